This is an optimization exercise on Yosys and OpenROAD, whose aim is small area, not a production implementation. Where RTL was checked, it was by simulation tests only, not by an equivalence proof against the original. Order is by start time. A run may have started before the one above it ended, and the first run may already hold edits. The series may have gaps, and a smaller design here may also do less where the tests do not look. Only the layout flow was run in runs 4, 5, 14, 18, 19, 21, 22, 31, 32, 35, 42, 45 and 47 to 49; the RTL was not checked for function there. Power and IR drop assume default switching activity. The clock port is modelled as an ideal driver; clocking choices that lean on that would not hold on a real chip.

**design/flow/run.sh**
```bash
#!/bin/bash
# synth_recipe.tcl (not shown) runs the flow's synth.tcl, then flattens the netlist and writes it again
# the make line also repeats each setting of config.mk as NAME=value (left out here)
make -C /OpenROAD-flow-scripts/flow DESIGN_CONFIG=/design/flow/config.mk WORK_HOME=/design/flow/orfs CLKGATE_MAP_FILE= SYNTH_SCRIPT=/design/flow/synth_recipe.tcl finish
```
**design/flow/config.mk**
```make
export PLATFORM = sky130hd
export DESIGN_NAME = cnn_top
export DESIGN_NICKNAME = cnn_top
export VERILOG_FILES = /design/flow/design.v
export SDC_FILE = /design/flow/constraint.sdc
export NUM_CORES = 4
export LEC_CHECK = 0
export CAP_MARGIN = 20
export CORE_MARGIN = 2
export CORE_UTILIZATION = 40
export SLEW_MARGIN = 20
```
**design/flow/constraint.sdc**
```tcl
create_clock -name core_clock -period 5.5 [get_ports {clk}]
set_input_delay 1.1000 -clock core_clock [delete_from_list [all_inputs] [get_ports {clk}]]
set_output_delay 1.1000 -clock core_clock [all_outputs]
set_load 0.01 [all_outputs]
```
**design/flow/design.v**
```verilog
`timescale 1ns / 1ps
module sliding_window #(
    parameter int DATA_WIDTH = 8,   
    parameter int IMG_WIDTH  = 28    
)(
    input  logic                   clk,
    input  logic                   rst_n,    
    input  logic                   i_valid,  
    input  logic [DATA_WIDTH-1:0]  i_data,   
    output logic                   o_valid,  
    output logic [8:0][DATA_WIDTH-1:0] o_window
);
    logic [IMG_WIDTH-1:0][DATA_WIDTH-1:0] line_buf_0;  
    logic [IMG_WIDTH-1:0][DATA_WIDTH-1:0] line_buf_1;  
    logic [2:0][2:0][DATA_WIDTH-1:0] window;
    logic [$clog2(IMG_WIDTH)-1:0] x_cnt;
    logic [$clog2(IMG_WIDTH)-1:0] y_cnt; 
    logic                         warmup_done; 
    always_ff @(posedge clk or negedge rst_n) begin
        if (!rst_n) begin
            x_cnt <= 0;
            y_cnt <= 0;
            o_valid <= 0;
            warmup_done <= 0;
            line_buf_0 <= '0;
            line_buf_1 <= '0;
            for (int r=0; r<3; r++) begin
                for (int c=0; c<3; c++) window[r][c] <= 0;
            end
        end
        else if (i_valid) begin
            line_buf_0 <= {line_buf_0[IMG_WIDTH-2:0], i_data};
            line_buf_1 <= {line_buf_1[IMG_WIDTH-2:0], line_buf_0[IMG_WIDTH-1]};
            window[0][0] <= line_buf_1[IMG_WIDTH-1]; 
            window[0][1] <= window[0][0];            
            window[0][2] <= window[0][1];
            window[1][0] <= line_buf_0[IMG_WIDTH-1]; 
            window[1][1] <= window[1][0];
            window[1][2] <= window[1][1];
            window[2][0] <= i_data;
            window[2][1] <= window[2][0];
            window[2][2] <= window[2][1];
            if (x_cnt == IMG_WIDTH - 1) begin
                x_cnt <= 0;
                y_cnt <= y_cnt + 1; 
                if (y_cnt >= 2) warmup_done <= 1; 
            end
            else begin
                x_cnt <= x_cnt + 1;
            end
            if ((warmup_done || y_cnt >= 2) && x_cnt >= 2) 
                o_valid <= 1;
            else
                o_valid <= 0;
        end 
        else begin
            o_valid <= 0;
        end
    end
    always_comb begin
        o_window[0] = window[0][2]; o_window[1] = window[0][1]; o_window[2] = window[0][0];
        o_window[3] = window[1][2]; o_window[4] = window[1][1]; o_window[5] = window[1][0];
        o_window[6] = window[2][2]; o_window[7] = window[2][1]; o_window[8] = window[2][0];
    end
endmodule
`timescale 1ns / 1ps
module conv_mac #(
    parameter int DATA_WIDTH = 8,
    parameter int OUT_WIDTH  = 32  
)(
    input  logic                   clk,
    input  logic                   rst_n,
    input  logic                   i_valid,  
    input  logic [8:0][DATA_WIDTH-1:0] i_window,
    input  logic [8:0][7:0]        i_weights,
    output logic                   o_valid,
    output logic signed [OUT_WIDTH-1:0] o_result
);
    logic [8:0][OUT_WIDTH-1:0]   mult_results;
    logic                        valid_stage1;
    always_ff @(posedge clk or negedge rst_n) begin
        if (!rst_n) begin
            valid_stage1 <= 0;
            for(int i=0; i<9; i++) mult_results[i] <= 0;
        end
        else begin
            valid_stage1 <= i_valid;
            if (i_valid) begin
                for(int i=0; i<9; i++) begin
                    mult_results[i] <= $signed({1'b0, i_window[i]}) * $signed(i_weights[i]);
                end
            end
        end
    end
    always_ff @(posedge clk or negedge rst_n) begin
        if (!rst_n) begin
            o_valid <= 0;
            o_result <= 0;
        end
        else begin
            o_valid <= valid_stage1;
            if (valid_stage1) begin
                o_result <= mult_results[0] + mult_results[1] + mult_results[2] +
                            mult_results[3] + mult_results[4] + mult_results[5] +
                            mult_results[6] + mult_results[7] + mult_results[8];
            end
        end
    end
endmodule
`timescale 1ns / 1ps
module cnn_top #(
    parameter int DATA_WIDTH = 8,
    parameter int OUT_WIDTH  = 32,
    parameter int IMG_WIDTH  = 28   
)(
    input  logic                   clk,
    input  logic                   rst_n,
    input  logic [DATA_WIDTH-1:0]  s_axis_tdata,    
    input  logic                   s_axis_tvalid,   
    output logic                   s_axis_tready,   
    output logic [OUT_WIDTH-1:0]   m_axis_tdata,    
    output logic                   m_axis_tvalid,   
    input  logic                   m_axis_tready,   
    output logic                   m_axis_tlast     
);
    logic                  win_valid;
    logic [8:0][DATA_WIDTH-1:0] win_data;
    logic [8:0][7:0]       weights;
    assign s_axis_tready = 1'b1; 
    assign m_axis_tlast  = 1'b0;  
    assign weights[0] = -8'sd1; assign weights[1] = -8'sd1; assign weights[2] = -8'sd1;
    assign weights[3] = -8'sd1; assign weights[4] =  8'sd8; assign weights[5] = -8'sd1;
    assign weights[6] = -8'sd1; assign weights[7] = -8'sd1; assign weights[8] = -8'sd1;
    sliding_window #(
        .DATA_WIDTH(DATA_WIDTH),
        .IMG_WIDTH(IMG_WIDTH)
    ) u_sliding_window (
        .clk(clk),
        .rst_n(rst_n),
        .i_valid(s_axis_tvalid),   
        .i_data(s_axis_tdata),     
        .o_valid(win_valid),
        .o_window(win_data)
    );
    conv_mac #(
        .DATA_WIDTH(DATA_WIDTH),
        .OUT_WIDTH(OUT_WIDTH)
    ) u_conv_mac (
        .clk(clk),
        .rst_n(rst_n),
        .i_valid(win_valid),
        .i_window(win_data),
        .i_weights(weights),       
        .o_valid(m_axis_tvalid),   
        .o_result(m_axis_tdata)    
    );
endmodule
```
==> results of run 1 <==
through the flow:
stage	cell area [sq um]	hold slack [ns]
3_5_place_dp	30800	0.466
5_1_grt	33100	0.490
6_report	33100	0.473
4_1_cts	33100	0.479
2_1_floorplan	29300	0.372
3_3_place_gp	30800	0.464
cells in the mapped netlist, types with 2 or more instances:
cell type,n
sky130_fd_sc_hd__a221o_1,2
sky130_fd_sc_hd__o31ai_1,4
sky130_fd_sc_hd__a31oi_1,5
sky130_fd_sc_hd__nand2_1,97
sky130_fd_sc_hd__a21o_1,6
sky130_fd_sc_hd__or3_1,8
sky130_fd_sc_hd__o21ai_0,128
sky130_fd_sc_hd__nand3_1,11
sky130_fd_sc_hd__a21oi_2,4
sky130_fd_sc_hd__a21oi_1,27
sky130_fd_sc_hd__ha_1,55
sky130_fd_sc_hd__and2_1,9
sky130_fd_sc_hd__nand2b_1,15
sky130_fd_sc_hd__nand4_1,10
sky130_fd_sc_hd__o21ai_1,5
sky130_fd_sc_hd__nor3_1,13
sky130_fd_sc_hd__inv_1,268
sky130_fd_sc_hd__mux2i_1,8
sky130_fd_sc_hd__o211a_1,3
sky130_fd_sc_hd__fa_1,114
sky130_fd_sc_hd__xnor2_1,44
sky130_fd_sc_hd__nor3b_1,2
sky130_fd_sc_hd__mux2_2,505
sky130_fd_sc_hd__a211oi_1,2
sky130_fd_sc_hd__buf_1,4
sky130_fd_sc_hd__o21bai_1,2
sky130_fd_sc_hd__o311a_1,2
sky130_fd_sc_hd__o21a_1,12
sky130_fd_sc_hd__buf_2,36
sky130_fd_sc_hd__clkbuf_1,51
sky130_fd_sc_hd__o211ai_1,4
sky130_fd_sc_hd__and3_1,5
sky130_fd_sc_hd__a221oi_1,2
sky130_fd_sc_hd__o311ai_1,2
sky130_fd_sc_hd__nor2_1,43
sky130_fd_sc_hd__nor2b_1,5
sky130_fd_sc_hd__buf_4,2
sky130_fd_sc_hd__conb_1,2
sky130_fd_sc_hd__dfrtp_1,646
sky130_fd_sc_hd__nor4_1,17
sky130_fd_sc_hd__xor2_1,10
sky130_fd_sc_hd__a22oi_1,2
routing by layer:
layer,vias up,share of wire (%)
met5,-,0
li1,7477,-
met4,0,3.2
met1,8214,46
met3,106,3.1
met2,178,48
worst max path at each step:
stage | from | to | slack, ns
final | u_conv_mac.mult_results[2] | u_conv_mac.o_result[16] | 0.64
after global routing | u_conv_mac.mult_results[2] | u_conv_mac.o_result[16] | 0.32
after CTS | u_conv_mac.mult_results[2] | u_conv_mac.o_result[16] | 0.62
after detailed placement | u_conv_mac.mult_results[2] | u_conv_mac.o_result[16] | 0.65
after global placement | u_conv_mac.mult_results[2] | u_conv_mac.o_result[16] | 0.63
after floorplan | u_conv_mac.mult_results[124] | u_conv_mac.o_result[17] | 1.12
state kept, by name, indices dropped and copies added, names as in the netlist:
register,cells
u_sliding_window.warmup_done,1
u_sliding_window.x_cnt,5
u_sliding_window.y_cnt,5
u_conv_mac.o_result,32
u_conv_mac.o_valid,1
u_sliding_window.o_valid,1
u_sliding_window.line_buf_0,201
u_sliding_window.line_buf_1,200
u_sliding_window.window,71
u_conv_mac.valid_stage1,1
u_conv_mac.mult_results,128
layout make-up:
cell class / instances / share of cell area, %
Inverter: 268 / 3.04
Sequential cell: 646 / 48.8
Tap cell: 959 / 3.62
Timing Repair Buffer: 60 / 2.04
Clock buffer: 106 / 6.19
Clock inverter: 22 / 0.831
Multi-Input combinational cell: 1205 / 35.4
cells by family (layout without fill, tap and decap cells):
kind of cell,after synthesis,after routing,share of synthesized area [%]
mux,513,513,19.7
simple gates,243,243,3.95
fa+ha+maj,169,169,10.1
flops,646,646,55.2
compound gates,224,224,4.63
buf+inv,361,456,4.80
xor+xnor,54,54,1.61
other cells,2,2,0.0256
worst register-to-register path, delay by kind of cell, from the launching register on:
kind	cells	cell delay (ns)
adders and majority gates	6	2.74
AOI/OAI and AO/OA	3	0.75
DFF	1	0.32
and+or+nand+nor	1	0.17
xor gates and xnor gates	1	0.18
muxes	1	0.26
buffers and inverters	5	0.31
==> qor.log, run 1 <==
qor: yosys.synth.cell_area 29300 sq um
qor: cts.cts_repair_resize_count 0
qor: cts.postCtsHoldBufs 0
qor: cells_and_area.post-route-util 45.5%
qor: place.dp_worst_setup_slack 0.649 ns
qor: sta.worst_slew_margin 46.3%
qor: cells_and_area.commonest_cells_after_routing_fill_and_taps_aside sky130_fd_sc_hd__dfrtp_1, sky130_fd_sc_hd__mux2_2, sky130_fd_sc_hd__inv_1, sky130_fd_sc_hd__o21ai_0, sky130_fd_sc_hd__fa_1
qor: cells_and_area.multiInputGateArea 11700 sq um
qor: sta.setup_violations 0
qor: worst_setup_path.worstSetupEndpointType register
qor: job.max_cap_viol_count 0
qor: cells_and_area.final_cells 3266
qor: worst_setup_path.instance_count_on_the_critical_path 17
qor: cts.clkTransAtPathRegs 0.06 ns
qor: die.core 72700 sq um
qor: place.post-place-cells 3137
qor: cts.clock-sinks 646
qor: die.ios 47
qor: worst_setup_path.worst_setup_path_start_kind register
qor: worst_hold_path.hold_path_startpoint u_sliding_window.line_buf_1[216]
qor: die.rows 99
qor: worst_setup_path.rr_startpoint u_conv_mac.mult_results[2]
qor: cells_and_area.fillCellCount 6467
qor: routing.vias_per_cell 4.89
qor: routing.route.vias.total 16.0k
qor: status.status complete, no violations
qor: worst_setup_path.worstPathBufferInverterCount 5
qor: yosys.postSynthRegisterBits 646
qor: die.dieHeight 275 um
qor: grt.antenna_found_initial 0
qor: worst_setup_path.worst_path_dominant_cell_family adder cells
qor: sta.rsz_0062_raised_after_global_routing false
qor: sta.fin_worst_skew 0.0237 ns
qor: sta.final_hold_viol_count 0
qor: routing.wl_per_cell 15.6 um
qor: worst_setup_path.reg2reg_depth 17
qor: grt.grtUsageTotal 14.0%
qor: cts.worst_skew_pair.late_latency 0.62 ns
qor: grt.first_global_vias 16.9k
qor: sta.fin_setup_tns 0 ns
qor: sta.layout_setup_ws 0.643 ns
qor: routing.drt-initial-drc-count 872
qor: yosys.syn-mean-instance-area 13.2 sq um
qor: routing.totalWireLength 50900 um
qor: worst_setup_path.crit_chain inv_1 -> fa_1 -> inv_1 -> fa_1 -> fa_1 -> inv_1 -> fa_1 -> inv_1 -> ha_1 -> inv_1 -> fa_1 -> nor2b_1 -> o31ai_1 -> a21oi_2 -> a41oi_2 -> xnor2_1 -> mux2_2
qor: yosys.ys_types 62
qor: worst_hold_path.min_path_cells 2
qor: yosys.cells_taking_the_most_area_after_synthesis sky130_fd_sc_hd__dfrtp_1, sky130_fd_sc_hd__mux2_2, sky130_fd_sc_hd__fa_1
qor: yosys.synth_edf_count 0
qor: cts.clockBufferDepth 3
qor: grt.grt_pass1_wl 86400 um
qor: worst_setup_path.critPathMaxFanout 6
qor: sta.tightest_slew 0.805 ns
qor: routing.remaining_drc_errors 0
qor: place.port-buffer-count 43
qor: sta.period_needed 4.86 ns
qor: cts.post_cts_buffers 0
qor: cells_and_area.final_net_count 2433
qor: cells_and_area.mostFrequentLayoutCell sky130_fd_sc_hd__dfrtp_1
qor: cts.cts_max_level 3
qor: die.floorplan.die.width 275 um
qor: cts.cts_root_buffer_type sky130_fd_sc_hd__clkbuf_16
qor: worst_setup_path.crit_arrival 5.34 ns
qor: worst_setup_path.cp.required 5.99 ns
qor: grt.busiest_layer met2
qor: die.initial_utilization 40.3%
qor: worst_setup_path.r2r_setup_slack 0.64 ns
qor: sta.max_freq 206 MHz
qor: cells_and_area.combined_flip_flop_and_latch_cell_area 16200 sq um
qor: die.design.die.area 75400 sq um
qor: yosys.synth_cells 2212
qor: worst_setup_path.worst_path_max_delay_cell sky130_fd_sc_hd__fa_1
qor: sta.ratio_of_final_minimum_period_to_clock_period 88.3%
qor: cells_and_area.antennaDiodeCount 0
qor: yosys.synth_top_cell_by_area sky130_fd_sc_hd__dfrtp_1
qor: cts.cts-buffers-inserted 71
qor: place.post-dp-hpwl 34100 um
qor: grt.globalRouteMet2Util 22.8%
qor: yosys.async_set_or_reset_register_ratio_after_synthesis 100%
qor: worst_hold_path.min_to u_sliding_window.window[0]
qor: routing.drt-pass1-iter-count 5
qor: grt.globalRouteMet1Util 18.8%
qor: worst_setup_path.critPathMaxStageDelay 0.57 ns
qor: grt.grt-ovfl-total 0
qor: worst_hold_path.min-delay-path-class reg2reg
qor: grt.maximum_number_of_pins_on_one_net_before_global_route_repair 158
qor: cells_and_area.post_route_cells_drive_above_1_share 28.0%
qor: sta.timing_max_transition_violations_final 0
qor: yosys.ys.warnings.count 2
qor: routing.route.antenna.remaining_nets 0
qor: yosys.sequential_area_share_after_synthesis 55.2%
qor: worst_setup_path.critPathKind reg2reg
qor: yosys.ys.flop_type sky130_fd_sc_hd__dfrtp_1
qor: cts.tritoncts built
qor: cells_and_area.area_delta_synth_final 13.0%
qor: worst_setup_path.reg2reg_capture_point u_conv_mac.o_result[16]
qor: place.globalplace.congestion 0.860
qor: yosys.synth.top_cell.area_share 55.2%
qor: grt.grt.met3_usage 2.72%
Power of run 1 is left out: the tool's default activity adds up to more than one toggle a clock period on the data nets, which glitch-free logic cannot reach.
==> inputs of run 2 (changes only) <==
==> design/flow/design.v (replaced) <==
`timescale 1ns / 1ps
module sliding_window #(
    parameter int DATA_WIDTH = 8,
    parameter int IMG_WIDTH  = 28,
    parameter int DEPTH      = 2*IMG_WIDTH + 2
)(
    input  logic                              clk,
    input  logic                              rst_n,
    input  logic                              i_valid,
    input  logic [DATA_WIDTH-1:0]             i_data,
    output logic                              o_ready,    
    output logic [DEPTH-1:0][DATA_WIDTH-1:0]  o_hist
);
    logic [DEPTH-1:0][DATA_WIDTH-1:0] hist;
    logic [4:0] x_cnt;       
    logic [1:0] y_cnt;       
    always_ff @(posedge clk) begin
        if (i_valid)
            hist <= {hist[DEPTH-2:0], i_data};
    end
    wire x_last = x_cnt[4] & x_cnt[3] & x_cnt[1] & x_cnt[0];    
    always_ff @(posedge clk or negedge rst_n) begin
        if (!rst_n) begin
            x_cnt <= '0;
            y_cnt <= '0;
        end else if (i_valid) begin
            if (x_last) begin
                x_cnt <= '0;
                if (!y_cnt[1]) y_cnt <= y_cnt + 2'd1;
            end else begin
                x_cnt <= x_cnt + 5'd1;
            end
        end
    end
    assign o_ready = y_cnt[1] & (x_cnt[4] | x_cnt[3] | x_cnt[2] | x_cnt[1]);
    assign o_hist  = hist;
endmodule
`timescale 1ns / 1ps
module conv_mac #(
    parameter int DATA_WIDTH = 8,
    parameter int IMG_WIDTH  = 28,
    parameter int DEPTH      = 2*IMG_WIDTH + 2
)(
    input  logic [DATA_WIDTH-1:0]             i_px,
    input  logic [DEPTH-1:0][DATA_WIDTH-1:0]  i_hist,    
    output logic [11:0]                       o_result
);
    localparam int W = IMG_WIDTH;
    logic [10:0] nsum;    
    assign nsum = 11'(i_hist[2*W+1]) + 11'(i_hist[2*W]) + 11'(i_hist[2*W-1])
                + 11'(i_hist[W+1])   + 11'(i_hist[W-1])
                + 11'(i_hist[1])     + 11'(i_hist[0]);
    assign o_result = {1'b0, i_hist[W], 3'b000} - {1'b0, nsum} - 12'(i_px);
endmodule
`timescale 1ns / 1ps
module cnn_top #(
    parameter int DATA_WIDTH = 8,
    parameter int OUT_WIDTH  = 32,
    parameter int IMG_WIDTH  = 28
)(
    input  logic                   clk,
    input  logic                   rst_n,
    input  logic [DATA_WIDTH-1:0]  s_axis_tdata,
    input  logic                   s_axis_tvalid,
    output logic                   s_axis_tready,
    output logic [OUT_WIDTH-1:0]   m_axis_tdata,
    output logic                   m_axis_tvalid,
    input  logic                   m_axis_tready,
    output logic                   m_axis_tlast
);
    localparam int DEPTH = 2*IMG_WIDTH + 2;
    logic                              win_ready;
    logic [DEPTH-1:0][DATA_WIDTH-1:0]  hist;
    logic [11:0]                       result;
    assign s_axis_tready = 1'b1;
    assign m_axis_tlast  = 1'b0;
    sliding_window #(
        .DATA_WIDTH(DATA_WIDTH),
        .IMG_WIDTH(IMG_WIDTH),
        .DEPTH(DEPTH)
    ) u_sliding_window (
        .clk(clk),
        .rst_n(rst_n),
        .i_valid(s_axis_tvalid),
        .i_data(s_axis_tdata),
        .o_ready(win_ready),
        .o_hist(hist)
    );
    conv_mac #(
        .DATA_WIDTH(DATA_WIDTH),
        .IMG_WIDTH(IMG_WIDTH),
        .DEPTH(DEPTH)
    ) u_conv_mac (
        .i_px(s_axis_tdata),
        .i_hist(hist),
        .o_result(result)
    );
    assign m_axis_tvalid = s_axis_tvalid & win_ready;
    assign m_axis_tdata  = {{(OUT_WIDTH-12){result[11]}}, result};
endmodule
==> qor.log, run 2 <==
qor: worst_hold_path.min-delay-path-class reg2reg
qor: sta.max_freq 136 MHz [-34%]
qor: sta.period_needed 7.34 ns [+2.48 ns]
qor: routing.wl_per_cell 15.1 um [-3.3%]
qor: sta.fin_worst_skew 0.0157 ns [-0.00807 ns]
qor: routing.totalWireLength 22400 um [-56%]
qor: place.dp_worst_setup_slack -1.66 ns [-2.31 ns]
qor: routing.drt-initial-drc-count 479 [-45%]
qor: worst_setup_path.crit_arrival 6.24 ns [+0.90 ns]
qor: job.max_cap_viol_count 0 [unchanged]
qor: cells_and_area.biggestRegsByFlops u_sliding_window.hist (464), u_sliding_window.x_cnt (5), u_sliding_window.y_cnt (2)
qor: cts.cts_repair_resize_count 153 [+153]
qor: grt.grtUsageTotal 10.6% [-3.5 points]
qor: die.ios 47 [unchanged]
qor: die.rows 74 [-25%]
qor: yosys.async_set_or_reset_register_ratio_after_synthesis 1.49% [-99 points]
qor: cells_and_area.registers.top_by_ff_count u_sliding_window.hist
qor: yosys.ys.warnings.count 1 [-1]
qor: grt.grt_pass1_wl 36200 um [-58%]
qor: die.design.die.area 43200 sq um [-43%]
qor: grt.first_global_vias 6703 [-60%]
qor: cells_and_area.post-route-cell-area 19900 sq um [-40%]
qor: yosys.cells_taking_the_most_area_after_synthesis sky130_fd_sc_hd__edfxtp_1, sky130_fd_sc_hd__fa_1, sky130_fd_sc_hd__ha_1
qor: cts.clock-sinks 471 [-27%]
qor: cts.clockBufferDepth 3 [unchanged]
qor: sta.setup_violations 30 [+30]
qor: yosys.synth_cells 788 [-64%]
qor: routing.remaining_drc_errors 0 [unchanged]
qor: yosys.synth_common_cells sky130_fd_sc_hd__edfxtp_1, sky130_fd_sc_hd__inv_1, sky130_fd_sc_hd__fa_1, sky130_fd_sc_hd__ha_1, sky130_fd_sc_hd__buf_4
qor: yosys.synth_edf_count 464 [+464]
qor: status.status failed layout checks
qor: worst_setup_path.worstSetupEndpointType primary output
qor: cts.postCtsHoldBufs 0 [unchanged]
qor: worst_setup_path.worst_setup_path_start_kind register
qor: yosys.post-synth-top-count-cell sky130_fd_sc_hd__edfxtp_1
qor: die.floorplan.die.width 208 um [-24%]
qor: place.post-dp-hpwl 12700 um [-63%]
qor: cts.cts-buffers-inserted 44 [-38%]
qor: worst_setup_path.cp.required 4.40 ns [-1.59 ns]
qor: place.port-buffer-count 43 [unchanged]
qor: yosys.ys.flop_type sky130_fd_sc_hd__edfxtp_1
qor: routing.route.vias.total 6615 [-59%]
qor: yosys.synth_top_cell_by_area sky130_fd_sc_hd__edfxtp_1
qor: grt.grt-ovfl-total 0 [unchanged]
qor: cts.tritoncts built
qor: sta.layout_setup_ws -1.84 ns [-2.48 ns]
qor: cells_and_area.post_route_cells_drive_above_1_share 24.2% [-3.8 points]
qor: sta.timing_max_transition_violations_final 0 [unchanged]
qor: cts.clkTransAtPathRegs 0.06 ns [about the same]
qor: cells_and_area.final_net_count 1007 [-59%]
qor: die.initial_utilization 40.6% [+0.34 points]
qor: cts.worst_skew_pair.late_latency 0.55 ns [-0.07 ns]
qor: yosys.syn-mean-instance-area 21.1 sq um [+59%]
qor: yosys.synth.cell_area 16600 sq um [-43%]
qor: sta.ratio_of_final_minimum_period_to_clock_period 133% [+45 points]
qor: status.checkFailReasons negative setup slack
qor: yosys.sequential_area_share_after_synthesis 84.8% [+30 points]
qor: grt.maximum_number_of_pins_on_one_net_before_global_route_repair 196 [+24%]
qor: cts.post_cts_buffers 10 [+10]
qor: sta.fin_setup_tns -49.69 ns [-49.69 ns]
qor: sta.final.hold.worst_slack 0.412 ns [-0.0609 ns]
qor: worst_setup_path.worst_path_max_delay_cell sky130_fd_sc_hd__fa_1
qor: sta.tightest_slew 0.985 ns [+0.180 ns]
qor: routing.vias_per_cell 4.45 [-9.1%]
qor: cells_and_area.commonest_cells_after_routing_fill_and_taps_aside sky130_fd_sc_hd__edfxtp_1, sky130_fd_sc_hd__inv_1, sky130_fd_sc_hd__buf_4, sky130_fd_sc_hd__clkbuf_16, sky130_fd_sc_hd__fa_1
qor: grt.antenna_found_initial 1 [+1]
qor: worst_setup_path.critPathKind reg2out
qor: worst_setup_path.critPathMaxFanout 10 [+4]
qor: place.globalplace.congestion 0.768 [-11%]
qor: sta.worst_slew_margin 34.3% [-12 points]
qor: place.postPlaceCellArea 18300 sq um [-40%]
qor: die.dieHeight 208 um [-24%]
qor: cells_and_area.flip_flop_count_of_the_largest_register_after_layout 464 [+130%]
qor: worst_setup_path.path_common_cell sky130_fd_sc_hd__fa_1
qor: worst_setup_path.critPathMaxStageDelay 0.55 ns [-0.02 ns]
qor: routing.route.antenna.remaining_nets 0 [unchanged]
qor: sta.rsz_0062_raised_after_global_routing true
qor: cts.cts_root_buffer_type sky130_fd_sc_hd__clkbuf_16
qor: die.core 40900 sq um [-44%]
qor: cells_and_area.mostFrequentLayoutCell sky130_fd_sc_hd__edfxtp_1
qor: yosys.synth.top_cell.area_share 83.8% [+29 points]
qor: cells_and_area.antennaDiodeCount 0 [unchanged]
qor: yosys.ys_types 38 [-39%]
qor: routing.drt-pass1-iter-count 6 [+1]
qor: cts.cts_max_level 2 [-1]
qor: yosys.postSynthRegisterBits 471 [-27%]
qor: sta.final_hold_viol_count 0 [unchanged]
qor: cells_and_area.area_delta_synth_final 19.8%
## run 2: cell count changes in the layout (fill, tap and decap cells not counted), moves of 34 or more
cell	before	now
sky130_fd_sc_hd__dfrtp_1	645	7
sky130_fd_sc_hd__fa_1	114	37
sky130_fd_sc_hd__o21ai_0	128	5
sky130_fd_sc_hd__nand2_1	97	17
sky130_fd_sc_hd__inv_1	268	90
sky130_fd_sc_hd__ha_1	55	19
sky130_fd_sc_hd__edfxtp_1	0	464
sky130_fd_sc_hd__mux2_2	505	1
sky130_fd_sc_hd__nor2_1	43	9
sky130_fd_sc_hd__buf_4	9	53
sky130_fd_sc_hd__xnor2_1	44	10
## run 2: metal layers
layer,part of all wire (%),routed length [um],track usage (%),vias to the layer above
met5,0,0,0,-
met2,43,9560,14.9,90
met3,4.2,944,2.49,35
li1,-,-,-,3138
met4,1.9,422,3.33,0
met1,51,11500,16.2,3352
## run 2: final cells by class
class,count,area (sq um)
Timing Repair Buffer,109,963
Inverter,98,368
Multi-Input combinational cell,197,2400
Clock buffer,55,1170
Tap cell,532,666
Clock inverter,26,259
Fill cell,3371,21000
Sequential cell,471,14100
## run 2: per-stage QoR
stage	util [%]	cells
after floorplan	-	788
after detailed placement	44.7	1396
after global placement	44.7	1396
after global routing	48.7	1488
after CTS	48.6	1488
final	48.7	1488
## run 2: kinds of logic (layout without fill, tap and decap cells)
logic type,Yosys count,in the layout,synth area share (%)
AND/OR/NAND/NOR,60,60,1.82
flip-flops,471,471,84.8
XOR/XNOR,24,24,1.26
multiplexers,1,1,0.0677
AO/OA/AOI/OAI,36,36,1.45
buffers and inverters,120,288,3.20
adder cells (fa/ha/maj),74,74,7.33
other,2,2,0.0451
## run 2: worst max-delay path, delay by kind of cell, from the launching register on
family	cells	cell delay, ns
fa+ha+maj	8	2.96
buf+inv	7	0.58
flops	1	0.35
xor+xnor	3	0.58
compound gates	6	0.75
simple gates	4	0.47
## run 2: path summary, 6_finish.rpt
| kind | start | to | slack [ns] | cells past startpoint |
|---|---|---|---|---|
| max in group asynchronous | rst_n | u_sliding_window.x_cnt[2] | 4.46 | 1 |
| min reg2reg | u_sliding_window.hist[316] | u_sliding_window.hist[324] | 0.41 | 0 |
| min in group asynchronous | rst_n | u_sliding_window.x_cnt[3] | 0.81 | 1 |
| min | u_sliding_window.hist[316] | u_sliding_window.hist[324] | 0.41 | 0 |
| max | u_sliding_window.hist[448] | m_axis_tdata[16] | -1.84 | 28 |
| max reg2reg | u_sliding_window.x_cnt[0] | u_sliding_window.x_cnt[4] | 4.33 | 5 |
Power of run 2 is left out for the same reason.
==> inputs of run 3 (changes only) <==
--- a/design/flow/design.v
+++ b/design/flow/design.v
@@ -42,14 +42,22 @@
     parameter int DEPTH      = 2*IMG_WIDTH + 2
 )(
+    input  logic                              clk,
+    input  logic                              rst_n,
+    input  logic                              i_valid,
     input  logic [DATA_WIDTH-1:0]             i_px,
     input  logic [DEPTH-1:0][DATA_WIDTH-1:0]  i_hist,    
+    output logic                              o_valid,
     output logic [11:0]                       o_result
 );
     localparam int W = IMG_WIDTH;
-    logic [10:0] nsum;    
+    logic [10:0] nsum;
     assign nsum = 11'(i_hist[2*W+1]) + 11'(i_hist[2*W]) + 11'(i_hist[2*W-1])
                 + 11'(i_hist[W+1])   + 11'(i_hist[W-1])
-                + 11'(i_hist[1])     + 11'(i_hist[0]);
-    assign o_result = {1'b0, i_hist[W], 3'b000} - {1'b0, nsum} - 12'(i_px);
+                + 11'(i_hist[1])     + 11'(i_hist[0]) + 11'(i_px);
+    always_ff @(posedge clk)
+        o_result <= {1'b0, i_hist[W], 3'b000} - {1'b0, nsum};
+    always_ff @(posedge clk or negedge rst_n)
+        if (!rst_n) o_valid <= 1'b0;
+        else        o_valid <= i_valid;
 endmodule
 `timescale 1ns / 1ps
@@ -92,9 +100,12 @@
         .DEPTH(DEPTH)
     ) u_conv_mac (
+        .clk(clk),
+        .rst_n(rst_n),
+        .i_valid(s_axis_tvalid & win_ready),
         .i_px(s_axis_tdata),
         .i_hist(hist),
+        .o_valid(m_axis_tvalid),
         .o_result(result)
     );
-    assign m_axis_tvalid = s_axis_tvalid & win_ready;
-    assign m_axis_tdata  = {{(OUT_WIDTH-12){result[11]}}, result};
+    assign m_axis_tdata = {{(OUT_WIDTH-12){result[11]}}, result};
 endmodule
==> qor.log, run 3 <==
qor: sta.timing_max_transition_violations_final 0 [unchanged]
qor: cells_and_area.antennaDiodeCount 1 [+1]
qor: cells_and_area.commonest_cells_after_routing_fill_and_taps_aside sky130_fd_sc_hd__edfxtp_1, sky130_fd_sc_hd__inv_1, sky130_fd_sc_hd__clkbuf_16, sky130_fd_sc_hd__clkdlybuf4s50_1, sky130_fd_sc_hd__fa_1
qor: cells_and_area.clkCellAreaFrac 7.14% [-0.037 points]
qor: cells_and_area.multiInputGateArea 2140 sq um [-11%]
qor: cells_and_area.nFlopsAndLatches 484 [+2.8%]
qor: sta.tightest_slew 0.688 ns [-0.297 ns]
qor: routing.drt-pass1-iter-count 4 [-2]
qor: die.rows 74 [unchanged]
qor: worst_setup_path.critPathMaxFanout 4 [-6]
qor: yosys.sequential_area_share_after_synthesis 85.9% [+1.1 points]
qor: cells_and_area.fraction_of_area_in_registers 73.4% [+2.6 points]
qor: die.ios 47 [unchanged]
qor: cells_and_area.biggestRegsByFlops u_sliding_window.hist (464), u_conv_mac.o_result (12), u_sliding_window.x_cnt (5)
qor: sta.worst_slew_margin 54.1% [+20 points]
qor: cts.cts-buffers-inserted 45 [+2.3%]
qor: die.floorplan.die.width 209 um [+0.31%]
qor: yosys.synth_edf_count 464 [unchanged]
qor: cts.tritoncts built
qor: yosys.synth_common_cells sky130_fd_sc_hd__edfxtp_1, sky130_fd_sc_hd__inv_1, sky130_fd_sc_hd__fa_1, sky130_fd_sc_hd__ha_1, sky130_fd_sc_hd__buf_4
qor: cells_and_area.post-route-cell-area 19600 sq um [-1.8%]
qor: cells_and_area.combined_flip_flop_and_latch_cell_area 14400 sq um [+1.9%]
qor: routing.top_layer met4
qor: grt.first_global_vias 6406 [-4.4%]
qor: cells_and_area.final_net_count 945 [-6.2%]
qor: yosys.postSynthRegisterBits 484 [+2.8%]
qor: routing.wl_per_cell 15.5 um [+3.0%]
qor: routing.route.antenna.remaining_nets 0 [unchanged]
qor: cells_and_area.multi_input_area_share 10.9% [-1.1 points]
qor: place.dp_worst_setup_slack -0.684 ns [+0.981 ns]
qor: routing.vias_per_cell 4.48 [+0.75%]
qor: cells_and_area.registers.top_by_ff_count u_sliding_window.hist
qor: cts.postCtsHoldBufs 0 [unchanged]
qor: cts.cts_root_buffer_type sky130_fd_sc_hd__clkbuf_16
qor: worst_setup_path.crit_arrival 6.19 ns [-0.05 ns]
qor: status.status failed layout checks
qor: cells_and_area.multi_input_comb_cells 184 [-6.6%]
qor: die.design.die.area 43500 sq um [+0.61%]
qor: die.nWellTaps 532 [unchanged]
qor: routing.detail_route.wirelength.met1 11300 um [-1.6%]
qor: cells_and_area.post_route_cells_drive_above_1_share 15.7% [-8.4 points]
qor: worst_setup_path.r2r_setup_slack -0.22 ns [-4.55 ns]
qor: yosys.ys_types 40 [+5.3%]
qor: yosys.ys.flop_type sky130_fd_sc_hd__edfxtp_1
qor: grt.maximum_number_of_pins_on_one_net_before_global_route_repair 123 [-37%]
qor: sta.rsz_0062_raised_after_global_routing true
qor: cells_and_area.fillCellCount 3407 [+1.1%]
qor: cells_and_area.flip_flop_count_of_the_largest_register_after_layout 464 [unchanged]
qor: cells_and_area.post-route-util 47.6% [-1.1 points]
qor: worst_setup_path.cp.required 5.97 ns [+1.57 ns]
qor: die.initial_utilization 40.7% [+0.070 points]
qor: cells_and_area.area_delta_synth_final 17.0%
qor: routing.totalWireLength 22200 um [-1.1%]
qor: cells_and_area.final_cells 1430 [-3.9%]
qor: sta.setup_violations 3 [-90%]
qor: status.checkFailReasons negative setup slack
qor: yosys.synth_cells 758 [-3.8%]
qor: routing.detailroute.wirelength.met2 9540 um [-0.16%]
qor: worst_setup_path.worstSetupEndpointType register
qor: worst_setup_path.worst_setup_path_start_kind register
qor: yosys.cells_taking_the_most_area_after_synthesis sky130_fd_sc_hd__edfxtp_1, sky130_fd_sc_hd__fa_1, sky130_fd_sc_hd__ha_1
qor: sta.final.hold.worst_slack 0.412 ns [+0.000202 ns]
qor: cells_and_area.mostFrequentLayoutCell sky130_fd_sc_hd__edfxtp_1
qor: place.post-place-cells 1342 [-3.9%]
qor: job.max_cap_viol_count 0 [unchanged]
qor: place.port-buffer-count 43 [unchanged]
qor: worst_setup_path.critPathKind reg2reg
qor: sta.ratio_of_final_minimum_period_to_clock_period 104% [-29 points]
qor: worst_hold_path.min-delay-path-class reg2reg
qor: cts.clock-sinks 484 [+2.8%]
qor: sta.layout_setup_ws -0.221 ns [+1.62 ns]
-- run 3: changes by cell type after synthesis, moves of 3 or more --
cell                      delta
sky130_fd_sc_hd__a21o_1      +4
sky130_fd_sc_hd__dfxtp_1    +12
sky130_fd_sc_hd__inv_1      -30
sky130_fd_sc_hd__nand2_1     -7
sky130_fd_sc_hd__nand3_1     -3
sky130_fd_sc_hd__nor2_1      -4
sky130_fd_sc_hd__nor3_1      -3
-- run 3: kinds of logic (layout without fill, tap and decap cells) --
group           count (synthesis)  count (layout)  synth area share [%]
xor+xnor                       26              26                  1.36
mux                             1               1                0.0673
flops                         484             484                  85.9
other cells                     2               3                0.0449
fa+ha+maj                      72              72                  7.13
buf+inv                        90             229                  2.51
simple gates                   42              42                  1.32
compound gates                 41              41                  1.68
-- run 3: final timing paths --
| kind | start | end | depth (start not counted) |
|---|---|---|---|
| setup reg to reg | u_sliding_window.hist[448] | u_conv_mac.o_result[10] | 24 |
| min in group asynchronous | rst_n | u_sliding_window.x_cnt[1] | 1 |
| hold reg to reg | u_sliding_window.hist[256] | u_sliding_window.hist[264] | 0 |
| setup / recovery | u_sliding_window.hist[448] | u_conv_mac.o_result[10] | 24 |
| max in group asynchronous | rst_n | u_sliding_window.x_cnt[4] | 1 |
| hold / removal | u_sliding_window.hist[256] | u_sliding_window.hist[264] | 0 |
-- run 3: critical path, stage by stage, from the launching register on --
cell and delay, ns:
sky130_fd_sc_hd__edfxtp_1 0.37, sky130_fd_sc_hd__ha_2 0.21, sky130_fd_sc_hd__inv_2 0.04, sky130_fd_sc_hd__fa_2 0.36, sky130_fd_sc_hd__nor2b_2 0.14, sky130_fd_sc_hd__o21ai_2 0.07, sky130_fd_sc_hd__a21oi_2 0.19, sky130_fd_sc_hd__a211oi_2 0.07
sky130_fd_sc_hd__xnor2_2 0.16, sky130_fd_sc_hd__fa_1 0.48, sky130_fd_sc_hd__inv_1 0.05, sky130_fd_sc_hd__fa_1 0.49, sky130_fd_sc_hd__fa_1 0.44, sky130_fd_sc_hd__fa_1 0.51, sky130_fd_sc_hd__inv_1 0.06, sky130_fd_sc_hd__ha_4 0.28
sky130_fd_sc_hd__nand3_1 0.07, sky130_fd_sc_hd__o211ai_1 0.25, sky130_fd_sc_hd__nor2_1 0.10, sky130_fd_sc_hd__xor2_1 0.15, sky130_fd_sc_hd__ha_1 0.32, sky130_fd_sc_hd__a21o_1 0.18, sky130_fd_sc_hd__a21o_1 0.21, sky130_fd_sc_hd__a221oi_2 0.30
sky130_fd_sc_hd__xnor2_1 0.15
-- run 3: routing by layer --
layer,GRT usage [%],up-vias
li1,-,3030
met1,16.1,3250
met2,14.2,88
met3,2.57,37
met4,3.28,0
met5,0,-
Power of run 3 is not shown: the default activity estimate is doubtful for this run.
==> inputs of run 4 (changes only) <==
--- a/design/flow/design.v
+++ b/design/flow/design.v
@@ -3,5 +3,5 @@
     parameter int DATA_WIDTH = 8,
     parameter int IMG_WIDTH  = 28,
-    parameter int DEPTH      = 2*IMG_WIDTH + 2
+    parameter int DEPTH      = 2*IMG_WIDTH
 )(
     input  logic                              clk,
@@ -40,9 +40,10 @@
     parameter int DATA_WIDTH = 8,
     parameter int IMG_WIDTH  = 28,
-    parameter int DEPTH      = 2*IMG_WIDTH + 2
+    parameter int DEPTH      = 2*IMG_WIDTH
 )(
     input  logic                              clk,
     input  logic                              rst_n,
-    input  logic                              i_valid,
+    input  logic                              i_beat,    
+    input  logic                              i_valid,   
     input  logic [DATA_WIDTH-1:0]             i_px,
     input  logic [DEPTH-1:0][DATA_WIDTH-1:0]  i_hist,    
@@ -51,8 +52,13 @@
 );
     localparam int W = IMG_WIDTH;
+    logic [8:0] t0, t1, t2;
+    assign t0 = 9'(i_px) + 9'(i_hist[2*W-1]);
+    always_ff @(posedge clk)
+        if (i_beat) begin
+            t1 <= t0;
+            t2 <= t1;
+        end
     logic [10:0] nsum;
-    assign nsum = 11'(i_hist[2*W+1]) + 11'(i_hist[2*W]) + 11'(i_hist[2*W-1])
-                + 11'(i_hist[W+1])   + 11'(i_hist[W-1])
-                + 11'(i_hist[1])     + 11'(i_hist[0]) + 11'(i_px);
+    assign nsum = 11'(t0) + 11'(t1) + 11'(t2) + 11'(i_hist[W-1]) + 11'(i_hist[W+1]);
     always_ff @(posedge clk)
         o_result <= {1'b0, i_hist[W], 3'b000} - {1'b0, nsum};
@@ -77,5 +83,5 @@
     output logic                   m_axis_tlast
 );
-    localparam int DEPTH = 2*IMG_WIDTH + 2;
+    localparam int DEPTH = 2*IMG_WIDTH;
     logic                              win_ready;
     logic [DEPTH-1:0][DATA_WIDTH-1:0]  hist;
@@ -102,4 +108,5 @@
         .clk(clk),
         .rst_n(rst_n),
+        .i_beat(s_axis_tvalid),
         .i_valid(s_axis_tvalid & win_ready),
         .i_px(s_axis_tdata),
--- a/design/flow/config.mk
+++ b/design/flow/config.mk
@@ -8,4 +8,5 @@
 export CAP_MARGIN = 20
 export CORE_MARGIN = 2
-export CORE_UTILIZATION = 40
+export CORE_UTILIZATION = 70
+export CTS_BUF_LIST = sky130_fd_sc_hd__clkbuf_4 sky130_fd_sc_hd__clkbuf_8
 export SLEW_MARGIN = 20
==> qor.log, run 4 <==
qor: status.status failed layout checks
qor: status.checkFailReasons negative setup slack
qor: sta.ratio_of_final_minimum_period_to_clock_period 104% [-0.32 points]
qor: routing.route.vias.total 6906
qor: pwr.p_seq_share 38.6%
qor: yosys.cells_taking_the_most_area_after_synthesis sky130_fd_sc_hd__edfxtp_1, sky130_fd_sc_hd__ha_1, sky130_fd_sc_hd__fa_1
qor: die.floorplan.die.width 158 um [-24%]
qor: cells_and_area.final_net_count 1007 [+6.6%]
qor: routing.totalWireLength 22900 um [+3.5%]
qor: cells_and_area.post_route_cells_drive_above_1_share 24.7% [+9.0 points]
qor: cts.cts_root_buffer_type sky130_fd_sc_hd__clkbuf_8
qor: die.ios 47 [unchanged]
qor: worst_setup_path.reg2reg_depth 26 [+8.3%]
qor: place.dp_worst_setup_slack -1.40 ns [-0.719 ns]
qor: die.design.die.area 25000 sq um [-43%]
qor: grt.maximum_number_of_pins_on_one_net_before_global_route_repair 120 [-2.4%]
qor: worst_setup_path.r2r_setup_slack 0.02 ns [+0.24 ns]
qor: cells_and_area.area_delta_synth_final 18.2%
qor: worst_hold_path.min_to u_sliding_window.hist[286]
qor: routing.route.antenna.remaining_nets 0 [unchanged]
qor: routing.vias_per_cell 5.28 [+18%]
qor: sta.worst_slew_margin 41.7% [-12 points]
qor: yosys.postSynthRegisterBits 486 [+0.41%]
qor: worst_setup_path.worstPathBufferInverterCount 6 [+3]
qor: worst_setup_path.crit_arrival 6.20 ns [about the same]
qor: cells_and_area.mostFrequentLayoutCell sky130_fd_sc_hd__edfxtp_1
qor: cts.tritoncts built
qor: worst_setup_path.path_common_cell sky130_fd_sc_hd__buf_4
qor: routing.remaining_drc_errors 0
qor: cts.clock-sinks 486 [+0.41%]
qor: cells_and_area.post-route-cell-area 19600 sq um [+0.26%]
qor: worst_hold_path.min_path_cells 0 [unchanged]
qor: yosys.sequential_area_share_after_synthesis 86.9% [+1.1 points]
qor: pwr.static-leakage-power 0.00716 uW
qor: worst_hold_path.hold_path_startpoint u_sliding_window.hist[278]
qor: worst_setup_path.reg2reg_capture_point u_conv_mac.o_result[11]
qor: place.post-place-cells 1166 [-13%]
qor: place.port-buffer-count 43 [unchanged]
qor: sta.tightest_slew 0.874 ns [+0.186 ns]
qor: yosys.synth_cells 764 [+0.79%]
qor: yosys.post-synth-top-count-cell sky130_fd_sc_hd__edfxtp_1
qor: cts.cts-buffers-inserted 73 [+62%]
qor: routing.wl_per_cell 17.5 um [+13%]
qor: sta.timing_max_transition_violations_final 0 [unchanged]
qor: cells_and_area.post-route-util 83.9% [+36 points]
qor: cells_and_area.commonest_cells_after_routing_fill_and_taps_aside sky130_fd_sc_hd__edfxtp_1, sky130_fd_sc_hd__clkbuf_8, sky130_fd_sc_hd__buf_4, sky130_fd_sc_hd__inv_1, sky130_fd_sc_hd__clkdlybuf4s50_1
qor: worst_setup_path.cp.required 6.00 ns [+0.03 ns]
qor: worst_setup_path.critPathMaxStageDelay 0.49 ns [-0.02 ns]
qor: cells_and_area.antennaDiodeCount 0 [-1]
qor: cells_and_area.final_cells 1309 [-8.5%]
qor: sta.final.hold.worst_slack 0.410 ns [-0.00200 ns]
qor: sta.layout_setup_ws -0.204 ns [+0.0178 ns]
qor: worst_setup_path.critPathKind in2reg
qor: yosys.synth_edf_count 466 [+0.43%]
qor: worst_setup_path.worst_setup_path_start_kind input pin
qor: sta.rsz_0062_raised_after_global_routing true
qor: job.max_cap_viol_count 0 [unchanged]
qor: pwr.net_switching_fraction_of_the_power 29.1%
qor: worst_setup_path.critPathMaxFanout 4 [unchanged]
qor: worst_setup_path.worst_path_max_delay_cell sky130_fd_sc_hd__fa_1
qor: worst_setup_path.worst_path_dominant_cell_family adder cells
qor: grt.first_global_vias 6970 [+8.8%]
qor: worst_hold_path.min-delay-path-class reg2reg
qor: yosys.synth_common_cells sky130_fd_sc_hd__edfxtp_1, sky130_fd_sc_hd__inv_1, sky130_fd_sc_hd__ha_1, sky130_fd_sc_hd__buf_4, sky130_fd_sc_hd__xnor2_1
qor: sta.final_hold_viol_count 0
qor: worst_setup_path.rr_startpoint u_sliding_window.hist[440]
qor: cts.postCtsHoldBufs 0 [unchanged]
qor: cells_and_area.flip_flop_count_of_the_largest_register_after_layout 448 [-3.4%]
qor: worst_setup_path.worstSetupEndpointType register
qor: yosys.ys.flop_type sky130_fd_sc_hd__edfxtp_1
qor: sta.setup_violations 4 [+1]
[run 4: changes by cell type in the layout (fill, tap and decap cells not counted), moves of 4 or more]
cell / delta
sky130_fd_sc_hd__xnor2_1: +6
sky130_fd_sc_hd__clkdlybuf4s50_1: -5
sky130_fd_sc_hd__clkinv_1: +16
sky130_fd_sc_hd__buf_4: +43
sky130_fd_sc_hd__nand3_1: +4
sky130_fd_sc_hd__clkbuf_16: -47
sky130_fd_sc_hd__clkbuf_1: -9
sky130_fd_sc_hd__clkbuf_4: +15
sky130_fd_sc_hd__clkbuf_8: +76
sky130_fd_sc_hd__nor3_1: +4
sky130_fd_sc_hd__inv_1: -18
sky130_fd_sc_hd__ha_4: +8
sky130_fd_sc_hd__clkinv_2: -7
sky130_fd_sc_hd__fa_1: -23
[run 4: cells by family (layout without fill, tap and decap cells)]
family	Yosys count	count (layout)	share of synthesized area, %
muxes	1	1	0.0678
buffers and inverters	75	301	2.19
other	2	2	0.0452
AOI/OAI and AO/OA	55	55	2.19
and+or+nand+nor	54	54	1.65
DFF	486	486	86.9
adders and majority gates	58	58	5.18
xor gates and xnor gates	33	33	1.74
[run 4: area by class of cell]
class,instances,area (sq um)
inverters,53,199
fillers,1083,3770
clock inverters,37,201
well taps,319,399
repair buffers,120,1040
multi-input cells,203,2200
clock buffers,91,1160
flip-flops and latches,486,14400
[run 4: repair_timing]
action | 4_1_cts | 5_1_grt
pin swaps | 23 | 45
setup endpoints to repair | 6 | 5
resized for setup | 34 | 42
setup buffers | 7 | 9
[run 4: how the worst max path moves through the flow]
stage          slack [ns]            start                      end  cells after the start
6_report            -0.20  s_axis_tdata[1]  u_conv_mac.o_result[11]                     25
5_1_grt             -0.39  s_axis_tdata[2]  u_conv_mac.o_result[10]                     26
4_1_cts             -0.21  s_axis_tdata[0]  u_conv_mac.o_result[10]                     28
3_3_place_gp        -1.23  s_axis_tdata[0]  u_conv_mac.o_result[10]                     28
2_1_floorplan       -0.48  s_axis_tdata[0]  u_conv_mac.o_result[10]                     27
3_5_place_dp        -1.40  s_axis_tdata[0]  u_conv_mac.o_result[10]                     27
[run 4: power groups by stage]
stage | Sequential (uW) | Combinational [uW] | Clock (uW)
5_1_grt | 4570 | 4930 | 2940
3_3_place_gp | 4590 | 3590 | 0
6_report | 4540 | 4520 | 2700
4_1_cts | 4540 | 3980 | 2790
3_5_place_dp | 4610 | 3750 | 0
2_1_floorplan | 4590 | 2370 | 0
[run 4: per-layer routing]
metal	track usage [%]	wire, um
met3	4.05	1100
met4	7.51	391
met2	27.1	10800
met5	0	0
met1	28.0	10700
==> inputs of run 5 (changes only) <==
--- a/design/flow/config.mk
+++ b/design/flow/config.mk
@@ -9,4 +9,3 @@
 export CORE_MARGIN = 2
 export CORE_UTILIZATION = 70
-export CTS_BUF_LIST = sky130_fd_sc_hd__clkbuf_4 sky130_fd_sc_hd__clkbuf_8
 export SLEW_MARGIN = 20
==> qor.log, run 5 <==
qor: sta.layout_setup_ws -0.390 ns [-0.186 ns]
qor: cells_and_area.fillCellCount 995 [-8.1%]
qor: yosys.synth_common_cells sky130_fd_sc_hd__edfxtp_1, sky130_fd_sc_hd__inv_1, sky130_fd_sc_hd__ha_1, sky130_fd_sc_hd__buf_4, sky130_fd_sc_hd__xnor2_1
qor: worst_setup_path.reg2reg_capture_point u_conv_mac.o_result[11]
qor: sta.timing_max_transition_violations_final 0 [unchanged]
qor: sta.rsz_0062_raised_after_global_routing true
qor: worst_setup_path.crit_arrival 6.35 ns [+0.15 ns]
qor: worst_setup_path.critPathMaxFanout 5 [+1]
qor: pwr.p_total 12400 uW
qor: worst_setup_path.r2r_setup_slack -0.17 ns [-0.19 ns]
qor: worst_hold_path.hold_path_startpoint u_sliding_window.hist[88]
qor: grt.maximum_number_of_pins_on_one_net_before_global_route_repair 120 [unchanged]
qor: cells_and_area.flip_flop_count_of_the_largest_register_after_layout 448 [unchanged]
qor: place.dp_worst_setup_slack -1.40 ns [unchanged]
qor: yosys.syn-mean-instance-area 21.7 sq um
qor: routing.vias_per_cell 5.64 [+6.9%]
qor: cells_and_area.multiInputGateArea 2220 sq um [+1.0%]
qor: cts.clock-sinks 486 [unchanged]
qor: worst_hold_path.min_path_cells 0 [unchanged]
qor: cts.cts_root_buffer_type sky130_fd_sc_hd__clkbuf_16
qor: place.port-buffer-count 43 [unchanged]
qor: yosys.synth_cells 764 [unchanged]
qor: worst_hold_path.min-delay-path-class reg2reg
qor: cells_and_area.post_route_cells_drive_above_1_share 22.9% [-1.8 points]
qor: cells_and_area.mostFrequentLayoutCell sky130_fd_sc_hd__edfxtp_1
qor: status.status failed layout checks
qor: cells_and_area.commonest_cells_after_routing_fill_and_taps_aside sky130_fd_sc_hd__edfxtp_1, sky130_fd_sc_hd__buf_4, sky130_fd_sc_hd__clkbuf_16, sky130_fd_sc_hd__inv_1, sky130_fd_sc_hd__clkdlybuf4s50_1
qor: routing.wl_per_cell 22.3 um [+27%]
qor: cts.cts-buffers-inserted 45 [-38%]
qor: worst_setup_path.path_common_cell sky130_fd_sc_hd__ha_1
qor: die.ios 47 [unchanged]
qor: sta.ratio_of_final_minimum_period_to_clock_period 107% [+3.4 points]
qor: die.design.die.area 25000 sq um [unchanged]
qor: sta.setup_violations 5 [+1]
qor: yosys.ys.flop_type sky130_fd_sc_hd__edfxtp_1
qor: worst_setup_path.rr_startpoint u_sliding_window.hist[440]
qor: yosys.synth_top_cell_by_area sky130_fd_sc_hd__edfxtp_1
qor: worst_hold_path.min_to u_sliding_window.hist[96]
qor: sta.final.hold.worst_slack 0.412 ns [+0.00137 ns]
qor: pwr.static-leakage-power 0.00722 uW [+0.84%]
qor: cells_and_area.area_delta_synth_final 19.2%
qor: worst_setup_path.critPathMaxStageDelay 0.39 ns [-0.10 ns]
qor: routing.totalWireLength 28200 um [+23%]
qor: cells_and_area.antennaDiodeCount 0 [unchanged]
qor: worst_setup_path.reg2reg_depth 26 [unchanged]
qor: cts.tritoncts built
qor: sta.worst_slew_margin 42.6% [+0.89 points]
qor: yosys.postSynthRegisterBits 486 [unchanged]
qor: sta.final_hold_viol_count 0 [unchanged]
qor: worst_setup_path.worstSetupEndpointType register
qor: yosys.synth.top_cell.area_share 84.3%
qor: yosys.synth_edf_count 466 [unchanged]
qor: die.core 23400 sq um
qor: routing.route.antenna.remaining_nets 0 [unchanged]
qor: yosys.cells_taking_the_most_area_after_synthesis sky130_fd_sc_hd__edfxtp_1, sky130_fd_sc_hd__ha_1, sky130_fd_sc_hd__fa_1
qor: worst_setup_path.critPathKind in2reg
qor: worst_setup_path.worst_setup_path_start_kind input pin
qor: routing.remaining_drc_errors 0 [unchanged]
qor: die.floorplan.die.width 158 um [unchanged]
qor: yosys.sequential_area_share_after_synthesis 86.9% [unchanged]
qor: worst_setup_path.worst_path_max_delay_cell sky130_fd_sc_hd__ha_1
qor: sta.tightest_slew 0.860 ns [-0.0134 ns]
qor: worst_setup_path.cp.required 5.96 ns [-0.04 ns]
qor: cells_and_area.final_net_count 982 [-2.5%]
qor: pwr.pwr_density_cell 626 nW/um^2
qor: routing.route.vias.total 7143 [+3.4%]
qor: status.checkFailReasons negative setup slack
qor: yosys.post-synth-top-count-cell sky130_fd_sc_hd__edfxtp_1
qor: job.max_cap_viol_count 0 [unchanged]
qor: cells_and_area.combined_flip_flop_and_latch_cell_area 14400 sq um [unchanged]
qor: grt.first_global_vias 7343 [+5.4%]
[run 5: cell counts after synthesis]
No cell type changed its count.
[run 5: metal layers]
| layer | up-vias | global-route usage, % | routed length (um) |
|---|---|---|---|
| met5 | - | 0 | 0 |
| li1 | 3174 | - | - |
| met2 | 296 | 37.9 | 14100 |
| met4 | 0 | 8.02 | 915 |
| met3 | 88 | 3.81 | 1560 |
| met1 | 3585 | 31.2 | 11600 |
[run 5: cell families (layout without fill, tap and decap cells)]
logic type      count (synthesis)  count (layout)  synth area share, %
buf+inv                        75             258                 2.19
other cells                     2               2               0.0452
flops                         486             486                 86.9
mux                             1               1               0.0678
simple gates                   54              54                 1.65
compound gates                 55              55                 2.19
xor+xnor                       33              33                 1.74
fa+ha+maj                      58              58                 5.18
[run 5: final cells by class]
class	count	area share (%)
tap	319	2.02
clock inverter	25	1.19
multi-input combinational	203	11.2
clock buffer	57	6.03
timing repair buffer	123	5.61
sequential	486	72.9
inverter	53	1.01
[run 5: report_power, final]
part | total (uW) | leakage [uW] | switching (uW) | internal [uW]
clock network | 3040 | 0.000703 | 1340 | 1700
logic | 4800 | 0.00175 | 2230 | 2570
registers | 4550 | 0.00476 | 142 | 4410
[run 5: repair_timing]
action | 4_1_cts | 5_1_grt
endpoints found under the setup margin | 8 | 6
pin swaps | 52 | 44
gates cloned | 0 | 0
buffers inserted | 13 | 6
resized for setup | 55 | 37
hold endpoints to repair | 0 | 0
hold buffers | 0 | 0
[run 5: worst max-delay path by stage]
stage | slack, ns | endpoint | startpoint
6_report | -0.39 | u_conv_mac.o_result[11] | s_axis_tdata[4]
2_1_floorplan | -0.48 | u_conv_mac.o_result[10] | s_axis_tdata[0]
5_1_grt | -0.51 | u_conv_mac.o_result[9] | s_axis_tdata[0]
3_5_place_dp | -1.40 | u_conv_mac.o_result[10] | s_axis_tdata[0]
3_3_place_gp | -1.23 | u_conv_mac.o_result[10] | s_axis_tdata[0]
4_1_cts | -0.34 | u_conv_mac.o_result[10] | s_axis_tdata[0]
[run 5: worst max-delay path: cells and delay by family]
kind | cells | cell delay [ns]
buffers and inverters | 6 | 1.03
and+or+nand+nor | 3 | 0.36
xor gates and xnor gates | 3 | 0.61
AOI/OAI and AO/OA | 6 | 1.30
adders and majority gates | 6 | 1.94
[run 5: per-stage QoR]
stage / area (sq um) / utilization (%) / std cells / TNS [ns]
after floorplan: 16700 / - / 764 / -1.51
after global placement: 17800 / 76.2 / 1166 / -7.64
after detailed placement: 17800 / 76.2 / 1166 / -8.40
after CTS: 19500 / 83.5 / 1260 / -0.921
after global routing: 19800 / 84.6 / 1266 / -2.06
final: 19800 / 84.6 / 1266 / -1.30
==> inputs of run 6 (changes only) <==
--- a/design/flow/design.v
+++ b/design/flow/design.v
@@ -52,6 +52,11 @@
 );
     localparam int W = IMG_WIDTH;
+    logic [7:0] p56, m0, m2, cn;
+    assign p56 = i_hist[2*W-1];      
+    assign m0  = i_hist[W-1];        
+    assign m2  = i_hist[W+1];        
+    assign cn  = ~i_hist[W];         
     logic [8:0] t0, t1, t2;
-    assign t0 = 9'(i_px) + 9'(i_hist[2*W-1]);
+    assign t0 = 9'(i_px) + 9'(p56);
     always_ff @(posedge clk)
         if (i_beat) begin
@@ -59,8 +64,94 @@
             t2 <= t1;
         end
-    logic [10:0] nsum;
-    assign nsum = 11'(t0) + 11'(t1) + 11'(t2) + 11'(i_hist[W-1]) + 11'(i_hist[W+1]);
+    wire c_1 = i_px[0] ^ p56[0];
+    wire c_2 = i_px[0] & p56[0];
+    wire c_3 = i_px[1] ^ p56[1] ^ t1[1];
+    wire c_4 = (i_px[1] & p56[1]) | (i_px[1] & t1[1]) | (p56[1] & t1[1]);
+    wire c_5 = i_px[2] ^ p56[2] ^ t1[2];
+    wire c_6 = (i_px[2] & p56[2]) | (i_px[2] & t1[2]) | (p56[2] & t1[2]);
+    wire c_7 = i_px[3] ^ p56[3] ^ t1[3];
+    wire c_8 = (i_px[3] & p56[3]) | (i_px[3] & t1[3]) | (p56[3] & t1[3]);
+    wire c_9 = i_px[4] ^ p56[4] ^ t1[4];
+    wire c_10 = (i_px[4] & p56[4]) | (i_px[4] & t1[4]) | (p56[4] & t1[4]);
+    wire c_11 = i_px[5] ^ p56[5] ^ t1[5];
+    wire c_12 = (i_px[5] & p56[5]) | (i_px[5] & t1[5]) | (p56[5] & t1[5]);
+    wire c_13 = i_px[6] ^ p56[6] ^ t1[6];
+    wire c_14 = (i_px[6] & p56[6]) | (i_px[6] & t1[6]) | (p56[6] & t1[6]);
+    wire c_15 = i_px[7] ^ p56[7] ^ t1[7];
+    wire c_16 = (i_px[7] & p56[7]) | (i_px[7] & t1[7]) | (p56[7] & t1[7]);
+    wire c_17 = c_1 ^ t1[0] ^ t2[0];
+    wire c_18 = (c_1 & t1[0]) | (c_1 & t2[0]) | (t1[0] & t2[0]);
+    wire c_19 = c_3 ^ t2[1] ^ m0[1];
+    wire c_20 = (c_3 & t2[1]) | (c_3 & m0[1]) | (t2[1] & m0[1]);
+    wire c_21 = m2[1] ^ 1'b1;
+    wire c_22 = m2[1] & 1'b1;
+    wire c_23 = c_5 ^ t2[2] ^ m0[2];
+    wire c_24 = (c_5 & t2[2]) | (c_5 & m0[2]) | (t2[2] & m0[2]);
+    wire c_25 = m2[2] ^ 1'b1 ^ c_4;
+    wire c_26 = (m2[2] & 1'b1) | (m2[2] & c_4) | (1'b1 & c_4);
+    wire c_27 = c_7 ^ t2[3] ^ m0[3];
+    wire c_28 = (c_7 & t2[3]) | (c_7 & m0[3]) | (t2[3] & m0[3]);
+    wire c_29 = m2[3] ^ cn[0] ^ c_6;
+    wire c_30 = (m2[3] & cn[0]) | (m2[3] & c_6) | (cn[0] & c_6);
+    wire c_31 = c_9 ^ t2[4] ^ m0[4];
+    wire c_32 = (c_9 & t2[4]) | (c_9 & m0[4]) | (t2[4] & m0[4]);
+    wire c_33 = m2[4] ^ cn[1] ^ c_8;
+    wire c_34 = (m2[4] & cn[1]) | (m2[4] & c_8) | (cn[1] & c_8);
+    wire c_35 = c_11 ^ t2[5] ^ m0[5];
+    wire c_36 = (c_11 & t2[5]) | (c_11 & m0[5]) | (t2[5] & m0[5]);
+    wire c_37 = m2[5] ^ cn[2] ^ c_10;
+    wire c_38 = (m2[5] & cn[2]) | (m2[5] & c_10) | (cn[2] & c_10);
+    wire c_39 = c_13 ^ t2[6] ^ m0[6];
+    wire c_40 = (c_13 & t2[6]) | (c_13 & m0[6]) | (t2[6] & m0[6]);
+    wire c_41 = m2[6] ^ cn[3] ^ c_12;
+    wire c_42 = (m2[6] & cn[3]) | (m2[6] & c_12) | (cn[3] & c_12);
+    wire c_43 = c_15 ^ t2[7] ^ m0[7];
+    wire c_44 = (c_15 & t2[7]) | (c_15 & m0[7]) | (t2[7] & m0[7]);
+    wire c_45 = m2[7] ^ cn[4] ^ c_14;
+    wire c_46 = (m2[7] & cn[4]) | (m2[7] & c_14) | (cn[4] & c_14);
+    wire c_47 = t1[8] ^ t2[8] ^ cn[5];
+    wire c_48 = (t1[8] & t2[8]) | (t1[8] & cn[5]) | (t2[8] & cn[5]);
+    wire c_49 = c_17 ^ m0[0];
+    wire c_50 = c_17 & m0[0];
+    wire c_51 = c_19 ^ c_21 ^ c_2;
+    wire c_52 = (c_19 & c_21) | (c_19 & c_2) | (c_21 & c_2);
+    wire c_53 = c_23 ^ c_25 ^ c_20;
+    wire c_54 = (c_23 & c_25) | (c_23 & c_20) | (c_25 & c_20);
+    wire c_55 = c_27 ^ c_29 ^ c_24;
+    wire c_56 = (c_27 & c_29) | (c_27 & c_24) | (c_29 & c_24);
+    wire c_57 = c_31 ^ c_33 ^ c_28;
+    wire c_58 = (c_31 & c_33) | (c_31 & c_28) | (c_33 & c_28);
+    wire c_59 = c_35 ^ c_37 ^ c_32;
+    wire c_60 = (c_35 & c_37) | (c_35 & c_32) | (c_37 & c_32);
+    wire c_61 = c_39 ^ c_41 ^ c_36;
+    wire c_62 = (c_39 & c_41) | (c_39 & c_36) | (c_41 & c_36);
+    wire c_63 = c_43 ^ c_45 ^ c_40;
+    wire c_64 = (c_43 & c_45) | (c_43 & c_40) | (c_45 & c_40);
+    wire c_65 = c_47 ^ c_16 ^ c_44;
+    wire c_66 = (c_47 & c_16) | (c_47 & c_44) | (c_16 & c_44);
+    wire c_67 = c_49 ^ m2[0];
+    wire c_68 = c_49 & m2[0];
+    wire c_69 = c_51 ^ c_18 ^ c_50;
+    wire c_70 = (c_51 & c_18) | (c_51 & c_50) | (c_18 & c_50);
+    wire c_71 = c_53 ^ c_22 ^ c_52;
+    wire c_72 = (c_53 & c_22) | (c_53 & c_52) | (c_22 & c_52);
+    wire c_73 = c_55 ^ c_26 ^ c_54;
+    wire c_74 = (c_55 & c_26) | (c_55 & c_54) | (c_26 & c_54);
+    wire c_75 = c_57 ^ c_30 ^ c_56;
+    wire c_76 = (c_57 & c_30) | (c_57 & c_56) | (c_30 & c_56);
+    wire c_77 = c_59 ^ c_34 ^ c_58;
+    wire c_78 = (c_59 & c_34) | (c_59 & c_58) | (c_34 & c_58);
+    wire c_79 = c_61 ^ c_38 ^ c_60;
+    wire c_80 = (c_61 & c_38) | (c_61 & c_60) | (c_38 & c_60);
+    wire c_81 = c_63 ^ c_42 ^ c_62;
+    wire c_82 = (c_63 & c_42) | (c_63 & c_62) | (c_42 & c_62);
+    wire c_83 = c_65 ^ c_46 ^ c_64;
+    wire c_84 = (c_65 & c_46) | (c_65 & c_64) | (c_46 & c_64);
+    wire c_85 = cn[6] ^ c_48 ^ c_66;
+    wire c_86 = (cn[6] & c_48) | (cn[6] & c_66) | (c_48 & c_66);
+    logic [11:0] sum;
+    assign sum = {1'b1, cn[7], c_85, c_83, c_81, c_79, c_77, c_75, c_73, c_71, c_69, c_67} + {1'b0, c_86, c_84, c_82, c_80, c_78, c_76, c_74, c_72, c_70, c_68, 1'b1};
     always_ff @(posedge clk)
-        o_result <= {1'b0, i_hist[W], 3'b000} - {1'b0, nsum};
+        o_result <= ~sum;
     always_ff @(posedge clk or negedge rst_n)
         if (!rst_n) o_valid <= 1'b0;
--- a/design/flow/config.mk
+++ b/design/flow/config.mk
@@ -9,3 +9,6 @@
 export CORE_MARGIN = 2
 export CORE_UTILIZATION = 70
+export CTS_BUF_LIST = sky130_fd_sc_hd__clkbuf_8
+export CTS_CLUSTER_DIAMETER = 35
+export CTS_CLUSTER_SIZE = 22
 export SLEW_MARGIN = 20
==> qor.log, run 6 <==
qor: status.status complete, no violations
qor: worst_setup_path.worst_path_dominant_cell_family adder cells
qor: cells_and_area.final_cells 1163 [-8.1%]
qor: place.port-buffer-count 43 [unchanged]
qor: worst_setup_path.worstPathBufferInverterCount 3 [-3]
qor: sta.layout_setup_ws 0.735 ns [+1.12 ns]
qor: yosys.post-synth-top-count-cell sky130_fd_sc_hd__edfxtp_1
qor: routing.wl_per_cell 17.6 um [-21%]
qor: yosys.syn-mean-instance-area 23.0 sq um [+5.8%]
qor: cells_and_area.mostFrequentLayoutCell sky130_fd_sc_hd__edfxtp_1
qor: routing.vias_per_cell 5.26 [-6.7%]
qor: routing.drt-initial-drc-count 583
qor: cts.cts_repair_resize_count 0 [-100%]
qor: sta.timing_max_transition_violations_final 0 [unchanged]
qor: worst_setup_path.critPathMaxFanout 2 [-3]
qor: worst_setup_path.worstSetupEndpointType register
qor: cts.postCtsHoldBufs 0 [unchanged]
qor: cells_and_area.fillCellCount 1227 [+23%]
qor: yosys.sequential_area_share_after_synthesis 87.6% [+0.66 points]
qor: cells_and_area.final_net_count 875 [-11%]
qor: cells_and_area.post-route-cell-area 18300 sq um [-7.3%]
qor: worst_setup_path.worst_setup_path_start_kind input pin
qor: die.ios 47 [unchanged]
qor: cells_and_area.post_route_cells_drive_above_1_share 12.2% [-11 points]
qor: sta.final_hold_viol_count 0 [unchanged]
qor: pwr.static-leakage-power 0.00650 uW [-9.9%]
qor: sta.ratio_of_final_minimum_period_to_clock_period 86.6% [-20 points]
qor: cells_and_area.area_delta_synth_final 11.3%
qor: cells_and_area.commonest_cells_after_routing_fill_and_taps_aside sky130_fd_sc_hd__edfxtp_1, sky130_fd_sc_hd__inv_1, sky130_fd_sc_hd__clkbuf_8, sky130_fd_sc_hd__clkdlybuf4s50_1, sky130_fd_sc_hd__fa_1
qor: yosys.synth_common_cells sky130_fd_sc_hd__edfxtp_1, sky130_fd_sc_hd__inv_1, sky130_fd_sc_hd__fa_1, sky130_fd_sc_hd__buf_4, sky130_fd_sc_hd__ha_1
qor: yosys.dominant_combinational_cell_family_by_area_after_synthesis adder cells
qor: place.dp_worst_setup_slack 0.150 ns [+1.55 ns]
qor: sta.worst_slew_margin 34.5% [-8.1 points]
qor: sta.rsz_0062_raised_after_global_routing false
qor: die.initial_utilization 70.8%
qor: routing.totalWireLength 20400 um [-28%]
qor: yosys.synth.top_cell.area_share 84.9% [+0.64 points]
qor: worst_setup_path.critPathMaxStageDelay 0.59 ns [+0.20 ns]
qor: worst_setup_path.worst_path_max_delay_cell sky130_fd_sc_hd__fa_1
qor: yosys.synth_fa_ha_area_share 6.53% [+1.3 points]
qor: yosys.synth_edf_count 466 [unchanged]
qor: place.post-place-cells 1067 [-8.5%]
qor: grt.first_global_vias 6153 [-16%]
qor: worst_setup_path.path_common_cell sky130_fd_sc_hd__fa_1
qor: worst_hold_path.min-delay-path-class reg2reg
qor: cts.clock-sinks 486 [unchanged]
qor: die.floorplan.die.width 157 um [-0.37%]
qor: cells_and_area.antennaDiodeCount 0 [unchanged]
qor: sta.tightest_slew 0.982 ns [+0.122 ns]
qor: yosys.synth_top_cell_by_area sky130_fd_sc_hd__edfxtp_1
qor: routing.route.vias.total 6119 [-14%]
qor: yosys.synth_mux_area_share 0.129% [+0.061 points]
qor: cells_and_area.multiInputGateArea 1680 sq um [-24%]
qor: cts.post_cts_buffers 0 [-13]
qor: worst_setup_path.critPathKind in2reg
qor: pwr.pwr_density_cell 461 nW/um^2 [-26%]
qor: routing.route.antenna.remaining_nets 0 [unchanged]
qor: cts.cts-buffers-inserted 51 [+13%]
qor: worst_setup_path.cp.required 5.97 ns [about the same]
qor: yosys.cells_taking_the_most_area_after_synthesis sky130_fd_sc_hd__edfxtp_1, sky130_fd_sc_hd__fa_1, sky130_fd_sc_hd__ha_1
qor: cells_and_area.post-route-util 78.9% [-5.7 points]
qor: cells_and_area.combined_flip_flop_and_latch_cell_area 14400 sq um [unchanged]
qor: worst_setup_path.crit_arrival 5.23 ns [-1.12 ns]
qor: yosys.simple_gate_area_share_of_the_yosys_netlist 1.07% [-0.58 points]
qor: yosys.synth_cells 717 [-6.2%]
qor: job.max_cap_viol_count 0 [unchanged]
qor: cells_and_area.flip_flop_count_of_the_largest_register_after_layout 448 [unchanged]
qor: grt.maximum_number_of_pins_on_one_net_before_global_route_repair 137 [+14%]
qor: pwr.p_total 8450 uW [-32%]
qor: cts.tritoncts built
qor: die.design.die.area 24800 sq um [-0.73%]
-- run 6: cell types whose count changed after synthesis, moves of 2 or more --
cell	change
sky130_fd_sc_hd__nor3_1	-5
sky130_fd_sc_hd__a211oi_1	-2
sky130_fd_sc_hd__and3_1	-2
sky130_fd_sc_hd__or3_1	-2
sky130_fd_sc_hd__a21oi_1	-12
sky130_fd_sc_hd__o21bai_1	-3
sky130_fd_sc_hd__xor2_1	-2
sky130_fd_sc_hd__xnor2_1	-14
sky130_fd_sc_hd__fa_1	+22
sky130_fd_sc_hd__o21ai_0	-5
sky130_fd_sc_hd__ha_1	-18
-- run 6: worst register-to-register path, cell delays in order, from the launching register on --
cell	delay [ns]
sky130_fd_sc_hd__edfxtp_1	0.53
sky130_fd_sc_hd__fa_1	0.56
sky130_fd_sc_hd__inv_1	0.05
sky130_fd_sc_hd__fa_1	0.46
sky130_fd_sc_hd__fa_1	0.50
sky130_fd_sc_hd__fa_1	0.59
sky130_fd_sc_hd__inv_1	0.05
sky130_fd_sc_hd__ha_1	0.29
sky130_fd_sc_hd__a211oi_2	0.27
sky130_fd_sc_hd__o21ai_1	0.15
sky130_fd_sc_hd__a31oi_1	0.30
sky130_fd_sc_hd__o221ai_1	0.18
sky130_fd_sc_hd__a21o_1	0.20
-- run 6: final cells by class --
type	instances	area share (%)
multi-input cells	156	9.16
flip-flops and latches	486	78.7
clock buffers	51	3.83
inverters	52	1.06
clock inverters	45	2.13
repair buffers	54	2.96
well taps	319	2.18
-- run 6: kinds of logic after synthesis --
group	count (synthesis)
flops	486
buf+inv	75
fa+ha+maj	62
simple gates	38
compound gates	35
xor+xnor	17
other cells	2
mux	2
-- run 6: per-layer routing --
layer / track usage (%) / up-vias / part of all wire [%]
li1: - / 2861 / -
met1: 27.5 / 3103 / 50
met2: 23.7 / 119 / 44
met3: 3.83 / 36 / 4.4
met4: 5.06 / 0 / 1.8
met5: 0 / - / 0
-- run 6: worst paths after layout --
path | from | end | depth (start not counted)
max | s_axis_tdata[1] | u_conv_mac.o_result[11] | 13
min | u_sliding_window.hist[198] | u_sliding_window.hist[206] | 0
max reg2reg | u_sliding_window.hist[441] | u_conv_mac.o_result[11] | 12
min reg2reg | u_sliding_window.hist[198] | u_sliding_window.hist[206] | 0
max in group asynchronous | rst_n | u_sliding_window.y_cnt[1] | 1
min in group asynchronous | rst_n | u_sliding_window.x_cnt[4] | 1
-- run 6: report_power, final --
part	switching [uW]	internal [uW]	leakage, uW
clock	1280	1080	0.000525
combinational	857	731	0.00121
sequential	133	4380	0.00476
==> inputs of run 7 (changes only) <==
--- a/design/flow/config.mk
+++ b/design/flow/config.mk
@@ -10,5 +10,5 @@
 export CORE_UTILIZATION = 70
 export CTS_BUF_LIST = sky130_fd_sc_hd__clkbuf_8
-export CTS_CLUSTER_DIAMETER = 35
-export CTS_CLUSTER_SIZE = 22
+export CTS_CLUSTER_DIAMETER = 50
+export CTS_CLUSTER_SIZE = 20
 export SLEW_MARGIN = 20
==> qor.log, run 7 <==
qor: sta.worst_slew_margin 32.4% [-2.1 points]
qor: cells_and_area.final_net_count 861 [-1.6%]
qor: routing.totalWireLength 20100 um [-1.5%]
qor: yosys.synth.cell_area 16500 sq um
qor: cells_and_area.antennaDiodeCount 0 [unchanged]
qor: die.initial_utilization 70.8% [unchanged]
qor: sta.timing_max_transition_violations_final 0 [unchanged]
qor: yosys.cells_taking_the_most_area_after_synthesis sky130_fd_sc_hd__edfxtp_1, sky130_fd_sc_hd__fa_1, sky130_fd_sc_hd__ha_1
qor: sta.tightest_slew 1.01 ns [+0.0320 ns]
qor: sta.ratio_of_final_minimum_period_to_clock_period 86.6% [about the same]
qor: cts.tritoncts built
qor: sta.final_hold_viol_count 0 [unchanged]
qor: yosys.synth.top_cell.area_share 84.9% [unchanged]
qor: sta.max_freq 210 MHz
qor: cts.postCtsHoldBufs 0 [unchanged]
qor: cts.clockBufferDepth 3
qor: routing.route.antenna.remaining_nets 0 [unchanged]
qor: yosys.synth_cells 717 [unchanged]
qor: routing.drt-initial-drc-count 594 [+1.9%]
qor: cts.cts_repair_resize_count 0 [unchanged]
qor: grt.first_global_vias 6026 [-2.1%]
qor: yosys.dominant_combinational_cell_family_by_area_after_synthesis adder cells
qor: cells_and_area.post-route-util 77.5% [-1.3 points]
qor: worst_setup_path.r2r_setup_slack 1.30 ns
qor: status.status complete, no violations
qor: worst_setup_path.crit_arrival 5.20 ns [-0.03 ns]
qor: yosys.sequential_area_share_after_synthesis 87.6% [unchanged]
qor: cells_and_area.commonest_cells_after_routing_fill_and_taps_aside sky130_fd_sc_hd__edfxtp_1, sky130_fd_sc_hd__inv_1, sky130_fd_sc_hd__clkdlybuf4s50_1, sky130_fd_sc_hd__fa_1, sky130_fd_sc_hd__clkbuf_8
qor: die.floorplan.die.width 157 um [unchanged]
qor: worst_setup_path.worstSetupEndpointType register
qor: yosys.post-synth-top-count-cell sky130_fd_sc_hd__edfxtp_1
qor: yosys.syn-mean-instance-area 23.0 sq um [unchanged]
qor: cts.cts-buffers-inserted 37 [-27%]
qor: worst_hold_path.min-delay-path-class reg2reg
qor: worst_setup_path.worst_setup_path_start_kind input pin
qor: yosys.synth_common_cells sky130_fd_sc_hd__edfxtp_1, sky130_fd_sc_hd__inv_1, sky130_fd_sc_hd__fa_1, sky130_fd_sc_hd__buf_4, sky130_fd_sc_hd__ha_1
qor: worst_setup_path.reg2reg_depth 12 [unchanged]
qor: place.port-buffer-count 43 [unchanged]
qor: cts.post_cts_buffers 0 [unchanged]
qor: worst_setup_path.critPathMaxFanout 2 [unchanged]
qor: die.dieHeight 157 um
qor: worst_setup_path.critPathKind in2reg
qor: worst_setup_path.reg2reg_capture_point u_conv_mac.o_result[11]
qor: worst_hold_path.min_to u_sliding_window.hist[248]
qor: pwr.static-leakage-power 0.00637 uW [-1.9%]
qor: yosys.postSynthRegisterBits 486
qor: job.max_cap_viol_count 0 [unchanged]
qor: sta.rsz_0062_raised_after_global_routing false
qor: die.ios 47 [unchanged]
qor: grt.maximum_number_of_pins_on_one_net_before_global_route_repair 137 [unchanged]
qor: worst_hold_path.min_path_cells 0 [unchanged]
qor: routing.wl_per_cell 17.8 um [+1.2%]
qor: routing.vias_per_cell 5.32 [+1.2%]
qor: cells_and_area.flip_flop_count_of_the_largest_register_after_layout 448 [unchanged]
qor: cells_and_area.fillCellCount 1255 [+2.3%]
qor: cts.cts_root_buffer_type sky130_fd_sc_hd__clkbuf_8
qor: yosys.synth_edf_count 466 [unchanged]
qor: pwr.p_total 8020 uW [-5.1%]
qor: yosys.ys.warnings.count 2
qor: yosys.synth_fa_ha_area_share 6.53% [unchanged]
qor: yosys.synth_top_cell_by_area sky130_fd_sc_hd__edfxtp_1
qor: place.post-dp-hpwl 11200 um
qor: die.design.die.area 24800 sq um [unchanged]
qor: yosys.synth_mux_area_share 0.129% [unchanged]
qor: cells_and_area.post_route_cells_drive_above_1_share 9.21% [-3.0 points]
qor: cells_and_area.area_delta_synth_final 9.46%
qor: pwr.pwr_density_cell 445 nW/um^2 [-3.5%]
qor: die.rows 56
qor: worst_hold_path.hold_path_startpoint u_sliding_window.hist[240]
qor: routing.route.vias.total 6033 [-1.4%]
qor: yosys.simple_gate_area_share_of_the_yosys_netlist 1.07% [unchanged]
run 7: per-layer routing:
layer / global-route usage (%) / part of all wire [%] / up-vias
met3: 3.30 / 3.3 / 34
met5: 0 / 0 / -
li1: - / - / 2814
met1: 27.4 / 51 / 3088
met4: 5.41 / 1.9 / 0
met2: 23.9 / 44 / 97
run 7: layout make-up:
| class | count | area, sq um | share of cell area [%] |
|---|---|---|---|
| inverters | 52 | 195 | 1.08 |
| flip-flops and latches | 486 | 14400 | 80.0 |
| repair buffers | 54 | 543 | 3.01 |
| well taps | 319 | 399 | 2.21 |
| clock buffers | 39 | 537 | 2.98 |
| clock inverters | 27 | 249 | 1.38 |
| multi-input cells | 156 | 1680 | 9.32 |
run 7: worst max path at each step:
stage / cells past startpoint / startpoint / to / slack [ns]
3_3_place_gp: 13 / s_axis_tdata[1] / u_conv_mac.o_result[11] / 0.19
4_1_cts: 13 / s_axis_tdata[1] / u_conv_mac.o_result[11] / 0.75
3_5_place_dp: 13 / s_axis_tdata[1] / u_conv_mac.o_result[11] / 0.15
6_report: 13 / s_axis_tdata[1] / u_conv_mac.o_result[11] / 0.74
2_1_floorplan: 12 / s_axis_tdata[1] / u_conv_mac.o_result[11] / 0.96
5_1_grt: 13 / s_axis_tdata[1] / u_conv_mac.o_result[11] / 0.55
run 7: per-stage QoR:
step                      worst slack (ns)  instances
after global routing                 0.553       1133
after floorplan                      0.965        717
after global placement               0.186       1067
after detailed placement             0.150       1067
final                                0.739       1133
after CTS                            0.749       1133
run 7: cells by family after synthesis:
logic type      count (synthesis)
other cells                     2
xor+xnor                       17
simple gates                   38
fa+ha+maj                      62
flops                         486
mux                             2
buf+inv                        75
compound gates                 35
run 7: worst max-delay path: stages:
cell and delay (ns):
sky130_fd_sc_hd__clkdlybuf4s50_1 0.51, sky130_fd_sc_hd__fa_1 0.57, sky130_fd_sc_hd__inv_1 0.05, sky130_fd_sc_hd__fa_1 0.46
sky130_fd_sc_hd__fa_1 0.50, sky130_fd_sc_hd__fa_1 0.59, sky130_fd_sc_hd__inv_1 0.05, sky130_fd_sc_hd__ha_1 0.29
sky130_fd_sc_hd__a211oi_2 0.27, sky130_fd_sc_hd__o21ai_1 0.14, sky130_fd_sc_hd__a31oi_1 0.28, sky130_fd_sc_hd__o221ai_1 0.17
sky130_fd_sc_hd__a21o_1 0.20
run 7: where the power goes:
part	internal (uW)	total, uW	switching [uW]
Combinational	731	1580	846
Sequential	4380	4510	133
Clock	805	1930	1130
Total	5910	8020	2110
==> inputs of run 8 (changes only) <==
==> design/flow/flow/run.sh (new file) <==
#!/bin/bash
# Standard layout (standard.sh: the ORFS flow, synthesis unchanged), with
# clock tree synthesis told not to add dummy loads.
set -euo pipefail
export CTS_ARGS="-sink_clustering_enable -repair_clock_nets -buf_list sky130_fd_sc_hd__clkbuf_8 -sink_clustering_size 20 -sink_clustering_max_diameter 50 -dont_use_dummy_load"
bash standard.sh > standard.log 2>&1
==> design/flow/standard.sh (new file) <==
#!/bin/bash
# synth_recipe.tcl (not shown) runs the flow's synth.tcl, then flattens the netlist and writes it again
# the make line also repeats each setting of config.mk as NAME=value (left out here)
make -C /OpenROAD-flow-scripts/flow DESIGN_CONFIG=/design/flow/config.mk WORK_HOME=/design/flow/orfs CLKGATE_MAP_FILE= SYNTH_SCRIPT=/design/flow/synth_recipe.tcl "${@:-finish}"
removed: design/flow/run.sh
==> qor.log, run 8 <==
qor: sta.layout_setup_ws 0.725 ns [-0.0142 ns]
qor: worst_hold_path.min_path_cells 0 [unchanged]
qor: sta.timing_max_transition_violations_final 0 [unchanged]
qor: yosys.ys.flop_type sky130_fd_sc_hd__edfxtp_1
qor: routing.route.antenna.remaining_nets 0 [unchanged]
qor: yosys.ys.warnings.count 2 [unchanged]
qor: place.post-dp-hpwl 11200 um [unchanged]
qor: yosys.synth_top_cell_by_area sky130_fd_sc_hd__edfxtp_1
qor: status.status complete, no violations
qor: worst_setup_path.reg2reg_depth 12 [unchanged]
qor: cells_and_area.fillCellCount 1279 [+1.9%]
qor: die.ios 47 [unchanged]
qor: pwr.worst_ir_drop_vdd 0.287 mV
qor: yosys.postSynthRegisterBits 486 [unchanged]
qor: yosys.post-synth-top-count-cell sky130_fd_sc_hd__edfxtp_1
qor: cells_and_area.commonest_cells_after_routing_fill_and_taps_aside sky130_fd_sc_hd__edfxtp_1, sky130_fd_sc_hd__inv_1, sky130_fd_sc_hd__clkdlybuf4s50_1, sky130_fd_sc_hd__fa_1, sky130_fd_sc_hd__clkbuf_8
qor: cells_and_area.antennaDiodeCount 0 [unchanged]
qor: yosys.synth.top_cell.area_share 84.9% [unchanged]
qor: cts.clockBufferDepth 3 [unchanged]
qor: place.dp_worst_setup_slack 0.150 ns [unchanged]
qor: routing.wl_per_cell 18.2 um [+2.3%]
qor: cts.postCtsHoldBufs 0 [unchanged]
qor: cells_and_area.area_delta_synth_final 7.78%
qor: cells_and_area.post-route-util 76.4% [-1.2 points]
qor: place.port-buffer-count 43 [unchanged]
qor: pwr.pwr_density_cell 432 nW/um^2 [-2.9%]
qor: yosys.async_set_or_reset_register_ratio_after_synthesis 1.65%
qor: yosys.sequential_area_share_after_synthesis 87.6% [unchanged]
qor: yosys.syn-mean-instance-area 23.0 sq um [unchanged]
qor: die.dieHeight 157 um [unchanged]
qor: sta.fin_setup_tns 0 ns
qor: yosys.synth_cells 717 [unchanged]
qor: cts.cts-buffers-inserted 37 [unchanged]
qor: die.rows 56 [unchanged]
qor: die.design.die.area 24800 sq um [unchanged]
qor: worst_setup_path.critPathKind in2reg
qor: yosys.synth_common_cells sky130_fd_sc_hd__edfxtp_1, sky130_fd_sc_hd__inv_1, sky130_fd_sc_hd__fa_1, sky130_fd_sc_hd__buf_4, sky130_fd_sc_hd__ha_1
qor: cts.cts_root_buffer_type sky130_fd_sc_hd__clkbuf_8
qor: yosys.synth.cell_area 16500 sq um [unchanged]
qor: pwr.static-leakage-power 0.00624 uW [-2.1%]
qor: sta.rsz_0062_raised_after_global_routing false
qor: grt.first_global_vias 5998 [-0.46%]
qor: die.floorplan.die.width 157 um [unchanged]
qor: die.initial_utilization 70.8% [unchanged]
qor: cells_and_area.final_net_count 861 [unchanged]
qor: yosys.cells_taking_the_most_area_after_synthesis sky130_fd_sc_hd__edfxtp_1, sky130_fd_sc_hd__fa_1, sky130_fd_sc_hd__ha_1
qor: worst_setup_path.worst_setup_path_start_kind input pin
qor: sta.worst_slew_margin 31.7% [-0.68 points]
qor: cts.cts_repair_resize_count 0 [unchanged]
qor: grt.maximum_number_of_pins_on_one_net_before_global_route_repair 137 [unchanged]
qor: worst_hold_path.min-delay-path-class reg2reg
qor: cells_and_area.post_route_cells_drive_above_1_share 6.75% [-2.5 points]
qor: sta.tightest_slew 1.02 ns [+0.0102 ns]
qor: cts.tritoncts built
qor: sta.ratio_of_final_minimum_period_to_clock_period 86.8% [+0.26 points]
qor: routing.vias_per_cell 5.44 [+2.1%]
qor: cts.post_cts_buffers 0 [unchanged]
qor: routing.drt-initial-drc-count 537 [-9.6%]
qor: routing.route.vias.total 6003 [-0.50%]
qor: worst_setup_path.reg2reg_capture_point u_conv_mac.o_result[11]
qor: cells_and_area.flip_flop_count_of_the_largest_register_after_layout 448 [unchanged]
qor: job.max_cap_viol_count 0 [unchanged]
qor: routing.totalWireLength 20100 um [-0.30%]
qor: worst_setup_path.crit_arrival 5.20 ns [about the same]
qor: worst_setup_path.worstSetupEndpointType register
qor: worst_setup_path.r2r_setup_slack 1.28 ns [-0.02 ns]
qor: yosys.synth_edf_count 466 [unchanged]
qor: place.post-place-cells 1067 [unchanged]
qor: worst_setup_path.critPathMaxFanout 2 [unchanged]
qor: sta.max_freq 209 MHz [-0.30%]
qor: sta.final_hold_viol_count 0 [unchanged]
run 8: cell counts after synthesis:
No cell type changed its count.
run 8: cells by family (layout without fill, tap and decap cells):
group	Yosys count	count (layout)	synth area share (%)
flip-flops	486	486	87.6
buffers and inverters	75	143	2.21
adder cells (fa/ha/maj)	62	62	6.53
AND/OR/NAND/NOR	38	38	1.07
AO/OA/AOI/OAI	35	35	1.52
XOR/XNOR	17	17	0.904
other	2	2	0.0456
multiplexers	2	2	0.129
run 8: worst max-delay path by stage:
stage / to / slack (ns) / depth (start not counted) / startpoint
2_1_floorplan: u_conv_mac.o_result[11] / 0.96 / 12 / s_axis_tdata[1]
3_3_place_gp: u_conv_mac.o_result[11] / 0.19 / 13 / s_axis_tdata[1]
3_5_place_dp: u_conv_mac.o_result[11] / 0.15 / 13 / s_axis_tdata[1]
4_1_cts: u_conv_mac.o_result[11] / 0.73 / 13 / s_axis_tdata[1]
5_1_grt: u_conv_mac.o_result[11] / 0.53 / 13 / s_axis_tdata[1]
6_report: u_conv_mac.o_result[11] / 0.72 / 13 / s_axis_tdata[1]
run 8: metal layers:
metal	up-vias	wire (um)	track usage (%)	share of wire (%)
met5	-	0	0	0
li1	2779	-	-	-
met2	95	8880	23.7	44
met1	3093	10100	27.4	50
met4	0	394	5.11	2.0
met3	36	736	3.36	3.7
run 8: report_power, final:
part | internal, uW | switching, uW
clock network | 606 | 968
logic | 731 | 850
registers | 4380 | 133
total | 5720 | 1950
run 8: final cells by class:
type | count | area (sq um) | area share, %
Sequential cell | 486 | 14400 | 81.3
Tap cell | 319 | 399 | 2.25
Inverter | 52 | 195 | 1.10
Multi-Input combinational cell | 156 | 1680 | 9.46
Timing Repair Buffer | 54 | 543 | 3.06
Clock buffer | 37 | 509 | 2.87
run 8: critical path, cell delays in order:
cell and delay [ns]:
sky130_fd_sc_hd__clkdlybuf4s50_1 0.51, sky130_fd_sc_hd__fa_1 0.57, sky130_fd_sc_hd__inv_1 0.05, sky130_fd_sc_hd__fa_1 0.46
sky130_fd_sc_hd__fa_1 0.50, sky130_fd_sc_hd__fa_1 0.59, sky130_fd_sc_hd__inv_1 0.05, sky130_fd_sc_hd__ha_1 0.29
sky130_fd_sc_hd__a211oi_2 0.27, sky130_fd_sc_hd__o21ai_1 0.14, sky130_fd_sc_hd__a31oi_1 0.28, sky130_fd_sc_hd__o221ai_1 0.18
sky130_fd_sc_hd__a21o_1 0.20
==> inputs of run 9 (changes only) <==
==> design/flow/flow/run.sh (replaced) <==
#!/bin/bash
# Standard layout (standard.sh: the ORFS flow, synthesis unchanged), with
# clock tree synthesis told not to add dummy loads, the smallest buffer on the
# ports, and power recovery (downsizing off the critical paths) after routing.
set -euo pipefail
export CTS_ARGS="-sink_clustering_enable -repair_clock_nets -buf_list sky130_fd_sc_hd__clkbuf_8 -sink_clustering_size 20 -sink_clustering_max_diameter 50 -dont_use_dummy_load"
export BUFFER_PORTS_ARGS="-buffer_cell sky130_fd_sc_hd__buf_1"
export RECOVER_POWER=100
bash standard.sh > standard.log 2>&1
==> qor.log, run 9 <==
qor: worst_setup_path.critPathKind in2reg
qor: worst_setup_path.worst_setup_path_start_kind input pin
qor: pwr.worst_ir_drop_vdd 0.278 mV [-3.3%]
qor: routing.route.antenna.remaining_nets 0 [unchanged]
qor: sta.setup_violations 0
qor: worst_setup_path.crit_arrival 5.03 ns [-0.17 ns]
qor: die.design.die.area 24800 sq um [unchanged]
qor: cts.clkTransAtPathRegs 0.11 ns
qor: routing.totalWireLength 19400 um [-3.2%]
qor: sta.final.hold.worst_slack 0.361 ns
qor: routing.drt-initial-drc-count 365 [-32%]
qor: cts.postCtsHoldBufs 0 [unchanged]
qor: sta.timing_max_transition_violations_final 55 [+55]
qor: worst_hold_path.min_path_cells 0 [unchanged]
qor: pwr.pwr_density_cell 428 nW/um^2 [-0.91%]
qor: cells_and_area.post-route-util 75.1% [-1.2 points]
qor: worst_setup_path.reg2reg_capture_point u_conv_mac.o_result[11]
qor: worst_setup_path.worst_setup_path_endpoint u_conv_mac.o_result[11]
qor: cells_and_area.biggestRegsByFlops u_sliding_window.hist (448), u_conv_mac.o_result (12)
qor: pwr.p_total 7470 uW
qor: yosys.post-synth-top-count-cell sky130_fd_sc_hd__edfxtp_1
qor: yosys.ys_types 36
qor: place.post-dp-hpwl 10700 um [-4.2%]
qor: routing.route.vias.total 5967 [-0.60%]
qor: routing.drt-pass1-iter-count 4
qor: cts.cts_max_level 2
qor: place.dp_worst_setup_slack 0.486 ns [+0.335 ns]
qor: routing.wl_per_cell 17.6 um [-3.2%]
qor: die.rows 56 [unchanged]
qor: cells_and_area.registers.top_by_ff_count u_sliding_window.hist
qor: cells_and_area.mostFrequentLayoutCell sky130_fd_sc_hd__edfxtp_1
qor: worst_hold_path.min-delay-path-class reg2reg
qor: yosys.postSynthRegisterBits 486 [unchanged]
qor: die.dieHeight 157 um [unchanged]
qor: grt.grt-ovfl-total 0
qor: sta.rsz_0062_raised_after_global_routing false
qor: grt.grtUsageTotal 16.4%
qor: yosys.synth_top_cell_by_area sky130_fd_sc_hd__edfxtp_1
qor: cells_and_area.antennaDiodeCount 0 [unchanged]
qor: cts.clock-sinks 486
qor: grt.grt_pass1_wl 30700 um
qor: cells_and_area.flip_flop_count_of_the_largest_register_after_layout 448 [unchanged]
qor: worst_setup_path.cp.required 5.89 ns
qor: yosys.synth.cell_area 16500 sq um [unchanged]
qor: sta.tightest_slew 3.35 ns [+2.32 ns]
qor: cts.worst_skew_pair.late_latency 0.55 ns
qor: die.ios 47 [unchanged]
qor: yosys.async_set_or_reset_register_ratio_after_synthesis 1.65% [unchanged]
qor: cells_and_area.final_net_count 860 [-0.12%]
qor: worst_setup_path.reg2reg_depth 12 [unchanged]
qor: place.globalplace.congestion 0.718
qor: cts.cts_repair_resize_count 0 [unchanged]
qor: cts.clockBufferDepth 3 [unchanged]
qor: worst_hold_path.hold_path_startpoint u_sliding_window.hist[164]
qor: sta.ratio_of_final_minimum_period_to_clock_period 84.2% [-2.6 points]
qor: worst_setup_path.rr_startpoint u_sliding_window.hist[441]
qor: yosys.synth.top_cell.area_share 84.9% [unchanged]
qor: yosys.ys.warnings.count 2 [unchanged]
qor: sta.fin_setup_tns 0 ns [unchanged]
qor: worst_setup_path.critPathMaxFanout 2 [unchanged]
qor: die.core 23300 sq um
qor: cts.cts_root_buffer_type sky130_fd_sc_hd__clkbuf_8
qor: cells_and_area.post_route_cells_drive_above_1_share 5.99% [-0.76 points]
qor: worst_setup_path.setup.worst_path.start s_axis_tdata[1]
qor: place.port-buffer-count 43 [unchanged]
qor: yosys.synth_common_cells sky130_fd_sc_hd__edfxtp_1, sky130_fd_sc_hd__inv_1, sky130_fd_sc_hd__fa_1, sky130_fd_sc_hd__buf_4, sky130_fd_sc_hd__ha_1
qor: die.initial_utilization 70.8% [unchanged]
qor: status.status failed layout checks
qor: sta.period_needed 4.63 ns
qor: cells_and_area.area_delta_synth_final 6.02%
qor: yosys.sequential_area_share_after_synthesis 87.6% [unchanged]
qor: sta.fin_worst_skew 0.0844 ns
qor: yosys.cells_taking_the_most_area_after_synthesis sky130_fd_sc_hd__edfxtp_1, sky130_fd_sc_hd__fa_1, sky130_fd_sc_hd__ha_1
qor: routing.vias_per_cell 5.41 [-0.51%]
qor: routing.remaining_drc_errors 0
qor: pwr.static-leakage-power 0.00611 uW [-2.1%]
qor: status.checkFailReasons max-capacitance violations, max-slew violations
qor: sta.max_freq 216 MHz [+3.1%]
qor: yosys.syn-mean-instance-area 23.0 sq um [unchanged]
qor: grt.first_global_vias 5877 [-2.0%]
qor: sta.layout_setup_ws 0.867 ns [+0.143 ns]
qor: sta.worst_slew_margin -123% [-150 points]
qor: yosys.synth_edf_count 466 [unchanged]
qor: cells_and_area.combined_flip_flop_and_latch_cell_area 14400 sq um [unchanged]
qor: cells_and_area.commonest_cells_after_routing_fill_and_taps_aside sky130_fd_sc_hd__edfxtp_1, sky130_fd_sc_hd__inv_1, sky130_fd_sc_hd__fa_1, sky130_fd_sc_hd__clkbuf_8, sky130_fd_sc_hd__buf_1
qor: sta.final_hold_viol_count 0 [unchanged]
qor: yosys.ys.flop_type sky130_fd_sc_hd__edfxtp_1
qor: cts.tritoncts built
qor: worst_setup_path.worstSetupEndpointType register
qor: cts.cts-buffers-inserted 37 [unchanged]
qor: job.max_cap_viol_count 1 [+1]
qor: cells_and_area.multiInputGateArea 1670 sq um [-0.52%]
qor: cells_and_area.fillCellCount 1314 [+2.7%]
qor: grt.antenna_found_initial 0
qor: cts.post_cts_buffers 0 [unchanged]
qor: die.floorplan.die.width 157 um [unchanged]
qor: grt.maximum_number_of_pins_on_one_net_before_global_route_repair 149 [+8.8%]
qor: worst_setup_path.r2r_setup_slack 1.07 ns [-0.21 ns]
qor: yosys.synth_cells 717 [unchanged]
## run 9: cell counts after synthesis
Identical to the previous run, type by type.
## run 9: area by class of cell
class / instances / share of cell area [%]
Inverter: 52 / 1.12
Clock buffer: 37 / 2.91
Sequential cell: 486 / 82.6
Multi-Input combinational cell: 156 / 9.57
Timing Repair Buffer: 53 / 1.50
Tap cell: 319 / 2.28
## run 9: report_power, final
part	leakage, uW	switching [uW]	internal, uW
Sequential	0.00476	128	4380
Clock	0.000266	954	605
Combinational	0.00108	832	572
## run 9: cells by family (layout without fill, tap and decap cells)
group / Yosys count / in the layout / synth area share (%)
mux: 2 / 2 / 0.129
other cells: 2 / 2 / 0.0456
xor+xnor: 17 / 17 / 0.904
fa+ha+maj: 62 / 62 / 6.53
compound gates: 35 / 35 / 1.52
buf+inv: 75 / 142 / 2.21
simple gates: 38 / 38 / 1.07
flops: 486 / 486 / 87.6
## run 9: how the worst min path moves through the flow
| stage | slack (ns) | to |
|---|---|---|
| after floorplan | 0.40 | u_sliding_window.hist[100] |
| after global placement | 0.40 | u_sliding_window.hist[445] |
| after detailed placement | 0.40 | u_sliding_window.hist[149] |
| after CTS | 0.37 | u_sliding_window.hist[172] |
| after global routing | 0.36 | u_sliding_window.hist[172] |
| final | 0.36 | u_sliding_window.hist[172] |
## run 9: through the flow
step,std cells,instance area (sq um)
finish,1103,17500
global route,1103,17500
CTS,1103,17500
detailed placement,1066,17000
global placement,1066,17000
floorplan,717,16500
## run 9: critical path: stages
cell	delay (ns)
sky130_fd_sc_hd__clkbuf_1	0.15
sky130_fd_sc_hd__fa_1	0.56
sky130_fd_sc_hd__inv_1	0.05
sky130_fd_sc_hd__fa_1	0.47
sky130_fd_sc_hd__fa_1	0.51
sky130_fd_sc_hd__fa_1	0.60
sky130_fd_sc_hd__inv_1	0.05
sky130_fd_sc_hd__ha_1	0.29
sky130_fd_sc_hd__a211oi_1	0.31
sky130_fd_sc_hd__o21ai_0	0.21
sky130_fd_sc_hd__a31oi_1	0.33
sky130_fd_sc_hd__o221ai_1	0.19
sky130_fd_sc_hd__a21o_1	0.20
## run 9: routing by layer
layer	track usage, %	share of wire, %
met3	2.97	3.1
met5	0	0
met1	27.0	51
met2	23.1	44
met4	5.32	2.0
==> inputs of run 10 (changes only) <==
==> design/flow/flow/run.sh (replaced) <==
#!/bin/bash
# Standard layout (standard.sh: the ORFS flow, synthesis unchanged), with
# clock tree synthesis told not to add dummy loads and the smallest buffer on
# the ports.
set -euo pipefail
export CTS_ARGS="-sink_clustering_enable -repair_clock_nets -buf_list sky130_fd_sc_hd__clkbuf_8 -sink_clustering_size 20 -sink_clustering_max_diameter 50 -dont_use_dummy_load"
export BUFFER_PORTS_ARGS="-buffer_cell sky130_fd_sc_hd__buf_1"
bash standard.sh > standard.log 2>&1
--- a/design/flow/config.mk
+++ b/design/flow/config.mk
@@ -8,5 +8,5 @@
 export CAP_MARGIN = 20
 export CORE_MARGIN = 2
-export CORE_UTILIZATION = 70
+export CORE_UTILIZATION = 80
 export CTS_BUF_LIST = sky130_fd_sc_hd__clkbuf_8
 export CTS_CLUSTER_DIAMETER = 50
==> qor.log, run 10 <==
qor: status.status stopped before the end
qor: status.last-stage-reached 4_1_cts
qor: status.run.stop_error [ERROR DPL-0033] detailed placement checks failed during check placement.
qor: cts.cts_root_buffer_type sky130_fd_sc_hd__clkbuf_8
qor: yosys.simple_gate_area_share_of_the_yosys_netlist 1.07% [unchanged]
qor: yosys.cells_taking_the_most_area_after_synthesis sky130_fd_sc_hd__edfxtp_1, sky130_fd_sc_hd__fa_1, sky130_fd_sc_hd__ha_1
qor: yosys.synth-compound-area-share 1.52% [unchanged]
qor: cts.clockBufferDepth 3 [unchanged]
qor: yosys.sequential_area_share_after_synthesis 87.6% [unchanged]
qor: yosys.ys.warnings.count 2 [unchanged]
qor: yosys.synth.cell_area 16500 sq um [unchanged]
qor: yosys.xor_xnor_fraction_of_synth_area 0.904% [unchanged]
qor: yosys.synth_top_cell_by_area sky130_fd_sc_hd__edfxtp_1
qor: place.port-buffer-count 43 [unchanged]
qor: cts.cts-buffers-inserted 37 [unchanged]
qor: cts.cts_repair_resize_count 0 [unchanged]
qor: yosys.dominant_combinational_cell_family_by_area_after_synthesis adder cells
qor: die.rows 52 [-7.1%]
qor: yosys.ys_types 36 [unchanged]
qor: yosys.synth_mux_area_share 0.129% [unchanged]
qor: yosys.synth_fa_ha_area_share 6.53% [unchanged]
qor: place.dp_worst_setup_slack 0.378 ns [-0.107 ns]
qor: cts.post_cts_buffers 0 [unchanged]
qor: place.postPlaceCellArea 16900 sq um [-0.36%]
qor: die.ios 47 [unchanged]
qor: yosys.synth_cells 717 [unchanged]
qor: die.floorplan.die.width 148 um [-6.3%]
qor: place.globalplace.congestion 0.729 [+1.5%]
qor: yosys.syn-mean-instance-area 23.0 sq um [unchanged]
qor: cts.cts_max_level 2 [unchanged]
qor: yosys.async_set_or_reset_register_ratio_after_synthesis 1.65% [unchanged]
qor: yosys.synth_common_cells sky130_fd_sc_hd__edfxtp_1, sky130_fd_sc_hd__inv_1, sky130_fd_sc_hd__fa_1, sky130_fd_sc_hd__buf_4, sky130_fd_sc_hd__ha_1
qor: yosys.post-synth-top-count-cell sky130_fd_sc_hd__edfxtp_1
qor: yosys.ys.flop_type sky130_fd_sc_hd__edfxtp_1
qor: die.initial_utilization 81.4% [+11 points]
qor: place.post-dp-hpwl 13800 um [+29%]
qor: die.dieHeight 148 um [-6.3%]
qor: yosys.synth.top_cell.area_share 84.9% [unchanged]
qor: yosys.synth_edf_count 466 [unchanged]
qor: cts.postCtsHoldBufs 0 [unchanged]
qor: yosys.postSynthRegisterBits 486 [unchanged]
qor: cts.clock-sinks 486 [unchanged]
==> run 10: cell counts after synthesis <==
No cell type changed its count.
==> run 10: per-stage QoR <==
| step | instances | hold slack (ns) |
|---|---|---|
| after floorplan | 717 | 0.400 |
| after global placement | 1017 | 0.404 |
| after detailed placement | 1017 | 0.405 |
==> run 10: cells by family after synthesis <==
kind of cell / count (synthesis)
DFF: 486
buffers and inverters: 75
adders and majority gates: 62
and+or+nand+nor: 38
AOI/OAI and AO/OA: 35
xor gates and xnor gates: 17
other: 2
muxes: 2
==> run 10: worst min-delay path by stage <==
stage,endpoint,slack [ns],cells after the start
detailed placement,u_sliding_window.hist[203],0.40,0
global placement,u_sliding_window.hist[219],0.40,0
floorplan,u_sliding_window.hist[100],0.40,0
==> inputs of run 11 (changes only) <==
--- a/design/flow/config.mk
+++ b/design/flow/config.mk
@@ -8,5 +8,5 @@
 export CAP_MARGIN = 20
 export CORE_MARGIN = 2
-export CORE_UTILIZATION = 80
+export CORE_UTILIZATION = 70
 export CTS_BUF_LIST = sky130_fd_sc_hd__clkbuf_8
 export CTS_CLUSTER_DIAMETER = 50
==> qor.log, run 11 <==
qor: yosys.ys.flop_type sky130_fd_sc_hd__edfxtp_1
qor: yosys.async_set_or_reset_register_ratio_after_synthesis 1.65% [unchanged]
qor: yosys.sequential_area_share_after_synthesis 87.6% [unchanged]
qor: yosys.xor_xnor_fraction_of_synth_area 0.904% [unchanged]
qor: worst_setup_path.worst_path_dominant_cell_family adder cells
qor: routing.totalWireLength 19500 um
qor: die.initial_utilization 70.8% [-11 points]
qor: grt.first_global_vias 5877
qor: cells_and_area.fillCellCount 1308
qor: yosys.ys.warnings.count 2 [unchanged]
qor: yosys.post-synth-top-count-cell sky130_fd_sc_hd__edfxtp_1
qor: die.dieHeight 157 um [+6.7%]
qor: cts.worst_skew_pair.late_latency 0.55 ns
qor: yosys.dominant_combinational_cell_family_by_area_after_synthesis adder cells
qor: place.port-buffer-count 43 [unchanged]
qor: cts.postCtsHoldBufs 0 [unchanged]
qor: die.floorplan.die.width 157 um [+6.7%]
qor: pwr.static-leakage-power 0.00613 uW
qor: yosys.synth.top_cell.area_share 84.9% [unchanged]
qor: yosys.synth_edf_count 466 [unchanged]
qor: sta.period_needed 4.50 ns
qor: sta.setup_violations 0
qor: routing.vias_per_cell 5.42
qor: cts.clockBufferDepth 3 [unchanged]
qor: cts.tritoncts built
qor: cts.cts_root_buffer_type sky130_fd_sc_hd__clkbuf_8
qor: die.ios 47 [unchanged]
qor: routing.route.antenna.remaining_nets 0
qor: routing.remaining_drc_errors 0
qor: yosys.syn-mean-instance-area 23.0 sq um [unchanged]
qor: worst_setup_path.r2r_setup_slack 1.21 ns
qor: sta.timing_max_transition_violations_final 0
qor: cells_and_area.flip_flop_count_of_the_largest_register_after_layout 448
qor: worst_setup_path.worstSetupEndpointType register
qor: worst_setup_path.rr_startpoint u_sliding_window.hist[441]
qor: cts.clock-sinks 486 [unchanged]
qor: cells_and_area.antennaDiodeCount 0
qor: yosys.synth_common_cells sky130_fd_sc_hd__edfxtp_1, sky130_fd_sc_hd__inv_1, sky130_fd_sc_hd__fa_1, sky130_fd_sc_hd__buf_4, sky130_fd_sc_hd__ha_1
qor: yosys.ys_types 36 [unchanged]
qor: place.post-dp-hpwl 10700 um [-22%]
qor: yosys.postSynthRegisterBits 486 [unchanged]
qor: yosys.synth.cell_area 16500 sq um [unchanged]
qor: sta.ratio_of_final_minimum_period_to_clock_period 81.8%
qor: yosys.cells_taking_the_most_area_after_synthesis sky130_fd_sc_hd__edfxtp_1, sky130_fd_sc_hd__fa_1, sky130_fd_sc_hd__ha_1
qor: pwr.switching_power 1920 uW
qor: routing.drt-initial-drc-count 401
qor: cts.cts_max_level 2 [unchanged]
qor: yosys.synth_cells 717 [unchanged]
qor: worst_setup_path.reg2reg_depth 12
qor: yosys.synth_top_cell_by_area sky130_fd_sc_hd__edfxtp_1
qor: yosys.simple_gate_area_share_of_the_yosys_netlist 1.07% [unchanged]
qor: die.rows 56 [+7.7%]
qor: yosys.synth_mux_area_share 0.129% [unchanged]
qor: worst_setup_path.worstPathBufferInverterCount 3
qor: worst_setup_path.worst_setup_path_start_kind input pin
qor: pwr.cellInternalPower 5570 uW
qor: worst_hold_path.min-delay-path-class reg2reg
qor: yosys.synth-compound-area-share 1.52% [unchanged]
qor: worst_setup_path.critPathKind in2reg
qor: yosys.synth_fa_ha_area_share 6.53% [unchanged]
qor: grt.grt_pass1_wl 30700 um
qor: routing.wl_per_cell 17.6 um
qor: sta.max_freq 222 MHz
qor: cts.cts-buffers-inserted 37 [unchanged]
qor: cts.cts_repair_resize_count 0 [unchanged]
qor: status.status complete, no violations
qor: worst_setup_path.crit_chain buf_1 -> fa_1 -> inv_1 -> fa_1 -> fa_1 -> fa_1 -> inv_1 -> ha_1 -> a211oi_2 -> o21ai_1 -> a31oi_1 -> o221ai_1 -> a21o_1
qor: grt.busiest_layer met1
qor: cts.post_cts_buffers 0 [unchanged]
qor: cells_and_area.final_net_count 860
qor: place.globalplace.congestion 0.718 [-1.5%]
run 11: cell counts after synthesis:
No cell type changed its count.
run 11: layout make-up:
class	instances	area [sq um]	share of cell area (%)
Tap cell	319	399	2.28
Multi-Input combinational cell	156	1680	9.60
Sequential cell	486	14400	82.5
Clock buffer	37	509	2.91
Timing Repair Buffer	53	278	1.59
Inverter	52	195	1.12
run 11: through the flow:
step / util [%] / instance area, sq um / cells / total power [uW] / setup slack [ns]
finish: 75.2 / 17500 / 1103 / 7490 / 1.00
global route: 75.2 / 17500 / 1103 / 7930 / 0.841
CTS: 75.2 / 17500 / 1103 / 7590 / 1.03
detailed placement: 73.0 / 17000 / 1066 / 6020 / 0.486
global placement: 73.0 / 17000 / 1066 / 5960 / 0.547
floorplan: - / 16500 / 717 / 5660 / 0.965
run 11: worst register-to-register path, stage by stage, from the launching register on:
cell                       delay (ns)
sky130_fd_sc_hd__edfxtp_1        0.52
sky130_fd_sc_hd__fa_1            0.55
sky130_fd_sc_hd__inv_1           0.05
sky130_fd_sc_hd__fa_1            0.47
sky130_fd_sc_hd__fa_1            0.51
sky130_fd_sc_hd__fa_1            0.60
sky130_fd_sc_hd__inv_1           0.05
sky130_fd_sc_hd__ha_1            0.30
sky130_fd_sc_hd__a211oi_2        0.26
sky130_fd_sc_hd__o21ai_1         0.14
sky130_fd_sc_hd__a31oi_1         0.31
sky130_fd_sc_hd__o221ai_1        0.19
sky130_fd_sc_hd__a21o_1          0.20
run 11: layer usage:
| metal | vias up | share of wire, % |
|---|---|---|
| li1 | 2776 | - |
| met1 | 3077 | 51 |
| met2 | 90 | 44 |
| met3 | 32 | 3.2 |
| met4 | 0 | 2.0 |
| met5 | - | 0 |
run 11: how the worst max path moves through the flow:
stage                         start                      end  slack [ns]  cells past startpoint
floorplan           s_axis_tdata[1]  u_conv_mac.o_result[11]        0.96                     12
global placement    s_axis_tdata[1]  u_conv_mac.o_result[11]        0.55                     13
detailed placement  s_axis_tdata[1]  u_conv_mac.o_result[11]        0.49                     13
CTS                 s_axis_tdata[1]  u_conv_mac.o_result[11]        1.03                     13
global route        s_axis_tdata[1]  u_conv_mac.o_result[11]        0.84                     13
finish              s_axis_tdata[1]  u_conv_mac.o_result[11]        1.00                     13
run 11: cell families (layout without fill, tap and decap cells):
kind of cell,count (synthesis),in the layout
flops,486,486
compound gates,35,35
other cells,2,2
xor+xnor,17,17
mux,2,2
buf+inv,75,142
simple gates,38,38
fa+ha+maj,62,62
run 11: power groups by stage:
stage,Sequential [uW],Combinational (uW),Clock [uW]
floorplan,4570,1100,0
global placement,4580,1380,0
detailed placement,4590,1430,0
CTS,4510,1430,1640
global route,4540,1620,1760
finish,4510,1420,1560
==> inputs of run 12 (changes only) <==
==> design/flow/flow/run.sh (replaced) <==
#!/bin/bash
# Standard layout (standard.sh: the ORFS flow, synthesis unchanged), with
# clock tree synthesis told not to add dummy loads and the smallest buffer on
# the ports.
set -euo pipefail
export CTS_ARGS="-sink_clustering_enable -repair_clock_nets -buf_list sky130_fd_sc_hd__clkbuf_16 -sink_clustering_size 30 -sink_clustering_max_diameter 60 -dont_use_dummy_load"
export BUFFER_PORTS_ARGS="-buffer_cell sky130_fd_sc_hd__buf_1"
bash standard.sh > standard.log 2>&1
--- a/design/flow/config.mk
+++ b/design/flow/config.mk
@@ -9,6 +9,6 @@
 export CORE_MARGIN = 2
 export CORE_UTILIZATION = 70
-export CTS_BUF_LIST = sky130_fd_sc_hd__clkbuf_8
-export CTS_CLUSTER_DIAMETER = 50
-export CTS_CLUSTER_SIZE = 20
+export CTS_BUF_LIST = sky130_fd_sc_hd__clkbuf_16
+export CTS_CLUSTER_DIAMETER = 60
+export CTS_CLUSTER_SIZE = 30
 export SLEW_MARGIN = 20
==> qor.log, run 12 <==
qor: die.floorplan.die.width 157 um [unchanged]
qor: cells_and_area.antennaDiodeCount 0 [unchanged]
qor: cts.tritoncts built
qor: routing.route.antenna.remaining_nets 0 [unchanged]
qor: yosys.synth_top_cell_by_area sky130_fd_sc_hd__edfxtp_1
qor: routing.vias_per_cell 5.45 [+0.55%]
qor: yosys.async_set_or_reset_register_ratio_after_synthesis 1.65% [unchanged]
qor: sta.period_needed 4.47 ns [-0.0283 ns]
qor: grt.first_global_vias 5785 [-1.6%]
qor: cts.postCtsHoldBufs 0 [unchanged]
qor: cts.cts_max_level 1 [-1]
qor: yosys.ys.warnings.count 2 [unchanged]
qor: yosys.sequential_area_share_after_synthesis 87.6% [unchanged]
qor: cts.clkTransAtPathRegs 0.10 ns
qor: yosys.post-synth-top-count-cell sky130_fd_sc_hd__edfxtp_1
qor: yosys.synth.top_cell.area_share 84.9% [unchanged]
qor: yosys.synth_common_cells sky130_fd_sc_hd__edfxtp_1, sky130_fd_sc_hd__inv_1, sky130_fd_sc_hd__fa_1, sky130_fd_sc_hd__buf_4, sky130_fd_sc_hd__ha_1
qor: routing.totalWireLength 19400 um [about the same]
qor: sta.final_hold_viol_count 0
qor: cts.clock-sinks 486 [unchanged]
qor: worst_setup_path.worstPathBufferInverterCount 3 [unchanged]
qor: place.post-dp-hpwl 10700 um [unchanged]
qor: worst_hold_path.min-delay-path-class reg2reg
qor: pwr.cellInternalPower 5890 uW [+5.9%]
qor: die.rows 56 [unchanged]
qor: cts.cts_root_buffer_type sky130_fd_sc_hd__clkbuf_16
qor: worst_setup_path.critPathKind in2reg
qor: worst_setup_path.worst_path_dominant_cell_family adder cells
qor: sta.layout_setup_ws 1.03 ns [+0.0283 ns]
qor: sta.ratio_of_final_minimum_period_to_clock_period 81.3% [-0.52 points]
qor: place.port-buffer-count 43 [unchanged]
qor: yosys.synth_edf_count 466 [unchanged]
qor: yosys.cells_taking_the_most_area_after_synthesis sky130_fd_sc_hd__edfxtp_1, sky130_fd_sc_hd__fa_1, sky130_fd_sc_hd__ha_1
qor: place.dp_worst_setup_slack 0.486 ns [unchanged]
qor: pwr.static-leakage-power 0.00622 uW [+1.5%]
qor: yosys.synth.cell_area 16500 sq um [unchanged]
qor: sta.max_freq 224 MHz [+0.63%]
qor: cts.clockBufferDepth 3 [unchanged]
qor: place.post-place-cells 1066 [unchanged]
qor: worst_setup_path.worst_setup_path_start_kind input pin
qor: pwr.switching_power 1970 uW [+2.3%]
qor: worst_setup_path.crit_chain buf_1 -> fa_1 -> inv_1 -> fa_1 -> fa_1 -> fa_1 -> inv_1 -> ha_1 -> a211oi_2 -> o21ai_1 -> a31oi_1 -> o221ai_1 -> a21o_1
qor: cts.post_cts_buffers 0 [unchanged]
qor: status.status complete, no violations
qor: worst_setup_path.worstSetupEndpointType register
qor: cts.cts_repair_resize_count 0 [unchanged]
qor: job.max_cap_viol_count 0
qor: place.globalplace.congestion 0.718 [unchanged]
qor: routing.remaining_drc_errors 0 [unchanged]
qor: yosys.postSynthRegisterBits 486 [unchanged]
qor: yosys.synth_cells 717 [unchanged]
qor: pwr.net_switching_fraction_of_the_power 25.0%
qor: die.initial_utilization 70.8% [unchanged]
qor: yosys.ys.flop_type sky130_fd_sc_hd__edfxtp_1
qor: yosys.syn-mean-instance-area 23.0 sq um [unchanged]
qor: cells_and_area.area_delta_synth_final 7.49%
qor: sta.timing_max_transition_violations_final 0 [unchanged]
qor: routing.wl_per_cell 17.8 um [+0.64%]
qor: cts.cts-buffers-inserted 29 [-22%]
qor: cells_and_area.fillCellCount 1292 [-1.2%]
qor: routing.drt-initial-drc-count 422 [+5.2%]
qor: cts.worst_skew_pair.late_latency 0.54 ns [about the same]
qor: cells_and_area.final_net_count 852 [-0.93%]
qor: grt.grt_pass1_wl 30700 um [+0.20%]
qor: worst_setup_path.worst_path_max_delay_cell sky130_fd_sc_hd__fa_1
qor: cells_and_area.final_cells 1095 [-0.73%]
qor: die.dieHeight 157 um [unchanged]
qor: die.ios 47 [unchanged]
qor: yosys.ys_types 36 [unchanged]
qor: cells_and_area.flip_flop_count_of_the_largest_register_after_layout 448 [unchanged]
qor: sta.setup_violations 0 [unchanged]
[run 12: per-stage QoR]
stage / utilization, % / total power, uW / hold WS (ns) / cell area (sq um)
floorplan: - / 5660 / 0.400 / 16500
global placement: 73.0 / 5960 / 0.401 / 17000
detailed placement: 73.0 / 6020 / 0.405 / 17000
CTS: 76.1 / 7950 / 0.387 / 17700
global route: 76.1 / 8280 / 0.391 / 17700
finish: 76.1 / 7860 / 0.389 / 17700
[run 12: cells by family after synthesis]
logic type / synth area share (%)
xor gates and xnor gates: 0.904
other: 0.0456
DFF: 87.6
muxes: 0.129
AOI/OAI and AO/OA: 1.52
adders and majority gates: 6.53
and+or+nand+nor: 1.07
buffers and inverters: 2.21
[run 12: metal layers]
| metal | up-vias | GRT usage (%) | part of all wire [%] |
|---|---|---|---|
| met5 | - | 0 | 0 |
| met4 | 0 | 4.11 | 2.2 |
| met3 | 37 | 2.37 | 2.8 |
| met2 | 93 | 23.0 | 44 |
| met1 | 3063 | 27.4 | 51 |
| li1 | 2771 | - | - |
[run 12: final timing paths]
path	startpoint	endpoint	slack (ns)	depth (start not counted)
min reg2reg	u_sliding_window.hist[341]	u_sliding_window.hist[349]	0.39	0
max in group asynchronous	rst_n	u_sliding_window.x_cnt[3]	4.75	1
max reg2reg	u_sliding_window.hist[441]	u_conv_mac.o_result[11]	1.25	12
min in group asynchronous	rst_n	u_sliding_window.x_cnt[4]	0.46	1
max	s_axis_tdata[1]	u_conv_mac.o_result[11]	1.03	13
min	u_sliding_window.hist[341]	u_sliding_window.hist[349]	0.39	0
[run 12: final cells by class]
type	instances	area, sq um	area share (%)
flip-flops and latches	486	14400	81.5
multi-input cells	156	1680	9.49
clock buffers	29	726	4.10
well taps	319	399	2.25
repair buffers	53	278	1.57
inverters	52	195	1.10
[run 12: power groups by stage]
stage	Combinational, uW	Sequential (uW)	Clock, uW
floorplan	1100	4570	0
global placement	1380	4580	0
detailed placement	1430	4590	0
CTS	1430	4520	2000
global route	1620	4540	2110
finish	1420	4510	1940
[run 12: worst register-to-register path, stage by stage (launching register included)]
cell and delay [ns]:
sky130_fd_sc_hd__edfxtp_1 0.51, sky130_fd_sc_hd__fa_1 0.55, sky130_fd_sc_hd__inv_1 0.05, sky130_fd_sc_hd__fa_1 0.47, sky130_fd_sc_hd__fa_1 0.51, sky130_fd_sc_hd__fa_1 0.60, sky130_fd_sc_hd__inv_1 0.06, sky130_fd_sc_hd__ha_1 0.30
sky130_fd_sc_hd__a211oi_2 0.26, sky130_fd_sc_hd__o21ai_1 0.14, sky130_fd_sc_hd__a31oi_1 0.31, sky130_fd_sc_hd__o221ai_1 0.19, sky130_fd_sc_hd__a21o_1 0.20
==> inputs of run 13 (changes only) <==
==> design/flow/flow/run.sh (replaced) <==
#!/bin/bash
# Standard layout (standard.sh: the ORFS flow, synthesis unchanged), with
# clock tree synthesis told not to add dummy loads and the smallest buffer on
# the ports.
set -euo pipefail
export CTS_ARGS="-sink_clustering_enable -repair_clock_nets -buf_list sky130_fd_sc_hd__clkbuf_16 -sink_clustering_size 40 -sink_clustering_max_diameter 60 -dont_use_dummy_load"
export BUFFER_PORTS_ARGS="-buffer_cell sky130_fd_sc_hd__buf_1"
bash standard.sh > standard.log 2>&1
--- a/design/flow/config.mk
+++ b/design/flow/config.mk
@@ -11,4 +11,4 @@
 export CTS_BUF_LIST = sky130_fd_sc_hd__clkbuf_16
 export CTS_CLUSTER_DIAMETER = 60
-export CTS_CLUSTER_SIZE = 30
+export CTS_CLUSTER_SIZE = 40
 export SLEW_MARGIN = 20
==> qor.log, run 13 <==
qor: sta.period_needed 4.46 ns [-0.0132 ns]
qor: cts.cts_max_level 1 [unchanged]
qor: sta.timing_max_transition_violations_final 0 [unchanged]
qor: place.post-place-cells 1066 [unchanged]
qor: cts.tritoncts built
qor: grt.grtUsageTotal 16.1%
qor: yosys.dominant_combinational_cell_family_by_area_after_synthesis adder cells
qor: job.max_cap_viol_count 0 [unchanged]
qor: cts.cts_root_buffer_type sky130_fd_sc_hd__clkbuf_16
qor: routing.route.antenna.remaining_nets 0 [unchanged]
qor: yosys.synth.top_cell.area_share 84.9% [unchanged]
qor: grt.first_global_vias 5733 [-0.90%]
qor: yosys.ys.flop_type sky130_fd_sc_hd__edfxtp_1
qor: yosys.ys_types 36 [unchanged]
qor: routing.remaining_drc_errors 0 [unchanged]
qor: yosys.postSynthRegisterBits 486 [unchanged]
qor: worst_setup_path.worst_setup_path_start_kind input pin
qor: routing.vias_per_cell 5.43 [-0.34%]
qor: yosys.synth_fa_ha_area_share 6.53% [unchanged]
qor: sta.final_hold_viol_count 0 [unchanged]
qor: place.globalplace.congestion 0.718 [unchanged]
qor: yosys.synth.cell_area 16500 sq um [unchanged]
qor: yosys.synth-compound-area-share 1.52% [unchanged]
qor: yosys.synth_cells 717 [unchanged]
qor: yosys.syn-mean-instance-area 23.0 sq um [unchanged]
qor: yosys.synth_edf_count 466 [unchanged]
qor: status.status complete, no violations
qor: cts.worst_skew_pair.late_latency 0.57 ns [+0.03 ns]
qor: worst_setup_path.critPathKind in2reg
qor: yosys.async_set_or_reset_register_ratio_after_synthesis 1.65% [unchanged]
qor: routing.totalWireLength 19300 um [-0.91%]
qor: cells_and_area.flip_flop_count_of_the_largest_register_after_layout 448 [unchanged]
qor: cts.cts_repair_resize_count 0 [unchanged]
qor: sta.max_freq 224 MHz [+0.30%]
qor: die.dieHeight 157 um [unchanged]
qor: die.floorplan.die.width 157 um [unchanged]
qor: yosys.synth_top_cell_by_area sky130_fd_sc_hd__edfxtp_1
qor: yosys.post-synth-top-count-cell sky130_fd_sc_hd__edfxtp_1
qor: worst_setup_path.reg2reg_depth 12 [unchanged]
qor: cells_and_area.final_cells 1094 [-0.091%]
qor: die.ios 47 [unchanged]
qor: grt.grt_pass1_wl 30400 um [-0.99%]
qor: cells_and_area.fillCellCount 1297 [+0.39%]
qor: worst_setup_path.worst_path_max_delay_cell sky130_fd_sc_hd__fa_1
qor: cells_and_area.antennaDiodeCount 0 [unchanged]
qor: worst_hold_path.min_path_cells 0 [unchanged]
qor: cells_and_area.final_net_count 851 [-0.12%]
qor: cts.clkTransAtPathRegs 0.10 ns [about the same]
qor: sta.setup_violations 0 [unchanged]
qor: pwr.worst_ir_drop_vdd 0.309 mV
qor: worst_hold_path.min-delay-path-class reg2reg
qor: pwr.static-leakage-power 0.00621 uW [-0.20%]
qor: die.rows 56 [unchanged]
qor: cts.post_cts_buffers 0 [unchanged]
qor: worst_setup_path.crit_chain buf_1 -> fa_1 -> inv_1 -> fa_1 -> fa_1 -> fa_1 -> inv_1 -> ha_1 -> a211oi_2 -> o21ai_1 -> a31oi_1 -> o221ai_1 -> a21o_1
qor: cells_and_area.area_delta_synth_final 7.34%
qor: yosys.simple_gate_area_share_of_the_yosys_netlist 1.07% [unchanged]
qor: yosys.xor_xnor_fraction_of_synth_area 0.904% [unchanged]
qor: yosys.synth_common_cells sky130_fd_sc_hd__edfxtp_1, sky130_fd_sc_hd__inv_1, sky130_fd_sc_hd__fa_1, sky130_fd_sc_hd__buf_4, sky130_fd_sc_hd__ha_1
qor: worst_setup_path.worstSetupEndpointType register
qor: yosys.ys.warnings.count 2 [unchanged]
qor: yosys.synth_mux_area_share 0.129% [unchanged]
qor: cts.postCtsHoldBufs 0 [unchanged]
qor: routing.drt-initial-drc-count 398 [-5.7%]
qor: place.post-dp-hpwl 10700 um [unchanged]
qor: die.initial_utilization 70.8% [unchanged]
qor: place.port-buffer-count 43 [unchanged]
qor: pwr.p_total 7820 uW [-0.53%]
qor: cts.cts-buffers-inserted 28 [-3.4%]
qor: yosys.sequential_area_share_after_synthesis 87.6% [unchanged]
qor: cts.clock-sinks 486 [unchanged]
[run 13: cell types whose count changed in the layout (fill, tap and decap cells not counted), sizes merged]
| cell | previous run | this run |
|---|---|---|
| clkbuf | 30 | 29 |
[run 13: critical path: cells and delay by family]
| kind | cells | cell delay [ns] |
|---|---|---|
| buf+inv | 3 | 0.25 |
| fa+ha+maj | 5 | 2.44 |
| compound gates | 5 | 1.11 |
[run 13: cell families (layout without fill, tap and decap cells)]
logic type	count (synthesis)	count (layout)
AOI/OAI and AO/OA	35	35
buffers and inverters	75	133
muxes	2	2
other	2	2
and+or+nand+nor	38	38
xor gates and xnor gates	17	17
adders and majority gates	62	62
DFF	486	486
[run 13: final timing paths]
kind | startpoint | to | slack, ns
worst max-delay path | s_axis_tdata[1] | u_conv_mac.o_result[11] | 1.04
worst min-delay path | u_sliding_window.hist[341] | u_sliding_window.hist[349] | 0.38
worst max register to register | u_sliding_window.hist[441] | u_conv_mac.o_result[11] | 1.25
worst min register to register | u_sliding_window.hist[341] | u_sliding_window.hist[349] | 0.38
max in group asynchronous | rst_n | u_sliding_window.x_cnt[3] | 4.74
min in group asynchronous | rst_n | u_sliding_window.x_cnt[4] | 0.47
[run 13: through the flow]
stage | setup WS, ns | area (sq um) | util [%] | hold slack [ns]
2_1_floorplan | 0.965 | 16500 | - | 0.400
3_3_place_gp | 0.547 | 17000 | 73.0 | 0.401
3_5_place_dp | 0.486 | 17000 | 73.0 | 0.405
4_1_cts | 1.04 | 17700 | 76.0 | 0.383
5_1_grt | 0.857 | 17700 | 76.0 | 0.389
6_report | 1.04 | 17700 | 76.0 | 0.381
[run 13: layer usage]
layer | GRT usage, % | up-vias | part of all wire (%)
li1 | - | 2763 | -
met4 | 4.11 | 0 | 2.2
met1 | 27.2 | 3055 | 52
met3 | 2.37 | 35 | 2.7
met2 | 22.7 | 85 | 43
met5 | 0 | - | 0
[run 13: power by group]
part | internal, uW | switching [uW]
Clock | 900 | 996
Combinational | 583 | 833
Sequential | 4380 | 128
Total | 5860 | 1960
[run 13: final cells by class]
type | count | area, sq um | area share (%)
sequential | 486 | 14400 | 81.6
inverter | 52 | 195 | 1.10
tap | 319 | 399 | 2.26
multi-input combinational | 156 | 1680 | 9.50
timing repair buffer | 53 | 278 | 1.57
clock buffer | 28 | 701 | 3.96
==> inputs of run 14 (changes only) <==
--- a/design/flow/design.v
+++ b/design/flow/design.v
@@ -151,5 +151,27 @@
     wire c_86 = (cn[6] & c_48) | (cn[6] & c_66) | (c_48 & c_66);
     logic [11:0] sum;
-    assign sum = {1'b1, cn[7], c_85, c_83, c_81, c_79, c_77, c_75, c_73, c_71, c_69, c_67} + {1'b0, c_86, c_84, c_82, c_80, c_78, c_76, c_74, c_72, c_70, c_68, 1'b1};
+        assign sum[0] = c_67 ^ 1'b1 ^ 1'b0;
+    wire r_0 = (c_67 & 1'b1) | (c_67 & 1'b0) | (1'b1 & 1'b0);
+    assign sum[1] = c_69 ^ c_68 ^ r_0;
+    wire r_1 = (c_69 & c_68) | (c_69 & r_0) | (c_68 & r_0);
+    assign sum[2] = c_71 ^ c_70 ^ r_1;
+    wire r_2 = (c_71 & c_70) | (c_71 & r_1) | (c_70 & r_1);
+    assign sum[3] = c_73 ^ c_72 ^ r_2;
+    wire r_3 = (c_73 & c_72) | (c_73 & r_2) | (c_72 & r_2);
+    assign sum[4] = c_75 ^ c_74 ^ r_3;
+    wire r_4 = (c_75 & c_74) | (c_75 & r_3) | (c_74 & r_3);
+    assign sum[5] = c_77 ^ c_76 ^ r_4;
+    wire r_5 = (c_77 & c_76) | (c_77 & r_4) | (c_76 & r_4);
+    assign sum[6] = c_79 ^ c_78 ^ r_5;
+    wire r_6 = (c_79 & c_78) | (c_79 & r_5) | (c_78 & r_5);
+    assign sum[7] = c_81 ^ c_80 ^ r_6;
+    wire r_7 = (c_81 & c_80) | (c_81 & r_6) | (c_80 & r_6);
+    assign sum[8] = c_83 ^ c_82 ^ r_7;
+    wire r_8 = (c_83 & c_82) | (c_83 & r_7) | (c_82 & r_7);
+    assign sum[9] = c_85 ^ c_84 ^ r_8;
+    wire r_9 = (c_85 & c_84) | (c_85 & r_8) | (c_84 & r_8);
+    assign sum[10] = cn[7] ^ c_86 ^ r_9;
+    wire r_10 = (cn[7] & c_86) | (cn[7] & r_9) | (c_86 & r_9);
+    assign sum[11] = 1'b1 ^ 1'b0 ^ r_10;
     always_ff @(posedge clk)
         o_result <= ~sum;
==> design/flow/flow/run.sh (replaced) <==
#!/bin/bash
# Standard layout (standard.sh: the ORFS flow, synthesis unchanged), with
# clock tree synthesis told not to add dummy loads and the smallest buffer on
# the ports.
set -euo pipefail
export CTS_ARGS="-sink_clustering_enable -repair_clock_nets -buf_list sky130_fd_sc_hd__clkbuf_16 -sink_clustering_size 36 -sink_clustering_max_diameter 70 -dont_use_dummy_load"
export BUFFER_PORTS_ARGS="-buffer_cell sky130_fd_sc_hd__buf_1"
bash standard.sh > standard.log 2>&1
--- a/design/flow/config.mk
+++ b/design/flow/config.mk
@@ -10,5 +10,5 @@
 export CORE_UTILIZATION = 70
 export CTS_BUF_LIST = sky130_fd_sc_hd__clkbuf_16
-export CTS_CLUSTER_DIAMETER = 60
-export CTS_CLUSTER_SIZE = 40
+export CTS_CLUSTER_DIAMETER = 70
+export CTS_CLUSTER_SIZE = 36
 export SLEW_MARGIN = 20
==> qor.log, run 14 <==
qor: status.status failed layout checks
qor: status.checkFailReasons negative setup slack
qor: die.ios 47 [unchanged]
qor: yosys.postSynthRegisterBits 486 [unchanged]
qor: grt.grt_pass1_wl 31000 um [+2.0%]
qor: yosys.ys.flop_type sky130_fd_sc_hd__edfxtp_1
qor: yosys.ys.warnings.count 2 [unchanged]
qor: worst_setup_path.worst_path_dominant_cell_family adder cells
qor: yosys.synth_cells 708 [-1.3%]
qor: yosys.synth_fa_ha_area_share 6.90% [+0.37 points]
qor: die.initial_utilization 71.9% [+1.1 points]
qor: worst_setup_path.worstSetupEndpointType register
qor: cts.clkTransAtPathRegs 0.12 ns [+0.02 ns]
qor: worst_setup_path.worst_path_max_delay_cell sky130_fd_sc_hd__fa_1
qor: cells_and_area.flip_flop_count_of_the_largest_register_after_layout 448 [unchanged]
qor: worst_setup_path.rr_startpoint u_sliding_window.hist[441]
qor: cells_and_area.area_delta_synth_final 6.20%
qor: grt.grtUsageTotal 16.5% [+0.48 points]
qor: worst_setup_path.worst_setup_path_start_kind input pin
qor: yosys.synth_top_cell_by_area sky130_fd_sc_hd__edfxtp_1
qor: sta.period_needed 6.43 ns [+1.97 ns]
qor: cts.cts_root_buffer_type sky130_fd_sc_hd__clkbuf_16
qor: place.post-place-cells 1055 [-1.0%]
qor: sta.max_freq 156 MHz [-31%]
qor: cts.cts-buffers-inserted 18 [-36%]
qor: cts.cts_max_level 1 [unchanged]
qor: worst_setup_path.reg2reg_depth 19 [+7]
qor: place.dp_worst_setup_slack -1.49 ns [-1.98 ns]
qor: grt.first_global_vias 5707 [-0.45%]
qor: worst_setup_path.critPathKind in2reg
qor: die.dieHeight 157 um [-0.28%]
qor: worst_hold_path.min_path_cells 0 [unchanged]
qor: yosys.synth.top_cell.area_share 85.4% [+0.49 points]
qor: cts.worst_skew_pair.late_latency 0.52 ns [-0.05 ns]
qor: place.globalplace.congestion 0.772 [+7.6%]
qor: cells_and_area.fillCellCount 1266 [-2.4%]
qor: yosys.syn-mean-instance-area 23.1 sq um [+0.69%]
qor: die.floorplan.die.width 157 um [-0.28%]
qor: pwr.worst_ir_drop_vdd 0.331 mV [+7.1%]
qor: sta.layout_setup_ws -0.927 ns [-1.97 ns]
qor: cells_and_area.post-route-util 76.4% [+0.36 points]
qor: sta.setup_violations 5 [+5]
qor: yosys.synth-compound-area-share 0.611% [-0.91 points]
qor: yosys.post-synth-top-count-cell sky130_fd_sc_hd__edfxtp_1
qor: routing.totalWireLength 19400 um [+0.83%]
qor: sta.final_hold_viol_count 0 [unchanged]
qor: yosys.synth_common_cells sky130_fd_sc_hd__edfxtp_1, sky130_fd_sc_hd__inv_1, sky130_fd_sc_hd__fa_1, sky130_fd_sc_hd__buf_4
qor: cts.clock-sinks 486 [unchanged]
qor: job.max_cap_viol_count 0 [unchanged]
qor: worst_hold_path.min-delay-path-class reg2reg
qor: routing.drt-initial-drc-count 478 [+20%]
qor: worst_setup_path.worstPathBufferInverterCount 6 [+3]
qor: cells_and_area.antennaDiodeCount 0 [unchanged]
qor: worst_setup_path.crit_chain buf_8 -> fa_1 -> inv_1 -> fa_1 -> inv_1 -> fa_1 -> fa_1 -> fa_2 -> fa_2 -> fa_2 -> fa_2 -> fa_2 -> fa_2 -> fa_2 -> fa_2 -> inv_2 -> fa_1 -> inv_1 -> fa_1 -> inv_1
qor: routing.remaining_drc_errors 0 [unchanged]
qor: yosys.xor_xnor_fraction_of_synth_area 0.527% [-0.38 points]
qor: sta.timing_max_transition_violations_final 0 [unchanged]
qor: routing.vias_per_cell 5.27 [-2.9%]
qor: place.post-dp-hpwl 11100 um [+3.4%]
qor: yosys.ys_types 26 [-28%]
qor: pwr.static-leakage-power 0.00618 uW [-0.42%]
qor: yosys.sequential_area_share_after_synthesis 88.1% [+0.50 points]
qor: cts.postCtsHoldBufs 0 [unchanged]
qor: die.rows 55 [-1.8%]
qor: yosys.async_set_or_reset_register_ratio_after_synthesis 1.65% [unchanged]
qor: cells_and_area.final_cells 1074 [-1.8%]
qor: worst_hold_path.hold_path_startpoint u_sliding_window.hist[187]
qor: yosys.dominant_combinational_cell_family_by_area_after_synthesis adder cells
qor: yosys.synth_mux_area_share 0.0687% [-0.060 points]
qor: place.port-buffer-count 43 [unchanged]
qor: yosys.synth.cell_area 16400 sq um [-0.57%]
[run 14: cell types whose count changed after synthesis, moves of 3 or more]
cell,previous run,this run
sky130_fd_sc_hd__xor2_1,10,3
sky130_fd_sc_hd__ha_1,22,12
sky130_fd_sc_hd__o211ai_1,4,0
sky130_fd_sc_hd__nand3_1,6,0
sky130_fd_sc_hd__nor2_1,8,4
sky130_fd_sc_hd__nand2_1,13,8
sky130_fd_sc_hd__a21oi_1,7,4
sky130_fd_sc_hd__nand2b_1,3,0
sky130_fd_sc_hd__a21o_1,7,2
sky130_fd_sc_hd__inv_1,52,91
sky130_fd_sc_hd__and3_1,3,0
sky130_fd_sc_hd__fa_1,40,49
[run 14: cells by family after synthesis]
logic type / count (synthesis)
other cells: 2
fa+ha+maj: 61
buf+inv: 113
compound gates: 17
simple gates: 19
mux: 1
flops: 486
xor+xnor: 9
[run 14: final timing paths]
check	to	slack, ns
max in group asynchronous	u_sliding_window.y_cnt[1]	4.68
worst max-delay path	u_conv_mac.o_result[10]	-0.93
min in group asynchronous	u_sliding_window.x_cnt[4]	0.49
worst min-delay path	u_sliding_window.hist[195]	0.39
worst min register to register	u_sliding_window.hist[195]	0.39
worst max register to register	u_conv_mac.o_result[10]	-0.68
[run 14: layout make-up]
class,count,area [sq um],share of cell area [%]
Timing Repair Buffer,57,319,1.83
Inverter,91,342,1.96
Sequential cell,486,14400,83.0
Tap cell,313,392,2.25
Multi-Input combinational cell,109,1460,8.41
Clock buffer,18,450,2.59
[run 14: what timing repair did]
action	4_1_cts	5_1_grt
endpoints found under the setup margin	5	5
buffers inserted	1	0
resized for setup	4	0
[run 14: through the flow]
| stage | setup TNS (ns) | cell area [sq um] | total power [uW] |
|---|---|---|---|
| after floorplan | -4.16 | 16400 | 5280 |
| after global placement | -5.73 | 16900 | 5570 |
| after detailed placement | -5.87 | 16900 | 5610 |
| after CTS | -2.74 | 17400 | 7110 |
| after global routing | -3.24 | 17400 | 7390 |
| final | -2.70 | 17400 | 7010 |
[run 14: power breakdown]
part / switching (uW) / internal (uW) / leakage, uW
logic: 592 / 392 / 0.00119
registers: 136 / 4380 / 0.00476
clock network: 918 / 595 / 0.000222
total: 1650 / 5370 / 0.00618
[run 14: routing by layer]
layer  track usage (%)  vias to the layer above  routed length (um)
met1              27.5                     2909                9650
met5                 0                        -                   0
li1                  -                     2632                   -
met3              2.18                       24                 699
met4              4.02                        0                 399
met2              24.3                       96                8680
==> inputs of run 15 (changes only) <==
--- a/design/flow/design.v
+++ b/design/flow/design.v
@@ -151,27 +151,5 @@
     wire c_86 = (cn[6] & c_48) | (cn[6] & c_66) | (c_48 & c_66);
     logic [11:0] sum;
-        assign sum[0] = c_67 ^ 1'b1 ^ 1'b0;
-    wire r_0 = (c_67 & 1'b1) | (c_67 & 1'b0) | (1'b1 & 1'b0);
-    assign sum[1] = c_69 ^ c_68 ^ r_0;
-    wire r_1 = (c_69 & c_68) | (c_69 & r_0) | (c_68 & r_0);
-    assign sum[2] = c_71 ^ c_70 ^ r_1;
-    wire r_2 = (c_71 & c_70) | (c_71 & r_1) | (c_70 & r_1);
-    assign sum[3] = c_73 ^ c_72 ^ r_2;
-    wire r_3 = (c_73 & c_72) | (c_73 & r_2) | (c_72 & r_2);
-    assign sum[4] = c_75 ^ c_74 ^ r_3;
-    wire r_4 = (c_75 & c_74) | (c_75 & r_3) | (c_74 & r_3);
-    assign sum[5] = c_77 ^ c_76 ^ r_4;
-    wire r_5 = (c_77 & c_76) | (c_77 & r_4) | (c_76 & r_4);
-    assign sum[6] = c_79 ^ c_78 ^ r_5;
-    wire r_6 = (c_79 & c_78) | (c_79 & r_5) | (c_78 & r_5);
-    assign sum[7] = c_81 ^ c_80 ^ r_6;
-    wire r_7 = (c_81 & c_80) | (c_81 & r_6) | (c_80 & r_6);
-    assign sum[8] = c_83 ^ c_82 ^ r_7;
-    wire r_8 = (c_83 & c_82) | (c_83 & r_7) | (c_82 & r_7);
-    assign sum[9] = c_85 ^ c_84 ^ r_8;
-    wire r_9 = (c_85 & c_84) | (c_85 & r_8) | (c_84 & r_8);
-    assign sum[10] = cn[7] ^ c_86 ^ r_9;
-    wire r_10 = (cn[7] & c_86) | (cn[7] & r_9) | (c_86 & r_9);
-    assign sum[11] = 1'b1 ^ 1'b0 ^ r_10;
+    assign sum = {1'b1, cn[7], c_85, c_83, c_81, c_79, c_77, c_75, c_73, c_71, c_69, c_67} + {1'b0, c_86, c_84, c_82, c_80, c_78, c_76, c_74, c_72, c_70, c_68, 1'b1};
     always_ff @(posedge clk)
         o_result <= ~sum;
==> qor.log, run 15 <==
qor: place.postPlaceCellArea 17000 sq um [+0.33%]
qor: yosys.synth.cell_area 16500 sq um [+0.57%]
qor: cts.cts_max_level 1 [unchanged]
qor: cells_and_area.fillCellCount 1319 [+4.2%]
qor: cells_and_area.post-route-cell-area 17500 sq um [+0.35%]
qor: cells_and_area.antennaDiodeCount 0 [unchanged]
qor: cts.cts_root_buffer_type sky130_fd_sc_hd__clkbuf_16
qor: cts.cts-buffers-inserted 19 [+1]
qor: sta.worst_slew_margin 42.4%
qor: die.floorplan.die.width 157 um [+0.28%]
qor: routing.route.antenna.remaining_nets 0
qor: grt.grtUsageTotal 15.9% [-0.67 points]
qor: cts.cts_repair_resize_count 0 [-4]
qor: worst_setup_path.worst_path_max_delay_cell sky130_fd_sc_hd__fa_1
qor: cells_and_area.area_delta_synth_final 5.97%
qor: sta.period_needed 4.44 ns [-1.98 ns]
qor: yosys.synth_top_cell_by_area sky130_fd_sc_hd__edfxtp_1
qor: sta.layout_setup_ws 1.06 ns [+1.98 ns]
qor: die.initial_utilization 70.8% [-1.1 points]
qor: sta.timing_max_transition_violations_final 0 [unchanged]
qor: cells_and_area.final_cells 1085 [+1.0%]
qor: sta.setup_violations 0 [-5]
qor: yosys.post-synth-top-count-cell sky130_fd_sc_hd__edfxtp_1
qor: sta.fin_setup_tns 0 ns [+2.70 ns]
qor: sta.final_hold_viol_count 0 [unchanged]
qor: cells_and_area.flip_flop_count_of_the_largest_register_after_layout 448 [unchanged]
qor: cts.clkTransAtPathRegs 0.11 ns [about the same]
qor: pwr.worst_ir_drop_vdd 0.257 mV [-22%]
qor: sta.max_freq 225 MHz [+45%]
qor: cts.clock-sinks 486 [unchanged]
qor: place.post-dp-hpwl 10700 um [-3.3%]
qor: routing.vias_per_cell 5.43 [+3.0%]
qor: place.dp_worst_setup_slack 0.486 ns [+1.98 ns]
qor: worst_setup_path.critPathKind in2reg
qor: yosys.ys.warnings.count 2 [unchanged]
qor: cts.worst_skew_pair.late_latency 0.53 ns [about the same]
qor: worst_setup_path.critPathMaxStageDelay 0.60 ns
qor: yosys.synth.top_cell.area_share 84.9% [-0.49 points]
qor: routing.remaining_drc_errors 0 [unchanged]
qor: worst_setup_path.crit_arrival 4.88 ns
qor: die.rows 56 [+1.8%]
qor: cts.post_cts_buffers 0 [-1]
qor: place.globalplace.congestion 0.718 [-7.0%]
qor: yosys.synth_edf_count 466
qor: cells_and_area.post-route-util 75.1% [-1.3 points]
qor: yosys.syn-mean-instance-area 23.0 sq um [-0.69%]
qor: worst_setup_path.crit_chain buf_1 -> fa_1 -> inv_1 -> fa_1 -> fa_1 -> fa_1 -> inv_1 -> ha_1 -> a211oi_2 -> o21ai_1 -> a31oi_1 -> o221ai_1 -> a21o_1
qor: worst_setup_path.worst_setup_path_start_kind input pin
qor: grt.first_global_vias 5642 [-1.1%]
qor: die.ios 47 [unchanged]
qor: yosys.async_set_or_reset_register_ratio_after_synthesis 1.65% [unchanged]
qor: routing.totalWireLength 19000 um [-2.3%]
qor: yosys.synth_common_cells sky130_fd_sc_hd__edfxtp_1, sky130_fd_sc_hd__inv_1, sky130_fd_sc_hd__fa_1, sky130_fd_sc_hd__buf_4, sky130_fd_sc_hd__ha_1
qor: worst_setup_path.worstSetupEndpointType register
qor: yosys.postSynthRegisterBits 486 [unchanged]
qor: worst_hold_path.min-delay-path-class reg2reg
qor: place.post-place-cells 1066 [+1.0%]
qor: cts.postCtsHoldBufs 0 [unchanged]
qor: cells_and_area.final_net_count 842
qor: yosys.ys.flop_type sky130_fd_sc_hd__edfxtp_1
qor: pwr.pwr_density_cell 428 nW/um^2
qor: die.dieHeight 157 um [+0.28%]
qor: grt.grt_pass1_wl 30000 um [-3.3%]
qor: routing.drt-initial-drc-count 408 [-15%]
qor: status.status complete, no violations
qor: yosys.synth_cells 717 [+1.3%]
qor: yosys.sequential_area_share_after_synthesis 87.6% [-0.50 points]
qor: job.max_cap_viol_count 0 [unchanged]
qor: place.port-buffer-count 43 [unchanged]
qor: yosys.ys_types 36 [+38%]
qor: pwr.static-leakage-power 0.00609 uW [-1.4%]
[run 15: changes by cell type after synthesis, moves of 5 or more]
cell	before	now
sky130_fd_sc_hd__fa_1	49	40
sky130_fd_sc_hd__ha_1	12	22
sky130_fd_sc_hd__nand3_1	0	6
sky130_fd_sc_hd__nand2_1	8	13
sky130_fd_sc_hd__xor2_1	3	10
sky130_fd_sc_hd__a21o_1	2	7
sky130_fd_sc_hd__inv_1	91	52
[run 15: through the flow]
stage          hold WS, ns  total power, uW
2_1_floorplan        0.400             5660
3_3_place_gp         0.401             5960
3_5_place_dp         0.405             6020
4_1_cts              0.381             7560
5_1_grt              0.380             7890
6_report             0.376             7470
[run 15: logic make-up (layout without fill, tap and decap cells)]
| group | after synthesis | in the layout | synth area share (%) |
|---|---|---|---|
| compound gates | 35 | 35 | 1.52 |
| flops | 486 | 486 | 87.6 |
| mux | 2 | 2 | 0.129 |
| other cells | 2 | 2 | 0.0456 |
| buf+inv | 75 | 124 | 2.21 |
| simple gates | 38 | 38 | 1.07 |
| fa+ha+maj | 62 | 62 | 6.53 |
| xor+xnor | 17 | 17 | 0.904 |
[run 15: area by class of cell]
cell class	instances	area, sq um	area share [%]
Multi-Input combinational cell	156	1680	9.62
Timing Repair Buffer	53	278	1.59
Tap cell	319	399	2.29
Sequential cell	486	14400	82.7
Inverter	52	195	1.12
Clock buffer	19	475	2.72
[run 15: worst max-delay path: cells and delay by family]
| kind | cells | cell delay (ns) |
|---|---|---|
| AO/OA/AOI/OAI | 5 | 1.11 |
| adder cells (fa/ha/maj) | 5 | 2.43 |
| buffers and inverters | 3 | 0.24 |
[run 15: where the power goes]
group / internal, uW / leakage (uW) / switching [uW] / total, uW
sequential: 4380 / 0.00476 / 127 / 4510
combinational: 583 / 0.00110 / 834 / 1420
clock: 626 / 0.000234 / 924 / 1550
total: 5590 / 0.00609 / 1890 / 7470
[run 15: worst paths after layout]
kind / start / end / slack, ns / cells past startpoint
setup / recovery: s_axis_tdata[1] / u_conv_mac.o_result[11] / 1.06 / 13
hold / removal: u_sliding_window.hist[386] / u_sliding_window.hist[394] / 0.38 / 0
setup reg to reg: u_sliding_window.hist[441] / u_conv_mac.o_result[11] / 1.26 / 12
hold reg to reg: u_sliding_window.hist[386] / u_sliding_window.hist[394] / 0.38 / 0
max in group asynchronous: rst_n / u_conv_mac.o_valid / 4.74 / 1
min in group asynchronous: rst_n / u_sliding_window.y_cnt[1] / 0.47 / 1
[run 15: metal layers]
metal / global-route usage, % / vias up / wire [um]
met5: 0 / - / 0
met2: 22.5 / 85 / 8320
met3: 2.42 / 24 / 596
met4: 3.55 / 0 / 355
met1: 26.9 / 3039 / 9700
li1: - / 2745 / -
==> inputs of run 16 (changes only) <==
==> design/flow/flow/run.sh (replaced) <==
#!/bin/bash
# Standard layout (standard.sh: the ORFS flow, synthesis unchanged), with
# clock tree synthesis told not to add dummy loads and the smallest buffer on
# the ports.
set -euo pipefail
export CTS_ARGS="-sink_clustering_enable -repair_clock_nets -buf_list sky130_fd_sc_hd__clkbuf_16 -sink_clustering_size 40 -sink_clustering_max_diameter 70 -dont_use_dummy_load"
export BUFFER_PORTS_ARGS="-buffer_cell sky130_fd_sc_hd__buf_1"
bash standard.sh > standard.log 2>&1
--- a/design/flow/config.mk
+++ b/design/flow/config.mk
@@ -11,4 +11,4 @@
 export CTS_BUF_LIST = sky130_fd_sc_hd__clkbuf_16
 export CTS_CLUSTER_DIAMETER = 70
-export CTS_CLUSTER_SIZE = 36
+export CTS_CLUSTER_SIZE = 40
 export SLEW_MARGIN = 20
==> qor.log, run 16 <==
qor: yosys.synth-compound-area-share 1.52% [unchanged]
qor: pwr.pwr-share-clk 20.7% [about the same]
qor: worst_setup_path.reg2reg_capture_point u_conv_mac.o_result[11]
qor: routing.vias_per_cell 5.43 [about the same]
qor: cts.worst_skew_pair.late_latency 0.53 ns [about the same]
qor: cts.postCtsHoldBufs 0 [unchanged]
qor: cts.clock-sinks 486 [unchanged]
qor: pwr.pwr_density_cell 428 nW/um^2 [about the same]
qor: die.floorplan.die.width 157 um [unchanged]
qor: sta.max_freq 223 MHz [-0.88%]
qor: sta.final_hold_viol_count 0 [unchanged]
qor: worst_setup_path.reg2reg_depth 12 [unchanged]
qor: place.post-dp-hpwl 10700 um [unchanged]
qor: yosys.sequential_area_share_after_synthesis 87.6% [unchanged]
qor: sta.setup_violations 0 [unchanged]
qor: routing.totalWireLength 19000 um [about the same]
qor: die.ios 47 [unchanged]
qor: pwr.cellInternalPower 5590 uW [about the same]
qor: cts.cts_repair_resize_count 0 [unchanged]
qor: worst_setup_path.worstPathBufferInverterCount 3 [unchanged]
qor: cts.cts_root_buffer_type sky130_fd_sc_hd__clkbuf_16
qor: routing.remaining_drc_errors 0 [unchanged]
qor: sta.fin_setup_tns 0 ns [unchanged]
qor: cells_and_area.flip_flop_count_of_the_largest_register_after_layout 448 [unchanged]
qor: yosys.synth_cells 717 [unchanged]
qor: worst_hold_path.min_to u_sliding_window.hist[161]
qor: pwr.worst_ir_drop_vdd 0.304 mV [+18%]
qor: yosys.synth_common_cells sky130_fd_sc_hd__edfxtp_1, sky130_fd_sc_hd__inv_1, sky130_fd_sc_hd__fa_1, sky130_fd_sc_hd__buf_4, sky130_fd_sc_hd__ha_1
qor: pwr.switching_power 1890 uW [about the same]
qor: routing.drt-initial-drc-count 396 [-2.9%]
qor: yosys.ys_types 36 [unchanged]
qor: worst_setup_path.rr_startpoint u_sliding_window.hist[441]
qor: yosys.simple_gate_area_share_of_the_yosys_netlist 1.07% [unchanged]
qor: sta.worst_slew_margin 43.5% [+1.1 points]
qor: yosys.postSynthRegisterBits 486 [unchanged]
qor: routing.route.antenna.remaining_nets 0 [unchanged]
qor: yosys.syn-mean-instance-area 23.0 sq um [unchanged]
qor: worst_setup_path.worst_path_max_delay_cell sky130_fd_sc_hd__fa_1
qor: cts.cts-buffers-inserted 19 [unchanged]
qor: grt.first_global_vias 5684 [+0.74%]
qor: yosys.synth_edf_count 466 [unchanged]
qor: worst_setup_path.critPathKind in2reg
qor: sta.timing_max_transition_violations_final 0 [unchanged]
qor: yosys.xor_xnor_fraction_of_synth_area 0.904% [unchanged]
qor: yosys.synth.top_cell.area_share 84.9% [unchanged]
qor: pwr.combinationalPowerShare 19.0% [about the same]
qor: yosys.synth.cell_area 16500 sq um [unchanged]
qor: worst_hold_path.hold_path_startpoint u_sliding_window.hist[153]
qor: cts.post_cts_buffers 0 [unchanged]
qor: sta.period_needed 4.48 ns [+0.0394 ns]
qor: cts.cts_max_level 1 [unchanged]
qor: worst_setup_path.worstSetupEndpointType register
qor: job.max_cap_viol_count 0 [unchanged]
qor: cells_and_area.final_net_count 842 [unchanged]
qor: worst_setup_path.crit_arrival 4.88 ns [about the same]
qor: worst_setup_path.critPathMaxStageDelay 0.60 ns [about the same]
qor: worst_setup_path.r2r_setup_slack 1.24 ns [-0.02 ns]
qor: die.rows 56 [unchanged]
qor: yosys.ys.warnings.count 2 [unchanged]
qor: grt.grtUsageTotal 15.9% [+0.062 points]
qor: yosys.synth_fa_ha_area_share 6.53% [unchanged]
qor: die.initial_utilization 70.8% [unchanged]
qor: place.port-buffer-count 43 [unchanged]
qor: cells_and_area.antennaDiodeCount 0 [unchanged]
qor: status.status complete, no violations
qor: grt.grt_pass1_wl 30100 um [+0.27%]
qor: sta.fin_worst_skew 0.0556 ns
qor: worst_setup_path.worst_path_dominant_cell_family adder cells
qor: yosys.synth_mux_area_share 0.129% [unchanged]
qor: place.globalplace.congestion 0.718 [unchanged]
qor: worst_hold_path.min-delay-path-class reg2reg
==> run 16: cell counts after synthesis <==
No cell type changed its count.
==> run 16: cell type report <==
class | instances | area, sq um | area share (%)
Sequential cell | 486 | 14400 | 82.7
Multi-Input combinational cell | 156 | 1680 | 9.62
Clock buffer | 19 | 475 | 2.72
Tap cell | 319 | 399 | 2.29
Timing Repair Buffer | 53 | 278 | 1.59
Inverter | 52 | 195 | 1.12
==> run 16: worst max-delay path by stage <==
stage                              endpoint            start  depth (start not counted)  slack, ns
floorplan           u_conv_mac.o_result[11]  s_axis_tdata[1]                         12       0.96
global placement    u_conv_mac.o_result[11]  s_axis_tdata[1]                         13       0.55
detailed placement  u_conv_mac.o_result[11]  s_axis_tdata[1]                         13       0.49
CTS                 u_conv_mac.o_result[11]  s_axis_tdata[1]                         13       1.02
global route        u_conv_mac.o_result[11]  s_axis_tdata[1]                         13       0.84
finish              u_conv_mac.o_result[11]  s_axis_tdata[1]                         13       1.02
==> run 16: kinds of logic after synthesis <==
kind of cell	count (synthesis)
compound gates	35
flops	486
mux	2
buf+inv	75
simple gates	38
xor+xnor	17
other cells	2
fa+ha+maj	62
==> run 16: stage by stage <==
| step | hold WS, ns | std cells | power [uW] | worst slack (ns) | util, % |
|---|---|---|---|---|---|
| floorplan | 0.400 | 717 | 5660 | 0.965 | - |
| global placement | 0.401 | 1066 | 5960 | 0.547 | 73.0 |
| detailed placement | 0.405 | 1066 | 6020 | 0.486 | 73.0 |
| CTS | 0.381 | 1085 | 7570 | 1.02 | 75.1 |
| global route | 0.380 | 1085 | 7890 | 0.839 | 75.1 |
| finish | 0.373 | 1085 | 7470 | 1.02 | 75.1 |
==> run 16: per-layer routing <==
layer	global-route usage [%]	vias up	wire length [um]
li1	-	2742	-
met1	26.8	3050	9700
met2	23.0	74	8450
met3	2.51	22	535
met4	3.20	0	308
met5	0	-	0
==> run 16: power groups by stage <==
stage	sequential (uW)	clock [uW]	combinational (uW)
2_1_floorplan	4570	0	1100
3_3_place_gp	4580	0	1380
3_5_place_dp	4590	0	1430
4_1_cts	4510	1620	1440
5_1_grt	4540	1720	1630
6_report	4510	1550	1420
==> inputs of run 17 (changes only) <==
==> design/flow/flow/run.sh (replaced) <==
#!/bin/bash
# Standard layout (standard.sh: the ORFS flow, synthesis unchanged), with
# clock tree synthesis told not to add dummy loads and the smallest buffer on
# the ports.
set -euo pipefail
export CTS_ARGS="-sink_clustering_enable -repair_clock_nets -buf_list sky130_fd_sc_hd__clkbuf_16 -sink_clustering_size 38 -sink_clustering_max_diameter 60 -dont_use_dummy_load"
export BUFFER_PORTS_ARGS="-buffer_cell sky130_fd_sc_hd__buf_1"
bash standard.sh > standard.log 2>&1
--- a/design/flow/config.mk
+++ b/design/flow/config.mk
@@ -10,5 +10,5 @@
 export CORE_UTILIZATION = 70
 export CTS_BUF_LIST = sky130_fd_sc_hd__clkbuf_16
-export CTS_CLUSTER_DIAMETER = 70
-export CTS_CLUSTER_SIZE = 40
+export CTS_CLUSTER_DIAMETER = 60
+export CTS_CLUSTER_SIZE = 38
 export SLEW_MARGIN = 20
==> qor.log, run 17 <==
qor: status.status complete, no violations
qor: pwr.pwr_density_cell 442 nW/um^2 [+3.3%]
qor: cts.cts_root_buffer_type sky130_fd_sc_hd__clkbuf_16
qor: sta.rsz_0062_raised_after_global_routing false
qor: worst_setup_path.worst_setup_path_start_kind input pin
qor: worst_setup_path.crit_chain buf_1 -> fa_1 -> inv_1 -> fa_1 -> fa_1 -> fa_1 -> inv_1 -> ha_1 -> a211oi_2 -> o21ai_1 -> a31oi_1 -> o221ai_1 -> a21o_1
qor: cts.clkTransAtPathRegs 0.10 ns
qor: sta.fin_worst_skew 0.0425 ns [-0.0131 ns]
qor: cts.worst_skew_pair.late_latency 0.57 ns [+0.04 ns]
qor: yosys.synth.cell_area 16500 sq um [unchanged]
qor: yosys.synth_cells 717 [unchanged]
qor: routing.drt-pass1-iter-count 4
qor: cells_and_area.flip_flop_count_of_the_largest_register_after_layout 448 [unchanged]
qor: routing.totalWireLength 19300 um [+1.4%]
qor: yosys.synth.top_cell.area_share 84.9% [unchanged]
qor: sta.max_freq 224 MHz [+0.55%]
qor: cts.cts-buffers-inserted 28 [+9]
qor: sta.period_needed 4.46 ns [-0.0244 ns]
qor: pwr.static-leakage-power 0.00621 uW
qor: routing.route.antenna.remaining_nets 0 [unchanged]
qor: die.dieHeight 157 um
qor: routing.route.vias.total 5938
qor: cells_and_area.mostFrequentLayoutCell sky130_fd_sc_hd__edfxtp_1
qor: routing.vias_per_cell 5.43 [about the same]
qor: worst_setup_path.worst_path_max_delay_cell sky130_fd_sc_hd__fa_1
qor: yosys.ys_types 36 [unchanged]
qor: cells_and_area.multiInputGateArea 1680 sq um [unchanged]
qor: grt.grt-ovfl-total 0
qor: worst_setup_path.critPathMaxStageDelay 0.60 ns [about the same]
qor: cells_and_area.registers.top_by_ff_count u_sliding_window.hist
qor: sta.ratio_of_final_minimum_period_to_clock_period 81.0%
qor: cells_and_area.commonest_cells_after_routing_fill_and_taps_aside sky130_fd_sc_hd__edfxtp_1, sky130_fd_sc_hd__inv_1, sky130_fd_sc_hd__buf_1, sky130_fd_sc_hd__fa_1, sky130_fd_sc_hd__clkbuf_16
qor: job.max_cap_viol_count 0 [unchanged]
qor: grt.maximum_number_of_pins_on_one_net_before_global_route_repair 149
qor: cts.cts_max_level 1 [unchanged]
qor: place.globalplace.congestion 0.718 [unchanged]
qor: routing.remaining_drc_errors 0 [unchanged]
qor: place.port-buffer-count 43 [unchanged]
qor: worst_setup_path.cp.required 5.93 ns
qor: yosys.async_set_or_reset_register_ratio_after_synthesis 1.65%
qor: die.rows 56 [unchanged]
qor: cells_and_area.post-route-util 76.0% [+0.97 points]
qor: grt.grt_pass1_wl 30400 um [+1.1%]
qor: worst_setup_path.crit_arrival 4.89 ns [about the same]
qor: yosys.ys.flop_type sky130_fd_sc_hd__edfxtp_1
qor: sta.final_hold_viol_count 0 [unchanged]
qor: routing.drt-initial-drc-count 398 [+0.51%]
qor: cts.tritoncts built
qor: worst_hold_path.min-delay-path-class reg2reg
qor: sta.final.hold.worst_slack 0.381 ns [+0.00799 ns]
qor: sta.layout_setup_ws 1.04 ns [+0.0244 ns]
qor: cts.cts_repair_resize_count 0 [unchanged]
qor: die.floorplan.die.width 157 um [unchanged]
qor: place.post-dp-hpwl 10700 um [unchanged]
qor: cells_and_area.post-route-cell-area 17700 sq um
qor: yosys.post-synth-top-count-cell sky130_fd_sc_hd__edfxtp_1
qor: sta.tightest_slew 0.853 ns
qor: die.core 23300 sq um
qor: yosys.ys.warnings.count 2 [unchanged]
qor: cts.clockBufferDepth 3
qor: sta.setup_violations 0 [unchanged]
qor: worst_setup_path.path_common_cell sky130_fd_sc_hd__fa_1
qor: yosys.syn-mean-instance-area 23.0 sq um [unchanged]
qor: die.initial_utilization 70.8% [unchanged]
qor: sta.timing_max_transition_violations_final 0 [unchanged]
qor: grt.antenna_found_initial 0
qor: cts.post_cts_buffers 0 [unchanged]
qor: place.postPlaceCellArea 17000 sq um
qor: grt.grtUsageTotal 16.1% [+0.12 points]
qor: worst_setup_path.critPathMaxFanout 2
qor: cells_and_area.fillCellCount 1297
qor: cells_and_area.antennaDiodeCount 0 [unchanged]
qor: cells_and_area.final_net_count 851 [+1.1%]
qor: routing.wl_per_cell 17.6 um
qor: yosys.postSynthRegisterBits 486 [unchanged]
qor: sta.worst_slew_margin 43.1% [-0.42 points]
qor: die.design.die.area 24800 sq um
qor: cells_and_area.area_delta_synth_final 7.34%
qor: sta.fin_setup_tns 0 ns [unchanged]
qor: cts.clock-sinks 486 [unchanged]
qor: place.dp_worst_setup_slack 0.486 ns [unchanged]
qor: yosys.synth_edf_count 466 [unchanged]
qor: grt.first_global_vias 5733 [+0.86%]
qor: pwr.worst_ir_drop_vdd 0.309 mV [+1.8%]
qor: yosys.sequential_area_share_after_synthesis 87.6% [unchanged]
qor: die.ios 47 [unchanged]
qor: yosys.cells_taking_the_most_area_after_synthesis sky130_fd_sc_hd__edfxtp_1, sky130_fd_sc_hd__fa_1, sky130_fd_sc_hd__ha_1
qor: cells_and_area.combined_flip_flop_and_latch_cell_area 14400 sq um [unchanged]
qor: worst_setup_path.critPathKind in2reg
qor: cells_and_area.biggestRegsByFlops u_sliding_window.hist (448), u_conv_mac.o_result (12)
qor: yosys.synth_top_cell_by_area sky130_fd_sc_hd__edfxtp_1
qor: cells_and_area.post_route_cells_drive_above_1_share 5.55%
qor: cts.postCtsHoldBufs 0 [unchanged]
qor: yosys.synth_common_cells sky130_fd_sc_hd__edfxtp_1, sky130_fd_sc_hd__inv_1, sky130_fd_sc_hd__fa_1, sky130_fd_sc_hd__buf_4, sky130_fd_sc_hd__ha_1
qor: worst_setup_path.worstSetupEndpointType register
run 17: cell count changes in the layout (fill, tap and decap cells not counted):
cell                        before  now
sky130_fd_sc_hd__clkbuf_16      19   28
run 17: routing by layer:
metal  part of all wire, %  routed length [um]  global-route usage [%]  vias to the layer above
met5                     0                   0                       0                        -
met4                   2.2                 419                    4.11                        0
met3                   2.7                 529                    2.37                       35
met2                    43                8370                    22.7                       85
met1                    52                9950                    27.2                     3055
li1                      -                   -                       -                     2763
run 17: final timing paths:
path | start | endpoint | slack [ns] | depth (start not counted)
worst min-delay path | u_sliding_window.hist[341] | u_sliding_window.hist[349] | 0.38 | 0
worst max register to register | u_sliding_window.hist[441] | u_conv_mac.o_result[11] | 1.25 | 12
min in group asynchronous | rst_n | u_sliding_window.x_cnt[4] | 0.47 | 1
worst min register to register | u_sliding_window.hist[341] | u_sliding_window.hist[349] | 0.38 | 0
max in group asynchronous | rst_n | u_sliding_window.x_cnt[3] | 4.74 | 1
worst max-delay path | s_axis_tdata[1] | u_conv_mac.o_result[11] | 1.04 | 13
run 17: kinds of logic after synthesis:
family	share of synthesized area [%]
buf+inv	2.21
other cells	0.0456
flops	87.6
fa+ha+maj	6.53
mux	0.129
simple gates	1.07
xor+xnor	0.904
compound gates	1.52
run 17: critical path: cells and delay by family:
| kind | cells | cell delay (ns) |
|---|---|---|
| buffers and inverters | 3 | 0.25 |
| adders and majority gates | 5 | 2.44 |
| AOI/OAI and AO/OA | 5 | 1.11 |
run 17: layout make-up:
type | instances | share of cell area, %
flip-flops and latches | 486 | 81.6
multi-input cells | 156 | 9.50
clock buffers | 28 | 3.96
well taps | 319 | 2.26
repair buffers | 53 | 1.57
inverters | 52 | 1.10
run 17: per-stage QoR:
| stage | total power [uW] | cells |
|---|---|---|
| after global placement | 5960 | 1066 |
| after detailed placement | 6020 | 1066 |
| after global routing | 8240 | 1094 |
| final | 7820 | 1094 |
| after CTS | 7910 | 1094 |
| after floorplan | 5660 | 717 |
run 17: where the power goes:
| part | total [uW] | switching [uW] | internal (uW) | leakage (uW) |
|---|---|---|---|---|
| clock | 1900 | 996 | 900 | 0.000345 |
| sequential | 4510 | 128 | 4380 | 0.00476 |
| combinational | 1420 | 833 | 583 | 0.00110 |
==> run 18: too many edits to list; what changed since run 17 <==
design/flow/design.v: 209 -> 209 lines; modules unchanged: 2
  conv_mac: edited, 121 -> 121 lines, not shown
==> design/flow/flow/run.sh (replaced) <==
#!/bin/bash
# Standard layout (standard.sh: the ORFS flow, synthesis unchanged), with
# clock tree synthesis told not to add dummy loads and the smallest buffer on
# the ports.
set -euo pipefail
export CTS_ARGS="-sink_clustering_enable -repair_clock_nets -buf_list sky130_fd_sc_hd__clkbuf_16 -sink_clustering_size 36 -sink_clustering_max_diameter 70 -dont_use_dummy_load"
export BUFFER_PORTS_ARGS="-buffer_cell sky130_fd_sc_hd__buf_1"
bash standard.sh > standard.log 2>&1
--- a/design/flow/config.mk
+++ b/design/flow/config.mk
@@ -10,5 +10,5 @@
 export CORE_UTILIZATION = 70
 export CTS_BUF_LIST = sky130_fd_sc_hd__clkbuf_16
-export CTS_CLUSTER_DIAMETER = 60
-export CTS_CLUSTER_SIZE = 38
+export CTS_CLUSTER_DIAMETER = 70
+export CTS_CLUSTER_SIZE = 36
 export SLEW_MARGIN = 20
==> qor.log, run 18 <==
qor: die.rows 55 [-1.8%]
qor: die.initial_utilization 71.6% [+0.80 points]
qor: pwr.worst_ir_drop_vdd 0.341 mV [+10%]
qor: yosys.synth.top_cell.area_share 86.0% [+1.1 points]
qor: yosys.dominant_combinational_cell_family_by_area_after_synthesis adder cells
qor: cts.cts_root_buffer_type sky130_fd_sc_hd__clkbuf_16
qor: sta.worst_slew_margin 46.6% [+3.5 points]
qor: grt.grtUsageTotal 15.8% [-0.25 points]
qor: yosys.synth_common_cells sky130_fd_sc_hd__edfxtp_1, sky130_fd_sc_hd__inv_1, sky130_fd_sc_hd__fa_1, sky130_fd_sc_hd__buf_4, sky130_fd_sc_hd__ha_1
qor: worst_setup_path.crit_chain buf_8 -> ha_4 -> inv_2 -> fa_2 -> inv_2 -> fa_2 -> inv_2 -> fa_2 -> fa_2 -> fa_2 -> fa_2 -> fa_1 -> inv_2 -> fa_1 -> fa_2 -> fa_2 -> ha_4 -> a21o_1 -> a21oi_2 -> o2111a_1 -> nor3_2
qor: yosys.postSynthRegisterBits 486 [unchanged]
qor: worst_setup_path.reg2reg_depth 20 [+8]
qor: yosys.synth_edf_count 466 [unchanged]
qor: yosys.synth_top_cell_by_area sky130_fd_sc_hd__edfxtp_1
qor: cells_and_area.registers.top_by_ff_count u_sliding_window.hist
qor: die.design.die.area 24500 sq um [-1.2%]
qor: worst_setup_path.worst_setup_path_endpoint u_conv_mac.o_result[10]
qor: cells_and_area.mostFrequentLayoutCell sky130_fd_sc_hd__edfxtp_1
qor: worst_setup_path.reg2reg_capture_point u_conv_mac.o_result[10]
qor: worst_setup_path.worst_setup_path_start_kind input pin
qor: place.port-buffer-count 43 [unchanged]
qor: die.core 22700 sq um [-2.4%]
qor: yosys.simple_gate_area_share_of_the_yosys_netlist 0.946% [-0.12 points]
qor: routing.wl_per_cell 17.9 um [+1.8%]
qor: worst_hold_path.min-delay-path-class reg2reg
qor: yosys.ys.flop_type sky130_fd_sc_hd__edfxtp_1
qor: pwr.p_total 8020 uW [+2.5%]
qor: yosys.synth_cells 692 [-3.5%]
qor: worst_setup_path.rr_startpoint u_sliding_window.hist[440]
qor: routing.dr_wl_met3 732 um [+38%]
qor: routing.totalWireLength 18600 um [-3.5%]
qor: yosys.sequential_area_share_after_synthesis 88.7% [+1.1 points]
qor: yosys.synth_mux_area_share 0.0692% [-0.060 points]
qor: yosys.ys.warnings.count 2 [unchanged]
qor: yosys.cells_taking_the_most_area_after_synthesis sky130_fd_sc_hd__edfxtp_1, sky130_fd_sc_hd__fa_1, sky130_fd_sc_hd__dfxtp_1
qor: sta.ratio_of_final_minimum_period_to_clock_period 107% [+26 points]
qor: yosys.async_set_or_reset_register_ratio_after_synthesis 1.65% [unchanged]
qor: cts.tritoncts built
qor: status.status failed layout checks
qor: worst_setup_path.critPathMaxFanout 4 [+2]
qor: yosys.synth_fa_ha_area_share 5.95% [-0.58 points]
qor: sta.layout_setup_ws -0.378 ns [-1.42 ns]
qor: cells_and_area.final_net_count 820 [-3.6%]
qor: routing.top_layer met4
qor: place.globalplace.congestion 0.719 [+0.22%]
qor: yosys.post-synth-top-count-cell sky130_fd_sc_hd__edfxtp_1
qor: grt.antenna_found_initial 0 [unchanged]
qor: sta.setup_violations 5 [+5]
qor: cells_and_area.final_cells 1038 [-5.1%]
qor: worst_hold_path.min_to u_sliding_window.hist[204]
qor: yosys.synth-compound-area-share 1.49% [-0.027 points]
qor: yosys.synth.cell_area 16300 sq um [-1.3%]
qor: status.checkFailReasons negative setup slack
qor: worst_setup_path.setup.worst_path.start s_axis_tdata[0]
qor: yosys.xor_xnor_fraction_of_synth_area 0.485% [-0.42 points]
qor: cts.cts-buffers-inserted 18 [-36%]
qor: worst_setup_path.path_common_cell sky130_fd_sc_hd__fa_2
qor: grt.first_global_vias 5553 [-3.1%]
qor: cts.cts_max_level 1 [unchanged]
qor: sta.fin_worst_skew 0.0349 ns [-0.00758 ns]
qor: sta.rsz_0062_raised_after_global_routing true
qor: cells_and_area.commonest_cells_after_routing_fill_and_taps_aside sky130_fd_sc_hd__edfxtp_1, sky130_fd_sc_hd__inv_1, sky130_fd_sc_hd__buf_1, sky130_fd_sc_hd__fa_1, sky130_fd_sc_hd__buf_4
qor: yosys.syn-mean-instance-area 23.5 sq um [+2.3%]
qor: cts.clkTransAtPathRegs 0.12 ns [+0.02 ns]
qor: sta.period_needed 5.88 ns [+1.42 ns]
qor: routing.detail_route.wirelength.met1 9470 um [-4.8%]
qor: die.floorplan.die.width 156 um [-0.62%]
qor: worst_setup_path.worstPathBufferInverterCount 5 [+2]
qor: cts.clock-sinks 486 [unchanged]
qor: worst_setup_path.critPathKind in2reg
qor: yosys.ys_types 41 [+14%]
==> run 18: power by group <==
part	switching [uW]	leakage, uW	total [uW]	internal [uW]
combinational	1040	0.00107	2020	980
clock	910	0.000222	1510	595
sequential	115	0.00476	4490	4370
==> run 18: worst reg2reg max path, cell delays in order, from the launching register on <==
cell and delay, ns:
sky130_fd_sc_hd__edfxtp_1 0.39, sky130_fd_sc_hd__ha_4 0.13, sky130_fd_sc_hd__inv_2 0.03, sky130_fd_sc_hd__fa_2 0.34, sky130_fd_sc_hd__inv_2 0.08, sky130_fd_sc_hd__fa_2 0.19
sky130_fd_sc_hd__inv_2 0.04, sky130_fd_sc_hd__fa_2 0.33, sky130_fd_sc_hd__fa_2 0.37, sky130_fd_sc_hd__fa_2 0.36, sky130_fd_sc_hd__fa_2 0.35, sky130_fd_sc_hd__fa_1 0.50
sky130_fd_sc_hd__inv_2 0.05, sky130_fd_sc_hd__fa_1 0.49, sky130_fd_sc_hd__fa_2 0.44, sky130_fd_sc_hd__fa_2 0.56, sky130_fd_sc_hd__ha_4 0.21, sky130_fd_sc_hd__a21o_1 0.18
sky130_fd_sc_hd__a21oi_2 0.18, sky130_fd_sc_hd__o2111a_1 0.23, sky130_fd_sc_hd__nor3_2 0.05
==> run 18: cell type report <==
cell class | count | area, sq um
inverters | 53 | 199
clock buffers | 18 | 450
multi-input cells | 129 | 1630
flip-flops and latches | 486 | 14400
repair buffers | 66 | 392
diodes | 1 | 2.50
well taps | 285 | 357
fillers | 1212 | 5250
==> run 18: logic make-up (layout without fill, tap and decap cells) <==
logic type,after synthesis,count (layout)
XOR/XNOR,9,9
adder cells (fa/ha/maj),54,54
AO/OA/AOI/OAI,35,35
flip-flops,486,486
other,2,3
buffers and inverters,77,137
multiplexers,1,1
AND/OR/NAND/NOR,28,28
==> run 18: per-stage QoR <==
stage | hold slack, ns | TNS [ns]
final | 0.404 | -1.48
after global routing | 0.418 | -2.05
after CTS | 0.404 | -1.35
after detailed placement | 0.405 | -5.62
after global placement | 0.403 | -4.73
after floorplan | 0.400 | -2.26
==> run 18: layer usage <==
metal  track usage, %  up-vias
li1                 -     2682
met1             27.1     2934
met2             22.3      106
met3             2.44       28
met4             3.45        0
met5                0        -
==> run 18: timing repair <==
| action | 4_1_cts | 5_1_grt |
|---|---|---|
| gates resized for setup | 17 | 3 |
| endpoints found under the setup margin | 6 | 6 |
| pin swaps | 10 | 4 |
| buffers inserted | 1 | 0 |
--- run 19: outline of the changes from run 18 ---
design/flow/design.v: 209 -> 225 lines; modules unchanged: 2
  conv_mac: edited, 121 -> 137 lines, shown in part
==> module conv_mac as of run 19, first 32 of 137 lines <==
module conv_mac #(
    parameter int DATA_WIDTH = 8,
    parameter int IMG_WIDTH  = 28,
    parameter int DEPTH      = 2*IMG_WIDTH
)(
    input  logic                              clk,
    input  logic                              rst_n,
    input  logic                              i_beat,    
    input  logic                              i_valid,   
    input  logic [DATA_WIDTH-1:0]             i_px,
    input  logic [DEPTH-1:0][DATA_WIDTH-1:0]  i_hist,    
    output logic                              o_valid,
    output logic [11:0]                       o_result
);
    localparam int W = IMG_WIDTH;
    logic [7:0] p56, m0, m2, cn;
    assign p56 = i_hist[2*W-1];      
    assign m0  = i_hist[W-1];        
    assign m2  = i_hist[W+1];        
    assign cn  = ~i_hist[W];         
    logic [8:0] t0, t1, t2;
    assign t0[0] = i_px[0] ^ p56[0];
    wire r_0 = i_px[0] & p56[0];
    assign t0[1] = i_px[1] ^ p56[1] ^ r_0;
    wire r_1 = (i_px[1] & p56[1]) | (i_px[1] & r_0) | (p56[1] & r_0);
    assign t0[2] = i_px[2] ^ p56[2] ^ r_1;
    wire r_2 = (i_px[2] & p56[2]) | (i_px[2] & r_1) | (p56[2] & r_1);
    assign t0[3] = i_px[3] ^ p56[3] ^ r_2;
    wire r_3 = (i_px[3] & p56[3]) | (i_px[3] & r_2) | (p56[3] & r_2);
    assign t0[4] = i_px[4] ^ p56[4] ^ r_3;
    wire r_4 = (i_px[4] & p56[4]) | (i_px[4] & r_3) | (p56[4] & r_3);
    assign t0[5] = i_px[5] ^ p56[5] ^ r_4;
==> qor.log, run 19 <==
qor: sta.tightest_slew 0.860 ns
qor: yosys.synth_cells 702 [+1.4%]
qor: sta.period_needed 4.49 ns [-1.39 ns]
qor: place.port-buffer-count 43 [unchanged]
qor: pwr.top_power_group registers
qor: yosys.ys.warnings.count 2 [unchanged]
qor: pwr.net_switching_fraction_of_the_power 25.2% [-0.60 points]
qor: sta.ratio_of_final_minimum_period_to_clock_period 81.6% [-25 points]
qor: worst_setup_path.critPathKind in2reg
qor: cells_and_area.registers.top_by_ff_count u_sliding_window.hist
qor: place.globalplace.congestion 0.746 [+3.7%]
qor: pwr.power.sequential.total 4510 uW [about the same]
qor: cts.tritoncts built
qor: pwr.pwr-share-clk 20.5% [+1.7 points]
qor: pwr.p_seq_share 61.0% [+5.0 points]
qor: cells_and_area.post_route_cells_drive_above_1_share 4.41%
qor: die.design.die.area 24700 sq um [+0.73%]
qor: cts.post_cts_buffers 0 [-1]
qor: yosys.synth_top_cell_by_area sky130_fd_sc_hd__edfxtp_1
qor: yosys.synth.top_cell.area_share 85.4% [-0.64 points]
qor: yosys.syn-mean-instance-area 23.4 sq um [-0.68%]
qor: pwr.cellInternalPower 5530 uW [-7.1%]
qor: yosys.synth_common_cells sky130_fd_sc_hd__edfxtp_1, sky130_fd_sc_hd__inv_1, sky130_fd_sc_hd__fa_1, sky130_fd_sc_hd__buf_4, sky130_fd_sc_hd__ha_1
qor: worst_setup_path.instance_count_on_the_critical_path 15
qor: cts.clock-sinks 486 [unchanged]
qor: worst_setup_path.worst_setup_path_endpoint u_conv_mac.o_result[7]
qor: cells_and_area.antennaDiodeCount 0 [-1]
qor: yosys.sequential_area_share_after_synthesis 88.1% [-0.66 points]
qor: worst_setup_path.reg2reg_capture_point u_conv_mac.o_result[7]
qor: routing.drt-pass1-iter-count 4
qor: pwr.switching_power 1860 uW [-10%]
qor: die.floorplan.die.width 157 um [+0.36%]
qor: worst_setup_path.rr_startpoint u_sliding_window.hist[441]
qor: yosys.post-synth-top-count-cell sky130_fd_sc_hd__edfxtp_1
qor: worst_setup_path.crit_chain buf_1 -> fa_1 -> inv_1 -> fa_1 -> inv_1 -> fa_1 -> inv_1 -> fa_1 -> inv_1 -> ha_1 -> a21o_1 -> a21oi_2 -> o21ai_2 -> a31oi_1 -> xor2_1
qor: worst_setup_path.worstPathBufferInverterCount 5 [unchanged]
qor: sta.setup_violations 0 [-5]
qor: cts.cts_max_level 1 [unchanged]
qor: pwr.combinationalPowerShare 18.5% [-6.7 points]
qor: pwr.pg_comb 1370 uW [-32%]
qor: routing.totalWireLength 18900 um [+1.5%]
qor: worst_setup_path.worst_setup_path_start_kind input pin
qor: worst_setup_path.worstSetupEndpointType register
qor: sta.fin_worst_skew 0.0692 ns [+0.0343 ns]
qor: pwr.worst_ir_drop_vdd 0.291 mV [-15%]
qor: status.status complete, no violations
qor: yosys.ys.flop_type sky130_fd_sc_hd__edfxtp_1
qor: grt.first_global_vias 5509 [-0.79%]
qor: yosys.synth_edf_count 466 [unchanged]
qor: cts.cts_root_buffer_type sky130_fd_sc_hd__clkbuf_16
qor: cts.clkTransAtPathRegs 0.11 ns [about the same]
qor: cells_and_area.commonest_cells_after_routing_fill_and_taps_aside sky130_fd_sc_hd__edfxtp_1, sky130_fd_sc_hd__inv_1, sky130_fd_sc_hd__fa_1, sky130_fd_sc_hd__buf_1, sky130_fd_sc_hd__clkbuf_16
qor: routing.wl_per_cell 17.8 um [-0.73%]
qor: worst_hold_path.min-delay-path-class reg2reg
qor: cells_and_area.final_net_count 823 [+0.37%]
qor: pwr.clk-power 1520 uW [about the same]
qor: cells_and_area.mostFrequentLayoutCell sky130_fd_sc_hd__edfxtp_1
qor: grt.grtUsageTotal 15.7% [-0.053 points]
qor: worst_setup_path.critPathMaxFanout 4 [unchanged]
qor: sta.worst_slew_margin 42.7% [-4.0 points]
qor: grt.antenna_found_initial 0 [unchanged]
qor: yosys.async_set_or_reset_register_ratio_after_synthesis 1.65% [unchanged]
qor: worst_setup_path.reg2reg_depth 14 [-30%]
qor: die.rows 55 [unchanged]
qor: die.initial_utilization 71.7% [+0.11 points]
qor: yosys.synth.cell_area 16400 sq um [+0.75%]
qor: cts.cts_repair_resize_count 0 [-17]
qor: yosys.cells_taking_the_most_area_after_synthesis sky130_fd_sc_hd__edfxtp_1, sky130_fd_sc_hd__fa_1, sky130_fd_sc_hd__dfxtp_1
qor: sta.fin_setup_tns 0 ns [+1.48 ns]
qor: worst_setup_path.setup.worst_path.start s_axis_tdata[1]
qor: yosys.ys_types 40 [-2.4%]
==> run 19: cell types whose count changed in the layout (fill, tap and decap cells not counted), moves of 3 or more <==
cell,previous run,this run
sky130_fd_sc_hd__ha_4,5,0
sky130_fd_sc_hd__inv_2,6,0
sky130_fd_sc_hd__ha_1,10,15
sky130_fd_sc_hd__a21oi_2,4,1
sky130_fd_sc_hd__inv_1,47,61
sky130_fd_sc_hd__buf_4,19,6
sky130_fd_sc_hd__fa_2,8,0
sky130_fd_sc_hd__fa_1,31,46
==> run 19: worst min path at each step <==
| stage | start | endpoint | cells after the start | slack [ns] |
|---|---|---|---|---|
| floorplan | u_sliding_window.hist[92] | u_sliding_window.hist[100] | 0 | 0.40 |
| global placement | u_sliding_window.hist[163] | u_sliding_window.hist[171] | 0 | 0.40 |
| detailed placement | u_sliding_window.hist[93] | u_sliding_window.hist[101] | 0 | 0.40 |
| CTS | u_sliding_window.hist[249] | u_sliding_window.hist[257] | 0 | 0.37 |
| global route | u_sliding_window.hist[249] | u_sliding_window.hist[257] | 0 | 0.37 |
| finish | u_sliding_window.hist[249] | u_sliding_window.hist[257] | 0 | 0.37 |
==> run 19: cells by family after synthesis <==
logic type | after synthesis | synth area share, %
muxes | 2 | 0.130
AOI/OAI and AO/OA | 26 | 1.10
xor gates and xnor gates | 10 | 0.534
DFF | 486 | 88.1
adders and majority gates | 61 | 6.76
and+or+nand+nor | 30 | 0.916
other | 2 | 0.0458
buffers and inverters | 85 | 2.46
==> run 19: through the flow <==
step / power (uW) / util [%] / cells / setup WS (ns) / hold slack [ns]
finish: 7390 / 75.9 / 1061 / 1.01 / 0.370
global route: 7790 / 75.9 / 1061 / 0.803 / 0.373
CTS: 7470 / 75.9 / 1061 / 0.977 / 0.370
detailed placement: 5980 / 73.9 / 1043 / 0.464 / 0.405
global placement: 5880 / 73.9 / 1043 / 0.542 / 0.405
floorplan: 5620 / - / 702 / 0.953 / 0.400
==> run 19: layout make-up <==
cell class | count | area (sq um) | area share (%)
multi-input cells | 131 | 1560 | 8.97
repair buffers | 52 | 270 | 1.56
well taps | 313 | 392 | 2.26
clock buffers | 18 | 450 | 2.60
flip-flops and latches | 486 | 14400 | 83.3
inverters | 61 | 229 | 1.32
==> run 19: routing by layer <==
layer | global-route usage [%] | vias up | routed length, um
met5 | 0 | - | 0
met4 | 3.33 | 0 | 361
met3 | 2.31 | 28 | 602
met2 | 22.9 | 60 | 8460
met1 | 26.4 | 2960 | 9450
li1 | - | 2658 | -
==> inputs of run 20 (changes only) <==
==> design/flow/design.v (replaced) <==
`timescale 1ns / 1ps
module sliding_window #(
    parameter int DATA_WIDTH = 8,
    parameter int IMG_WIDTH  = 28,
    parameter int DEPTH      = 2*IMG_WIDTH
)(
    input  logic                              clk,
    input  logic                              rst_n,
    input  logic                              i_valid,
    input  logic [DATA_WIDTH-1:0]             i_data,
    output logic                              o_ready,    
    output logic [DEPTH-1:0][DATA_WIDTH-1:0]  o_hist
);
    logic [DEPTH-1:0][DATA_WIDTH-1:0] hist;
    logic [4:0] x_cnt;       
    logic [1:0] y_cnt;       
    always_ff @(posedge clk) begin
        if (i_valid)
            hist <= {hist[DEPTH-2:0], i_data};
    end
    wire x_last = x_cnt[4] & x_cnt[3] & x_cnt[1] & x_cnt[0];    
    always_ff @(posedge clk or negedge rst_n) begin
        if (!rst_n) begin
            x_cnt <= '0;
            y_cnt <= '0;
        end else if (i_valid) begin
            if (x_last) begin
                x_cnt <= '0;
                if (!y_cnt[1]) y_cnt <= y_cnt + 2'd1;
            end else begin
                x_cnt <= x_cnt + 5'd1;
            end
        end
    end
    assign o_ready = y_cnt[1] & (x_cnt[4] | x_cnt[3] | x_cnt[2] | x_cnt[1]);
    assign o_hist  = hist;
endmodule
`timescale 1ns / 1ps
module conv_mac #(
    parameter int DATA_WIDTH = 8,
    parameter int IMG_WIDTH  = 28,
    parameter int DEPTH      = 2*IMG_WIDTH
)(
    input  logic                              clk,
    input  logic                              rst_n,
    input  logic                              i_beat,    
    input  logic                              i_valid,   
    input  logic [DATA_WIDTH-1:0]             i_px,
    input  logic [DEPTH-1:0][DATA_WIDTH-1:0]  i_hist,    
    output logic                              o_valid,
    output logic [11:0]                       o_result
);
    localparam int W = IMG_WIDTH;
    logic [7:0] p56, m0, m2, cn;
    assign p56 = i_hist[2*W-1];      
    assign m0  = i_hist[W-1];        
    assign m2  = i_hist[W+1];        
    assign cn  = ~i_hist[W];         
    logic [8:0] t0, t1, t2;
    assign t0 = 9'(i_px) + 9'(p56);
    always_ff @(posedge clk)
        if (i_beat) begin
            t1 <= t0;
            t2 <= t1;
        end
    wire c_1 = t1[0] ^ t2[0] ^ m0[0];
    wire c_2 = (t1[0] & t2[0]) | (t1[0] & m0[0]) | (t2[0] & m0[0]);
    wire c_3 = t1[1] ^ t2[1] ^ m0[1];
    wire c_4 = (t1[1] & t2[1]) | (t1[1] & m0[1]) | (t2[1] & m0[1]);
    wire c_5 = m2[1] ^ 1'b1;
    wire c_6 = m2[1] & 1'b1;
    wire c_7 = t1[2] ^ t2[2] ^ m0[2];
    wire c_8 = (t1[2] & t2[2]) | (t1[2] & m0[2]) | (t2[2] & m0[2]);
    wire c_9 = m2[2] ^ 1'b1 ^ t0[2];
    wire c_10 = (m2[2] & 1'b1) | (m2[2] & t0[2]) | (1'b1 & t0[2]);
    wire c_11 = t1[3] ^ t2[3] ^ m0[3];
    wire c_12 = (t1[3] & t2[3]) | (t1[3] & m0[3]) | (t2[3] & m0[3]);
    wire c_13 = m2[3] ^ cn[0] ^ t0[3];
    wire c_14 = (m2[3] & cn[0]) | (m2[3] & t0[3]) | (cn[0] & t0[3]);
    wire c_15 = t1[4] ^ t2[4] ^ m0[4];
    wire c_16 = (t1[4] & t2[4]) | (t1[4] & m0[4]) | (t2[4] & m0[4]);
    wire c_17 = m2[4] ^ cn[1] ^ t0[4];
    wire c_18 = (m2[4] & cn[1]) | (m2[4] & t0[4]) | (cn[1] & t0[4]);
    wire c_19 = t1[5] ^ t2[5] ^ m0[5];
    wire c_20 = (t1[5] & t2[5]) | (t1[5] & m0[5]) | (t2[5] & m0[5]);
    wire c_21 = m2[5] ^ cn[2] ^ t0[5];
    wire c_22 = (m2[5] & cn[2]) | (m2[5] & t0[5]) | (cn[2] & t0[5]);
    wire c_23 = t1[6] ^ t2[6] ^ m0[6];
    wire c_24 = (t1[6] & t2[6]) | (t1[6] & m0[6]) | (t2[6] & m0[6]);
    wire c_25 = m2[6] ^ cn[3] ^ t0[6];
    wire c_26 = (m2[6] & cn[3]) | (m2[6] & t0[6]) | (cn[3] & t0[6]);
    wire c_27 = t1[7] ^ t2[7] ^ m0[7];
    wire c_28 = (t1[7] & t2[7]) | (t1[7] & m0[7]) | (t2[7] & m0[7]);
    wire c_29 = m2[7] ^ cn[4] ^ t0[7];
    wire c_30 = (m2[7] & cn[4]) | (m2[7] & t0[7]) | (cn[4] & t0[7]);
    wire c_31 = t1[8] ^ t2[8] ^ cn[5];
    wire c_32 = (t1[8] & t2[8]) | (t1[8] & cn[5]) | (t2[8] & cn[5]);
    wire c_33 = c_1 ^ m2[0];
    wire c_34 = c_1 & m2[0];
    wire c_35 = c_3 ^ c_5 ^ t0[1];
    wire c_36 = (c_3 & c_5) | (c_3 & t0[1]) | (c_5 & t0[1]);
    wire c_37 = c_7 ^ c_9 ^ c_4;
    wire c_38 = (c_7 & c_9) | (c_7 & c_4) | (c_9 & c_4);
    wire c_39 = c_11 ^ c_13 ^ c_8;
    wire c_40 = (c_11 & c_13) | (c_11 & c_8) | (c_13 & c_8);
    wire c_41 = c_15 ^ c_17 ^ c_12;
    wire c_42 = (c_15 & c_17) | (c_15 & c_12) | (c_17 & c_12);
    wire c_43 = c_19 ^ c_21 ^ c_16;
    wire c_44 = (c_19 & c_21) | (c_19 & c_16) | (c_21 & c_16);
    wire c_45 = c_23 ^ c_25 ^ c_20;
    wire c_46 = (c_23 & c_25) | (c_23 & c_20) | (c_25 & c_20);
    wire c_47 = c_27 ^ c_29 ^ c_24;
    wire c_48 = (c_27 & c_29) | (c_27 & c_24) | (c_29 & c_24);
    wire c_49 = c_31 ^ t0[8] ^ c_28;
    wire c_50 = (c_31 & t0[8]) | (c_31 & c_28) | (t0[8] & c_28);
    wire c_51 = c_33 ^ 1'b1;
    wire c_52 = c_33 & 1'b1;
    wire c_53 = c_35 ^ c_2 ^ c_34;
    wire c_54 = (c_35 & c_2) | (c_35 & c_34) | (c_2 & c_34);
    wire c_55 = c_37 ^ c_6 ^ c_36;
    wire c_56 = (c_37 & c_6) | (c_37 & c_36) | (c_6 & c_36);
    wire c_57 = c_39 ^ c_10 ^ c_38;
    wire c_58 = (c_39 & c_10) | (c_39 & c_38) | (c_10 & c_38);
    wire c_59 = c_41 ^ c_14 ^ c_40;
    wire c_60 = (c_41 & c_14) | (c_41 & c_40) | (c_14 & c_40);
    wire c_61 = c_43 ^ c_18 ^ c_42;
    wire c_62 = (c_43 & c_18) | (c_43 & c_42) | (c_18 & c_42);
    wire c_63 = c_45 ^ c_22 ^ c_44;
    wire c_64 = (c_45 & c_22) | (c_45 & c_44) | (c_22 & c_44);
    wire c_65 = c_47 ^ c_26 ^ c_46;
    wire c_66 = (c_47 & c_26) | (c_47 & c_46) | (c_26 & c_46);
    wire c_67 = c_49 ^ c_30 ^ c_48;
    wire c_68 = (c_49 & c_30) | (c_49 & c_48) | (c_30 & c_48);
    wire c_69 = cn[6] ^ c_32 ^ c_50;
    wire c_70 = (cn[6] & c_32) | (cn[6] & c_50) | (c_32 & c_50);
    logic [11:0] sum;
    assign sum = {1'b1, cn[7], c_69, c_67, c_65, c_63, c_61, c_59, c_57, c_55, c_53, c_51} + {1'b0, c_70, c_68, c_66, c_64, c_62, c_60, c_58, c_56, c_54, c_52, t0[0]};
    always_ff @(posedge clk)
        o_result <= ~sum;
    always_ff @(posedge clk or negedge rst_n)
        if (!rst_n) o_valid <= 1'b0;
        else        o_valid <= i_valid;
endmodule
`timescale 1ns / 1ps
module cnn_top #(
    parameter int DATA_WIDTH = 8,
    parameter int OUT_WIDTH  = 32,
    parameter int IMG_WIDTH  = 28
)(
    input  logic                   clk,
    input  logic                   rst_n,
    input  logic [DATA_WIDTH-1:0]  s_axis_tdata,
    input  logic                   s_axis_tvalid,
    output logic                   s_axis_tready,
    output logic [OUT_WIDTH-1:0]   m_axis_tdata,
    output logic                   m_axis_tvalid,
    input  logic                   m_axis_tready,
    output logic                   m_axis_tlast
);
    localparam int DEPTH = 2*IMG_WIDTH;
    logic                              win_ready;
    logic [DEPTH-1:0][DATA_WIDTH-1:0]  hist;
    logic [11:0]                       result;
    assign s_axis_tready = 1'b1;
    assign m_axis_tlast  = 1'b0;
    sliding_window #(
        .DATA_WIDTH(DATA_WIDTH),
        .IMG_WIDTH(IMG_WIDTH),
        .DEPTH(DEPTH)
    ) u_sliding_window (
        .clk(clk),
        .rst_n(rst_n),
        .i_valid(s_axis_tvalid),
        .i_data(s_axis_tdata),
        .o_ready(win_ready),
        .o_hist(hist)
    );
    conv_mac #(
        .DATA_WIDTH(DATA_WIDTH),
        .IMG_WIDTH(IMG_WIDTH),
        .DEPTH(DEPTH)
    ) u_conv_mac (
        .clk(clk),
        .rst_n(rst_n),
        .i_beat(s_axis_tvalid),
        .i_valid(s_axis_tvalid & win_ready),
        .i_px(s_axis_tdata),
        .i_hist(hist),
        .o_valid(m_axis_tvalid),
        .o_result(result)
    );
    assign m_axis_tdata = {{(OUT_WIDTH-12){result[11]}}, result};
endmodule
==> qor.log, run 20 <==
qor: worst_setup_path.crit_chain buf_1 -> ha_1 -> fa_1 -> a21o_1 -> a21oi_2 -> o211ai_1 -> xnor2_1 -> fa_1 -> inv_1 -> fa_1 -> fa_1 -> ha_1 -> buf_4 -> nand2_1 -> a21boi_0 -> nand2_1 -> a311oi_1
qor: sta.setup_violations 0 [unchanged]
qor: pwr.switching_power 1950 uW [+4.6%]
qor: yosys.ys_types 46 [+15%]
qor: sta.final.hold.worst_slack 0.350 ns [-0.0193 ns]
qor: pwr.pwr-share-clk 20.5% [about the same]
qor: worst_setup_path.critPathMaxFanout 7 [+3]
qor: cts.cts_root_buffer_type sky130_fd_sc_hd__clkbuf_16
qor: place.post-place-cells 1058 [+1.4%]
qor: cts.clock-sinks 486 [unchanged]
qor: pwr.p_seq_share 59.5% [-1.5 points]
qor: grt.antenna_found_initial 1 [+1]
qor: pwr.cellInternalPower 5610 uW [+1.4%]
qor: job.max_cap_viol_count 0
qor: sta.tightest_slew 0.832 ns [-0.0276 ns]
qor: worst_hold_path.hold_path_startpoint u_sliding_window.hist[204]
qor: yosys.dominant_combinational_cell_family_by_area_after_synthesis adder cells
qor: worst_hold_path.min-delay-path-class reg2reg
qor: cells_and_area.post_route_cells_drive_above_1_share 4.75% [+0.34 points]
qor: die.rows 56 [+1.8%]
qor: yosys.synth_mux_area_share 0.0686% [-0.061 points]
qor: cells_and_area.combined_flip_flop_and_latch_cell_area 14400 sq um [unchanged]
qor: cells_and_area.multiInputGateArea 1630 sq um [+4.7%]
qor: routing.totalWireLength 19200 um [+2.0%]
qor: yosys.synth.cell_area 16400 sq um [about the same]
qor: place.globalplace.congestion 0.772 [+3.5%]
qor: routing.drt-pass1-iter-count 5 [+1]
qor: sta.ratio_of_final_minimum_period_to_clock_period 91.6% [+10 points]
qor: yosys.synth.top_cell.area_share 85.3% [about the same]
qor: worst_setup_path.critPathKind in2reg
qor: pwr.pwr_density_cell 435 nW/um^2
qor: sta.layout_setup_ws 0.460 ns [-0.551 ns]
qor: die.initial_utilization 70.5% [-1.2 points]
qor: yosys.post-synth-top-count-cell sky130_fd_sc_hd__edfxtp_1
qor: cts.tritoncts built
qor: cells_and_area.mostFrequentLayoutCell sky130_fd_sc_hd__edfxtp_1
qor: worst_setup_path.rr_startpoint u_sliding_window.hist[440]
qor: status.status complete, no violations
qor: pwr.worst_ir_drop_vdd 0.334 mV [+15%]
qor: pwr.p_total 7550 uW [+2.2%]
qor: worst_setup_path.worstPathBufferInverterCount 3 [-2]
qor: sta.period_needed 5.04 ns [+0.551 ns]
qor: yosys.xor_xnor_fraction_of_synth_area 0.908% [+0.37 points]
qor: sta.worst_slew_margin 44.5% [+1.8 points]
qor: yosys.cells_taking_the_most_area_after_synthesis sky130_fd_sc_hd__edfxtp_1, sky130_fd_sc_hd__fa_1, sky130_fd_sc_hd__ha_1
qor: yosys.synth_top_cell_by_area sky130_fd_sc_hd__edfxtp_1
qor: routing.wl_per_cell 17.9 um [+0.47%]
qor: sta.fin_worst_skew 0.0834 ns [+0.0141 ns]
qor: cells_and_area.commonest_cells_after_routing_fill_and_taps_aside sky130_fd_sc_hd__edfxtp_1, sky130_fd_sc_hd__inv_1, sky130_fd_sc_hd__buf_1, sky130_fd_sc_hd__fa_1, sky130_fd_sc_hd__ha_1
qor: yosys.ys.warnings.count 2 [unchanged]
qor: grt.grtUsageTotal 15.9% [+0.13 points]
qor: cells_and_area.antennaDiodeCount 0 [unchanged]
qor: yosys.synth_edf_count 466 [unchanged]
qor: yosys.synth_fa_ha_area_share 5.71% [-1.1 points]
qor: place.dp_worst_setup_slack -0.0107 ns [-0.475 ns]
qor: pwr.net_switching_fraction_of_the_power 25.8% [+0.59 points]
qor: yosys.ys.flop_type sky130_fd_sc_hd__edfxtp_1
qor: cells_and_area.biggestRegsByFlops u_sliding_window.hist (448), u_conv_mac.o_result (12)
qor: cells_and_area.registers.top_by_ff_count u_sliding_window.hist
qor: worst_setup_path.worst_setup_path_start_kind input pin
qor: yosys.simple_gate_area_share_of_the_yosys_netlist 1.33% [+0.41 points]
qor: die.design.die.area 24700 sq um [about the same]
qor: pwr.combinationalPowerShare 20.0% [+1.5 points]
qor: cts.cts_repair_resize_count 0 [unchanged]
qor: worst_setup_path.worstSetupEndpointType register
qor: worst_setup_path.setup.worst_path.start s_axis_tdata[0]
qor: cts.cts_max_level 1 [unchanged]
qor: yosys.syn-mean-instance-area 23.0 sq um [-1.3%]
qor: grt.first_global_vias 5618 [+2.0%]
qor: cts.post_cts_buffers 0 [unchanged]
qor: yosys.synth-compound-area-share 1.87% [+0.77 points]
[run 20: routing by layer]
metal  part of all wire (%)  vias up  GRT usage (%)
met1                     50     3028           26.2
met5                      0        -              0
met4                    1.7        0           3.29
met2                     45      101           23.5
met3                    3.5       19           2.45
li1                       -     2751              -
[run 20: power by group through the flow]
stage          registers [uW]  clock network, uW  logic, uW
2_1_floorplan            4560                  0       1150
3_3_place_gp             4570                  0       1390
3_5_place_dp             4580                  0       1480
4_1_cts                  4500               1610       1490
5_1_grt                  4530               1710       1670
6_report                 4500               1550       1510
[run 20: stage by stage]
step / area [sq um] / TNS (ns) / utilization [%]
after detailed placement: 16900 / -0.0107 / 72.5
after global routing: 17300 / 0 / 74.6
final: 17300 / 0 / 74.6
after global placement: 16900 / 0 / 72.5
after floorplan: 16400 / 0 / -
after CTS: 17300 / 0 / 74.6
[run 20: layout make-up]
class / instances / share of cell area, %
Sequential cell: 486 / 83.2
Multi-Input combinational cell: 159 / 9.38
Clock buffer: 19 / 2.74
Tap cell: 319 / 2.30
Timing Repair Buffer: 51 / 1.44
Inverter: 43 / 0.930
[run 20: path summary, 6_finish.rpt]
kind                                                   end  slack, ns  depth (start not counted)
max in group asynchronous        u_sliding_window.x_cnt[4]       4.75                          1
worst max-delay path                u_conv_mac.o_result[9]       0.46                         17
min in group asynchronous        u_sliding_window.x_cnt[0]       0.46                          1
worst min register to register  u_sliding_window.hist[212]       0.35                          0
worst min-delay path            u_sliding_window.hist[212]       0.35                          0
worst max register to register      u_conv_mac.o_result[9]       0.81                         16
[run 20: cells by family (layout without fill, tap and decap cells)]
group	after synthesis	in the layout
adder cells (fa/ha/maj)	55	55
AND/OR/NAND/NOR	44	44
multiplexers	1	1
flip-flops	486	486
AO/OA/AOI/OAI	40	40
other	2	2
XOR/XNOR	17	17
buffers and inverters	67	113
==> inputs of run 21 (changes only) <==
--- a/design/flow/design.v
+++ b/design/flow/design.v
@@ -57,6 +57,7 @@
     assign m2  = i_hist[W+1];        
     assign cn  = ~i_hist[W];         
-    logic [8:0] t0, t1, t2;
+    logic [8:0] t0;
     assign t0 = 9'(i_px) + 9'(p56);
+    logic [8:0] t1, t2;
     always_ff @(posedge clk)
         if (i_beat) begin
@@ -134,8 +135,41 @@
     wire c_69 = cn[6] ^ c_32 ^ c_50;
     wire c_70 = (cn[6] & c_32) | (cn[6] & c_50) | (c_32 & c_50);
-    logic [11:0] sum;
-    assign sum = {1'b1, cn[7], c_69, c_67, c_65, c_63, c_61, c_59, c_57, c_55, c_53, c_51} + {1'b0, c_70, c_68, c_66, c_64, c_62, c_60, c_58, c_56, c_54, c_52, t0[0]};
-    always_ff @(posedge clk)
-        o_result <= ~sum;
+    logic [7:0] lo_sum;
+    logic lo_carry;
+    assign lo_sum[0] = c_51 ^ t0[0];
+    wire lc_0 = c_51 & t0[0];
+    assign lo_sum[1] = c_53 ^ c_52 ^ lc_0;
+    wire lc_1 = (c_53 & c_52) | (c_53 & lc_0) | (c_52 & lc_0);
+    assign lo_sum[2] = c_55 ^ c_54 ^ lc_1;
+    wire lc_2 = (c_55 & c_54) | (c_55 & lc_1) | (c_54 & lc_1);
+    assign lo_sum[3] = c_57 ^ c_56 ^ lc_2;
+    wire lc_3 = (c_57 & c_56) | (c_57 & lc_2) | (c_56 & lc_2);
+    assign lo_sum[4] = c_59 ^ c_58 ^ lc_3;
+    wire lc_4 = (c_59 & c_58) | (c_59 & lc_3) | (c_58 & lc_3);
+    assign lo_sum[5] = c_61 ^ c_60 ^ lc_4;
+    wire lc_5 = (c_61 & c_60) | (c_61 & lc_4) | (c_60 & lc_4);
+    assign lo_sum[6] = c_63 ^ c_62 ^ lc_5;
+    wire lc_6 = (c_63 & c_62) | (c_63 & lc_5) | (c_62 & lc_5);
+    assign lo_sum[7] = c_65 ^ c_64 ^ lc_6;
+    wire lc_7 = (c_65 & c_64) | (c_65 & lc_6) | (c_64 & lc_6);
+    assign lo_carry = lc_7;
+    logic [7:0] lo_r;
+    logic [3:0] ha_r, hb_r;
+    logic hc_in;
+    always_ff @(posedge clk) begin
+        lo_r  <= lo_sum;
+        hc_in <= lo_carry;
+        ha_r  <= {1'b1, cn[7], c_69, c_67};
+        hb_r  <= {1'b0, c_70, c_68, c_66};
+    end
+    logic [3:0] hi_sum;
+    assign hi_sum[0] = ha_r[0] ^ hb_r[0] ^ hc_in;
+    wire hc_0 = (ha_r[0] & hb_r[0]) | (ha_r[0] & hc_in) | (hb_r[0] & hc_in);
+    assign hi_sum[1] = ha_r[1] ^ hb_r[1] ^ hc_0;
+    wire hc_1 = (ha_r[1] & hb_r[1]) | (ha_r[1] & hc_0) | (hb_r[1] & hc_0);
+    assign hi_sum[2] = ha_r[2] ^ hb_r[2] ^ hc_1;
+    wire hc_2 = (ha_r[2] & hb_r[2]) | (ha_r[2] & hc_1) | (hb_r[2] & hc_1);
+    assign hi_sum[3] = ha_r[3] ^ hb_r[3] ^ hc_2;
+    assign o_result = ~{hi_sum, lo_r};
     always_ff @(posedge clk or negedge rst_n)
         if (!rst_n) o_valid <= 1'b0;
==> qor.log, run 21 <==
qor: status.status complete, no violations
qor: cts.postCtsHoldBufs 0
qor: cts.cts-buffers-inserted 18
qor: worst_hold_path.min-delay-path-class reg2reg
qor: grt.antenna_found_initial 0 [-1]
qor: grt.grtUsageTotal 15.5% [-0.37 points]
qor: die.core 22600 sq um
qor: die.rows 55 [-1.8%]
qor: grt.first_global_vias 5418 [-3.6%]
qor: cells_and_area.post-route-util 75.7% [+1.1 points]
qor: cts.worst_skew_pair.late_latency 0.53 ns
qor: sta.fin_worst_skew 0.0452 ns [-0.0382 ns]
qor: die.design.die.area 24400 sq um [-1.3%]
qor: yosys.cells_taking_the_most_area_after_synthesis sky130_fd_sc_hd__edfxtp_1, sky130_fd_sc_hd__fa_1, sky130_fd_sc_hd__dfxtp_1
qor: grt.grt-ovfl-total 0
qor: cts.clock-sinks 489 [+0.62%]
qor: yosys.synth.top_cell.area_share 86.4% [+1.1 points]
qor: cts.cts_max_level 1 [unchanged]
qor: cells_and_area.mostFrequentLayoutCell sky130_fd_sc_hd__edfxtp_1
qor: yosys.postSynthRegisterBits 489
qor: cts.tritoncts built
qor: cells_and_area.commonest_cells_after_routing_fill_and_taps_aside sky130_fd_sc_hd__edfxtp_1, sky130_fd_sc_hd__inv_1, sky130_fd_sc_hd__buf_1, sky130_fd_sc_hd__fa_1, sky130_fd_sc_hd__clkbuf_16
qor: sta.max_freq 189 MHz
qor: routing.totalWireLength 18400 um [-4.5%]
qor: sta.worst_slew_margin 37.7% [-6.8 points]
qor: cts.clkTransAtPathRegs 0.12 ns
qor: routing.drt-initial-drc-count 486
qor: sta.setup_violations 0 [unchanged]
qor: cells_and_area.final_net_count 792
qor: yosys.synth_fa_ha_area_share 6.12% [+0.41 points]
qor: pwr.static-leakage-power 0.00596 uW
qor: sta.rsz_0062_raised_after_global_routing false
qor: die.ios 47
qor: pwr.p_total 6910 uW [-8.5%]
qor: cells_and_area.registers.top_by_ff_count u_sliding_window.hist
qor: yosys.ys.warnings.count 2 [unchanged]
qor: sta.final_hold_viol_count 0
qor: yosys.synth_top_cell_by_area sky130_fd_sc_hd__edfxtp_1
qor: worst_setup_path.critPathKind in2reg
qor: yosys.xor_xnor_fraction_of_synth_area 0.487% [-0.42 points]
qor: cells_and_area.flip_flop_count_of_the_largest_register_after_layout 448
qor: worst_setup_path.worstSetupEndpointType register
qor: sta.ratio_of_final_minimum_period_to_clock_period 96.1% [+4.4 points]
qor: job.max_cap_viol_count 0 [unchanged]
qor: routing.drt-pass1-iter-count 4 [-1]
qor: routing.route.vias.total 5537
qor: worst_setup_path.crit_chain buf_1 -> ha_1 -> fa_2 -> xnor2_2 -> ha_1 -> fa_1 -> inv_1 -> fa_1 -> fa_1 -> fa_1 -> inv_1 -> fa_1 -> inv_1 -> fa_1 -> fa_1 -> fa_1
qor: cts.clockBufferDepth 3
qor: worst_setup_path.cp.required 5.90 ns
qor: yosys.synth_edf_count 466 [unchanged]
qor: die.floorplan.die.width 156 um
qor: cells_and_area.fillCellCount 1208
qor: pwr.worst_ir_drop_vdd 0.360 mV [+7.8%]
qor: worst_setup_path.critPathMaxStageDelay 0.50 ns
qor: grt.maximum_number_of_pins_on_one_net_before_global_route_repair 131
qor: cts.cts_root_buffer_type sky130_fd_sc_hd__clkbuf_16
qor: routing.wl_per_cell 18.2 um [+1.9%]
qor: sta.tightest_slew 0.935 ns [+0.103 ns]
qor: grt.grt_pass1_wl 29000 um
qor: die.dieHeight 156 um
qor: cells_and_area.antennaDiodeCount 0 [unchanged]
qor: cts.post_cts_buffers 0 [unchanged]
qor: place.post-place-cells 991 [-6.3%]
qor: place.globalplace.congestion 0.743 [-3.8%]
qor: yosys.syn-mean-instance-area 24.1 sq um [+4.6%]
qor: worst_setup_path.crit_arrival 5.69 ns
qor: cells_and_area.final_cells 1009
qor: pwr.pwr_density_cell 403 nW/um^2 [-7.4%]
qor: yosys.synth_mux_area_share 0.0695% [+0.00090 points]
qor: worst_setup_path.path_common_cell sky130_fd_sc_hd__fa_1
qor: die.initial_utilization 71.5% [+1.0 points]
qor: cells_and_area.post_route_cells_drive_above_1_share 5.80% [+1.1 points]
qor: place.post-dp-hpwl 10100 um
qor: yosys.synth_cells 672
qor: cells_and_area.biggestRegsByFlops u_sliding_window.hist (448), u_conv_mac.t1 (9), u_conv_mac.t2 (9)
qor: yosys.ys_types 32 [-30%]
qor: yosys.synth.cell_area 16200 sq um [-1.3%]
qor: routing.route.antenna.remaining_nets 0
qor: cts.cts_repair_resize_count 0 [unchanged]
qor: place.port-buffer-count 43
qor: yosys.dominant_combinational_cell_family_by_area_after_synthesis adder cells
qor: routing.vias_per_cell 5.49
qor: worst_setup_path.critPathMaxFanout 2 [-5]
qor: yosys.synth_common_cells sky130_fd_sc_hd__edfxtp_1, sky130_fd_sc_hd__inv_1, sky130_fd_sc_hd__fa_1, sky130_fd_sc_hd__buf_4, sky130_fd_sc_hd__dfxtp_1
qor: yosys.synth-compound-area-share 0.649% [-1.2 points]
qor: yosys.simple_gate_area_share_of_the_yosys_netlist 0.750% [-0.58 points]
qor: yosys.ys.flop_type sky130_fd_sc_hd__edfxtp_1
qor: yosys.post-synth-top-count-cell sky130_fd_sc_hd__edfxtp_1
qor: worst_setup_path.worst_path_max_delay_cell sky130_fd_sc_hd__fa_1
qor: sta.timing_max_transition_violations_final 0
qor: sta.period_needed 5.28 ns [+0.244 ns]
qor: routing.remaining_drc_errors 0
qor: cells_and_area.area_delta_synth_final 5.88%
qor: yosys.async_set_or_reset_register_ratio_after_synthesis 1.64%
qor: yosys.sequential_area_share_after_synthesis 89.5%
qor: worst_setup_path.worst_setup_path_start_kind input pin
## run 21: changes by cell type after synthesis, sizes merged, moves of 5 or more
cell   before  now
nand3       7    1
a21oi       9    4
nand2      13    7
fa         33   42
ha         22   12
and3        5    0
inv        43   54
xor2        9    4
## run 21: final timing paths
check,slack (ns),cells past startpoint,to,start
max,0.22,16,u_conv_mac.lo_r[7],s_axis_tdata[0]
min,0.39,0,u_sliding_window.hist[139],u_sliding_window.hist[131]
max reg2reg,0.50,15,u_conv_mac.lo_r[7],u_sliding_window.hist[440]
min reg2reg,0.39,0,u_sliding_window.hist[139],u_sliding_window.hist[131]
max in group asynchronous,4.75,1,u_sliding_window.x_cnt[3],rst_n
min in group asynchronous,0.46,1,u_sliding_window.x_cnt[4],rst_n
## run 21: cells by family after synthesis
kind of cell | after synthesis
and+or+nand+nor | 24
other | 2
xor gates and xnor gates | 9
buffers and inverters | 78
AOI/OAI and AO/OA | 15
muxes | 1
adders and majority gates | 54
DFF | 489
## run 21: layer usage
layer  global-route usage [%]  wire (um)  vias to the layer above
li1                         -          -                     2560
met1                     25.6       9190                     2853
met2                     23.0       8140                      101
met3                     2.50        736                       23
met4                     3.10        314                        0
met5                        0          0                        -
## run 21: power breakdown
group | internal, uW | switching (uW)
sequential | 4400 | 125
clock | 595 | 920
combinational | 339 | 530
## run 21: layout make-up
class	instances	area (sq um)	share of cell area, %
inverter	54	203	1.18
sequential	489	14500	84.5
tap	285	357	2.08
clock buffer	18	450	2.63
timing repair buffer	58	315	1.84
multi-input combinational	105	1330	7.73
## run 21: stage by stage
stage | instance area [sq um] | worst slack (ns) | setup TNS (ns) | hold slack [ns]
floorplan | 16200 | 0.0101 | 0 | 0.397
CTS | 17100 | 0.160 | 0 | 0.399
global route | 17100 | 0.0106 | 0 | 0.408
finish | 17100 | 0.216 | 0 | 0.394
detailed placement | 16700 | -0.395 | -0.717 | 0.405
global placement | 16700 | -0.295 | -0.519 | 0.406
## run 21: critical path: cells and delay by family
family,cells,cell delay [ns]
XOR/XNOR,1,0.15
adder cells (fa/ha/maj),11,4.15
buffers and inverters,4,0.28
==> inputs of run 22 (changes only) <==
--- a/design/flow/design.v
+++ b/design/flow/design.v
@@ -135,5 +135,5 @@
     wire c_69 = cn[6] ^ c_32 ^ c_50;
     wire c_70 = (cn[6] & c_32) | (cn[6] & c_50) | (c_32 & c_50);
-    logic [7:0] lo_sum;
+    logic [8:0] lo_sum;
     logic lo_carry;
     assign lo_sum[0] = c_51 ^ t0[0];
@@ -153,15 +153,17 @@
     assign lo_sum[7] = c_65 ^ c_64 ^ lc_6;
     wire lc_7 = (c_65 & c_64) | (c_65 & lc_6) | (c_64 & lc_6);
-    assign lo_carry = lc_7;
-    logic [7:0] lo_r;
-    logic [3:0] ha_r, hb_r;
+    assign lo_sum[8] = c_67 ^ c_66 ^ lc_7;
+    wire lc_8 = (c_67 & c_66) | (c_67 & lc_7) | (c_66 & lc_7);
+    assign lo_carry = lc_8;
+    logic [8:0] lo_r;
+    logic [2:0] ha_r, hb_r;
     logic hc_in;
     always_ff @(posedge clk) begin
         lo_r  <= lo_sum;
         hc_in <= lo_carry;
-        ha_r  <= {1'b1, cn[7], c_69, c_67};
-        hb_r  <= {1'b0, c_70, c_68, c_66};
+        ha_r  <= {1'b1, cn[7], c_69};
+        hb_r  <= {1'b0, c_70, c_68};
     end
-    logic [3:0] hi_sum;
+    logic [2:0] hi_sum;
     assign hi_sum[0] = ha_r[0] ^ hb_r[0] ^ hc_in;
     wire hc_0 = (ha_r[0] & hb_r[0]) | (ha_r[0] & hc_in) | (hb_r[0] & hc_in);
@@ -169,6 +171,4 @@
     wire hc_1 = (ha_r[1] & hb_r[1]) | (ha_r[1] & hc_0) | (hb_r[1] & hc_0);
     assign hi_sum[2] = ha_r[2] ^ hb_r[2] ^ hc_1;
-    wire hc_2 = (ha_r[2] & hb_r[2]) | (ha_r[2] & hc_1) | (hb_r[2] & hc_1);
-    assign hi_sum[3] = ha_r[3] ^ hb_r[3] ^ hc_2;
     assign o_result = ~{hi_sum, lo_r};
     always_ff @(posedge clk or negedge rst_n)
==> qor.log, run 22 <==
qor: pwr.static-leakage-power 0.00593 uW [-0.50%]
qor: worst_setup_path.worst_path_max_delay_cell sky130_fd_sc_hd__fa_1
qor: cts.postCtsHoldBufs 0 [unchanged]
qor: grt.antenna_found_initial 0 [unchanged]
qor: cells_and_area.commonest_cells_after_routing_fill_and_taps_aside sky130_fd_sc_hd__edfxtp_1, sky130_fd_sc_hd__inv_1, sky130_fd_sc_hd__buf_1, sky130_fd_sc_hd__fa_1, sky130_fd_sc_hd__clkbuf_16
qor: worst_hold_path.min_to u_sliding_window.hist[91]
qor: sta.rsz_0062_raised_after_global_routing false
qor: pwr.p_total 6960 uW [+0.78%]
qor: routing.remaining_drc_errors 0 [unchanged]
qor: yosys.sequential_area_share_after_synthesis 89.6% [about the same]
qor: sta.timing_max_transition_violations_final 0 [unchanged]
qor: worst_setup_path.worstPathBufferInverterCount 4 [unchanged]
qor: cts.tritoncts built
qor: die.ios 47 [unchanged]
qor: job.max_cap_viol_count 0 [unchanged]
qor: cts.clkTransAtPathRegs 0.12 ns [about the same]
qor: worst_setup_path.worst_path_dominant_cell_family adder cells
qor: cells_and_area.mostFrequentLayoutCell sky130_fd_sc_hd__edfxtp_1
qor: yosys.synth.top_cell.area_share 86.6% [+0.20 points]
qor: place.port-buffer-count 43 [unchanged]
qor: grt.globalRouteMet2Util 23.0% [about the same]
qor: yosys.synth_common_cells sky130_fd_sc_hd__edfxtp_1, sky130_fd_sc_hd__inv_1, sky130_fd_sc_hd__fa_1, sky130_fd_sc_hd__buf_4, sky130_fd_sc_hd__dfxtp_1
qor: yosys.ys_types 30 [-6.3%]
qor: yosys.syn-mean-instance-area 24.3 sq um [+0.67%]
qor: pwr.pwr_density_cell 406 nW/um^2 [+0.67%]
qor: status.status complete, no violations
qor: yosys.synth.cell_area 16200 sq um [-0.23%]
qor: cts.cts_max_level 1 [unchanged]
qor: worst_hold_path.min_path_cells 0 [unchanged]
qor: grt.grtUsageTotal 15.9% [+0.37 points]
qor: place.globalplace.congestion 0.756 [+1.8%]
qor: die.floorplan.die.width 156 um [-0.12%]
qor: routing.wl_per_cell 18.6 um [+2.3%]
qor: cts.cts_root_buffer_type sky130_fd_sc_hd__clkbuf_16
qor: sta.ratio_of_final_minimum_period_to_clock_period 97.6% [+1.5 points]
qor: cells_and_area.area_delta_synth_final 6.24%
qor: routing.totalWireLength 18700 um [+1.6%]
qor: worst_setup_path.path_common_cell sky130_fd_sc_hd__fa_2
qor: routing.drt-pass1-iter-count 4 [unchanged]
qor: grt.globalRouteMet1Util 26.7% [+1.1 points]
qor: sta.final.hold.worst_slack 0.373 ns [-0.0213 ns]
qor: worst_setup_path.crit_chain clkbuf_2 -> ha_4 -> fa_2 -> xnor2_2 -> ha_1 -> fa_1 -> inv_1 -> fa_1 -> fa_2 -> fa_2 -> inv_2 -> fa_1 -> inv_1 -> fa_2 -> fa_2 -> fa_2 -> fa_1
qor: place.dp_worst_setup_slack -0.544 ns [-0.149 ns]
qor: worst_setup_path.reg2reg_depth 19 [+4]
qor: routing.route.vias.total 5520 [-0.31%]
qor: sta.period_needed 5.37 ns [+0.0829 ns]
qor: grt.grt.met3_usage 2.33% [-0.17 points]
qor: sta.layout_setup_ws 0.133 ns [-0.0829 ns]
qor: die.design.die.area 24300 sq um [-0.23%]
qor: die.rows 55 [unchanged]
qor: worst_setup_path.critPathMaxFanout 2 [unchanged]
qor: cells_and_area.flip_flop_count_of_the_largest_register_after_layout 448 [unchanged]
qor: die.initial_utilization 71.4% [-0.17 points]
qor: cts.clock-sinks 488 [-0.20%]
qor: sta.setup_violations 0 [unchanged]
qor: yosys.ys.warnings.count 2 [unchanged]
qor: place.post-dp-hpwl 10200 um [+1.4%]
qor: cells_and_area.post-route-cell-area 17200 sq um [+0.11%]
qor: worst_setup_path.worstSetupEndpointType register
qor: place.postPlaceCellArea 16700 sq um [about the same]
qor: grt.grt-ovfl-total 0 [unchanged]
qor: sta.max_freq 186 MHz [-1.5%]
qor: routing.vias_per_cell 5.51 [+0.39%]
qor: worst_setup_path.r2r_setup_slack 0.29 ns [-0.21 ns]
qor: cells_and_area.post_route_cells_drive_above_1_share 7.39% [+1.6 points]
qor: routing.drt-initial-drc-count 427 [-12%]
qor: cts.cts-buffers-inserted 19 [+1]
qor: grt.busiest_layer met1
qor: worst_hold_path.hold_path_startpoint u_sliding_window.hist[83]
qor: worst_setup_path.rr_startpoint u_sliding_window.hist[441]
qor: cts.cts_repair_resize_count 0 [unchanged]
run 22: cell count changes in the layout (fill, tap and decap cells not counted), moves of 2 or more:
cell / delta
sky130_fd_sc_hd__inv_1: -5
sky130_fd_sc_hd__fa_1: -5
sky130_fd_sc_hd__buf_1: -3
sky130_fd_sc_hd__ha_1: -2
sky130_fd_sc_hd__buf_4: -2
sky130_fd_sc_hd__clkbuf_2: +3
sky130_fd_sc_hd__nand2_1: -2
sky130_fd_sc_hd__inv_2: +2
sky130_fd_sc_hd__fa_2: +5
sky130_fd_sc_hd__ha_4: +2
run 22: power by group:
part / internal, uW / switching [uW]
sequential: 4390 / 123
clock: 626 / 931
combinational: 361 / 532
total: 5380 / 1590
run 22: worst register-to-register path, delay by kind of cell (launching register included):
| family | cells | cell delay [ns] |
|---|---|---|
| AND/OR/NAND/NOR | 2 | 0.18 |
| flip-flops | 1 | 0.49 |
| XOR/XNOR | 1 | 0.11 |
| buffers and inverters | 5 | 0.25 |
| AO/OA/AOI/OAI | 1 | 0.16 |
| adder cells (fa/ha/maj) | 10 | 3.91 |
run 22: per-layer routing:
layer	up-vias	wire [um]
li1	2545	-
met1	2876	9430
met2	79	8330
met3	20	558
met4	0	353
met5	-	0
run 22: worst max path at each step:
stage	slack, ns	startpoint	cells past startpoint	to
finish	0.13	s_axis_tdata[0]	17	u_conv_mac.lo_r[8]
global route	0.008	s_axis_tdata[1]	20	u_conv_mac.lo_r[8]
CTS	0.004	s_axis_tdata[0]	17	u_conv_mac.lo_r[8]
detailed placement	-0.54	s_axis_tdata[0]	17	u_conv_mac.lo_r[8]
global placement	-0.49	s_axis_tdata[0]	17	u_conv_mac.lo_r[8]
floorplan	-0.16	s_axis_tdata[0]	16	u_conv_mac.lo_r[8]
run 22: kinds of logic after synthesis:
family          share of synthesized area (%)
buf+inv                                  2.28
simple gates                            0.635
fa+ha+maj                                6.13
flops                                    89.6
xor+xnor                                0.488
compound gates                          0.744
mux                                    0.0697
other cells                            0.0465
run 22: final cells by class:
cell class / count / area (sq um)
clock buffer: 19 / 475
fill: 1199 / 5480
inverter: 51 / 191
multi-input combinational: 103 / 1360
sequential: 488 / 14500
tap: 285 / 357
timing repair buffer: 56 / 304
run 22: per-stage QoR:
| step | TNS [ns] | instances |
|---|---|---|
| finish | 0 | 1002 |
| global route | 0 | 1002 |
| global placement | -1.06 | 983 |
| CTS | 0 | 1002 |
| detailed placement | -1.21 | 983 |
| floorplan | -0.254 | 666 |
==> inputs of run 23 (changes only) <==
--- a/design/flow/design.v
+++ b/design/flow/design.v
@@ -135,5 +135,5 @@
     wire c_69 = cn[6] ^ c_32 ^ c_50;
     wire c_70 = (cn[6] & c_32) | (cn[6] & c_50) | (c_32 & c_50);
-    logic [8:0] lo_sum;
+    logic [6:0] lo_sum;
     logic lo_carry;
     assign lo_sum[0] = c_51 ^ t0[0];
@@ -151,19 +151,15 @@
     assign lo_sum[6] = c_63 ^ c_62 ^ lc_5;
     wire lc_6 = (c_63 & c_62) | (c_63 & lc_5) | (c_62 & lc_5);
-    assign lo_sum[7] = c_65 ^ c_64 ^ lc_6;
-    wire lc_7 = (c_65 & c_64) | (c_65 & lc_6) | (c_64 & lc_6);
-    assign lo_sum[8] = c_67 ^ c_66 ^ lc_7;
-    wire lc_8 = (c_67 & c_66) | (c_67 & lc_7) | (c_66 & lc_7);
-    assign lo_carry = lc_8;
-    logic [8:0] lo_r;
-    logic [2:0] ha_r, hb_r;
+    assign lo_carry = lc_6;
+    logic [6:0] lo_r;
+    logic [4:0] ha_r, hb_r;
     logic hc_in;
     always_ff @(posedge clk) begin
         lo_r  <= lo_sum;
         hc_in <= lo_carry;
-        ha_r  <= {1'b1, cn[7], c_69};
-        hb_r  <= {1'b0, c_70, c_68};
+        ha_r  <= {1'b1, cn[7], c_69, c_67, c_65};
+        hb_r  <= {1'b0, c_70, c_68, c_66, c_64};
     end
-    logic [2:0] hi_sum;
+    logic [4:0] hi_sum;
     assign hi_sum[0] = ha_r[0] ^ hb_r[0] ^ hc_in;
     wire hc_0 = (ha_r[0] & hb_r[0]) | (ha_r[0] & hc_in) | (hb_r[0] & hc_in);
@@ -171,4 +167,8 @@
     wire hc_1 = (ha_r[1] & hb_r[1]) | (ha_r[1] & hc_0) | (hb_r[1] & hc_0);
     assign hi_sum[2] = ha_r[2] ^ hb_r[2] ^ hc_1;
+    wire hc_2 = (ha_r[2] & hb_r[2]) | (ha_r[2] & hc_1) | (hb_r[2] & hc_1);
+    assign hi_sum[3] = ha_r[3] ^ hb_r[3] ^ hc_2;
+    wire hc_3 = (ha_r[3] & hb_r[3]) | (ha_r[3] & hc_2) | (hb_r[3] & hc_2);
+    assign hi_sum[4] = ha_r[4] ^ hb_r[4] ^ hc_3;
     assign o_result = ~{hi_sum, lo_r};
     always_ff @(posedge clk or negedge rst_n)
==> qor.log, run 23 <==
qor: cts.cts-buffers-inserted 18 [-1]
qor: yosys.synth_common_cells sky130_fd_sc_hd__edfxtp_1, sky130_fd_sc_hd__inv_1, sky130_fd_sc_hd__fa_1, sky130_fd_sc_hd__buf_4, sky130_fd_sc_hd__dfxtp_1
qor: cells_and_area.fillCellCount 1236 [+3.1%]
qor: cells_and_area.flip_flop_count_of_the_largest_register_after_layout 448 [unchanged]
qor: routing.route.vias.total 5604 [+1.5%]
qor: place.globalplace.congestion 0.734 [-2.9%]
qor: die.floorplan.die.width 156 um [+0.24%]
qor: sta.max_freq 202 MHz [+8.5%]
qor: routing.remaining_drc_errors 0 [unchanged]
qor: cells_and_area.antennaDiodeCount 0
qor: cells_and_area.commonest_cells_after_routing_fill_and_taps_aside sky130_fd_sc_hd__edfxtp_1, sky130_fd_sc_hd__inv_1, sky130_fd_sc_hd__fa_1, sky130_fd_sc_hd__buf_1, sky130_fd_sc_hd__clkbuf_16
qor: yosys.ys_types 33 [+10%]
qor: cts.cts_repair_resize_count 0 [unchanged]
qor: grt.globalRouteMet2Util 23.4% [+0.36 points]
qor: grt.grt_pass1_wl 29300 um
qor: cts.tritoncts built
qor: place.postPlaceCellArea 16700 sq um [about the same]
qor: worst_setup_path.path_common_cell sky130_fd_sc_hd__fa_1
qor: routing.drt-initial-drc-count 471 [+10%]
qor: cts.clkTransAtPathRegs 0.12 ns [about the same]
qor: grt.globalRouteMet1Util 25.6% [-1.1 points]
qor: yosys.ys.warnings.count 2 [unchanged]
qor: worst_setup_path.worst_path_max_delay_cell sky130_fd_sc_hd__fa_1
qor: worst_setup_path.crit_arrival 5.36 ns
qor: cts.cts_root_buffer_type sky130_fd_sc_hd__clkbuf_16
qor: pwr.p_total 6930 uW [-0.46%]
qor: sta.ratio_of_final_minimum_period_to_clock_period 89.9% [-7.7 points]
qor: worst_setup_path.critPathMaxFanout 2 [unchanged]
qor: worst_setup_path.worstSetupEndpointType register
qor: cts.postCtsHoldBufs 0 [unchanged]
qor: cells_and_area.area_delta_synth_final 5.45%
qor: worst_setup_path.critPathKind in2reg
qor: die.design.die.area 24400 sq um [+0.48%]
qor: routing.vias_per_cell 5.56 [+0.92%]
qor: yosys.syn-mean-instance-area 24.0 sq um [-1.1%]
qor: worst_setup_path.crit_chain buf_1 -> ha_1 -> fa_1 -> xnor2_1 -> ha_1 -> fa_1 -> inv_1 -> fa_1 -> fa_1 -> fa_1 -> inv_1 -> fa_1 -> inv_1 -> fa_1 -> fa_1
qor: cells_and_area.post-route-cell-area 17100 sq um [-0.26%]
qor: place.port-buffer-count 43 [unchanged]
qor: die.rows 55 [unchanged]
qor: pwr.pwr_density_cell 405 nW/um^2 [-0.20%]
qor: worst_setup_path.worst_path_dominant_cell_family adder cells
qor: grt.busiest_layer met1
qor: die.ios 47 [unchanged]
qor: pwr.static-leakage-power 0.00596 uW [+0.52%]
qor: cells_and_area.mostFrequentLayoutCell sky130_fd_sc_hd__edfxtp_1
qor: cells_and_area.combined_flip_flop_and_latch_cell_area 14500 sq um [+0.28%]
qor: sta.worst_slew_margin 34.9%
qor: sta.rsz_0062_raised_after_global_routing false
qor: place.post-dp-hpwl 10600 um [+3.1%]
qor: routing.wl_per_cell 18.8 um [+0.85%]
qor: status.status complete, no violations
qor: grt.antenna_found_initial 0 [unchanged]
qor: die.initial_utilization 71.5% [+0.13 points]
qor: sta.timing_max_transition_violations_final 0 [unchanged]
qor: yosys.cells_taking_the_most_area_after_synthesis sky130_fd_sc_hd__edfxtp_1, sky130_fd_sc_hd__fa_1, sky130_fd_sc_hd__dfxtp_1
qor: cts.cts_max_level 1 [unchanged]
qor: grt.grt-ovfl-total 0 [unchanged]
qor: sta.final_hold_viol_count 0
qor: sta.final.hold.worst_slack 0.406 ns [+0.0329 ns]
qor: sta.setup_violations 0 [unchanged]
qor: grt.grtUsageTotal 15.7% [-0.17 points]
qor: yosys.sequential_area_share_after_synthesis 89.4% [-0.19 points]
qor: routing.totalWireLength 18900 um [+1.5%]
qor: cells_and_area.post_route_cells_drive_above_1_share 4.29% [-3.1 points]
qor: sta.period_needed 4.94 ns [-0.423 ns]
qor: worst_setup_path.worstPathBufferInverterCount 4 [unchanged]
qor: cts.clock-sinks 490 [+0.41%]
qor: yosys.synth.cell_area 16200 sq um [+0.49%]
qor: routing.drt-pass1-iter-count 4 [unchanged]
qor: yosys.synth.top_cell.area_share 86.2% [-0.42 points]
qor: job.max_cap_viol_count 0 [unchanged]
## run 23: changes by cell type after synthesis, moves of 3 or more
| cell | delta |
|---|---|
| sky130_fd_sc_hd__a21o_1 | +3 |
| sky130_fd_sc_hd__and3_1 | +3 |
| sky130_fd_sc_hd__inv_1 | +4 |
| sky130_fd_sc_hd__nand2_1 | +3 |
| sky130_fd_sc_hd__nor2_1 | -4 |
## run 23: final timing paths
| check | start | endpoint | slack, ns | cells after the start |
|---|---|---|---|---|
| min reg2reg | u_sliding_window.hist[258] | u_sliding_window.hist[266] | 0.41 | 0 |
| min in group asynchronous | rst_n | u_sliding_window.x_cnt[3] | 0.47 | 1 |
| max reg2reg | u_sliding_window.hist[440] | u_conv_mac.lo_r[6] | 0.86 | 14 |
| max in group asynchronous | rst_n | u_sliding_window.y_cnt[1] | 4.71 | 1 |
| min | u_sliding_window.hist[258] | u_sliding_window.hist[266] | 0.41 | 0 |
| max | s_axis_tdata[0] | u_conv_mac.lo_r[6] | 0.56 | 15 |
## run 23: area by class of cell
type	instances	share of cell area, %
multi-input combinational	108	7.81
sequential	490	84.8
clock buffer	18	2.63
inverter	56	1.23
timing repair buffer	51	1.46
tap	285	2.08
## run 23: logic make-up (layout without fill, tap and decap cells)
kind of cell | Yosys count | after routing | share of synthesized area, %
buffers and inverters | 79 | 125 | 2.36
multiplexers | 2 | 2 | 0.131
flip-flops | 490 | 490 | 89.4
AND/OR/NAND/NOR | 23 | 23 | 0.717
adder cells (fa/ha/maj) | 54 | 54 | 6.10
other | 2 | 2 | 0.0463
AO/OA/AOI/OAI | 20 | 20 | 0.856
XOR/XNOR | 7 | 7 | 0.378
## run 23: per-stage QoR
| step | utilization [%] | setup WS, ns | setup TNS [ns] | instances |
|---|---|---|---|---|
| final | 75.4 | 0.556 | 0 | 1008 |
| after global routing | 75.4 | 0.478 | 0 | 1008 |
| after CTS | 75.4 | 0.548 | 0 | 1008 |
| after detailed placement | 73.4 | -0.0114 | -0.0114 | 990 |
| after global placement | 73.4 | 0.0272 | 0 | 990 |
| after floorplan | - | 0.352 | 0 | 677 |
## run 23: layer usage
layer	part of all wire [%]	vias to the layer above	wire length, um
met5	0	-	0
met4	1.2	0	232
met3	3.3	19	623
met2	46	66	8730
met1	49	2945	9360
li1	-	2574	-
## run 23: power breakdown
part	switching [uW]	leakage [uW]	internal, uW
Combinational	553	0.000944	327
Sequential	120	0.00480	4410
Clock	928	0.000222	596
Total	1600	0.00596	5330
==> inputs of run 24 (changes only) <==
==> design/flow/flow/run.sh (replaced) <==
#!/bin/bash
# Standard layout (standard.sh: the ORFS flow, synthesis unchanged), with
# clock tree synthesis told not to add dummy loads and the smallest buffer on
# the ports.
set -euo pipefail
export CTS_ARGS="-sink_clustering_enable -repair_clock_nets -buf_list sky130_fd_sc_hd__clkbuf_16 -sink_clustering_size 36 -sink_clustering_max_diameter 70 -dont_use_dummy_load -root_buf sky130_fd_sc_hd__clkbuf_8"
export BUFFER_PORTS_ARGS="-buffer_cell sky130_fd_sc_hd__buf_1"
bash standard.sh > standard.log 2>&1
==> qor.log, run 24 <==
qor: status.status complete, no violations
qor: cts.cts-buffers-inserted 18 [unchanged]
qor: yosys.synth.cell_area 16200 sq um [unchanged]
qor: worst_setup_path.critPathMaxFanout 2 [unchanged]
qor: grt.grt_pass1_wl 29300 um [+0.19%]
qor: yosys.synth_common_cells sky130_fd_sc_hd__edfxtp_1, sky130_fd_sc_hd__inv_1, sky130_fd_sc_hd__fa_1, sky130_fd_sc_hd__buf_4, sky130_fd_sc_hd__dfxtp_1
qor: routing.route.vias.total 5588 [-0.29%]
qor: place.port-buffer-count 43 [unchanged]
qor: sta.final.hold.worst_slack 0.404 ns [-0.00130 ns]
qor: worst_setup_path.path_common_cell sky130_fd_sc_hd__fa_1
qor: cts.clkTransAtPathRegs 0.12 ns [about the same]
qor: place.postPlaceCellArea 16700 sq um [unchanged]
qor: grt.busiest_layer met1
qor: yosys.sequential_area_share_after_synthesis 89.4% [unchanged]
qor: worst_setup_path.crit_arrival 5.37 ns [about the same]
qor: job.max_cap_viol_count 0 [unchanged]
qor: yosys.syn-mean-instance-area 24.0 sq um [unchanged]
qor: pwr.pwr-share-clk 21.3% [-0.7 points]
qor: pwr.switching_power 1600 uW [-0.23%]
qor: sta.ratio_of_final_minimum_period_to_clock_period 88.8% [-1.1 points]
qor: cells_and_area.fillCellCount 1238 [+0.16%]
qor: worst_setup_path.setup.worst_path.start s_axis_tdata[0]
qor: sta.period_needed 4.88 ns [-0.0603 ns]
qor: sta.rsz_0062_raised_after_global_routing false
qor: worst_setup_path.reg2reg_capture_point u_conv_mac.lo_r[6]
qor: yosys.ys_types 33 [unchanged]
qor: yosys.cells_taking_the_most_area_after_synthesis sky130_fd_sc_hd__edfxtp_1, sky130_fd_sc_hd__fa_1, sky130_fd_sc_hd__dfxtp_1
qor: grt.globalRouteMet1Util 25.7% [about the same]
qor: routing.totalWireLength 18900 um [-0.24%]
qor: worst_setup_path.rr_startpoint u_sliding_window.hist[440]
qor: cts.tritoncts built
qor: routing.drt-initial-drc-count 442 [-6.2%]
qor: worst_setup_path.worstSetupEndpointType register
qor: sta.timing_max_transition_violations_final 0 [unchanged]
qor: pwr.combinationalPowerShare 12.8% [about the same]
qor: grt.globalRouteMet2Util 23.5% [+0.084 points]
qor: place.globalplace.congestion 0.734 [unchanged]
qor: routing.vias_per_cell 5.54 [-0.29%]
qor: cells_and_area.mostFrequentLayoutCell sky130_fd_sc_hd__edfxtp_1
qor: sta.layout_setup_ws 0.616 ns [+0.0603 ns]
qor: routing.wl_per_cell 18.7 um [-0.24%]
qor: routing.remaining_drc_errors 0 [unchanged]
qor: cts.clock-sinks 490 [unchanged]
qor: cells_and_area.flip_flop_count_of_the_largest_register_after_layout 448 [unchanged]
qor: worst_setup_path.worst_path_max_delay_cell sky130_fd_sc_hd__fa_1
qor: cts.cts_max_level 1 [unchanged]
qor: pwr.p_seq_share 65.8% [+0.5 points]
qor: cts.cts_root_buffer_type sky130_fd_sc_hd__clkbuf_8
qor: sta.max_freq 205 MHz [+1.2%]
qor: grt.antenna_found_initial 0 [unchanged]
qor: cells_and_area.antennaDiodeCount 0 [unchanged]
qor: sta.final_hold_viol_count 0 [unchanged]
qor: worst_setup_path.critPathKind in2reg
qor: sta.worst_slew_margin 34.6% [-0.25 points]
qor: worst_setup_path.cp.required 5.98 ns
qor: cts.cts_repair_resize_count 0 [unchanged]
qor: pwr.net_switching_fraction_of_the_power 23.2% [+0.13 points]
qor: pwr.cellInternalPower 5280 uW [-0.98%]
qor: cells_and_area.post_route_cells_drive_above_1_share 4.29% [unchanged]
qor: cells_and_area.post-route-cell-area 17100 sq um [-0.20%]
qor: die.rows 55 [unchanged]
qor: place.post-place-cells 990 [unchanged]
qor: die.initial_utilization 71.5% [unchanged]
qor: worst_setup_path.r2r_setup_slack 0.86 ns [about the same]
qor: sta.setup_violations 0 [unchanged]
qor: die.design.die.area 24400 sq um [unchanged]
qor: place.dp_worst_setup_slack -0.0114 ns [unchanged]
qor: grt.grt-ovfl-total 0 [unchanged]
qor: cells_and_area.area_delta_synth_final 5.24%
qor: pwr.pwr_density_cell 402 nW/um^2 [-0.61%]
qor: die.floorplan.die.width 156 um [unchanged]
-- run 24: cell counts after synthesis --
Identical to the previous run, type by type.
-- run 24: kinds of logic (layout without fill, tap and decap cells) --
| logic type | after synthesis | in the layout | share of synthesized area, % |
|---|---|---|---|
| flops | 490 | 490 | 89.4 |
| fa+ha+maj | 54 | 54 | 6.10 |
| buf+inv | 79 | 125 | 2.36 |
| simple gates | 23 | 23 | 0.717 |
| mux | 2 | 2 | 0.131 |
| compound gates | 20 | 20 | 0.856 |
| xor+xnor | 7 | 7 | 0.378 |
| other cells | 2 | 2 | 0.0463 |
-- run 24: routing by layer --
metal | wire, um | share of wire (%) | vias to the layer above
met1 | 9420 | 50 | 2940
met5 | 0 | 0 | -
met2 | 8680 | 46 | 51
met4 | 244 | 1.3 | 0
li1 | - | - | 2575
met3 | 555 | 2.9 | 22
-- run 24: critical path, delay by kind of cell --
kind	cells	cell delay (ns)
adder cells (fa/ha/maj)	10	3.77
XOR/XNOR	1	0.21
buffers and inverters	4	0.29
-- run 24: power by group through the flow --
stage                     sequential (uW)  combinational [uW]  clock (uW)
after CTS                            4530                 908        1530
final                                4530                 883        1470
after floorplan                      4560                 652           0
after global routing                 4550                1010        1630
after detailed placement             4600                 900           0
after global placement               4600                 841           0
-- run 24: layout make-up --
class	instances	area share (%)
sequential	490	85.0
multi-input combinational	108	7.82
clock buffer	18	2.44
inverter	56	1.23
timing repair buffer	51	1.46
tap	285	2.09
-- run 24: stage by stage --
stage	setup TNS, ns	power [uW]
2_1_floorplan	0	5210
3_3_place_gp	0	5440
3_5_place_dp	-0.0114	5510
4_1_cts	0	6970
5_1_grt	0	7190
6_report	0	6870
-- run 24: worst max path at each step --
stage / slack (ns) / cells after the start / endpoint
final: 0.62 / 15 / u_conv_mac.lo_r[6]
after CTS: 0.62 / 15 / u_conv_mac.lo_r[6]
after global routing: 0.56 / 15 / u_conv_mac.lo_r[6]
after floorplan: 0.35 / 14 / u_conv_mac.lo_r[6]
after detailed placement: -0.01 / 15 / u_conv_mac.lo_r[6]
after global placement: 0.03 / 15 / u_conv_mac.lo_r[6]
==> inputs of run 25 (changes only) <==
==> design/flow/flow/run.sh (replaced) <==
#!/bin/bash
# Standard layout (standard.sh: the ORFS flow, synthesis unchanged), with
# clock tree synthesis told not to add dummy loads and the smallest buffer on
# the ports.
set -euo pipefail
export CTS_ARGS="-sink_clustering_enable -repair_clock_nets -buf_list \"sky130_fd_sc_hd__clkbuf_8 sky130_fd_sc_hd__clkbuf_16\" -sink_clustering_size 36 -sink_clustering_max_diameter 70 -dont_use_dummy_load"
export BUFFER_PORTS_ARGS="-buffer_cell sky130_fd_sc_hd__buf_1"
bash standard.sh > standard.log 2>&1
==> qor.log, run 25 <==
qor: yosys.synth-compound-area-share 0.856% [unchanged]
qor: sta.ratio_of_final_minimum_period_to_clock_period 89.9% [+1.1 points]
qor: routing.route.vias.total 5604 [+0.29%]
qor: job.max_cap_viol_count 0 [unchanged]
qor: cells_and_area.fillCellCount 1236 [-0.16%]
qor: yosys.simple_gate_area_share_of_the_yosys_netlist 0.717% [unchanged]
qor: worst_setup_path.crit_arrival 5.36 ns [about the same]
qor: die.rows 55 [unchanged]
qor: cts.cts-buffers-inserted 18 [unchanged]
qor: die.initial_utilization 71.5% [unchanged]
qor: cells_and_area.mostFrequentLayoutCell sky130_fd_sc_hd__edfxtp_1
qor: status.status complete, no violations
qor: worst_setup_path.path_common_cell sky130_fd_sc_hd__fa_1
qor: cts.tritoncts built
qor: yosys.ys_types 33 [unchanged]
qor: grt.globalRouteMet2Util 23.4% [-0.084 points]
qor: worst_setup_path.worst_path_max_delay_cell sky130_fd_sc_hd__fa_1
qor: cts.cts_root_buffer_type sky130_fd_sc_hd__clkbuf_16
qor: worst_setup_path.worstSetupEndpointType register
qor: sta.final_hold_viol_count 0 [unchanged]
qor: routing.remaining_drc_errors 0 [unchanged]
qor: place.dp_worst_setup_slack -0.0114 ns [unchanged]
qor: sta.rsz_0062_raised_after_global_routing false
qor: place.port-buffer-count 43 [unchanged]
qor: cells_and_area.combined_flip_flop_and_latch_cell_area 14500 sq um
qor: cells_and_area.flip_flop_count_of_the_largest_register_after_layout 448 [unchanged]
qor: yosys.sequential_area_share_after_synthesis 89.4% [unchanged]
qor: die.design.die.area 24400 sq um [unchanged]
qor: cells_and_area.area_delta_synth_final 5.45%
qor: cts.clkTransAtPathRegs 0.12 ns [about the same]
qor: yosys.ys.flop_type sky130_fd_sc_hd__edfxtp_1
qor: pwr.p_total 6930 uW [+0.82%]
qor: cells_and_area.antennaDiodeCount 0 [unchanged]
qor: yosys.syn-mean-instance-area 24.0 sq um [unchanged]
qor: routing.totalWireLength 18900 um [+0.24%]
qor: yosys.synth_common_cells sky130_fd_sc_hd__edfxtp_1, sky130_fd_sc_hd__inv_1, sky130_fd_sc_hd__fa_1, sky130_fd_sc_hd__buf_4, sky130_fd_sc_hd__dfxtp_1
qor: grt.grt_pass1_wl 29300 um [-0.19%]
qor: yosys.synth_fa_ha_area_share 6.10% [unchanged]
qor: grt.globalRouteMet1Util 25.6% [about the same]
qor: sta.layout_setup_ws 0.556 ns [-0.0603 ns]
qor: cells_and_area.post_route_cells_drive_above_1_share 4.29% [unchanged]
qor: die.floorplan.die.width 156 um [unchanged]
qor: yosys.synth_mux_area_share 0.131% [unchanged]
qor: place.postPlaceCellArea 16700 sq um [unchanged]
qor: grt.busiest_layer met1
qor: yosys.cells_taking_the_most_area_after_synthesis sky130_fd_sc_hd__edfxtp_1, sky130_fd_sc_hd__fa_1, sky130_fd_sc_hd__dfxtp_1
qor: yosys.xor_xnor_fraction_of_synth_area 0.378% [unchanged]
qor: yosys.synth.cell_area 16200 sq um [unchanged]
qor: sta.max_freq 202 MHz [-1.2%]
qor: sta.final.hold.worst_slack 0.406 ns [+0.00130 ns]
qor: sta.period_needed 4.94 ns [+0.0603 ns]
qor: sta.timing_max_transition_violations_final 0 [unchanged]
qor: worst_setup_path.critPathMaxFanout 2 [unchanged]
qor: yosys.dominant_combinational_cell_family_by_area_after_synthesis adder cells
qor: routing.drt-initial-drc-count 471 [+6.6%]
qor: pwr.static-leakage-power 0.00596 uW
qor: cells_and_area.post-route-cell-area 17100 sq um [+0.20%]
qor: place.globalplace.congestion 0.734 [unchanged]
qor: routing.wl_per_cell 18.8 um [+0.24%]
qor: sta.setup_violations 0 [unchanged]
qor: cts.cts_max_level 1 [unchanged]
qor: cts.clock-sinks 490 [unchanged]
qor: grt.antenna_found_initial 0 [unchanged]
qor: cts.cts_repair_resize_count 0 [unchanged]
qor: pwr.pwr_density_cell 405 nW/um^2 [+0.62%]
qor: grt.grt-ovfl-total 0 [unchanged]
qor: worst_setup_path.critPathKind in2reg
qor: worst_setup_path.crit_chain buf_1 -> ha_1 -> fa_1 -> xnor2_1 -> ha_1 -> fa_1 -> inv_1 -> fa_1 -> fa_1 -> fa_1 -> inv_1 -> fa_1 -> inv_1 -> fa_1 -> fa_1
qor: routing.vias_per_cell 5.56 [+0.29%]
qor: worst_setup_path.cp.required 5.92 ns [-0.06 ns]
qor: sta.worst_slew_margin 34.9% [+0.25 points]
## run 25: changes by cell type in the layout (fill, tap and decap cells not counted)
| cell | before | now |
|---|---|---|
| sky130_fd_sc_hd__clkbuf_8 | 3 | 0 |
| sky130_fd_sc_hd__clkbuf_16 | 15 | 18 |
## run 25: final cells by class
cell class | instances | share of cell area (%)
Timing Repair Buffer | 51 | 1.46
Multi-Input combinational cell | 108 | 7.81
Tap cell | 285 | 2.08
Sequential cell | 490 | 84.8
Inverter | 56 | 1.23
Clock buffer | 18 | 2.63
## run 25: kinds of logic (layout without fill, tap and decap cells)
| kind of cell | count (synthesis) | in the layout |
|---|---|---|
| AO/OA/AOI/OAI | 20 | 20 |
| XOR/XNOR | 7 | 7 |
| adder cells (fa/ha/maj) | 54 | 54 |
| buffers and inverters | 79 | 125 |
| flip-flops | 490 | 490 |
| multiplexers | 2 | 2 |
| other | 2 | 2 |
| AND/OR/NAND/NOR | 23 | 23 |
## run 25: through the flow
step	std cells	setup TNS [ns]
2_1_floorplan	677	0
3_3_place_gp	990	0
3_5_place_dp	990	-0.0114
4_1_cts	1008	0
5_1_grt	1008	0
6_report	1008	0
## run 25: path summary, 6_finish.rpt
| kind | from | end | slack, ns | depth (start not counted) |
|---|---|---|---|---|
| setup / recovery | s_axis_tdata[0] | u_conv_mac.lo_r[6] | 0.56 | 15 |
| hold / removal | u_sliding_window.hist[258] | u_sliding_window.hist[266] | 0.41 | 0 |
| setup reg to reg | u_sliding_window.hist[440] | u_conv_mac.lo_r[6] | 0.86 | 14 |
| hold reg to reg | u_sliding_window.hist[258] | u_sliding_window.hist[266] | 0.41 | 0 |
| max in group asynchronous | rst_n | u_sliding_window.y_cnt[1] | 4.71 | 1 |
| min in group asynchronous | rst_n | u_sliding_window.x_cnt[3] | 0.47 | 1 |
## run 25: worst max-delay path, delay by kind of cell
family / cells / cell delay [ns]
adder cells (fa/ha/maj): 10 / 3.77
buffers and inverters: 4 / 0.28
XOR/XNOR: 1 / 0.21
## run 25: per-layer routing
metal,vias to the layer above,part of all wire [%]
met5,-,0
met4,0,1.2
met3,19,3.3
met2,66,46
met1,2945,49
li1,2574,-
## run 25: report_power, final
part           internal (uW)  total, uW  switching (uW)
sequential              4410       4530             120
clock                    596       1520             928
combinational            327        880             553
total                   5330       6930            1600
==> inputs of run 26 (changes only) <==
==> design/flow/flow/run.sh (replaced) <==
#!/bin/bash
# Standard layout (standard.sh: the ORFS flow, synthesis unchanged), with
# clock tree synthesis told not to add dummy loads and the smallest buffer on
# the ports.
set -euo pipefail
export CTS_ARGS="-sink_clustering_enable -repair_clock_nets -buf_list sky130_fd_sc_hd__clkbuf_16 -sink_clustering_size 36 -sink_clustering_max_diameter 70 -dont_use_dummy_load -root_buf sky130_fd_sc_hd__clkbuf_8 -tree_buf sky130_fd_sc_hd__clkbuf_8"
export BUFFER_PORTS_ARGS="-buffer_cell sky130_fd_sc_hd__buf_1"
bash standard.sh > standard.log 2>&1
==> qor.log, run 26 <==
qor: cells_and_area.area_delta_synth_final 5.24%
qor: cells_and_area.biggestRegsByFlops u_sliding_window.hist (448), u_conv_mac.t1 (9), u_conv_mac.t2 (9)
qor: worst_setup_path.cp.required 5.98 ns [+0.06 ns]
qor: worst_setup_path.critPathMaxFanout 2 [unchanged]
qor: cells_and_area.post_route_cells_drive_above_1_share 4.29% [unchanged]
qor: die.rows 55 [unchanged]
qor: routing.remaining_drc_errors 0 [unchanged]
qor: pwr.pwr_density_cell 402 nW/um^2 [-0.61%]
qor: yosys.ys.warnings.count 2
qor: routing.totalWireLength 18900 um [-0.24%]
qor: place.dp_worst_setup_slack -0.0114 ns [unchanged]
qor: yosys.cells_taking_the_most_area_after_synthesis sky130_fd_sc_hd__edfxtp_1, sky130_fd_sc_hd__fa_1, sky130_fd_sc_hd__dfxtp_1
qor: worst_setup_path.reg2reg_capture_point u_conv_mac.lo_r[6]
qor: sta.period_needed 4.88 ns [-0.0603 ns]
qor: job.max_cap_viol_count 0 [unchanged]
qor: grt.grt-ovfl-total 0 [unchanged]
qor: cts.cts_root_buffer_type sky130_fd_sc_hd__clkbuf_8
qor: yosys.synth.cell_area 16200 sq um [unchanged]
qor: routing.route.antenna.remaining_nets 0
qor: cts.clock-sinks 490 [unchanged]
qor: grt.grt_pass1_wl 29300 um [+0.19%]
qor: die.floorplan.die.width 156 um [unchanged]
qor: sta.rsz_0062_raised_after_global_routing false
qor: cells_and_area.antennaDiodeCount 0 [unchanged]
qor: worst_setup_path.crit_chain buf_1 -> ha_1 -> fa_1 -> xnor2_1 -> ha_1 -> fa_1 -> inv_1 -> fa_1 -> fa_1 -> fa_1 -> inv_1 -> fa_1 -> inv_1 -> fa_1 -> fa_1
qor: cts.cts-buffers-inserted 18 [unchanged]
qor: yosys.dominant_combinational_cell_family_by_area_after_synthesis adder cells
qor: yosys.synth_common_cells sky130_fd_sc_hd__edfxtp_1, sky130_fd_sc_hd__inv_1, sky130_fd_sc_hd__fa_1, sky130_fd_sc_hd__buf_4, sky130_fd_sc_hd__dfxtp_1
qor: worst_setup_path.crit_arrival 5.37 ns [about the same]
qor: cts.cts_max_level 1 [unchanged]
qor: cts.cts_repair_resize_count 0 [unchanged]
qor: place.port-buffer-count 43 [unchanged]
qor: routing.route.vias.total 5588 [-0.29%]
qor: sta.setup_violations 0 [unchanged]
qor: status.status complete, no violations
qor: worst_setup_path.reg2reg_depth 14 [unchanged]
qor: sta.fin_setup_tns 0 ns [unchanged]
qor: sta.final_hold_viol_count 0 [unchanged]
qor: sta.timing_max_transition_violations_final 0 [unchanged]
qor: worst_setup_path.worst_path_dominant_cell_family adder cells
qor: cells_and_area.mostFrequentLayoutCell sky130_fd_sc_hd__edfxtp_1
qor: worst_setup_path.worst_path_max_delay_cell sky130_fd_sc_hd__fa_1
qor: pwr.p_seq_share 65.8% [+0.5 points]
qor: sta.layout_setup_ws 0.616 ns [+0.0603 ns]
qor: grt.antenna_found_initial 0 [unchanged]
qor: yosys.ys_types 33 [unchanged]
qor: pwr.net_switching_fraction_of_the_power 23.2% [+0.13 points]
qor: worst_setup_path.rr_startpoint u_sliding_window.hist[440]
qor: sta.worst_slew_margin 34.6% [-0.25 points]
qor: pwr.static-leakage-power 0.00595 uW [-0.26%]
qor: routing.wl_per_cell 18.7 um [-0.24%]
qor: sta.max_freq 205 MHz [+1.2%]
qor: cells_and_area.fillCellCount 1238 [+0.16%]
qor: die.initial_utilization 71.5% [unchanged]
qor: yosys.synth_top_cell_by_area sky130_fd_sc_hd__edfxtp_1
qor: worst_setup_path.r2r_setup_slack 0.86 ns [about the same]
qor: pwr.pwr-share-clk 21.3% [-0.7 points]
qor: worst_setup_path.path_common_cell sky130_fd_sc_hd__fa_1
qor: yosys.xor_xnor_fraction_of_synth_area 0.378% [unchanged]
qor: yosys.simple_gate_area_share_of_the_yosys_netlist 0.717% [unchanged]
qor: sta.ratio_of_final_minimum_period_to_clock_period 88.8% [-1.1 points]
qor: routing.vias_per_cell 5.54 [-0.29%]
qor: pwr.combinationalPowerShare 12.8% [about the same]
qor: worst_setup_path.worstPathBufferInverterCount 4 [unchanged]
qor: pwr.cellInternalPower 5280 uW [-0.98%]
qor: cells_and_area.flip_flop_count_of_the_largest_register_after_layout 448 [unchanged]
qor: worst_setup_path.critPathKind in2reg
qor: cts.tritoncts built
qor: yosys.syn-mean-instance-area 24.0 sq um [unchanged]
qor: place.globalplace.congestion 0.734 [unchanged]
qor: yosys.sequential_area_share_after_synthesis 89.4% [unchanged]
## run 26: power by group through the flow
stage	clock network [uW]	logic, uW	registers [uW]
final	1470	883	4530
after global routing	1630	1010	4550
after CTS	1530	908	4530
after detailed placement	0	900	4600
after global placement	0	841	4600
after floorplan	0	652	4560
## run 26: worst max-delay path by stage
stage	start	endpoint	slack, ns	cells past startpoint
6_report	s_axis_tdata[0]	u_conv_mac.lo_r[6]	0.62	15
5_1_grt	s_axis_tdata[0]	u_conv_mac.lo_r[6]	0.56	15
3_3_place_gp	s_axis_tdata[0]	u_conv_mac.lo_r[6]	0.03	15
3_5_place_dp	s_axis_tdata[0]	u_conv_mac.lo_r[6]	-0.01	15
2_1_floorplan	s_axis_tdata[0]	u_conv_mac.lo_r[6]	0.35	14
4_1_cts	s_axis_tdata[0]	u_conv_mac.lo_r[6]	0.62	15
## run 26: layer usage
metal,track usage [%],wire (um),vias up
li1,-,-,2575
met1,25.7,9420,2940
met2,23.5,8680,51
met3,2.60,555,22
met4,3.19,244,0
met5,0,0,-
## run 26: final cells by class
type                            count  area (sq um)  area share (%)
Sequential cell                   490         14500            85.0
Multi-Input combinational cell    108          1340            7.82
Clock buffer                       18           417            2.44
Timing Repair Buffer               51           250            1.46
Tap cell                          285           357            2.09
Inverter                           56           210            1.23
## run 26: logic make-up (layout without fill, tap and decap cells)
kind of cell	after synthesis	after routing
AO/OA/AOI/OAI	20	20
XOR/XNOR	7	7
adder cells (fa/ha/maj)	54	54
buffers and inverters	79	125
flip-flops	490	490
multiplexers	2	2
other	2	2
AND/OR/NAND/NOR	23	23
## run 26: per-stage QoR
stage                     util, %  total power (uW)  cells  cell area, sq um  hold WS, ns
after floorplan                 -              5210    677             16200        0.397
after global placement       73.4              5440    990             16700        0.402
after detailed placement     73.4              5510    990             16700        0.405
after CTS                    75.2              6970   1008             17100        0.367
after global routing         75.2              7190   1008             17100        0.396
final                        75.2              6870   1008             17100        0.404
==> inputs of run 27 (changes only) <==
==> design/flow/flow/run.sh (replaced) <==
#!/bin/bash
# Standard layout (standard.sh: the ORFS flow, synthesis unchanged), with
# clock tree synthesis told not to add dummy loads and the smallest buffer on
# the ports.
set -euo pipefail
export CTS_ARGS="-sink_clustering_enable -repair_clock_nets -buf_list sky130_fd_sc_hd__clkbuf_16 -sink_clustering_size 36 -sink_clustering_max_diameter 70 -dont_use_dummy_load -root_buf sky130_fd_sc_hd__clkbuf_4"
export BUFFER_PORTS_ARGS="-buffer_cell sky130_fd_sc_hd__buf_1"
bash standard.sh > standard.log 2>&1
==> qor.log, run 27 <==
qor: status.status complete, no violations
qor: cts.cts-buffers-inserted 18 [unchanged]
qor: worst_setup_path.worstSetupEndpointType register
qor: yosys.synth_cells 677
qor: worst_setup_path.critPathKind in2reg
qor: worst_setup_path.crit_chain buf_1 -> ha_1 -> fa_1 -> xnor2_1 -> ha_1 -> fa_1 -> inv_1 -> fa_1 -> fa_1 -> fa_1 -> inv_1 -> fa_1 -> inv_1 -> fa_1 -> fa_1
qor: cts.postCtsHoldBufs 0
qor: grt.maximum_number_of_pins_on_one_net_before_global_route_repair 134
qor: place.post-place-cells 990 [unchanged]
qor: place.globalplace.congestion 0.734 [unchanged]
qor: sta.rsz_0062_raised_after_global_routing false
qor: cells_and_area.final_cells 1009 [+0.099%]
qor: pwr.net_switching_fraction_of_the_power 23.3% [+0.060 points]
qor: cts.clock-sinks 490 [unchanged]
qor: sta.ratio_of_final_minimum_period_to_clock_period 86.2% [-2.6 points]
qor: place.port-buffer-count 43 [unchanged]
qor: cells_and_area.fillCellCount 1246 [+0.65%]
qor: worst_setup_path.setup.worst_path.start s_axis_tdata[0]
qor: sta.fin_setup_tns 0 ns [unchanged]
qor: cells_and_area.multiInputGateArea 1340 sq um [unchanged]
qor: routing.remaining_drc_errors 0 [unchanged]
qor: grt.first_global_vias 5428
qor: yosys.ys_types 33 [unchanged]
qor: worst_setup_path.cp.required 6.12 ns [+0.14 ns]
qor: cts.cts_max_level 1 [unchanged]
qor: sta.max_freq 211 MHz [+3.1%]
qor: cells_and_area.combined_flip_flop_and_latch_cell_area 14500 sq um [unchanged]
qor: yosys.synth_edf_count 466
qor: grt.antenna_found_initial 1 [+1]
qor: die.dieHeight 156 um
qor: yosys.post-synth-top-count-cell sky130_fd_sc_hd__edfxtp_1
qor: routing.drt-initial-drc-count 465
qor: yosys.ys.warnings.count 2 [unchanged]
qor: cells_and_area.post_route_cells_drive_above_1_share 4.29% [unchanged]
qor: worst_setup_path.worst_path_max_delay_cell sky130_fd_sc_hd__fa_1
qor: cts.post_cts_buffers 0
qor: pwr.combinationalPowerShare 12.9% [about the same]
qor: pwr.worst_ir_drop_vdd 0.321 mV
qor: yosys.synth_common_cells sky130_fd_sc_hd__edfxtp_1, sky130_fd_sc_hd__inv_1, sky130_fd_sc_hd__fa_1, sky130_fd_sc_hd__buf_4, sky130_fd_sc_hd__dfxtp_1
qor: worst_setup_path.critPathMaxStageDelay 0.51 ns
qor: sta.tightest_slew 0.982 ns
qor: cts.clkTransAtPathRegs 0.12 ns
qor: yosys.synth.cell_area 16200 sq um [unchanged]
qor: yosys.postSynthRegisterBits 490
qor: cells_and_area.biggestRegsByFlops u_sliding_window.hist (448), u_conv_mac.t1 (9), u_conv_mac.t2 (9)
qor: sta.setup_violations 0 [unchanged]
qor: cells_and_area.mostFrequentLayoutCell sky130_fd_sc_hd__edfxtp_1
qor: cells_and_area.area_delta_synth_final 5.14% [about the same]
qor: worst_hold_path.min-delay-path-class in2async
qor: worst_setup_path.path_common_cell sky130_fd_sc_hd__fa_1
qor: worst_setup_path.critPathMaxFanout 2 [unchanged]
qor: pwr.p_seq_share 66.2% [+0.4 points]
qor: grt.grt_pass1_wl 29200 um [-0.31%]
qor: die.initial_utilization 71.5% [unchanged]
qor: cells_and_area.registers.top_by_ff_count u_sliding_window.hist
qor: routing.vias_per_cell 5.54 [about the same]
qor: worst_setup_path.rr_startpoint u_sliding_window.hist[440]
qor: cts.tritoncts built
qor: pwr.pwr-share-clk 20.9% [-0.4 points]
qor: die.ios 47
qor: cells_and_area.commonest_cells_after_routing_fill_and_taps_aside sky130_fd_sc_hd__edfxtp_1, sky130_fd_sc_hd__inv_1, sky130_fd_sc_hd__fa_1, sky130_fd_sc_hd__buf_1, sky130_fd_sc_hd__dfxtp_1
qor: job.max_cap_viol_count 0 [unchanged]
qor: pwr.pwr_density_cell 401 nW/um^2 [-0.44%]
qor: yosys.ys.flop_type sky130_fd_sc_hd__edfxtp_1
qor: die.floorplan.die.width 156 um [unchanged]
qor: die.rows 55 [unchanged]
qor: place.postPlaceCellArea 16700 sq um [unchanged]
qor: die.core 22700 sq um
qor: routing.wl_per_cell 18.7 um [-0.32%]
qor: sta.layout_setup_ws 0.761 ns [+0.145 ns]
qor: pwr.static-leakage-power 0.00594 uW [-0.13%]
qor: cells_and_area.final_net_count 791
qor: sta.period_needed 4.74 ns [-0.145 ns]
qor: place.post-dp-hpwl 10600 um
qor: yosys.cells_taking_the_most_area_after_synthesis sky130_fd_sc_hd__edfxtp_1, sky130_fd_sc_hd__fa_1, sky130_fd_sc_hd__dfxtp_1
qor: pwr.p_total 6840 uW [-0.54%]
qor: place.dp_worst_setup_slack -0.0114 ns [unchanged]
qor: yosys.synth.top_cell.area_share 86.2%
qor: grt.grt-ovfl-total 0 [unchanged]
qor: cts.cts_root_buffer_type sky130_fd_sc_hd__clkbuf_4
qor: worst_setup_path.worst_setup_path_start_kind input pin
qor: cts.worst_skew_pair.late_latency 0.73 ns
qor: sta.timing_max_transition_violations_final 0 [unchanged]
qor: cells_and_area.post-route-cell-area 17100 sq um [about the same]
qor: cts.clockBufferDepth 3
qor: cts.cts_repair_resize_count 0 [unchanged]
qor: sta.worst_slew_margin 34.5% [-0.11 points]
qor: pwr.cellInternalPower 5240 uW [-0.62%]
qor: cells_and_area.flip_flop_count_of_the_largest_register_after_layout 448 [unchanged]
qor: yosys.syn-mean-instance-area 24.0 sq um [unchanged]
qor: yosys.synth_top_cell_by_area sky130_fd_sc_hd__edfxtp_1
qor: routing.drt-pass1-iter-count 4
qor: routing.totalWireLength 18900 um [-0.22%]
qor: grt.grtUsageTotal 15.7%
qor: sta.fin_worst_skew 0.0380 ns
qor: worst_setup_path.crit_arrival 5.36 ns [about the same]
qor: yosys.async_set_or_reset_register_ratio_after_synthesis 1.63%
qor: sta.final_hold_viol_count 0 [unchanged]
qor: routing.route.vias.total 5590 [+0.036%]
qor: routing.route.antenna.remaining_nets 0 [unchanged]
qor: yosys.sequential_area_share_after_synthesis 89.4% [unchanged]
qor: die.design.die.area 24400 sq um
## run 27: cell counts after synthesis
Identical to the previous run, type by type.
## run 27: logic make-up after synthesis
logic type / synth area share, %
compound gates: 0.856
xor+xnor: 0.378
fa+ha+maj: 6.10
buf+inv: 2.36
flops: 89.4
mux: 0.131
other cells: 0.0463
simple gates: 0.717
## run 27: final cells by class
type / instances / share of cell area, %
sequential: 490 / 85.0
tap: 285 / 2.09
antenna: 1 / 0.0147
timing repair buffer: 51 / 1.47
inverter: 56 / 1.23
multi-input combinational: 108 / 7.83
clock buffer: 18 / 2.33
## run 27: power groups by stage
stage | logic (uW) | clock network, uW | registers (uW)
2_1_floorplan | 652 | 0 | 4560
3_3_place_gp | 841 | 0 | 4600
3_5_place_dp | 900 | 0 | 4600
4_1_cts | 908 | 1500 | 4530
5_1_grt | 1010 | 1600 | 4550
6_report | 881 | 1430 | 4530
## run 27: final timing paths
kind / to / slack [ns] / cells after the start
worst max-delay path: u_conv_mac.lo_r[6] / 0.76 / 15
worst min-delay path: u_sliding_window.x_cnt[3] / 0.27 / 1
worst max register to register: u_conv_mac.lo_r[6] / 0.86 / 14
worst min register to register: u_sliding_window.hist[266] / 0.41 / 0
max in group asynchronous: u_sliding_window.y_cnt[1] / 4.91 / 1
min in group core_clock: u_sliding_window.hist[266] / 0.41 / 0
## run 27: through the flow
stage               util, %  hold WS (ns)
floorplan                 -         0.397
global route           75.2         0.229
CTS                    75.1         0.197
detailed placement     73.4         0.405
global placement       73.4         0.402
finish                 75.2         0.266
## run 27: metal layers
metal,share of wire (%),vias to the layer above,GRT usage (%)
li1,-,2577,-
met1,50,2947,25.7
met2,46,47,23.4
met3,2.7,19,2.52
met4,1.4,0,3.10
met5,0,-,0
## run 27: worst max-delay path: cells and delay by family
| kind | cells | cell delay, ns |
|---|---|---|
| adder cells (fa/ha/maj) | 10 | 3.77 |
| buffers and inverters | 4 | 0.29 |
| XOR/XNOR | 1 | 0.21 |
==> inputs of run 28 (changes only) <==
--- a/design/flow/flow/run.sh
+++ b/design/flow/flow/run.sh
@@ -1,5 +1,6 @@
 #!/bin/bash
 # Standard layout (standard.sh: the ORFS flow, synthesis unchanged), with
-# clock tree synthesis told not to add dummy loads and the smallest buffer on
+# clock tree synthesis told not to add dummy loads and to use a small buffer
+# at the root of the clock tree, and the smallest buffer on
 # the ports.
 set -euo pipefail
==> qor.log, run 28 <==
qor: status.status complete, no violations
qor: cells_and_area.commonest_cells_after_routing_fill_and_taps_aside sky130_fd_sc_hd__edfxtp_1, sky130_fd_sc_hd__inv_1, sky130_fd_sc_hd__fa_1, sky130_fd_sc_hd__buf_1, sky130_fd_sc_hd__dfxtp_1
qor: routing.totalWireLength 18900 um [unchanged]
qor: cells_and_area.flip_flop_count_of_the_largest_register_after_layout 448 [unchanged]
qor: yosys.synth_cells 677 [unchanged]
qor: cts.tritoncts built
qor: sta.fin_setup_tns 0 ns [unchanged]
qor: yosys.async_set_or_reset_register_ratio_after_synthesis 1.63% [unchanged]
qor: cts.cts_repair_resize_count 0 [unchanged]
qor: routing.drt-pass1-iter-count 4 [unchanged]
qor: cells_and_area.final_net_count 791 [unchanged]
qor: die.initial_utilization 71.5% [unchanged]
qor: worst_setup_path.setup.worst_path.start s_axis_tdata[0]
qor: yosys.sequential_area_share_after_synthesis 89.4% [unchanged]
qor: worst_setup_path.worst_path_dominant_cell_family adder cells
qor: yosys.synth.top_cell.area_share 86.2% [unchanged]
qor: routing.remaining_drc_errors 0 [unchanged]
qor: cts.clkTransAtPathRegs 0.12 ns [about the same]
qor: sta.tightest_slew 0.982 ns [unchanged]
qor: sta.rsz_0062_raised_after_global_routing false
qor: sta.ratio_of_final_minimum_period_to_clock_period 86.2% [unchanged]
qor: cts.cts-buffers-inserted 18 [unchanged]
qor: place.globalplace.congestion 0.734 [unchanged]
qor: routing.drt-initial-drc-count 465 [unchanged]
qor: die.ios 47 [unchanged]
qor: place.post-dp-hpwl 10600 um [unchanged]
qor: pwr.static-leakage-power 0.00594 uW [unchanged]
qor: yosys.cells_taking_the_most_area_after_synthesis sky130_fd_sc_hd__edfxtp_1, sky130_fd_sc_hd__fa_1, sky130_fd_sc_hd__dfxtp_1
qor: die.rows 55 [unchanged]
qor: yosys.ys.flop_type sky130_fd_sc_hd__edfxtp_1
qor: place.port-buffer-count 43 [unchanged]
qor: die.floorplan.die.width 156 um [unchanged]
qor: routing.wl_per_cell 18.7 um [unchanged]
qor: sta.fin_worst_skew 0.0380 ns [unchanged]
qor: job.max_cap_viol_count 0 [unchanged]
qor: yosys.ys.warnings.count 2 [unchanged]
qor: sta.final_hold_viol_count 0 [unchanged]
qor: worst_hold_path.min-delay-path-class in2async
qor: sta.max_freq 211 MHz [unchanged]
qor: grt.antenna_found_initial 1 [unchanged]
qor: worst_setup_path.path_common_cell sky130_fd_sc_hd__fa_1
qor: pwr.pwr_density_cell 401 nW/um^2 [unchanged]
qor: yosys.synth_edf_count 466 [unchanged]
qor: sta.period_needed 4.74 ns [unchanged]
qor: worst_setup_path.worstPathBufferInverterCount 4 [unchanged]
qor: cells_and_area.post-route-util 75.2% [unchanged]
qor: cts.worst_skew_pair.late_latency 0.73 ns [about the same]
qor: yosys.syn-mean-instance-area 24.0 sq um [unchanged]
qor: worst_setup_path.worst_setup_path_start_kind input pin
qor: yosys.synth.cell_area 16200 sq um [unchanged]
qor: grt.maximum_number_of_pins_on_one_net_before_global_route_repair 134 [unchanged]
qor: worst_setup_path.worstSetupEndpointType register
qor: cts.clockBufferDepth 3 [unchanged]
qor: cts.cts_max_level 1 [unchanged]
qor: cells_and_area.registers.top_by_ff_count u_sliding_window.hist
qor: yosys.synth_common_cells sky130_fd_sc_hd__edfxtp_1, sky130_fd_sc_hd__inv_1, sky130_fd_sc_hd__fa_1, sky130_fd_sc_hd__buf_4, sky130_fd_sc_hd__dfxtp_1
qor: grt.first_global_vias 5428 [unchanged]
qor: worst_setup_path.worst_path_max_delay_cell sky130_fd_sc_hd__fa_1
qor: worst_setup_path.crit_arrival 5.36 ns [about the same]
qor: yosys.post-synth-top-count-cell sky130_fd_sc_hd__edfxtp_1
qor: worst_setup_path.cp.required 6.12 ns [about the same]
qor: worst_setup_path.critPathKind in2reg
qor: routing.route.antenna.remaining_nets 0 [unchanged]
qor: routing.vias_per_cell 5.54 [unchanged]
qor: worst_setup_path.crit_chain buf_1 -> ha_1 -> fa_1 -> xnor2_1 -> ha_1 -> fa_1 -> inv_1 -> fa_1 -> fa_1 -> fa_1 -> inv_1 -> fa_1 -> inv_1 -> fa_1 -> fa_1
qor: pwr.worst_ir_drop_vdd 0.321 mV [unchanged]
qor: cts.cts_root_buffer_type sky130_fd_sc_hd__clkbuf_4
qor: grt.grtUsageTotal 15.7% [unchanged]
qor: die.core 22700 sq um [unchanged]
qor: cts.post_cts_buffers 0 [unchanged]
qor: yosys.synth_top_cell_by_area sky130_fd_sc_hd__edfxtp_1
run 28: metrics by stage:
step                instances  worst slack (ns)  hold slack [ns]  total power [uW]  instance area [sq um]
finish                   1009             0.761            0.266              6840                  17100
global route             1009             0.726            0.229              7160                  17100
CTS                      1008             0.794            0.197              6930                  17100
detailed placement        990           -0.0114            0.405              5510                  16700
global placement          990            0.0272            0.402              5440                  16700
floorplan                 677             0.352            0.397              5210                  16200
run 28: cell families (layout without fill, tap and decap cells):
logic type	after synthesis	in the layout	synth area share [%]
flops	490	490	89.4
buf+inv	79	125	2.36
fa+ha+maj	54	54	6.10
simple gates	23	23	0.717
compound gates	20	20	0.856
xor+xnor	7	7	0.378
other cells	2	3	0.0463
mux	2	2	0.131
run 28: power by group:
part | switching (uW) | total [uW] | internal [uW]
clock | 919 | 1430 | 511
combinational | 554 | 881 | 328
sequential | 120 | 4530 | 4410
total | 1590 | 6840 | 5240
run 28: path summary, 6_finish.rpt:
path / endpoint / slack [ns] / depth (start not counted)
max in group asynchronous: u_sliding_window.y_cnt[1] / 4.91 / 1
max reg2reg: u_conv_mac.lo_r[6] / 0.86 / 14
min reg2reg: u_sliding_window.hist[266] / 0.41 / 0
min in group core_clock: u_sliding_window.hist[266] / 0.41 / 0
min: u_sliding_window.x_cnt[3] / 0.27 / 1
max: u_conv_mac.lo_r[6] / 0.76 / 15
run 28: per-layer routing:
| layer | global-route usage, % | share of wire (%) |
|---|---|---|
| met5 | 0 | 0 |
| met4 | 3.10 | 1.4 |
| met3 | 2.52 | 2.7 |
| met2 | 23.4 | 46 |
| met1 | 25.7 | 50 |
run 28: layout make-up:
type | count | area [sq um]
tap | 285 | 357
timing repair buffer | 51 | 250
multi-input combinational | 108 | 1340
inverter | 56 | 210
clock buffer | 18 | 398
fill | 1246 | 5640
sequential | 490 | 14500
antenna | 1 | 2.50
run 28: worst reg2reg max path, cell delays in order (launching register included):
cell and delay [ns]:
sky130_fd_sc_hd__edfxtp_1 0.39, sky130_fd_sc_hd__ha_1 0.26, sky130_fd_sc_hd__fa_1 0.42, sky130_fd_sc_hd__xnor2_1 0.21, sky130_fd_sc_hd__ha_1 0.28, sky130_fd_sc_hd__fa_1 0.51
sky130_fd_sc_hd__inv_1 0.06, sky130_fd_sc_hd__fa_1 0.50, sky130_fd_sc_hd__fa_1 0.45, sky130_fd_sc_hd__fa_1 0.38, sky130_fd_sc_hd__inv_1 0.09, sky130_fd_sc_hd__fa_1 0.16
sky130_fd_sc_hd__inv_1 0.05, sky130_fd_sc_hd__fa_1 0.38, sky130_fd_sc_hd__fa_1 0.44
==> run 29: too many edits to list; what changed since run 28 <==
design/flow/design.v: 227 -> 241 lines; modules unchanged: 2
  conv_mac: edited, 139 -> 139 lines, shown in part
  conv_fa: new, 7 lines
  conv_ha: new, 7 lines
==> module conv_mac as of run 29, first 24 of 139 lines <==
module conv_mac #(
    parameter int DATA_WIDTH = 8,
    parameter int IMG_WIDTH  = 28,
    parameter int DEPTH      = 2*IMG_WIDTH
)(
    input  logic                              clk,
    input  logic                              rst_n,
    input  logic                              i_beat,    
    input  logic                              i_valid,   
    input  logic [DATA_WIDTH-1:0]             i_px,
    input  logic [DEPTH-1:0][DATA_WIDTH-1:0]  i_hist,    
    output logic                              o_valid,
    output logic [11:0]                       o_result
);
    localparam int W = IMG_WIDTH;
    logic [7:0] p56, m0, m2, cn;
    assign p56 = i_hist[2*W-1];      
    assign m0  = i_hist[W-1];        
    assign m2  = i_hist[W+1];        
    assign cn  = ~i_hist[W];         
    logic [8:0] t0;
    assign t0 = 9'(i_px) + 9'(p56);
    logic [8:0] t1, t2;
    always_ff @(posedge clk)
==> module conv_fa as of run 29 <==
module conv_fa (
    input  logic a, b, c,
    output logic s, co
);
    assign s  = a ^ b ^ c;
    assign co = (a & b) | (a & c) | (b & c);
endmodule
==> module conv_ha as of run 29 <==
module conv_ha (
    input  logic a, b,
    output logic s, co
);
    assign s  = a ^ b;
    assign co = a & b;
endmodule
--- a/design/flow/config.mk
+++ b/design/flow/config.mk
@@ -13,2 +13,4 @@
 export CTS_CLUSTER_SIZE = 36
 export SLEW_MARGIN = 20
+export SYNTH_HIERARCHICAL = 1
+export SYNTH_MINIMUM_KEEP_SIZE = 0
==> qor.log, run 29 <==
qor: yosys.cells_taking_the_most_area_after_synthesis sky130_fd_sc_hd__edfxtp_1, sky130_fd_sc_hd__fa_1, sky130_fd_sc_hd__dfxtp_1
qor: place.port-buffer-count 43 [unchanged]
qor: cts.cts_repair_resize_count 0 [unchanged]
qor: cts.cts_root_buffer_type sky130_fd_sc_hd__clkbuf_4
qor: routing.vias_per_cell 5.55 [+0.24%]
qor: pwr.static-leakage-power 0.00581 uW [-2.2%]
qor: routing.remaining_drc_errors 0 [unchanged]
qor: die.floorplan.die.width 156 um [-0.26%]
qor: yosys.synth.cell_area 16100 sq um [-0.53%]
qor: worst_setup_path.cp.required 6.11 ns [about the same]
qor: sta.ratio_of_final_minimum_period_to_clock_period 91.7% [+5.5 points]
qor: worst_hold_path.min-delay-path-class in2async
qor: worst_setup_path.worst_path_max_delay_cell sky130_fd_sc_hd__fa_1
qor: worst_setup_path.worst_setup_path_start_kind input pin
qor: pwr.worst_ir_drop_vdd 0.319 mV [-0.67%]
qor: grt.first_global_vias 5185 [-4.5%]
qor: yosys.ys.flop_type sky130_fd_sc_hd__edfxtp_1
qor: die.initial_utilization 71.3% [-0.16 points]
qor: routing.drt-initial-drc-count 419 [-9.9%]
qor: sta.period_needed 5.04 ns [+0.303 ns]
qor: job.max_cap_viol_count 0 [unchanged]
qor: grt.antenna_found_initial 1 [unchanged]
qor: yosys.async_set_or_reset_register_ratio_after_synthesis 1.63% [unchanged]
qor: yosys.simple_gate_area_share_of_the_yosys_netlist 0.790% [+0.074 points]
qor: worst_setup_path.path_common_cell sky130_fd_sc_hd__fa_1
qor: yosys.synth.top_cell.area_share 86.7% [+0.46 points]
qor: cts.clockBufferDepth 3 [unchanged]
qor: sta.tightest_slew 0.859 ns [-0.123 ns]
qor: sta.max_freq 198 MHz [-6.0%]
qor: yosys.ys.warnings.count 8 [+6]
qor: yosys.sequential_area_share_after_synthesis 89.9% [+0.48 points]
qor: yosys.post-synth-top-count-cell sky130_fd_sc_hd__edfxtp_1
qor: worst_setup_path.worstPathBufferInverterCount 1 [-3]
qor: yosys.synth_mux_area_share 0.132% [+0.00070 points]
qor: routing.detail_route.wirelength.met1 9380 um [-0.36%]
qor: status.status complete, no violations
qor: place.post-dp-hpwl 9670 um [-8.4%]
qor: cts.post_cts_buffers 0 [unchanged]
qor: worst_setup_path.worstSetupEndpointType register
qor: cts.worst_skew_pair.late_latency 0.74 ns [about the same]
qor: die.ios 47 [unchanged]
qor: routing.top_layer met4
qor: worst_setup_path.critPathKind in2reg
qor: routing.detailroute.wirelength.met2 7820 um [-9.9%]
qor: sta.rsz_0062_raised_after_global_routing false
qor: routing.drt-pass1-iter-count 5 [+1]
qor: cells_and_area.flip_flop_count_of_the_largest_register_after_layout 448 [unchanged]
qor: cells_and_area.final_net_count 765 [-3.3%]
qor: sta.final.hold.worst_slack 0.248 ns [-0.0178 ns]
qor: yosys.synth-compound-area-share 0.821% [-0.034 points]
qor: place.globalplace.congestion 0.795 [+8.3%]
qor: cts.tritoncts built
qor: yosys.syn-mean-instance-area 25.0 sq um [+4.2%]
qor: grt.maximum_number_of_pins_on_one_net_before_global_route_repair 166 [+24%]
qor: yosys.synth_top_cell_by_area sky130_fd_sc_hd__edfxtp_1
qor: yosys.dominant_combinational_cell_family_by_area_after_synthesis adder cells
qor: yosys.synth_common_cells sky130_fd_sc_hd__edfxtp_1, sky130_fd_sc_hd__fa_1, sky130_fd_sc_hd__buf_4, sky130_fd_sc_hd__inv_1, sky130_fd_sc_hd__dfxtp_1
qor: sta.fin_worst_skew 0.0529 ns [+0.0149 ns]
qor: pwr.pwr_density_cell 401 nW/um^2 [about the same]
qor: routing.dr_wl_met3 553 um [+8.2%]
qor: yosys.synth_fa_ha_area_share 6.34% [+0.23 points]
qor: pwr.p_total 6830 uW [-0.10%]
qor: worst_setup_path.crit_arrival 5.66 ns [+0.30 ns]
qor: die.rows 55 [unchanged]
qor: sta.fin_setup_tns 0 ns [unchanged]
qor: routing.route.antenna.remaining_nets 0 [unchanged]
qor: cts.cts_max_level 1 [unchanged]
qor: worst_setup_path.worst_path_dominant_cell_family adder cells
qor: sta.final_hold_viol_count 0 [unchanged]
qor: cells_and_area.post-route-util 75.3% [+0.10 points]
qor: routing.wl_per_cell 18.5 um [-0.87%]
==> run 29: changes by cell type after synthesis, moves of 3 or more <==
| cell | before | now |
|---|---|---|
| sky130_fd_sc_hd__inv_1 | 55 | 21 |
| sky130_fd_sc_hd__nor2_1 | 2 | 6 |
| sky130_fd_sc_hd__a21oi_1 | 3 | 6 |
| sky130_fd_sc_hd__o21ai_0 | 5 | 2 |
| sky130_fd_sc_hd__and3_1 | 3 | 0 |
| sky130_fd_sc_hd__nand2_1 | 8 | 5 |
==> run 29: path summary, 6_finish.rpt <==
kind / from / end / slack [ns] / cells past startpoint
worst max register to register: u_sliding_window.hist[440] / u_conv_mac.lo_r[6] / 0.54 / 11
worst min register to register: u_sliding_window.hist[179] / u_sliding_window.hist[187] / 0.37 / 0
max in group asynchronous: rst_n / u_sliding_window.y_cnt[0] / 4.96 / 1
worst max-delay path: s_axis_tdata[0] / u_conv_mac.lo_r[6] / 0.46 / 12
min in group core_clock: u_sliding_window.hist[179] / u_sliding_window.hist[187] / 0.37 / 0
worst min-delay path: rst_n / u_sliding_window.x_cnt[4] / 0.25 / 1
==> run 29: per-module statistics from Yosys, one instance, submodules excluded, excerpt <==
| module | cell area [sq um] | flops+latches | cells |
|---|---|---|---|
| cnn_top | 179 | 0 | 25 |
| conv_fa | 20.0 | 0 | 1 |
| conv_ha | 12.5 | 0 | 1 |
==> run 29: through the flow <==
step | instances | cell area [sq um] | worst slack [ns]
global route | 981 | 17000 | 0.328
CTS | 980 | 17000 | 0.456
global placement | 961 | 16600 | -0.295
floorplan | 648 | 16200 | 0.0365
finish | 981 | 17000 | 0.459
detailed placement | 961 | 16600 | -0.344
==> run 29: kinds of logic (layout without fill, tap and decap cells) <==
| family | count (synthesis) | count (layout) |
|---|---|---|
| adders and majority gates | 56 | 56 |
| DFF | 490 | 490 |
| and+or+nand+nor | 24 | 24 |
| other | 3 | 6 |
| xor gates and xnor gates | 7 | 7 |
| buffers and inverters | 45 | 92 |
| AOI/OAI and AO/OA | 19 | 19 |
| muxes | 2 | 2 |
==> run 29: area by class of cell <==
type	count	area [sq um]
diodes	1	2.50
clock buffers	19	423
fillers	1234	5600
inverters	22	82.6
multi-input cells	113	1390
flip-flops and latches	490	14500
well taps	285	357
repair buffers	51	275
==> run 29: routing by layer <==
metal  vias to the layer above  global-route usage [%]
met3                        29                    2.44
li1                       2524                       -
met2                        84                    21.2
met1                      2811                    26.4
met4                         0                    3.93
met5                         -                       0
==> run 29: where the power goes <==
part / internal (uW) / switching (uW) / total (uW)
combinational: 325 / 498 / 823
clock: 541 / 931 / 1470
sequential: 4410 / 126 / 4540
==> inputs of run 30 (changes only) <==
==> design/flow/flow/run.sh (replaced) <==
#!/bin/bash
# Standard layout (standard.sh: the ORFS flow, synthesis unchanged), with
# clock tree synthesis told not to add dummy loads and to use a small buffer
# at the root of the clock tree, and the smallest buffer on
# the ports.
set -euo pipefail
export CTS_ARGS="-sink_clustering_enable -repair_clock_nets -buf_list sky130_fd_sc_hd__clkbuf_16 -sink_clustering_size 33 -sink_clustering_max_diameter 70 -dont_use_dummy_load -root_buf sky130_fd_sc_hd__clkbuf_4"
export BUFFER_PORTS_ARGS="-buffer_cell sky130_fd_sc_hd__buf_1"
bash standard.sh > standard.log 2>&1
--- a/design/flow/config.mk
+++ b/design/flow/config.mk
@@ -11,5 +11,5 @@
 export CTS_BUF_LIST = sky130_fd_sc_hd__clkbuf_16
 export CTS_CLUSTER_DIAMETER = 70
-export CTS_CLUSTER_SIZE = 36
+export CTS_CLUSTER_SIZE = 33
 export SLEW_MARGIN = 20
 export SYNTH_HIERARCHICAL = 1
==> qor.log, run 30 <==
qor: status.status complete, no violations
qor: sta.rsz_0062_raised_after_global_routing false
qor: routing.remaining_drc_errors 0 [unchanged]
qor: sta.period_needed 5.05 ns [+0.00487 ns]
qor: die.ios 47 [unchanged]
qor: place.post-dp-hpwl 9670 um [unchanged]
qor: routing.totalWireLength 18300 um
qor: yosys.syn-mean-instance-area 25.0 sq um [unchanged]
qor: die.design.die.area 24300 sq um
qor: yosys.synth_common_cells sky130_fd_sc_hd__edfxtp_1, sky130_fd_sc_hd__fa_1, sky130_fd_sc_hd__buf_4, sky130_fd_sc_hd__inv_1, sky130_fd_sc_hd__dfxtp_1
qor: yosys.sequential_area_share_after_synthesis 89.9% [unchanged]
qor: pwr.worst_ir_drop_vdd 0.267 mV [-16%]
qor: yosys.synth.cell_area 16100 sq um [unchanged]
qor: cells_and_area.flip_flop_count_of_the_largest_register_after_layout 448 [unchanged]
qor: routing.route.vias.total 5509
qor: cts.clkTransAtPathRegs 0.11 ns
qor: yosys.synth.top_cell.area_share 86.7% [unchanged]
qor: sta.layout_setup_ws 0.454 ns [-0.00487 ns]
qor: die.rows 55 [unchanged]
qor: cts.cts-buffers-inserted 19
qor: cells_and_area.mostFrequentLayoutCell sky130_fd_sc_hd__edfxtp_1
qor: yosys.post-synth-top-count-cell sky130_fd_sc_hd__edfxtp_1
qor: sta.fin_setup_tns 0 ns [unchanged]
qor: worst_setup_path.worstSetupEndpointType register
qor: place.port-buffer-count 43 [unchanged]
qor: yosys.ys_types 33
qor: sta.timing_max_transition_violations_final 0
qor: cells_and_area.final_net_count 765 [unchanged]
qor: yosys.cells_taking_the_most_area_after_synthesis sky130_fd_sc_hd__edfxtp_1, sky130_fd_sc_hd__fa_1, sky130_fd_sc_hd__dfxtp_1
qor: sta.fin_worst_skew 0.0517 ns [-0.00124 ns]
qor: routing.drt-pass1-iter-count 6 [+1]
qor: grt.first_global_vias 5167 [-0.35%]
qor: sta.worst_slew_margin 43.1%
qor: die.dieHeight 156 um
qor: grt.grt_pass1_wl 28400 um
qor: place.dp_worst_setup_slack -0.344 ns [unchanged]
qor: cells_and_area.post_route_cells_drive_above_1_share 4.89%
qor: worst_setup_path.reg2reg_depth 11 [unchanged]
qor: worst_setup_path.critPathMaxFanout 2
qor: yosys.ys.flop_type sky130_fd_sc_hd__edfxtp_1
qor: cells_and_area.area_delta_synth_final 5.52%
qor: yosys.synth_top_cell_by_area sky130_fd_sc_hd__edfxtp_1
qor: routing.route.antenna.remaining_nets 0 [unchanged]
qor: routing.drt-initial-drc-count 467 [+11%]
qor: yosys.synth_cells 646
qor: sta.ratio_of_final_minimum_period_to_clock_period 91.8% [about the same]
qor: worst_setup_path.worst_setup_path_start_kind input pin
qor: pwr.pwr_density_cell 401 nW/um^2 [+0.14%]
qor: worst_setup_path.crit_arrival 5.66 ns [about the same]
qor: pwr.static-leakage-power 0.00581 uW [unchanged]
qor: routing.wl_per_cell 18.6 um [+0.67%]
qor: cells_and_area.biggestRegsByFlops u_sliding_window.hist (448), u_conv_mac.t1 (9), u_conv_mac.t2 (9)
qor: sta.max_freq 198 MHz [about the same]
qor: yosys.postSynthRegisterBits 490
qor: cts.worst_skew_pair.late_latency 0.73 ns [about the same]
qor: yosys.ys.warnings.count 8 [unchanged]
qor: grt.maximum_number_of_pins_on_one_net_before_global_route_repair 166 [unchanged]
qor: die.initial_utilization 71.3% [unchanged]
qor: cts.post_cts_buffers 0 [unchanged]
qor: cells_and_area.registers.top_by_ff_count u_sliding_window.hist
qor: worst_setup_path.critPathKind in2reg
qor: cts.postCtsHoldBufs 0
qor: cells_and_area.commonest_cells_after_routing_fill_and_taps_aside sky130_fd_sc_hd__edfxtp_1, sky130_fd_sc_hd__fa_1, sky130_fd_sc_hd__buf_1, sky130_fd_sc_hd__inv_1
qor: cts.tritoncts built
qor: worst_hold_path.min-delay-path-class in2async
qor: sta.final_hold_viol_count 0 [unchanged]
qor: routing.vias_per_cell 5.62 [+1.1%]
qor: grt.grtUsageTotal 15.3%
qor: grt.antenna_found_initial 1 [unchanged]
qor: sta.final.hold.worst_slack 0.257 ns [+0.00821 ns]
qor: job.max_cap_viol_count 0 [unchanged]
qor: cts.clockBufferDepth 3 [unchanged]
qor: yosys.synth_edf_count 466
qor: grt.grt-ovfl-total 0
qor: die.floorplan.die.width 156 um [unchanged]
qor: die.core 22600 sq um
qor: worst_setup_path.cp.required 6.11 ns [about the same]
qor: place.globalplace.congestion 0.795 [unchanged]
qor: sta.setup_violations 0
qor: sta.tightest_slew 0.853 ns [-0.00630 ns]
qor: cts.cts_root_buffer_type sky130_fd_sc_hd__clkbuf_4
qor: cts.cts_repair_resize_count 0 [unchanged]
qor: yosys.async_set_or_reset_register_ratio_after_synthesis 1.63% [unchanged]
qor: cts.clock-sinks 490
qor: cts.cts_max_level 1 [unchanged]
==> run 30: cell counts in the layout (fill, tap and decap cells not counted) <==
No cell type changed its count.
==> run 30: report_power, final <==
part	switching [uW]	leakage [uW]	internal, uW	total (uW)
Combinational	499	0.000803	326	825
Clock	938	0.000211	542	1480
Sequential	125	0.00480	4410	4530
Total	1560	0.00581	5280	6840
==> run 30: cell families (layout without fill, tap and decap cells) <==
logic type	count (synthesis)	in the layout	synth area share, %
buf+inv	45	92	1.58
other cells	3	6	0.0697
fa+ha+maj	56	56	6.34
flops	490	490	89.9
xor+xnor	7	7	0.380
compound gates	19	19	0.821
simple gates	24	24	0.790
mux	2	2	0.132
==> run 30: final cells by class <==
cell class                 count  area (sq um)
clock buffer                  19           423
timing repair buffer          51           275
antenna                        1          2.50
multi-input combinational    113          1390
fill                        1239          5600
tap                          285           357
sequential                   490         14500
inverter                      22          82.6
==> run 30: worst paths after layout <==
check | from | to | slack (ns)
setup / recovery | s_axis_tdata[0] | u_conv_mac.lo_r[6] | 0.45
hold / removal | rst_n | u_sliding_window.x_cnt[2] | 0.26
setup reg to reg | u_sliding_window.hist[440] | u_conv_mac.lo_r[6] | 0.55
hold reg to reg | u_sliding_window.hist[179] | u_sliding_window.hist[187] | 0.38
max in group asynchronous | rst_n | u_sliding_window.y_cnt[0] | 4.96
min in group core_clock | u_sliding_window.hist[179] | u_sliding_window.hist[187] | 0.38
==> run 30: per-stage QoR <==
step           cell area [sq um]  utilization (%)  power (uW)  cells
6_report                   17000             75.3        6840    981
5_1_grt                    17000             75.3        7160    981
4_1_cts                    17000             75.2        6930    980
3_5_place_dp               16600             73.4        5460    961
3_3_place_gp               16600             73.4        5440    961
2_1_floorplan              16200                -        5200    648
==> run 30: worst max-delay path: stages <==
cell	delay, ns
sky130_fd_sc_hd__buf_1	0.11
sky130_fd_sc_hd__ha_1	0.26
sky130_fd_sc_hd__fa_1	0.41
sky130_fd_sc_hd__xor2_1	0.23
sky130_fd_sc_hd__fa_1	0.47
sky130_fd_sc_hd__fa_1	0.51
sky130_fd_sc_hd__fa_1	0.52
sky130_fd_sc_hd__fa_1	0.44
sky130_fd_sc_hd__fa_1	0.39
sky130_fd_sc_hd__fa_1	0.38
sky130_fd_sc_hd__fa_1	0.39
sky130_fd_sc_hd__fa_1	0.44
==> run 30: metal layers <==
metal / share of wire [%] / vias up / global-route usage (%)
met5: 0 / - / 0
met1: 52 / 2870 / 26.7
met3: 2.8 / 28 / 2.36
met2: 43 / 85 / 21.0
li1: - / 2526 / -
met4: 2.1 / 0 / 3.80
==> inputs of run 31 (changes only) <==
--- a/design/flow/design.v
+++ b/design/flow/design.v
@@ -58,5 +58,14 @@
     assign cn  = ~i_hist[W];         
     logic [8:0] t0;
-    assign t0 = 9'(i_px) + 9'(p56);
+    wire [7:0] r;
+    conv_ha u_t0_0 (.a(i_px[0]), .b(p56[0]), .s(t0[0]), .co(r[0]));
+    conv_fa u_t0_1 (.a(i_px[1]), .b(p56[1]), .c(r[0]), .s(t0[1]), .co(r[1]));
+    conv_fa u_t0_2 (.a(i_px[2]), .b(p56[2]), .c(r[1]), .s(t0[2]), .co(r[2]));
+    conv_fa u_t0_3 (.a(i_px[3]), .b(p56[3]), .c(r[2]), .s(t0[3]), .co(r[3]));
+    conv_fa u_t0_4 (.a(i_px[4]), .b(p56[4]), .c(r[3]), .s(t0[4]), .co(r[4]));
+    conv_fa u_t0_5 (.a(i_px[5]), .b(p56[5]), .c(r[4]), .s(t0[5]), .co(r[5]));
+    conv_fa u_t0_6 (.a(i_px[6]), .b(p56[6]), .c(r[5]), .s(t0[6]), .co(r[6]));
+    conv_fa u_t0_7 (.a(i_px[7]), .b(p56[7]), .c(r[6]), .s(t0[7]), .co(r[7]));
+    assign t0[8] = r[7];
     logic [8:0] t1, t2;
     always_ff @(posedge clk)
@@ -135,5 +144,5 @@
     wire c_69, c_70;
     conv_fa u_fa31 (.a(cn[6]), .b(c_32), .c(c_50), .s(c_69), .co(c_70));
-    logic [6:0] lo_sum;
+    logic [9:0] lo_sum;
     logic lo_carry;
     wire lc_0;
@@ -151,24 +160,24 @@
     wire lc_6;
     conv_fa u_fa37 (.a(c_63), .b(c_62), .c(lc_5), .s(lo_sum[6]), .co(lc_6));
-    assign lo_carry = lc_6;
-    logic [6:0] lo_r;
-    logic [4:0] ha_r, hb_r;
+    wire lc_7;
+    conv_fa u_fa38 (.a(c_65), .b(c_64), .c(lc_6), .s(lo_sum[7]), .co(lc_7));
+    wire lc_8;
+    conv_fa u_fa39 (.a(c_67), .b(c_66), .c(lc_7), .s(lo_sum[8]), .co(lc_8));
+    wire lc_9;
+    conv_fa u_fa40 (.a(c_69), .b(c_68), .c(lc_8), .s(lo_sum[9]), .co(lc_9));
+    assign lo_carry = lc_9;
+    logic [9:0] lo_r;
+    logic [1:0] ha_r, hb_r;
     logic hc_in;
     always_ff @(posedge clk) begin
         lo_r  <= lo_sum;
         hc_in <= lo_carry;
-        ha_r  <= {1'b1, cn[7], c_69, c_67, c_65};
-        hb_r  <= {1'b0, c_70, c_68, c_66, c_64};
+        ha_r  <= {1'b1, cn[7]};
+        hb_r  <= {1'b0, c_70};
     end
-    logic [4:0] hi_sum;
+    logic [1:0] hi_sum;
     wire hc_0;
-    conv_fa u_fa38 (.a(ha_r[0]), .b(hb_r[0]), .c(hc_in), .s(hi_sum[0]), .co(hc_0));
-    wire hc_1;
-    conv_fa u_fa39 (.a(ha_r[1]), .b(hb_r[1]), .c(hc_0), .s(hi_sum[1]), .co(hc_1));
-    wire hc_2;
-    conv_fa u_fa40 (.a(ha_r[2]), .b(hb_r[2]), .c(hc_1), .s(hi_sum[2]), .co(hc_2));
-    wire hc_3;
-    conv_fa u_fa41 (.a(ha_r[3]), .b(hb_r[3]), .c(hc_2), .s(hi_sum[3]), .co(hc_3));
-    assign hi_sum[4] = ha_r[4] ^ hb_r[4] ^ hc_3;
+    conv_fa u_fa41 (.a(ha_r[0]), .b(hb_r[0]), .c(hc_in), .s(hi_sum[0]), .co(hc_0));
+    assign hi_sum[1] = ha_r[1] ^ hb_r[1] ^ hc_0;
     assign o_result = ~{hi_sum, lo_r};
     always_ff @(posedge clk or negedge rst_n)
==> design/flow/flow/run.sh (replaced) <==
#!/bin/bash
# Standard layout (standard.sh: the ORFS flow, synthesis unchanged), with
# clock tree synthesis told not to add dummy loads and to use a small buffer
# at the root of the clock tree, and the smallest buffer on
# the ports.
set -euo pipefail
export CTS_ARGS="-sink_clustering_enable -repair_clock_nets -buf_list sky130_fd_sc_hd__clkbuf_16 -sink_clustering_size 36 -sink_clustering_max_diameter 70 -dont_use_dummy_load -root_buf sky130_fd_sc_hd__clkbuf_4"
export BUFFER_PORTS_ARGS="-buffer_cell sky130_fd_sc_hd__buf_1"
bash standard.sh > standard.log 2>&1
--- a/design/flow/config.mk
+++ b/design/flow/config.mk
@@ -11,5 +11,5 @@
 export CTS_BUF_LIST = sky130_fd_sc_hd__clkbuf_16
 export CTS_CLUSTER_DIAMETER = 70
-export CTS_CLUSTER_SIZE = 33
+export CTS_CLUSTER_SIZE = 36
 export SLEW_MARGIN = 20
 export SYNTH_HIERARCHICAL = 1
==> qor.log, run 31 <==
qor: status.status failed layout checks
qor: status.checkFailReasons negative setup slack
qor: yosys.synth_common_cells sky130_fd_sc_hd__edfxtp_1, sky130_fd_sc_hd__fa_1, sky130_fd_sc_hd__buf_4, sky130_fd_sc_hd__inv_1, sky130_fd_sc_hd__dfxtp_1
qor: cells_and_area.biggestRegsByFlops u_sliding_window.hist (448), u_conv_mac.lo_r (10)
qor: cts.postCtsHoldBufs 0 [unchanged]
qor: yosys.synth_top_cell_by_area sky130_fd_sc_hd__edfxtp_1
qor: cells_and_area.registers.top_by_ff_count u_sliding_window.hist
qor: sta.layout_setup_ws -0.559 ns [-1.01 ns]
qor: cells_and_area.commonest_cells_after_routing_fill_and_taps_aside sky130_fd_sc_hd__edfxtp_1, sky130_fd_sc_hd__buf_1, sky130_fd_sc_hd__fa_1, sky130_fd_sc_hd__inv_1, sky130_fd_sc_hd__clkbuf_16
qor: cts.cts-buffers-inserted 19 [unchanged]
qor: sta.setup_violations 3 [+3]
qor: routing.drt-initial-drc-count 434 [-7.1%]
qor: cells_and_area.final_net_count 726 [-5.1%]
qor: pwr.pwr_density_cell 404 nW/um^2 [+0.53%]
qor: cells_and_area.post-route-util 75.0% [-0.30 points]
qor: yosys.syn-mean-instance-area 26.1 sq um [+4.6%]
qor: die.design.die.area 24000 sq um [-1.4%]
qor: cells_and_area.post-route-cell-area 16900 sq um [-1.0%]
qor: routing.drt-pass1-iter-count 4 [-2]
qor: routing.remaining_drc_errors 0 [unchanged]
qor: pwr.static-leakage-power 0.00568 uW [-2.3%]
qor: sta.timing_max_transition_violations_final 0 [unchanged]
qor: worst_setup_path.worst_setup_path_start_kind input pin
qor: job.max_cap_viol_count 0 [unchanged]
qor: cells_and_area.final_cells 943 [-3.9%]
qor: yosys.sequential_area_share_after_synthesis 90.8% [+0.93 points]
qor: yosys.post-synth-top-count-cell sky130_fd_sc_hd__edfxtp_1
qor: worst_setup_path.critPathKind in2reg
qor: grt.maximum_number_of_pins_on_one_net_before_global_route_repair 88 [-47%]
qor: sta.period_needed 6.06 ns [+1.01 ns]
qor: die.ios 47 [unchanged]
qor: pwr.combinationalPowerShare 12.6% [+0.5 points]
qor: pwr.p_seq_share 66.1% [-0.2 points]
qor: place.dp_worst_setup_slack -1.38 ns [-1.04 ns]
qor: grt.grt_pass1_wl 28400 um [about the same]
qor: grt.antenna_found_initial 1 [unchanged]
qor: die.core 22500 sq um [-0.61%]
qor: yosys.synth_cells 609 [-5.7%]
qor: cts.cts_root_buffer_type sky130_fd_sc_hd__clkbuf_4
qor: place.postPlaceCellArea 16400 sq um [-1.1%]
qor: cells_and_area.mostFrequentLayoutCell sky130_fd_sc_hd__edfxtp_1
qor: cells_and_area.fillCellCount 1236 [-0.24%]
qor: yosys.ys.warnings.count 8 [unchanged]
qor: pwr.cellInternalPower 5290 uW [+0.29%]
qor: pwr.worst_ir_drop_vdd 0.269 mV [+0.65%]
qor: worst_setup_path.cp.required 6.17 ns [+0.06 ns]
qor: yosys.ys_types 23 [-30%]
qor: worst_setup_path.critPathMaxFanout 2 [unchanged]
qor: pwr.pg_comb 856 uW [+3.8%]
qor: yosys.synth.top_cell.area_share 87.9% [+1.3 points]
qor: sta.fin_worst_skew 0.0536 ns [+0.00194 ns]
qor: pwr.top_power_group registers
qor: cells_and_area.flip_flop_count_of_the_largest_register_after_layout 448 [unchanged]
qor: routing.route.vias.total 5177 [-6.0%]
qor: place.port-buffer-count 43 [unchanged]
qor: place.post-place-cells 923 [-4.0%]
qor: sta.rsz_0062_raised_after_global_routing true
qor: pwr.power.sequential.total 4500 uW [about the same]
qor: cts.tritoncts built
qor: grt.grtUsageTotal 15.5% [+0.16 points]
qor: worst_hold_path.min-delay-path-class in2async
qor: cts.clkTransAtPathRegs 0.12 ns [about the same]
qor: grt.grt-ovfl-total 0 [unchanged]
qor: routing.wl_per_cell 19.0 um [+1.9%]
qor: worst_setup_path.crit_arrival 6.73 ns [+1.07 ns]
qor: cts.post_cts_buffers 0 [unchanged]
qor: grt.first_global_vias 5168 [+0.019%]
qor: yosys.synth.cell_area 15900 sq um [-1.4%]
qor: sta.final.hold.worst_slack 0.259 ns [+0.00244 ns]
qor: pwr.pwr-share-clk 21.3% [-0.3 points]
qor: sta.ratio_of_final_minimum_period_to_clock_period 110% [+18 points]
==> run 31: cells by family after synthesis <==
| kind of cell | synth area share, % |
|---|---|
| flip-flops | 90.8 |
| adder cells (fa/ha/maj) | 6.64 |
| buffers and inverters | 1.53 |
| AND/OR/NAND/NOR | 0.440 |
| AO/OA/AOI/OAI | 0.267 |
| other | 0.0707 |
| XOR/XNOR | 0.165 |
| multiplexers | 0.0707 |
==> run 31: worst paths after layout <==
| path | slack (ns) | cells past startpoint | start | end |
|---|---|---|---|---|
| min | 0.26 | 1 | rst_n | u_conv_mac.o_valid |
| max reg2reg | -0.51 | 14 | u_sliding_window.hist[440] | u_conv_mac.lo_r[9] |
| min in group core_clock | 0.39 | 0 | u_sliding_window.hist[1] | u_sliding_window.hist[9] |
| max in group asynchronous | 4.94 | 1 | rst_n | u_sliding_window.x_cnt[0] |
| max | -0.56 | 15 | s_axis_tdata[0] | u_conv_mac.lo_r[9] |
| min reg2reg | 0.39 | 0 | u_sliding_window.hist[1] | u_sliding_window.hist[9] |
==> run 31: repair_timing <==
item | in CTS | in global routing
setup endpoints to repair | 3 | 3
pin swaps | 6 | 0
gates resized for setup | 3 | 0
==> run 31: area by class of cell <==
cell class / instances / area (sq um) / share of cell area, %
antenna: 1 / 2.50 / 0.0148
sequential: 487 / 14500 / 85.7
tap: 285 / 357 / 2.11
timing repair buffer: 50 / 288 / 1.71
inverter: 19 / 71.3 / 0.423
clock buffer: 19 / 423 / 2.51
multi-input combinational: 82 / 1270 / 7.54
==> run 31: layer usage <==
layer	vias to the layer above	share of wire (%)	GRT usage [%]	routed length, um
met2	77	45	22.3	8020
li1	2372	-	-	-
met4	0	1.9	3.17	346
met3	22	3.0	2.44	531
met5	-	0	0	0
met1	2706	50	26.3	9020
==> run 31: worst max-delay path: stages <==
cell	delay, ns
sky130_fd_sc_hd__buf_6	0.10
sky130_fd_sc_hd__ha_4	0.15
sky130_fd_sc_hd__fa_2	0.33
sky130_fd_sc_hd__fa_2	0.36
sky130_fd_sc_hd__fa_2	0.56
sky130_fd_sc_hd__fa_1	0.45
sky130_fd_sc_hd__fa_1	0.57
sky130_fd_sc_hd__fa_1	0.45
sky130_fd_sc_hd__fa_2	0.37
sky130_fd_sc_hd__fa_2	0.35
sky130_fd_sc_hd__fa_2	0.36
sky130_fd_sc_hd__fa_2	0.35
sky130_fd_sc_hd__fa_2	0.34
sky130_fd_sc_hd__fa_2	0.35
sky130_fd_sc_hd__fa_2	0.54
==> run 31: per-module statistics from Yosys (local to each module, per instance), excerpt <==
module   cell area [sq um]  copies in the design  flops+latches  cells inside
conv_ha               12.5                     5              0             1
cnn_top                179                     1              0            25
conv_fa               20.0                    49              0             1
==> inputs of run 32 (changes only) <==
--- a/design/flow/design.v
+++ b/design/flow/design.v
@@ -144,5 +144,5 @@
     wire c_69, c_70;
     conv_fa u_fa31 (.a(cn[6]), .b(c_32), .c(c_50), .s(c_69), .co(c_70));
-    logic [9:0] lo_sum;
+    logic [8:0] lo_sum;
     logic lo_carry;
     wire lc_0;
@@ -164,20 +164,20 @@
     wire lc_8;
     conv_fa u_fa39 (.a(c_67), .b(c_66), .c(lc_7), .s(lo_sum[8]), .co(lc_8));
-    wire lc_9;
-    conv_fa u_fa40 (.a(c_69), .b(c_68), .c(lc_8), .s(lo_sum[9]), .co(lc_9));
-    assign lo_carry = lc_9;
-    logic [9:0] lo_r;
-    logic [1:0] ha_r, hb_r;
+    assign lo_carry = lc_8;
+    logic [8:0] lo_r;
+    logic [2:0] ha_r, hb_r;
     logic hc_in;
     always_ff @(posedge clk) begin
         lo_r  <= lo_sum;
         hc_in <= lo_carry;
-        ha_r  <= {1'b1, cn[7]};
-        hb_r  <= {1'b0, c_70};
+        ha_r  <= {1'b1, cn[7], c_69};
+        hb_r  <= {1'b0, c_70, c_68};
     end
-    logic [1:0] hi_sum;
+    logic [2:0] hi_sum;
     wire hc_0;
-    conv_fa u_fa41 (.a(ha_r[0]), .b(hb_r[0]), .c(hc_in), .s(hi_sum[0]), .co(hc_0));
-    assign hi_sum[1] = ha_r[1] ^ hb_r[1] ^ hc_0;
+    conv_fa u_fa40 (.a(ha_r[0]), .b(hb_r[0]), .c(hc_in), .s(hi_sum[0]), .co(hc_0));
+    wire hc_1;
+    conv_fa u_fa41 (.a(ha_r[1]), .b(hb_r[1]), .c(hc_0), .s(hi_sum[1]), .co(hc_1));
+    assign hi_sum[2] = ha_r[2] ^ hb_r[2] ^ hc_1;
     assign o_result = ~{hi_sum, lo_r};
     always_ff @(posedge clk or negedge rst_n)
==> qor.log, run 32 <==
qor: status.checkFailReasons negative setup slack
qor: cells_and_area.mostFrequentLayoutCell sky130_fd_sc_hd__edfxtp_1
qor: yosys.synth_cells 610 [+0.16%]
qor: pwr.pwr-share-clk 21.9% [+0.6 points]
qor: cells_and_area.commonest_cells_after_routing_fill_and_taps_aside sky130_fd_sc_hd__edfxtp_1, sky130_fd_sc_hd__buf_1, sky130_fd_sc_hd__fa_1, sky130_fd_sc_hd__inv_1, sky130_fd_sc_hd__clkbuf_16
qor: yosys.synth_fa_ha_area_share 6.63% [-0.0083 points]
qor: routing.drt-pass1-iter-count 4 [unchanged]
qor: routing.drt-initial-drc-count 373 [-14%]
qor: cts.cts-buffers-inserted 20 [+1]
qor: pwr.cellInternalPower 5300 uW [+0.22%]
qor: grt.maximum_number_of_pins_on_one_net_before_global_route_repair 131 [+49%]
qor: routing.route.vias.total 5183 [+0.12%]
qor: worst_setup_path.cp.required 6.19 ns [+0.02 ns]
qor: pwr.p_seq_share 66.2% [about the same]
qor: yosys.dominant_combinational_cell_family_by_area_after_synthesis adder cells
qor: sta.setup_violations 2 [-1]
qor: grt.grt-ovfl-total 0 [unchanged]
qor: grt.antenna_found_initial 1 [unchanged]
qor: die.design.die.area 24000 sq um [+0.12%]
qor: sta.tightest_slew 1.06 ns
qor: sta.fin_worst_skew 0.0618 ns [+0.00818 ns]
qor: yosys.synth_top_cell_by_area sky130_fd_sc_hd__edfxtp_1
qor: worst_setup_path.critPathMaxFanout 2 [unchanged]
qor: yosys.synth.cell_area 15900 sq um [+0.13%]
qor: grt.grt_pass1_wl 28500 um [+0.22%]
qor: yosys.postSynthRegisterBits 488
qor: pwr.combinationalPowerShare 11.9% [-0.7 points]
qor: cells_and_area.flip_flop_count_of_the_largest_register_after_layout 448 [unchanged]
qor: yosys.synth_common_cells sky130_fd_sc_hd__edfxtp_1, sky130_fd_sc_hd__fa_1, sky130_fd_sc_hd__buf_4, sky130_fd_sc_hd__inv_1, sky130_fd_sc_hd__dfxtp_1
qor: sta.rsz_0062_raised_after_global_routing true
qor: routing.remaining_drc_errors 0 [unchanged]
qor: place.port-buffer-count 43 [unchanged]
qor: grt.grtUsageTotal 15.5% [+0.047 points]
qor: pwr.top_power_group registers
qor: yosys.synth_mux_area_share 0.0707% [-0.000089 points]
qor: yosys.post-synth-top-count-cell sky130_fd_sc_hd__edfxtp_1
qor: sta.period_needed 5.67 ns [-0.391 ns]
qor: cells_and_area.fillCellCount 1222 [-1.1%]
qor: sta.timing_max_transition_violations_final 0 [unchanged]
qor: yosys.synth-compound-area-share 0.267% [-0.00034 points]
qor: cts.postCtsHoldBufs 0 [unchanged]
qor: cells_and_area.post-route-util 75.0% [+0.083 points]
qor: cts.cts_root_buffer_type sky130_fd_sc_hd__clkbuf_4
qor: worst_setup_path.worst_setup_path_start_kind input pin
qor: pwr.worst_ir_drop_vdd 0.325 mV [+21%]
qor: sta.layout_setup_ws -0.168 ns [+0.391 ns]
qor: job.max_cap_viol_count 0 [unchanged]
qor: cells_and_area.final_net_count 726 [unchanged]
qor: sta.ratio_of_final_minimum_period_to_clock_period 103% [-7.1 points]
qor: yosys.xor_xnor_fraction_of_synth_area 0.165% [-0.00021 points]
qor: pwr.static-leakage-power 0.00568 uW [about the same]
qor: cts.tritoncts built
qor: cts.clkTransAtPathRegs 0.11 ns [about the same]
qor: pwr.pwr_density_cell 404 nW/um^2 [about the same]
qor: grt.first_global_vias 5093 [-1.5%]
qor: cells_and_area.registers.top_by_ff_count u_sliding_window.hist
qor: yosys.sequential_area_share_after_synthesis 90.8% [about the same]
qor: worst_setup_path.critPathKind in2reg
qor: pwr.pg_comb 810 uW [-5.4%]
qor: status.status failed layout checks
qor: worst_hold_path.min-delay-path-class in2async
qor: yosys.ys_types 23 [unchanged]
qor: yosys.simple_gate_area_share_of_the_yosys_netlist 0.440% [-0.00055 points]
qor: cells_and_area.combined_flip_flop_and_latch_cell_area 14500 sq um [+0.14%]
qor: yosys.synth.top_cell.area_share 87.8% [-0.11 points]
qor: die.core 22500 sq um [unchanged]
qor: cells_and_area.multiInputGateArea 1270 sq um [-0.20%]
qor: worst_setup_path.crit_arrival 6.36 ns [-0.37 ns]
qor: yosys.ys.warnings.count 8 [unchanged]
qor: pwr.power.sequential.total 4520 uW [about the same]
qor: cts.cts_max_level 1
[run 32: modules after synthesis, one instance, submodules excluded, excerpt]
| module | flops+latches | cells |
|---|---|---|
| cnn_top | 0 | 25 |
| conv_fa | 0 | 1 |
| conv_ha | 0 | 1 |
[run 32: cell type report]
class / count / area share (%)
diodes: 5 / 0.0741
clock buffers: 20 / 2.65
inverters: 19 / 0.422
flip-flops and latches: 488 / 85.7
multi-input cells: 82 / 7.52
well taps: 285 / 2.11
repair buffers: 48 / 1.50
[run 32: cells by family after synthesis]
logic type / count (synthesis)
DFF: 488
xor gates and xnor gates: 3
adders and majority gates: 55
and+or+nand+nor: 12
AOI/OAI and AO/OA: 6
other: 3
buffers and inverters: 42
muxes: 1
[run 32: critical path: stages]
cell and delay [ns]:
sky130_fd_sc_hd__clkbuf_2 0.12, sky130_fd_sc_hd__ha_4 0.17, sky130_fd_sc_hd__fa_2 0.33, sky130_fd_sc_hd__fa_2 0.34
sky130_fd_sc_hd__fa_2 0.54, sky130_fd_sc_hd__fa_1 0.45, sky130_fd_sc_hd__fa_1 0.53, sky130_fd_sc_hd__fa_1 0.45
sky130_fd_sc_hd__fa_2 0.41, sky130_fd_sc_hd__fa_2 0.36, sky130_fd_sc_hd__fa_2 0.35, sky130_fd_sc_hd__fa_2 0.35
sky130_fd_sc_hd__fa_2 0.34, sky130_fd_sc_hd__fa_2 0.51
[run 32: metrics by stage]
step	setup slack, ns	total power [uW]	instance area [sq um]	std cells	hold slack, ns
after floorplan	-0.639	5140	16000	612	0.397
after global placement	-0.911	5370	16400	922	0.405
after detailed placement	-0.984	5440	16400	922	0.405
after CTS	-0.178	6930	16900	942	0.222
after global routing	-0.247	7140	16900	947	0.246
final	-0.168	6820	16900	947	0.268
[run 32: repair_timing]
item                       CTS  global route
gates resized for setup      0             1
buffers inserted             0             0
setup endpoints to repair    2             2
[run 32: worst paths after layout]
check,depth (start not counted),end,startpoint,slack (ns)
worst max-delay path,14,u_conv_mac.lo_r[8],s_axis_tdata[0],-0.17
worst min-delay path,1,u_conv_mac.o_valid,rst_n,0.27
worst max register to register,13,u_conv_mac.lo_r[8],u_sliding_window.hist[440],-0.14
worst min register to register,0,u_sliding_window.hist[148],u_sliding_window.hist[140],0.36
max in group asynchronous,1,u_sliding_window.y_cnt[0],rst_n,4.93
min in group core_clock,0,u_sliding_window.hist[148],u_sliding_window.hist[140],0.36
[run 32: layer usage]
layer | GRT usage [%] | vias up | routed length [um]
met3 | 2.45 | 27 | 485
met2 | 22.2 | 70 | 8120
met1 | 26.5 | 2703 | 9110
met4 | 3.35 | 0 | 349
li1 | - | 2383 | -
met5 | 0 | - | 0
==> inputs of run 33 (changes only) <==
--- a/design/flow/design.v
+++ b/design/flow/design.v
@@ -144,5 +144,5 @@
     wire c_69, c_70;
     conv_fa u_fa31 (.a(cn[6]), .b(c_32), .c(c_50), .s(c_69), .co(c_70));
-    logic [8:0] lo_sum;
+    logic [6:0] lo_sum;
     logic lo_carry;
     wire lc_0;
@@ -160,24 +160,24 @@
     wire lc_6;
     conv_fa u_fa37 (.a(c_63), .b(c_62), .c(lc_5), .s(lo_sum[6]), .co(lc_6));
-    wire lc_7;
-    conv_fa u_fa38 (.a(c_65), .b(c_64), .c(lc_6), .s(lo_sum[7]), .co(lc_7));
-    wire lc_8;
-    conv_fa u_fa39 (.a(c_67), .b(c_66), .c(lc_7), .s(lo_sum[8]), .co(lc_8));
-    assign lo_carry = lc_8;
-    logic [8:0] lo_r;
-    logic [2:0] ha_r, hb_r;
+    assign lo_carry = lc_6;
+    logic [6:0] lo_r;
+    logic [4:0] ha_r, hb_r;
     logic hc_in;
     always_ff @(posedge clk) begin
         lo_r  <= lo_sum;
         hc_in <= lo_carry;
-        ha_r  <= {1'b1, cn[7], c_69};
-        hb_r  <= {1'b0, c_70, c_68};
+        ha_r  <= {1'b1, cn[7], c_69, c_67, c_65};
+        hb_r  <= {1'b0, c_70, c_68, c_66, c_64};
     end
-    logic [2:0] hi_sum;
+    logic [4:0] hi_sum;
     wire hc_0;
-    conv_fa u_fa40 (.a(ha_r[0]), .b(hb_r[0]), .c(hc_in), .s(hi_sum[0]), .co(hc_0));
+    conv_fa u_fa38 (.a(ha_r[0]), .b(hb_r[0]), .c(hc_in), .s(hi_sum[0]), .co(hc_0));
     wire hc_1;
-    conv_fa u_fa41 (.a(ha_r[1]), .b(hb_r[1]), .c(hc_0), .s(hi_sum[1]), .co(hc_1));
-    assign hi_sum[2] = ha_r[2] ^ hb_r[2] ^ hc_1;
+    conv_fa u_fa39 (.a(ha_r[1]), .b(hb_r[1]), .c(hc_0), .s(hi_sum[1]), .co(hc_1));
+    wire hc_2;
+    conv_fa u_fa40 (.a(ha_r[2]), .b(hb_r[2]), .c(hc_1), .s(hi_sum[2]), .co(hc_2));
+    wire hc_3;
+    conv_fa u_fa41 (.a(ha_r[3]), .b(hb_r[3]), .c(hc_2), .s(hi_sum[3]), .co(hc_3));
+    assign hi_sum[4] = ha_r[4] ^ hb_r[4] ^ hc_3;
     assign o_result = ~{hi_sum, lo_r};
     always_ff @(posedge clk or negedge rst_n)
==> qor.log, run 33 <==
qor: yosys.synth.top_cell.area_share 87.6% [-0.22 points]
qor: yosys.synth.cell_area 16000 sq um [+0.25%]
qor: cells_and_area.post-route-cell-area 16900 sq um [-0.19%]
qor: sta.period_needed 5.13 ns [-0.535 ns]
qor: routing.remaining_drc_errors 0 [unchanged]
qor: cells_and_area.combined_flip_flop_and_latch_cell_area 14500 sq um [+0.28%]
qor: sta.tightest_slew 0.866 ns [-0.195 ns]
qor: grt.grt.met3_usage 2.37% [-0.084 points]
qor: pwr.pwr_density_cell 404 nW/um^2 [about the same]
qor: cells_and_area.commonest_cells_after_routing_fill_and_taps_aside sky130_fd_sc_hd__edfxtp_1, sky130_fd_sc_hd__fa_1, sky130_fd_sc_hd__buf_1, sky130_fd_sc_hd__inv_1
qor: cts.cts_root_buffer_type sky130_fd_sc_hd__clkbuf_4
qor: cells_and_area.fillCellCount 1228 [+0.49%]
qor: cts.clkTransAtPathRegs 0.12 ns [about the same]
qor: yosys.ys.warnings.count 8 [unchanged]
qor: die.design.die.area 24000 sq um [+0.25%]
qor: sta.final.hold.worst_slack 0.254 ns [-0.0139 ns]
qor: pwr.cellInternalPower 5270 uW [-0.56%]
qor: worst_setup_path.crit_arrival 5.73 ns [-0.63 ns]
qor: grt.maximum_number_of_pins_on_one_net_before_global_route_repair 141 [+7.6%]
qor: grt.antenna_found_initial 1 [unchanged]
qor: routing.drt-pass1-iter-count 5 [+1]
qor: place.port-buffer-count 43 [unchanged]
qor: cts.postCtsHoldBufs 0 [unchanged]
qor: pwr.pwr-share-clk 21.4% [-0.5 points]
qor: worst_setup_path.critPathKind in2reg
qor: yosys.post-synth-top-count-cell sky130_fd_sc_hd__edfxtp_1
qor: place.dp_worst_setup_slack -0.384 ns [+0.600 ns]
qor: cts.cts_max_level 1 [unchanged]
qor: worst_setup_path.worst_path_dominant_cell_family adder cells
qor: status.status complete, no violations
qor: worst_setup_path.path_common_cell sky130_fd_sc_hd__fa_1
qor: die.core 22500 sq um [unchanged]
qor: sta.ratio_of_final_minimum_period_to_clock_period 93.3% [-9.7 points]
qor: place.postPlaceCellArea 16400 sq um [about the same]
qor: yosys.ys_types 23 [unchanged]
qor: worst_hold_path.min-delay-path-class in2async
qor: grt.grt-ovfl-total 0 [unchanged]
qor: grt.first_global_vias 5206 [+2.2%]
qor: worst_setup_path.worst_setup_path_start_kind input pin
qor: grt.globalRouteMet1Util 25.9% [-0.59 points]
qor: pwr.worst_ir_drop_vdd 0.344 mV [+5.8%]
qor: yosys.postSynthRegisterBits 490 [+0.41%]
qor: pwr.static-leakage-power 0.00569 uW [+0.15%]
qor: yosys.synth_common_cells sky130_fd_sc_hd__edfxtp_1, sky130_fd_sc_hd__fa_1, sky130_fd_sc_hd__buf_4, sky130_fd_sc_hd__inv_1, sky130_fd_sc_hd__dfxtp_1
qor: cells_and_area.mostFrequentLayoutCell sky130_fd_sc_hd__edfxtp_1
qor: pwr.combinationalPowerShare 11.9% [about the same]
qor: yosys.synth_top_cell_by_area sky130_fd_sc_hd__edfxtp_1
qor: grt.globalRouteMet2Util 22.6% [+0.40 points]
qor: cts.cts_repair_resize_count 0 [unchanged]
qor: cells_and_area.multiInputGateArea 1240 sq um [-2.4%]
qor: yosys.cells_taking_the_most_area_after_synthesis sky130_fd_sc_hd__edfxtp_1, sky130_fd_sc_hd__fa_1, sky130_fd_sc_hd__dfxtp_1
qor: cells_and_area.flip_flop_count_of_the_largest_register_after_layout 448 [unchanged]
qor: cts.post_cts_buffers 0 [unchanged]
qor: worst_setup_path.critPathMaxStageDelay 0.57 ns [+0.03 ns]
qor: sta.fin_worst_skew 0.0660 ns [+0.00428 ns]
qor: grt.busiest_layer met1
qor: cts.tritoncts built
qor: job.max_cap_viol_count 0 [unchanged]
qor: sta.layout_setup_ws 0.366 ns [+0.535 ns]
qor: worst_setup_path.critPathMaxFanout 2 [unchanged]
qor: yosys.synth_cells 612 [+0.33%]
qor: worst_setup_path.crit_chain buf_1 -> ha_1 -> fa_1 -> fa_1 -> fa_2 -> fa_1 -> fa_1 -> fa_1 -> fa_2 -> fa_2 -> fa_2 -> fa_1
qor: routing.route.vias.total 5235 [+1.0%]
qor: routing.totalWireLength 17800 um
qor: sta.timing_max_transition_violations_final 0 [unchanged]
qor: worst_setup_path.worst_path_max_delay_cell sky130_fd_sc_hd__fa_2
qor: sta.rsz_0062_raised_after_global_routing false
qor: worst_setup_path.worstPathBufferInverterCount 1 [unchanged]
qor: cells_and_area.registers.top_by_ff_count u_sliding_window.hist
qor: routing.drt-initial-drc-count 394 [+5.6%]
qor: place.globalplace.congestion 0.753
-- run 33: logic make-up (layout without fill, tap and decap cells) --
logic type,Yosys count,in the layout,share of synthesized area (%)
XOR/XNOR,3,3,0.165
other,3,6,0.0705
flip-flops,490,490,90.9
multiplexers,1,1,0.0705
AO/OA/AOI/OAI,6,6,0.266
adder cells (fa/ha/maj),55,55,6.61
AND/OR/NAND/NOR,12,12,0.439
buffers and inverters,42,87,1.53
-- run 33: power by group through the flow --
stage / clock, uW / sequential [uW] / combinational [uW]
2_1_floorplan: 0 / 4570 / 603
4_1_cts: 1540 / 4540 / 842
6_report: 1460 / 4540 / 810
5_1_grt: 1630 / 4570 / 922
3_3_place_gp: 0 / 4610 / 790
3_5_place_dp: 0 / 4620 / 839
-- run 33: final timing paths --
check | start | end | slack (ns) | depth (start not counted)
setup / recovery | s_axis_tdata[0] | u_conv_mac.lo_r[6] | 0.37 | 12
hold / removal | rst_n | u_conv_mac.o_valid | 0.25 | 1
setup reg to reg | u_sliding_window.hist[440] | u_conv_mac.lo_r[6] | 0.49 | 11
hold reg to reg | u_sliding_window.hist[133] | u_sliding_window.hist[141] | 0.34 | 0
max in group asynchronous | rst_n | u_sliding_window.x_cnt[4] | 4.96 | 1
min in group core_clock | u_sliding_window.hist[133] | u_sliding_window.hist[141] | 0.34 | 0
-- run 33: area by class of cell --
| class | instances | area share [%] |
|---|---|---|
| flip-flops and latches | 490 | 86.1 |
| inverters | 19 | 0.423 |
| diodes | 1 | 0.0148 |
| multi-input cells | 82 | 7.36 |
| repair buffers | 49 | 1.47 |
| well taps | 285 | 2.12 |
| clock buffers | 19 | 2.51 |
-- run 33: layer usage --
| layer | part of all wire (%) | up-vias |
|---|---|---|
| li1 | - | 2383 |
| met1 | 50 | 2754 |
| met2 | 45 | 78 |
| met3 | 2.7 | 20 |
| met4 | 2.1 | 0 |
| met5 | 0 | - |
-- run 33: Yosys stat by module (local to each module, per instance), a selection --
module | flip-flops and latches | copies in the design | area (sq um) | cells
cnn_top | 0 | 1 | 179 | 25
conv_fa | 0 | 49 | 20.0 | 1
conv_ha | 0 | 5 | 12.5 | 1
-- run 33: metrics by stage --
stage	power, uW	setup TNS (ns)	cells	util, %
2_1_floorplan	5170	-0.0571	614	-
3_3_place_gp	5400	-1.21	925	73.0
3_5_place_dp	5460	-1.61	925	73.0
4_1_cts	6920	0	944	74.9
5_1_grt	7130	0	945	74.9
6_report	6800	0	945	74.9
==> inputs of run 34 (changes only) <==
--- a/design/flow/design.v
+++ b/design/flow/design.v
@@ -144,5 +144,5 @@
     wire c_69, c_70;
     conv_fa u_fa31 (.a(cn[6]), .b(c_32), .c(c_50), .s(c_69), .co(c_70));
-    logic [6:0] lo_sum;
+    logic [7:0] lo_sum;
     logic lo_carry;
     wire lc_0;
@@ -160,24 +160,24 @@
     wire lc_6;
     conv_fa u_fa37 (.a(c_63), .b(c_62), .c(lc_5), .s(lo_sum[6]), .co(lc_6));
-    assign lo_carry = lc_6;
-    logic [6:0] lo_r;
-    logic [4:0] ha_r, hb_r;
+    wire lc_7;
+    conv_fa u_fa38 (.a(c_65), .b(c_64), .c(lc_6), .s(lo_sum[7]), .co(lc_7));
+    assign lo_carry = lc_7;
+    logic [7:0] lo_r;
+    logic [3:0] ha_r, hb_r;
     logic hc_in;
     always_ff @(posedge clk) begin
         lo_r  <= lo_sum;
         hc_in <= lo_carry;
-        ha_r  <= {1'b1, cn[7], c_69, c_67, c_65};
-        hb_r  <= {1'b0, c_70, c_68, c_66, c_64};
+        ha_r  <= {1'b1, cn[7], c_69, c_67};
+        hb_r  <= {1'b0, c_70, c_68, c_66};
     end
-    logic [4:0] hi_sum;
+    logic [3:0] hi_sum;
     wire hc_0;
-    conv_fa u_fa38 (.a(ha_r[0]), .b(hb_r[0]), .c(hc_in), .s(hi_sum[0]), .co(hc_0));
+    conv_fa u_fa39 (.a(ha_r[0]), .b(hb_r[0]), .c(hc_in), .s(hi_sum[0]), .co(hc_0));
     wire hc_1;
-    conv_fa u_fa39 (.a(ha_r[1]), .b(hb_r[1]), .c(hc_0), .s(hi_sum[1]), .co(hc_1));
+    conv_fa u_fa40 (.a(ha_r[1]), .b(hb_r[1]), .c(hc_0), .s(hi_sum[1]), .co(hc_1));
     wire hc_2;
-    conv_fa u_fa40 (.a(ha_r[2]), .b(hb_r[2]), .c(hc_1), .s(hi_sum[2]), .co(hc_2));
-    wire hc_3;
-    conv_fa u_fa41 (.a(ha_r[3]), .b(hb_r[3]), .c(hc_2), .s(hi_sum[3]), .co(hc_3));
-    assign hi_sum[4] = ha_r[4] ^ hb_r[4] ^ hc_3;
+    conv_fa u_fa41 (.a(ha_r[2]), .b(hb_r[2]), .c(hc_1), .s(hi_sum[2]), .co(hc_2));
+    assign hi_sum[3] = ha_r[3] ^ hb_r[3] ^ hc_2;
     assign o_result = ~{hi_sum, lo_r};
     always_ff @(posedge clk or negedge rst_n)
==> qor.log, run 34 <==
qor: sta.final_hold_viol_count 0
qor: cts.cts-buffers-inserted 18
qor: grt.antenna_found_initial 1 [unchanged]
qor: yosys.syn-mean-instance-area 26.1 sq um
qor: place.globalplace.congestion 0.718 [-4.7%]
qor: sta.period_needed 5.36 ns [+0.231 ns]
qor: routing.drt-initial-drc-count 411 [+4.3%]
qor: sta.rsz_0062_raised_after_global_routing false
qor: worst_setup_path.critPathKind in2reg
qor: worst_setup_path.critPathMaxFanout 2 [unchanged]
qor: grt.maximum_number_of_pins_on_one_net_before_global_route_repair 151 [+7.1%]
qor: cells_and_area.multiInputGateArea 1270 sq um [+2.2%]
qor: grt.first_global_vias 5096 [-2.1%]
qor: pwr.p_total 6760 uW [-0.68%]
qor: yosys.synth_cells 611 [-0.16%]
qor: yosys.synth_edf_count 466
qor: pwr.worst_ir_drop_vdd 0.449 mV [+31%]
qor: cts.tritoncts built
qor: yosys.postSynthRegisterBits 489 [-0.20%]
qor: die.initial_utilization 70.9%
qor: sta.layout_setup_ws 0.135 ns [-0.231 ns]
qor: status.status complete, no violations
qor: yosys.synth_common_cells sky130_fd_sc_hd__edfxtp_1, sky130_fd_sc_hd__fa_1, sky130_fd_sc_hd__buf_4, sky130_fd_sc_hd__inv_1, sky130_fd_sc_hd__dfxtp_1
qor: cts.cts_repair_resize_count 0 [unchanged]
qor: cts.clkTransAtPathRegs 0.12 ns [about the same]
qor: sta.fin_setup_tns 0 ns [unchanged]
qor: yosys.synth_top_cell_by_area sky130_fd_sc_hd__edfxtp_1
qor: die.floorplan.die.width 155 um
qor: pwr.static-leakage-power 0.00566 uW [-0.55%]
qor: sta.tightest_slew 0.730 ns [-0.136 ns]
qor: yosys.ys.flop_type sky130_fd_sc_hd__edfxtp_1
qor: cells_and_area.commonest_cells_after_routing_fill_and_taps_aside sky130_fd_sc_hd__edfxtp_1, sky130_fd_sc_hd__buf_1, sky130_fd_sc_hd__fa_1, sky130_fd_sc_hd__inv_1
qor: yosys.cells_taking_the_most_area_after_synthesis sky130_fd_sc_hd__edfxtp_1, sky130_fd_sc_hd__fa_1, sky130_fd_sc_hd__dfxtp_1
qor: pwr.pwr_density_cell 401 nW/um^2 [-0.53%]
qor: cells_and_area.registers.top_by_ff_count u_sliding_window.hist
qor: grt.grt_pass1_wl 27400 um
qor: place.port-buffer-count 43 [unchanged]
qor: worst_setup_path.worstSetupEndpointType register
qor: yosys.ys.warnings.count 8 [unchanged]
qor: worst_setup_path.crit_arrival 6.03 ns [+0.30 ns]
qor: sta.setup_violations 0
qor: yosys.post-synth-top-count-cell sky130_fd_sc_hd__edfxtp_1
qor: yosys.sequential_area_share_after_synthesis 90.8%
qor: routing.remaining_drc_errors 0 [unchanged]
qor: cts.cts_max_level 1 [unchanged]
qor: cells_and_area.area_delta_synth_final 5.48%
qor: yosys.async_set_or_reset_register_ratio_after_synthesis 1.64%
qor: cells_and_area.final_cells 942 [-0.32%]
qor: yosys.synth.top_cell.area_share 87.7% [+0.11 points]
qor: cells_and_area.post-route-util 74.8% [-0.11 points]
qor: yosys.synth.cell_area 16000 sq um [-0.13%]
qor: cells_and_area.final_net_count 725
qor: routing.route.antenna.remaining_nets 0
qor: cells_and_area.mostFrequentLayoutCell sky130_fd_sc_hd__edfxtp_1
qor: die.dieHeight 155 um
qor: routing.totalWireLength 17400 um [-2.3%]
qor: job.max_cap_viol_count 0 [unchanged]
qor: worst_hold_path.min-delay-path-class in2async
qor: sta.ratio_of_final_minimum_period_to_clock_period 97.5% [+4.2 points]
qor: sta.worst_slew_margin 51.3%
qor: cts.clockBufferDepth 3
qor: grt.grtUsageTotal 14.9%
qor: cts.post_cts_buffers 0 [unchanged]
qor: place.post-place-cells 923 [-0.22%]
qor: grt.grt-ovfl-total 0 [unchanged]
qor: place.dp_worst_setup_slack -0.627 ns [-0.243 ns]
qor: sta.fin_worst_skew 0.0624 ns [-0.00362 ns]
qor: worst_setup_path.reg2reg_depth 12 [+1]
qor: die.ios 47
qor: routing.wl_per_cell 18.5 um
qor: cells_and_area.flip_flop_count_of_the_largest_register_after_layout 448 [unchanged]
qor: cts.clock-sinks 489
qor: cells_and_area.biggestRegsByFlops u_sliding_window.hist (448), u_conv_mac.t1 (9), u_conv_mac.t2 (9)
qor: worst_setup_path.worst_setup_path_start_kind input pin
qor: cells_and_area.post-route-cell-area 16800 sq um [-0.15%]
qor: die.design.die.area 24000 sq um [-0.12%]
qor: die.rows 55
qor: worst_setup_path.cp.required 6.17 ns
qor: die.core 22500 sq um [unchanged]
qor: cells_and_area.fillCellCount 1203 [-2.0%]
qor: cts.postCtsHoldBufs 0 [unchanged]
qor: cells_and_area.post_route_cells_drive_above_1_share 6.40%
qor: cts.cts_root_buffer_type sky130_fd_sc_hd__clkbuf_4
qor: routing.vias_per_cell 5.51
qor: sta.final.hold.worst_slack 0.257 ns [+0.00304 ns]
qor: yosys.ys_types 23 [unchanged]
qor: sta.max_freq 186 MHz
qor: cells_and_area.combined_flip_flop_and_latch_cell_area 14500 sq um [-0.14%]
qor: sta.timing_max_transition_violations_final 0 [unchanged]
qor: routing.drt-pass1-iter-count 6 [+1]
qor: routing.route.vias.total 5186 [-0.94%]
qor: place.postPlaceCellArea 16400 sq um [unchanged]
qor: cts.worst_skew_pair.late_latency 0.73 ns
qor: place.post-dp-hpwl 9330 um
[run 34: path summary, 6_finish.rpt]
path	to	slack (ns)	startpoint
setup / recovery	u_conv_mac.lo_r[7]	0.14	s_axis_tdata[0]
hold / removal	u_sliding_window.y_cnt[0]	0.26	rst_n
hold reg to reg	u_sliding_window.hist[250]	0.38	u_sliding_window.hist[242]
max in group asynchronous	u_sliding_window.x_cnt[1]	4.93	rst_n
min in group core_clock	u_sliding_window.hist[250]	0.38	u_sliding_window.hist[242]
setup reg to reg	u_conv_mac.lo_r[7]	0.24	u_sliding_window.hist[440]
[run 34: power breakdown]
part           leakage (uW)  switching, uW  total (uW)  internal, uW
Combinational      0.000676            473         808           335
Sequential          0.00479            124        4520          4400
Clock              0.000199            915        1430           511
Total               0.00566           1510        6760          5240
[run 34: final cells by class]
type,count,share of cell area [%]
Multi-Input combinational cell,82,7.53
Sequential cell,489,86.1
Timing Repair Buffer,48,1.43
Inverter,19,0.424
Tap cell,285,2.12
Antenna cell,1,0.0149
Clock buffer,18,2.36
[run 34: kinds of logic after synthesis]
group	synth area share, %
AO/OA/AOI/OAI	0.267
XOR/XNOR	0.165
adder cells (fa/ha/maj)	6.62
buffers and inverters	1.53
flip-flops	90.8
multiplexers	0.0706
other	0.0706
AND/OR/NAND/NOR	0.439
[run 34: critical path, stage by stage]
cell,delay (ns)
sky130_fd_sc_hd__buf_1,0.13
sky130_fd_sc_hd__ha_4,0.19
sky130_fd_sc_hd__fa_2,0.33
sky130_fd_sc_hd__fa_2,0.35
sky130_fd_sc_hd__fa_2,0.35
sky130_fd_sc_hd__fa_2,0.55
sky130_fd_sc_hd__fa_1,0.44
sky130_fd_sc_hd__fa_1,0.52
sky130_fd_sc_hd__fa_1,0.45
sky130_fd_sc_hd__fa_2,0.40
sky130_fd_sc_hd__fa_2,0.35
sky130_fd_sc_hd__fa_2,0.35
sky130_fd_sc_hd__fa_2,0.52
[run 34: per-layer routing]
metal | wire [um] | share of wire [%] | global-route usage, %
met1 | 8840 | 51 | 25.2
met4 | 365 | 2.1 | 3.88
met3 | 541 | 3.1 | 2.26
met5 | 0 | 0 | 0
met2 | 7660 | 44 | 21.4
[run 34: per-module statistics from Yosys, one instance, submodules excluded, excerpt]
module | times used | flops+latches
conv_fa | 49 | 0
cnn_top | 1 | 0
conv_ha | 5 | 0
--- run 35: outline of the changes from run 34 ---
design/flow/design.v: 250 -> 250 lines; modules unchanged: 4
  conv_mac: edited, 148 -> 148 lines, not shown
==> qor.log, run 35 <==
qor: status.status complete, no violations
qor: yosys.sequential_area_share_after_synthesis 90.9% [about the same]
qor: cells_and_area.final_net_count 725 [unchanged]
qor: worst_setup_path.reg2reg_depth 12 [unchanged]
qor: cts.tritoncts built
qor: cts.postCtsHoldBufs 0 [unchanged]
qor: yosys.post-synth-top-count-cell sky130_fd_sc_hd__edfxtp_1
qor: yosys.syn-mean-instance-area 26.0 sq um [-0.57%]
qor: worst_setup_path.critPathMaxFanout 2 [unchanged]
qor: place.post-dp-hpwl 9660 um [+3.6%]
qor: cells_and_area.area_delta_synth_final 5.58% [about the same]
qor: worst_setup_path.crit_arrival 6.04 ns [about the same]
qor: die.design.die.area 24000 sq um [about the same]
qor: worst_setup_path.path_common_cell sky130_fd_sc_hd__fa_2
qor: sta.fin_worst_skew 0.0426 ns [-0.0199 ns]
qor: worst_setup_path.critPathKind in2reg
qor: cts.clock-sinks 489 [unchanged]
qor: yosys.ys.warnings.count 8 [unchanged]
qor: cts.clockBufferDepth 3 [unchanged]
qor: sta.worst_slew_margin 39.0% [-12 points]
qor: worst_setup_path.instance_count_on_the_critical_path 13 [unchanged]
qor: die.rows 55 [unchanged]
qor: die.ios 47 [unchanged]
qor: sta.tightest_slew 0.915 ns [+0.185 ns]
qor: pwr.p_total 6790 uW [+0.54%]
qor: cts.cts_repair_resize_count 0 [unchanged]
qor: job.max_cap_viol_count 0 [unchanged]
qor: yosys.synth_cells 614 [+0.49%]
qor: yosys.async_set_or_reset_register_ratio_after_synthesis 1.64% [unchanged]
qor: routing.wl_per_cell 18.8 um [+1.6%]
qor: routing.route.antenna.remaining_nets 0 [unchanged]
qor: cells_and_area.post_route_cells_drive_above_1_share 6.38% [-0.019 points]
qor: yosys.synth_edf_count 466 [unchanged]
qor: routing.drt-initial-drc-count 425 [+3.4%]
qor: worst_setup_path.worst_setup_path_start_kind input pin
qor: sta.fin_setup_tns 0 ns [unchanged]
qor: die.dieHeight 155 um [about the same]
qor: sta.rsz_0062_raised_after_global_routing false
qor: routing.drt-pass1-iter-count 4 [-2]
qor: sta.ratio_of_final_minimum_period_to_clock_period 97.9% [+0.32 points]
qor: die.core 22500 sq um [unchanged]
qor: routing.remaining_drc_errors 0 [unchanged]
qor: die.floorplan.die.width 155 um [about the same]
qor: pwr.pwr_density_cell 404 nW/um^2 [+0.53%]
qor: cts.cts_max_level 1 [unchanged]
qor: routing.totalWireLength 17700 um [+1.8%]
qor: cts.post_cts_buffers 0 [unchanged]
qor: grt.grtUsageTotal 15.1% [+0.20 points]
qor: pwr.worst_ir_drop_vdd 0.305 mV [-32%]
qor: cts.cts_root_buffer_type sky130_fd_sc_hd__clkbuf_4
qor: yosys.ys_types 23 [unchanged]
qor: cts.worst_skew_pair.late_latency 0.73 ns [about the same]
qor: worst_setup_path.cp.required 6.15 ns [-0.02 ns]
qor: grt.maximum_number_of_pins_on_one_net_before_global_route_repair 143 [-5.3%]
qor: grt.antenna_found_initial 1 [unchanged]
qor: yosys.synth.cell_area 15900 sq um [about the same]
qor: sta.setup_violations 0 [unchanged]
qor: pwr.static-leakage-power 0.00568 uW [+0.26%]
qor: place.port-buffer-count 43 [unchanged]
qor: cts.cts-buffers-inserted 19 [+1]
qor: sta.layout_setup_ws 0.118 ns [-0.0177 ns]
qor: worst_setup_path.worst_path_max_delay_cell sky130_fd_sc_hd__fa_2
qor: cells_and_area.flip_flop_count_of_the_largest_register_after_layout 448 [unchanged]
qor: sta.period_needed 5.38 ns [+0.0177 ns]
qor: place.globalplace.congestion 0.770 [+7.2%]
qor: cells_and_area.registers.top_by_ff_count u_sliding_window.hist
qor: grt.first_global_vias 5021 [-1.5%]
qor: yosys.cells_taking_the_most_area_after_synthesis sky130_fd_sc_hd__edfxtp_1, sky130_fd_sc_hd__fa_1, sky130_fd_sc_hd__dfxtp_1
qor: yosys.synth_top_cell_by_area sky130_fd_sc_hd__edfxtp_1
qor: grt.grt_pass1_wl 27800 um [+1.3%]
qor: cells_and_area.biggestRegsByFlops u_sliding_window.hist (448), u_conv_mac.t1 (9), u_conv_mac.t2 (9)
-- run 35: cell count changes in the layout (fill, tap and decap cells not counted) --
cell | previous run | this run
sky130_fd_sc_hd__inv_1 | 19 | 25
sky130_fd_sc_hd__conb_1 | 5 | 2
sky130_fd_sc_hd__ha_1 | 5 | 4
sky130_fd_sc_hd__clkbuf_16 | 15 | 16
sky130_fd_sc_hd__fa_2 | 12 | 11
-- run 35: stage by stage --
step	hold WS [ns]	utilization [%]	cells	instance area [sq um]
2_1_floorplan	0.397	-	614	16000
3_3_place_gp	0.403	72.9	924	16400
3_5_place_dp	0.405	72.9	924	16400
4_1_cts	0.207	74.8	943	16800
5_1_grt	0.233	74.8	944	16800
6_report	0.270	74.8	944	16800
-- run 35: final cells by class --
class                      instances  area (sq um)
antenna                            1          2.50
clock buffer                      19           423
fill                            1229          5670
inverter                          25          93.8
multi-input combinational         77          1220
sequential                       489         14500
tap                              285           357
timing repair buffer              48           240
-- run 35: per-module statistics from Yosys, one instance, submodules excluded, excerpt --
| module | cells inside | cell area, sq um | flip-flops and latches | copies in the design |
|---|---|---|---|---|
| cnn_top | 25 | 179 | 0 | 1 |
| conv_fa | 1 | 20.0 | 0 | 48 |
| conv_ha | 1 | 12.5 | 0 | 3 |
-- run 35: metal layers --
layer | up-vias | track usage [%] | share of wire [%]
li1 | 2383 | - | -
met1 | 2720 | 25.8 | 50
met2 | 54 | 21.6 | 45
met3 | 22 | 2.42 | 3.0
met4 | 0 | 3.44 | 1.8
met5 | - | 0 | 0
-- run 35: where the power goes --
group	leakage (uW)	switching (uW)	internal, uW
Sequential	0.00479	123	4400
Combinational	0.000678	474	333
Clock	0.000211	923	541
-- run 35: path summary, 6_finish.rpt --
path	slack, ns	startpoint	end
min in group core_clock	0.38	u_sliding_window.hist[387]	u_sliding_window.hist[395]
max in group asynchronous	4.94	rst_n	u_sliding_window.x_cnt[3]
setup / recovery	0.12	s_axis_tdata[0]	u_conv_mac.lo_r[7]
hold reg to reg	0.38	u_sliding_window.hist[387]	u_sliding_window.hist[395]
hold / removal	0.27	rst_n	u_sliding_window.x_cnt[0]
setup reg to reg	0.19	u_sliding_window.hist[440]	u_conv_mac.lo_r[7]
-- run 35: cells by family (layout without fill, tap and decap cells) --
group | Yosys count | after routing | share of synthesized area [%]
AOI/OAI and AO/OA | 6 | 6 | 0.267
DFF | 489 | 489 | 90.9
and+or+nand+nor | 12 | 12 | 0.440
buffers and inverters | 48 | 92 | 1.67
adders and majority gates | 53 | 53 | 6.42
muxes | 1 | 1 | 0.0706
xor gates and xnor gates | 3 | 3 | 0.165
other | 2 | 3 | 0.0471
==> inputs of run 36 (changes only) <==
==> design/flow/design.v: back to that of run 34 <==
==> design/flow/flow/run.sh (replaced) <==
#!/bin/bash
# Standard layout (standard.sh: the ORFS flow, synthesis unchanged), with
# clock tree synthesis told not to add dummy loads and to use a small buffer
# at the root of the clock tree, and the smallest buffer on
# the ports.
set -euo pipefail
export CTS_ARGS="-sink_clustering_enable -repair_clock_nets -buf_list sky130_fd_sc_hd__clkbuf_16 -sink_clustering_size 36 -sink_clustering_max_diameter 70 -dont_use_dummy_load -root_buf sky130_fd_sc_hd__clkbuf_2"
export BUFFER_PORTS_ARGS="-buffer_cell sky130_fd_sc_hd__buf_1"
bash standard.sh > standard.log 2>&1
==> qor.log, run 36 <==
qor: worst_setup_path.crit_arrival 6.08 ns [+0.04 ns]
qor: die.core 22500 sq um [unchanged]
qor: die.ios 47 [unchanged]
qor: sta.tightest_slew 0.741 ns [-0.173 ns]
qor: place.port-buffer-count 43 [unchanged]
qor: cells_and_area.area_delta_synth_final 5.50% [about the same]
qor: routing.route.antenna.remaining_nets 0 [unchanged]
qor: pwr.static-leakage-power 0.00566 uW [-0.21%]
qor: yosys.sequential_area_share_after_synthesis 90.8% [about the same]
qor: routing.drt-initial-drc-count 418 [-1.6%]
qor: die.floorplan.die.width 155 um [about the same]
qor: cells_and_area.post-route-cell-area 16800 sq um [about the same]
qor: worst_setup_path.cp.required 6.35 ns [+0.20 ns]
qor: cells_and_area.biggestRegsByFlops u_sliding_window.hist (448), u_conv_mac.t1 (9), u_conv_mac.t2 (9)
qor: worst_setup_path.reg2reg_depth 12 [unchanged]
qor: cells_and_area.registers.top_by_ff_count u_sliding_window.hist
qor: place.globalplace.congestion 0.718 [-6.8%]
qor: sta.worst_slew_margin 50.6% [+12 points]
qor: yosys.ys.warnings.count 8 [unchanged]
qor: cells_and_area.flip_flop_count_of_the_largest_register_after_layout 448 [unchanged]
qor: worst_setup_path.worst_setup_path_start_kind register
qor: yosys.syn-mean-instance-area 26.1 sq um [+0.58%]
qor: cts.post_cts_buffers 0 [unchanged]
qor: worst_setup_path.r2r_setup_slack 0.27 ns [+0.08 ns]
qor: worst_hold_path.min_to u_sliding_window.hist[250]
qor: routing.drt-pass1-iter-count 4 [unchanged]
qor: cts.clock-sinks 489 [unchanged]
qor: yosys.synth_edf_count 466 [unchanged]
qor: place.postPlaceCellArea 16400 sq um [+0.15%]
qor: cts.cts_max_level 1 [unchanged]
qor: pwr.pwr_density_cell 400 nW/um^2 [-0.83%]
qor: yosys.synth_cells 611 [-0.49%]
qor: worst_hold_path.hold_path_startpoint u_sliding_window.hist[242]
qor: cells_and_area.final_net_count 726 [+0.14%]
qor: grt.antenna_found_initial 1 [unchanged]
qor: grt.grtUsageTotal 14.9% [-0.20 points]
qor: cts.cts-buffers-inserted 18 [-1]
qor: cts.tritoncts built
qor: cts.cts_root_buffer_type sky130_fd_sc_hd__clkbuf_2
qor: grt.maximum_number_of_pins_on_one_net_before_global_route_repair 151 [+5.6%]
qor: grt.first_global_vias 5096 [+1.5%]
qor: die.design.die.area 24000 sq um [about the same]
qor: sta.ratio_of_final_minimum_period_to_clock_period 95.2% [-2.7 points]
qor: grt.grt_pass1_wl 27400 um [-1.3%]
qor: worst_setup_path.critPathKind reg2reg
qor: worst_setup_path.rr_startpoint u_sliding_window.hist[440]
qor: pwr.worst_ir_drop_vdd 0.450 mV [+48%]
qor: routing.wl_per_cell 18.5 um [-1.5%]
qor: cts.worst_skew_pair.late_latency 0.91 ns [+0.18 ns]
qor: sta.setup_violations 0 [unchanged]
qor: yosys.cells_taking_the_most_area_after_synthesis sky130_fd_sc_hd__edfxtp_1, sky130_fd_sc_hd__fa_1, sky130_fd_sc_hd__dfxtp_1
qor: yosys.post-synth-top-count-cell sky130_fd_sc_hd__edfxtp_1
qor: die.rows 55 [unchanged]
qor: worst_setup_path.worst_path_max_delay_cell sky130_fd_sc_hd__fa_2
qor: yosys.synth.top_cell.area_share 87.7%
qor: worst_setup_path.path_common_cell sky130_fd_sc_hd__fa_2
qor: yosys.ys_types 23 [unchanged]
qor: yosys.synth.cell_area 16000 sq um [about the same]
qor: worst_setup_path.reg2reg_capture_point u_conv_mac.lo_r[7]
qor: sta.period_needed 5.23 ns [-0.148 ns]
qor: sta.fin_worst_skew 0.0889 ns [+0.0464 ns]
qor: worst_setup_path.critPathMaxFanout 2 [unchanged]
qor: sta.rsz_0062_raised_after_global_routing false
qor: die.dieHeight 155 um [about the same]
qor: cells_and_area.post_route_cells_drive_above_1_share 6.39% [+0.0097 points]
qor: worst_setup_path.setup.worst_path.start u_sliding_window.hist[440]
qor: cts.cts_repair_resize_count 0 [unchanged]
qor: yosys.async_set_or_reset_register_ratio_after_synthesis 1.64% [unchanged]
qor: routing.totalWireLength 17400 um [-1.6%]
qor: yosys.synth_top_cell_by_area sky130_fd_sc_hd__edfxtp_1
qor: status.status complete, no violations
==> run 36: changes by cell type after synthesis <==
cell / previous run / this run
sky130_fd_sc_hd__conb_1: 2 / 3
sky130_fd_sc_hd__fa_1: 48 / 49
sky130_fd_sc_hd__ha_1: 5 / 6
sky130_fd_sc_hd__inv_1: 25 / 19
==> run 36: power breakdown <==
group	internal (uW)	leakage, uW	switching (uW)
registers	4400	0.00479	124
clock network	494	0.000197	913
logic	335	0.000680	472
total	5230	0.00566	1510
==> run 36: modules after synthesis, one instance, submodules excluded, excerpt <==
module	area, sq um	flops+latches	copies in the design	cells inside
cnn_top	179	0	1	25
conv_fa	20.0	0	49	1
conv_ha	12.5	0	5	1
==> run 36: timing repair <==
action / in CTS / in global routing
hold endpoints to repair: 8 / 0
setup endpoints to repair: 0 / 0
hold buffers: 1 / 0
==> run 36: cell families after synthesis <==
logic type	after synthesis	synth area share [%]
flops	489	90.8
fa+ha+maj	55	6.62
buf+inv	42	1.53
simple gates	12	0.439
compound gates	6	0.267
other cells	3	0.0706
xor+xnor	3	0.165
mux	1	0.0706
==> run 36: final cells by class <==
cell class,instances,area (sq um)
Timing Repair Buffer,49,250
Antenna cell,1,2.50
Fill cell,1203,5670
Inverter,19,71.3
Clock buffer,18,390
Multi-Input combinational cell,82,1270
Tap cell,285,357
Sequential cell,489,14500
==> run 36: metrics by stage <==
stage          setup TNS [ns]  utilization, %  total power, uW  cells  worst slack, ns
2_1_floorplan          -0.469               -             5170    613           -0.300
3_3_place_gp            -1.21            73.0             5390    923           -0.563
3_5_place_dp            -1.40            73.0             5440    923           -0.627
4_1_cts                     0            74.8             6850    942            0.235
5_1_grt                     0            74.8             7070    943            0.164
6_report                    0            74.8             6740    943            0.266
==> run 36: how the worst max path moves through the flow <==
stage / to / cells after the start
finish: u_conv_mac.lo_r[7] / 12
global placement: u_conv_mac.lo_r[7] / 13
detailed placement: u_conv_mac.lo_r[7] / 13
CTS: u_conv_mac.lo_r[7] / 12
global route: u_conv_mac.lo_r[7] / 12
floorplan: u_conv_mac.lo_r[7] / 12
==> run 36: layer usage <==
metal | track usage, % | part of all wire [%]
met5 | 0 | 0
met4 | 3.88 | 2.2
met3 | 2.26 | 3.1
met2 | 21.4 | 44
met1 | 25.2 | 51
--- run 37: outline of the changes from run 36 ---
design/flow/design.v: 250 -> 244 lines; modules unchanged: 2
  sliding_window: edited, 36 -> 36 lines, not shown
  conv_mac: edited, 148 -> 142 lines, shown in part
  cnn_top: edited, 49 -> 49 lines, not shown
==> module conv_mac, changes in run 37, first 22 of 172 lines <==
@@ -8,5 +8,5 @@
     input  logic                              i_beat,    
     input  logic                              i_valid,   
-    input  logic [DATA_WIDTH-1:0]             i_px,
+    input  logic [DATA_WIDTH-1:0]             i_px,      
     input  logic [DEPTH-1:0][DATA_WIDTH-1:0]  i_hist,    
     output logic                              o_valid,
@@ -14,9 +14,9 @@
 );
     localparam int W = IMG_WIDTH;
-    logic [7:0] p56, m0, m2, cn;
+    logic [7:0] p56, m0, m2, cp;
     assign p56 = i_hist[2*W-1];      
     assign m0  = i_hist[W-1];        
     assign m2  = i_hist[W+1];        
-    assign cn  = ~i_hist[W];         
+    assign cp  = ~i_hist[W];         
     logic [8:0] t0;
     wire [7:0] r;
@@ -39,89 +39,83 @@
     conv_fa u_fa0 (.a(t1[0]), .b(t2[0]), .c(m0[0]), .s(c_1), .co(c_2));
     wire c_3, c_4;
==> design/flow/flow/run.sh (replaced) <==
#!/bin/bash
# Standard layout (standard.sh: the ORFS flow, synthesis unchanged), with
# clock tree synthesis told not to add dummy loads and to use a small buffer
# at the root of the clock tree, and the smallest buffer on
# the ports.
set -euo pipefail
export CTS_ARGS="-sink_clustering_enable -repair_clock_nets -buf_list sky130_fd_sc_hd__clkbuf_16 -sink_clustering_size 36 -sink_clustering_max_diameter 70 -dont_use_dummy_load -root_buf sky130_fd_sc_hd__clkbuf_4"
export BUFFER_PORTS_ARGS="-buffer_cell sky130_fd_sc_hd__buf_1"
bash standard.sh > standard.log 2>&1
==> qor.log, run 37 <==
qor: sta.fin_setup_tns 0 ns [unchanged]
qor: routing.route.antenna.remaining_nets 0 [unchanged]
qor: status.status complete, no violations
qor: die.design.die.area 24000 sq um [-0.14%]
qor: die.ios 47 [unchanged]
qor: yosys.synth.top_cell.area_share 87.8% [+0.12 points]
qor: yosys.post-synth-top-count-cell sky130_fd_sc_hd__edfxtp_1
qor: sta.setup_violations 0 [unchanged]
qor: cts.tritoncts built
qor: pwr.combinationalPowerShare 11.1% [-0.9 points]
qor: pwr.p_seq_share 67.0% [about the same]
qor: yosys.synth_edf_count 466 [unchanged]
qor: pwr.net_switching_fraction_of_the_power 22.3% [-0.14 points]
qor: sta.worst_slew_margin 33.4% [-17 points]
qor: yosys.synth_fa_ha_area_share 6.35% [-0.27 points]
qor: grt.grt_pass1_wl 27800 um [+1.3%]
qor: cells_and_area.registers.top_by_ff_count u_sliding_window.hist
qor: routing.drt-pass1-iter-count 4 [unchanged]
qor: pwr.p_total 6740 uW [about the same]
qor: yosys.ys_types 23 [unchanged]
qor: sta.layout_setup_ws 0.346 ns [+0.0805 ns]
qor: worst_setup_path.crit_arrival 5.74 ns [-0.34 ns]
qor: place.port-buffer-count 43 [unchanged]
qor: sta.ratio_of_final_minimum_period_to_clock_period 93.7% [-1.5 points]
qor: die.floorplan.die.width 155 um [about the same]
qor: yosys.syn-mean-instance-area 25.9 sq um [-0.79%]
qor: cts.worst_skew_pair.late_latency 0.73 ns [-0.18 ns]
qor: cts.cts_repair_resize_count 0 [unchanged]
qor: cts.cts-buffers-inserted 19 [+1]
qor: cells_and_area.final_cells 948 [+0.53%]
qor: grt.antenna_found_initial 1 [unchanged]
qor: routing.totalWireLength 17800 um [+1.8%]
qor: sta.period_needed 5.15 ns [-0.0805 ns]
qor: sta.fin_worst_skew 0.0445 ns [-0.0444 ns]
qor: routing.drt-initial-drc-count 461 [+10%]
qor: cells_and_area.fillCellCount 1230 [+2.2%]
qor: die.core 22500 sq um [unchanged]
qor: cells_and_area.post_route_cells_drive_above_1_share 6.80% [+0.40 points]
qor: yosys.synth_top_cell_by_area sky130_fd_sc_hd__edfxtp_1
qor: cts.cts_max_level 1 [unchanged]
qor: yosys.sequential_area_share_after_synthesis 91.0% [+0.13 points]
qor: cts.post_cts_buffers 0 [unchanged]
qor: yosys.synth_mux_area_share 0.0707% [+0.00010 points]
qor: yosys.synth-compound-area-share 0.267% [+0.00038 points]
qor: sta.rsz_0062_raised_after_global_routing false
qor: yosys.ys.warnings.count 8 [unchanged]
qor: cells_and_area.post-route-cell-area 16800 sq um [about the same]
qor: cells_and_area.post-route-util 74.8% [about the same]
qor: cts.cts_root_buffer_type sky130_fd_sc_hd__clkbuf_4
qor: cts.postCtsHoldBufs 0 [-1]
qor: die.rows 55 [unchanged]
qor: grt.grtUsageTotal 15.1% [+0.19 points]
qor: yosys.dominant_combinational_cell_family_by_area_after_synthesis adder cells
qor: pwr.static-leakage-power 0.00569 uW [+0.39%]
qor: pwr.cellInternalPower 5240 uW [+0.20%]
qor: worst_setup_path.critPathKind in2reg
qor: place.post-place-cells 928 [+0.54%]
qor: sta.tightest_slew 0.999 ns [+0.258 ns]
qor: worst_setup_path.critPathMaxFanout 2 [unchanged]
qor: cells_and_area.flip_flop_count_of_the_largest_register_after_layout 448 [unchanged]
qor: cells_and_area.biggestRegsByFlops u_sliding_window.hist (448), u_conv_mac.t1 (9), u_conv_mac.t2 (9)
qor: yosys.async_set_or_reset_register_ratio_after_synthesis 1.64% [unchanged]
qor: cells_and_area.area_delta_synth_final 5.67%
qor: cts.clock-sinks 489 [unchanged]
qor: routing.wl_per_cell 18.7 um [+1.3%]
qor: grt.first_global_vias 5148 [+1.0%]
qor: yosys.simple_gate_area_share_of_the_yosys_netlist 0.440% [+0.00062 points]
qor: worst_setup_path.cp.required 6.09 ns [-0.26 ns]
qor: cells_and_area.final_net_count 728 [+0.28%]
qor: place.dp_worst_setup_slack -0.351 ns [+0.276 ns]
qor: pwr.worst_ir_drop_vdd 0.508 mV [+13%]
==> run 37: cell types whose count changed after synthesis <==
cell / delta
sky130_fd_sc_hd__fa_1: -1
sky130_fd_sc_hd__ha_1: -2
sky130_fd_sc_hd__inv_1: +8
sky130_fd_sc_hd__buf_4: -1
==> run 37: final cells by class <==
class	count	area, sq um	share of cell area, %
clock buffers	19	423	2.51
well taps	285	357	2.12
inverters	27	101	0.602
diodes	1	2.50	0.0149
multi-input cells	78	1210	7.19
flip-flops and latches	489	14500	86.1
repair buffers	49	248	1.47
==> run 37: kinds of logic after synthesis <==
| family | count (synthesis) |
|---|---|
| XOR/XNOR | 3 |
| AO/OA/AOI/OAI | 6 |
| flip-flops | 489 |
| multiplexers | 1 |
| buffers and inverters | 49 |
| AND/OR/NAND/NOR | 12 |
| other | 3 |
| adder cells (fa/ha/maj) | 52 |
==> run 37: worst max-delay path: stages <==
cell	delay, ns
sky130_fd_sc_hd__buf_1	0.11
sky130_fd_sc_hd__inv_1	0.06
sky130_fd_sc_hd__ha_1	0.22
sky130_fd_sc_hd__fa_2	0.38
sky130_fd_sc_hd__fa_2	0.35
sky130_fd_sc_hd__fa_2	0.35
sky130_fd_sc_hd__fa_2	0.35
sky130_fd_sc_hd__fa_2	0.57
sky130_fd_sc_hd__fa_1	0.45
sky130_fd_sc_hd__fa_2	0.42
sky130_fd_sc_hd__fa_2	0.42
sky130_fd_sc_hd__fa_1	0.54
sky130_fd_sc_hd__fa_1	0.43
==> run 37: final timing paths <==
kind                       cells after the start                       start                    endpoint  slack, ns
max                                           13             s_axis_tdata[0]          u_conv_mac.lo_r[7]       0.35
min                                            1                       rst_n   u_sliding_window.y_cnt[0]       0.27
max reg2reg                                   11  u_sliding_window.hist[440]          u_conv_mac.lo_r[7]       0.49
min reg2reg                                    0  u_sliding_window.hist[266]  u_sliding_window.hist[274]       0.38
max in group asynchronous                      1                       rst_n   u_sliding_window.x_cnt[4]       4.95
min in group core_clock                        0  u_sliding_window.hist[266]  u_sliding_window.hist[274]       0.38
==> run 37: layer usage <==
layer | track usage (%) | wire length, um | up-vias
li1 | - | - | 2380
met1 | 26.3 | 9130 | 2707
met2 | 21.1 | 7610 | 86
met3 | 2.31 | 700 | 23
met4 | 3.44 | 308 | 0
met5 | 0 | 0 | -
==> run 37: power groups by stage <==
stage	clock network (uW)	registers (uW)	logic [uW]
after floorplan	0	4570	524
after global placement	0	4590	716
after detailed placement	0	4600	754
after CTS	1540	4520	773
after global routing	1640	4550	855
final	1480	4520	745
==> run 37: Yosys stat by module (local to each module, per instance), a selection <==
module   flops+latches  cells inside
cnn_top              0            33
conv_fa              0             1
conv_ha              0             1
==> inputs of run 38 (changes only) <==
==> design/flow/design.v: back to that of run 34 <==
--- a/design/flow/config.mk
+++ b/design/flow/config.mk
@@ -6,5 +6,5 @@
 export NUM_CORES = 4
 export LEC_CHECK = 0
-export CAP_MARGIN = 20
+export CAP_MARGIN = 0
 export CORE_MARGIN = 2
 export CORE_UTILIZATION = 70
@@ -12,5 +12,5 @@
 export CTS_CLUSTER_DIAMETER = 70
 export CTS_CLUSTER_SIZE = 36
-export SLEW_MARGIN = 20
+export SLEW_MARGIN = 0
 export SYNTH_HIERARCHICAL = 1
 export SYNTH_MINIMUM_KEEP_SIZE = 0
==> qor.log, run 38 <==
qor: yosys.sequential_area_share_after_synthesis 90.8% [-0.13 points]
qor: yosys.synth_top_cell_by_area sky130_fd_sc_hd__edfxtp_1
qor: routing.vias_per_cell 5.51
qor: worst_setup_path.critPathMaxStageDelay 0.55 ns [-0.02 ns]
qor: pwr.cellInternalPower 5240 uW [+0.12%]
qor: status.status complete, no violations
qor: yosys.synth_edf_count 466 [unchanged]
qor: cells_and_area.biggestRegsByFlops u_sliding_window.hist (448), u_conv_mac.t1 (9), u_conv_mac.t2 (9)
qor: pwr.worst_ir_drop_vdd 0.449 mV [-12%]
qor: pwr.pg_comb 808 uW [+8.5%]
qor: pwr.power.sequential.total 4520 uW [about the same]
qor: sta.rsz_0062_raised_after_global_routing false
qor: cells_and_area.final_net_count 725 [-0.41%]
qor: yosys.post-synth-top-count-cell sky130_fd_sc_hd__edfxtp_1
qor: sta.setup_violations 0 [unchanged]
qor: cells_and_area.post_route_cells_drive_above_1_share 6.40% [-0.40 points]
qor: worst_setup_path.path_common_cell sky130_fd_sc_hd__fa_2
qor: cells_and_area.registers.top_by_ff_count u_sliding_window.hist
qor: grt.antenna_found_initial 1 [unchanged]
qor: cells_and_area.combined_flip_flop_and_latch_cell_area 14500 sq um [unchanged]
qor: worst_setup_path.worst_path_dominant_cell_family adder cells
qor: cts.clock-sinks 489 [unchanged]
qor: place.dp_worst_setup_slack -0.627 ns [-0.276 ns]
qor: yosys.synth_cells 611
qor: pwr.switching_power 1510 uW
qor: die.core 22500 sq um [unchanged]
qor: sta.layout_setup_ws 0.135 ns [-0.211 ns]
qor: pwr.p_seq_share 67.0% [about the same]
qor: grt.first_global_vias 5096 [-1.0%]
qor: grt.grt_pass1_wl 27400 um [-1.3%]
qor: pwr.static-leakage-power 0.00566 uW [-0.44%]
qor: yosys.synth.top_cell.area_share 87.7% [-0.12 points]
qor: routing.wl_per_cell 18.5 um [-1.3%]
qor: pwr.clk-power 1430 uW [-3%]
qor: pwr.combinationalPowerShare 12.0% [+0.9 points]
qor: sta.period_needed 5.36 ns [+0.211 ns]
qor: pwr.net_switching_fraction_of_the_power 22.4% [+0.12 points]
qor: cts.cts-buffers-inserted 18 [-1]
qor: sta.worst_slew_margin 51.3% [+18 points]
qor: cts.worst_skew_pair.late_latency 0.73 ns [about the same]
qor: cts.post_cts_buffers 0 [unchanged]
qor: routing.drt-initial-drc-count 411 [-11%]
qor: cts.postCtsHoldBufs 0 [unchanged]
qor: cts.cts_root_buffer_type sky130_fd_sc_hd__clkbuf_4
qor: cells_and_area.post-route-util 74.8% [about the same]
qor: pwr.p_total 6760 uW [+0.27%]
qor: yosys.syn-mean-instance-area 26.1 sq um [+0.80%]
qor: yosys.ys_types 23 [unchanged]
qor: worst_setup_path.crit_arrival 6.03 ns [+0.29 ns]
qor: die.design.die.area 24000 sq um [+0.14%]
qor: worst_setup_path.crit_chain buf_1 -> ha_4 -> fa_2 -> fa_2 -> fa_2 -> fa_2 -> fa_1 -> fa_1 -> fa_1 -> fa_2 -> fa_2 -> fa_2 -> fa_2
qor: cts.tritoncts built
qor: worst_hold_path.min-delay-path-class in2async
qor: yosys.async_set_or_reset_register_ratio_after_synthesis 1.64% [unchanged]
qor: grt.grtUsageTotal 14.9% [-0.19 points]
qor: worst_setup_path.cp.required 6.17 ns [+0.08 ns]
qor: place.port-buffer-count 43 [unchanged]
qor: sta.fin_worst_skew 0.0624 ns [+0.0179 ns]
qor: routing.route.antenna.remaining_nets 0 [unchanged]
qor: cells_and_area.multiInputGateArea 1270 sq um [+4.6%]
qor: die.floorplan.die.width 155 um [about the same]
qor: worst_setup_path.critPathMaxFanout 2 [unchanged]
qor: cells_and_area.fillCellCount 1203 [-2.2%]
qor: cts.cts_repair_resize_count 0 [unchanged]
qor: cells_and_area.flip_flop_count_of_the_largest_register_after_layout 448 [unchanged]
qor: sta.tightest_slew 0.730 ns [-0.269 ns]
qor: worst_setup_path.worst_path_max_delay_cell sky130_fd_sc_hd__fa_2
qor: pwr.top_power_group registers
qor: cts.cts_max_level 1 [unchanged]
qor: worst_setup_path.worstPathBufferInverterCount 1 [-1]
qor: worst_setup_path.critPathKind in2reg
-- run 38: worst reg2reg max path: stages, from the launching register on --
cell and delay (ns):
sky130_fd_sc_hd__edfxtp_1 0.43, sky130_fd_sc_hd__ha_4 0.18, sky130_fd_sc_hd__fa_2 0.33, sky130_fd_sc_hd__fa_2 0.35, sky130_fd_sc_hd__fa_2 0.35, sky130_fd_sc_hd__fa_2 0.55
sky130_fd_sc_hd__fa_1 0.44, sky130_fd_sc_hd__fa_1 0.52, sky130_fd_sc_hd__fa_1 0.45, sky130_fd_sc_hd__fa_2 0.40, sky130_fd_sc_hd__fa_2 0.35, sky130_fd_sc_hd__fa_2 0.35
sky130_fd_sc_hd__fa_2 0.52
-- run 38: modules after synthesis, one instance, submodules excluded, a selection --
module | cell area (sq um) | flip-flops and latches | copies in the design | cells inside
cnn_top | 179 | 0 | 1 | 25
conv_fa | 20.0 | 0 | 49 | 1
conv_ha | 12.5 | 0 | 5 | 1
-- run 38: metrics by stage --
step	hold WS, ns	TNS (ns)	instances	area, sq um
finish	0.257	0	942	16800
global route	0.222	0	942	16800
CTS	0.195	0	941	16800
detailed placement	0.405	-1.40	923	16400
global placement	0.404	-1.21	923	16400
floorplan	0.397	-0.469	613	16000
-- run 38: per-layer routing --
layer | GRT usage [%] | wire length, um | up-vias | share of wire (%)
li1 | - | - | 2383 | -
met1 | 25.2 | 8840 | 2704 | 51
met2 | 21.4 | 7660 | 80 | 44
met3 | 2.26 | 541 | 19 | 3.1
met4 | 3.88 | 365 | 0 | 2.1
met5 | 0 | 0 | - | 0
-- run 38: cell families after synthesis --
group	Yosys count	synth area share, %
flip-flops	489	90.8
XOR/XNOR	3	0.165
adder cells (fa/ha/maj)	55	6.62
buffers and inverters	42	1.53
AO/OA/AOI/OAI	6	0.267
multiplexers	1	0.0706
AND/OR/NAND/NOR	12	0.439
other	3	0.0706
-- run 38: final timing paths --
check,end,startpoint,slack [ns],depth (start not counted)
worst max-delay path,u_conv_mac.lo_r[7],s_axis_tdata[0],0.14,13
worst min-delay path,u_sliding_window.y_cnt[0],rst_n,0.26,1
worst max register to register,u_conv_mac.lo_r[7],u_sliding_window.hist[440],0.24,12
worst min register to register,u_sliding_window.hist[250],u_sliding_window.hist[242],0.38,0
max in group asynchronous,u_sliding_window.x_cnt[1],rst_n,4.93,1
min in group core_clock,u_sliding_window.hist[250],u_sliding_window.hist[242],0.38,0
-- run 38: final cells by class --
class | instances | share of cell area (%)
Multi-Input combinational cell | 82 | 7.53
Clock buffer | 18 | 2.36
Timing Repair Buffer | 48 | 1.43
Antenna cell | 1 | 0.0149
Tap cell | 285 | 2.12
Inverter | 19 | 0.424
Sequential cell | 489 | 86.1
==> inputs of run 39 (changes only) <==
==> design/flow/flow/run.sh (replaced) <==
#!/bin/bash
# Standard layout (standard.sh: the ORFS flow, synthesis unchanged), with
# clock tree synthesis told not to add dummy loads and to use a small buffer
# at the root of the clock tree, and the smallest buffer on
# the ports.
set -euo pipefail
export CTS_ARGS="-sink_clustering_enable -repair_clock_nets -buf_list sky130_fd_sc_hd__clkbuf_16 -sink_clustering_size 36 -sink_clustering_max_diameter 50 -dont_use_dummy_load -root_buf sky130_fd_sc_hd__clkbuf_4"
export BUFFER_PORTS_ARGS="-buffer_cell sky130_fd_sc_hd__buf_1"
bash standard.sh > standard.log 2>&1
--- a/design/flow/config.mk
+++ b/design/flow/config.mk
@@ -6,11 +6,11 @@
 export NUM_CORES = 4
 export LEC_CHECK = 0
-export CAP_MARGIN = 0
+export CAP_MARGIN = 20
 export CORE_MARGIN = 2
 export CORE_UTILIZATION = 70
 export CTS_BUF_LIST = sky130_fd_sc_hd__clkbuf_16
-export CTS_CLUSTER_DIAMETER = 70
+export CTS_CLUSTER_DIAMETER = 50
 export CTS_CLUSTER_SIZE = 36
-export SLEW_MARGIN = 0
+export SLEW_MARGIN = 20
 export SYNTH_HIERARCHICAL = 1
 export SYNTH_MINIMUM_KEEP_SIZE = 0
==> qor.log, run 39 <==
qor: sta.rsz_0062_raised_after_global_routing false
qor: place.port-buffer-count 43 [unchanged]
qor: worst_setup_path.worst_path_dominant_cell_family adder cells
qor: worst_setup_path.worstPathBufferInverterCount 1 [unchanged]
qor: grt.antenna_found_initial 1 [unchanged]
qor: worst_setup_path.instance_count_on_the_critical_path 13 [unchanged]
qor: pwr.static-leakage-power 0.00587 uW [+3.6%]
qor: die.design.die.area 24000 sq um [unchanged]
qor: cts.cts_max_level 2 [+1]
qor: routing.route.antenna.remaining_nets 0 [unchanged]
qor: worst_setup_path.reg2reg_capture_point u_conv_mac.lo_r[7]
qor: cts.cts_root_buffer_type sky130_fd_sc_hd__clkbuf_4
qor: die.floorplan.die.width 155 um [unchanged]
qor: routing.remaining_drc_errors 0
qor: yosys.simple_gate_area_share_of_the_yosys_netlist 0.439% [unchanged]
qor: routing.wl_per_cell 18.7 um [+1.1%]
qor: worst_setup_path.rr_startpoint u_sliding_window.hist[440]
qor: sta.tightest_slew 0.737 ns [+0.00699 ns]
qor: worst_hold_path.min-delay-path-class in2async
qor: yosys.synth_cells 611 [unchanged]
qor: worst_setup_path.critPathKind in2reg
qor: pwr.worst_ir_drop_vdd 0.327 mV [-27%]
qor: grt.grt_pass1_wl 28400 um [+3.6%]
qor: cells_and_area.post_route_cells_drive_above_1_share 8.90% [+2.5 points]
qor: grt.first_global_vias 5274 [+3.5%]
qor: worst_setup_path.critPathMaxFanout 2 [unchanged]
qor: sta.fin_worst_skew 0.0362 ns [-0.0262 ns]
qor: yosys.ys_types 23 [unchanged]
qor: worst_setup_path.setup.worst_path.start s_axis_tdata[0]
qor: yosys.sequential_area_share_after_synthesis 90.8% [unchanged]
qor: cells_and_area.biggestRegsByFlops u_sliding_window.hist (448), u_conv_mac.t1 (9), u_conv_mac.t2 (9)
qor: cells_and_area.post-route-util 76.6% [+1.8 points]
qor: cells_and_area.flip_flop_count_of_the_largest_register_after_layout 448 [unchanged]
qor: yosys.post-synth-top-count-cell sky130_fd_sc_hd__edfxtp_1
qor: yosys.synth_mux_area_share 0.0706% [unchanged]
qor: worst_setup_path.worst_setup_path_endpoint u_conv_mac.lo_r[7]
qor: cells_and_area.fillCellCount 1162 [-3.4%]
qor: worst_setup_path.crit_arrival 6.01 ns [-0.02 ns]
qor: worst_setup_path.reg2reg_depth 12 [unchanged]
qor: pwr.p_total 7380 uW [+9.2%]
qor: yosys.synth_edf_count 466 [unchanged]
qor: cts.cts-buffers-inserted 36 [+18]
qor: yosys.dominant_combinational_cell_family_by_area_after_synthesis adder cells
qor: yosys.synth-compound-area-share 0.267% [unchanged]
qor: worst_setup_path.r2r_setup_slack 0.26 ns [+0.02 ns]
qor: die.core 22500 sq um [unchanged]
qor: sta.period_needed 5.36 ns [-0.00129 ns]
qor: cts.cts_repair_resize_count 0 [unchanged]
qor: routing.drt-initial-drc-count 419 [+1.9%]
qor: sta.setup_violations 0 [unchanged]
qor: worst_setup_path.crit_chain buf_1 -> ha_4 -> fa_2 -> fa_2 -> fa_2 -> fa_2 -> fa_2 -> fa_1 -> fa_1 -> fa_1 -> fa_2 -> fa_2 -> fa_2
qor: cts.postCtsHoldBufs 0 [unchanged]
qor: sta.max_freq 186 MHz
qor: cts.clock-sinks 489 [unchanged]
qor: yosys.synth_top_cell_by_area sky130_fd_sc_hd__edfxtp_1
qor: worst_setup_path.worst_setup_path_start_kind input pin
qor: grt.grtUsageTotal 15.6% [+0.68 points]
qor: worst_setup_path.path_common_cell sky130_fd_sc_hd__fa_2
qor: status.status complete, no violations
qor: worst_setup_path.worst_path_max_delay_cell sky130_fd_sc_hd__fa_2
qor: cts.post_cts_buffers 0 [unchanged]
qor: yosys.synth.top_cell.area_share 87.7% [unchanged]
qor: cts.tritoncts built
qor: yosys.async_set_or_reset_register_ratio_after_synthesis 1.64% [unchanged]
qor: yosys.xor_xnor_fraction_of_synth_area 0.165% [unchanged]
qor: yosys.synth_fa_ha_area_share 6.62% [unchanged]
qor: cells_and_area.registers.top_by_ff_count u_sliding_window.hist
qor: sta.worst_slew_margin 50.9% [-0.47 points]
qor: yosys.syn-mean-instance-area 26.1 sq um [unchanged]
qor: routing.vias_per_cell 5.49 [-0.30%]
qor: cells_and_area.final_net_count 743 [+2.5%]
run 39: cell counts after synthesis:
No cell type changed its count.
run 39: Yosys stat by module (local to each module, per instance), excerpt:
module   area [sq um]  flip-flops and latches
conv_ha          12.5                       0
conv_fa          20.0                       0
cnn_top           179                       0
run 39: worst reg2reg max path, delay by kind of cell, from the launching register on:
kind                       cells  cell delay, ns
DFF                            1            0.41
adders and majority gates     12            4.77
run 39: worst min-delay path by stage:
| stage | startpoint | end | depth (start not counted) |
|---|---|---|---|
| 2_1_floorplan | u_sliding_window.hist[231] | u_conv_mac.ha_r[2] | 1 |
| 3_3_place_gp | u_sliding_window.hist[439] | u_sliding_window.hist[447] | 0 |
| 5_1_grt | rst_n | u_sliding_window.x_cnt[0] | 1 |
| 6_report | rst_n | u_sliding_window.x_cnt[0] | 1 |
| 4_1_cts | rst_n | u_sliding_window.x_cnt[0] | 1 |
| 3_5_place_dp | u_sliding_window.hist[93] | u_sliding_window.hist[101] | 0 |
run 39: cells by family (layout without fill, tap and decap cells):
group                    after synthesis  count (layout)
flip-flops                           489             489
buffers and inverters                 42             103
AO/OA/AOI/OAI                          6               6
adder cells (fa/ha/maj)               55              55
other                                  3               6
AND/OR/NAND/NOR                       12              12
multiplexers                           1               1
XOR/XNOR                               3               3
run 39: report_power, final:
part,switching [uW],internal [uW],leakage [uW]
clock network,1040,1020,0.000405
registers,125,4400,0.00479
logic,469,331,0.000676
run 39: final cells by class:
type	instances	area [sq um]	area share, %
sequential	489	14500	84.0
tap	285	357	2.07
multi-input combinational	82	1270	7.35
antenna	1	2.50	0.0145
inverter	19	71.3	0.414
timing repair buffer	48	240	1.39
clock buffer	36	813	4.72
run 39: metal layers:
metal | routed length, um | GRT usage [%]
met3 | 775 | 3.15
met1 | 9020 | 26.2
met5 | 0 | 0
met2 | 7800 | 21.4
met4 | 340 | 5.03
run 39: through the flow:
step	worst slack [ns]	hold slack [ns]	instance area (sq um)	cells	TNS, ns
after CTS	0.153	0.237	17200	959	0
after detailed placement	-0.627	0.405	16400	923	-1.40
after floorplan	-0.300	0.397	16000	613	-0.469
final	0.137	0.292	17200	960	0
after global placement	-0.563	0.404	16400	923	-1.21
after global routing	0.0580	0.276	17200	960	0
==> inputs of run 40 (changes only) <==
==> design/flow/flow/run.sh (replaced) <==
#!/bin/bash
# Standard layout (standard.sh: the ORFS flow, synthesis unchanged), with
# clock tree synthesis told not to add dummy loads and to use a small buffer
# at the root of the clock tree, and the smallest buffer on
# the ports.
set -euo pipefail
export CTS_ARGS="-sink_clustering_enable -repair_clock_nets -buf_list sky130_fd_sc_hd__clkbuf_16 -sink_clustering_size 36 -sink_clustering_max_diameter 100 -dont_use_dummy_load -root_buf sky130_fd_sc_hd__clkbuf_4"
export BUFFER_PORTS_ARGS="-buffer_cell sky130_fd_sc_hd__buf_1"
bash standard.sh > standard.log 2>&1
--- a/design/flow/config.mk
+++ b/design/flow/config.mk
@@ -10,5 +10,5 @@
 export CORE_UTILIZATION = 70
 export CTS_BUF_LIST = sky130_fd_sc_hd__clkbuf_16
-export CTS_CLUSTER_DIAMETER = 50
+export CTS_CLUSTER_DIAMETER = 100
 export CTS_CLUSTER_SIZE = 36
 export SLEW_MARGIN = 20
==> qor.log, run 40 <==
qor: status.status complete, no violations
qor: sta.ratio_of_final_minimum_period_to_clock_period 98.0%
qor: yosys.synth_edf_count 466 [unchanged]
qor: pwr.static-leakage-power 0.00565 uW [-3.7%]
qor: cells_and_area.area_delta_synth_final 5.32%
qor: yosys.cells_taking_the_most_area_after_synthesis sky130_fd_sc_hd__edfxtp_1, sky130_fd_sc_hd__fa_1, sky130_fd_sc_hd__dfxtp_1
qor: worst_setup_path.rr_startpoint u_sliding_window.hist[440]
qor: die.ios 47
qor: cts.cts-buffers-inserted 17 [-53%]
qor: cells_and_area.registers.top_by_ff_count u_sliding_window.hist
qor: cts.clkTransAtPathRegs 0.12 ns
qor: cts.cts_max_level 1 [-1]
qor: routing.totalWireLength 17300 um
qor: yosys.syn-mean-instance-area 26.1 sq um [unchanged]
qor: routing.drt-pass1-iter-count 6
qor: yosys.synth_common_cells sky130_fd_sc_hd__edfxtp_1, sky130_fd_sc_hd__fa_1, sky130_fd_sc_hd__buf_4, sky130_fd_sc_hd__inv_1, sky130_fd_sc_hd__dfxtp_1
qor: cells_and_area.post-route-cell-area 16800 sq um [-2.6%]
qor: sta.timing_max_transition_violations_final 0
qor: sta.rsz_0062_raised_after_global_routing false
qor: sta.max_freq 185 MHz [-0.51%]
qor: cts.cts_repair_resize_count 0 [unchanged]
qor: yosys.postSynthRegisterBits 489
qor: yosys.ys.flop_type sky130_fd_sc_hd__edfxtp_1
qor: routing.route.antenna.remaining_nets 0 [unchanged]
qor: yosys.synth.cell_area 16000 sq um
qor: worst_setup_path.critPathMaxFanout 2 [unchanged]
qor: grt.antenna_found_initial 1 [unchanged]
qor: routing.route.vias.total 5187
qor: place.postPlaceCellArea 16400 sq um [unchanged]
qor: place.globalplace.congestion 0.718
qor: cells_and_area.biggestRegsByFlops u_sliding_window.hist (448), u_conv_mac.t1 (9), u_conv_mac.t2 (9)
qor: sta.fin_worst_skew 0.0333 ns [-0.00290 ns]
qor: cells_and_area.commonest_cells_after_routing_fill_and_taps_aside sky130_fd_sc_hd__edfxtp_1, sky130_fd_sc_hd__buf_1, sky130_fd_sc_hd__fa_1, sky130_fd_sc_hd__inv_1, sky130_fd_sc_hd__dfxtp_1
qor: worst_setup_path.reg2reg_depth 12 [unchanged]
qor: pwr.worst_ir_drop_vdd 0.434 mV [+33%]
qor: worst_hold_path.min-delay-path-class in2async
qor: die.initial_utilization 70.9%
qor: job.max_cap_viol_count 0
qor: cells_and_area.final_net_count 724 [-2.6%]
qor: worst_setup_path.reg2reg_capture_point u_conv_mac.lo_r[7]
qor: cts.worst_skew_pair.late_latency 0.70 ns
qor: place.port-buffer-count 43 [unchanged]
qor: yosys.ys_types 23 [unchanged]
qor: cells_and_area.fillCellCount 1211 [+4.2%]
qor: sta.final_hold_viol_count 0
qor: yosys.ys.warnings.count 8
qor: place.post-dp-hpwl 9330 um
qor: worst_setup_path.r2r_setup_slack 0.24 ns [-0.02 ns]
qor: place.dp_worst_setup_slack -0.627 ns [unchanged]
qor: yosys.synth_cells 611 [unchanged]
qor: die.design.die.area 24000 sq um [unchanged]
qor: routing.wl_per_cell 18.4 um [-1.5%]
qor: worst_setup_path.worstSetupEndpointType register
qor: die.rows 55
qor: sta.worst_slew_margin 50.4% [-0.52 points]
qor: grt.grtUsageTotal 14.8% [-0.78 points]
qor: sta.layout_setup_ws 0.109 ns [-0.0277 ns]
qor: cells_and_area.mostFrequentLayoutCell sky130_fd_sc_hd__edfxtp_1
qor: routing.remaining_drc_errors 0 [unchanged]
qor: sta.setup_violations 0 [unchanged]
qor: yosys.synth_top_cell_by_area sky130_fd_sc_hd__edfxtp_1
qor: yosys.async_set_or_reset_register_ratio_after_synthesis 1.64% [unchanged]
qor: worst_setup_path.worst_setup_path_start_kind input pin
qor: worst_setup_path.crit_arrival 6.04 ns [+0.03 ns]
qor: yosys.sequential_area_share_after_synthesis 90.8% [unchanged]
qor: cts.cts_root_buffer_type sky130_fd_sc_hd__clkbuf_4
qor: cells_and_area.post_route_cells_drive_above_1_share 6.26% [-2.6 points]
qor: sta.tightest_slew 0.745 ns [+0.00783 ns]
qor: cts.post_cts_buffers 0 [unchanged]
qor: die.floorplan.die.width 155 um [unchanged]
qor: sta.final.hold.worst_slack 0.278 ns [-0.0143 ns]
qor: routing.vias_per_cell 5.51 [+0.43%]
qor: cts.clockBufferDepth 3
qor: die.core 22500 sq um [unchanged]
qor: cts.postCtsHoldBufs 0 [unchanged]
qor: pwr.pwr_density_cell 400 nW/um^2
qor: die.dieHeight 155 um
qor: worst_setup_path.cp.required 6.15 ns
qor: pwr.p_total 6730 uW [-8.9%]
qor: cts.clock-sinks 489 [unchanged]
qor: grt.grt-ovfl-total 0
qor: yosys.post-synth-top-count-cell sky130_fd_sc_hd__edfxtp_1
qor: grt.first_global_vias 5136 [-2.6%]
qor: sta.period_needed 5.39 ns [+0.0277 ns]
qor: cells_and_area.flip_flop_count_of_the_largest_register_after_layout 448 [unchanged]
qor: yosys.synth.top_cell.area_share 87.7% [unchanged]
qor: worst_setup_path.critPathKind in2reg
qor: cts.tritoncts built
qor: grt.grt_pass1_wl 27300 um [-3.8%]
qor: routing.drt-initial-drc-count 429 [+2.4%]
qor: grt.maximum_number_of_pins_on_one_net_before_global_route_repair 151
-- run 40: worst max-delay path by stage --
stage | start | endpoint | slack [ns] | cells after the start
4_1_cts | s_axis_tdata[0] | u_conv_mac.lo_r[7] | 0.15 | 13
2_1_floorplan | s_axis_tdata[0] | u_conv_mac.lo_r[7] | -0.30 | 12
6_report | s_axis_tdata[0] | u_conv_mac.lo_r[7] | 0.11 | 13
3_3_place_gp | s_axis_tdata[0] | u_conv_mac.lo_r[7] | -0.56 | 13
3_5_place_dp | s_axis_tdata[0] | u_conv_mac.lo_r[7] | -0.63 | 13
5_1_grt | s_axis_tdata[0] | u_conv_mac.lo_r[7] | 0.07 | 13
-- run 40: logic make-up (layout without fill, tap and decap cells) --
group                      Yosys count  count (layout)  share of synthesized area [%]
other                                3               6                         0.0706
and+or+nand+nor                     12              12                          0.439
xor gates and xnor gates             3               3                          0.165
buffers and inverters               42              84                           1.53
adders and majority gates           55              55                           6.62
DFF                                489             489                           90.8
AOI/OAI and AO/OA                    6               6                          0.267
muxes                                1               1                         0.0706
-- run 40: worst max-delay path, cell delays in order --
cell and delay (ns):
sky130_fd_sc_hd__buf_1 0.13, sky130_fd_sc_hd__ha_4 0.19, sky130_fd_sc_hd__fa_2 0.33, sky130_fd_sc_hd__fa_2 0.35
sky130_fd_sc_hd__fa_2 0.35, sky130_fd_sc_hd__fa_2 0.56, sky130_fd_sc_hd__fa_1 0.43, sky130_fd_sc_hd__fa_1 0.51
sky130_fd_sc_hd__fa_1 0.46, sky130_fd_sc_hd__fa_2 0.41, sky130_fd_sc_hd__fa_2 0.35, sky130_fd_sc_hd__fa_2 0.35
sky130_fd_sc_hd__fa_2 0.52
-- run 40: layout make-up --
type / count / area (sq um) / area share, %
multi-input combinational: 82 / 1270 / 7.54
timing repair buffer: 48 / 240 / 1.43
clock buffer: 17 / 373 / 2.22
sequential: 489 / 14500 / 86.2
antenna: 1 / 2.50 / 0.0149
tap: 285 / 357 / 2.12
inverter: 19 / 71.3 / 0.424
-- run 40: routing by layer --
layer,track usage (%),vias up,part of all wire (%)
met2,21.4,85,44
met4,3.13,0,1.7
li1,-,2382,-
met1,25.0,2700,51
met5,0,-,0
met3,2.56,20,3.5
-- run 40: power by group --
group	internal (uW)	total (uW)	switching, uW
combinational	337	814	476
clock	481	1390	907
sequential	4400	4520	125
-- run 40: modules after synthesis (local to each module, per instance), a selection --
module   times used  cell area [sq um]
conv_ha           5               12.5
conv_fa          49               20.0
cnn_top           1                179
-- run 40: stage by stage --
step                      std cells  TNS (ns)  util [%]
final                           941         0      74.7
after global routing            941         0      74.7
after CTS                       940         0      74.7
after detailed placement        923     -1.40      73.0
after global placement          923     -1.21      73.0
after floorplan                 613    -0.469         -
==> inputs of run 41 (changes only) <==
==> design/flow/flow/run.sh (replaced) <==
#!/bin/bash
# Standard layout (standard.sh: the ORFS flow, synthesis unchanged), with
# clock tree synthesis told not to add dummy loads and to use a small buffer
# at the root of the clock tree, and the smallest buffer on
# the ports.
set -euo pipefail
export CTS_ARGS="-sink_clustering_enable -repair_clock_nets -buf_list sky130_fd_sc_hd__clkbuf_16 -sink_clustering_size 36 -sink_clustering_max_diameter 150 -dont_use_dummy_load -root_buf sky130_fd_sc_hd__clkbuf_4"
export BUFFER_PORTS_ARGS="-buffer_cell sky130_fd_sc_hd__buf_1"
bash standard.sh > standard.log 2>&1
--- a/design/flow/config.mk
+++ b/design/flow/config.mk
@@ -10,5 +10,5 @@
 export CORE_UTILIZATION = 70
 export CTS_BUF_LIST = sky130_fd_sc_hd__clkbuf_16
-export CTS_CLUSTER_DIAMETER = 100
+export CTS_CLUSTER_DIAMETER = 150
 export CTS_CLUSTER_SIZE = 36
 export SLEW_MARGIN = 20
==> qor.log, run 41 <==
qor: worst_setup_path.cp.required 6.15 ns [about the same]
qor: grt.grt_pass1_wl 27300 um [unchanged]
qor: cells_and_area.post_route_cells_drive_above_1_share 6.26% [unchanged]
qor: yosys.cells_taking_the_most_area_after_synthesis sky130_fd_sc_hd__edfxtp_1, sky130_fd_sc_hd__fa_1, sky130_fd_sc_hd__dfxtp_1
qor: die.design.die.area 24000 sq um [unchanged]
qor: cells_and_area.multiInputGateArea 1270 sq um [unchanged]
qor: cells_and_area.post-route-cell-area 16800 sq um [unchanged]
qor: cells_and_area.flip_flop_count_of_the_largest_register_after_layout 448 [unchanged]
qor: yosys.async_set_or_reset_register_ratio_after_synthesis 1.64% [unchanged]
qor: place.globalplace.congestion 0.718 [unchanged]
qor: yosys.synth_edf_count 466 [unchanged]
qor: worst_setup_path.worst_setup_path_start_kind input pin
qor: cells_and_area.post-route-util 74.7% [unchanged]
qor: sta.period_needed 5.39 ns [unchanged]
qor: worst_setup_path.crit_arrival 6.04 ns [about the same]
qor: cts.clockBufferDepth 3 [unchanged]
qor: cells_and_area.registers.top_by_ff_count u_sliding_window.hist
qor: pwr.static-leakage-power 0.00565 uW [unchanged]
qor: grt.grtUsageTotal 14.8% [unchanged]
qor: cells_and_area.fillCellCount 1211 [unchanged]
qor: yosys.postSynthRegisterBits 489 [unchanged]
qor: cells_and_area.commonest_cells_after_routing_fill_and_taps_aside sky130_fd_sc_hd__edfxtp_1, sky130_fd_sc_hd__buf_1, sky130_fd_sc_hd__fa_1, sky130_fd_sc_hd__inv_1, sky130_fd_sc_hd__dfxtp_1
qor: cts.cts-buffers-inserted 17 [unchanged]
qor: yosys.sequential_area_share_after_synthesis 90.8% [unchanged]
qor: cells_and_area.final_net_count 724 [unchanged]
qor: sta.timing_max_transition_violations_final 0 [unchanged]
qor: grt.antenna_found_initial 1 [unchanged]
qor: yosys.synth.cell_area 16000 sq um [unchanged]
qor: place.post-place-cells 923 [unchanged]
qor: yosys.ys.flop_type sky130_fd_sc_hd__edfxtp_1
qor: cts.post_cts_buffers 0 [unchanged]
qor: sta.max_freq 185 MHz [unchanged]
qor: yosys.synth_common_cells sky130_fd_sc_hd__edfxtp_1, sky130_fd_sc_hd__fa_1, sky130_fd_sc_hd__buf_4, sky130_fd_sc_hd__inv_1, sky130_fd_sc_hd__dfxtp_1
qor: cells_and_area.final_cells 941 [unchanged]
qor: place.postPlaceCellArea 16400 sq um [unchanged]
qor: routing.route.vias.total 5187 [unchanged]
qor: grt.maximum_number_of_pins_on_one_net_before_global_route_repair 151 [unchanged]
qor: worst_setup_path.reg2reg_depth 12 [unchanged]
qor: routing.remaining_drc_errors 0 [unchanged]
qor: sta.tightest_slew 0.745 ns [unchanged]
qor: yosys.ys.warnings.count 8 [unchanged]
qor: yosys.syn-mean-instance-area 26.1 sq um [unchanged]
qor: yosys.synth.top_cell.area_share 87.7% [unchanged]
qor: routing.vias_per_cell 5.51 [unchanged]
qor: pwr.worst_ir_drop_vdd 0.434 mV [unchanged]
qor: cells_and_area.biggestRegsByFlops u_sliding_window.hist (448), u_conv_mac.t1 (9), u_conv_mac.t2 (9)
qor: die.initial_utilization 70.9% [unchanged]
qor: cts.clkTransAtPathRegs 0.12 ns [about the same]
qor: grt.grt-ovfl-total 0 [unchanged]
qor: worst_setup_path.rr_startpoint u_sliding_window.hist[440]
qor: worst_setup_path.critPathMaxFanout 2 [unchanged]
qor: routing.route.antenna.remaining_nets 0 [unchanged]
qor: worst_hold_path.min-delay-path-class in2async
qor: worst_setup_path.worstSetupEndpointType register
qor: yosys.post-synth-top-count-cell sky130_fd_sc_hd__edfxtp_1
qor: die.floorplan.die.width 155 um [unchanged]
qor: sta.ratio_of_final_minimum_period_to_clock_period 98.0% [unchanged]
qor: cts.postCtsHoldBufs 0 [unchanged]
qor: die.dieHeight 155 um [unchanged]
qor: cts.worst_skew_pair.late_latency 0.70 ns [about the same]
qor: yosys.ys_types 23 [unchanged]
qor: place.dp_worst_setup_slack -0.627 ns [unchanged]
qor: status.status complete, no violations
qor: die.ios 47 [unchanged]
qor: cts.cts_root_buffer_type sky130_fd_sc_hd__clkbuf_4
qor: routing.wl_per_cell 18.4 um [unchanged]
qor: cells_and_area.mostFrequentLayoutCell sky130_fd_sc_hd__edfxtp_1
qor: cts.cts_repair_resize_count 0 [unchanged]
qor: die.rows 55 [unchanged]
qor: routing.totalWireLength 17300 um [unchanged]
qor: grt.first_global_vias 5136 [unchanged]
==> run 41: cell counts in the layout (fill, tap and decap cells not counted) <==
Identical to the previous run, type by type.
==> run 41: logic make-up (layout without fill, tap and decap cells) <==
logic type | count (synthesis) | after routing | share of synthesized area [%]
adders and majority gates | 55 | 55 | 6.62
muxes | 1 | 1 | 0.0706
other | 3 | 6 | 0.0706
and+or+nand+nor | 12 | 12 | 0.439
buffers and inverters | 42 | 84 | 1.53
xor gates and xnor gates | 3 | 3 | 0.165
DFF | 489 | 489 | 90.8
AOI/OAI and AO/OA | 6 | 6 | 0.267
==> run 41: final timing paths <==
| path | end | slack [ns] |
|---|---|---|
| worst max register to register | u_conv_mac.lo_r[7] | 0.24 |
| min in group core_clock | u_sliding_window.hist[135] | 0.39 |
| worst min-delay path | u_sliding_window.x_cnt[3] | 0.28 |
| max in group asynchronous | u_sliding_window.x_cnt[4] | 4.94 |
| worst min register to register | u_sliding_window.hist[135] | 0.39 |
| worst max-delay path | u_conv_mac.lo_r[7] | 0.11 |
==> run 41: report_power, final <==
part	leakage [uW]	internal (uW)	switching [uW]	total, uW
clock	0.000186	481	907	1390
sequential	0.00479	4400	125	4520
combinational	0.000676	337	476	814
==> run 41: cell type report <==
cell class                 count  area share [%]
antenna                        1          0.0149
sequential                   489            86.2
inverter                      19           0.424
timing repair buffer          48            1.43
multi-input combinational     82            7.54
clock buffer                  17            2.22
tap                          285            2.12
==> run 41: through the flow <==
| stage | setup TNS (ns) | hold WS, ns | power [uW] |
|---|---|---|---|
| final | 0 | 0.278 | 6730 |
| after global routing | 0 | 0.262 | 7050 |
| after CTS | 0 | 0.241 | 6830 |
| after detailed placement | -1.40 | 0.405 | 5440 |
| after global placement | -1.21 | 0.404 | 5390 |
| after floorplan | -0.469 | 0.397 | 5170 |
==> run 41: layer usage <==
metal | wire length (um) | GRT usage [%] | share of wire [%]
met3 | 614 | 2.56 | 3.5
met2 | 7560 | 21.4 | 44
met5 | 0 | 0 | 0
met1 | 8850 | 25.0 | 51
met4 | 298 | 3.13 | 1.7
==> run 41: worst max-delay path: stages <==
cell	delay [ns]
sky130_fd_sc_hd__buf_1	0.13
sky130_fd_sc_hd__ha_4	0.19
sky130_fd_sc_hd__fa_2	0.33
sky130_fd_sc_hd__fa_2	0.35
sky130_fd_sc_hd__fa_2	0.35
sky130_fd_sc_hd__fa_2	0.56
sky130_fd_sc_hd__fa_1	0.43
sky130_fd_sc_hd__fa_1	0.51
sky130_fd_sc_hd__fa_1	0.46
sky130_fd_sc_hd__fa_2	0.41
sky130_fd_sc_hd__fa_2	0.35
sky130_fd_sc_hd__fa_2	0.35
sky130_fd_sc_hd__fa_2	0.52
==> run 42: too many edits to list; what changed since run 41 <==
design/flow/design.v: 250 -> 244 lines; modules unchanged: 2
  sliding_window: edited, 36 -> 36 lines, not shown
  conv_mac: edited, 148 -> 142 lines, shown in part
  cnn_top: edited, 49 -> 49 lines, not shown
==> module conv_mac, changes in run 42, first 15 of 179 lines <==
@@ -8,5 +8,5 @@
     input  logic                              i_beat,    
     input  logic                              i_valid,   
-    input  logic [DATA_WIDTH-1:0]             i_px,
+    input  logic [DATA_WIDTH-1:0]             i_px,      
     input  logic [DEPTH-1:0][DATA_WIDTH-1:0]  i_hist,    
     output logic                              o_valid,
@@ -14,9 +14,9 @@
 );
     localparam int W = IMG_WIDTH;
-    logic [7:0] p56, m0, m2, cn;
+    logic [7:0] p56, m0, m2, cp;
     assign p56 = i_hist[2*W-1];      
     assign m0  = i_hist[W-1];        
     assign m2  = i_hist[W+1];        
==> design/flow/flow/run.sh (replaced) <==
#!/bin/bash
# Standard layout (standard.sh: the ORFS flow, synthesis unchanged), with
# clock tree synthesis told not to add dummy loads and to use a small buffer
# at the root of the clock tree, and the smallest buffer on
# the ports.
set -euo pipefail
export CTS_ARGS="-sink_clustering_enable -repair_clock_nets -buf_list sky130_fd_sc_hd__clkbuf_16 -sink_clustering_size 36 -sink_clustering_max_diameter 100 -dont_use_dummy_load -root_buf sky130_fd_sc_hd__clkbuf_4"
export BUFFER_PORTS_ARGS="-buffer_cell sky130_fd_sc_hd__buf_1"
bash standard.sh > standard.log 2>&1
--- a/design/flow/config.mk
+++ b/design/flow/config.mk
@@ -10,5 +10,5 @@
 export CORE_UTILIZATION = 70
 export CTS_BUF_LIST = sky130_fd_sc_hd__clkbuf_16
-export CTS_CLUSTER_DIAMETER = 150
+export CTS_CLUSTER_DIAMETER = 100
 export CTS_CLUSTER_SIZE = 36
 export SLEW_MARGIN = 20
==> qor.log, run 42 <==
qor: status.status complete, no violations
qor: worst_setup_path.worst_setup_path_start_kind input pin
qor: worst_setup_path.path_common_cell sky130_fd_sc_hd__fa_2
qor: yosys.synth.top_cell.area_share 87.9% [+0.23 points]
qor: sta.ratio_of_final_minimum_period_to_clock_period 98.6% [+0.56 points]
qor: cells_and_area.final_net_count 726 [+0.28%]
qor: place.dp_worst_setup_slack -0.805 ns [-0.177 ns]
qor: yosys.async_set_or_reset_register_ratio_after_synthesis 1.64% [+0.0034 points]
qor: worst_setup_path.cp.required 6.14 ns [about the same]
qor: yosys.synth_mux_area_share 0.0708% [+0.00019 points]
qor: cts.worst_skew_pair.late_latency 0.75 ns [+0.05 ns]
qor: yosys.ys.flop_type sky130_fd_sc_hd__edfxtp_1
qor: grt.grtUsageTotal 15.2% [+0.36 points]
qor: worst_setup_path.instance_count_on_the_critical_path 15 [+2]
qor: yosys.cells_taking_the_most_area_after_synthesis sky130_fd_sc_hd__edfxtp_1, sky130_fd_sc_hd__fa_1, sky130_fd_sc_hd__dfxtp_1
qor: yosys.post-synth-top-count-cell sky130_fd_sc_hd__edfxtp_1
qor: yosys.synth-compound-area-share 0.267% [+0.00071 points]
qor: cells_and_area.flip_flop_count_of_the_largest_register_after_layout 448 [unchanged]
qor: cts.clkTransAtPathRegs 0.12 ns [about the same]
qor: grt.grt-ovfl-total 0 [unchanged]
qor: routing.wl_per_cell 19.0 um [+3.2%]
qor: grt.maximum_number_of_pins_on_one_net_before_global_route_repair 98 [-35%]
qor: die.initial_utilization 70.7% [-0.19 points]
qor: cells_and_area.mostFrequentLayoutCell sky130_fd_sc_hd__edfxtp_1
qor: job.max_cap_viol_count 0
qor: cells_and_area.commonest_cells_after_routing_fill_and_taps_aside sky130_fd_sc_hd__edfxtp_1, sky130_fd_sc_hd__buf_1, sky130_fd_sc_hd__fa_1, sky130_fd_sc_hd__inv_1, sky130_fd_sc_hd__fa_2
qor: worst_setup_path.reg2reg_depth 12 [unchanged]
qor: sta.max_freq 184 MHz [-0.57%]
qor: pwr.p_total 6660 uW [-0.95%]
qor: pwr.worst_ir_drop_vdd 0.430 mV [-0.89%]
qor: sta.final.hold.worst_slack 0.240 ns [-0.0380 ns]
qor: grt.antenna_found_initial 1 [unchanged]
qor: yosys.ys_types 23 [unchanged]
qor: yosys.syn-mean-instance-area 25.9 sq um [-0.75%]
qor: grt.grt_pass1_wl 27800 um [+1.7%]
qor: cts.clockBufferDepth 3 [unchanged]
qor: cells_and_area.registers.top_by_ff_count u_sliding_window.hist
qor: yosys.xor_xnor_fraction_of_synth_area 0.165% [+0.00044 points]
qor: worst_setup_path.crit_chain buf_1 -> buf_4 -> inv_8 -> ha_4 -> fa_2 -> fa_2 -> fa_2 -> fa_2 -> fa_2 -> fa_2 -> fa_1 -> fa_2 -> fa_2 -> fa_1 -> fa_1
qor: worst_setup_path.critPathMaxFanout 2 [unchanged]
qor: worst_setup_path.worstPathBufferInverterCount 3 [+2]
qor: sta.timing_max_transition_violations_final 0 [unchanged]
qor: yosys.synth_common_cells sky130_fd_sc_hd__edfxtp_1, sky130_fd_sc_hd__fa_1, sky130_fd_sc_hd__inv_1, sky130_fd_sc_hd__buf_4, sky130_fd_sc_hd__dfxtp_1
qor: die.rows 55 [unchanged]
qor: worst_hold_path.min-delay-path-class in2async
qor: yosys.ys.warnings.count 8 [unchanged]
qor: worst_setup_path.critPathMaxStageDelay 0.57 ns [about the same]
qor: routing.remaining_drc_errors 0 [unchanged]
qor: yosys.synth_fa_ha_area_share 6.35% [-0.27 points]
qor: worst_setup_path.worstSetupEndpointType register
qor: place.globalplace.congestion 0.745 [+3.7%]
qor: cells_and_area.post_route_cells_drive_above_1_share 7.58% [+1.3 points]
qor: die.design.die.area 24000 sq um [-0.26%]
qor: routing.vias_per_cell 5.54 [+0.45%]
qor: sta.period_needed 5.42 ns [+0.0310 ns]
qor: cells_and_area.final_cells 946 [+0.53%]
qor: worst_setup_path.crit_arrival 6.07 ns [+0.03 ns]
qor: worst_setup_path.r2r_setup_slack 0.24 ns [about the same]
qor: die.ios 47 [unchanged]
qor: yosys.dominant_combinational_cell_family_by_area_after_synthesis adder cells
qor: cts.cts-buffers-inserted 17 [unchanged]
qor: pwr.static-leakage-power 0.00566 uW [+0.19%]
qor: worst_setup_path.worst_path_dominant_cell_family adder cells
qor: place.post-place-cells 928 [+0.54%]
qor: grt.first_global_vias 5133 [-0.058%]
qor: routing.route.vias.total 5238 [+0.98%]
qor: yosys.postSynthRegisterBits 488 [-0.20%]
qor: sta.tightest_slew 1.03 ns [+0.284 ns]
qor: yosys.sequential_area_share_after_synthesis 91.0% [+0.12 points]
qor: routing.totalWireLength 18000 um [+3.8%]
qor: sta.fin_setup_tns 0 ns [unchanged]
run 42: cell types whose count changed in the layout (fill, tap and decap cells not counted):
cell                      change
sky130_fd_sc_hd__buf_4        +1
sky130_fd_sc_hd__dfxtp_1      -1
sky130_fd_sc_hd__fa_1         -7
sky130_fd_sc_hd__ha_1         -2
sky130_fd_sc_hd__conb_1       -1
sky130_fd_sc_hd__buf_12       +1
sky130_fd_sc_hd__fa_2         +6
sky130_fd_sc_hd__inv_8        +1
sky130_fd_sc_hd__inv_1        +7
run 42: routing by layer:
layer	share of wire [%]	vias to the layer above	GRT usage, %
li1	-	2378	-
met3	4.0	20	2.52
met2	44	90	22.4
met5	0	-	0
met4	1.9	0	3.57
met1	50	2750	24.9
run 42: through the flow:
step	instance area [sq um]	utilization [%]
6_report	16800	74.7
2_1_floorplan	16000	-
3_3_place_gp	16400	73.0
5_1_grt	16800	74.7
4_1_cts	16800	74.7
3_5_place_dp	16400	73.0
run 42: final cells by class:
type	instances	area (sq um)
inverter	27	109
tap	285	357
fill	1197	5690
antenna	1	2.50
clock buffer	17	373
timing repair buffer	50	268
multi-input combinational	78	1230
sequential	488	14500
run 42: where the power goes:
| group | switching [uW] | internal [uW] | total, uW |
|---|---|---|---|
| sequential | 122 | 4390 | 4510 |
| clock | 911 | 481 | 1390 |
| combinational | 441 | 319 | 761 |
| total | 1470 | 5190 | 6660 |
run 42: worst register-to-register path, stage by stage (launching register included):
cell,delay (ns)
sky130_fd_sc_hd__edfxtp_1,0.44
sky130_fd_sc_hd__ha_4,0.19
sky130_fd_sc_hd__fa_2,0.38
sky130_fd_sc_hd__fa_2,0.37
sky130_fd_sc_hd__fa_2,0.40
sky130_fd_sc_hd__fa_2,0.38
sky130_fd_sc_hd__fa_2,0.38
sky130_fd_sc_hd__fa_2,0.57
sky130_fd_sc_hd__fa_1,0.45
sky130_fd_sc_hd__fa_2,0.40
sky130_fd_sc_hd__fa_2,0.35
sky130_fd_sc_hd__fa_1,0.50
sky130_fd_sc_hd__fa_1,0.41
run 42: worst paths after layout:
path | start | to
worst max register to register | u_sliding_window.hist[440] | u_conv_mac.lo_r[8]
worst min register to register | u_sliding_window.hist[1] | u_sliding_window.hist[9]
min in group core_clock | u_sliding_window.hist[1] | u_sliding_window.hist[9]
worst min-delay path | rst_n | u_sliding_window.x_cnt[4]
worst max-delay path | s_axis_tdata[0] | u_conv_mac.lo_r[8]
max in group asynchronous | rst_n | u_sliding_window.y_cnt[0]
run 42: repair_timing:
item | CTS | global route
hold buffers | 0 | 0
resized for setup | 0 | 1
setup endpoints to repair | 0 | 2
==> inputs of run 43 (changes only) <==
--- a/design/flow/design.v
+++ b/design/flow/design.v
@@ -138,5 +138,5 @@
     wire c_63, c_64;
     conv_fa u_fa30 (.a(cp[6]), .b(c_58), .c(c_60), .s(c_63), .co(c_64));
-    logic [8:0] lo_sum;
+    logic [7:0] lo_sum;
     logic lo_carry;
     wire lc_0;
@@ -156,22 +156,22 @@
     wire lc_7;
     conv_fa u_fa37 (.a(c_53), .b(c_55), .c(lc_6), .s(lo_sum[7]), .co(lc_7));
-    wire lc_8;
-    conv_fa u_fa38 (.a(c_59), .b(c_61), .c(lc_7), .s(lo_sum[8]), .co(lc_8));
-    assign lo_carry = lc_8;
-    logic [8:0] lo_r;
-    logic [2:0] ha_r, hb_r;
+    assign lo_carry = lc_7;
+    logic [7:0] lo_r;
+    logic [3:0] ha_r, hb_r;
     logic hc_in;
     always_ff @(posedge clk) begin
         lo_r  <= lo_sum;
         hc_in <= lo_carry;
-        ha_r  <= {1'b1, cp[7], c_62};
-        hb_r  <= {1'b0, c_64, c_63};
+        ha_r  <= {1'b1, cp[7], c_62, c_59};
+        hb_r  <= {1'b0, c_64, c_63, c_61};
     end
-    logic [2:0] hi_sum;
+    logic [3:0] hi_sum;
     wire hc_0;
-    conv_fa u_fa39 (.a(ha_r[0]), .b(hb_r[0]), .c(hc_in), .s(hi_sum[0]), .co(hc_0));
+    conv_fa u_fa38 (.a(ha_r[0]), .b(hb_r[0]), .c(hc_in), .s(hi_sum[0]), .co(hc_0));
     wire hc_1;
-    conv_fa u_fa40 (.a(ha_r[1]), .b(hb_r[1]), .c(hc_0), .s(hi_sum[1]), .co(hc_1));
-    assign hi_sum[2] = ha_r[2] ^ hb_r[2] ^ hc_1;
+    conv_fa u_fa39 (.a(ha_r[1]), .b(hb_r[1]), .c(hc_0), .s(hi_sum[1]), .co(hc_1));
+    wire hc_2;
+    conv_fa u_fa40 (.a(ha_r[2]), .b(hb_r[2]), .c(hc_1), .s(hi_sum[2]), .co(hc_2));
+    assign hi_sum[3] = ha_r[3] ^ hb_r[3] ^ hc_2;
     assign o_result = {hi_sum, lo_r};
     always_ff @(posedge clk or negedge rst_n)
==> qor.log, run 43 <==
qor: status.status complete, no violations
qor: yosys.synth_common_cells sky130_fd_sc_hd__edfxtp_1, sky130_fd_sc_hd__fa_1, sky130_fd_sc_hd__inv_1, sky130_fd_sc_hd__buf_4, sky130_fd_sc_hd__dfxtp_1
qor: sta.fin_worst_skew 0.0701 ns
qor: grt.first_global_vias 5094 [-0.76%]
qor: worst_setup_path.worst_setup_path_start_kind input pin
qor: place.port-buffer-count 43
qor: cells_and_area.post_route_cells_drive_above_1_share 6.52% [-1.1 points]
qor: routing.wl_per_cell 18.7 um [-1.3%]
qor: worst_setup_path.crit_chain buf_1 -> inv_1 -> ha_1 -> fa_2 -> fa_2 -> fa_2 -> fa_2 -> fa_2 -> fa_1 -> fa_2 -> fa_2 -> fa_1 -> fa_1
qor: worst_setup_path.path_common_cell sky130_fd_sc_hd__fa_2
qor: routing.drt-initial-drc-count 447
qor: cts.worst_skew_pair.late_latency 0.75 ns [about the same]
qor: sta.timing_max_transition_violations_final 0 [unchanged]
qor: cells_and_area.biggestRegsByFlops u_sliding_window.hist (448), u_conv_mac.t1 (9), u_conv_mac.t2 (9)
qor: sta.max_freq 196 MHz [+6.1%]
qor: sta.final_hold_viol_count 0
qor: die.floorplan.die.width 155 um
qor: grt.maximum_number_of_pins_on_one_net_before_global_route_repair 138 [+41%]
qor: cells_and_area.mostFrequentLayoutCell sky130_fd_sc_hd__edfxtp_1
qor: cts.clkTransAtPathRegs 0.12 ns [about the same]
qor: worst_setup_path.worstSetupEndpointType register
qor: worst_setup_path.critPathMaxStageDelay 0.57 ns [about the same]
qor: yosys.post-synth-top-count-cell sky130_fd_sc_hd__edfxtp_1
qor: die.dieHeight 155 um
qor: yosys.syn-mean-instance-area 25.9 sq um [about the same]
qor: sta.setup_violations 0
qor: cells_and_area.area_delta_synth_final 5.36%
qor: routing.totalWireLength 17700 um [-1.3%]
qor: cts.postCtsHoldBufs 0 [unchanged]
qor: cts.cts_repair_resize_count 0 [unchanged]
qor: place.globalplace.congestion 0.745 [about the same]
qor: grt.grtUsageTotal 15.1% [-0.069 points]
qor: yosys.ys.warnings.count 8 [unchanged]
qor: worst_setup_path.worst_path_dominant_cell_family adder cells
qor: worst_setup_path.crit_arrival 5.69 ns [-0.38 ns]
qor: yosys.synth_edf_count 466
qor: cts.tritoncts built
qor: routing.vias_per_cell 5.48 [-1.1%]
qor: yosys.synth.top_cell.area_share 87.8% [-0.11 points]
qor: worst_setup_path.worstPathBufferInverterCount 2 [-1]
qor: cts.post_cts_buffers 0
qor: yosys.synth.cell_area 15900 sq um
qor: sta.final.hold.worst_slack 0.239 ns [-0.00114 ns]
qor: worst_setup_path.cp.required 6.09 ns [-0.05 ns]
qor: place.post-dp-hpwl 9280 um
qor: cells_and_area.commonest_cells_after_routing_fill_and_taps_aside sky130_fd_sc_hd__edfxtp_1, sky130_fd_sc_hd__buf_1, sky130_fd_sc_hd__fa_1, sky130_fd_sc_hd__inv_1, sky130_fd_sc_hd__dfxtp_1
qor: worst_hold_path.min-delay-path-class in2async
qor: yosys.ys_types 23 [unchanged]
qor: yosys.synth_top_cell_by_area sky130_fd_sc_hd__edfxtp_1
qor: yosys.ys.flop_type sky130_fd_sc_hd__edfxtp_1
qor: routing.route.vias.total 5181 [-1.1%]
qor: cts.cts-buffers-inserted 17 [unchanged]
qor: cts.cts_max_level 1
qor: die.ios 47 [unchanged]
qor: routing.remaining_drc_errors 0 [unchanged]
qor: yosys.cells_taking_the_most_area_after_synthesis sky130_fd_sc_hd__edfxtp_1, sky130_fd_sc_hd__fa_1, sky130_fd_sc_hd__dfxtp_1
qor: cells_and_area.final_net_count 726 [unchanged]
qor: die.design.die.area 24000 sq um [+0.12%]
qor: sta.rsz_0062_raised_after_global_routing false
qor: grt.antenna_found_initial 1 [unchanged]
qor: sta.worst_slew_margin 33.8%
qor: pwr.pwr_density_cell 397 nW/um^2
qor: yosys.postSynthRegisterBits 489 [+0.20%]
qor: cells_and_area.flip_flop_count_of_the_largest_register_after_layout 448 [unchanged]
qor: grt.grt-ovfl-total 0 [unchanged]
qor: die.rows 55 [unchanged]
qor: yosys.sequential_area_share_after_synthesis 91.0% [about the same]
qor: die.core 22500 sq um
qor: sta.period_needed 5.11 ns [-0.314 ns]
qor: cts.cts_root_buffer_type sky130_fd_sc_hd__clkbuf_4
qor: worst_setup_path.worst_path_max_delay_cell sky130_fd_sc_hd__fa_2
qor: pwr.worst_ir_drop_vdd 0.263 mV [-39%]
qor: cells_and_area.registers.top_by_ff_count u_sliding_window.hist
qor: worst_setup_path.critPathMaxFanout 2 [unchanged]
qor: pwr.static-leakage-power 0.00566 uW [about the same]
qor: die.initial_utilization 70.8% [+0.089 points]
qor: sta.tightest_slew 0.993 ns [-0.0359 ns]
qor: grt.grt_pass1_wl 27800 um [-0.18%]
qor: routing.drt-pass1-iter-count 4
qor: routing.route.antenna.remaining_nets 0
qor: job.max_cap_viol_count 0 [unchanged]
qor: yosys.synth_cells 615
qor: sta.ratio_of_final_minimum_period_to_clock_period 92.9% [-5.7 points]
qor: yosys.async_set_or_reset_register_ratio_after_synthesis 1.64% [-0.0034 points]
qor: worst_setup_path.critPathKind in2reg
qor: cts.clockBufferDepth 3 [unchanged]
qor: cells_and_area.post-route-util 74.6% [-0.13 points]
qor: cts.clock-sinks 489
==> run 43: modules after synthesis (local to each module, per instance), excerpt <==
module	cell area, sq um	flip-flops and latches
cnn_top	209	0
conv_fa	20.0	0
conv_ha	12.5	0
==> run 43: routing by layer <==
| layer | track usage [%] | vias to the layer above | wire length, um |
|---|---|---|---|
| met5 | 0 | - | 0 |
| met4 | 3.88 | 0 | 393 |
| met3 | 2.31 | 22 | 659 |
| met2 | 20.9 | 88 | 7580 |
| met1 | 26.3 | 2695 | 9110 |
| li1 | - | 2376 | - |
==> run 43: layout make-up <==
cell class	count	area, sq um
inverters	27	101
well taps	285	357
fillers	1228	5720
multi-input cells	78	1210
clock buffers	17	373
repair buffers	49	248
diodes	1	2.50
flip-flops and latches	489	14500
==> run 43: logic make-up after synthesis <==
| kind of cell | Yosys count | share of synthesized area (%) |
|---|---|---|
| XOR/XNOR | 3 | 0.165 |
| AO/OA/AOI/OAI | 6 | 0.267 |
| other | 3 | 0.0707 |
| buffers and inverters | 49 | 1.67 |
| multiplexers | 1 | 0.0707 |
| flip-flops | 489 | 91.0 |
| adder cells (fa/ha/maj) | 52 | 6.35 |
| AND/OR/NAND/NOR | 12 | 0.440 |
==> run 43: metrics by stage <==
step	cells	instance area [sq um]	TNS (ns)	total power, uW	setup WS [ns]
2_1_floorplan	616	16000	-0.0422	5100	-0.0422
3_3_place_gp	928	16400	-1.04	5310	-0.320
3_5_place_dp	928	16400	-1.21	5350	-0.351
4_1_cts	945	16800	0	6750	0.399
5_1_grt	946	16800	0	6950	0.287
6_report	946	16800	0	6660	0.392
==> run 43: path summary, 6_finish.rpt <==
path / from / end / slack [ns] / cells past startpoint
max: s_axis_tdata[0] / u_conv_mac.lo_r[7] / 0.39 / 13
min: rst_n / u_sliding_window.y_cnt[0] / 0.24 / 1
max reg2reg: u_sliding_window.hist[440] / u_conv_mac.lo_r[7] / 0.56 / 11
min reg2reg: u_sliding_window.hist[394] / u_sliding_window.hist[402] / 0.37 / 0
max in group asynchronous: rst_n / u_sliding_window.x_cnt[4] / 4.97 / 1
min in group core_clock: u_sliding_window.hist[394] / u_sliding_window.hist[402] / 0.37 / 0
==> run 43: power breakdown <==
group / switching [uW] / internal [uW] / total (uW)
registers: 122 / 4400 / 4520
clock network: 925 / 480 / 1410
logic: 438 / 298 / 736
==> inputs of run 44 (changes only) <==
--- a/design/flow/design.v
+++ b/design/flow/design.v
@@ -14,5 +14,5 @@
     logic [DEPTH-1:0][DATA_WIDTH-1:0] hist;
     logic [4:0] x_cnt;       
-    logic [1:0] y_cnt;       
+    logic       row1, row2;  
     always_ff @(posedge clk) begin
         if (i_valid)
@@ -23,9 +23,11 @@
         if (!rst_n) begin
             x_cnt <= '0;
-            y_cnt <= '0;
+            row1  <= 1'b0;
+            row2  <= 1'b0;
         end else if (i_valid) begin
             if (x_last) begin
                 x_cnt <= '0;
-                if (!y_cnt[1]) y_cnt <= y_cnt + 2'd1;
+                row1  <= 1'b1;
+                row2  <= row1;
             end else begin
                 x_cnt <= x_cnt + 5'd1;
@@ -33,5 +35,5 @@
         end
     end
-    assign o_ready = y_cnt[1] & (x_cnt[4] | x_cnt[3] | x_cnt[2] | x_cnt[1]);
+    assign o_ready = row2 & (x_cnt[4] | x_cnt[3] | x_cnt[2] | x_cnt[1]);
     assign o_nhist = hist;
 endmodule
==> design/flow/flow/run.sh (replaced) <==
#!/bin/bash
# Standard layout (standard.sh: the ORFS flow, synthesis unchanged), with
# clock tree synthesis told not to add dummy loads and to use a small buffer
# at the root of the clock tree, and the smallest buffer on
# the ports.
set -euo pipefail
export CTS_ARGS="-sink_clustering_enable -repair_clock_nets -buf_list sky130_fd_sc_hd__clkbuf_16 -sink_clustering_size 36 -sink_clustering_max_diameter 80 -dont_use_dummy_load -root_buf sky130_fd_sc_hd__clkbuf_4"
export BUFFER_PORTS_ARGS="-buffer_cell sky130_fd_sc_hd__buf_1"
bash standard.sh > standard.log 2>&1
--- a/design/flow/config.mk
+++ b/design/flow/config.mk
@@ -10,5 +10,5 @@
 export CORE_UTILIZATION = 70
 export CTS_BUF_LIST = sky130_fd_sc_hd__clkbuf_16
-export CTS_CLUSTER_DIAMETER = 100
+export CTS_CLUSTER_DIAMETER = 80
 export CTS_CLUSTER_SIZE = 36
 export SLEW_MARGIN = 20
==> qor.log, run 44 <==
qor: die.core 22500 sq um [unchanged]
qor: yosys.xor_xnor_fraction_of_synth_area 0.165% [+0.00017 points]
qor: worst_hold_path.min-delay-path-class in2async
qor: sta.ratio_of_final_minimum_period_to_clock_period 93.5% [+0.64 points]
qor: yosys.dominant_combinational_cell_family_by_area_after_synthesis adder cells
qor: place.dp_worst_setup_slack -0.411 ns [-0.0598 ns]
qor: pwr.cellInternalPower 5180 uW [about the same]
qor: grt.antenna_found_initial 1 [unchanged]
qor: cells_and_area.post-route-util 74.6% [about the same]
qor: pwr.worst_ir_drop_vdd 0.270 mV [+2.8%]
qor: pwr.static-leakage-power 0.00565 uW [-0.14%]
qor: yosys.simple_gate_area_share_of_the_yosys_netlist 0.330% [-0.11 points]
qor: cells_and_area.flip_flop_count_of_the_largest_register_after_layout 448 [unchanged]
qor: pwr.power.sequential.total 4520 uW [about the same]
qor: place.post-place-cells 925 [-0.32%]
qor: worst_setup_path.crit_arrival 5.72 ns [+0.03 ns]
qor: yosys.sequential_area_share_after_synthesis 91.1% [+0.093 points]
qor: yosys.synth-compound-area-share 0.181% [-0.086 points]
qor: place.globalplace.congestion 0.723 [-3.0%]
qor: cts.postCtsHoldBufs 0 [unchanged]
qor: grt.globalRouteMet2Util 22.3% [+1.5 points]
qor: sta.timing_max_transition_violations_final 0 [unchanged]
qor: place.post-dp-hpwl 9760 um [+5.2%]
qor: routing.route.vias.total 5223 [+0.81%]
qor: yosys.synth_edf_count 466 [unchanged]
qor: yosys.synth_common_cells sky130_fd_sc_hd__edfxtp_1, sky130_fd_sc_hd__fa_1, sky130_fd_sc_hd__inv_1, sky130_fd_sc_hd__buf_4, sky130_fd_sc_hd__dfxtp_1
qor: yosys.post-synth-top-count-cell sky130_fd_sc_hd__edfxtp_1
qor: pwr.net_switching_fraction_of_the_power 22.0% [-0.33 points]
qor: routing.drt-pass1-iter-count 4 [unchanged]
qor: routing.wl_per_cell 18.9 um [+0.74%]
qor: cts.cts_repair_resize_count 0 [unchanged]
qor: routing.route.antenna.remaining_nets 0 [unchanged]
qor: cts.tritoncts built
qor: job.max_cap_viol_count 0 [unchanged]
qor: pwr.clk-power 1390 uW [about the same]
qor: worst_setup_path.critPathKind in2reg
qor: yosys.synth.cell_area 15900 sq um [-0.10%]
qor: cells_and_area.final_net_count 723 [-0.41%]
qor: grt.grt.met3_usage 2.47% [+0.15 points]
qor: cts.cts_max_level 1 [unchanged]
qor: yosys.ys.warnings.count 8 [unchanged]
qor: worst_setup_path.worst_setup_path_start_kind input pin
qor: sta.final_hold_viol_count 0 [unchanged]
qor: cells_and_area.fillCellCount 1206 [-1.8%]
qor: sta.max_freq 194 MHz [-0.69%]
qor: cts.clock-sinks 489 [unchanged]
qor: grt.grtUsageTotal 15.1% [-0.046 points]
qor: worst_setup_path.critPathMaxFanout 2 [unchanged]
qor: die.initial_utilization 70.7% [-0.072 points]
qor: grt.grt_pass1_wl 27500 um [-0.82%]
qor: status.status complete, no violations
qor: cells_and_area.combined_flip_flop_and_latch_cell_area 14500 sq um [unchanged]
qor: sta.tightest_slew 0.874 ns [-0.119 ns]
qor: worst_setup_path.cp.required 6.08 ns [about the same]
qor: die.rows 55 [unchanged]
qor: grt.busiest_layer met1
qor: routing.detail_route.wirelength.met1 9160 um [+0.63%]
qor: yosys.syn-mean-instance-area 26.1 sq um [+0.72%]
qor: grt.maximum_number_of_pins_on_one_net_before_global_route_repair 121 [-12%]
qor: pwr.pg_comb 734 uW [about the same]
qor: place.postPlaceCellArea 16400 sq um [about the same]
qor: sta.fin_worst_skew 0.0214 ns [-0.0487 ns]
qor: grt.first_global_vias 5102 [+0.16%]
qor: grt.globalRouteMet1Util 24.9% [-1.4 points]
qor: pwr.top_power_group registers
qor: routing.drt-initial-drc-count 398 [-11%]
qor: cells_and_area.mostFrequentLayoutCell sky130_fd_sc_hd__edfxtp_1
qor: grt.grt-ovfl-total 0 [unchanged]
qor: die.ios 47 [unchanged]
qor: sta.worst_slew_margin 41.8% [+8.0 points]
qor: cells_and_area.biggestRegsByFlops u_sliding_window.hist (448), u_conv_mac.t1 (9), u_conv_mac.t2 (9)
-- run 44: changes by cell type in the layout (fill, tap and decap cells not counted), moves of 2 or more --
cell                     previous run  this run
sky130_fd_sc_hd__and3_2             2         0
sky130_fd_sc_hd__and3_4             0         2
sky130_fd_sc_hd__buf_4              3         5
sky130_fd_sc_hd__nor2_1             4         2
-- run 44: per-module statistics from Yosys (local to each module, per instance), excerpt --
module   flops+latches  copies in the design  area, sq um  cells inside
conv_ha              0                     2         12.5             1
conv_fa              0                    48         20.0             1
cnn_top              0                     1          209            33
-- run 44: layout make-up --
class | instances | share of cell area, %
well taps | 285 | 2.12
flip-flops and latches | 489 | 86.4
repair buffers | 51 | 1.57
clock buffers | 17 | 2.22
multi-input cells | 73 | 7.12
inverters | 27 | 0.604
diodes | 1 | 0.0149
-- run 44: worst max-delay path, cell delays in order --
cell and delay, ns:
sky130_fd_sc_hd__buf_1 0.10, sky130_fd_sc_hd__inv_1 0.05, sky130_fd_sc_hd__ha_1 0.23, sky130_fd_sc_hd__fa_2 0.56, sky130_fd_sc_hd__fa_1 0.45, sky130_fd_sc_hd__fa_2 0.39, sky130_fd_sc_hd__fa_2 0.46, sky130_fd_sc_hd__fa_2 0.36
sky130_fd_sc_hd__fa_1 0.40, sky130_fd_sc_hd__fa_1 0.40, sky130_fd_sc_hd__fa_1 0.43, sky130_fd_sc_hd__fa_2 0.35, sky130_fd_sc_hd__fa_1 0.43
-- run 44: cell families (layout without fill, tap and decap cells) --
family,count (synthesis),in the layout
simple gates,8,8
other cells,3,5
flops,489,489
xor+xnor,3,3
mux,2,2
compound gates,4,4
fa+ha+maj,52,52
buf+inv,49,95
-- run 44: stage by stage --
step | total power [uW] | setup TNS [ns]
floorplan | 5090 | -0.0422
global placement | 5310 | -1.09
detailed placement | 5360 | -1.41
CTS | 6740 | 0
global route | 6940 | 0
finish | 6640 | 0
-- run 44: worst paths after layout --
| path | from | end | slack, ns | depth (start not counted) |
|---|---|---|---|---|
| setup / recovery | s_axis_tdata[0] | u_conv_mac.lo_r[7] | 0.36 | 13 |
| hold / removal | rst_n | u_sliding_window.x_cnt[4] | 0.29 | 1 |
| setup reg to reg | u_sliding_window.hist[440] | u_conv_mac.lo_r[7] | 0.53 | 11 |
| hold reg to reg | u_sliding_window.hist[163] | u_sliding_window.hist[171] | 0.41 | 0 |
| max in group asynchronous | rst_n | u_sliding_window.row1 | 4.91 | 1 |
| min in group core_clock | u_sliding_window.hist[163] | u_sliding_window.hist[171] | 0.41 | 0 |
==> inputs of run 45 (changes only) <==
--- a/design/flow/design.v
+++ b/design/flow/design.v
@@ -140,40 +140,38 @@
     wire c_63, c_64;
     conv_fa u_fa30 (.a(cp[6]), .b(c_58), .c(c_60), .s(c_63), .co(c_64));
-    logic [7:0] lo_sum;
+    logic [8:0] lo_sum;
     logic lo_carry;
-    wire lc_0;
-    conv_ha u_ha0 (.a(c_3), .b(1'b0), .s(lo_sum[0]), .co(lc_0));
-    wire lc_1;
-    conv_fa u_fa31 (.a(c_9), .b(1'b0), .c(lc_0), .s(lo_sum[1]), .co(lc_1));
+    assign lo_sum[0] = c_3;
+    assign lo_sum[1] = c_9;
     wire lc_2;
-    conv_fa u_fa32 (.a(c_13), .b(c_15), .c(lc_1), .s(lo_sum[2]), .co(lc_2));
+    conv_ha u_ha0 (.a(c_13), .b(c_15), .s(lo_sum[2]), .co(lc_2));
     wire lc_3;
-    conv_fa u_fa33 (.a(c_21), .b(c_23), .c(lc_2), .s(lo_sum[3]), .co(lc_3));
+    conv_fa u_fa31 (.a(c_21), .b(c_23), .c(lc_2), .s(lo_sum[3]), .co(lc_3));
     wire lc_4;
-    conv_fa u_fa34 (.a(c_29), .b(c_31), .c(lc_3), .s(lo_sum[4]), .co(lc_4));
+    conv_fa u_fa32 (.a(c_29), .b(c_31), .c(lc_3), .s(lo_sum[4]), .co(lc_4));
     wire lc_5;
-    conv_fa u_fa35 (.a(c_37), .b(c_39), .c(lc_4), .s(lo_sum[5]), .co(lc_5));
+    conv_fa u_fa33 (.a(c_37), .b(c_39), .c(lc_4), .s(lo_sum[5]), .co(lc_5));
     wire lc_6;
-    conv_fa u_fa36 (.a(c_45), .b(c_47), .c(lc_5), .s(lo_sum[6]), .co(lc_6));
+    conv_fa u_fa34 (.a(c_45), .b(c_47), .c(lc_5), .s(lo_sum[6]), .co(lc_6));
     wire lc_7;
-    conv_fa u_fa37 (.a(c_53), .b(c_55), .c(lc_6), .s(lo_sum[7]), .co(lc_7));
-    assign lo_carry = lc_7;
-    logic [7:0] lo_r;
-    logic [3:0] ha_r, hb_r;
+    conv_fa u_fa35 (.a(c_53), .b(c_55), .c(lc_6), .s(lo_sum[7]), .co(lc_7));
+    wire lc_8;
+    conv_fa u_fa36 (.a(c_59), .b(c_61), .c(lc_7), .s(lo_sum[8]), .co(lc_8));
+    assign lo_carry = lc_8;
+    logic [8:0] lo_r;
+    logic [2:0] ha_r, hb_r;
     logic hc_in;
     always_ff @(posedge clk) begin
         lo_r  <= lo_sum;
         hc_in <= lo_carry;
-        ha_r  <= {1'b1, cp[7], c_62, c_59};
-        hb_r  <= {1'b0, c_64, c_63, c_61};
+        ha_r  <= {1'b1, cp[7], c_62};
+        hb_r  <= {1'b0, c_64, c_63};
     end
-    logic [3:0] hi_sum;
+    logic [2:0] hi_sum;
     wire hc_0;
-    conv_fa u_fa38 (.a(ha_r[0]), .b(hb_r[0]), .c(hc_in), .s(hi_sum[0]), .co(hc_0));
+    conv_fa u_fa37 (.a(ha_r[0]), .b(hb_r[0]), .c(hc_in), .s(hi_sum[0]), .co(hc_0));
     wire hc_1;
-    conv_fa u_fa39 (.a(ha_r[1]), .b(hb_r[1]), .c(hc_0), .s(hi_sum[1]), .co(hc_1));
-    wire hc_2;
-    conv_fa u_fa40 (.a(ha_r[2]), .b(hb_r[2]), .c(hc_1), .s(hi_sum[2]), .co(hc_2));
-    assign hi_sum[3] = ha_r[3] ^ hb_r[3] ^ hc_2;
+    conv_fa u_fa38 (.a(ha_r[1]), .b(hb_r[1]), .c(hc_0), .s(hi_sum[1]), .co(hc_1));
+    assign hi_sum[2] = ha_r[2] ^ hb_r[2] ^ hc_1;
     assign o_result = {hi_sum, lo_r};
     always_ff @(posedge clk or negedge rst_n)
==> qor.log, run 45 <==
qor: worst_setup_path.worst_path_max_delay_cell sky130_fd_sc_hd__fa_2
qor: worst_hold_path.min-delay-path-class in2async
qor: cts.clock-sinks 488 [-0.20%]
qor: job.max_cap_viol_count 0 [unchanged]
qor: cells_and_area.fillCellCount 1190 [-1.3%]
qor: worst_setup_path.path_common_cell sky130_fd_sc_hd__fa_2
qor: sta.max_freq 185 MHz [-4.7%]
qor: sta.timing_max_transition_violations_final 0 [unchanged]
qor: cts.cts_max_level 1 [unchanged]
qor: cells_and_area.mostFrequentLayoutCell sky130_fd_sc_hd__edfxtp_1
qor: worst_setup_path.r2r_setup_slack 0.27 ns [-0.26 ns]
qor: routing.wl_per_cell 18.8 um [-0.49%]
qor: place.postPlaceCellArea 16400 sq um [-0.21%]
qor: worst_setup_path.worst_setup_path_start_kind input pin
qor: worst_setup_path.instance_count_on_the_critical_path 15 [+2]
qor: place.post-place-cells 919 [-0.65%]
qor: die.ios 47 [unchanged]
qor: cts.cts_root_buffer_type sky130_fd_sc_hd__clkbuf_4
qor: worst_setup_path.crit_arrival 6.00 ns [+0.28 ns]
qor: routing.route.antenna.remaining_nets 0 [unchanged]
qor: worst_setup_path.critPathMaxFanout 2 [unchanged]
qor: yosys.synth.cell_area 15900 sq um [-0.40%]
qor: cts.tritoncts built
qor: worst_setup_path.critPathKind in2reg
qor: worst_setup_path.worstSetupEndpointType register
qor: place.post-dp-hpwl 9320 um [-4.5%]
qor: yosys.synth_edf_count 466 [unchanged]
qor: yosys.synth_top_cell_by_area sky130_fd_sc_hd__edfxtp_1
qor: sta.final_hold_viol_count 0 [unchanged]
qor: yosys.sequential_area_share_after_synthesis 91.3% [+0.24 points]
qor: sta.fin_worst_skew 0.0394 ns [+0.0180 ns]
qor: grt.first_global_vias 5000 [-2.0%]
qor: worst_setup_path.setup.worst_path.start s_axis_tdata[0]
qor: worst_setup_path.worstPathBufferInverterCount 3 [+1]
qor: place.globalplace.congestion 0.749 [+3.6%]
qor: die.initial_utilization 70.7% [about the same]
qor: sta.rsz_0062_raised_after_global_routing false
qor: worst_setup_path.worst_setup_path_endpoint u_conv_mac.lo_r[8]
qor: cells_and_area.final_cells 937
qor: sta.tightest_slew 1.03 ns [+0.154 ns]
qor: status.status complete, no violations
qor: grt.maximum_number_of_pins_on_one_net_before_global_route_repair 114 [-5.8%]
qor: worst_setup_path.cp.required 6.10 ns [+0.02 ns]
qor: worst_setup_path.worst_path_dominant_cell_family adder cells
qor: cts.cts_repair_resize_count 0 [unchanged]
qor: sta.ratio_of_final_minimum_period_to_clock_period 98.2% [+4.6 points]
qor: grt.grt_pass1_wl 27300 um [-0.98%]
qor: die.rows 55 [unchanged]
qor: pwr.worst_ir_drop_vdd 0.312 mV [+15%]
qor: worst_setup_path.crit_chain buf_1 -> buf_4 -> inv_8 -> ha_4 -> fa_2 -> fa_1 -> fa_2 -> fa_2 -> fa_2 -> fa_2 -> fa_2 -> fa_2 -> fa_2 -> fa_2 -> fa_1
qor: cells_and_area.final_net_count 715 [-1.1%]
qor: yosys.synth_common_cells sky130_fd_sc_hd__edfxtp_1, sky130_fd_sc_hd__fa_1, sky130_fd_sc_hd__inv_1, sky130_fd_sc_hd__buf_4, sky130_fd_sc_hd__dfxtp_1
qor: routing.detail_route.wirelength.met1 9220 um [+0.59%]
qor: pwr.static-leakage-power 0.00562 uW [-0.56%]
qor: worst_setup_path.reg2reg_capture_point u_conv_mac.lo_r[8]
qor: grt.grtUsageTotal 14.9% [-0.19 points]
qor: grt.antenna_found_initial 1 [unchanged]
qor: worst_setup_path.reg2reg_depth 12 [+1]
qor: cells_and_area.flip_flop_count_of_the_largest_register_after_layout 448 [unchanged]
qor: worst_setup_path.rr_startpoint u_sliding_window.hist[440]
qor: place.dp_worst_setup_slack -0.831 ns [-0.420 ns]
qor: grt.grt-ovfl-total 0 [unchanged]
qor: routing.drt-pass1-iter-count 4 [unchanged]
qor: routing.drt-initial-drc-count 457 [+15%]
qor: yosys.syn-mean-instance-area 26.2 sq um [+0.26%]
qor: routing.route.vias.total 5109 [-2.2%]
qor: cts.postCtsHoldBufs 0 [unchanged]
qor: die.core 22400 sq um [-0.31%]
qor: yosys.post-synth-top-count-cell sky130_fd_sc_hd__edfxtp_1
qor: yosys.ys.warnings.count 8 [unchanged]
qor: worst_setup_path.critPathMaxStageDelay 0.55 ns [about the same]
## run 45: final cells by class
| class | count | area (sq um) | share of cell area [%] |
|---|---|---|---|
| diodes | 1 | 2.50 | 0.0149 |
| clock buffers | 17 | 373 | 2.23 |
| inverters | 27 | 109 | 0.650 |
| multi-input cells | 69 | 1170 | 6.97 |
| flip-flops and latches | 488 | 14500 | 86.4 |
| well taps | 285 | 357 | 2.13 |
| repair buffers | 50 | 268 | 1.60 |
## run 45: per-module statistics from Yosys (local to each module, per instance), excerpt
| module | flip-flops and latches | cell area [sq um] |
|---|---|---|
| cnn_top | 0 | 209 |
| conv_fa | 0 | 20.0 |
| conv_ha | 0 | 12.5 |
## run 45: worst min path at each step
stage,from,to,slack (ns),cells after the start
2_1_floorplan,u_sliding_window.hist[231],u_conv_mac.ha_r[1],0.40,1
3_5_place_dp,u_sliding_window.hist[108],u_sliding_window.hist[116],0.40,0
5_1_grt,rst_n,u_sliding_window.row1,0.26,1
4_1_cts,rst_n,u_sliding_window.x_cnt[1],0.22,1
3_3_place_gp,u_sliding_window.hist[241],u_sliding_window.hist[249],0.40,0
6_report,rst_n,u_sliding_window.row1,0.26,1
## run 45: routing by layer
| metal | up-vias | track usage [%] |
|---|---|---|
| li1 | 2353 | - |
| met1 | 2660 | 25.7 |
| met2 | 76 | 20.8 |
| met3 | 20 | 2.58 |
| met4 | 0 | 3.17 |
| met5 | - | 0 |
## run 45: per-stage QoR
stage / power [uW] / util, % / setup TNS, ns
final: 6640 / 74.7 / 0
after global routing: 6940 / 74.7 / 0
after CTS: 6730 / 74.7 / 0
after detailed placement: 5350 / 73.0 / -2.88
after global placement: 5310 / 73.0 / -2.62
after floorplan: 5060 / - / -0.900
## run 45: cell families after synthesis
group,count (synthesis),share of synthesized area [%]
xor gates and xnor gates,3,0.166
adders and majority gates,50,6.12
and+or+nand+nor,8,0.332
AOI/OAI and AO/OA,4,0.182
DFF,488,91.3
muxes,2,0.166
buffers and inverters,49,1.68
other,2,0.0474
## run 45: worst register-to-register path: cells and delay by family (launching register included)
| kind | cells | cell delay, ns |
|---|---|---|
| flip-flops | 1 | 0.43 |
| adder cells (fa/ha/maj) | 12 | 4.70 |
## run 45: repair_timing
item | in CTS | in global routing
setup endpoints to repair | 1 | 2
pin swaps | 4 | 8
gates cloned | 0 | 0
setup buffers | 0 | 0
## run 45: power by group
part	switching (uW)	internal (uW)	total (uW)
Clock	915	481	1400
Combinational	428	309	737
Sequential	118	4390	4500
Total	1460	5180	6640
==> inputs of run 46 (changes only) <==
--- a/design/flow/design.v
+++ b/design/flow/design.v
@@ -140,5 +140,5 @@
     wire c_63, c_64;
     conv_fa u_fa30 (.a(cp[6]), .b(c_58), .c(c_60), .s(c_63), .co(c_64));
-    logic [8:0] lo_sum;
+    logic [7:0] lo_sum;
     logic lo_carry;
     assign lo_sum[0] = c_3;
@@ -156,22 +156,22 @@
     wire lc_7;
     conv_fa u_fa35 (.a(c_53), .b(c_55), .c(lc_6), .s(lo_sum[7]), .co(lc_7));
-    wire lc_8;
-    conv_fa u_fa36 (.a(c_59), .b(c_61), .c(lc_7), .s(lo_sum[8]), .co(lc_8));
-    assign lo_carry = lc_8;
-    logic [8:0] lo_r;
-    logic [2:0] ha_r, hb_r;
+    assign lo_carry = lc_7;
+    logic [7:0] lo_r;
+    logic [3:0] ha_r, hb_r;
     logic hc_in;
     always_ff @(posedge clk) begin
         lo_r  <= lo_sum;
         hc_in <= lo_carry;
-        ha_r  <= {1'b1, cp[7], c_62};
-        hb_r  <= {1'b0, c_64, c_63};
+        ha_r  <= {1'b1, cp[7], c_62, c_59};
+        hb_r  <= {1'b0, c_64, c_63, c_61};
     end
-    logic [2:0] hi_sum;
+    logic [3:0] hi_sum;
     wire hc_0;
-    conv_fa u_fa37 (.a(ha_r[0]), .b(hb_r[0]), .c(hc_in), .s(hi_sum[0]), .co(hc_0));
+    conv_fa u_fa36 (.a(ha_r[0]), .b(hb_r[0]), .c(hc_in), .s(hi_sum[0]), .co(hc_0));
     wire hc_1;
-    conv_fa u_fa38 (.a(ha_r[1]), .b(hb_r[1]), .c(hc_0), .s(hi_sum[1]), .co(hc_1));
-    assign hi_sum[2] = ha_r[2] ^ hb_r[2] ^ hc_1;
+    conv_fa u_fa37 (.a(ha_r[1]), .b(hb_r[1]), .c(hc_0), .s(hi_sum[1]), .co(hc_1));
+    wire hc_2;
+    conv_fa u_fa38 (.a(ha_r[2]), .b(hb_r[2]), .c(hc_1), .s(hi_sum[2]), .co(hc_2));
+    assign hi_sum[3] = ha_r[3] ^ hb_r[3] ^ hc_2;
     assign o_result = {hi_sum, lo_r};
     always_ff @(posedge clk or negedge rst_n)
==> qor.log, run 46 <==
qor: status.status complete, no violations
qor: yosys.ys.warnings.count 8 [unchanged]
qor: pwr.pg_comb 683 uW [-7.3%]
qor: pwr.net_switching_fraction_of_the_power 21.7% [-0.34 points]
qor: routing.route.vias.total 5129 [+0.39%]
qor: pwr.clk-power 1380 uW [about the same]
qor: pwr.worst_ir_drop_vdd 0.279 mV [-11%]
qor: sta.timing_max_transition_violations_final 0 [unchanged]
qor: grt.first_global_vias 4961 [-0.78%]
qor: yosys.sequential_area_share_after_synthesis 91.3% [about the same]
qor: grt.grt_pass1_wl 27400 um [+0.38%]
qor: place.postPlaceCellArea 16300 sq um [-0.18%]
qor: cells_and_area.mostFrequentLayoutCell sky130_fd_sc_hd__edfxtp_1
qor: cells_and_area.final_cells 937 [unchanged]
qor: worst_hold_path.min-delay-path-class in2async
qor: worst_setup_path.r2r_setup_slack 0.54 ns [+0.27 ns]
qor: worst_setup_path.crit_arrival 5.68 ns [-0.32 ns]
qor: cts.cts_root_buffer_type sky130_fd_sc_hd__clkbuf_4
qor: yosys.synth_common_cells sky130_fd_sc_hd__edfxtp_1, sky130_fd_sc_hd__fa_1, sky130_fd_sc_hd__inv_1, sky130_fd_sc_hd__buf_4, sky130_fd_sc_hd__dfxtp_1
qor: routing.drt-pass1-iter-count 4 [unchanged]
qor: cells_and_area.multiInputGateArea 1140 sq um [-1.9%]
qor: sta.ratio_of_final_minimum_period_to_clock_period 92.6% [-5.5 points]
qor: cts.cts_max_level 1 [unchanged]
qor: pwr.pwr-share-clk 21.0% [about the same]
qor: cts.postCtsHoldBufs 0 [unchanged]
qor: pwr.cellInternalPower 5150 uW [-0.50%]
qor: sta.rsz_0062_raised_after_global_routing false
qor: cells_and_area.count_of_inverters_not_on_the_clock_network_in_the_layout 27 [unchanged]
qor: die.rows 55 [unchanged]
qor: cells_and_area.non_clock_buffering_overhead 1.48% [-0.12 points]
qor: routing.route.antenna.remaining_nets 0 [unchanged]
qor: pwr.static-leakage-power 0.00562 uW [about the same]
qor: grt.grtUsageTotal 15.0% [+0.12 points]
qor: cells_and_area.final_net_count 715 [unchanged]
qor: sta.final_hold_viol_count 0 [unchanged]
qor: sta.fin_worst_skew 0.0292 ns [-0.0102 ns]
qor: pwr.combinationalPowerShare 10.4% [-0.7 points]
qor: grt.maximum_number_of_pins_on_one_net_before_global_route_repair 147 [+29%]
qor: sta.max_freq 196 MHz [+6.0%]
qor: die.initial_utilization 70.8% [+0.089 points]
qor: routing.drt-initial-drc-count 379 [-17%]
qor: cells_and_area.post-route-util 74.5% [-0.13 points]
qor: yosys.synth.cell_area 15900 sq um [+0.13%]
qor: place.post-place-cells 919 [unchanged]
qor: cells_and_area.multi_input_comb_cells 69 [unchanged]
qor: cts.tritoncts built
qor: cells_and_area.nFlopsAndLatches 489 [+0.20%]
qor: cells_and_area.fraction_of_area_in_registers 86.7% [+0.27 points]
qor: die.ios 47 [unchanged]
qor: routing.wl_per_cell 18.6 um [-0.90%]
qor: cts.clock-sinks 489 [+0.20%]
qor: grt.antenna_found_initial 1 [unchanged]
qor: yosys.synth_top_cell_by_area sky130_fd_sc_hd__edfxtp_1
qor: cells_and_area.clock_buffer_count 17 [unchanged]
qor: worst_setup_path.critPathMaxFanout 2 [unchanged]
qor: worst_setup_path.worst_setup_path_start_kind input pin
qor: cts.post_cts_buffers 0 [unchanged]
qor: cells_and_area.clkCellAreaFrac 2.23% [+0.0040 points]
qor: cells_and_area.antennaDiodeCount 1 [unchanged]
qor: worst_setup_path.cp.required 6.08 ns [-0.02 ns]
qor: cts.cts_repair_resize_count 0 [unchanged]
qor: pwr.switching_power 1430 uW [-2.4%]
qor: place.globalplace.congestion 0.692 [-7.6%]
qor: cells_and_area.multi_input_area_share 6.85% [-0.12 points]
qor: die.core 22400 sq um [unchanged]
qor: pwr.top_power_group registers
qor: cells_and_area.buffers_excl_clock 49 [-2.0%]
qor: cells_and_area.flip_flop_count_of_the_largest_register_after_layout 448 [unchanged]
qor: sta.tightest_slew 0.836 ns [-0.191 ns]
qor: cells_and_area.fillCellCount 1235 [+3.8%]
qor: yosys.synth_edf_count 466 [unchanged]
==> run 46: cells by family (layout without fill, tap and decap cells) <==
logic type,Yosys count,in the layout,synth area share [%]
AOI/OAI and AO/OA,4,4,0.181
xor gates and xnor gates,3,3,0.166
adders and majority gates,50,50,6.12
buffers and inverters,49,93,1.68
DFF,489,489,91.3
muxes,2,2,0.166
other,2,3,0.0473
and+or+nand+nor,8,8,0.331
==> run 46: modules after synthesis, one instance, submodules excluded, excerpt <==
module | cells | cell area [sq um] | copies in the design | flip-flops and latches
conv_fa | 1 | 20.0 | 46 | 0
cnn_top | 33 | 209 | 1 | 0
conv_ha | 1 | 12.5 | 2 | 0
==> run 46: path summary, 6_finish.rpt <==
| kind | endpoint | startpoint | depth (start not counted) |
|---|---|---|---|
| max reg2reg | u_conv_mac.lo_r[7] | u_sliding_window.hist[440] | 11 |
| max in group asynchronous | u_sliding_window.x_cnt[3] | rst_n | 1 |
| min reg2reg | u_sliding_window.hist[114] | u_sliding_window.hist[106] | 0 |
| min | u_conv_mac.o_valid | rst_n | 1 |
| max | u_conv_mac.lo_r[7] | s_axis_tdata[0] | 13 |
| min in group core_clock | u_sliding_window.hist[114] | u_sliding_window.hist[106] | 0 |
==> run 46: critical path, stage by stage <==
cell                    delay (ns)
sky130_fd_sc_hd__buf_1        0.10
sky130_fd_sc_hd__inv_1        0.05
sky130_fd_sc_hd__ha_1         0.23
sky130_fd_sc_hd__fa_2         0.37
sky130_fd_sc_hd__fa_2         0.34
sky130_fd_sc_hd__fa_2         0.36
sky130_fd_sc_hd__fa_2         0.36
sky130_fd_sc_hd__fa_2         0.57
sky130_fd_sc_hd__fa_1         0.45
sky130_fd_sc_hd__fa_2         0.43
sky130_fd_sc_hd__fa_2         0.40
sky130_fd_sc_hd__fa_1         0.51
sky130_fd_sc_hd__fa_1         0.41
==> run 46: per-stage QoR <==
step / power, uW / setup slack, ns / hold WS [ns] / TNS (ns)
after floorplan: 5070 / -0.0422 / 0.397 / -0.0422
after global placement: 5270 / -0.319 / 0.404 / -1.05
after detailed placement: 5310 / -0.336 / 0.405 / -1.19
after CTS: 6680 / 0.438 / 0.244 / 0
after global routing: 6900 / 0.348 / 0.278 / 0
final: 6580 / 0.405 / 0.297 / 0
==> run 46: routing by layer <==
metal | routed length [um] | up-vias | global-route usage [%]
li1 | - | 2353 | -
met1 | 8890 | 2706 | 25.6
met2 | 7730 | 52 | 21.1
met3 | 559 | 18 | 2.44
met4 | 266 | 0 | 3.84
met5 | 0 | - | 0
==> inputs of run 47 (changes only) <==
--- a/design/flow/design.v
+++ b/design/flow/design.v
@@ -8,5 +8,5 @@
     input  logic                              rst_n,
     input  logic                              i_valid,
-    input  logic [DATA_WIDTH-1:0]             i_data,
+    input  logic [DATA_WIDTH-1:0]             i_data,     
     output logic                              o_ready,    
     output logic [DEPTH-1:0][DATA_WIDTH-1:0]  o_nhist    
@@ -17,5 +17,5 @@
     always_ff @(posedge clk) begin
         if (i_valid)
-            hist <= {hist[DEPTH-2:0], ~i_data};
+            hist <= {hist[DEPTH-2:0], i_data};
     end
     wire x_last = x_cnt[4] & x_cnt[3] & x_cnt[1] & x_cnt[0];    
@@ -212,5 +212,7 @@
     logic                              win_ready;
     logic [DEPTH-1:0][DATA_WIDTH-1:0]  nhist;    
+    logic [DATA_WIDTH-1:0]             npx;      
     logic [11:0]                       result;
+    assign npx = ~s_axis_tdata;
     assign s_axis_tready = 1'b1;
     assign m_axis_tlast  = 1'b0;
@@ -223,5 +225,5 @@
         .rst_n(rst_n),
         .i_valid(s_axis_tvalid),
-        .i_data(s_axis_tdata),
+        .i_data(npx),
         .o_ready(win_ready),
         .o_nhist(nhist)
@@ -236,5 +238,5 @@
         .i_beat(s_axis_tvalid),
         .i_valid(s_axis_tvalid & win_ready),
-        .i_px(~s_axis_tdata),
+        .i_px(npx),
         .i_hist(nhist),
         .o_valid(m_axis_tvalid),
==> qor.log, run 47 <==
qor: status.status complete, no violations
qor: place.port-buffer-count 43
qor: yosys.async_set_or_reset_register_ratio_after_synthesis 1.64%
qor: die.core 22400 sq um [unchanged]
qor: die.dieHeight 154 um
qor: yosys.synth.cell_area 15800 sq um [-0.19%]
qor: worst_setup_path.cp.required 6.14 ns [+0.06 ns]
qor: worst_setup_path.crit_chain buf_1 -> buf_4 -> inv_12 -> ha_4 -> fa_2 -> fa_2 -> fa_2 -> fa_2 -> fa_2 -> fa_2 -> fa_1 -> fa_1 -> fa_1 -> fa_1
qor: cells_and_area.flip_flop_count_of_the_largest_register_after_layout 448 [unchanged]
qor: die.initial_utilization 70.6% [-0.13 points]
qor: sta.worst_slew_margin 32.8%
qor: sta.period_needed 5.10 ns
qor: yosys.ys.flop_type sky130_fd_sc_hd__edfxtp_1
qor: grt.first_global_vias 4992 [+0.62%]
qor: sta.layout_setup_ws 0.401 ns [-0.00464 ns]
qor: pwr.worst_ir_drop_vdd 0.271 mV [-2.7%]
qor: pwr.pwr_density_cell 394 nW/um^2
qor: place.globalplace.congestion 0.676 [-2.3%]
qor: die.rows 55 [unchanged]
qor: sta.max_freq 196 MHz [about the same]
qor: cts.cts-buffers-inserted 17
qor: worst_setup_path.crit_arrival 5.74 ns [+0.06 ns]
qor: cells_and_area.post_route_cells_drive_above_1_share 7.43%
qor: cells_and_area.biggestRegsByFlops u_sliding_window.hist (448), u_conv_mac.t1 (9), u_conv_mac.t2 (9)
qor: cells_and_area.post-route-cell-area 16700 sq um
qor: cts.clock-sinks 489 [unchanged]
qor: die.ios 47 [unchanged]
qor: cells_and_area.commonest_cells_after_routing_fill_and_taps_aside sky130_fd_sc_hd__edfxtp_1, sky130_fd_sc_hd__buf_1, sky130_fd_sc_hd__fa_1, sky130_fd_sc_hd__inv_1, sky130_fd_sc_hd__dfxtp_1
qor: worst_setup_path.critPathMaxFanout 2 [unchanged]
qor: cells_and_area.fillCellCount 1203 [-2.6%]
qor: cts.tritoncts built
qor: yosys.cells_taking_the_most_area_after_synthesis sky130_fd_sc_hd__edfxtp_1, sky130_fd_sc_hd__fa_1, sky130_fd_sc_hd__dfxtp_1
qor: grt.grtUsageTotal 15.1% [+0.074 points]
qor: die.design.die.area 23900 sq um
qor: yosys.ys_types 20
qor: routing.vias_per_cell 5.52
qor: sta.fin_worst_skew 0.0897 ns [+0.0605 ns]
qor: yosys.synth_cells 599
qor: grt.antenna_found_initial 2 [+1]
qor: cts.cts_repair_resize_count 0 [unchanged]
qor: yosys.synth_edf_count 466 [unchanged]
qor: cells_and_area.area_delta_synth_final 5.66%
qor: cells_and_area.mostFrequentLayoutCell sky130_fd_sc_hd__edfxtp_1
qor: routing.route.antenna.remaining_nets 0 [unchanged]
qor: routing.drt-initial-drc-count 445 [+17%]
qor: cts.clockBufferDepth 3
qor: cts.cts_root_buffer_type sky130_fd_sc_hd__clkbuf_4
qor: worst_setup_path.worst_setup_path_start_kind input pin
qor: place.postPlaceCellArea 16400 sq um [+0.12%]
qor: worst_setup_path.worstPathBufferInverterCount 3 [+1]
qor: worst_setup_path.worstSetupEndpointType register
qor: yosys.synth_top_cell_by_area sky130_fd_sc_hd__edfxtp_1
qor: cts.clkTransAtPathRegs 0.12 ns
qor: sta.ratio_of_final_minimum_period_to_clock_period 92.7% [about the same]
qor: sta.final.hold.worst_slack 0.274 ns [-0.0228 ns]
qor: yosys.postSynthRegisterBits 489
qor: sta.rsz_0062_raised_after_global_routing false
qor: place.dp_worst_setup_slack -0.433 ns [-0.0968 ns]
qor: worst_setup_path.critPathMaxStageDelay 0.57 ns [about the same]
qor: routing.wl_per_cell 19.1 um [+2.5%]
qor: job.max_cap_viol_count 0
qor: yosys.sequential_area_share_after_synthesis 91.5% [+0.17 points]
qor: worst_setup_path.critPathKind in2reg
qor: die.floorplan.die.width 154 um
qor: cts.post_cts_buffers 0 [unchanged]
qor: grt.maximum_number_of_pins_on_one_net_before_global_route_repair 81 [-45%]
qor: yosys.post-synth-top-count-cell sky130_fd_sc_hd__edfxtp_1
qor: sta.final_hold_viol_count 0 [unchanged]
qor: pwr.static-leakage-power 0.00560 uW [-0.48%]
qor: yosys.syn-mean-instance-area 26.4 sq um
qor: place.post-dp-hpwl 9720 um
qor: grt.grt-ovfl-total 0
qor: cells_and_area.final_net_count 710 [-0.70%]
qor: sta.setup_violations 0
qor: grt.grt_pass1_wl 27500 um [+0.35%]
qor: yosys.synth.top_cell.area_share 88.3%
qor: sta.tightest_slew 1.01 ns [+0.172 ns]
qor: routing.drt-pass1-iter-count 4 [unchanged]
qor: cts.cts_max_level 1 [unchanged]
qor: worst_hold_path.min-delay-path-class in2async
qor: routing.route.vias.total 5147 [+0.35%]
qor: cts.postCtsHoldBufs 0 [unchanged]
qor: routing.remaining_drc_errors 0
qor: worst_setup_path.worst_path_max_delay_cell sky130_fd_sc_hd__fa_1
qor: cts.worst_skew_pair.late_latency 0.75 ns
qor: sta.timing_max_transition_violations_final 0 [unchanged]
qor: worst_setup_path.worst_path_dominant_cell_family adder cells
qor: routing.totalWireLength 17800 um
qor: cells_and_area.registers.top_by_ff_count u_sliding_window.hist
qor: yosys.ys.warnings.count 8 [unchanged]
qor: yosys.synth_common_cells sky130_fd_sc_hd__edfxtp_1, sky130_fd_sc_hd__fa_1, sky130_fd_sc_hd__buf_4, sky130_fd_sc_hd__inv_1, sky130_fd_sc_hd__dfxtp_1
qor: worst_setup_path.path_common_cell sky130_fd_sc_hd__fa_2
-- run 47: changes by cell type after synthesis, sizes merged --
cell / change
inv: -8
-- run 47: through the flow --
step | TNS (ns) | total power, uW | utilization (%) | std cells
finish | 0 | 6600 | 74.6 | 932
floorplan | -0.0200 | 5070 | - | 599
CTS | 0 | 6700 | 74.6 | 931
global placement | -1.58 | 5270 | 72.9 | 914
detailed placement | -1.80 | 5320 | 72.9 | 914
global route | 0 | 6900 | 74.6 | 932
-- run 47: path summary, 6_finish.rpt --
check / start / to / slack [ns] / cells past startpoint
setup / recovery: s_axis_tdata[0] / u_conv_mac.lo_r[7] / 0.40 / 14
hold / removal: rst_n / u_sliding_window.x_cnt[1] / 0.27 / 1
setup reg to reg: u_sliding_window.hist[440] / u_conv_mac.lo_r[7] / 0.59 / 11
hold reg to reg: u_sliding_window.hist[122] / u_sliding_window.hist[130] / 0.37 / 0
max in group asynchronous: rst_n / u_conv_mac.o_valid / 4.93 / 1
min in group core_clock: u_sliding_window.hist[122] / u_sliding_window.hist[130] / 0.37 / 0
-- run 47: final cells by class --
| class | count | area, sq um | share of cell area [%] |
|---|---|---|---|
| Antenna cell | 1 | 2.50 | 0.0149 |
| Clock buffer | 17 | 373 | 2.23 |
| Inverter | 19 | 83.8 | 0.501 |
| Multi-Input combinational cell | 69 | 1160 | 6.93 |
| Sequential cell | 489 | 14500 | 86.6 |
| Tap cell | 285 | 357 | 2.13 |
| Timing Repair Buffer | 52 | 270 | 1.61 |
-- run 47: logic make-up after synthesis --
logic type               count (synthesis)  synth area share [%]
XOR/XNOR                                 3                 0.166
flip-flops                             489                  91.5
AND/OR/NAND/NOR                          8                 0.332
adder cells (fa/ha/maj)                 50                  6.13
multiplexers                             2                 0.166
buffers and inverters                   41                  1.49
other                                    2                0.0474
AO/OA/AOI/OAI                            4                 0.182
-- run 47: where the power goes --
group          leakage [uW]  switching [uW]  internal, uW  total [uW]
registers           0.00479             120          4400        4520
logic              0.000625             409           283         692
clock network      0.000186             911           481        1390
-- run 47: Yosys stat by module, one instance, submodules excluded, excerpt --
module | cell area, sq um | flops+latches | copies in the design | cells inside
conv_fa | 20.0 | 0 | 46 | 1
conv_ha | 12.5 | 0 | 2 | 1
cnn_top | 209 | 0 | 1 | 33
-- run 47: metal layers --
layer  global-route usage, %  routed length, um  vias up
met2                    21.8               7820       70
li1                        -                  -     2339
met1                    25.5               9010     2715
met3                    2.24                611       23
met5                       0                  0        -
met4                    3.40                352        0
==> inputs of run 48 (changes only) <==
==> design/flow/flow/run.sh (replaced) <==
#!/bin/bash
# Standard layout (standard.sh: the ORFS flow, synthesis unchanged), with
# clock tree synthesis told not to add dummy loads and to use a small buffer
# at the root of the clock tree, and the smallest buffer on
# the ports.
set -euo pipefail
export CTS_ARGS="-sink_clustering_enable -repair_clock_nets -buf_list sky130_fd_sc_hd__clkbuf_16 -sink_clustering_size 36 -sink_clustering_max_diameter 70 -dont_use_dummy_load -root_buf sky130_fd_sc_hd__clkbuf_4"
export BUFFER_PORTS_ARGS="-buffer_cell sky130_fd_sc_hd__buf_1"
bash standard.sh > standard.log 2>&1
--- a/design/flow/config.mk
+++ b/design/flow/config.mk
@@ -10,5 +10,5 @@
 export CORE_UTILIZATION = 70
 export CTS_BUF_LIST = sky130_fd_sc_hd__clkbuf_16
-export CTS_CLUSTER_DIAMETER = 80
+export CTS_CLUSTER_DIAMETER = 70
 export CTS_CLUSTER_SIZE = 36
 export SLEW_MARGIN = 20
==> qor.log, run 48 <==
qor: cells_and_area.final_cells 934 [+0.21%]
qor: yosys.ys_types 20 [unchanged]
qor: die.design.die.area 23900 sq um [unchanged]
qor: place.dp_worst_setup_slack -0.433 ns [unchanged]
qor: cts.cts-buffers-inserted 19 [+2]
qor: worst_setup_path.worst_setup_path_start_kind input pin
qor: die.dieHeight 154 um [unchanged]
qor: sta.period_needed 5.11 ns [+0.0145 ns]
qor: place.port-buffer-count 43 [unchanged]
qor: pwr.pwr_density_cell 398 nW/um^2 [+0.88%]
qor: yosys.synth_fa_ha_area_share 6.13% [unchanged]
qor: routing.drt-initial-drc-count 395 [-11%]
qor: sta.ratio_of_final_minimum_period_to_clock_period 93.0% [+0.26 points]
qor: worst_setup_path.path_common_cell sky130_fd_sc_hd__fa_2
qor: grt.grt-ovfl-total 0 [unchanged]
qor: worst_setup_path.crit_chain buf_1 -> buf_4 -> inv_12 -> ha_4 -> fa_2 -> fa_2 -> fa_2 -> fa_2 -> fa_2 -> fa_2 -> fa_1 -> fa_1 -> fa_1 -> fa_1
qor: routing.route.antenna.remaining_nets 0 [unchanged]
qor: yosys.synth_top_cell_by_area sky130_fd_sc_hd__edfxtp_1
qor: yosys.synth_mux_area_share 0.166% [unchanged]
qor: grt.antenna_found_initial 2 [unchanged]
qor: cts.postCtsHoldBufs 0 [unchanged]
qor: cts.cts_max_level 1 [unchanged]
qor: cts.cts_root_buffer_type sky130_fd_sc_hd__clkbuf_4
qor: sta.timing_max_transition_violations_final 0 [unchanged]
qor: grt.first_global_vias 4996 [+0.080%]
qor: worst_setup_path.reg2reg_depth 11 [unchanged]
qor: cts.clock-sinks 489 [unchanged]
qor: worst_setup_path.worst_path_max_delay_cell sky130_fd_sc_hd__fa_1
qor: routing.wl_per_cell 19.1 um [about the same]
qor: die.core 22400 sq um [unchanged]
qor: sta.worst_slew_margin 33.5% [+0.68 points]
qor: worst_hold_path.min-delay-path-class in2async
qor: worst_setup_path.critPathMaxFanout 2 [unchanged]
qor: pwr.worst_ir_drop_vdd 0.277 mV [+2.1%]
qor: routing.remaining_drc_errors 0 [unchanged]
qor: yosys.synth_cells 599 [unchanged]
qor: die.rows 55 [unchanged]
qor: cts.post_cts_buffers 0 [unchanged]
qor: yosys.synth_common_cells sky130_fd_sc_hd__edfxtp_1, sky130_fd_sc_hd__fa_1, sky130_fd_sc_hd__buf_4, sky130_fd_sc_hd__inv_1, sky130_fd_sc_hd__dfxtp_1
qor: pwr.p_total 6680 uW [+1.2%]
qor: sta.final_hold_viol_count 0 [unchanged]
qor: routing.vias_per_cell 5.52 [about the same]
qor: sta.setup_violations 0 [unchanged]
qor: routing.drt-pass1-iter-count 4 [unchanged]
qor: die.floorplan.die.width 154 um [unchanged]
qor: yosys.ys.flop_type sky130_fd_sc_hd__edfxtp_1
qor: yosys.syn-mean-instance-area 26.4 sq um [unchanged]
qor: yosys.synth_edf_count 466 [unchanged]
qor: yosys.simple_gate_area_share_of_the_yosys_netlist 0.332% [unchanged]
qor: grt.grtUsageTotal 15.1% [+0.061 points]
qor: status.status complete, no violations
qor: job.max_cap_viol_count 0 [unchanged]
qor: worst_setup_path.crit_arrival 5.77 ns [+0.03 ns]
qor: cells_and_area.mostFrequentLayoutCell sky130_fd_sc_hd__edfxtp_1
qor: yosys.async_set_or_reset_register_ratio_after_synthesis 1.64% [unchanged]
qor: worst_setup_path.worst_path_dominant_cell_family adder cells
qor: cells_and_area.post_route_cells_drive_above_1_share 7.72% [+0.29 points]
qor: sta.max_freq 196 MHz [-0.28%]
qor: yosys.dominant_combinational_cell_family_by_area_after_synthesis adder cells
qor: cells_and_area.final_net_count 712 [+0.28%]
qor: worst_setup_path.instance_count_on_the_critical_path 14 [unchanged]
qor: grt.grt_pass1_wl 27500 um [about the same]
qor: worst_setup_path.worstPathBufferInverterCount 3 [unchanged]
qor: yosys.sequential_area_share_after_synthesis 91.5% [unchanged]
qor: yosys.post-synth-top-count-cell sky130_fd_sc_hd__edfxtp_1
qor: routing.route.vias.total 5157 [+0.19%]
qor: yosys.synth.top_cell.area_share 88.3% [unchanged]
qor: cts.clkTransAtPathRegs 0.11 ns [about the same]
qor: worst_setup_path.cp.required 6.16 ns [+0.02 ns]
qor: cts.tritoncts built
qor: die.ios 47 [unchanged]
==> run 48: cell counts after synthesis <==
Identical to the previous run, type by type.
==> run 48: cell type report <==
class / count / area (sq um)
diodes: 1 / 2.50
flip-flops and latches: 489 / 14500
inverters: 19 / 83.8
fillers: 1203 / 5640
multi-input cells: 69 / 1160
well taps: 285 / 357
clock buffers: 19 / 423
repair buffers: 52 / 270
==> run 48: final timing paths <==
check | from | end | slack, ns
hold / removal | rst_n | u_sliding_window.x_cnt[1] | 0.24
max in group asynchronous | rst_n | u_sliding_window.x_cnt[2] | 4.97
setup reg to reg | u_sliding_window.hist[440] | u_conv_mac.lo_r[7] | 0.57
min in group core_clock | u_sliding_window.hist[229] | u_sliding_window.hist[237] | 0.34
setup / recovery | s_axis_tdata[0] | u_conv_mac.lo_r[7] | 0.39
hold reg to reg | u_sliding_window.hist[229] | u_sliding_window.hist[237] | 0.34
==> run 48: layer usage <==
| metal | vias to the layer above | GRT usage (%) | part of all wire, % |
|---|---|---|---|
| li1 | 2346 | - | - |
| met1 | 2723 | 25.6 | 51 |
| met2 | 68 | 21.8 | 44 |
| met3 | 20 | 2.19 | 3.0 |
| met4 | 0 | 3.88 | 2.0 |
| met5 | - | 0 | 0 |
==> run 48: power by group <==
group	internal, uW	total (uW)	leakage (uW)	switching [uW]
clock network	541	1460	0.000211	924
logic	285	698	0.000625	413
registers	4400	4520	0.00479	120
==> run 48: stage by stage <==
step / cell area, sq um / util, % / hold slack [ns]
after floorplan: 15900 / - / 0.397
after global placement: 16400 / 72.9 / 0.402
after detailed placement: 16400 / 72.9 / 0.405
after CTS: 16800 / 74.8 / 0.214
after global routing: 16800 / 74.8 / 0.243
final: 16800 / 74.8 / 0.240
==> run 48: per-module statistics from Yosys (local to each module, per instance), a selection <==
module	cell area, sq um	copies in the design	flops+latches
cnn_top	209	1	0
conv_fa	20.0	46	0
conv_ha	12.5	2	0
==> run 48: cell families (layout without fill, tap and decap cells) <==
group / after synthesis / count (layout)
AOI/OAI and AO/OA: 4 / 4
xor gates and xnor gates: 3 / 3
adders and majority gates: 50 / 50
buffers and inverters: 41 / 90
DFF: 489 / 489
muxes: 2 / 2
other: 2 / 3
and+or+nand+nor: 8 / 8
==> inputs of run 49 (changes only) <==
==> design/flow/flow/run.sh (replaced) <==
#!/bin/bash
# Standard layout (standard.sh: the ORFS flow, synthesis unchanged), with
# clock tree synthesis told not to add dummy loads and to use a small buffer
# at the root of the clock tree, and the smallest buffer on
# the ports.
set -euo pipefail
export CTS_ARGS="-sink_clustering_enable -repair_clock_nets -buf_list sky130_fd_sc_hd__clkbuf_16 -sink_clustering_size 36 -sink_clustering_max_diameter 100 -dont_use_dummy_load -root_buf sky130_fd_sc_hd__clkbuf_4"
export BUFFER_PORTS_ARGS="-buffer_cell sky130_fd_sc_hd__buf_1"
bash standard.sh > standard.log 2>&1
--- a/design/flow/config.mk
+++ b/design/flow/config.mk
@@ -10,5 +10,5 @@
 export CORE_UTILIZATION = 70
 export CTS_BUF_LIST = sky130_fd_sc_hd__clkbuf_16
-export CTS_CLUSTER_DIAMETER = 70
+export CTS_CLUSTER_DIAMETER = 100
 export CTS_CLUSTER_SIZE = 36
 export SLEW_MARGIN = 20
==> qor.log, run 49 <==
qor: grt.grt.met3_usage 2.33% [+0.14 points]
qor: grt.antenna_found_initial 2 [unchanged]
qor: grt.globalRouteMet2Util 21.8% [about the same]
qor: die.ios 47 [unchanged]
qor: grt.grt_pass1_wl 27400 um [-0.23%]
qor: yosys.sequential_area_share_after_synthesis 91.5% [unchanged]
qor: place.port-buffer-count 43 [unchanged]
qor: sta.setup_violations 0 [unchanged]
qor: yosys.synth_common_cells sky130_fd_sc_hd__edfxtp_1, sky130_fd_sc_hd__fa_1, sky130_fd_sc_hd__buf_4, sky130_fd_sc_hd__inv_1, sky130_fd_sc_hd__dfxtp_1
qor: grt.first_global_vias 4982 [-0.28%]
qor: cells_and_area.final_net_count 710 [-0.28%]
qor: pwr.pwr_density_cell 394 nW/um^2 [-0.93%]
qor: cells_and_area.mostFrequentLayoutCell sky130_fd_sc_hd__edfxtp_1
qor: routing.route.antenna.remaining_nets 0 [unchanged]
qor: cts.cts_max_level 1 [unchanged]
qor: routing.vias_per_cell 5.54 [+0.27%]
qor: worst_setup_path.worst_path_dominant_cell_family adder cells
qor: yosys.async_set_or_reset_register_ratio_after_synthesis 1.64% [unchanged]
qor: cts.clkTransAtPathRegs 0.12 ns [about the same]
qor: die.design.die.area 23900 sq um [unchanged]
qor: cts.tritoncts built
qor: yosys.syn-mean-instance-area 26.4 sq um [unchanged]
qor: yosys.synth_cells 599 [unchanged]
qor: sta.timing_max_transition_violations_final 0 [unchanged]
qor: grt.grtUsageTotal 15.1% [-0.079 points]
qor: worst_setup_path.cp.required 6.13 ns [-0.03 ns]
qor: routing.route.vias.total 5160 [+0.058%]
qor: pwr.static-leakage-power 0.00560 uW
qor: worst_setup_path.crit_arrival 5.75 ns [-0.02 ns]
qor: grt.globalRouteMet1Util 25.5% [-0.081 points]
qor: cells_and_area.post_route_cells_drive_above_1_share 7.43% [-0.29 points]
qor: sta.ratio_of_final_minimum_period_to_clock_period 93.0% [about the same]
qor: yosys.postSynthRegisterBits 489
qor: yosys.synth.top_cell.area_share 88.3% [unchanged]
qor: yosys.synth_top_cell_by_area sky130_fd_sc_hd__edfxtp_1
qor: cts.clock-sinks 489 [unchanged]
qor: pwr.worst_ir_drop_vdd 0.265 mV [-4.4%]
qor: sta.max_freq 196 MHz [about the same]
qor: cts.post_cts_buffers 0 [unchanged]
qor: die.rows 55 [unchanged]
qor: yosys.synth_edf_count 466 [unchanged]
qor: yosys.post-synth-top-count-cell sky130_fd_sc_hd__edfxtp_1
qor: grt.grt-ovfl-total 0 [unchanged]
qor: yosys.ys_types 20 [unchanged]
qor: worst_setup_path.worstPathBufferInverterCount 3 [unchanged]
qor: cts.postCtsHoldBufs 0 [unchanged]
qor: sta.worst_slew_margin 33.0% [-0.45 points]
qor: job.max_cap_viol_count 0 [unchanged]
qor: pwr.p_total 6600 uW [-1.2%]
qor: routing.drt-pass1-iter-count 4 [unchanged]
qor: cells_and_area.fillCellCount 1202 [-0.083%]
qor: sta.final_hold_viol_count 0 [unchanged]
qor: status.status complete, no violations
qor: worst_setup_path.crit_chain buf_1 -> buf_4 -> inv_12 -> ha_4 -> fa_2 -> fa_2 -> fa_2 -> fa_2 -> fa_2 -> fa_2 -> fa_1 -> fa_1 -> fa_1 -> fa_1
qor: worst_hold_path.min-delay-path-class in2async
qor: cts.cts-buffers-inserted 17 [-2]
qor: grt.busiest_layer met1
qor: worst_setup_path.worst_path_max_delay_cell sky130_fd_sc_hd__fa_1
qor: die.dieHeight 154 um [unchanged]
qor: cells_and_area.registers.top_by_ff_count u_sliding_window.hist
qor: die.floorplan.die.width 154 um [unchanged]
qor: worst_setup_path.critPathMaxFanout 2 [unchanged]
qor: yosys.ys.flop_type sky130_fd_sc_hd__edfxtp_1
qor: routing.drt-initial-drc-count 431 [+9.1%]
qor: die.core 22400 sq um [unchanged]
qor: routing.wl_per_cell 19.1 um [about the same]
qor: cells_and_area.post-route-util 74.6% [-0.22 points]
qor: routing.remaining_drc_errors 0 [unchanged]
qor: routing.totalWireLength 17800 um
qor: worst_setup_path.worst_setup_path_start_kind input pin
qor: sta.period_needed 5.11 ns [+0.0000660 ns]
-- run 49: cell counts after synthesis --
No cell type changed its count.
-- run 49: cell type report --
cell class,count,area [sq um],share of cell area (%)
Sequential cell,489,14500,86.6
Tap cell,285,357,2.13
Inverter,19,83.8,0.501
Antenna cell,1,2.50,0.0149
Timing Repair Buffer,52,270,1.61
Clock buffer,17,373,2.23
Multi-Input combinational cell,69,1160,6.93
-- run 49: cell families (layout without fill, tap and decap cells) --
| group | count (synthesis) | after routing | share of synthesized area, % |
|---|---|---|---|
| xor+xnor | 3 | 3 | 0.166 |
| compound gates | 4 | 4 | 0.182 |
| mux | 2 | 2 | 0.166 |
| fa+ha+maj | 50 | 50 | 6.13 |
| simple gates | 8 | 8 | 0.332 |
| other cells | 2 | 3 | 0.0474 |
| flops | 489 | 489 | 91.5 |
| buf+inv | 41 | 88 | 1.49 |
-- run 49: final timing paths --
path	depth (start not counted)	from	slack, ns	end
max	14	s_axis_tdata[0]	0.39	u_conv_mac.lo_r[7]
min	1	rst_n	0.29	u_sliding_window.x_cnt[3]
max reg2reg	11	u_sliding_window.hist[440]	0.58	u_conv_mac.lo_r[7]
min reg2reg	0	u_sliding_window.hist[122]	0.37	u_sliding_window.hist[130]
max in group asynchronous	1	rst_n	4.91	u_sliding_window.row2
min in group core_clock	0	u_sliding_window.hist[122]	0.37	u_sliding_window.hist[130]
-- run 49: Yosys stat by module, one instance, submodules excluded, excerpt --
module | copies in the design | cells | flip-flops and latches | area (sq um)
cnn_top | 1 | 33 | 0 | 209
conv_ha | 2 | 1 | 0 | 12.5
conv_fa | 46 | 1 | 0 | 20.0
-- run 49: metrics by stage --
stage,instances,setup TNS (ns),cell area (sq um),setup slack [ns],hold WS (ns)
3_5_place_dp,914,-1.80,16400,-0.433,0.405
2_1_floorplan,599,-0.0200,15900,-0.0200,0.397
4_1_cts,931,0,16700,0.401,0.256
3_3_place_gp,914,-1.58,16400,-0.387,0.402
5_1_grt,932,0,16700,0.251,0.280
6_report,932,0,16700,0.386,0.292
-- run 49: report_power, final --
part | total [uW] | switching, uW | internal (uW)
Combinational | 695 | 411 | 284
Sequential | 4520 | 120 | 4400
Clock | 1390 | 905 | 481
Total | 6600 | 1440 | 5160
-- run 49: metal layers --
| metal | share of wire [%] | routed length (um) |
|---|---|---|
| met5 | 0 | 0 |
| met4 | 2.0 | 352 |
| met3 | 4.3 | 763 |
| met2 | 44 | 7840 |
| met1 | 50 | 8820 |

-- separate check: timing with driven ports --
Ports are ideal in the flow. The routed layouts listed here were re-timed in OpenROAD. Step 1 sets driving cells, clkbuf_16 on the clock port and buf_2 on the other inputs (assumed; they add their load-dependent delay and slew). Step 2 moves the port delays by t, midway between the first and last clock arrival at a register: inputs arrive t later, outputs are due t later. That takes back most of the time a late clock gives input paths. a / b / c = no drivers / after step 1 / after step 2; a / b = the first two.
run | shift t [ns] | setup slack, ns | clock arrival spread, ns | worst slew at a driven data input, ns | cell pins on the clock port's net
run 1 | 0.668 | 0.643 / 0.643 / 0.643 | 0.027 / 0.026 | 0.05 | 1
run 2 | 0.591 | -1.838 / -1.888 / -1.296 | 0.017 / 0.017 | 0.05 | 1
run 3 | 0.587 | -0.221 / -0.221 / -0.580 | 0.028 / 0.028 | 0.07 | 1
run 4 | 0.616 | -0.204 / -0.184 / -0.800 | 0.026 / 0.026 | 0.05 | 1
run 5 | 0.588 | -0.390 / -0.365 / -0.953 | 0.028 / 0.028 | 0.08 | 1
run 6 | 0.610 | 0.735 / 0.753 / 0.143 | 0.029 / 0.028 | 0.05 | 1
run 7 | 0.583 | 0.739 / 0.758 / 0.175 | 0.035 / 0.036 | 0.05 | 1
run 8 | 0.561 | 0.725 / 0.743 / 0.182 | 0.059 / 0.059 | 0.05 | 1
run 9 | 0.550 | 0.867 / 0.886 / 0.335 | 0.085 / 0.085 | 0.03 | 1
run 11 | 0.551 | 1.001 / 1.021 / 0.470 | 0.085 / 0.084 | 0.03 | 1
run 12 | 0.578 | 1.030 / 1.050 / 0.473 | 0.055 / 0.055 | 0.03 | 1
run 13 | 0.584 | 1.043 / 1.063 / 0.479 | 0.058 / 0.058 | 0.03 | 1
run 14 | 0.550 | -0.927 / -0.928 / -1.478 | 0.044 / 0.044 | 0.06 | 1
run 15 | 0.551 | 1.058 / 1.078 / 0.527 | 0.054 / 0.054 | 0.03 | 1
run 16 | 0.548 | 1.018 / 1.040 / 0.492 | 0.058 / 0.058 | 0.03 | 1
run 17 | 0.584 | 1.043 / 1.063 / 0.479 | 0.058 / 0.058 | 0.03 | 1
run 18 | 0.550 | -0.378 / -0.385 / -0.936 | 0.038 / 0.039 | 0.05 | 1
run 19 | 0.537 | 1.011 / 1.033 / 0.495 | 0.071 / 0.071 | 0.04 | 1
run 20 | 0.544 | 0.460 / 0.484 / -0.060 | 0.087 / 0.088 | 0.03 | 1
run 21 | 0.550 | 0.216 / 0.241 / -0.309 | 0.048 / 0.047 | 0.03 | 1
run 22 | 0.564 | 0.133 / 0.143 / -0.421 | 0.056 / 0.056 | 0.06 | 1
run 23 | 0.560 | 0.556 / 0.581 / 0.021 | 0.039 / 0.040 | 0.03 | 1
run 24 | 0.614 | 0.616 / 0.637 / 0.023 | 0.045 / 0.046 | 0.03 | 1
run 25 | 0.560 | 0.556 / 0.581 / 0.021 | 0.039 / 0.040 | 0.03 | 1
run 26 | 0.614 | 0.616 / 0.637 / 0.023 | 0.045 / 0.046 | 0.03 | 1
run 27 | 0.754 | 0.761 / 0.783 / 0.028 | 0.043 / 0.043 | 0.03 | 1
run 28 | 0.754 | 0.761 / 0.783 / 0.028 | 0.043 / 0.043 | 0.03 | 1
run 29 | 0.756 | 0.459 / 0.480 / -0.276 | 0.054 / 0.054 | 0.05 | 1
run 30 | 0.747 | 0.454 / 0.474 / -0.273 | 0.052 / 0.052 | 0.05 | 1
run 31 | 0.736 | -0.559 / -0.553 / -1.289 | 0.060 / 0.060 | 0.04 | 1
run 32 | 0.764 | -0.168 / -0.149 / -0.913 | 0.063 / 0.063 | 0.04 | 1
run 33 | 0.738 | 0.366 / 0.387 / -0.351 | 0.067 / 0.067 | 0.03 | 1
run 34 | 0.740 | 0.135 / 0.154 / -0.586 | 0.069 / 0.068 | 0.04 | 1
run 35 | 0.744 | 0.118 / 0.130 / -0.614 | 0.044 / 0.044 | 0.03 | 1
run 36 | 0.905 | 0.266 / 0.266 / -0.574 | 0.095 / 0.095 | 0.04 | 1
run 37 | 0.752 | 0.346 / 0.362 / -0.389 | 0.049 / 0.049 | 0.03 | 1
run 38 | 0.740 | 0.135 / 0.154 / -0.586 | 0.069 / 0.068 | 0.04 | 1
run 39 | 0.732 | 0.137 / 0.156 / -0.576 | 0.037 / 0.037 | 0.04 | 1
run 40 | 0.728 | 0.109 / 0.130 / -0.598 | 0.037 / 0.036 | 0.04 | 1
run 41 | 0.728 | 0.109 / 0.130 / -0.598 | 0.037 / 0.036 | 0.04 | 1
run 42 | 0.755 | 0.078 / 0.091 / -0.664 | 0.075 / 0.074 | 0.03 | 1
run 43 | 0.756 | 0.392 / 0.407 / -0.349 | 0.072 / 0.072 | 0.03 | 1
run 44 | 0.723 | 0.356 / 0.373 / -0.350 | 0.032 / 0.032 | 0.03 | 1
run 45 | 0.744 | 0.101 / 0.115 / -0.628 | 0.041 / 0.041 | 0.03 | 1
run 46 | 0.740 | 0.405 / 0.408 / -0.332 | 0.036 / 0.036 | 0.04 | 1
run 47 | 0.748 | 0.401 / 0.418 / -0.330 | 0.095 / 0.094 | 0.03 | 1
run 48 | 0.752 | 0.386 / 0.403 / -0.348 | 0.141 / 0.141 | 0.03 | 1
run 49 | 0.742 | 0.386 / 0.404 / -0.338 | 0.089 / 0.089 | 0.03 | 1
Met with ideal ports but missed after step 2: setup timing in 22 of these runs. For run 36, which loses most, drivers alone change the setup slack by 0.000 ns; drivers and shift together by -0.840 ns.
